This is an optimization exercise on Yosys and OpenROAD, whose aim is small area, a short achievable clock period and few clock cycles per item, not a production implementation.
RTL that was checked went through simulation tests only; none was proved equivalent to the original.
Runs are listed by start time; runs that overlapped did not see each other's results, and the first one shown may already differ from the original design.
Some runs may be left out. An edit can pass the tests and still lose a function that they never use.
The RTL of runs 20, 22 and 24 was laid out without a check of its function.

<file path="flow/config.mk">
export PLATFORM = sky130hd
export DESIGN_NAME = pm32
export DESIGN_NICKNAME = pm32
export VERILOG_FILES = /design/flow/design.v
export SDC_FILE = /design/flow/constraint.sdc
export NUM_CORES = 4
export LEC_CHECK = 0
export CAP_MARGIN = 20
export CORE_MARGIN = 2
export CORE_UTILIZATION = 40
export SLEW_MARGIN = 20
</file>
<file path="flow/constraint.sdc">
create_clock -name core_clock -period 5.0 [get_ports {clk}]
set_input_delay 1.0000 -clock core_clock [delete_from_list [all_inputs] [get_ports {clk}]]
set_output_delay 1.0000 -clock core_clock [all_outputs]
set_load 0.01 [all_outputs]
</file>
<file path="flow/design.v">
`timescale    1ns/1ps
`default_nettype    none
module spm #(parameter SIZE = 32)(
    input  logic              clk,
    input  logic              rst,
    input  logic              clr,
    input  logic              y,
    input  logic [SIZE-1:0]   x,
    output logic              p
);
    logic [SIZE-1:1]     pp;
    logic [SIZE-1:0]     xy;
    genvar i;
    CSADD csa0 (.clk(clk), .rst(rst), .clr(clr), .x(x[0]&y), .y(pp[1]), .sum(p));
    generate
        for(i=1; i<SIZE-1; i++) begin : gen_csa
            CSADD csa (.clk(clk), .rst(rst), .clr(clr), .x(x[i]&y), .y(pp[i+1]), .sum(pp[i]));
        end
    endgenerate
    TCMP tcmp (.clk(clk), .rst(rst), .clr(clr), .a(x[SIZE-1]&y), .s(pp[SIZE-1]));
endmodule
module CSADD(
    input  logic  clk,
    input  logic  rst,
    input  logic  clr,
    input  logic  x,
    input  logic  y,
    output logic  sum
);
    logic sc;
    logic hsum1, hco1;
    assign hsum1 = y ^ sc;
    assign hco1 = y & sc;
    logic hsum2, hco2;
    assign hsum2 = x ^ hsum1;
    assign hco2 = x & hsum1;
    always_ff @(posedge clk or posedge rst) begin
        if (rst) begin
            sum <= 1'b0;
            sc <= 1'b0;
        end
        else if (clr) begin
            sum <= 1'b0;
            sc <= 1'b0;
        end
        else begin
            sum <= hsum2;
            sc <= hco1 ^ hco2;
        end
    end
endmodule
module TCMP (
    input  logic  clk,
    input  logic  rst,
    input  logic  clr,
    input  logic  a,
    output logic  s
);
    logic z;
    always_ff @(posedge clk or posedge rst) begin
        if (rst) begin
            s <= 1'b0;
            z <= 1'b0;
        end
        else if (clr) begin
            s <= 1'b0;
            z <= 1'b0;
        end
        else begin
            z <= a | z;
            s <= a ^ z;
        end
    end
endmodule
`timescale    1ns/1ps
`default_nettype    none
/*verilator lint_off TIMESCALEMOD*/
module pm32 (
    input  logic          clk,
    input  logic          rst,
    input  logic          start,
    input  logic [31:0]   mc,
    input  logic [31:0]   mp,
    output logic [63:0]   p,
    output logic          done,
    input  logic          op  
);
    logic        pw;
    logic [31:0] Y;
    logic [7:0]  cnt, ncnt;
    logic [1:0]  state, nstate;
    typedef enum logic [1:0] {
        IDLE    = 2'b00,
        RUNNING = 2'b01,
        DONE    = 2'b10
    } state_t;
    always_ff @(posedge clk or posedge rst) begin
        if(rst)
            state <= IDLE;
        else
            state <= nstate;
    end
    always_comb begin
        case(state)
            IDLE    : nstate = start ? RUNNING : IDLE;
            RUNNING : nstate = (cnt == 64) ? DONE : RUNNING;
            DONE    : nstate = start ? RUNNING : DONE;
            default : nstate = IDLE;
        endcase
    end
    always_ff @(posedge clk or posedge rst) begin
        if(rst)
            cnt <= '0;
        else
            cnt <= ncnt;
    end
    always_comb begin
        case(state)
            IDLE    : ncnt = '0;
            RUNNING : ncnt = cnt + 1'b1;
            DONE    : ncnt = '0;
            default : ncnt = '0;
        endcase
    end
    always_ff @(posedge clk or posedge rst) begin
        if(rst)
            Y <= '0;
        else if(start)
            Y <= mp;
        else if(state == RUNNING)
            Y <= {Y[31], Y[31:1]};
    end
    always_ff @(posedge clk or posedge rst) begin
        if(rst)
            p <= '0;
        else if(start)
            p <= '0;
        else if(state == RUNNING)
            p <= {pw, p[63:1]};
    end
    logic y;
    assign y = (state == RUNNING) ? Y[0] : 1'b0;
    spm #(.SIZE(32)) spm32(
        .clk(clk),
        .rst(rst),
        .clr(start),
        .x(mc),
        .y(y),
        .p(pw)
    );
    assign done = (state == DONE);
endmodule
</file>
<file path="flow/run.sh">
#!/bin/bash
# synth_recipe.tcl (not shown) runs the flow's synth.tcl, then flattens the netlist and writes it again
# the make line also repeats each setting of config.mk as NAME=value (left out here)
make -C /OpenROAD-flow-scripts/flow DESIGN_CONFIG=/design/flow/config.mk WORK_HOME=/design/flow/orfs CLKGATE_MAP_FILE= SYNTH_SCRIPT=/design/flow/synth_recipe.tcl finish
</file>
==> results of run 1 <==
cells by family after synthesis:
logic type	after synthesis	synth area share, %
compound gates	103	7.07
mux	32	4.35
flops	170	57.5
buf+inv	53	4.20
xor+xnor	3	0.355
fa+ha+maj	34	8.90
simple gates	275	17.6
area by class of cell:
class	count	area, um2
clock inverters	13	121
flip-flops and latches	170	4250
clock buffers	19	443
fillers	1614	8670
well taps	229	287
multi-input cells	447	2840
inverters	6	26.3
repair buffers	137	1380
cells in the mapped netlist:
cell type  instances
dfrtp_1          170
nand2_1          161
a21oi_1           67
nor2b_1           64
and3_1            31
fa_1              31
mux2i_1           31
o21ai_1           23
clkbuf_1          22
o21ai_0           11
buf_6             10
buf_2              8
inv_1              6
nand3_1            5
nor2_1             5
buf_4              4
ha_1               3
or3_1              3
buf_1              2
o2bb2ai_1          2
xor2_1             2
and2_1             1
and2b_1            1
buf_8              1
mux2_2             1
nand2b_1           1
nand4_1            1
nor3_1             1
nor4bb_1           1
xnor2_1            1
critical path, stage by stage (launching register included):
cell and delay (ns):
dfrtp_1 0.41, nor2b_1 0.21, clkdlybuf4s50_1 0.58
metrics by stage:
stage | setup slack, ns | util [%] | cell area [um2] | hold WS [ns]
floorplan | 1.83 | - | 7400 | 0.463
global route | 2.33 | 51.9 | 9350 | 0.531
CTS | 2.35 | 51.8 | 9330 | 0.504
detailed placement | 2.24 | 48.6 | 8770 | 0.492
global placement | 2.29 | 48.6 | 8770 | 0.491
finish | 2.39 | 51.9 | 9350 | 0.497
final timing paths:
path | to | startpoint
worst min-delay path | p[63] | spm32.csa0.sum
worst min register to register | p[63] | spm32.csa0.sum
min in group asynchronous | Y[29] | rst
worst max-delay path | done | state[0]
worst max register to register | spm32.gen_csa[14].csa.sum | state[1]
max in group asynchronous | p[54] | rst
flip-flops by register name, summed over array words and instances (netlist names):
signal	count
spm32.tcmp.s	1
p	64
spm32.csa0.sum	1
spm32.csa0.sc	1
spm32.gen_csa.csa.sum	30
spm32.gen_csa.csa.sc	30
Y	32
state	2
cnt	8
spm32.tcmp.z	1
metal layers:
layer	track usage (%)	share of wire (%)
met1	23.8	50
met2	24.1	45
met3	3.56	4.4
met4	4.42	0.83
met5	0	0
==> results_dict.tcl, run 1 <==
set metrics [dict create \
    syn_to_final_growth_pct 26.4 \
    setup_viol 0 \
    placed_cells 988 \
    skew_ns 0.00841 \
    drtIter0Drc 250 \
    dieArea_um2 19600 \
    rsz0062_at_grt "no" \
    synthTopCellsByArea "dfrtp_1 (58%), fa_1 (8.4%), nand2_1 (8.2%)" \
    synth_top_cell_by_area "dfrtp_1" \
    ant_nets 0 \
    clkTransAtPathRegs_ns 0.06 \
    drcViolationCount 0 \
    postCtsSetupBuffers 0 \
    cap_violations 0 \
    min_period_ns 2.61 \
    finish.net_count 881 \
    worst_hold_path_type "reg -> reg" \
    htreeDepth 4 \
    insertion_delay_ns 0.42 \
    arrival_ns 1.61 \
    dr_total_vias 4957 \
    worst-setup-path-type "reg -> out" \
    rows 49 \
    cp-start-kind "flip-flop" \
    end_kind "output port" \
    hold_viol 0 \
    syn_inst 670 \
    die_w_um 140 \
    start_util_pct 41.0 \
    netlist_area_um2 7400 \
    hold_buffers 0 \
    final_cell_mix "dfrtp_1 (170), nand2_1 (161), clkdlybuf4s50_1 (130), a21oi_1 (67), nor2b_1 (64)" \
    cts.repair.resized 0 \
    antenna_found_initial 0 \
    worstPathRequired_ns 4.00 \
    ys_seq_area_share_pct 57.5 \
    io_buffers 131 \
    synth_cell_types 30 \
    synth_top_area_share_pct 57.5 \
    ff2ff_path_depth 4 \
    grt.overflow.total 0 \
    crit_fanout 4 \
    totalWireLength_mm 14.6 \
    core_um2 18000 \
    gr-usage-all-layers_pct 16.1 \
    first_pass_iters 4 \
    tightestPinTransition_ns 1.10 \
    syn_area_per_cell_um2 11.0 \
    cts_tree "built" \
    layout-drive-gt1-share_pct 5.30 \
    cts_buffers 17 \
    dp_hpwl_mm 9.35 \
    clk_path_buf_depth 2 \
    synth_warnings 3 \
    whs_path_depth 2 \
    slew_viol_final 0 \
    relSlewSlack_pct 26.6 \
    fin_crit_sh_pct 52.2 \
    fin_cells 1021 \
    diodes 0 \
    fmax_mhz 383 \
    via_per_inst 4.86 \
    ios 133 \
    dieHeight_um 140 \
    status "complete, no violations" \
    grt_first_pass_wirelength_mm 25.5 \
    fin_tns_setup_ns 0 \
    cts_root_buf "clkbuf_16" \
    grt_start_max_net_pins 155 \
    final_common_cell "dfrtp_1" \
    wl_per_cell_um 14.3 \
    synth_seq_cells 170 \
    cts_sinks 170 \
    grt_pass1_vias 5074 \
    finalWeightedCongestion 0.704 \
    rrSetupSlack_ns 2.64 \
]
Testbench counts, summed over its fixed seeds: cycles 105,600, items 1,600.
Power of run 1 is not shown: the default activity estimate is doubtful for this run.
==> run 2, diff against run 1 <==
==> flow/design.v (replaced) <==
`timescale    1ns/1ps
`default_nettype    none
module pm32 (
    input  logic          clk,
    input  logic          rst,
    input  logic          start,
    input  logic [31:0]   mc,
    input  logic [31:0]   mp,
    output logic [63:0]   p,
    output logic          done,
    input  logic          op  
);
    always_ff @(posedge clk or posedge rst) begin
        if (rst)
            done <= 1'b0;
        else if (start)
            done <= 1'b1;
    end
    logic signed [31:0] a, b;
    logic signed [63:0] prod;
    assign a = mc;
    assign b = mp;
    assign prod = a * b;
    always_ff @(posedge clk) begin
        if (start)
            p <= prod;
    end
endmodule
==> results_dict.tcl, run 2 <==
set metrics [dict create \
    status "complete, but fails checks" \
    so_faults "setup timing" \
    grt.overflow.total 0 \
    drcViolationCount 0 \
    placed_area_um2 45700 \
    synth_xor_area_share_pct 1.67 \
    cts_root_buf "clkbuf_16" \
    synth_warnings 1 \
    finalWeightedCongestion 0.880 \
    ant_nets 0 \
    grt_start_max_net_pins 42 \
    whs_path_depth 1 \
    cp_common_cell "fa_1" \
    regMostFlops "p" \
    rsz0062_at_grt "yes" \
    top_regs "p (64), done (1)" \
    die_w_um 313 \
    fin_crit_sh_pct 155 \
    synth-compound-area-share_pct 3.83 \
    dr_total_vias 29500 \
    synth_common_cells "fa_1 (1,082), inv_1 (956), nand2_1 (522), and2_1 (513), clkbuf_1 (204)" \
    netlist_area_um2 38200 \
    syn_area_per_cell_um2 9.69 \
    dieArea_um2 98000 \
    post-route-util_pct 54.1 \
    cts_sinks 65 \
    syn_to_final_growth_pct 34.3 \
    synth_top_area_share_pct 56.7 \
    grt_first_pass_wirelength_mm 191 \
    synth_seq_cells 65 \
    antenna_found_initial 11 \
    dominantRegCellSynth "edfxtp_1" \
    synth_top_family_by_area "adder cells" \
    synth_top_cell_by_area "fa_1" \
    cts_tree "built" \
    cts_buffers 9 \
    setup_viol 56 \
    layout-drive-gt1-share_pct 28.1 \
    synth-simple-area-share_pct 15.2 \
    end_kind "flip-flop" \
    muxShareOfSynthArea_pct 0 \
    fmax_mhz 129 \
    dieHeight_um 313 \
    yosysMostFrequentCell "fa_1" \
    finish.net_count 5917 \
    final_area_um2 51300 \
    slowest_stage "fa_2" \
    insertion_delay_ns 0.36 \
    core_um2 94900 \
    worst_hold_path_type "reg -> reg" \
    rows 113 \
    cp-start-kind "primary input" \
    highest_layer "met5" \
    post-place-ws_ns -3.52 \
    hold_viol 0 \
    synth_cell_types 63 \
    synthArstFlopShare_pct 1.54 \
    arrival_ns 7.83 \
    crit_fanout 7 \
    clk_path_buf_depth 2 \
    ff2ff_path_depth 1 \
    slew_viol_final 0 \
    wl_per_cell_um 21.5 \
    first_pass_iters 6 \
    wl_met2_mm 63.3 \
    min_period_ns 7.73 \
    synth-adder-area-share_pct 62.8 \
    ys_seq_area_share_pct 5.10 \
    ios 133 \
    cp_slowest_stage_delay_ns 0.60 \
    dr_wl_met3_mm 9.06 \
    skew_ns 0 \
    tightestPinTransition_ns 0.939 \
    via_per_inst 5.04 \
    syn_inst 3940 \
    htreeDepth 3 \
    worstPathRequired_ns 5.10 \
    synth_edf_count 64 \
    grt_pass1_vias 32300 \
    clkTransAtPathRegs_ns 0.06 \
    gr-usage-all-layers_pct 26.1 \
    fin_ws_ns -2.73 \
    synthTopCellsByArea "fa_1 (57%), inv_1 (9.4%), and2_1 (8.4%)" \
    totalWireLength_mm 126 \
    start_util_pct 40.3 \
    drtIter0Drc 1750 \
    dp_hpwl_mm 92.1 \
    relSlewSlack_pct 37.4 \
    wl_met1_mm 47.7 \
    final_cell_mix "fa_1 (967), inv_1 (891), nand2_1 (496), buf_4 (448), and2_1 (439)" \
    final_common_cell "fa_1" \
    worst-setup-path-type "in -> reg" \
    io_buffers 131 \
    largest_register_ffs 64 \
    cap_violations 0 \
]
==> run 2: cell types whose count changed in the layout (fill, tap and decap cells not counted), sizes merged, moves of 56 or more <==
| cell | change |
|---|---|
| clkdlybuf4s50 | -64 |
| edfxtp | +64 |
| buf | +720 |
| inv | +951 |
| fa | +1051 |
| ha | +181 |
| nor2 | +56 |
| and2 | +512 |
| nand2 | +361 |
| dfrtp | -169 |
| nor2b | -57 |
==> run 2: cell type report <==
class,count,area (um2)
flip-flops and latches,65,1950
repair buffers,842,9700
fillers,8221,43600
diodes,4,10.0
well taps,1265,1580
clock buffers,9,225
clock inverters,7,111
inverters,956,3590
multi-input cells,2709,34100
==> run 2: metrics by stage <==
| stage | hold WS (ns) | instances | setup TNS [ns] |
|---|---|---|---|
| finish | 0.470 | 5857 | -125.16 |
| global placement | 0.455 | 5618 | -165.00 |
| floorplan | 0.512 | 3940 | -105.26 |
| global route | 0.498 | 5855 | -133.51 |
| CTS | 0.478 | 5814 | -122.13 |
| detailed placement | 0.466 | 5618 | -167.46 |
==> run 2: path summary, 6_finish.rpt <==
kind,start,end,slack (ns)
min in group asynchronous,rst,done,0.77
hold / removal,done,done,0.47
hold reg to reg,done,done,0.47
setup reg to reg,done,done,4.22
setup / recovery,mc[31],p[55],-2.73
max in group asynchronous,rst,done,4.13
==> run 2: critical path, delay by kind of cell <==
family | cells | cell delay (ns)
XOR/XNOR | 1 | 0.11
adder cells (fa/ha/maj) | 9 | 4.41
buffers and inverters | 10 | 1.06
AND/OR/NAND/NOR | 2 | 0.31
AO/OA/AOI/OAI | 6 | 0.95
==> run 2: what timing repair did <==
item / CTS / global route
setup endpoints to repair: 57 / 56
hold buffers: 0 / 0
resized for setup: 696 / 250
cloned: 53 / 4
pin swaps: 288 / 237
setup buffers: 131 / 43
==> run 2: layer usage <==
layer  up-vias  GRT usage (%)
met3       319           4.04
li1      12600              -
met1     15500           33.0
met4         4           8.66
met2      1081           45.8
met5         -              0
==> run 2: cell families (layout without fill, tap and decap cells) <==
kind of cell	count (synthesis)	in the layout
compound gates	210	210
simple gates	1160	1160
fa+ha+maj	1266	1266
flops	65	65
xor+xnor	73	73
other cells	0	4
buf+inv	1166	1814
Testbench counts for the RTL of run 2, summed over its fixed seeds: cycles 1,600, items 1,600.
Power of run 2 is left out: the tool's default activity adds up to more than one toggle a clock period on the data nets, which glitch-free logic cannot reach.
==> run 3, diff against run 2 <==
==> flow/design.v (replaced) <==
`timescale    1ns/1ps
`default_nettype    none
module pm32 (
    input  logic          clk,
    input  logic          rst,
    input  logic          start,
    input  logic [31:0]   mc,
    input  logic [31:0]   mp,
    output logic [63:0]   p,
    output logic          done,
    input  logic          op  
);
    always_ff @(posedge clk or posedge rst) begin
        if (rst)
            done <= 1'b0;
        else if (start)
            done <= 1'b1;
    end
    logic [15:0] ng, one, two, onen, twon;
    logic [32:0] mpx;
    assign mpx = {mp, 1'b0};
    genvar j, i;
    generate
        for (j = 0; j < 16; j++) begin : gen_enc
            assign ng[j]  = mpx[2*j+2] & ~(mpx[2*j+1] & mpx[2*j]);
            assign one[j] = mpx[2*j+1] ^ mpx[2*j];
            assign two[j] = (mpx[2*j+2] & ~mpx[2*j+1] & ~mpx[2*j]) | (~mpx[2*j+2] & mpx[2*j+1] & mpx[2*j]);
        end
    endgenerate
    assign onen = ~one;
    assign twon = ~two;
    logic [32:0] m;
    assign m = {mc[31], mc};
    logic [33:0] z0;
    logic [32:0] pp0;
    logic        ppn0;
    assign z0[0] = ~ng[0];
    assign ppn0 = ~pp0[32];
    logic [33:0] z1;
    logic [32:0] pp1;
    logic        ppn1;
    assign z1[0] = ~ng[1];
    assign ppn1 = ~pp1[32];
    logic [33:0] z2;
    logic [32:0] pp2;
    logic        ppn2;
    assign z2[0] = ~ng[2];
    assign ppn2 = ~pp2[32];
    logic [33:0] z3;
    logic [32:0] pp3;
    logic        ppn3;
    assign z3[0] = ~ng[3];
    assign ppn3 = ~pp3[32];
    logic [33:0] z4;
    logic [32:0] pp4;
    logic        ppn4;
    assign z4[0] = ~ng[4];
    assign ppn4 = ~pp4[32];
    logic [33:0] z5;
    logic [32:0] pp5;
    logic        ppn5;
    assign z5[0] = ~ng[5];
    assign ppn5 = ~pp5[32];
    logic [33:0] z6;
    logic [32:0] pp6;
    logic        ppn6;
    assign z6[0] = ~ng[6];
    assign ppn6 = ~pp6[32];
    logic [33:0] z7;
    logic [32:0] pp7;
    logic        ppn7;
    assign z7[0] = ~ng[7];
    assign ppn7 = ~pp7[32];
    logic [33:0] z8;
    logic [32:0] pp8;
    logic        ppn8;
    assign z8[0] = ~ng[8];
    assign ppn8 = ~pp8[32];
    logic [33:0] z9;
    logic [32:0] pp9;
    logic        ppn9;
    assign z9[0] = ~ng[9];
    assign ppn9 = ~pp9[32];
    logic [33:0] z10;
    logic [32:0] pp10;
    logic        ppn10;
    assign z10[0] = ~ng[10];
    assign ppn10 = ~pp10[32];
    logic [33:0] z11;
    logic [32:0] pp11;
    logic        ppn11;
    assign z11[0] = ~ng[11];
    assign ppn11 = ~pp11[32];
    logic [33:0] z12;
    logic [32:0] pp12;
    logic        ppn12;
    assign z12[0] = ~ng[12];
    assign ppn12 = ~pp12[32];
    logic [33:0] z13;
    logic [32:0] pp13;
    logic        ppn13;
    assign z13[0] = ~ng[13];
    assign ppn13 = ~pp13[32];
    logic [33:0] z14;
    logic [32:0] pp14;
    logic        ppn14;
    assign z14[0] = ~ng[14];
    assign ppn14 = ~pp14[32];
    logic [33:0] z15;
    logic [32:0] pp15;
    logic        ppn15;
    assign z15[0] = ~ng[15];
    assign ppn15 = ~pp15[32];
    generate
        for (i = 0; i < 33; i++) begin : gen_pp
            XN  x0 (.a(m[i]), .b(ng[0]), .y(z0[i+1]));
            SEL s0 (.z(z0[i+1]), .z1(z0[i]), .onen(onen[0]), .twon(twon[0]), .pp(pp0[i]));
            XN  x1 (.a(m[i]), .b(ng[1]), .y(z1[i+1]));
            SEL s1 (.z(z1[i+1]), .z1(z1[i]), .onen(onen[1]), .twon(twon[1]), .pp(pp1[i]));
            XN  x2 (.a(m[i]), .b(ng[2]), .y(z2[i+1]));
            SEL s2 (.z(z2[i+1]), .z1(z2[i]), .onen(onen[2]), .twon(twon[2]), .pp(pp2[i]));
            XN  x3 (.a(m[i]), .b(ng[3]), .y(z3[i+1]));
            SEL s3 (.z(z3[i+1]), .z1(z3[i]), .onen(onen[3]), .twon(twon[3]), .pp(pp3[i]));
            XN  x4 (.a(m[i]), .b(ng[4]), .y(z4[i+1]));
            SEL s4 (.z(z4[i+1]), .z1(z4[i]), .onen(onen[4]), .twon(twon[4]), .pp(pp4[i]));
            XN  x5 (.a(m[i]), .b(ng[5]), .y(z5[i+1]));
            SEL s5 (.z(z5[i+1]), .z1(z5[i]), .onen(onen[5]), .twon(twon[5]), .pp(pp5[i]));
            XN  x6 (.a(m[i]), .b(ng[6]), .y(z6[i+1]));
            SEL s6 (.z(z6[i+1]), .z1(z6[i]), .onen(onen[6]), .twon(twon[6]), .pp(pp6[i]));
            XN  x7 (.a(m[i]), .b(ng[7]), .y(z7[i+1]));
            SEL s7 (.z(z7[i+1]), .z1(z7[i]), .onen(onen[7]), .twon(twon[7]), .pp(pp7[i]));
            XN  x8 (.a(m[i]), .b(ng[8]), .y(z8[i+1]));
            SEL s8 (.z(z8[i+1]), .z1(z8[i]), .onen(onen[8]), .twon(twon[8]), .pp(pp8[i]));
            XN  x9 (.a(m[i]), .b(ng[9]), .y(z9[i+1]));
            SEL s9 (.z(z9[i+1]), .z1(z9[i]), .onen(onen[9]), .twon(twon[9]), .pp(pp9[i]));
            XN  x10 (.a(m[i]), .b(ng[10]), .y(z10[i+1]));
            SEL s10 (.z(z10[i+1]), .z1(z10[i]), .onen(onen[10]), .twon(twon[10]), .pp(pp10[i]));
            XN  x11 (.a(m[i]), .b(ng[11]), .y(z11[i+1]));
            SEL s11 (.z(z11[i+1]), .z1(z11[i]), .onen(onen[11]), .twon(twon[11]), .pp(pp11[i]));
            XN  x12 (.a(m[i]), .b(ng[12]), .y(z12[i+1]));
            SEL s12 (.z(z12[i+1]), .z1(z12[i]), .onen(onen[12]), .twon(twon[12]), .pp(pp12[i]));
            XN  x13 (.a(m[i]), .b(ng[13]), .y(z13[i+1]));
            SEL s13 (.z(z13[i+1]), .z1(z13[i]), .onen(onen[13]), .twon(twon[13]), .pp(pp13[i]));
            XN  x14 (.a(m[i]), .b(ng[14]), .y(z14[i+1]));
            SEL s14 (.z(z14[i+1]), .z1(z14[i]), .onen(onen[14]), .twon(twon[14]), .pp(pp14[i]));
            XN  x15 (.a(m[i]), .b(ng[15]), .y(z15[i+1]));
            SEL s15 (.z(z15[i+1]), .z1(z15[i]), .onen(onen[15]), .twon(twon[15]), .pp(pp15[i]));
        end
    endgenerate
    logic t1, t2, t3, t4, t5, t6, t7, t8, t9, t10, t11, t12, t13, t14, t15, t16, t17, t18, t19, t20, t21, t22, t23, t24, t25, t26, t27, t28, t29, t30, t31, t32, t33, t34, t35, t36, t37, t38, t39, t40, t41, t42, t43, t44, t45, t46, t47, t48, t49, t50, t51, t52, t53, t54, t55, t56, t57, t58, t59, t60, t61, t62, t63, t64, t65, t66, t67, t68, t69, t70, t71, t72, t73, t74, t75, t76, t77, t78, t79, t80, t81, t82, t83, t84, t85, t86, t87, t88, t89, t90, t91, t92, t93, t94, t95, t96, t97, t98, t99, t100, t101, t102, t103, t104, t105, t106, t107, t108, t109, t110, t111, t112, t113, t114, t115, t116, t117, t118, t119, t120, t121, t122, t123, t124, t125, t126, t127, t128, t129, t130, t131, t132, t133, t134, t135, t136, t137, t138, t139, t140, t141, t142, t143, t144, t145, t146, t147, t148, t149, t150, t151, t152, t153, t154, t155, t156, t157, t158, t159, t160, t161, t162, t163, t164, t165, t166, t167, t168, t169, t170, t171, t172, t173, t174, t175, t176, t177, t178, t179, t180, t181, t182, t183, t184, t185, t186, t187, t188, t189, t190, t191, t192, t193, t194, t195, t196, t197, t198, t199, t200, t201, t202, t203, t204, t205, t206, t207, t208, t209, t210, t211, t212, t213, t214, t215, t216, t217, t218, t219, t220, t221, t222, t223, t224, t225, t226, t227, t228, t229, t230, t231, t232, t233, t234, t235, t236, t237, t238, t239, t240, t241, t242, t243, t244, t245, t246, t247, t248, t249, t250, t251, t252, t253, t254, t255, t256, t257, t258, t259, t260, t261, t262, t263, t264, t265, t266, t267, t268, t269, t270, t271, t272, t273, t274, t275, t276, t277, t278, t279, t280, t281, t282, t283, t284, t285, t286, t287, t288, t289, t290, t291, t292, t293, t294, t295, t296, t297, t298, t299, t300, t301, t302, t303, t304, t305, t306, t307, t308, t309, t310, t311, t312, t313, t314, t315, t316, t317, t318, t319, t320, t321, t322, t323, t324, t325, t326, t327, t328, t329, t330, t331, t332, t333, t334, t335, t336, t337, t338, t339, t340, t341, t342, t343, t344, t345, t346, t347, t348, t349, t350, t351, t352, t353, t354, t355, t356, t357, t358, t359, t360, t361, t362, t363, t364, t365, t366, t367, t368, t369, t370, t371, t372, t373, t374, t375, t376, t377, t378, t379, t380, t381, t382, t383, t384, t385, t386, t387, t388, t389, t390, t391, t392, t393, t394, t395, t396, t397, t398, t399, t400, t401, t402, t403, t404, t405, t406, t407, t408, t409, t410, t411, t412, t413, t414, t415, t416, t417, t418, t419, t420, t421, t422, t423, t424, t425, t426, t427, t428, t429, t430, t431, t432, t433, t434, t435, t436, t437, t438, t439, t440, t441, t442, t443, t444, t445, t446, t447, t448, t449, t450, t451, t452, t453, t454, t455, t456, t457, t458, t459, t460, t461, t462, t463, t464, t465, t466, t467, t468, t469, t470, t471, t472, t473, t474, t475, t476, t477, t478, t479, t480, t481, t482, t483, t484, t485, t486, t487, t488, t489, t490, t491, t492, t493, t494, t495, t496, t497, t498, t499, t500, t501, t502, t503, t504, t505, t506, t507, t508, t509, t510, t511, t512, t513, t514, t515, t516, t517, t518, t519, t520, t521, t522, t523, t524, t525, t526, t527, t528, t529, t530, t531, t532, t533, t534, t535, t536, t537, t538, t539, t540, t541, t542, t543, t544, t545, t546, t547, t548, t549, t550, t551, t552, t553, t554, t555, t556, t557, t558, t559, t560, t561, t562, t563, t564, t565, t566, t567, t568, t569, t570, t571, t572, t573, t574, t575, t576, t577, t578, t579, t580, t581, t582, t583, t584, t585, t586, t587, t588, t589, t590, t591, t592, t593, t594, t595, t596, t597, t598, t599, t600, t601, t602, t603, t604, t605, t606, t607, t608, t609, t610, t611, t612, t613, t614, t615, t616, t617, t618, t619, t620, t621, t622, t623, t624, t625, t626, t627, t628, t629, t630, t631, t632, t633, t634, t635, t636, t637, t638, t639, t640, t641, t642, t643, t644, t645, t646, t647, t648, t649, t650, t651, t652, t653, t654, t655, t656, t657, t658, t659, t660, t661, t662, t663, t664, t665, t666, t667, t668, t669, t670, t671, t672, t673, t674, t675, t676, t677, t678, t679, t680, t681, t682, t683, t684, t685, t686, t687, t688, t689, t690, t691, t692, t693, t694, t695, t696, t697, t698, t699, t700, t701, t702, t703, t704, t705, t706, t707, t708, t709, t710, t711, t712, t713, t714, t715, t716, t717, t718, t719, t720, t721, t722, t723, t724, t725, t726, t727, t728, t729, t730, t731, t732, t733, t734, t735, t736, t737, t738, t739, t740, t741, t742, t743, t744, t745, t746, t747, t748, t749, t750, t751, t752, t753, t754, t755, t756, t757, t758, t759, t760, t761, t762, t763, t764, t765, t766, t767, t768, t769, t770, t771, t772, t773, t774, t775, t776, t777, t778, t779, t780, t781, t782, t783, t784, t785, t786, t787, t788, t789, t790, t791, t792, t793, t794, t795, t796, t797, t798, t799, t800, t801, t802, t803, t804, t805, t806, t807, t808, t809, t810, t811, t812, t813, t814, t815, t816, t817, t818, t819, t820, t821, t822, t823, t824, t825, t826, t827, t828, t829, t830, t831, t832, t833, t834, t835, t836, t837, t838, t839, t840, t841, t842, t843, t844, t845, t846, t847, t848, t849, t850, t851, t852, t853, t854, t855, t856, t857, t858, t859, t860, t861, t862, t863, t864, t865, t866, t867, t868, t869, t870, t871, t872, t873, t874, t875, t876, t877, t878, t879, t880, t881, t882, t883, t884, t885, t886, t887, t888, t889, t890, t891, t892, t893, t894, t895, t896, t897, t898, t899, t900, t901, t902, t903, t904, t905, t906, t907, t908, t909, t910, t911, t912, t913, t914, t915, t916, t917, t918, t919, t920, t921, t922, t923, t924, t925, t926, t927, t928, t929, t930, t931, t932, t933, t934, t935, t936, t937, t938, t939, t940, t941, t942, t943, t944, t945, t946, t947, t948, t949, t950, t951, t952, t953, t954, t955, t956, t957, t958, t959, t960;
    HA ut1 (.a(ng[1]), .b(pp0[2]), .s(t1), .c(t2));
    HA ut3 (.a(pp0[3]), .b(pp1[1]), .s(t3), .c(t4));
    FA ut5 (.a(ng[2]), .b(pp0[4]), .ci(pp1[2]), .s(t5), .c(t6));
    HA ut7 (.a(pp2[0]), .b(t4), .s(t7), .c(t8));
    FA ut9 (.a(pp0[5]), .b(pp1[3]), .ci(pp2[1]), .s(t9), .c(t10));
    HA ut11 (.a(t6), .b(t8), .s(t11), .c(t12));
    FA ut13 (.a(ng[3]), .b(pp0[6]), .ci(pp1[4]), .s(t13), .c(t14));
    FA ut15 (.a(pp2[2]), .b(pp3[0]), .ci(t10), .s(t15), .c(t16));
    HA ut17 (.a(t13), .b(t12), .s(t17), .c(t18));
    FA ut19 (.a(pp0[7]), .b(pp1[5]), .ci(pp2[3]), .s(t19), .c(t20));
    FA ut21 (.a(pp3[1]), .b(t14), .ci(t19), .s(t21), .c(t22));
    HA ut23 (.a(t16), .b(t18), .s(t23), .c(t24));
    FA ut25 (.a(ng[4]), .b(pp0[8]), .ci(pp1[6]), .s(t25), .c(t26));
    FA ut27 (.a(pp2[4]), .b(pp3[2]), .ci(pp4[0]), .s(t27), .c(t28));
    FA ut29 (.a(t20), .b(t25), .ci(t27), .s(t29), .c(t30));
    HA ut31 (.a(t22), .b(t29), .s(t31), .c(t32));
    FA ut33 (.a(pp0[9]), .b(pp1[7]), .ci(pp2[5]), .s(t33), .c(t34));
    FA ut35 (.a(pp3[3]), .b(pp4[1]), .ci(t26), .s(t35), .c(t36));
    FA ut37 (.a(t28), .b(t33), .ci(t35), .s(t37), .c(t38));
    HA ut39 (.a(t30), .b(t32), .s(t39), .c(t40));
    FA ut41 (.a(ng[5]), .b(pp0[10]), .ci(pp1[8]), .s(t41), .c(t42));
    FA ut43 (.a(pp2[6]), .b(pp3[4]), .ci(pp4[2]), .s(t43), .c(t44));
    FA ut45 (.a(pp5[0]), .b(t34), .ci(t41), .s(t45), .c(t46));
    FA ut47 (.a(t43), .b(t36), .ci(t45), .s(t47), .c(t48));
    HA ut49 (.a(t38), .b(t47), .s(t49), .c(t50));
    FA ut51 (.a(pp0[11]), .b(pp1[9]), .ci(pp2[7]), .s(t51), .c(t52));
    FA ut53 (.a(pp3[5]), .b(pp4[3]), .ci(pp5[1]), .s(t53), .c(t54));
    FA ut55 (.a(t42), .b(t44), .ci(t51), .s(t55), .c(t56));
    FA ut57 (.a(t53), .b(t46), .ci(t55), .s(t57), .c(t58));
    HA ut59 (.a(t48), .b(t57), .s(t59), .c(t60));
    FA ut61 (.a(ng[6]), .b(pp0[12]), .ci(pp1[10]), .s(t61), .c(t62));
    FA ut63 (.a(pp2[8]), .b(pp3[6]), .ci(pp4[4]), .s(t63), .c(t64));
    FA ut65 (.a(pp5[2]), .b(pp6[0]), .ci(t52), .s(t65), .c(t66));
    FA ut67 (.a(t54), .b(t61), .ci(t63), .s(t67), .c(t68));
    FA ut69 (.a(t65), .b(t56), .ci(t67), .s(t69), .c(t70));
    HA ut71 (.a(t58), .b(t69), .s(t71), .c(t72));
    FA ut73 (.a(pp0[13]), .b(pp1[11]), .ci(pp2[9]), .s(t73), .c(t74));
    FA ut75 (.a(pp3[7]), .b(pp4[5]), .ci(pp5[3]), .s(t75), .c(t76));
    FA ut77 (.a(pp6[1]), .b(t62), .ci(t64), .s(t77), .c(t78));
    FA ut79 (.a(t73), .b(t75), .ci(t66), .s(t79), .c(t80));
    FA ut81 (.a(t77), .b(t68), .ci(t79), .s(t81), .c(t82));
    HA ut83 (.a(t70), .b(t72), .s(t83), .c(t84));
    FA ut85 (.a(ng[7]), .b(pp0[14]), .ci(pp1[12]), .s(t85), .c(t86));
    FA ut87 (.a(pp2[10]), .b(pp3[8]), .ci(pp4[6]), .s(t87), .c(t88));
    FA ut89 (.a(pp5[4]), .b(pp6[2]), .ci(pp7[0]), .s(t89), .c(t90));
    FA ut91 (.a(t74), .b(t76), .ci(t85), .s(t91), .c(t92));
    FA ut93 (.a(t87), .b(t89), .ci(t78), .s(t93), .c(t94));
    FA ut95 (.a(t91), .b(t80), .ci(t93), .s(t95), .c(t96));
    HA ut97 (.a(t82), .b(t95), .s(t97), .c(t98));
    FA ut99 (.a(pp0[15]), .b(pp1[13]), .ci(pp2[11]), .s(t99), .c(t100));
    FA ut101 (.a(pp3[9]), .b(pp4[7]), .ci(pp5[5]), .s(t101), .c(t102));
    FA ut103 (.a(pp6[3]), .b(pp7[1]), .ci(t86), .s(t103), .c(t104));
    FA ut105 (.a(t88), .b(t90), .ci(t99), .s(t105), .c(t106));
    FA ut107 (.a(t101), .b(t103), .ci(t92), .s(t107), .c(t108));
    FA ut109 (.a(t105), .b(t94), .ci(t107), .s(t109), .c(t110));
    HA ut111 (.a(t96), .b(t109), .s(t111), .c(t112));
    FA ut113 (.a(ng[8]), .b(pp0[16]), .ci(pp1[14]), .s(t113), .c(t114));
    FA ut115 (.a(pp2[12]), .b(pp3[10]), .ci(pp4[8]), .s(t115), .c(t116));
    FA ut117 (.a(pp5[6]), .b(pp6[4]), .ci(pp7[2]), .s(t117), .c(t118));
    FA ut119 (.a(pp8[0]), .b(t100), .ci(t102), .s(t119), .c(t120));
    FA ut121 (.a(t113), .b(t115), .ci(t117), .s(t121), .c(t122));
    FA ut123 (.a(t104), .b(t106), .ci(t119), .s(t123), .c(t124));
    FA ut125 (.a(t121), .b(t108), .ci(t123), .s(t125), .c(t126));
    HA ut127 (.a(t110), .b(t125), .s(t127), .c(t128));
    FA ut129 (.a(pp0[17]), .b(pp1[15]), .ci(pp2[13]), .s(t129), .c(t130));
    FA ut131 (.a(pp3[11]), .b(pp4[9]), .ci(pp5[7]), .s(t131), .c(t132));
    FA ut133 (.a(pp6[5]), .b(pp7[3]), .ci(pp8[1]), .s(t133), .c(t134));
    FA ut135 (.a(t114), .b(t116), .ci(t118), .s(t135), .c(t136));
    FA ut137 (.a(t129), .b(t131), .ci(t133), .s(t137), .c(t138));
    FA ut139 (.a(t120), .b(t122), .ci(t135), .s(t139), .c(t140));
    FA ut141 (.a(t137), .b(t124), .ci(t139), .s(t141), .c(t142));
    HA ut143 (.a(t126), .b(t141), .s(t143), .c(t144));
    FA ut145 (.a(ng[9]), .b(pp0[18]), .ci(pp1[16]), .s(t145), .c(t146));
    FA ut147 (.a(pp2[14]), .b(pp3[12]), .ci(pp4[10]), .s(t147), .c(t148));
    FA ut149 (.a(pp5[8]), .b(pp6[6]), .ci(pp7[4]), .s(t149), .c(t150));
    FA ut151 (.a(pp8[2]), .b(pp9[0]), .ci(t130), .s(t151), .c(t152));
    FA ut153 (.a(t132), .b(t134), .ci(t145), .s(t153), .c(t154));
    FA ut155 (.a(t147), .b(t149), .ci(t136), .s(t155), .c(t156));
    FA ut157 (.a(t151), .b(t138), .ci(t153), .s(t157), .c(t158));
    FA ut159 (.a(t155), .b(t140), .ci(t157), .s(t159), .c(t160));
    HA ut161 (.a(t142), .b(t159), .s(t161), .c(t162));
    FA ut163 (.a(pp0[19]), .b(pp1[17]), .ci(pp2[15]), .s(t163), .c(t164));
    FA ut165 (.a(pp3[13]), .b(pp4[11]), .ci(pp5[9]), .s(t165), .c(t166));
    FA ut167 (.a(pp6[7]), .b(pp7[5]), .ci(pp8[3]), .s(t167), .c(t168));
    FA ut169 (.a(pp9[1]), .b(t146), .ci(t148), .s(t169), .c(t170));
    FA ut171 (.a(t150), .b(t163), .ci(t165), .s(t171), .c(t172));
    FA ut173 (.a(t167), .b(t152), .ci(t154), .s(t173), .c(t174));
    FA ut175 (.a(t169), .b(t171), .ci(t156), .s(t175), .c(t176));
    FA ut177 (.a(t158), .b(t173), .ci(t175), .s(t177), .c(t178));
    HA ut179 (.a(t160), .b(t177), .s(t179), .c(t180));
    FA ut181 (.a(ng[10]), .b(pp0[20]), .ci(pp1[18]), .s(t181), .c(t182));
    FA ut183 (.a(pp2[16]), .b(pp3[14]), .ci(pp4[12]), .s(t183), .c(t184));
    FA ut185 (.a(pp5[10]), .b(pp6[8]), .ci(pp7[6]), .s(t185), .c(t186));
    FA ut187 (.a(pp8[4]), .b(pp9[2]), .ci(pp10[0]), .s(t187), .c(t188));
    FA ut189 (.a(t164), .b(t166), .ci(t168), .s(t189), .c(t190));
    FA ut191 (.a(t181), .b(t183), .ci(t185), .s(t191), .c(t192));
    FA ut193 (.a(t187), .b(t170), .ci(t172), .s(t193), .c(t194));
    FA ut195 (.a(t189), .b(t191), .ci(t174), .s(t195), .c(t196));
    FA ut197 (.a(t193), .b(t176), .ci(t195), .s(t197), .c(t198));
    HA ut199 (.a(t178), .b(t197), .s(t199), .c(t200));
    FA ut201 (.a(pp0[21]), .b(pp1[19]), .ci(pp2[17]), .s(t201), .c(t202));
    FA ut203 (.a(pp3[15]), .b(pp4[13]), .ci(pp5[11]), .s(t203), .c(t204));
    FA ut205 (.a(pp6[9]), .b(pp7[7]), .ci(pp8[5]), .s(t205), .c(t206));
    FA ut207 (.a(pp9[3]), .b(pp10[1]), .ci(t182), .s(t207), .c(t208));
    FA ut209 (.a(t184), .b(t186), .ci(t188), .s(t209), .c(t210));
    FA ut211 (.a(t201), .b(t203), .ci(t205), .s(t211), .c(t212));
    FA ut213 (.a(t190), .b(t207), .ci(t192), .s(t213), .c(t214));
    FA ut215 (.a(t209), .b(t211), .ci(t194), .s(t215), .c(t216));
    FA ut217 (.a(t213), .b(t196), .ci(t215), .s(t217), .c(t218));
    HA ut219 (.a(t198), .b(t217), .s(t219), .c(t220));
    FA ut221 (.a(ng[11]), .b(pp0[22]), .ci(pp1[20]), .s(t221), .c(t222));
    FA ut223 (.a(pp2[18]), .b(pp3[16]), .ci(pp4[14]), .s(t223), .c(t224));
    FA ut225 (.a(pp5[12]), .b(pp6[10]), .ci(pp7[8]), .s(t225), .c(t226));
    FA ut227 (.a(pp8[6]), .b(pp9[4]), .ci(pp10[2]), .s(t227), .c(t228));
    FA ut229 (.a(pp11[0]), .b(t202), .ci(t204), .s(t229), .c(t230));
    FA ut231 (.a(t206), .b(t221), .ci(t223), .s(t231), .c(t232));
    FA ut233 (.a(t225), .b(t227), .ci(t208), .s(t233), .c(t234));
    FA ut235 (.a(t210), .b(t229), .ci(t212), .s(t235), .c(t236));
    FA ut237 (.a(t231), .b(t233), .ci(t214), .s(t237), .c(t238));
    FA ut239 (.a(t235), .b(t216), .ci(t237), .s(t239), .c(t240));
    HA ut241 (.a(t218), .b(t239), .s(t241), .c(t242));
    FA ut243 (.a(pp0[23]), .b(pp1[21]), .ci(pp2[19]), .s(t243), .c(t244));
    FA ut245 (.a(pp3[17]), .b(pp4[15]), .ci(pp5[13]), .s(t245), .c(t246));
    FA ut247 (.a(pp6[11]), .b(pp7[9]), .ci(pp8[7]), .s(t247), .c(t248));
    FA ut249 (.a(pp9[5]), .b(pp10[3]), .ci(pp11[1]), .s(t249), .c(t250));
    FA ut251 (.a(t222), .b(t224), .ci(t226), .s(t251), .c(t252));
    FA ut253 (.a(t228), .b(t243), .ci(t245), .s(t253), .c(t254));
    FA ut255 (.a(t247), .b(t249), .ci(t230), .s(t255), .c(t256));
    FA ut257 (.a(t232), .b(t251), .ci(t253), .s(t257), .c(t258));
    FA ut259 (.a(t234), .b(t255), .ci(t236), .s(t259), .c(t260));
    FA ut261 (.a(t257), .b(t238), .ci(t259), .s(t261), .c(t262));
    HA ut263 (.a(t240), .b(t261), .s(t263), .c(t264));
    FA ut265 (.a(ng[12]), .b(pp0[24]), .ci(pp1[22]), .s(t265), .c(t266));
    FA ut267 (.a(pp2[20]), .b(pp3[18]), .ci(pp4[16]), .s(t267), .c(t268));
    FA ut269 (.a(pp5[14]), .b(pp6[12]), .ci(pp7[10]), .s(t269), .c(t270));
    FA ut271 (.a(pp8[8]), .b(pp9[6]), .ci(pp10[4]), .s(t271), .c(t272));
    FA ut273 (.a(pp11[2]), .b(pp12[0]), .ci(t244), .s(t273), .c(t274));
    FA ut275 (.a(t246), .b(t248), .ci(t250), .s(t275), .c(t276));
    FA ut277 (.a(t265), .b(t267), .ci(t269), .s(t277), .c(t278));
    FA ut279 (.a(t271), .b(t252), .ci(t273), .s(t279), .c(t280));
    FA ut281 (.a(t254), .b(t275), .ci(t277), .s(t281), .c(t282));
    FA ut283 (.a(t256), .b(t279), .ci(t258), .s(t283), .c(t284));
    FA ut285 (.a(t281), .b(t260), .ci(t283), .s(t285), .c(t286));
    HA ut287 (.a(t262), .b(t285), .s(t287), .c(t288));
    FA ut289 (.a(pp0[25]), .b(pp1[23]), .ci(pp2[21]), .s(t289), .c(t290));
    FA ut291 (.a(pp3[19]), .b(pp4[17]), .ci(pp5[15]), .s(t291), .c(t292));
    FA ut293 (.a(pp6[13]), .b(pp7[11]), .ci(pp8[9]), .s(t293), .c(t294));
    FA ut295 (.a(pp9[7]), .b(pp10[5]), .ci(pp11[3]), .s(t295), .c(t296));
    FA ut297 (.a(pp12[1]), .b(t266), .ci(t268), .s(t297), .c(t298));
    FA ut299 (.a(t270), .b(t272), .ci(t289), .s(t299), .c(t300));
    FA ut301 (.a(t291), .b(t293), .ci(t295), .s(t301), .c(t302));
    FA ut303 (.a(t274), .b(t276), .ci(t297), .s(t303), .c(t304));
    FA ut305 (.a(t278), .b(t299), .ci(t301), .s(t305), .c(t306));
    FA ut307 (.a(t280), .b(t303), .ci(t282), .s(t307), .c(t308));
    FA ut309 (.a(t305), .b(t284), .ci(t307), .s(t309), .c(t310));
    HA ut311 (.a(t286), .b(t309), .s(t311), .c(t312));
    FA ut313 (.a(ng[13]), .b(pp0[26]), .ci(pp1[24]), .s(t313), .c(t314));
    FA ut315 (.a(pp2[22]), .b(pp3[20]), .ci(pp4[18]), .s(t315), .c(t316));
    FA ut317 (.a(pp5[16]), .b(pp6[14]), .ci(pp7[12]), .s(t317), .c(t318));
    FA ut319 (.a(pp8[10]), .b(pp9[8]), .ci(pp10[6]), .s(t319), .c(t320));
    FA ut321 (.a(pp11[4]), .b(pp12[2]), .ci(pp13[0]), .s(t321), .c(t322));
    FA ut323 (.a(t290), .b(t292), .ci(t294), .s(t323), .c(t324));
    FA ut325 (.a(t296), .b(t313), .ci(t315), .s(t325), .c(t326));
    FA ut327 (.a(t317), .b(t319), .ci(t321), .s(t327), .c(t328));
    FA ut329 (.a(t298), .b(t300), .ci(t302), .s(t329), .c(t330));
    FA ut331 (.a(t323), .b(t325), .ci(t327), .s(t331), .c(t332));
    FA ut333 (.a(t304), .b(t306), .ci(t329), .s(t333), .c(t334));
    FA ut335 (.a(t331), .b(t308), .ci(t333), .s(t335), .c(t336));
    HA ut337 (.a(t310), .b(t335), .s(t337), .c(t338));
    FA ut339 (.a(pp0[27]), .b(pp1[25]), .ci(pp2[23]), .s(t339), .c(t340));
    FA ut341 (.a(pp3[21]), .b(pp4[19]), .ci(pp5[17]), .s(t341), .c(t342));
    FA ut343 (.a(pp6[15]), .b(pp7[13]), .ci(pp8[11]), .s(t343), .c(t344));
    FA ut345 (.a(pp9[9]), .b(pp10[7]), .ci(pp11[5]), .s(t345), .c(t346));
    FA ut347 (.a(pp12[3]), .b(pp13[1]), .ci(t314), .s(t347), .c(t348));
    FA ut349 (.a(t316), .b(t318), .ci(t320), .s(t349), .c(t350));
    FA ut351 (.a(t322), .b(t339), .ci(t341), .s(t351), .c(t352));
    FA ut353 (.a(t343), .b(t345), .ci(t324), .s(t353), .c(t354));
    FA ut355 (.a(t347), .b(t326), .ci(t328), .s(t355), .c(t356));
    FA ut357 (.a(t349), .b(t351), .ci(t330), .s(t357), .c(t358));
    FA ut359 (.a(t353), .b(t332), .ci(t355), .s(t359), .c(t360));
    FA ut361 (.a(t357), .b(t334), .ci(t359), .s(t361), .c(t362));
    HA ut363 (.a(t336), .b(t361), .s(t363), .c(t364));
    FA ut365 (.a(ng[14]), .b(pp0[28]), .ci(pp1[26]), .s(t365), .c(t366));
    FA ut367 (.a(pp2[24]), .b(pp3[22]), .ci(pp4[20]), .s(t367), .c(t368));
    FA ut369 (.a(pp5[18]), .b(pp6[16]), .ci(pp7[14]), .s(t369), .c(t370));
    FA ut371 (.a(pp8[12]), .b(pp9[10]), .ci(pp10[8]), .s(t371), .c(t372));
    FA ut373 (.a(pp11[6]), .b(pp12[4]), .ci(pp13[2]), .s(t373), .c(t374));
    FA ut375 (.a(pp14[0]), .b(t340), .ci(t342), .s(t375), .c(t376));
    FA ut377 (.a(t344), .b(t346), .ci(t365), .s(t377), .c(t378));
    FA ut379 (.a(t367), .b(t369), .ci(t371), .s(t379), .c(t380));
    FA ut381 (.a(t373), .b(t348), .ci(t350), .s(t381), .c(t382));
    FA ut383 (.a(t352), .b(t375), .ci(t377), .s(t383), .c(t384));
    FA ut385 (.a(t379), .b(t354), .ci(t356), .s(t385), .c(t386));
    FA ut387 (.a(t381), .b(t383), .ci(t358), .s(t387), .c(t388));
    FA ut389 (.a(t385), .b(t360), .ci(t387), .s(t389), .c(t390));
    HA ut391 (.a(t362), .b(t389), .s(t391), .c(t392));
    FA ut393 (.a(pp0[29]), .b(pp1[27]), .ci(pp2[25]), .s(t393), .c(t394));
    FA ut395 (.a(pp3[23]), .b(pp4[21]), .ci(pp5[19]), .s(t395), .c(t396));
    FA ut397 (.a(pp6[17]), .b(pp7[15]), .ci(pp8[13]), .s(t397), .c(t398));
    FA ut399 (.a(pp9[11]), .b(pp10[9]), .ci(pp11[7]), .s(t399), .c(t400));
    FA ut401 (.a(pp12[5]), .b(pp13[3]), .ci(pp14[1]), .s(t401), .c(t402));
    FA ut403 (.a(t366), .b(t368), .ci(t370), .s(t403), .c(t404));
    FA ut405 (.a(t372), .b(t374), .ci(t393), .s(t405), .c(t406));
    FA ut407 (.a(t395), .b(t397), .ci(t399), .s(t407), .c(t408));
    FA ut409 (.a(t401), .b(t376), .ci(t378), .s(t409), .c(t410));
    FA ut411 (.a(t403), .b(t380), .ci(t405), .s(t411), .c(t412));
    FA ut413 (.a(t407), .b(t382), .ci(t384), .s(t413), .c(t414));
    FA ut415 (.a(t409), .b(t411), .ci(t386), .s(t415), .c(t416));
    FA ut417 (.a(t413), .b(t388), .ci(t415), .s(t417), .c(t418));
    HA ut419 (.a(t390), .b(t417), .s(t419), .c(t420));
    FA ut421 (.a(ng[15]), .b(pp0[30]), .ci(pp1[28]), .s(t421), .c(t422));
    FA ut423 (.a(pp2[26]), .b(pp3[24]), .ci(pp4[22]), .s(t423), .c(t424));
    FA ut425 (.a(pp5[20]), .b(pp6[18]), .ci(pp7[16]), .s(t425), .c(t426));
    FA ut427 (.a(pp8[14]), .b(pp9[12]), .ci(pp10[10]), .s(t427), .c(t428));
    FA ut429 (.a(pp11[8]), .b(pp12[6]), .ci(pp13[4]), .s(t429), .c(t430));
    FA ut431 (.a(pp14[2]), .b(pp15[0]), .ci(t394), .s(t431), .c(t432));
    FA ut433 (.a(t396), .b(t398), .ci(t400), .s(t433), .c(t434));
    FA ut435 (.a(t402), .b(t421), .ci(t423), .s(t435), .c(t436));
    FA ut437 (.a(t425), .b(t427), .ci(t429), .s(t437), .c(t438));
    FA ut439 (.a(t404), .b(t431), .ci(t406), .s(t439), .c(t440));
    FA ut441 (.a(t408), .b(t433), .ci(t435), .s(t441), .c(t442));
    FA ut443 (.a(t437), .b(t410), .ci(t412), .s(t443), .c(t444));
    FA ut445 (.a(t439), .b(t441), .ci(t414), .s(t445), .c(t446));
    FA ut447 (.a(t443), .b(t416), .ci(t445), .s(t447), .c(t448));
    HA ut449 (.a(t418), .b(t447), .s(t449), .c(t450));
    FA ut451 (.a(pp0[31]), .b(pp1[29]), .ci(pp2[27]), .s(t451), .c(t452));
    FA ut453 (.a(pp3[25]), .b(pp4[23]), .ci(pp5[21]), .s(t453), .c(t454));
    FA ut455 (.a(pp6[19]), .b(pp7[17]), .ci(pp8[15]), .s(t455), .c(t456));
    FA ut457 (.a(pp9[13]), .b(pp10[11]), .ci(pp11[9]), .s(t457), .c(t458));
    FA ut459 (.a(pp12[7]), .b(pp13[5]), .ci(pp14[3]), .s(t459), .c(t460));
    FA ut461 (.a(pp15[1]), .b(t422), .ci(t424), .s(t461), .c(t462));
    FA ut463 (.a(t426), .b(t428), .ci(t430), .s(t463), .c(t464));
    FA ut465 (.a(t451), .b(t453), .ci(t455), .s(t465), .c(t466));
    FA ut467 (.a(t457), .b(t459), .ci(t432), .s(t467), .c(t468));
    FA ut469 (.a(t434), .b(t461), .ci(t436), .s(t469), .c(t470));
    FA ut471 (.a(t438), .b(t463), .ci(t465), .s(t471), .c(t472));
    FA ut473 (.a(t467), .b(t440), .ci(t442), .s(t473), .c(t474));
    FA ut475 (.a(t469), .b(t471), .ci(t444), .s(t475), .c(t476));
    FA ut477 (.a(t473), .b(t446), .ci(t475), .s(t477), .c(t478));
    HA ut479 (.a(t448), .b(t477), .s(t479), .c(t480));
    FA1 ut481 (.a(ppn0), .b(pp1[30]), .s(t481), .c(t482));
    FA ut483 (.a(pp2[28]), .b(pp3[26]), .ci(pp4[24]), .s(t483), .c(t484));
    FA ut485 (.a(pp5[22]), .b(pp6[20]), .ci(pp7[18]), .s(t485), .c(t486));
    FA ut487 (.a(pp8[16]), .b(pp9[14]), .ci(pp10[12]), .s(t487), .c(t488));
    FA ut489 (.a(pp11[10]), .b(pp12[8]), .ci(pp13[6]), .s(t489), .c(t490));
    FA ut491 (.a(pp14[4]), .b(pp15[2]), .ci(t481), .s(t491), .c(t492));
    FA ut493 (.a(t452), .b(t454), .ci(t456), .s(t493), .c(t494));
    FA ut495 (.a(t458), .b(t460), .ci(t483), .s(t495), .c(t496));
    FA ut497 (.a(t485), .b(t487), .ci(t489), .s(t497), .c(t498));
    FA ut499 (.a(t491), .b(t462), .ci(t464), .s(t499), .c(t500));
    FA ut501 (.a(t466), .b(t493), .ci(t495), .s(t501), .c(t502));
    FA ut503 (.a(t497), .b(t468), .ci(t470), .s(t503), .c(t504));
    FA ut505 (.a(t499), .b(t472), .ci(t501), .s(t505), .c(t506));
    FA ut507 (.a(t474), .b(t503), .ci(t505), .s(t507), .c(t508));
    FA ut509 (.a(t476), .b(t507), .ci(t478), .s(t509), .c(t510));
    FA1 ut511 (.a(pp1[31]), .b(pp2[29]), .s(t511), .c(t512));
    FA ut513 (.a(pp3[27]), .b(pp4[25]), .ci(pp5[23]), .s(t513), .c(t514));
    FA ut515 (.a(pp6[21]), .b(pp7[19]), .ci(pp8[17]), .s(t515), .c(t516));
    FA ut517 (.a(pp9[15]), .b(pp10[13]), .ci(pp11[11]), .s(t517), .c(t518));
    FA ut519 (.a(pp12[9]), .b(pp13[7]), .ci(pp14[5]), .s(t519), .c(t520));
    FA ut521 (.a(pp15[3]), .b(t482), .ci(t511), .s(t521), .c(t522));
    FA ut523 (.a(t484), .b(t486), .ci(t488), .s(t523), .c(t524));
    FA ut525 (.a(t490), .b(t513), .ci(t515), .s(t525), .c(t526));
    FA ut527 (.a(t517), .b(t519), .ci(t492), .s(t527), .c(t528));
    FA ut529 (.a(t521), .b(t494), .ci(t496), .s(t529), .c(t530));
    FA ut531 (.a(t498), .b(t523), .ci(t525), .s(t531), .c(t532));
    FA ut533 (.a(t527), .b(t500), .ci(t502), .s(t533), .c(t534));
    FA ut535 (.a(t529), .b(t531), .ci(t504), .s(t535), .c(t536));
    FA ut537 (.a(t506), .b(t533), .ci(t535), .s(t537), .c(t538));
    HA ut539 (.a(t508), .b(t537), .s(t539), .c(t540));
    FA ut541 (.a(ppn1), .b(pp2[30]), .ci(pp3[28]), .s(t541), .c(t542));
    FA ut543 (.a(pp4[26]), .b(pp5[24]), .ci(pp6[22]), .s(t543), .c(t544));
    FA ut545 (.a(pp7[20]), .b(pp8[18]), .ci(pp9[16]), .s(t545), .c(t546));
    FA ut547 (.a(pp10[14]), .b(pp11[12]), .ci(pp12[10]), .s(t547), .c(t548));
    FA ut549 (.a(pp13[8]), .b(pp14[6]), .ci(pp15[4]), .s(t549), .c(t550));
    FA ut551 (.a(t512), .b(t514), .ci(t516), .s(t551), .c(t552));
    FA ut553 (.a(t518), .b(t520), .ci(t541), .s(t553), .c(t554));
    FA ut555 (.a(t543), .b(t545), .ci(t547), .s(t555), .c(t556));
    FA ut557 (.a(t549), .b(t522), .ci(t524), .s(t557), .c(t558));
    FA ut559 (.a(t526), .b(t551), .ci(t528), .s(t559), .c(t560));
    FA ut561 (.a(t553), .b(t555), .ci(t530), .s(t561), .c(t562));
    FA ut563 (.a(t557), .b(t532), .ci(t559), .s(t563), .c(t564));
    FA ut565 (.a(t534), .b(t561), .ci(t563), .s(t565), .c(t566));
    FA ut567 (.a(t536), .b(t565), .ci(t538), .s(t567), .c(t568));
    FA1 ut569 (.a(pp2[31]), .b(pp3[29]), .s(t569), .c(t570));
    FA ut571 (.a(pp4[27]), .b(pp5[25]), .ci(pp6[23]), .s(t571), .c(t572));
    FA ut573 (.a(pp7[21]), .b(pp8[19]), .ci(pp9[17]), .s(t573), .c(t574));
    FA ut575 (.a(pp10[15]), .b(pp11[13]), .ci(pp12[11]), .s(t575), .c(t576));
    FA ut577 (.a(pp13[9]), .b(pp14[7]), .ci(pp15[5]), .s(t577), .c(t578));
    FA ut579 (.a(t569), .b(t542), .ci(t544), .s(t579), .c(t580));
    FA ut581 (.a(t546), .b(t548), .ci(t550), .s(t581), .c(t582));
    FA ut583 (.a(t571), .b(t573), .ci(t575), .s(t583), .c(t584));
    FA ut585 (.a(t577), .b(t552), .ci(t554), .s(t585), .c(t586));
    FA ut587 (.a(t579), .b(t556), .ci(t581), .s(t587), .c(t588));
    FA ut589 (.a(t583), .b(t558), .ci(t560), .s(t589), .c(t590));
    FA ut591 (.a(t585), .b(t587), .ci(t562), .s(t591), .c(t592));
    FA ut593 (.a(t589), .b(t564), .ci(t591), .s(t593), .c(t594));
    HA ut595 (.a(t566), .b(t593), .s(t595), .c(t596));
    FA ut597 (.a(ppn2), .b(pp3[30]), .ci(pp4[28]), .s(t597), .c(t598));
    FA ut599 (.a(pp5[26]), .b(pp6[24]), .ci(pp7[22]), .s(t599), .c(t600));
    FA ut601 (.a(pp8[20]), .b(pp9[18]), .ci(pp10[16]), .s(t601), .c(t602));
    FA ut603 (.a(pp11[14]), .b(pp12[12]), .ci(pp13[10]), .s(t603), .c(t604));
    FA ut605 (.a(pp14[8]), .b(pp15[6]), .ci(t570), .s(t605), .c(t606));
    FA ut607 (.a(t572), .b(t574), .ci(t576), .s(t607), .c(t608));
    FA ut609 (.a(t578), .b(t597), .ci(t599), .s(t609), .c(t610));
    FA ut611 (.a(t601), .b(t603), .ci(t605), .s(t611), .c(t612));
    FA ut613 (.a(t580), .b(t582), .ci(t584), .s(t613), .c(t614));
    FA ut615 (.a(t607), .b(t609), .ci(t611), .s(t615), .c(t616));
    FA ut617 (.a(t586), .b(t588), .ci(t613), .s(t617), .c(t618));
    FA ut619 (.a(t615), .b(t590), .ci(t617), .s(t619), .c(t620));
    FA ut621 (.a(t592), .b(t619), .ci(t594), .s(t621), .c(t622));
    FA1 ut623 (.a(pp3[31]), .b(pp4[29]), .s(t623), .c(t624));
    FA ut625 (.a(pp5[27]), .b(pp6[25]), .ci(pp7[23]), .s(t625), .c(t626));
    FA ut627 (.a(pp8[21]), .b(pp9[19]), .ci(pp10[17]), .s(t627), .c(t628));
    FA ut629 (.a(pp11[15]), .b(pp12[13]), .ci(pp13[11]), .s(t629), .c(t630));
    FA ut631 (.a(pp14[9]), .b(pp15[7]), .ci(t623), .s(t631), .c(t632));
    FA ut633 (.a(t598), .b(t600), .ci(t602), .s(t633), .c(t634));
    FA ut635 (.a(t604), .b(t625), .ci(t627), .s(t635), .c(t636));
    FA ut637 (.a(t629), .b(t606), .ci(t631), .s(t637), .c(t638));
    FA ut639 (.a(t608), .b(t610), .ci(t633), .s(t639), .c(t640));
    FA ut641 (.a(t635), .b(t612), .ci(t637), .s(t641), .c(t642));
    FA ut643 (.a(t614), .b(t639), .ci(t616), .s(t643), .c(t644));
    FA ut645 (.a(t641), .b(t618), .ci(t643), .s(t645), .c(t646));
    HA ut647 (.a(t620), .b(t645), .s(t647), .c(t648));
    FA ut649 (.a(ppn3), .b(pp4[30]), .ci(pp5[28]), .s(t649), .c(t650));
    FA ut651 (.a(pp6[26]), .b(pp7[24]), .ci(pp8[22]), .s(t651), .c(t652));
    FA ut653 (.a(pp9[20]), .b(pp10[18]), .ci(pp11[16]), .s(t653), .c(t654));
    FA ut655 (.a(pp12[14]), .b(pp13[12]), .ci(pp14[10]), .s(t655), .c(t656));
    FA ut657 (.a(pp15[8]), .b(t624), .ci(t626), .s(t657), .c(t658));
    FA ut659 (.a(t628), .b(t630), .ci(t649), .s(t659), .c(t660));
    FA ut661 (.a(t651), .b(t653), .ci(t655), .s(t661), .c(t662));
    FA ut663 (.a(t632), .b(t634), .ci(t657), .s(t663), .c(t664));
    FA ut665 (.a(t636), .b(t659), .ci(t661), .s(t665), .c(t666));
    FA ut667 (.a(t638), .b(t640), .ci(t663), .s(t667), .c(t668));
    FA ut669 (.a(t665), .b(t642), .ci(t667), .s(t669), .c(t670));
    FA ut671 (.a(t644), .b(t669), .ci(t646), .s(t671), .c(t672));
    FA1 ut673 (.a(pp4[31]), .b(pp5[29]), .s(t673), .c(t674));
    FA ut675 (.a(pp6[27]), .b(pp7[25]), .ci(pp8[23]), .s(t675), .c(t676));
    FA ut677 (.a(pp9[21]), .b(pp10[19]), .ci(pp11[17]), .s(t677), .c(t678));
    FA ut679 (.a(pp12[15]), .b(pp13[13]), .ci(pp14[11]), .s(t679), .c(t680));
    FA ut681 (.a(pp15[9]), .b(t673), .ci(t650), .s(t681), .c(t682));
    FA ut683 (.a(t652), .b(t654), .ci(t656), .s(t683), .c(t684));
    FA ut685 (.a(t675), .b(t677), .ci(t679), .s(t685), .c(t686));
    FA ut687 (.a(t658), .b(t681), .ci(t660), .s(t687), .c(t688));
    FA ut689 (.a(t662), .b(t683), .ci(t685), .s(t689), .c(t690));
    FA ut691 (.a(t664), .b(t687), .ci(t666), .s(t691), .c(t692));
    FA ut693 (.a(t689), .b(t668), .ci(t691), .s(t693), .c(t694));
    HA ut695 (.a(t670), .b(t693), .s(t695), .c(t696));
    FA ut697 (.a(ppn4), .b(pp5[30]), .ci(pp6[28]), .s(t697), .c(t698));
    FA ut699 (.a(pp7[26]), .b(pp8[24]), .ci(pp9[22]), .s(t699), .c(t700));
    FA ut701 (.a(pp10[20]), .b(pp11[18]), .ci(pp12[16]), .s(t701), .c(t702));
    FA ut703 (.a(pp13[14]), .b(pp14[12]), .ci(pp15[10]), .s(t703), .c(t704));
    FA ut705 (.a(t674), .b(t676), .ci(t678), .s(t705), .c(t706));
    FA ut707 (.a(t680), .b(t697), .ci(t699), .s(t707), .c(t708));
    FA ut709 (.a(t701), .b(t703), .ci(t682), .s(t709), .c(t710));
    FA ut711 (.a(t684), .b(t705), .ci(t686), .s(t711), .c(t712));
    FA ut713 (.a(t707), .b(t709), .ci(t688), .s(t713), .c(t714));
    FA ut715 (.a(t690), .b(t711), .ci(t713), .s(t715), .c(t716));
    FA ut717 (.a(t692), .b(t715), .ci(t694), .s(t717), .c(t718));
    FA1 ut719 (.a(pp5[31]), .b(pp6[29]), .s(t719), .c(t720));
    FA ut721 (.a(pp7[27]), .b(pp8[25]), .ci(pp9[23]), .s(t721), .c(t722));
    FA ut723 (.a(pp10[21]), .b(pp11[19]), .ci(pp12[17]), .s(t723), .c(t724));
    FA ut725 (.a(pp13[15]), .b(pp14[13]), .ci(pp15[11]), .s(t725), .c(t726));
    FA ut727 (.a(t719), .b(t698), .ci(t700), .s(t727), .c(t728));
    FA ut729 (.a(t702), .b(t704), .ci(t721), .s(t729), .c(t730));
    FA ut731 (.a(t723), .b(t725), .ci(t706), .s(t731), .c(t732));
    FA ut733 (.a(t708), .b(t727), .ci(t729), .s(t733), .c(t734));
    FA ut735 (.a(t710), .b(t731), .ci(t712), .s(t735), .c(t736));
    FA ut737 (.a(t733), .b(t714), .ci(t735), .s(t737), .c(t738));
    HA ut739 (.a(t716), .b(t737), .s(t739), .c(t740));
    FA ut741 (.a(ppn5), .b(pp6[30]), .ci(pp7[28]), .s(t741), .c(t742));
    FA ut743 (.a(pp8[26]), .b(pp9[24]), .ci(pp10[22]), .s(t743), .c(t744));
    FA ut745 (.a(pp11[20]), .b(pp12[18]), .ci(pp13[16]), .s(t745), .c(t746));
    FA ut747 (.a(pp14[14]), .b(pp15[12]), .ci(t720), .s(t747), .c(t748));
    FA ut749 (.a(t722), .b(t724), .ci(t726), .s(t749), .c(t750));
    FA ut751 (.a(t741), .b(t743), .ci(t745), .s(t751), .c(t752));
    FA ut753 (.a(t747), .b(t728), .ci(t730), .s(t753), .c(t754));
    FA ut755 (.a(t749), .b(t751), .ci(t732), .s(t755), .c(t756));
    FA ut757 (.a(t734), .b(t753), .ci(t755), .s(t757), .c(t758));
    FA ut759 (.a(t736), .b(t757), .ci(t738), .s(t759), .c(t760));
    FA1 ut761 (.a(pp6[31]), .b(pp7[29]), .s(t761), .c(t762));
    FA ut763 (.a(pp8[27]), .b(pp9[25]), .ci(pp10[23]), .s(t763), .c(t764));
    FA ut765 (.a(pp11[21]), .b(pp12[19]), .ci(pp13[17]), .s(t765), .c(t766));
    FA ut767 (.a(pp14[15]), .b(pp15[13]), .ci(t761), .s(t767), .c(t768));
    FA ut769 (.a(t742), .b(t744), .ci(t746), .s(t769), .c(t770));
    FA ut771 (.a(t763), .b(t765), .ci(t748), .s(t771), .c(t772));
    FA ut773 (.a(t767), .b(t750), .ci(t752), .s(t773), .c(t774));
    FA ut775 (.a(t769), .b(t771), .ci(t754), .s(t775), .c(t776));
    FA ut777 (.a(t773), .b(t756), .ci(t775), .s(t777), .c(t778));
    HA ut779 (.a(t758), .b(t777), .s(t779), .c(t780));
    FA ut781 (.a(ppn6), .b(pp7[30]), .ci(pp8[28]), .s(t781), .c(t782));
    FA ut783 (.a(pp9[26]), .b(pp10[24]), .ci(pp11[22]), .s(t783), .c(t784));
    FA ut785 (.a(pp12[20]), .b(pp13[18]), .ci(pp14[16]), .s(t785), .c(t786));
    FA ut787 (.a(pp15[14]), .b(t762), .ci(t764), .s(t787), .c(t788));
    FA ut789 (.a(t766), .b(t781), .ci(t783), .s(t789), .c(t790));
    FA ut791 (.a(t785), .b(t768), .ci(t770), .s(t791), .c(t792));
    FA ut793 (.a(t787), .b(t772), .ci(t789), .s(t793), .c(t794));
    FA ut795 (.a(t774), .b(t791), .ci(t793), .s(t795), .c(t796));
    FA ut797 (.a(t776), .b(t795), .ci(t778), .s(t797), .c(t798));
    FA1 ut799 (.a(pp7[31]), .b(pp8[29]), .s(t799), .c(t800));
    FA ut801 (.a(pp9[27]), .b(pp10[25]), .ci(pp11[23]), .s(t801), .c(t802));
    FA ut803 (.a(pp12[21]), .b(pp13[19]), .ci(pp14[17]), .s(t803), .c(t804));
    FA ut805 (.a(pp15[15]), .b(t799), .ci(t782), .s(t805), .c(t806));
    FA ut807 (.a(t784), .b(t786), .ci(t801), .s(t807), .c(t808));
    FA ut809 (.a(t803), .b(t788), .ci(t805), .s(t809), .c(t810));
    FA ut811 (.a(t790), .b(t807), .ci(t792), .s(t811), .c(t812));
    FA ut813 (.a(t809), .b(t794), .ci(t811), .s(t813), .c(t814));
    HA ut815 (.a(t796), .b(t813), .s(t815), .c(t816));
    FA ut817 (.a(ppn7), .b(pp8[30]), .ci(pp9[28]), .s(t817), .c(t818));
    FA ut819 (.a(pp10[26]), .b(pp11[24]), .ci(pp12[22]), .s(t819), .c(t820));
    FA ut821 (.a(pp13[20]), .b(pp14[18]), .ci(pp15[16]), .s(t821), .c(t822));
    FA ut823 (.a(t800), .b(t802), .ci(t804), .s(t823), .c(t824));
    FA ut825 (.a(t817), .b(t819), .ci(t821), .s(t825), .c(t826));
    FA ut827 (.a(t806), .b(t808), .ci(t823), .s(t827), .c(t828));
    FA ut829 (.a(t825), .b(t810), .ci(t827), .s(t829), .c(t830));
    FA ut831 (.a(t812), .b(t829), .ci(t814), .s(t831), .c(t832));
    FA1 ut833 (.a(pp8[31]), .b(pp9[29]), .s(t833), .c(t834));
    FA ut835 (.a(pp10[27]), .b(pp11[25]), .ci(pp12[23]), .s(t835), .c(t836));
    FA ut837 (.a(pp13[21]), .b(pp14[19]), .ci(pp15[17]), .s(t837), .c(t838));
    FA ut839 (.a(t833), .b(t818), .ci(t820), .s(t839), .c(t840));
    FA ut841 (.a(t822), .b(t835), .ci(t837), .s(t841), .c(t842));
    FA ut843 (.a(t824), .b(t839), .ci(t826), .s(t843), .c(t844));
    FA ut845 (.a(t841), .b(t828), .ci(t843), .s(t845), .c(t846));
    HA ut847 (.a(t830), .b(t845), .s(t847), .c(t848));
    FA ut849 (.a(ppn8), .b(pp9[30]), .ci(pp10[28]), .s(t849), .c(t850));
    FA ut851 (.a(pp11[26]), .b(pp12[24]), .ci(pp13[22]), .s(t851), .c(t852));
    FA ut853 (.a(pp14[20]), .b(pp15[18]), .ci(t834), .s(t853), .c(t854));
    FA ut855 (.a(t836), .b(t838), .ci(t849), .s(t855), .c(t856));
    FA ut857 (.a(t851), .b(t853), .ci(t840), .s(t857), .c(t858));
    FA ut859 (.a(t842), .b(t855), .ci(t857), .s(t859), .c(t860));
    FA ut861 (.a(t844), .b(t859), .ci(t846), .s(t861), .c(t862));
    FA1 ut863 (.a(pp9[31]), .b(pp10[29]), .s(t863), .c(t864));
    FA ut865 (.a(pp11[27]), .b(pp12[25]), .ci(pp13[23]), .s(t865), .c(t866));
    FA ut867 (.a(pp14[21]), .b(pp15[19]), .ci(t863), .s(t867), .c(t868));
    FA ut869 (.a(t850), .b(t852), .ci(t865), .s(t869), .c(t870));
    FA ut871 (.a(t854), .b(t867), .ci(t856), .s(t871), .c(t872));
    FA ut873 (.a(t869), .b(t858), .ci(t871), .s(t873), .c(t874));
    HA ut875 (.a(t860), .b(t873), .s(t875), .c(t876));
    FA ut877 (.a(ppn9), .b(pp10[30]), .ci(pp11[28]), .s(t877), .c(t878));
    FA ut879 (.a(pp12[26]), .b(pp13[24]), .ci(pp14[22]), .s(t879), .c(t880));
    FA ut881 (.a(pp15[20]), .b(t864), .ci(t866), .s(t881), .c(t882));
    FA ut883 (.a(t877), .b(t879), .ci(t868), .s(t883), .c(t884));
    FA ut885 (.a(t881), .b(t870), .ci(t883), .s(t885), .c(t886));
    FA ut887 (.a(t872), .b(t885), .ci(t874), .s(t887), .c(t888));
    FA1 ut889 (.a(pp10[31]), .b(pp11[29]), .s(t889), .c(t890));
    FA ut891 (.a(pp12[27]), .b(pp13[25]), .ci(pp14[23]), .s(t891), .c(t892));
    FA ut893 (.a(pp15[21]), .b(t889), .ci(t878), .s(t893), .c(t894));
    FA ut895 (.a(t880), .b(t891), .ci(t882), .s(t895), .c(t896));
    FA ut897 (.a(t893), .b(t884), .ci(t895), .s(t897), .c(t898));
    HA ut899 (.a(t886), .b(t897), .s(t899), .c(t900));
    FA ut901 (.a(ppn10), .b(pp11[30]), .ci(pp12[28]), .s(t901), .c(t902));
    FA ut903 (.a(pp13[26]), .b(pp14[24]), .ci(pp15[22]), .s(t903), .c(t904));
    FA ut905 (.a(t890), .b(t892), .ci(t901), .s(t905), .c(t906));
    FA ut907 (.a(t903), .b(t894), .ci(t905), .s(t907), .c(t908));
    FA ut909 (.a(t896), .b(t907), .ci(t898), .s(t909), .c(t910));
    FA1 ut911 (.a(pp11[31]), .b(pp12[29]), .s(t911), .c(t912));
    FA ut913 (.a(pp13[27]), .b(pp14[25]), .ci(pp15[23]), .s(t913), .c(t914));
    FA ut915 (.a(t911), .b(t902), .ci(t904), .s(t915), .c(t916));
    FA ut917 (.a(t913), .b(t906), .ci(t915), .s(t917), .c(t918));
    HA ut919 (.a(t908), .b(t917), .s(t919), .c(t920));
    FA ut921 (.a(ppn11), .b(pp12[30]), .ci(pp13[28]), .s(t921), .c(t922));
    FA ut923 (.a(pp14[26]), .b(pp15[24]), .ci(t912), .s(t923), .c(t924));
    FA ut925 (.a(t914), .b(t921), .ci(t923), .s(t925), .c(t926));
    FA ut927 (.a(t916), .b(t925), .ci(t918), .s(t927), .c(t928));
    FA1 ut929 (.a(pp12[31]), .b(pp13[29]), .s(t929), .c(t930));
    FA ut931 (.a(pp14[27]), .b(pp15[25]), .ci(t929), .s(t931), .c(t932));
    FA ut933 (.a(t922), .b(t924), .ci(t931), .s(t933), .c(t934));
    HA ut935 (.a(t926), .b(t933), .s(t935), .c(t936));
    FA ut937 (.a(ppn12), .b(pp13[30]), .ci(pp14[28]), .s(t937), .c(t938));
    FA ut939 (.a(pp15[26]), .b(t930), .ci(t937), .s(t939), .c(t940));
    FA ut941 (.a(t932), .b(t939), .ci(t934), .s(t941), .c(t942));
    FA1 ut943 (.a(pp13[31]), .b(pp14[29]), .s(t943), .c(t944));
    FA ut945 (.a(pp15[27]), .b(t943), .ci(t938), .s(t945), .c(t946));
    HA ut947 (.a(t945), .b(t940), .s(t947), .c(t948));
    FA ut949 (.a(ppn13), .b(pp14[30]), .ci(pp15[28]), .s(t949), .c(t950));
    FA ut951 (.a(t944), .b(t949), .ci(t946), .s(t951), .c(t952));
    FA1 ut953 (.a(pp14[31]), .b(pp15[29]), .s(t953), .c(t954));
    HA ut955 (.a(t953), .b(t950), .s(t955), .c(t956));
    FA ut957 (.a(ppn14), .b(pp15[30]), .ci(t954), .s(t957), .c(t958));
    assign t959 = ~pp15[31];
    assign t960 = pp15[31];
    logic [63:0] s0, s1;
    assign s0 = {1'b1, ppn15, t959, t956, t955, t948, t947, t936, t935, t920, t919, t900, t899, t876, t875, t848, t847, t816, t815, t780, t779, t740, t739, t696, t695, t648, t647, t596, t568, t540, t539, t480, t450, t420, t392, t364, t338, t312, t288, t264, t242, t220, t200, t180, t162, t144, t128, t112, t98, t84, t81, t60, t50, t40, t37, t24, t21, t15, t9, t5, t2, pp1[0], pp0[1], ng[0]};
    assign s1 = {1'b0, t960, t958, t957, t952, t951, t942, t941, t928, t927, t910, t909, t888, t887, t862, t861, t832, t831, t798, t797, t760, t759, t718, t717, t672, t671, t622, t621, t595, t567, t510, t509, t479, t449, t419, t391, t363, t337, t311, t287, t263, t241, t219, t199, t179, t161, t143, t127, t111, t97, t83, t71, t59, t49, t39, t31, t23, t17, t11, t7, t3, t1, 1'b0, pp0[0]};
    logic [63:0] rs, rc;
    always_ff @(posedge clk) begin
        if (start) begin
            rs <= s0;
            rc <= s1;
        end
    end
    assign p = rs + rc;
endmodule
module XN (
    input  logic a,
    input  logic b,
    output logic y
);
    assign y = ~(a ^ b);
endmodule
module SEL (
    input  logic z,
    input  logic z1,
    input  logic onen,
    input  logic twon,
    output logic pp
);
    assign pp = ~((onen | z) & (twon | z1));
endmodule
module FA (
    input  logic a,
    input  logic b,
    input  logic ci,
    output logic s,
    output logic c
);
    assign s = a ^ b ^ ci;
    assign c = (a & b) | (a & ci) | (b & ci);
endmodule
module FA1 (
    input  logic a,
    input  logic b,
    output logic s,
    output logic c
);
    assign s = ~(a ^ b);
    assign c = a | b;
endmodule
module HA (
    input  logic a,
    input  logic b,
    output logic s,
    output logic c
);
    assign s = a ^ b;
    assign c = a & b;
endmodule
--- a/flow/config.mk
+++ b/flow/config.mk
@@ -11 +11,2 @@
 export SLEW_MARGIN = 20
+export SYNTH_HIERARCHICAL = 1
==> results_dict.tcl, run 3 <==
set metrics [dict create \
    ant_nets 0 \
    setup_viol 5 \
    hold_viol 0 \
    ios 133 \
    dieArea_um2 65600 \
    r2r_start "done" \
    antenna_found_initial 3 \
    whs_path_depth 1 \
    fin_cells 3918 \
    finish.net_count 3681 \
    io_buffers 131 \
    first_pass_iters 5 \
    syn_to_final_growth_pct 46.7 \
    grt.overflow.total 0 \
    crit_fanout 4 \
    fin_ws_ns -0.0221 \
    regMostFlops "rs" \
    syn_area_per_cell_um2 10.7 \
    core_um2 63000 \
    synth_cell_types 66 \
    placed_cells 3798 \
    cts_buffers 17 \
    syn_inst 2384 \
    dominantRegCellSynth "edfxtp_1" \
    worst-setup-path-type "in -> reg" \
    cts_tree "built" \
    fmax_mhz 199 \
    dp_hpwl_mm 80.3 \
    so_faults "setup timing" \
    dieHeight_um 256 \
    top_regs "rs (63), rc (62), done (1)" \
    layout-drive-gt1-share_pct 35.9 \
    totalWireLength_mm 98.4 \
    die_w_um 256 \
    rsz0062_at_grt "yes" \
    hold_buffers 0 \
    rrSetupSlack_ns 4.22 \
    synth_seq_cells 126 \
    cp_slowest_stage_delay_ns 0.60 \
    rows 92 \
    drcViolationCount 0 \
    skew_ns 0 \
    slowest_stage "fa_1" \
    tightestPinTransition_ns 0.844 \
    grt_pass1_vias 24100 \
    min_period_ns 5.02 \
    hold_end "done" \
    arrival_ns 5.20 \
    clk_path_buf_depth 2 \
    cts_sinks 126 \
    grt_first_pass_wirelength_mm 148 \
    largest_register_ffs 63 \
    cts_root_buf "clkbuf_16" \
    placed_area_um2 32900 \
    cp-start-kind "primary input" \
    insertion_delay_ns 0.43 \
    reg2reg_to "done" \
    hold_path.startpoint "done" \
    slew_viol_final 0 \
    drtIter0Drc 2086 \
    via_per_inst 5.98 \
    synthArstFlopShare_pct 0.794 \
    clkTransAtPathRegs_ns 0.06 \
    final_common_cell "o22ai_1" \
    dr_total_vias 23400 \
    synth_common_cells "xnor2_1 (565), o22ai_1 (531), fa_1 (420), ha_1 (137)" \
    ff2ff_path_depth 1 \
    final_cell_mix "o22ai_1 (438), buf_4 (405), xnor2_1 (382), fa_1 (307), xnor2_2 (129)" \
    fin_worst_hold_slack_ns 0.477 \
    final_area_um2 37300 \
    ys_seq_area_share_pct 14.9 \
    end_kind "flip-flop" \
    start_util_pct 40.4 \
    synth_top_cell_by_area "fa_1" \
    synthTopCellsByArea "fa_1 (33%), xnor2_1 (19%), edfxtp_1 (15%)" \
    worst_hold_path_type "reg -> reg" \
    yosysMostFrequentCell "xnor2_1" \
    worstPathRequired_ns 5.18 \
    finalWeightedCongestion 1.00 \
    gr-usage-all-layers_pct 29.3 \
    synth_warnings 7 \
    fin_crit_sh_pct 100 \
    status "complete, but fails checks" \
    grt_start_max_net_pins 65 \
    netlist_area_um2 25400 \
    relSlewSlack_pct 43.7 \
    wl_per_cell_um 25.1 \
    htreeDepth 4 \
    synth_top_area_share_pct 33.0 \
    crit_chain "dlygate4sd2_1 > buf_4 > nand2b_4 > clkinvlp_4 > buf_12 > buf_6 > xnor2_2 > o22ai_1 > fa_2 > fa_2 > fa_1 > fa_1 > fa_1 > fa_2" \
    cap_violations 0 \
    synth_edf_count 125 \
]
-- run 3: cell count changes after synthesis, moves of 465 or more --
cell,delta
and2_1,-511
fa_1,-662
inv_1,-831
nand2_1,-465
o22ai_1,+531
xnor2_1,+515
-- run 3: cells by family (layout without fill, tap and decap cells) --
| logic type | count (synthesis) | in the layout | share of synthesized area (%) |
|---|---|---|---|
| AOI/OAI and AO/OA | 762 | 762 | 19.0 |
| xor gates and xnor gates | 588 | 588 | 20.2 |
| adders and majority gates | 557 | 557 | 39.8 |
| buffers and inverters | 150 | 835 | 2.23 |
| DFF | 126 | 126 | 14.9 |
| other | 0 | 3 | 0 |
| and+or+nand+nor | 201 | 201 | 3.85 |
-- run 3: modules after synthesis, one instance, submodules excluded --
module | flip-flops and latches | times used
FA | 0 | 420
FA1 | 0 | 15
HA | 0 | 44
SEL | 0 | 528
XN | 0 | 528
pm32 | 126 | 1
-- run 3: layout make-up --
cell class | count | area (um2)
antenna | 3 | 7.51
clock buffer | 19 | 433
clock inverter | 13 | 100
fill | 5089 | 25700
inverter | 125 | 526
multi-input combinational | 2108 | 24400
sequential | 126 | 3780
tap | 846 | 1060
timing repair buffer | 677 | 7030
timing repair inverter | 1 | 7.51
-- run 3: timing repair --
action                                  CTS  global route
hold endpoints to repair                  0             0
gates resized for setup                 417           200
cloned                                   12             2
pin swaps                               125            78
endpoints found under the setup margin   82            67
buffers inserted                         41            33
-- run 3: layer usage --
layer | vias to the layer above | GRT usage, % | routed length [um]
met5 | - | 0 | 0
met4 | 0 | 8.98 | 3000
met3 | 172 | 5.84 | 8970
met2 | 1117 | 45.0 | 44100
met1 | 11900 | 41.8 | 42300
li1 | 10200 | - | -
-- run 3: how the worst max path moves through the flow --
stage	startpoint	end	slack, ns	cells past startpoint
floorplan	mp[11]	rc[30]	-0.63	12
detailed placement	mp[23]	rc[36]	-0.95	14
global route	mp[4]	rc[28]	-0.09	15
global placement	mp[23]	rc[34]	-0.92	14
finish	mp[27]	rc[32]	-0.02	14
CTS	mp[11]	rc[34]	-0.04	14
-- run 3: critical path, delay by kind of cell --
kind	cells	cell delay, ns
adders and majority gates	6	2.94
buffers and inverters	5	0.79
xor gates and xnor gates	1	0.20
AOI/OAI and AO/OA	1	0.18
and+or+nand+nor	1	0.08
-- run 3: through the flow --
| step | setup slack, ns | util [%] | setup TNS (ns) |
|---|---|---|---|
| 2_1_floorplan | -0.635 | - | -21.00 |
| 3_3_place_gp | -0.921 | 52.2 | -51.63 |
| 3_5_place_dp | -0.950 | 52.2 | -56.32 |
| 4_1_cts | -0.0405 | 57.3 | -0.0765 |
| 5_1_grt | -0.0932 | 59.2 | -0.554 |
| 6_report | -0.0221 | 59.3 | -0.0596 |
Testbench counts for the RTL of run 3, summed over its fixed seeds: cycles 1,600, items 1,600.
Power of run 3 is not shown: the default activity estimate is doubtful for this run.
==> run 4, diff against run 3 <==
--- a/flow/design.v
+++ b/flow/design.v
@@ -18,3 +18,3 @@
     end
-    logic [15:0] ng, one, two, onen, twon;
+    logic [15:0] ng, nx, one, two, onen, twon;
     logic [32:0] mpx;
@@ -24,2 +24,3 @@
         for (j = 0; j < 16; j++) begin : gen_enc
+            assign nx[j]  = mpx[2*j+2];
             assign ng[j]  = mpx[2*j+2] & ~(mpx[2*j+1] & mpx[2*j]);
@@ -36,3 +37,3 @@
     logic        ppn0;
-    assign z0[0] = ~ng[0];
+    assign z0[0] = ~nx[0];
     assign ppn0 = ~pp0[32];
@@ -41,3 +42,3 @@
     logic        ppn1;
-    assign z1[0] = ~ng[1];
+    assign z1[0] = ~nx[1];
     assign ppn1 = ~pp1[32];
@@ -46,3 +47,3 @@
     logic        ppn2;
-    assign z2[0] = ~ng[2];
+    assign z2[0] = ~nx[2];
     assign ppn2 = ~pp2[32];
@@ -51,3 +52,3 @@
     logic        ppn3;
-    assign z3[0] = ~ng[3];
+    assign z3[0] = ~nx[3];
     assign ppn3 = ~pp3[32];
@@ -56,3 +57,3 @@
     logic        ppn4;
-    assign z4[0] = ~ng[4];
+    assign z4[0] = ~nx[4];
     assign ppn4 = ~pp4[32];
@@ -61,3 +62,3 @@
     logic        ppn5;
-    assign z5[0] = ~ng[5];
+    assign z5[0] = ~nx[5];
     assign ppn5 = ~pp5[32];
@@ -66,3 +67,3 @@
     logic        ppn6;
-    assign z6[0] = ~ng[6];
+    assign z6[0] = ~nx[6];
     assign ppn6 = ~pp6[32];
@@ -71,3 +72,3 @@
     logic        ppn7;
-    assign z7[0] = ~ng[7];
+    assign z7[0] = ~nx[7];
     assign ppn7 = ~pp7[32];
@@ -76,3 +77,3 @@
     logic        ppn8;
-    assign z8[0] = ~ng[8];
+    assign z8[0] = ~nx[8];
     assign ppn8 = ~pp8[32];
@@ -81,3 +82,3 @@
     logic        ppn9;
-    assign z9[0] = ~ng[9];
+    assign z9[0] = ~nx[9];
     assign ppn9 = ~pp9[32];
@@ -86,3 +87,3 @@
     logic        ppn10;
-    assign z10[0] = ~ng[10];
+    assign z10[0] = ~nx[10];
     assign ppn10 = ~pp10[32];
@@ -91,3 +92,3 @@
     logic        ppn11;
-    assign z11[0] = ~ng[11];
+    assign z11[0] = ~nx[11];
     assign ppn11 = ~pp11[32];
@@ -96,3 +97,3 @@
     logic        ppn12;
-    assign z12[0] = ~ng[12];
+    assign z12[0] = ~nx[12];
     assign ppn12 = ~pp12[32];
@@ -101,3 +102,3 @@
     logic        ppn13;
-    assign z13[0] = ~ng[13];
+    assign z13[0] = ~nx[13];
     assign ppn13 = ~pp13[32];
@@ -106,3 +107,3 @@
     logic        ppn14;
-    assign z14[0] = ~ng[14];
+    assign z14[0] = ~nx[14];
     assign ppn14 = ~pp14[32];
@@ -111,3 +112,3 @@
     logic        ppn15;
-    assign z15[0] = ~ng[15];
+    assign z15[0] = ~nx[15];
     assign ppn15 = ~pp15[32];
@@ -115,33 +116,33 @@
         for (i = 0; i < 33; i++) begin : gen_pp
-            XN  x0 (.a(m[i]), .b(ng[0]), .y(z0[i+1]));
+            XN  x0 (.a(m[i]), .b(nx[0]), .y(z0[i+1]));
             SEL s0 (.z(z0[i+1]), .z1(z0[i]), .onen(onen[0]), .twon(twon[0]), .pp(pp0[i]));
-            XN  x1 (.a(m[i]), .b(ng[1]), .y(z1[i+1]));
+            XN  x1 (.a(m[i]), .b(nx[1]), .y(z1[i+1]));
             SEL s1 (.z(z1[i+1]), .z1(z1[i]), .onen(onen[1]), .twon(twon[1]), .pp(pp1[i]));
-            XN  x2 (.a(m[i]), .b(ng[2]), .y(z2[i+1]));
+            XN  x2 (.a(m[i]), .b(nx[2]), .y(z2[i+1]));
             SEL s2 (.z(z2[i+1]), .z1(z2[i]), .onen(onen[2]), .twon(twon[2]), .pp(pp2[i]));
-            XN  x3 (.a(m[i]), .b(ng[3]), .y(z3[i+1]));
+            XN  x3 (.a(m[i]), .b(nx[3]), .y(z3[i+1]));
             SEL s3 (.z(z3[i+1]), .z1(z3[i]), .onen(onen[3]), .twon(twon[3]), .pp(pp3[i]));
-            XN  x4 (.a(m[i]), .b(ng[4]), .y(z4[i+1]));
+            XN  x4 (.a(m[i]), .b(nx[4]), .y(z4[i+1]));
             SEL s4 (.z(z4[i+1]), .z1(z4[i]), .onen(onen[4]), .twon(twon[4]), .pp(pp4[i]));
-            XN  x5 (.a(m[i]), .b(ng[5]), .y(z5[i+1]));
+            XN  x5 (.a(m[i]), .b(nx[5]), .y(z5[i+1]));
             SEL s5 (.z(z5[i+1]), .z1(z5[i]), .onen(onen[5]), .twon(twon[5]), .pp(pp5[i]));
-            XN  x6 (.a(m[i]), .b(ng[6]), .y(z6[i+1]));
+            XN  x6 (.a(m[i]), .b(nx[6]), .y(z6[i+1]));
             SEL s6 (.z(z6[i+1]), .z1(z6[i]), .onen(onen[6]), .twon(twon[6]), .pp(pp6[i]));
-            XN  x7 (.a(m[i]), .b(ng[7]), .y(z7[i+1]));
+            XN  x7 (.a(m[i]), .b(nx[7]), .y(z7[i+1]));
             SEL s7 (.z(z7[i+1]), .z1(z7[i]), .onen(onen[7]), .twon(twon[7]), .pp(pp7[i]));
-            XN  x8 (.a(m[i]), .b(ng[8]), .y(z8[i+1]));
+            XN  x8 (.a(m[i]), .b(nx[8]), .y(z8[i+1]));
             SEL s8 (.z(z8[i+1]), .z1(z8[i]), .onen(onen[8]), .twon(twon[8]), .pp(pp8[i]));
-            XN  x9 (.a(m[i]), .b(ng[9]), .y(z9[i+1]));
+            XN  x9 (.a(m[i]), .b(nx[9]), .y(z9[i+1]));
             SEL s9 (.z(z9[i+1]), .z1(z9[i]), .onen(onen[9]), .twon(twon[9]), .pp(pp9[i]));
-            XN  x10 (.a(m[i]), .b(ng[10]), .y(z10[i+1]));
+            XN  x10 (.a(m[i]), .b(nx[10]), .y(z10[i+1]));
             SEL s10 (.z(z10[i+1]), .z1(z10[i]), .onen(onen[10]), .twon(twon[10]), .pp(pp10[i]));
-            XN  x11 (.a(m[i]), .b(ng[11]), .y(z11[i+1]));
+            XN  x11 (.a(m[i]), .b(nx[11]), .y(z11[i+1]));
             SEL s11 (.z(z11[i+1]), .z1(z11[i]), .onen(onen[11]), .twon(twon[11]), .pp(pp11[i]));
-            XN  x12 (.a(m[i]), .b(ng[12]), .y(z12[i+1]));
+            XN  x12 (.a(m[i]), .b(nx[12]), .y(z12[i+1]));
             SEL s12 (.z(z12[i+1]), .z1(z12[i]), .onen(onen[12]), .twon(twon[12]), .pp(pp12[i]));
-            XN  x13 (.a(m[i]), .b(ng[13]), .y(z13[i+1]));
+            XN  x13 (.a(m[i]), .b(nx[13]), .y(z13[i+1]));
             SEL s13 (.z(z13[i+1]), .z1(z13[i]), .onen(onen[13]), .twon(twon[13]), .pp(pp13[i]));
-            XN  x14 (.a(m[i]), .b(ng[14]), .y(z14[i+1]));
+            XN  x14 (.a(m[i]), .b(nx[14]), .y(z14[i+1]));
             SEL s14 (.z(z14[i+1]), .z1(z14[i]), .onen(onen[14]), .twon(twon[14]), .pp(pp14[i]));
-            XN  x15 (.a(m[i]), .b(ng[15]), .y(z15[i+1]));
+            XN  x15 (.a(m[i]), .b(nx[15]), .y(z15[i+1]));
             SEL s15 (.z(z15[i+1]), .z1(z15[i]), .onen(onen[15]), .twon(twon[15]), .pp(pp15[i]));
==> results_dict.tcl, run 4 <==
set metrics [dict create \
    r2r_start "done" \
    top_regs "rs (63), rc (62), done (1)" \
    ios 133 \
    final_cell_mix "xnor2_1 (535), o22ai_1 (444), buf_4 (359), fa_1 (343), edfxtp_1 (125)" \
    cts_tree "built" \
    syn_area_per_cell_um2 10.7 \
    largest_register_ffs 63 \
    final_common_cell "xnor2_1" \
    finalWeightedCongestion 0.987 \
    synth-compound-area-share_pct 19.1 \
    hold_viol 0 \
    wl_per_cell_um 24.8 \
    io_buffers 131 \
    skew_ns 0 \
    layout-drive-gt1-share_pct 26.7 \
    synth_xor_area_share_pct 20.3 \
    tightestPinTransition_ns 0.747 \
    via_per_inst 6.00 \
    muxShareOfSynthArea_pct 0 \
    syn_inst 2371 \
    cts_sinks 126 \
    synth_seq_cells 126 \
    fillCellCount 5391 \
    arrival_ns 5.17 \
    synth_top_cell_by_area "fa_1" \
    relSlewSlack_pct 50.2 \
    crit_fanout 5 \
    worst_hold_path_type "reg -> reg" \
    synth-adder-area-share_pct 39.9 \
    fmax_mhz 200 \
    ant_nets 0 \
    ys_seq_area_share_pct 14.9 \
    hold_end "done" \
    finish.net_count 3568 \
    synth_cell_types 66 \
    dieArea_um2 65500 \
    so_faults "setup timing" \
    yosysMostFrequentCell "xnor2_1" \
    cts_buffers 17 \
    fin_ws_ns -0.00451 \
    cp-start-kind "primary input" \
    start_util_pct 40.4 \
    drtIter0Drc 2152 \
    rsz0062_at_grt "yes" \
    setup_viol 1 \
    gr-usage-all-layers_pct 28.0 \
    clkTransAtPathRegs_ns 0.06 \
    grt_pass1_vias 22800 \
    synth_top_family_by_area "adder cells" \
    status "complete, but fails checks" \
    rrSetupSlack_ns 4.22 \
    dp_hpwl_mm 79.4 \
    cts_root_buf "clkbuf_16" \
    reg2reg_to "done" \
    grt_start_max_net_pins 61 \
    worstPathRequired_ns 5.17 \
    totalWireLength_mm 94.3 \
    antenna_found_initial 2 \
    synth_top_area_share_pct 33.1 \
    htreeDepth 4 \
    grt_first_pass_wirelength_mm 140 \
    worst-setup-path-type "in -> reg" \
    end_kind "flip-flop" \
    cap_violations 0 \
    dominantRegCellSynth "edfxtp_1" \
    ff2ff_path_depth 1 \
    placed_cells 3717 \
    slew_viol_final 0 \
    synth_common_cells "xnor2_1 (565), o22ai_1 (531), fa_1 (420), ha_1 (137)" \
    regMostFlops "rs" \
    min_period_ns 5.00 \
    dieHeight_um 256 \
    synthTopCellsByArea "fa_1 (33%), xnor2_1 (19%), edfxtp_1 (15%)" \
    hold_path.startpoint "done" \
    drcViolationCount 0 \
    insertion_delay_ns 0.41 \
    dr_total_vias 22800 \
    grt.overflow.total 0 \
    synth-simple-area-share_pct 3.62 \
    core_um2 62900 \
    clk_path_buf_depth 2 \
    rows 92 \
    fin_crit_sh_pct 100 \
    fin_cells 3804 \
    synthArstFlopShare_pct 0.794 \
    die_w_um 256 \
    hold_buffers 0 \
    netlist_area_um2 25400 \
    first_pass_iters 8 \
    whs_path_depth 1 \
    syn_to_final_growth_pct 34.1 \
    synth_edf_count 125 \
    synth_warnings 7 \
]
[run 4: cell count changes after synthesis]
cell,change
nand2_1,-13
nor3b_1,-2
nor2b_1,-1
and3_1,+14
nor2_1,+3
nand2b_1,-15
nor3_1,+1
[run 4: critical path, cell delays in order]
cell and delay (ns):
clkdlybuf4s50_1 0.45, buf_12 0.17, xnor2_1 0.25, o22ai_2 0.17, buf_4 0.16, fa_2 0.35, fa_1 0.47, fa_1 0.48
fa_2 0.43, fa_2 0.55, fa_1 0.41, ha_1 0.28
[run 4: per-layer routing]
metal | share of wire, % | GRT usage [%] | routed length [um] | up-vias
met3 | 11 | 6.56 | 10000 | 158
met5 | 0 | 0 | 0 | -
met2 | 44 | 42.7 | 41500 | 1209
li1 | - | - | - | 9946
met4 | 2.8 | 7.29 | 2670 | 0
met1 | 43 | 40.0 | 40100 | 11500
[run 4: kinds of logic after synthesis]
group	after synthesis
flip-flops	126
AND/OR/NAND/NOR	188
XOR/XNOR	588
buffers and inverters	150
AO/OA/AOI/OAI	762
adder cells (fa/ha/maj)	557
[run 4: repair_timing]
action | 4_1_cts | 5_1_grt
gates resized for setup | 74 | 176
endpoints found under the setup margin | 55 | 56
gates cloned | 3 | 3
pin swaps | 19 | 51
buffers inserted | 15 | 32
[run 4: layout make-up]
class,count,area [um2],area share [%]
timing repair inverter,3,22.5,0.0662
timing repair buffer,575,5550,16.3
tap,846,1060,3.11
clock buffer,18,429,1.26
antenna,2,5.00,0.0147
inverter,125,526,1.54
clock inverter,14,151,0.445
multi-input combinational,2095,22500,66.1
sequential,126,3780,11.1
[run 4: worst max-delay path by stage]
stage,from,to,slack [ns]
floorplan,mp[2],rc[34],-0.06
global placement,mp[16],rc[40],-0.67
detailed placement,mp[16],rc[40],-0.75
CTS,mp[20],rc[36],-0.07
global route,rc[9],p[58],-0.12
finish,mc[24],rc[30],-0.005
[run 4: per-module statistics from Yosys, one instance, submodules excluded]
module | cell area, um2 | flops+latches | times used | cells
FA1 | 27.5 | 0 | 15 | 5
XN | 8.76 | 0 | 528 | 1
pm32 | 8080 | 126 | 1 | 776
SEL | 6.26 | 0 | 528 | 1
HA | 12.5 | 0 | 44 | 1
FA | 20.0 | 0 | 420 | 1
[run 4: per-stage QoR]
stage / area, um2 / TNS (ns) / hold slack [ns] / utilization, % / worst slack (ns)
2_1_floorplan: 25900 / -0.120 / 0.512 / - / -0.0583
3_3_place_gp: 31800 / -32.14 / 0.452 / 50.6 / -0.673
3_5_place_dp: 31800 / -35.66 / 0.458 / 50.6 / -0.751
4_1_cts: 32900 / -0.190 / 0.485 / 52.3 / -0.0715
5_1_grt: 34000 / -0.216 / 0.497 / 54.1 / -0.122
6_report: 34000 / -0.00451 / 0.481 / 54.1 / -0.00451
Testbench counts for the RTL of run 4, summed over its fixed seeds: cycles 1,600, items 1,600.
Power of run 4 is not shown: the default activity estimate is doubtful for this run.
==> run 5, diff against run 4 <==
==> flow/flow/run.sh (new file) <==
#!/bin/bash
# The standard layout, with the port buffers made of buf_4 cells instead of the
# cell buffer_ports picks by itself (a slow delay buffer on sky130hd).
set -euo pipefail
export BUFFER_PORTS_ARGS="-buffer_cell sky130_fd_sc_hd__buf_4"
bash standard.sh > standard.log 2>&1
==> flow/standard.sh (new file) <==
#!/bin/bash
# synth_recipe.tcl (not shown) runs the flow's synth.tcl, then flattens the netlist and writes it again
# the make line also repeats each setting of config.mk as NAME=value (left out here)
make -C /OpenROAD-flow-scripts/flow DESIGN_CONFIG=/design/flow/config.mk WORK_HOME=/design/flow/orfs CLKGATE_MAP_FILE= SYNTH_SCRIPT=/design/flow/synth_recipe.tcl "${@:-finish}"
removed: flow/run.sh
==> results_dict.tcl, run 5 <==
set metrics [dict create \
    status "complete, no violations" \
    regMostFlops "rs" \
    worst_hold_path_type "in -> async" \
    grt.overflow.total 0 \
    synth_seq_cells 126 \
    largest_register_ffs 63 \
    totalWireLength_mm 91.7 \
    final_common_cell "xnor2_1" \
    dominantRegCellSynth "edfxtp_1" \
    start_util_pct 40.4 \
    tightestPinTransition_ns 0.903 \
    finish.net_count 3431 \
    syn_inst 2371 \
    end_kind "flip-flop" \
    dr_total_vias 22200 \
    cts_sinks 126 \
    synth_top_area_share_pct 33.1 \
    drtIter0Drc 2018 \
    cp-start-kind "primary input" \
    synth_warnings 7 \
    gr-usage-all-layers_pct 27.5 \
    post-route-util_pct 49.7 \
    synthArstFlopShare_pct 0.794 \
    arrival_ns 5.08 \
    grt_pass1_vias 22400 \
    worst-setup-path-type "in -> reg" \
    final_cell_mix "xnor2_1 (565), o22ai_1 (497), buf_4 (407), fa_1 (390), ha_1 (135)" \
    first_pass_iters 5 \
    layout-drive-gt1-share_pct 21.1 \
    die_w_um 256 \
    ant_nets 0 \
    fin_crit_sh_pct 98.6 \
    insertion_delay_ns 0.42 \
    rsz0062_at_grt "yes" \
    slew_viol_final 0 \
    min_period_ns 4.93 \
    dieHeight_um 256 \
    hold_buffers 0 \
    cts_tree "built" \
    synth_cell_types 66 \
    top_regs "rs (63), rc (62), done (1)" \
    diodes 0 \
    grt_first_pass_wirelength_mm 138 \
    ios 133 \
    antenna_found_initial 0 \
    cts_root_buf "clkbuf_16" \
    hold_viol 0 \
    grt_start_max_net_pins 74 \
    io_buffers 131 \
    worstPathRequired_ns 5.16 \
    ys_seq_area_share_pct 14.9 \
    netlist_area_um2 25400 \
    synth_edf_count 125 \
    finalWeightedCongestion 0.999 \
    setup_viol 0 \
    dp_hpwl_mm 78.2 \
    skew_ns 0 \
    cap_violations 0 \
    via_per_inst 6.06 \
    fmax_mhz 203 \
    core_um2 62900 \
    crit_fanout 19 \
    htreeDepth 4 \
    clkTransAtPathRegs_ns 0.06 \
    rows 92 \
    syn_area_per_cell_um2 10.7 \
    cts_buffers 17 \
    synth_common_cells "xnor2_1 (565), o22ai_1 (531), fa_1 (420), ha_1 (137)" \
    drcViolationCount 0 \
    dieArea_um2 65500 \
    clk_path_buf_depth 2 \
    synth_top_cell_by_area "fa_1" \
    wl_per_cell_um 25.0 \
    yosysMostFrequentCell "xnor2_1" \
    relSlewSlack_pct 39.8 \
    syn_to_final_growth_pct 23.0 \
    rrSetupSlack_ns 4.22 \
    synthTopCellsByArea "fa_1 (33%), xnor2_1 (19%), edfxtp_1 (15%)" \
]
## run 5: cell counts after synthesis
Identical to the previous run, type by type.
## run 5: Yosys stat by module (local to each module, per instance)
module	times used	flip-flops and latches	cells inside	area, um2
pm32	1	126	776	8080
FA1	15	0	5	27.5
FA	420	0	1	20.0
HA	44	0	1	12.5
XN	528	0	1	8.76
SEL	528	0	1	6.26
## run 5: what timing repair did
action,in CTS,in global routing
buffers inserted,0,3
resized for setup,0,12
setup endpoints to repair,0,10
## run 5: cell type report
type                       instances  area, um2
multi-input combinational       2095      21500
tap                              846       1060
fill                            5706      31600
inverter                         125        522
clock buffer                      17        425
sequential                       126       3780
clock inverter                    15        184
timing repair inverter             1       7.51
timing repair buffer             440       3710
## run 5: stage by stage
stage               std cells  setup WS [ns]  hold slack, ns  instance area (um2)  TNS [ns]
finish                   3665         0.0704           0.414                31200         0
global route             3665       -0.00623           0.402                31200  -0.00623
CTS                      3661         0.0421           0.393                31100         0
detailed placement       3629         -0.410           0.460                30500    -12.03
global placement         3629         -0.325           0.453                30500     -9.58
floorplan                2371        -0.0583           0.512                25900    -0.120
## run 5: metal layers
layer  part of all wire (%)  GRT usage, %  routed length (um)  vias up
li1                       -             -                   -     9661
met1                     43          39.4               39700    11200
met2                     44          42.2               40100     1181
met3                     10          5.16                9160      137
met4                    3.0          8.53                2780        0
met5                      0             0                   0        -
## run 5: cells by family after synthesis
| family | after synthesis | share of synthesized area [%] |
|---|---|---|
| AO/OA/AOI/OAI | 762 | 19.1 |
| XOR/XNOR | 588 | 20.3 |
| adder cells (fa/ha/maj) | 557 | 39.9 |
| AND/OR/NAND/NOR | 188 | 3.62 |
| buffers and inverters | 150 | 2.24 |
| flip-flops | 126 | 14.9 |
## run 5: final timing paths
kind | startpoint | end | cells after the start
setup / recovery | mp[15] | rc[38] | 14
hold / removal | rst | done | 2
setup reg to reg | done | done | 1
hold reg to reg | done | done | 1
max in group asynchronous | rst | done | 2
min in group core_clock | done | done | 1
## run 5: critical path, cell delays in order
cell and delay [ns]:
buf_4 0.19, buf_6 0.18, inv_1 0.06, and3_1 0.17
a21oi_4 0.14, buf_12 0.17, buf_4 0.17, o22ai_1 0.15
fa_1 0.45, fa_1 0.52, fa_1 0.43, fa_1 0.52
fa_1 0.44, fa_1 0.47
Power of run 5 is not shown: the default activity estimate is doubtful for this run.
## Run 6: large edit since run 5, in outline
flow/design.v: 688 -> 1137 lines; modules unchanged: 3
  pm32: edited, 642 -> 1040 lines, shown in part
  XR: new, 7 lines
  FSA: new, 10 lines
  FSAN: new, 10 lines
  XRN: new, 7 lines
  G0: new, 7 lines
  G1: new, 7 lines
  G2: new, 7 lines
  G3: new, 7 lines
  G4: new, 7 lines
  removed: FA1, HA
==> module pm32 as of run 6, first 66 of 1040 lines <==
module pm32 (
    input  logic          clk,
    input  logic          rst,
    input  logic          start,
    input  logic [31:0]   mc,
    input  logic [31:0]   mp,
    output logic [63:0]   p,
    output logic          done,
    input  logic          op  
);
    always_ff @(posedge clk or posedge rst) begin
        if (rst)
            done <= 1'b0;
        else if (start)
            done <= 1'b1;
    end
    logic [15:0] ng, nx, one, two, onen, twon;
    logic [32:0] mpx;
    assign mpx = {mp, 1'b0};
    genvar j, i;
    generate
        for (j = 0; j < 16; j++) begin : gen_enc
            assign nx[j]  = mpx[2*j+2];
            assign ng[j]  = mpx[2*j+2] & ~(mpx[2*j+1] & mpx[2*j]);
            assign one[j] = mpx[2*j+1] ^ mpx[2*j];
            assign two[j] = (mpx[2*j+2] & ~mpx[2*j+1] & ~mpx[2*j]) | (~mpx[2*j+2] & mpx[2*j+1] & mpx[2*j]);
        end
    endgenerate
    assign onen = ~one;
    assign twon = ~two;
    logic [32:0] m;
    assign m = {mc[31], mc};
    logic [33:0] z0;
    logic [32:0] pp0;
    assign z0[0] = ~nx[0];
    logic [33:0] z1;
    logic [32:0] pp1;
    assign z1[0] = ~nx[1];
    logic [33:0] z2;
    logic [32:0] pp2;
    assign z2[0] = ~nx[2];
    logic [33:0] z3;
    logic [32:0] pp3;
    assign z3[0] = ~nx[3];
    logic [33:0] z4;
    logic [32:0] pp4;
    assign z4[0] = ~nx[4];
    logic [33:0] z5;
    logic [32:0] pp5;
    assign z5[0] = ~nx[5];
    logic [33:0] z6;
    logic [32:0] pp6;
    assign z6[0] = ~nx[6];
    logic [33:0] z7;
    logic [32:0] pp7;
    assign z7[0] = ~nx[7];
    logic [33:0] z8;
    logic [32:0] pp8;
    assign z8[0] = ~nx[8];
    logic [33:0] z9;
    logic [32:0] pp9;
    assign z9[0] = ~nx[9];
    logic [33:0] z10;
    logic [32:0] pp10;
    assign z10[0] = ~nx[10];
    logic [33:0] z11;
==> module XR as of run 6 <==
module XR (
    input  logic a,
    input  logic b,
    output logic y
);
    assign y = a ^ b;
endmodule
==> module FSA as of run 6 <==
module FSA (
    input  logic x,
    input  logic c,
    input  logic d,
    output logic s,
    output logic con
);
    assign s   = x ^ c;
    assign con = ~(x ? c : d);
endmodule
==> module FSAN as of run 6 <==
module FSAN (
    input  logic x,
    input  logic c,
    input  logic d,
    output logic s,
    output logic con
);
    assign s   = ~(x ^ c);
    assign con = ~(x ? c : d);
endmodule
==> module XRN as of run 6 <==
module XRN (
    input  logic a,
    input  logic b,
    output logic y
);
    assign y = ~(a ^ b);
endmodule
==> module G0 as of run 6 <==
module G0 (
    input  logic a,
    input  logic b,
    output logic y
);
    assign y = a ^ b;
endmodule
==> module G1 as of run 6 <==
module G1 (
    input  logic a,
    input  logic b,
    output logic y
);
    assign y = ~(a & b);
endmodule
==> module G2 as of run 6 <==
module G2 (
    input  logic a,
    input  logic b,
    output logic y
);
    assign y = a & ~b;
endmodule
==> module G3 as of run 6 <==
module G3 (
    input  logic a,
    input  logic b,
    output logic y
);
    assign y = a | ~b;
endmodule
==> module G4 as of run 6 <==
module G4 (
    input  logic a,
    input  logic b,
    output logic y
);
    assign y = ~(a | b);
endmodule
==> results_dict.tcl, run 6 <==
set metrics [dict create \
    status "complete, no violations" \
    synthTopCellsByArea "xnor2_1 (23%), xor2_1 (17%), edfxtp_1 (13%)" \
    syn_area_per_cell_um2 9.04 \
    placed_area_um2 33500 \
    cp-start-kind "flip-flop" \
    layout-drive-gt1-share_pct 16.6 \
    fillCellCount 6725 \
    dieHeight_um 270 \
    crit_chain "ha_1 > nand4_1 > or2_2 > a211oi_2 > nor3_1 > a211oi_2 > a21oi_1 > o21ai_2 > a31oi_1 > xnor2_1 > buf_4" \
    top_regs "rs (63), rc (61), done (1)" \
    skew_ns 0 \
    dr_total_vias 25600 \
    final_area_um2 34100 \
    yosysMostFrequentCell "xnor2_1" \
    ant_nets 0 \
    cts_tree "built" \
    ios 133 \
    synth_common_cells "xnor2_1 (742), xor2_1 (535), o22ai_1 (530), mux2i_1 (317), inv_1 (154)" \
    io_buffers 131 \
    clkTransAtPathRegs_ns 0.06 \
    hold_viol 0 \
    dieArea_um2 72700 \
    syn_to_final_growth_pct 20.9 \
    start_util_pct 40.4 \
    synth_top_area_share_pct 23.0 \
    worst_hold_path_type "in -> async" \
    cts_buffers 17 \
    regMostFlops "rs" \
    cap_violations 0 \
    cts_root_buf "clkbuf_16" \
    cp_common_cell "a211oi_2" \
    grt_start_max_net_pins 126 \
    synth_top_cell_by_area "xnor2_1" \
    clk_path_buf_depth 2 \
    dominantRegCellSynth "edfxtp_1" \
    insertion_delay_ns 0.42 \
    final_common_cell "xnor2_1" \
    grt_pass1_vias 24300 \
    post-route-util_pct 48.8 \
    cp_slowest_stage_delay_ns 0.47 \
    post-place-ws_ns 0.00175 \
    cts_sinks 125 \
    dp_hpwl_mm 80.4 \
    totalWireLength_mm 94.3 \
    slowest_stage "ha_1" \
    synth_warnings 7 \
    largest_register_ffs 63 \
    netlist_area_um2 28200 \
    end_kind "output port" \
    finalWeightedCongestion 0.980 \
    slew_viol_final 0 \
    ys_seq_area_share_pct 13.3 \
    syn_inst 3123 \
    final_cell_mix "xnor2_1 (741), xor2_1 (535), o22ai_1 (530), buf_4 (487), mux2i_1 (317)" \
    fin_crit_sh_pct 98.5 \
    rsz0062_at_grt "no" \
    die_w_um 270 \
    synth_seq_cells 125 \
    finish.net_count 3880 \
    wl_per_cell_um 20.6 \
    drcViolationCount 0 \
    tightestPinTransition_ns 0.739 \
    worst-setup-path-type "reg -> out" \
    grt.overflow.total 0 \
    fin_ws_ns 0.0772 \
    gr-usage-all-layers_pct 25.2 \
    setup_viol 0 \
    rows 97 \
    synth_edf_count 124 \
    first_pass_iters 5 \
    via_per_inst 5.59 \
    min_period_ns 4.92 \
    crit_fanout 8 \
    drtIter0Drc 2396 \
    relSlewSlack_pct 50.7 \
    grt_first_pass_wirelength_mm 144 \
    fmax_mhz 203 \
    htreeDepth 4 \
    worstPathRequired_ns 4.00 \
    core_um2 69900 \
    antenna_found_initial 2 \
    synth_cell_types 63 \
    arrival_ns 3.92 \
    synthArstFlopShare_pct 0.800 \
]
## run 6: cell count changes after synthesis, moves of 29 or more
cell,delta
nand2_1,+36
xor2_1,+512
mux2i_1,+317
ha_1,-59
xnor2_1,+177
inv_1,+29
fa_1,-316
## run 6: metal layers
metal	GRT usage, %	share of wire, %	vias up
met4	6.81	2.4	0
met1	37.5	47	12200
met5	0	0	-
met3	3.68	8.6	116
met2	37.8	42	975
li1	-	-	12300
## run 6: repair_timing
action                                  in CTS  in global routing
pin swaps                                    0                  1
endpoints found under the setup margin       1                  6
gates resized for setup                      1                  5
buffers inserted                             0                  0
cloned                                       0                  0
endpoints found under the hold margin        0                  0
hold buffers                                 0                  0
## run 6: per-module statistics from Yosys, one instance, submodules excluded, a selection
module  copies in the design  flops+latches
pm32                       1            125
SEL                      528              0
G3                         1              0
G2                        24              0
G4                        15              0
XRN                       98              0
XN                       528              0
G0                        59              0
XR                       218              0
## run 6: per-stage QoR
step                instances  TNS (ns)  hold WS, ns
floorplan                3123   -0.0450        0.512
global placement         4551         0        0.455
detailed placement       4551         0        0.456
CTS                      4582         0        0.389
global route             4584         0        0.395
finish                   4584         0        0.408
## run 6: final timing paths
check | startpoint | endpoint | slack [ns] | depth (start not counted)
setup / recovery | rc[16] | p[59] | 0.08 | 11
hold / removal | rst | done | 0.41 | 2
hold reg to reg | done | done | 0.47 | 1
min in group core_clock | done | done | 0.47 | 1
max in group asynchronous | rst | done | 4.50 | 2
setup reg to reg | done | done | 4.23 | 1
## run 6: cell type report
type                    count  area (um2)  area share (%)
well taps                 940        1180            3.45
inverters                 154         578            1.69
repair buffers            514        4200            12.3
clock buffers              18         429            1.26
clock inverters            13         141           0.414
multi-input cells        2818       23900            69.9
flip-flops and latches    125        3750            11.0
diodes                      2        5.00          0.0147
## run 6: kinds of logic after synthesis
group,count (synthesis),synth area share [%]
fa+ha+maj,182,10.8
flops,125,13.3
mux,318,11.3
xor+xnor,1277,39.6
buf+inv,180,2.51
simple gates,279,5.41
compound gates,762,17.0
## run 6: worst max-delay path, delay by kind of cell, from the launching register on
family / cells / cell delay (ns)
AO/OA/AOI/OAI: 5 / 1.44
AND/OR/NAND/NOR: 3 / 0.74
adder cells (fa/ha/maj): 1 / 0.47
flip-flops: 1 / 0.38
XOR/XNOR: 1 / 0.28
buffers and inverters: 1 / 0.18
Testbench counts for the RTL of run 6, summed over its fixed seeds: cycles 1,600, items 1,600.
Power of run 6 is not shown: default switching activity piles up to over one toggle a cycle in this logic, so the estimate is an artifact.
==> run 7, diff against run 6 <==
--- a/flow/design.v
+++ b/flow/design.v
@@ -1040,3 +1040,548 @@
     end
-    assign p = (rs ^ 64'h634f02aa20570458) + (rc ^ 64'h08202880efd85100);
+    logic a1, a2, a3, a4, a5, a6, a7, a8, a9, a10, a11, a12, a13, a14, a15, a16, a17, a18, a19, a20, a21, a22, a23, a24, a25, a26, a27, a28, a29, a30, a31, a32, a33, a34, a35, a36, a37, a38, a39, a40, a41, a42, a43, a44, a45, a46, a47, a48, a49, a50, a51, a52, a53, a54, a55, a56, a57, a58, a59, a60, a61, a62, a63, a64, a65, a66, a67, a68, a69, a70, a71, a72, a73, a74, a75, a76, a77, a78, a79, a80, a81, a82, a83, a84, a85, a86, a87, a88, a89, a90, a91, a92, a93, a94, a95, a96, a97, a98, a99, a100, a101, a102, a103, a104, a105, a106, a107, a108, a109, a110, a111, a112, a113, a114, a115, a116, a117, a118, a119, a120, a121, a122, a123, a124, a125, a126, a127, a128, a129, a130, a131, a132, a133, a134, a135, a136, a137, a138, a139, a140, a141, a142, a143, a144, a145, a146, a147, a148, a149, a150, a151, a152, a153, a154, a155, a156, a157, a158, a159, a160, a161, a162, a163, a164, a165, a166, a167, a168, a169, a170, a171, a172, a173, a174, a175, a176, a177, a178, a179, a180, a181, a182, a183, a184, a185, a186, a187, a188, a189, a190, a191, a192, a193, a194, a195, a196, a197, a198, a199, a200, a201, a202, a203, a204, a205, a206, a207, a208, a209, a210, a211, a212, a213, a214, a215, a216, a217, a218, a219, a220, a221, a222, a223, a224, a225, a226, a227, a228, a229, a230, a231, a232, a233, a234, a235, a236, a237, a238, a239, a240, a241, a242, a243, a244, a245, a246, a247, a248, a249, a250, a251, a252, a253, a254, a255, a256, a257, a258, a259, a260, a261, a262, a263, a264, a265, a266, a267, a268, a269, a270, a271, a272, a273, a274, a275, a276, a277, a278, a279, a280, a281, a282, a283, a284, a285, a286, a287, a288, a289, a290, a291, a292, a293, a294, a295, a296, a297, a298, a299, a300, a301, a302, a303, a304, a305, a306, a307, a308, a309, a310, a311, a312, a313, a314, a315, a316, a317, a318, a319, a320, a321, a322, a323, a324, a325, a326, a327, a328, a329, a330, a331, a332, a333, a334, a335, a336, a337, a338, a339, a340, a341, a342, a343, a344, a345, a346, a347, a348, a349, a350, a351, a352, a353, a354, a355, a356, a357, a358, a359, a360, a361, a362, a363, a364, a365, a366, a367, a368, a369, a370, a371, a372, a373, a374, a375, a376, a377, a378, a379, a380, a381, a382, a383, a384, a385, a386, a387, a388, a389, a390, a391, a392, a393, a394, a395, a396, a397, a398, a399, a400, a401, a402, a403, a404, a405, a406, a407, a408, a409, a410, a411, a412, a413, a414, a415, a416, a417, a418, a419, a420, a421, a422, a423, a424, a425, a426, a427, a428, a429, a430, a431, a432, a433, a434, a435, a436, a437, a438, a439, a440, a441, a442, a443, a444, a445, a446, a447, a448, a449, a450, a451, a452, a453, a454, a455, a456, a457, a458, a459, a460, a461, a462, a463, a464, a465, a466, a467, a468, a469, a470, a471, a472, a473, a474, a475, a476, a477, a478, a479, a480, a481, a482, a483, a484, a485, a486, a487, a488, a489, a490, a491, a492, a493, a494, a495, a496, a497, a498, a499, a500, a501, a502, a503, a504, a505, a506, a507, a508, a509, a510, a511, a512, a513, a514, a515, a516, a517, a518, a519, a520, a521, a522, a523, a524, a525, a526, a527, a528, a529, a530, a531, a532, a533, a534, a535, a536, a537, a538, a539, a540, a541, a542, a543, a544;
+    assign a1 = ~rs[3];
+    assign a2 = ~rs[4];
+    assign a3 = ~rs[6];
+    assign a4 = ~rc[8];
+    assign a5 = ~rs[10];
+    assign a6 = ~rc[12];
+    assign a7 = ~rc[14];
+    assign a8 = ~rs[16];
+    assign a9 = ~rs[17];
+    assign a10 = ~rs[18];
+    assign a11 = ~rc[19];
+    assign a12 = ~rs[20];
+    assign a13 = ~rc[20];
+    assign a14 = ~rs[22];
+    assign a15 = ~rc[22];
+    assign a16 = ~rc[23];
+    assign a17 = ~rc[24];
+    assign a18 = ~rc[25];
+    assign a19 = ~rc[26];
+    assign a20 = ~rc[27];
+    assign a21 = ~rs[29];
+    assign a22 = ~rc[29];
+    assign a23 = ~rc[30];
+    assign a24 = ~rc[31];
+    assign a25 = ~rs[33];
+    assign a26 = ~rs[35];
+    assign a27 = ~rs[37];
+    assign a28 = ~rs[39];
+    assign a29 = ~rc[39];
+    assign a30 = ~rs[41];
+    assign a31 = ~rc[43];
+    assign a32 = ~rc[45];
+    assign a33 = ~rs[48];
+    assign a34 = ~rs[49];
+    assign a35 = ~rs[50];
+    assign a36 = ~rs[51];
+    assign a37 = ~rc[53];
+    assign a38 = ~rs[54];
+    assign a39 = ~rs[56];
+    assign a40 = ~rs[57];
+    assign a41 = ~rc[59];
+    assign a42 = ~rs[61];
+    assign a43 = ~rs[62];
+    H0 ua44 (.a(rs[0]), .b(rc[0]), .y(a44));
+    H0 ua45 (.a(rs[1]), .b(rc[1]), .y(a45));
+    H0 ua46 (.a(rs[2]), .b(rc[2]), .y(a46));
+    H0 ua47 (.a(a1), .b(rc[3]), .y(a47));
+    H0 ua48 (.a(a2), .b(rc[4]), .y(a48));
+    H0 ua49 (.a(rs[5]), .b(rc[5]), .y(a49));
+    H0 ua50 (.a(a3), .b(rc[6]), .y(a50));
+    H0 ua51 (.a(rs[7]), .b(rc[7]), .y(a51));
+    H0 ua52 (.a(rs[8]), .b(a4), .y(a52));
+    H0 ua53 (.a(rs[9]), .b(rc[9]), .y(a53));
+    H0 ua54 (.a(a5), .b(rc[10]), .y(a54));
+    H0 ua55 (.a(rs[11]), .b(rc[11]), .y(a55));
+    H0 ua56 (.a(rs[12]), .b(a6), .y(a56));
+    H0 ua57 (.a(rs[13]), .b(rc[13]), .y(a57));
+    H0 ua58 (.a(rs[14]), .b(a7), .y(a58));
+    H0 ua59 (.a(rs[15]), .b(rc[15]), .y(a59));
+    H0 ua60 (.a(a8), .b(rc[16]), .y(a60));
+    H0 ua61 (.a(a9), .b(rc[17]), .y(a61));
+    H0 ua62 (.a(a10), .b(rc[18]), .y(a62));
+    H0 ua63 (.a(rs[19]), .b(a11), .y(a63));
+    H0 ua64 (.a(a12), .b(a13), .y(a64));
+    H0 ua65 (.a(rs[21]), .b(rc[21]), .y(a65));
+    H0 ua66 (.a(a14), .b(a15), .y(a66));
+    H0 ua67 (.a(rs[23]), .b(a16), .y(a67));
+    H0 ua68 (.a(rs[24]), .b(a17), .y(a68));
+    H0 ua69 (.a(rs[25]), .b(a18), .y(a69));
+    H0 ua70 (.a(rs[26]), .b(a19), .y(a70));
+    H0 ua71 (.a(rs[27]), .b(a20), .y(a71));
+    H0 ua72 (.a(rs[28]), .b(rc[28]), .y(a72));
+    H0 ua73 (.a(a21), .b(a22), .y(a73));
+    H0 ua74 (.a(rs[30]), .b(a23), .y(a74));
+    H0 ua75 (.a(rs[31]), .b(a24), .y(a75));
+    H0 ua76 (.a(rs[32]), .b(rc[32]), .y(a76));
+    H0 ua77 (.a(a25), .b(rc[33]), .y(a77));
+    H0 ua78 (.a(rs[34]), .b(rc[34]), .y(a78));
+    H0 ua79 (.a(a26), .b(rc[35]), .y(a79));
+    H0 ua80 (.a(rs[36]), .b(rc[36]), .y(a80));
+    H0 ua81 (.a(a27), .b(rc[37]), .y(a81));
+    H0 ua82 (.a(rs[38]), .b(rc[38]), .y(a82));
+    H0 ua83 (.a(a28), .b(a29), .y(a83));
+    H0 ua84 (.a(rs[40]), .b(rc[40]), .y(a84));
+    H0 ua85 (.a(a30), .b(rc[41]), .y(a85));
+    H0 ua86 (.a(rs[42]), .b(rc[42]), .y(a86));
+    H0 ua87 (.a(rs[43]), .b(a31), .y(a87));
+    H0 ua88 (.a(rs[44]), .b(rc[44]), .y(a88));
+    H0 ua89 (.a(rs[45]), .b(a32), .y(a89));
+    H0 ua90 (.a(rs[46]), .b(rc[46]), .y(a90));
+    H0 ua91 (.a(rs[47]), .b(rc[47]), .y(a91));
+    H0 ua92 (.a(a33), .b(rc[48]), .y(a92));
+    H0 ua93 (.a(a34), .b(rc[49]), .y(a93));
+    H0 ua94 (.a(a35), .b(rc[50]), .y(a94));
+    H0 ua95 (.a(a36), .b(rc[51]), .y(a95));
+    H0 ua96 (.a(rs[52]), .b(rc[52]), .y(a96));
+    H0 ua97 (.a(rs[53]), .b(a37), .y(a97));
+    H0 ua98 (.a(a38), .b(rc[54]), .y(a98));
+    H0 ua99 (.a(rs[55]), .b(rc[55]), .y(a99));
+    H0 ua100 (.a(a39), .b(rc[56]), .y(a100));
+    H0 ua101 (.a(a40), .b(rc[57]), .y(a101));
+    H0 ua102 (.a(rs[58]), .b(rc[58]), .y(a102));
+    H0 ua103 (.a(rs[59]), .b(a41), .y(a103));
+    H0 ua104 (.a(rs[60]), .b(rc[60]), .y(a104));
+    H0 ua105 (.a(a42), .b(rc[61]), .y(a105));
+    H0 ua106 (.a(a43), .b(rc[62]), .y(a106));
+    H0 ua107 (.a(rs[63]), .b(rc[63]), .y(a107));
+    H1 ua108 (.a(rs[0]), .b(rc[0]), .y(a108));
+    H1 ua109 (.a(rs[1]), .b(rc[1]), .y(a109));
+    H1 ua110 (.a(rs[2]), .b(rc[2]), .y(a110));
+    H1 ua111 (.a(a1), .b(rc[3]), .y(a111));
+    H1 ua112 (.a(a2), .b(rc[4]), .y(a112));
+    H1 ua113 (.a(rs[5]), .b(rc[5]), .y(a113));
+    H1 ua114 (.a(a3), .b(rc[6]), .y(a114));
+    H1 ua115 (.a(rs[7]), .b(rc[7]), .y(a115));
+    H1 ua116 (.a(rs[8]), .b(a4), .y(a116));
+    H1 ua117 (.a(rs[9]), .b(rc[9]), .y(a117));
+    H1 ua118 (.a(a5), .b(rc[10]), .y(a118));
+    H1 ua119 (.a(rs[11]), .b(rc[11]), .y(a119));
+    H1 ua120 (.a(rs[12]), .b(a6), .y(a120));
+    H1 ua121 (.a(rs[13]), .b(rc[13]), .y(a121));
+    H1 ua122 (.a(rs[14]), .b(a7), .y(a122));
+    H1 ua123 (.a(rs[15]), .b(rc[15]), .y(a123));
+    H1 ua124 (.a(a8), .b(rc[16]), .y(a124));
+    H1 ua125 (.a(a9), .b(rc[17]), .y(a125));
+    H1 ua126 (.a(a10), .b(rc[18]), .y(a126));
+    H1 ua127 (.a(rs[19]), .b(a11), .y(a127));
+    H1 ua128 (.a(a12), .b(a13), .y(a128));
+    H1 ua129 (.a(rs[21]), .b(rc[21]), .y(a129));
+    H1 ua130 (.a(a14), .b(a15), .y(a130));
+    H1 ua131 (.a(rs[23]), .b(a16), .y(a131));
+    H1 ua132 (.a(rs[24]), .b(a17), .y(a132));
+    H1 ua133 (.a(rs[25]), .b(a18), .y(a133));
+    H1 ua134 (.a(rs[26]), .b(a19), .y(a134));
+    H1 ua135 (.a(rs[27]), .b(a20), .y(a135));
+    H1 ua136 (.a(rs[28]), .b(rc[28]), .y(a136));
+    H1 ua137 (.a(a21), .b(a22), .y(a137));
+    H1 ua138 (.a(rs[30]), .b(a23), .y(a138));
+    H1 ua139 (.a(rs[31]), .b(a24), .y(a139));
+    H1 ua140 (.a(rs[32]), .b(rc[32]), .y(a140));
+    H1 ua141 (.a(a25), .b(rc[33]), .y(a141));
+    H1 ua142 (.a(rs[34]), .b(rc[34]), .y(a142));
+    H1 ua143 (.a(a26), .b(rc[35]), .y(a143));
+    H1 ua144 (.a(rs[36]), .b(rc[36]), .y(a144));
+    H1 ua145 (.a(a27), .b(rc[37]), .y(a145));
+    H1 ua146 (.a(rs[38]), .b(rc[38]), .y(a146));
+    H1 ua147 (.a(a28), .b(a29), .y(a147));
+    H1 ua148 (.a(rs[40]), .b(rc[40]), .y(a148));
+    H1 ua149 (.a(a30), .b(rc[41]), .y(a149));
+    H1 ua150 (.a(rs[42]), .b(rc[42]), .y(a150));
+    H1 ua151 (.a(rs[43]), .b(a31), .y(a151));
+    H1 ua152 (.a(rs[44]), .b(rc[44]), .y(a152));
+    H1 ua153 (.a(rs[45]), .b(a32), .y(a153));
+    H1 ua154 (.a(rs[46]), .b(rc[46]), .y(a154));
+    H1 ua155 (.a(rs[47]), .b(rc[47]), .y(a155));
+    H1 ua156 (.a(a33), .b(rc[48]), .y(a156));
+    H1 ua157 (.a(a34), .b(rc[49]), .y(a157));
+    H1 ua158 (.a(a35), .b(rc[50]), .y(a158));
+    H1 ua159 (.a(a36), .b(rc[51]), .y(a159));
+    H1 ua160 (.a(rs[52]), .b(rc[52]), .y(a160));
+    H1 ua161 (.a(rs[53]), .b(a37), .y(a161));
+    H1 ua162 (.a(a38), .b(rc[54]), .y(a162));
+    H1 ua163 (.a(rs[55]), .b(rc[55]), .y(a163));
+    H1 ua164 (.a(a39), .b(rc[56]), .y(a164));
+    H1 ua165 (.a(a40), .b(rc[57]), .y(a165));
+    H1 ua166 (.a(rs[58]), .b(rc[58]), .y(a166));
+    H1 ua167 (.a(rs[59]), .b(a41), .y(a167));
+    H1 ua168 (.a(rs[60]), .b(rc[60]), .y(a168));
+    H1 ua169 (.a(a42), .b(rc[61]), .y(a169));
+    H1 ua170 (.a(a43), .b(rc[62]), .y(a170));
+    H2 ua171 (.a(a109), .b(a45), .c(a108), .y(a171));
+    H2 ua172 (.a(a111), .b(a47), .c(a110), .y(a172));
+    H3 ua173 (.a(a47), .b(a46), .y(a173));
+    H2 ua174 (.a(a113), .b(a49), .c(a112), .y(a174));
+    H3 ua175 (.a(a49), .b(a48), .y(a175));
+    H2 ua176 (.a(a115), .b(a51), .c(a114), .y(a176));
+    H3 ua177 (.a(a51), .b(a50), .y(a177));
+    H2 ua178 (.a(a117), .b(a53), .c(a116), .y(a178));
+    H3 ua179 (.a(a53), .b(a52), .y(a179));
+    H2 ua180 (.a(a119), .b(a55), .c(a118), .y(a180));
+    H3 ua181 (.a(a55), .b(a54), .y(a181));
+    H2 ua182 (.a(a121), .b(a57), .c(a120), .y(a182));
+    H3 ua183 (.a(a57), .b(a56), .y(a183));
+    H2 ua184 (.a(a123), .b(a59), .c(a122), .y(a184));
+    H3 ua185 (.a(a59), .b(a58), .y(a185));
+    H2 ua186 (.a(a125), .b(a61), .c(a124), .y(a186));
+    H3 ua187 (.a(a61), .b(a60), .y(a187));
+    H2 ua188 (.a(a127), .b(a63), .c(a126), .y(a188));
+    H3 ua189 (.a(a63), .b(a62), .y(a189));
+    H2 ua190 (.a(a129), .b(a65), .c(a128), .y(a190));
+    H3 ua191 (.a(a65), .b(a64), .y(a191));
+    H2 ua192 (.a(a131), .b(a67), .c(a130), .y(a192));
+    H3 ua193 (.a(a67), .b(a66), .y(a193));
+    H2 ua194 (.a(a133), .b(a69), .c(a132), .y(a194));
+    H3 ua195 (.a(a69), .b(a68), .y(a195));
+    H2 ua196 (.a(a135), .b(a71), .c(a134), .y(a196));
+    H3 ua197 (.a(a71), .b(a70), .y(a197));
+    H2 ua198 (.a(a137), .b(a73), .c(a136), .y(a198));
+    H3 ua199 (.a(a73), .b(a72), .y(a199));
+    H2 ua200 (.a(a139), .b(a75), .c(a138), .y(a200));
+    H3 ua201 (.a(a75), .b(a74), .y(a201));
+    H2 ua202 (.a(a141), .b(a77), .c(a140), .y(a202));
+    H3 ua203 (.a(a77), .b(a76), .y(a203));
+    H2 ua204 (.a(a143), .b(a79), .c(a142), .y(a204));
+    H3 ua205 (.a(a79), .b(a78), .y(a205));
+    H2 ua206 (.a(a145), .b(a81), .c(a144), .y(a206));
+    H3 ua207 (.a(a81), .b(a80), .y(a207));
+    H2 ua208 (.a(a147), .b(a83), .c(a146), .y(a208));
+    H3 ua209 (.a(a83), .b(a82), .y(a209));
+    H2 ua210 (.a(a149), .b(a85), .c(a148), .y(a210));
+    H3 ua211 (.a(a85), .b(a84), .y(a211));
+    H2 ua212 (.a(a151), .b(a87), .c(a150), .y(a212));
+    H3 ua213 (.a(a87), .b(a86), .y(a213));
+    H2 ua214 (.a(a153), .b(a89), .c(a152), .y(a214));
+    H3 ua215 (.a(a89), .b(a88), .y(a215));
+    H2 ua216 (.a(a155), .b(a91), .c(a154), .y(a216));
+    H3 ua217 (.a(a91), .b(a90), .y(a217));
+    H2 ua218 (.a(a157), .b(a93), .c(a156), .y(a218));
+    H3 ua219 (.a(a93), .b(a92), .y(a219));
+    H2 ua220 (.a(a159), .b(a95), .c(a158), .y(a220));
+    H3 ua221 (.a(a95), .b(a94), .y(a221));
+    H2 ua222 (.a(a161), .b(a97), .c(a160), .y(a222));
+    H3 ua223 (.a(a97), .b(a96), .y(a223));
+    H2 ua224 (.a(a163), .b(a99), .c(a162), .y(a224));
+    H3 ua225 (.a(a99), .b(a98), .y(a225));
+    H2 ua226 (.a(a165), .b(a101), .c(a164), .y(a226));
+    H3 ua227 (.a(a101), .b(a100), .y(a227));
+    H2 ua228 (.a(a167), .b(a103), .c(a166), .y(a228));
+    H3 ua229 (.a(a103), .b(a102), .y(a229));
+    H2 ua230 (.a(a169), .b(a105), .c(a168), .y(a230));
+    H3 ua231 (.a(a105), .b(a104), .y(a231));
+    H4 ua232 (.a(a172), .b(a173), .c(a171), .y(a232));
+    H4 ua233 (.a(a174), .b(a175), .c(a172), .y(a233));
+    H1 ua234 (.a(a175), .b(a173), .y(a234));
+    H4 ua235 (.a(a176), .b(a177), .c(a174), .y(a235));
+    H1 ua236 (.a(a177), .b(a175), .y(a236));
+    H4 ua237 (.a(a178), .b(a179), .c(a176), .y(a237));
+    H1 ua238 (.a(a179), .b(a177), .y(a238));
+    H4 ua239 (.a(a180), .b(a181), .c(a178), .y(a239));
+    H1 ua240 (.a(a181), .b(a179), .y(a240));
+    H4 ua241 (.a(a182), .b(a183), .c(a180), .y(a241));
+    H1 ua242 (.a(a183), .b(a181), .y(a242));
+    H4 ua243 (.a(a184), .b(a185), .c(a182), .y(a243));
+    H1 ua244 (.a(a185), .b(a183), .y(a244));
+    H4 ua245 (.a(a186), .b(a187), .c(a184), .y(a245));
+    H1 ua246 (.a(a187), .b(a185), .y(a246));
+    H4 ua247 (.a(a188), .b(a189), .c(a186), .y(a247));
+    H1 ua248 (.a(a189), .b(a187), .y(a248));
+    H4 ua249 (.a(a190), .b(a191), .c(a188), .y(a249));
+    H1 ua250 (.a(a191), .b(a189), .y(a250));
+    H4 ua251 (.a(a192), .b(a193), .c(a190), .y(a251));
+    H1 ua252 (.a(a193), .b(a191), .y(a252));
+    H4 ua253 (.a(a194), .b(a195), .c(a192), .y(a253));
+    H1 ua254 (.a(a195), .b(a193), .y(a254));
+    H4 ua255 (.a(a196), .b(a197), .c(a194), .y(a255));
+    H1 ua256 (.a(a197), .b(a195), .y(a256));
+    H4 ua257 (.a(a198), .b(a199), .c(a196), .y(a257));
+    H1 ua258 (.a(a199), .b(a197), .y(a258));
+    H4 ua259 (.a(a200), .b(a201), .c(a198), .y(a259));
+    H1 ua260 (.a(a201), .b(a199), .y(a260));
+    H4 ua261 (.a(a202), .b(a203), .c(a200), .y(a261));
+    H1 ua262 (.a(a203), .b(a201), .y(a262));
+    H4 ua263 (.a(a204), .b(a205), .c(a202), .y(a263));
+    H1 ua264 (.a(a205), .b(a203), .y(a264));
+    H4 ua265 (.a(a206), .b(a207), .c(a204), .y(a265));
+    H1 ua266 (.a(a207), .b(a205), .y(a266));
+    H4 ua267 (.a(a208), .b(a209), .c(a206), .y(a267));
+    H1 ua268 (.a(a209), .b(a207), .y(a268));
+    H4 ua269 (.a(a210), .b(a211), .c(a208), .y(a269));
+    H1 ua270 (.a(a211), .b(a209), .y(a270));
+    H4 ua271 (.a(a212), .b(a213), .c(a210), .y(a271));
+    H1 ua272 (.a(a213), .b(a211), .y(a272));
+    H4 ua273 (.a(a214), .b(a215), .c(a212), .y(a273));
+    H1 ua274 (.a(a215), .b(a213), .y(a274));
+    H4 ua275 (.a(a216), .b(a217), .c(a214), .y(a275));
+    H1 ua276 (.a(a217), .b(a215), .y(a276));
+    H4 ua277 (.a(a218), .b(a219), .c(a216), .y(a277));
+    H1 ua278 (.a(a219), .b(a217), .y(a278));
+    H4 ua279 (.a(a220), .b(a221), .c(a218), .y(a279));
+    H1 ua280 (.a(a221), .b(a219), .y(a280));
+    H4 ua281 (.a(a222), .b(a223), .c(a220), .y(a281));
+    H1 ua282 (.a(a223), .b(a221), .y(a282));
+    H4 ua283 (.a(a224), .b(a225), .c(a222), .y(a283));
+    H1 ua284 (.a(a225), .b(a223), .y(a284));
+    H4 ua285 (.a(a226), .b(a227), .c(a224), .y(a285));
+    H1 ua286 (.a(a227), .b(a225), .y(a286));
+    H4 ua287 (.a(a228), .b(a229), .c(a226), .y(a287));
+    H1 ua288 (.a(a229), .b(a227), .y(a288));
+    H4 ua289 (.a(a230), .b(a231), .c(a228), .y(a289));
+    H1 ua290 (.a(a231), .b(a229), .y(a290));
+    H5 ua291 (.a(a233), .b(a234), .c(a171), .y(a291));
+    H2 ua292 (.a(a235), .b(a236), .c(a232), .y(a292));
+    H2 ua293 (.a(a237), .b(a238), .c(a233), .y(a293));
+    H3 ua294 (.a(a238), .b(a234), .y(a294));
+    H2 ua295 (.a(a239), .b(a240), .c(a235), .y(a295));
+    H3 ua296 (.a(a240), .b(a236), .y(a296));
+    H2 ua297 (.a(a241), .b(a242), .c(a237), .y(a297));
+    H3 ua298 (.a(a242), .b(a238), .y(a298));
+    H2 ua299 (.a(a243), .b(a244), .c(a239), .y(a299));
+    H3 ua300 (.a(a244), .b(a240), .y(a300));
+    H2 ua301 (.a(a245), .b(a246), .c(a241), .y(a301));
+    H3 ua302 (.a(a246), .b(a242), .y(a302));
+    H2 ua303 (.a(a247), .b(a248), .c(a243), .y(a303));
+    H3 ua304 (.a(a248), .b(a244), .y(a304));
+    H2 ua305 (.a(a249), .b(a250), .c(a245), .y(a305));
+    H3 ua306 (.a(a250), .b(a246), .y(a306));
+    H2 ua307 (.a(a251), .b(a252), .c(a247), .y(a307));
+    H3 ua308 (.a(a252), .b(a248), .y(a308));
+    H2 ua309 (.a(a253), .b(a254), .c(a249), .y(a309));
+    H3 ua310 (.a(a254), .b(a250), .y(a310));
+    H2 ua311 (.a(a255), .b(a256), .c(a251), .y(a311));
+    H3 ua312 (.a(a256), .b(a252), .y(a312));
+    H2 ua313 (.a(a257), .b(a258), .c(a253), .y(a313));
+    H3 ua314 (.a(a258), .b(a254), .y(a314));
+    H2 ua315 (.a(a259), .b(a260), .c(a255), .y(a315));
+    H3 ua316 (.a(a260), .b(a256), .y(a316));
+    H2 ua317 (.a(a261), .b(a262), .c(a257), .y(a317));
+    H3 ua318 (.a(a262), .b(a258), .y(a318));
+    H2 ua319 (.a(a263), .b(a264), .c(a259), .y(a319));
+    H3 ua320 (.a(a264), .b(a260), .y(a320));
+    H2 ua321 (.a(a265), .b(a266), .c(a261), .y(a321));
+    H3 ua322 (.a(a266), .b(a262), .y(a322));
+    H2 ua323 (.a(a267), .b(a268), .c(a263), .y(a323));
+    H3 ua324 (.a(a268), .b(a264), .y(a324));
+    H2 ua325 (.a(a269), .b(a270), .c(a265), .y(a325));
+    H3 ua326 (.a(a270), .b(a266), .y(a326));
+    H2 ua327 (.a(a271), .b(a272), .c(a267), .y(a327));
+    H3 ua328 (.a(a272), .b(a268), .y(a328));
+    H2 ua329 (.a(a273), .b(a274), .c(a269), .y(a329));
+    H3 ua330 (.a(a274), .b(a270), .y(a330));
+    H2 ua331 (.a(a275), .b(a276), .c(a271), .y(a331));
+    H3 ua332 (.a(a276), .b(a272), .y(a332));
+    H2 ua333 (.a(a277), .b(a278), .c(a273), .y(a333));
+    H3 ua334 (.a(a278), .b(a274), .y(a334));
+    H2 ua335 (.a(a279), .b(a280), .c(a275), .y(a335));
+    H3 ua336 (.a(a280), .b(a276), .y(a336));
+    H2 ua337 (.a(a281), .b(a282), .c(a277), .y(a337));
+    H3 ua338 (.a(a282), .b(a278), .y(a338));
+    H2 ua339 (.a(a283), .b(a284), .c(a279), .y(a339));
+    H3 ua340 (.a(a284), .b(a280), .y(a340));
+    H2 ua341 (.a(a285), .b(a286), .c(a281), .y(a341));
+    H3 ua342 (.a(a286), .b(a282), .y(a342));
+    H2 ua343 (.a(a287), .b(a288), .c(a283), .y(a343));
+    H3 ua344 (.a(a288), .b(a284), .y(a344));
+    H2 ua345 (.a(a289), .b(a290), .c(a285), .y(a345));
+    H3 ua346 (.a(a290), .b(a286), .y(a346));
+    H4 ua347 (.a(a293), .b(a294), .c(a171), .y(a347));
+    H6 ua348 (.a(a295), .b(a296), .c(a232), .y(a348));
+    H4 ua349 (.a(a297), .b(a298), .c(a291), .y(a349));
+    H4 ua350 (.a(a299), .b(a300), .c(a292), .y(a350));
+    H4 ua351 (.a(a301), .b(a302), .c(a293), .y(a351));
+    H1 ua352 (.a(a302), .b(a294), .y(a352));
+    H4 ua353 (.a(a303), .b(a304), .c(a295), .y(a353));
+    H1 ua354 (.a(a304), .b(a296), .y(a354));
+    H4 ua355 (.a(a305), .b(a306), .c(a297), .y(a355));
+    H1 ua356 (.a(a306), .b(a298), .y(a356));
+    H4 ua357 (.a(a307), .b(a308), .c(a299), .y(a357));
+    H1 ua358 (.a(a308), .b(a300), .y(a358));
+    H4 ua359 (.a(a309), .b(a310), .c(a301), .y(a359));
+    H1 ua360 (.a(a310), .b(a302), .y(a360));
+    H4 ua361 (.a(a311), .b(a312), .c(a303), .y(a361));
+    H1 ua362 (.a(a312), .b(a304), .y(a362));
+    H4 ua363 (.a(a313), .b(a314), .c(a305), .y(a363));
+    H1 ua364 (.a(a314), .b(a306), .y(a364));
+    H4 ua365 (.a(a315), .b(a316), .c(a307), .y(a365));
+    H1 ua366 (.a(a316), .b(a308), .y(a366));
+    H4 ua367 (.a(a317), .b(a318), .c(a309), .y(a367));
+    H1 ua368 (.a(a318), .b(a310), .y(a368));
+    H4 ua369 (.a(a319), .b(a320), .c(a311), .y(a369));
+    H1 ua370 (.a(a320), .b(a312), .y(a370));
+    H4 ua371 (.a(a321), .b(a322), .c(a313), .y(a371));
+    H1 ua372 (.a(a322), .b(a314), .y(a372));
+    H4 ua373 (.a(a323), .b(a324), .c(a315), .y(a373));
+    H1 ua374 (.a(a324), .b(a316), .y(a374));
+    H4 ua375 (.a(a325), .b(a326), .c(a317), .y(a375));
+    H1 ua376 (.a(a326), .b(a318), .y(a376));
+    H4 ua377 (.a(a327), .b(a328), .c(a319), .y(a377));
+    H1 ua378 (.a(a328), .b(a320), .y(a378));
+    H4 ua379 (.a(a329), .b(a330), .c(a321), .y(a379));
+    H1 ua380 (.a(a330), .b(a322), .y(a380));
+    H4 ua381 (.a(a331), .b(a332), .c(a323), .y(a381));
+    H1 ua382 (.a(a332), .b(a324), .y(a382));
+    H4 ua383 (.a(a333), .b(a334), .c(a325), .y(a383));
+    H1 ua384 (.a(a334), .b(a326), .y(a384));
+    H4 ua385 (.a(a335), .b(a336), .c(a327), .y(a385));
+    H1 ua386 (.a(a336), .b(a328), .y(a386));
+    H4 ua387 (.a(a337), .b(a338), .c(a329), .y(a387));
+    H1 ua388 (.a(a338), .b(a330), .y(a388));
+    H4 ua389 (.a(a339), .b(a340), .c(a331), .y(a389));
+    H1 ua390 (.a(a340), .b(a332), .y(a390));
+    H4 ua391 (.a(a341), .b(a342), .c(a333), .y(a391));
+    H1 ua392 (.a(a342), .b(a334), .y(a392));
+    H4 ua393 (.a(a343), .b(a344), .c(a335), .y(a393));
+    H1 ua394 (.a(a344), .b(a336), .y(a394));
+    H4 ua395 (.a(a345), .b(a346), .c(a337), .y(a395));
+    H1 ua396 (.a(a346), .b(a338), .y(a396));
+    H5 ua397 (.a(a351), .b(a352), .c(a171), .y(a397));
+    H2 ua398 (.a(a353), .b(a354), .c(a232), .y(a398));
+    H5 ua399 (.a(a355), .b(a356), .c(a291), .y(a399));
+    H5 ua400 (.a(a357), .b(a358), .c(a292), .y(a400));
+    H2 ua401 (.a(a359), .b(a360), .c(a347), .y(a401));
+    H2 ua402 (.a(a361), .b(a362), .c(a348), .y(a402));
+    H2 ua403 (.a(a363), .b(a364), .c(a349), .y(a403));
+    H2 ua404 (.a(a365), .b(a366), .c(a350), .y(a404));
+    H2 ua405 (.a(a367), .b(a368), .c(a351), .y(a405));
+    H3 ua406 (.a(a368), .b(a352), .y(a406));
+    H2 ua407 (.a(a369), .b(a370), .c(a353), .y(a407));
+    H3 ua408 (.a(a370), .b(a354), .y(a408));
+    H2 ua409 (.a(a371), .b(a372), .c(a355), .y(a409));
+    H3 ua410 (.a(a372), .b(a356), .y(a410));
+    H2 ua411 (.a(a373), .b(a374), .c(a357), .y(a411));
+    H3 ua412 (.a(a374), .b(a358), .y(a412));
+    H2 ua413 (.a(a375), .b(a376), .c(a359), .y(a413));
+    H3 ua414 (.a(a376), .b(a360), .y(a414));
+    H2 ua415 (.a(a377), .b(a378), .c(a361), .y(a415));
+    H3 ua416 (.a(a378), .b(a362), .y(a416));
+    H2 ua417 (.a(a379), .b(a380), .c(a363), .y(a417));
+    H3 ua418 (.a(a380), .b(a364), .y(a418));
+    H2 ua419 (.a(a381), .b(a382), .c(a365), .y(a419));
+    H3 ua420 (.a(a382), .b(a366), .y(a420));
+    H2 ua421 (.a(a383), .b(a384), .c(a367), .y(a421));
+    H3 ua422 (.a(a384), .b(a368), .y(a422));
+    H2 ua423 (.a(a385), .b(a386), .c(a369), .y(a423));
+    H3 ua424 (.a(a386), .b(a370), .y(a424));
+    H2 ua425 (.a(a387), .b(a388), .c(a371), .y(a425));
+    H3 ua426 (.a(a388), .b(a372), .y(a426));
+    H2 ua427 (.a(a389), .b(a390), .c(a373), .y(a427));
+    H3 ua428 (.a(a390), .b(a374), .y(a428));
+    H2 ua429 (.a(a391), .b(a392), .c(a375), .y(a429));
+    H3 ua430 (.a(a392), .b(a376), .y(a430));
+    H2 ua431 (.a(a393), .b(a394), .c(a377), .y(a431));
+    H3 ua432 (.a(a394), .b(a378), .y(a432));
+    H2 ua433 (.a(a395), .b(a396), .c(a379), .y(a433));
+    H3 ua434 (.a(a396), .b(a380), .y(a434));
+    H4 ua435 (.a(a405), .b(a406), .c(a171), .y(a435));
+    H6 ua436 (.a(a407), .b(a408), .c(a232), .y(a436));
+    H4 ua437 (.a(a409), .b(a410), .c(a291), .y(a437));
+    H4 ua438 (.a(a411), .b(a412), .c(a292), .y(a438));
+    H6 ua439 (.a(a413), .b(a414), .c(a347), .y(a439));
+    H6 ua440 (.a(a415), .b(a416), .c(a348), .y(a440));
+    H6 ua441 (.a(a417), .b(a418), .c(a349), .y(a441));
+    H6 ua442 (.a(a419), .b(a420), .c(a350), .y(a442));
+    H4 ua443 (.a(a421), .b(a422), .c(a397), .y(a443));
+    H4 ua444 (.a(a423), .b(a424), .c(a398), .y(a444));
+    H4 ua445 (.a(a425), .b(a426), .c(a399), .y(a445));
+    H4 ua446 (.a(a427), .b(a428), .c(a400), .y(a446));
+    H4 ua447 (.a(a429), .b(a430), .c(a401), .y(a447));
+    H4 ua448 (.a(a431), .b(a432), .c(a402), .y(a448));
+    H4 ua449 (.a(a433), .b(a434), .c(a403), .y(a449));
+    H5 ua450 (.a(a110), .b(a46), .c(a171), .y(a450));
+    H2 ua451 (.a(a112), .b(a48), .c(a232), .y(a451));
+    H5 ua452 (.a(a114), .b(a50), .c(a291), .y(a452));
+    H5 ua453 (.a(a116), .b(a52), .c(a292), .y(a453));
+    H2 ua454 (.a(a118), .b(a54), .c(a347), .y(a454));
+    H2 ua455 (.a(a120), .b(a56), .c(a348), .y(a455));
+    H2 ua456 (.a(a122), .b(a58), .c(a349), .y(a456));
+    H2 ua457 (.a(a124), .b(a60), .c(a350), .y(a457));
+    H5 ua458 (.a(a126), .b(a62), .c(a397), .y(a458));
+    H5 ua459 (.a(a128), .b(a64), .c(a398), .y(a459));
+    H5 ua460 (.a(a130), .b(a66), .c(a399), .y(a460));
+    H5 ua461 (.a(a132), .b(a68), .c(a400), .y(a461));
+    H5 ua462 (.a(a134), .b(a70), .c(a401), .y(a462));
+    H5 ua463 (.a(a136), .b(a72), .c(a402), .y(a463));
+    H5 ua464 (.a(a138), .b(a74), .c(a403), .y(a464));
+    H5 ua465 (.a(a140), .b(a76), .c(a404), .y(a465));
+    H2 ua466 (.a(a142), .b(a78), .c(a435), .y(a466));
+    H2 ua467 (.a(a144), .b(a80), .c(a436), .y(a467));
+    H2 ua468 (.a(a146), .b(a82), .c(a437), .y(a468));
+    H2 ua469 (.a(a148), .b(a84), .c(a438), .y(a469));
+    H2 ua470 (.a(a150), .b(a86), .c(a439), .y(a470));
+    H2 ua471 (.a(a152), .b(a88), .c(a440), .y(a471));
+    H2 ua472 (.a(a154), .b(a90), .c(a441), .y(a472));
+    H2 ua473 (.a(a156), .b(a92), .c(a442), .y(a473));
+    H2 ua474 (.a(a158), .b(a94), .c(a443), .y(a474));
+    H2 ua475 (.a(a160), .b(a96), .c(a444), .y(a475));
+    H2 ua476 (.a(a162), .b(a98), .c(a445), .y(a476));
+    H2 ua477 (.a(a164), .b(a100), .c(a446), .y(a477));
+    H2 ua478 (.a(a166), .b(a102), .c(a447), .y(a478));
+    H2 ua479 (.a(a168), .b(a104), .c(a448), .y(a479));
+    H2 ua480 (.a(a170), .b(a106), .c(a449), .y(a480));
+    H7 ua481 (.a(a44), .y(a481));
+    H8 ua482 (.a(a45), .b(a108), .y(a482));
+    H0 ua483 (.a(a46), .b(a171), .y(a483));
+    H0 ua484 (.a(a47), .b(a450), .y(a484));
+    H8 ua485 (.a(a48), .b(a232), .y(a485));
+    H0 ua486 (.a(a49), .b(a451), .y(a486));
+    H0 ua487 (.a(a50), .b(a291), .y(a487));
+    H0 ua488 (.a(a51), .b(a452), .y(a488));
+    H0 ua489 (.a(a52), .b(a292), .y(a489));
+    H0 ua490 (.a(a53), .b(a453), .y(a490));
+    H8 ua491 (.a(a54), .b(a347), .y(a491));
+    H0 ua492 (.a(a55), .b(a454), .y(a492));
+    H8 ua493 (.a(a56), .b(a348), .y(a493));
+    H0 ua494 (.a(a57), .b(a455), .y(a494));
+    H8 ua495 (.a(a58), .b(a349), .y(a495));
+    H0 ua496 (.a(a59), .b(a456), .y(a496));
+    H8 ua497 (.a(a60), .b(a350), .y(a497));
+    H0 ua498 (.a(a61), .b(a457), .y(a498));
+    H0 ua499 (.a(a62), .b(a397), .y(a499));
+    H0 ua500 (.a(a63), .b(a458), .y(a500));
+    H0 ua501 (.a(a64), .b(a398), .y(a501));
+    H0 ua502 (.a(a65), .b(a459), .y(a502));
+    H0 ua503 (.a(a66), .b(a399), .y(a503));
+    H0 ua504 (.a(a67), .b(a460), .y(a504));
+    H0 ua505 (.a(a68), .b(a400), .y(a505));
+    H0 ua506 (.a(a69), .b(a461), .y(a506));
+    H0 ua507 (.a(a70), .b(a401), .y(a507));
+    H0 ua508 (.a(a71), .b(a462), .y(a508));
+    H0 ua509 (.a(a72), .b(a402), .y(a509));
+    H0 ua510 (.a(a73), .b(a463), .y(a510));
+    H0 ua511 (.a(a74), .b(a403), .y(a511));
+    H0 ua512 (.a(a75), .b(a464), .y(a512));
+    H0 ua513 (.a(a76), .b(a404), .y(a513));
+    H0 ua514 (.a(a77), .b(a465), .y(a514));
+    H8 ua515 (.a(a78), .b(a435), .y(a515));
+    H0 ua516 (.a(a79), .b(a466), .y(a516));
+    H8 ua517 (.a(a80), .b(a436), .y(a517));
+    H0 ua518 (.a(a81), .b(a467), .y(a518));
+    H8 ua519 (.a(a82), .b(a437), .y(a519));
+    H0 ua520 (.a(a83), .b(a468), .y(a520));
+    H8 ua521 (.a(a84), .b(a438), .y(a521));
+    H0 ua522 (.a(a85), .b(a469), .y(a522));
+    H8 ua523 (.a(a86), .b(a439), .y(a523));
+    H0 ua524 (.a(a87), .b(a470), .y(a524));
+    H8 ua525 (.a(a88), .b(a440), .y(a525));
+    H0 ua526 (.a(a89), .b(a471), .y(a526));
+    H8 ua527 (.a(a90), .b(a441), .y(a527));
+    H0 ua528 (.a(a91), .b(a472), .y(a528));
+    H8 ua529 (.a(a92), .b(a442), .y(a529));
+    H0 ua530 (.a(a93), .b(a473), .y(a530));
+    H8 ua531 (.a(a94), .b(a443), .y(a531));
+    H0 ua532 (.a(a95), .b(a474), .y(a532));
+    H8 ua533 (.a(a96), .b(a444), .y(a533));
+    H0 ua534 (.a(a97), .b(a475), .y(a534));
+    H8 ua535 (.a(a98), .b(a445), .y(a535));
+    H0 ua536 (.a(a99), .b(a476), .y(a536));
+    H8 ua537 (.a(a100), .b(a446), .y(a537));
+    H0 ua538 (.a(a101), .b(a477), .y(a538));
+    H8 ua539 (.a(a102), .b(a447), .y(a539));
+    H0 ua540 (.a(a103), .b(a478), .y(a540));
+    H8 ua541 (.a(a104), .b(a448), .y(a541));
+    H0 ua542 (.a(a105), .b(a479), .y(a542));
+    H8 ua543 (.a(a106), .b(a449), .y(a543));
+    H0 ua544 (.a(a107), .b(a480), .y(a544));
+    assign p = {a544, a543, a542, a541, a540, a539, a538, a537, a536, a535, a534, a533, a532, a531, a530, a529, a528, a527, a526, a525, a524, a523, a522, a521, a520, a519, a518, a517, a516, a515, a514, a513, a512, a511, a510, a509, a508, a507, a506, a505, a504, a503, a502, a501, a500, a499, a498, a497, a496, a495, a494, a493, a492, a491, a490, a489, a488, a487, a486, a485, a484, a483, a482, a481};
 endmodule
@@ -1137 +1682,67 @@
 endmodule
+module H0 (
+    input  logic a,
+    input  logic b,
+    output logic y
+);
+    assign y = ~(a ^ b);
+endmodule
+module H1 (
+    input  logic a,
+    input  logic b,
+    output logic y
+);
+    assign y = ~(a & b);
+endmodule
+module H2 (
+    input  logic a,
+    input  logic b,
+    input  logic c,
+    output logic y
+);
+    assign y = ~a | (~b & ~c);
+endmodule
+module H3 (
+    input  logic a,
+    input  logic b,
+    output logic y
+);
+    assign y = ~(a | b);
+endmodule
+module H4 (
+    input  logic a,
+    input  logic b,
+    input  logic c,
+    output logic y
+);
+    assign y = ~(a | (b & c));
+endmodule
+module H5 (
+    input  logic a,
+    input  logic b,
+    input  logic c,
+    output logic y
+);
+    assign y = ~a | (~b & c);
+endmodule
+module H6 (
+    input  logic a,
+    input  logic b,
+    input  logic c,
+    output logic y
+);
+    assign y = ~(a | (b & ~c));
+endmodule
+module H7 (
+    input  logic a,
+    output logic y
+);
+    assign y = ~a;
+endmodule
+module H8 (
+    input  logic a,
+    input  logic b,
+    output logic y
+);
+    assign y = a ^ b;
+endmodule
==> results_dict.tcl, run 7 <==
set metrics [dict create \
    status "complete, no violations" \
    crit_start "mp[11]" \
    drtIter0Drc 2493 \
    insertion_delay_ns 0.45 \
    fin_crit_sh_pct 95.0 \
    synth_top_cell_by_area "xnor2_1" \
    finish.net_count 3839 \
    slew_viol_final 0 \
    synthArstFlopShare_pct 0.800 \
    hold_viol 0 \
    grt_pass1_vias 24300 \
    crit_fanout 17 \
    largest_register_ffs 63 \
    ff2ff_path_depth 1 \
    dominantRegCellSynth "edfxtp_1" \
    relSlewSlack_pct 41.4 \
    worst-setup-path-type "in -> reg" \
    synthTopCellsByArea "xnor2_1 (25%), xor2_1 (17%), edfxtp_1 (13%)" \
    first_pass_iters 5 \
    antenna_found_initial 1 \
    die_w_um 269 \
    drcViolationCount 0 \
    setup_viol 0 \
    critPathCapture "rc[32]" \
    cts_root_buf "clkbuf_16" \
    tightestPinTransition_ns 0.879 \
    dieArea_um2 72400 \
    synth_edf_count 124 \
    r2r_start "done" \
    syn_area_per_cell_um2 8.92 \
    dr_total_vias 25500 \
    final_common_cell "xnor2_1" \
    htreeDepth 4 \
    rsz0062_at_grt "yes" \
    worstPathRequired_ns 5.21 \
    synth_seq_cells 125 \
    grt.overflow.total 0 \
    cts_buffers 17 \
    synth_cell_types 23 \
    netlist_area_um2 28100 \
    fillCellCount 6760 \
    ant_nets 0 \
    ios 133 \
    io_buffers 131 \
    regMostFlops "rs" \
    skew_ns 0 \
    fmax_mhz 211 \
    layout-drive-gt1-share_pct 19.3 \
    clk_path_buf_depth 2 \
    ys_seq_area_share_pct 13.3 \
    fin_ws_ns 0.252 \
    clkTransAtPathRegs_ns 0.07 \
    top_regs "rs (63), rc (61), done (1)" \
    hold_buffers 0 \
    via_per_inst 5.55 \
    grt_first_pass_wirelength_mm 148 \
    wl_per_cell_um 21.5 \
    cap_violations 0 \
    rrSetupSlack_ns 4.23 \
    totalWireLength_mm 98.9 \
    finalWeightedCongestion 0.982 \
    grt_start_max_net_pins 89 \
    fin_cells 4605 \
    cts_sinks 125 \
    dp_hpwl_mm 83.0 \
    final_cell_mix "xnor2_1 (815), xor2_1 (530), o22ai_1 (527), buf_4 (519), mux2i_1 (315)" \
    post-place-ws_ns -0.206 \
    syn_to_final_growth_pct 20.6 \
    cts_tree "built" \
    arrival_ns 4.96 \
    reg2reg_to "done" \
    cp-start-kind "primary input" \
    worst_hold_path_type "in -> async" \
    gr-usage-all-layers_pct 27.1 \
    synth_top_area_share_pct 25.4 \
    yosysMostFrequentCell "xnor2_1" \
    dieHeight_um 269 \
    core_um2 69800 \
    min_period_ns 4.75 \
    end_kind "flip-flop" \
    syn_inst 3149 \
    start_util_pct 40.3 \
    placed_cells 4572 \
    synth_common_cells "xnor2_1 (815), xor2_1 (531), o22ai_1 (528), mux2i_1 (316), inv_1 (155)" \
    diodes 0 \
    rows 97 \
    synth_warnings 7 \
]
## run 7: modules after synthesis, one instance, submodules excluded, a selection
module	cell area [um2]	cells inside
G4	3.75	1
FSA	18.8	2
H1	3.75	1
G0	8.76	1
SEL	6.26	1
pm32	5260	401
G1	3.75	1
G2	13.8	1
H7	3.75	1
H8	8.76	1
## run 7: per-layer routing
layer	wire length, um	share of wire (%)	vias to the layer above	global-route usage (%)
met1	42300	43	12200	35.6
met2	43900	44	1039	43.0
met3	7540	7.6	211	4.56
li1	-	-	12100	-
met5	0	0	-	0
met4	5140	5.2	0	13.4
## run 7: worst min-delay path by stage
stage               from  slack (ns)    to
floorplan           done        0.51  done
global placement    done        0.46  done
detailed placement  done        0.46  done
CTS                  rst        0.35  done
global route         rst        0.36  done
finish               rst        0.37  done
## run 7: cell families (layout without fill, tap and decap cells)
kind of cell,count (synthesis),after routing,synth area share [%]
simple gates,293,293,5.07
mux,316,316,11.3
other cells,2,4,0.0267
compound gates,729,729,16.5
flops,125,125,13.3
xor+xnor,1346,1346,42.0
buf+inv,219,733,3.78
fa+ha+maj,119,119,8.08
## run 7: critical path: stages
cell,delay [ns]
buf_4,0.16
buf_4,0.14
and3b_1,0.16
a21oi_2,0.14
buf_4,0.27
o22ai_1,0.12
xor2_1,0.34
xor2_2,0.26
xor2_1,0.26
mux2i_1,0.25
xor2_1,0.24
mux2i_1,0.29
xnor2_1,0.20
mux2i_1,0.28
xor2_1,0.27
mux2i_1,0.30
xnor2_1,0.11
buf_4,0.15
## run 7: repair_timing
| action | in CTS | in global routing |
|---|---|---|
| resized for setup | 0 | 3 |
| setup endpoints to repair | 0 | 4 |
| setup buffers | 0 | 1 |
## run 7: final cells by class
cell class	count	area (um2)	share of cell area (%)
repair buffers	546	4430	13.1
well taps	940	1180	3.47
inverters	155	582	1.72
multi-input cells	2807	23400	69.0
flip-flops and latches	125	3750	11.1
clock inverters	13	133	0.391
clock buffers	19	443	1.31
## run 7: stage by stage
step | TNS (ns) | area [um2] | util, % | hold WS (ns)
6_report | 0 | 33900 | 48.6 | 0.375
5_1_grt | -0.0111 | 33900 | 48.6 | 0.362
4_1_cts | 0 | 33900 | 48.5 | 0.348
3_5_place_dp | -1.64 | 33300 | 47.7 | 0.461
3_3_place_gp | -1.20 | 33300 | 47.7 | 0.457
2_1_floorplan | -0.0450 | 28200 | - | 0.512
Testbench counts for the RTL of run 7, summed over its fixed seeds: cycles 1,600, items 1,600.
Power of run 7 is left out for the same reason.
==> run 8, diff against run 7 <==
--- a/flow/config.mk
+++ b/flow/config.mk
@@ -7,6 +7,6 @@
 export LEC_CHECK = 0
-export CAP_MARGIN = 20
+export CAP_MARGIN = 0
 export CORE_MARGIN = 2
 export CORE_UTILIZATION = 40
-export SLEW_MARGIN = 20
+export SLEW_MARGIN = 0
 export SYNTH_HIERARCHICAL = 1
==> results_dict.tcl, run 8 <==
set metrics [dict create \
    status "complete, no violations" \
    synth_top_cell_by_area "xnor2_1" \
    crit_chain "buf_4 > buf_4 > and3b_1 > a21oi_2 > buf_4 > o22ai_1 > xor2_1 > xor2_2 > xor2_1 > mux2i_1 > xor2_1 > mux2i_1 > xnor2_1 > mux2i_1 > xor2_1 > mux2i_1 > xnor2_1 > buf_4" \
    via_per_inst 5.55 \
    wl_met2_mm 43.9 \
    synth_cell_types 23 \
    cap_violations 0 \
    min_period_ns 4.75 \
    hold_buffers 0 \
    crit_fanout 17 \
    ant_nets 0 \
    fmax_mhz 211 \
    fillCellCount 6760 \
    worst_hold_path_type "in -> async" \
    dr_wl_met3_mm 7.54 \
    synthTopCellsByArea "xnor2_1 (25%), xor2_1 (17%), edfxtp_1 (13%)" \
    wl_met1_mm 42.3 \
    highest_layer "met4" \
    worstPathRequired_ns 5.21 \
    insertion_delay_ns 0.45 \
    htreeDepth 4 \
    synth_common_cells "xnor2_1 (815), xor2_1 (531), o22ai_1 (528), mux2i_1 (316), inv_1 (155)" \
    io_buffers 131 \
    largest_register_ffs 63 \
    slew_viol_final 0 \
    cp-start-kind "primary input" \
    grt_pass1_vias 24300 \
    first_pass_iters 5 \
    cts_root_buf "clkbuf_16" \
    synth_warnings 7 \
    grt_first_pass_wirelength_mm 148 \
    synth_top_area_share_pct 25.4 \
    totalWireLength_mm 98.9 \
    drtIter0Drc 2493 \
    ios 133 \
    syn_to_final_growth_pct 20.6 \
    dp_hpwl_mm 83.0 \
    ys_seq_area_share_pct 13.3 \
    dieHeight_um 269 \
    cts_tree "built" \
    end_kind "flip-flop" \
    multiInputGateArea_um2 23400 \
    final_cell_mix "xnor2_1 (815), xor2_1 (530), o22ai_1 (527), buf_4 (519), mux2i_1 (315)" \
    clkTransAtPathRegs_ns 0.07 \
    dr_total_vias 25500 \
    start_util_pct 40.3 \
    cts_buffers 17 \
    fin_crit_sh_pct 95.0 \
    die_w_um 269 \
    fin_worst_hold_slack_ns 0.375 \
    clk_path_buf_depth 2 \
    setup_viol 0 \
    cts_sinks 125 \
    final_common_cell "xnor2_1" \
    regMostFlops "rs" \
    rsz0062_at_grt "yes" \
    top_regs "rs (63), rc (61), done (1)" \
    antenna_found_initial 1 \
    dominantRegCellSynth "edfxtp_1" \
    drcViolationCount 0 \
    syn_area_per_cell_um2 8.92 \
    diodes 0 \
    wl_per_cell_um 21.5 \
    tightestPinTransition_ns 0.879 \
    rows 97 \
    finish.net_count 3839 \
    syn_inst 3149 \
    relSlewSlack_pct 41.4 \
    dieArea_um2 72400 \
    yosysMostFrequentCell "xnor2_1" \
    grt.overflow.total 0 \
    skew_ns 0 \
    netlist_area_um2 28100 \
    finalWeightedCongestion 0.982 \
    gr-usage-all-layers_pct 27.1 \
    slowest_stage "xor2_1" \
    arrival_ns 4.96 \
    cp_slowest_stage_delay_ns 0.34 \
    grt_start_max_net_pins 89 \
    hold_viol 0 \
    synth_seq_cells 125 \
    worst-setup-path-type "in -> reg" \
    core_um2 69800 \
    layout-drive-gt1-share_pct 19.3 \
    seq_area_um2 3750 \
    synth_edf_count 124 \
    synthArstFlopShare_pct 0.800 \
]
## run 8: kinds of logic (layout without fill, tap and decap cells)
kind of cell | after synthesis | after routing | synth area share (%)
compound gates | 729 | 729 | 16.5
xor+xnor | 1346 | 1346 | 42.0
fa+ha+maj | 119 | 119 | 8.08
buf+inv | 219 | 733 | 3.78
flops | 125 | 125 | 13.3
mux | 316 | 316 | 11.3
other cells | 2 | 4 | 0.0267
simple gates | 293 | 293 | 5.07
## run 8: area by class of cell
| cell class | instances | share of cell area [%] |
|---|---|---|
| Clock inverter | 13 | 0.391 |
| Multi-Input combinational cell | 2807 | 69.0 |
| Sequential cell | 125 | 11.1 |
| Clock buffer | 19 | 1.31 |
| Timing Repair Buffer | 546 | 13.1 |
| Inverter | 155 | 1.72 |
| Tap cell | 940 | 3.47 |
## run 8: final timing paths
check	cells after the start	to	slack [ns]	startpoint
worst max-delay path	18	rc[32]	0.25	mp[11]
worst min-delay path	2	done	0.37	rst
worst max register to register	1	done	4.23	done
worst min register to register	1	done	0.47	done
max in group asynchronous	2	done	4.54	rst
min in group core_clock	1	done	0.47	done
## run 8: worst max-delay path, delay by kind of cell
family / cells / cell delay, ns
XOR/XNOR: 7 / 1.68
AND/OR/NAND/NOR: 1 / 0.16
buffers and inverters: 4 / 0.72
multiplexers: 4 / 1.12
AO/OA/AOI/OAI: 2 / 0.26
## run 8: routing by layer
layer  vias up  GRT usage (%)
met1     12200           35.6
met2      1039           43.0
met5         -              0
li1      12100              -
met4         0           13.4
met3       211           4.56
## run 8: Yosys stat by module, one instance, submodules excluded, excerpt
module / flip-flops and latches / times used
G4: 0 / 15
H7: 0 / 1
XRN: 0 / 98
G1: 0 / 19
FA: 0 / 104
H2: 0 / 99
H1: 0 / 115
## run 8: metrics by stage
| step | util [%] | std cells | setup TNS, ns | area (um2) | worst slack, ns |
|---|---|---|---|---|---|
| after floorplan | - | 3151 | -0.0450 | 28200 | -0.0450 |
| after global placement | 47.7 | 4572 | -1.20 | 33300 | -0.210 |
| after detailed placement | 47.7 | 4572 | -1.64 | 33300 | -0.206 |
| after CTS | 48.5 | 4604 | 0 | 33900 | 0.240 |
| after global routing | 48.6 | 4605 | -0.0111 | 33900 | -0.0111 |
| final | 48.6 | 4605 | 0 | 33900 | 0.252 |
## run 8: repair_timing
| action | CTS | global route |
|---|---|---|
| buffers inserted | 0 | 1 |
| endpoints found under the setup margin | 0 | 4 |
| gates resized for setup | 0 | 3 |
| hold endpoints to repair | 0 | 0 |
Power of run 8 is left out for the same reason.
## Run 9: large edit since run 8, in outline
flow/design.v: 1748 -> 1435 lines; modules unchanged: 18
  pm32: edited, 1585 -> 1256 lines, shown in part
  ENG: new, 8 lines
  EONE: new, 7 lines
  ETWO: new, 8 lines
  G2: edited, 7 -> 7 lines
  G3: edited, 7 -> 7 lines
  removed: G4
==> module pm32, changes in run 9, first 20 of 2061 lines <==
@@ -16,3 +16,3 @@
     end
-    logic [15:0] ng, nx, one, two, onen, twon;
+    logic [15:0] ng, nx, onen, twon;
     logic [32:0] mpx;
@@ -23,9 +23,7 @@
             assign nx[j]  = mpx[2*j+2];
-            assign ng[j]  = mpx[2*j+2] & ~(mpx[2*j+1] & mpx[2*j]);
-            assign one[j] = mpx[2*j+1] ^ mpx[2*j];
-            assign two[j] = (mpx[2*j+2] & ~mpx[2*j+1] & ~mpx[2*j]) | (~mpx[2*j+2] & mpx[2*j+1] & mpx[2*j]);
+            ENG  e0 (.c(mpx[2*j+2]), .a(mpx[2*j+1]), .b(mpx[2*j]), .y(ng[j]));
+            EONE e1 (.a(mpx[2*j+1]), .b(mpx[2*j]), .y(onen[j]));
+            ETWO e2 (.c(mpx[2*j+2]), .a(mpx[2*j+1]), .b(mpx[2*j]), .y(twon[j]));
         end
     endgenerate
-    assign onen = ~one;
-    assign twon = ~two;
     logic [32:0] m;
@@ -116,3 +114,3 @@
     endgenerate
==> module ENG as of run 9 <==
module ENG (
    input  logic c,
    input  logic a,
    input  logic b,
    output logic y
);
    assign y = c & ~(a & b);
endmodule
==> module EONE as of run 9 <==
module EONE (
    input  logic a,
    input  logic b,
    output logic y
);
    assign y = ~(a ^ b);
endmodule
==> module ETWO as of run 9 <==
module ETWO (
    input  logic c,
    input  logic a,
    input  logic b,
    output logic y
);
    assign y = ~((c & ~a & ~b) | (~c & a & b));
endmodule
==> module G2 as of run 9 <==
module G2 (
    input  logic a,
    input  logic b,
    output logic y
);
    assign y = a | ~b;
endmodule
==> module G3 as of run 9 <==
module G3 (
    input  logic a,
    input  logic b,
    output logic y
);
    assign y = ~(a | b);
endmodule
--- a/flow/config.mk
+++ b/flow/config.mk
@@ -7,6 +7,6 @@
 export LEC_CHECK = 0
-export CAP_MARGIN = 0
+export CAP_MARGIN = 20
 export CORE_MARGIN = 2
 export CORE_UTILIZATION = 40
-export SLEW_MARGIN = 0
+export SLEW_MARGIN = 20
 export SYNTH_HIERARCHICAL = 1
==> results_dict.tcl, run 9 <==
set metrics [dict create \
    grt_pass1_vias 22100 \
    fin_crit_sh_pct 97.8 \
    worst-setup-path-type "in -> reg" \
    ios 133 \
    finish.net_count 3359 \
    grt_first_pass_wirelength_mm 138 \
    synth_cell_types 20 \
    final_cell_mix "xnor2_1 (634), o22ai_1 (512), fa_1 (409), buf_4 (380), nand2_1 (143)" \
    rows 92 \
    clk_path_buf_depth 2 \
    synth_common_cells "xnor2_1 (650), o22ai_1 (528), fa_1 (420), nand2_1 (143), inv_1 (128)" \
    slowest_stage "fa_1" \
    cpLargestDelayFamily "adder cells" \
    crit_start "mp[23]" \
    tightestPinTransition_ns 0.969 \
    synth_warnings 7 \
    fin_tns_setup_ns 0 \
    io_buffers 131 \
    rsz0062_at_grt "no" \
    r2r_start "done" \
    rrSetupSlack_ns 4.28 \
    synth_top_area_share_pct 32.9 \
    cp_slowest_stage_delay_ns 0.52 \
    start_util_pct 40.5 \
    finalWeightedCongestion 0.975 \
    cp_common_cell "fa_1" \
    status "complete, no violations" \
    htreeDepth 4 \
    worstPathRequired_ns 5.16 \
    min_period_ns 4.89 \
    ys_seq_area_share_pct 14.7 \
    dp_hpwl_mm 79.3 \
    synth_edf_count 124 \
    layout-drive-gt1-share_pct 21.2 \
    end_kind "flip-flop" \
    grt_start_max_net_pins 70 \
    ff2ff_path_depth 1 \
    crit_chain "buf_4 > nor3b_1 > buf_4 > a21oi_4 > buf_4 > buf_4 > o22ai_1 > fa_1 > fa_1 > fa_1 > fa_1 > fa_1 > fa_1" \
    yosysMostFrequentCell "xnor2_1" \
    syn_area_per_cell_um2 10.2 \
    largest_register_ffs 63 \
    fmax_mhz 204 \
    final_common_cell "xnor2_1" \
    dominantRegCellSynth "edfxtp_1" \
    syn_inst 2494 \
    hold_viol 0 \
    drtIter0Drc 2014 \
    synthArstFlopShare_pct 0.800 \
    crit_fanout 16 \
    dr_total_vias 21700 \
    clkTransAtPathRegs_ns 0.06 \
    cts_root_buf "clkbuf_16" \
    antenna_found_initial 0 \
    cts_sinks 125 \
    core_um2 63100 \
    worst-path-buf-inv 4 \
    cp-start-kind "primary input" \
    cap_violations 0 \
    hold_buffers 0 \
    grt.overflow.total 0 \
    critPathCapture "rc[42]" \
    ant_nets 0 \
    insertion_delay_ns 0.43 \
    skew_ns 0 \
    worst_hold_path_type "in -> async" \
    regMostFlops "rs" \
    reg2reg_to "done" \
    slew_viol_final 0 \
    relSlewSlack_pct 35.4 \
    arrival_ns 5.05 \
    gr-usage-all-layers_pct 27.7 \
    synth_top_cell_by_area "fa_1" \
    drcViolationCount 0 \
    setup_viol 0 \
    diodes 0 \
    wl_per_cell_um 24.5 \
    via_per_inst 5.81 \
    cts_tree "built" \
    cts_buffers 17 \
    totalWireLength_mm 91.6 \
    synth_seq_cells 125 \
    dieArea_um2 65900 \
    netlist_area_um2 25500 \
    top_regs "rs (63), rc (61), done (1)" \
    dieHeight_um 257 \
    synthTopCellsByArea "fa_1 (33%), xnor2_1 (22%), edfxtp_1 (15%)" \
    die_w_um 257 \
    first_pass_iters 5 \
    path_depth 13 \
    syn_to_final_growth_pct 21.1 \
]
-- run 9: cell count changes after synthesis, moves of 16 or more --
cell      previous run  this run
fa_1               104       420
xor2_1             531        80
nor2_1             114        86
a21boi_2             0        16
mux2i_1            316         0
nand2b_1             1        17
nor2b_4             24         0
inv_1              155       128
xnor2_1            815       650
-- run 9: per-layer routing --
metal / global-route usage [%] / routed length (um) / vias up
met2: 44.8 / 42300 / 963
met3: 4.54 / 7080 / 133
met5: 0 / 0 / -
li1: - / - / 9580
met4: 7.38 / 2340 / 0
met1: 38.7 / 39900 / 11000
-- run 9: repair_timing --
action / in CTS / in global routing
buffers inserted: 0 / 2
endpoints found under the setup margin: 0 / 2
resized for setup: 0 / 6
-- run 9: stage by stage --
stage               hold slack, ns  setup slack, ns  util (%)  cells  cell area [um2]
finish                       0.398            0.110      49.0   3730            30900
floorplan                    0.504         -0.00300         -   2500            26100
global placement             0.451           -0.333      47.9   3695            30200
global route                 0.389           0.0153      49.0   3730            30900
detailed placement           0.469           -0.394      47.9   3695            30200
CTS                          0.373           0.0659      48.9   3727            30900
-- run 9: final cells by class --
type	instances	area, um2
fill	5873	32100
multi-input combinational	2184	21500
sequential	125	3750
timing repair buffer	415	3550
tap	846	1060
inverter	128	480
clock buffer	19	433
clock inverter	13	196
-- run 9: cell families (layout without fill, tap and decap cells) --
logic type / count (synthesis) / count (layout) / share of synthesized area (%)
AO/OA/AOI/OAI: 746 / 747 / 18.9
XOR/XNOR: 730 / 730 / 25.0
adder cells (fa/ha/maj): 420 / 420 / 32.9
buffers and inverters: 192 / 575 / 3.76
flip-flops: 125 / 125 / 14.7
other: 2 / 8 / 0.0294
AND/OR/NAND/NOR: 279 / 279 / 4.67
-- run 9: worst min path at each step --
stage,startpoint,end,cells after the start
after floorplan,done,done,1
after detailed placement,done,done,1
after global routing,rst,done,2
after CTS,rst,done,2
after global placement,done,done,1
final,rst,done,2
-- run 9: per-module statistics from Yosys, one instance, submodules excluded, a selection --
module  cells  area, um2  flip-flops and latches  times used
ETWO        3       18.8                       0          16
G1          1       3.75                       0          28
H5          2       12.5                       0          15
H6          2       12.5                       0           6
XN          1       8.76                       0         528
pm32      298       4640                     125           1
Testbench counts for the RTL of run 9, summed over its fixed seeds: cycles 1,600, items 1,600.
Power of run 9 is not shown: the default activity estimate is doubtful for this run.
## Run 10: large edit since run 9, in outline
flow/design.v: 1435 -> 1415 lines; modules unchanged: 23
  pm32: edited, 1256 -> 1236 lines, shown in part
==> module pm32 as of run 10, first 67 of 1236 lines <==
module pm32 (
    input  logic          clk,
    input  logic          rst,
    input  logic          start,
    input  logic [31:0]   mc,
    input  logic [31:0]   mp,
    output logic [63:0]   p,
    output logic          done,
    input  logic          op  
);
    always_ff @(posedge clk or posedge rst) begin
        if (rst)
            done <= 1'b0;
        else if (start)
            done <= 1'b1;
    end
    logic [15:0] ng, nx, onen, twon;
    logic [32:0] mpx;
    assign mpx = {mp, 1'b0};
    genvar j, i;
    generate
        for (j = 0; j < 16; j++) begin : gen_enc
            assign nx[j]  = mpx[2*j+2];
            ENG  e0 (.c(mpx[2*j+2]), .a(mpx[2*j+1]), .b(mpx[2*j]), .y(ng[j]));
            EONE e1 (.a(mpx[2*j+1]), .b(mpx[2*j]), .y(onen[j]));
            ETWO e2 (.c(mpx[2*j+2]), .a(mpx[2*j+1]), .b(mpx[2*j]), .y(twon[j]));
        end
    endgenerate
    logic [32:0] m;
    assign m = {mc[31], mc};
    logic [33:0] z0;
    logic [32:0] pp0;
    assign z0[0] = ~nx[0];
    logic [33:0] z1;
    logic [32:0] pp1;
    assign z1[0] = ~nx[1];
    logic [33:0] z2;
    logic [32:0] pp2;
    assign z2[0] = ~nx[2];
    logic [33:0] z3;
    logic [32:0] pp3;
    assign z3[0] = ~nx[3];
    logic [33:0] z4;
    logic [32:0] pp4;
    assign z4[0] = ~nx[4];
    logic [33:0] z5;
    logic [32:0] pp5;
    assign z5[0] = ~nx[5];
    logic [33:0] z6;
    logic [32:0] pp6;
    assign z6[0] = ~nx[6];
    logic [33:0] z7;
    logic [32:0] pp7;
    assign z7[0] = ~nx[7];
    logic [33:0] z8;
    logic [32:0] pp8;
    assign z8[0] = ~nx[8];
    logic [33:0] z9;
    logic [32:0] pp9;
    assign z9[0] = ~nx[9];
    logic [33:0] z10;
    logic [32:0] pp10;
    assign z10[0] = ~nx[10];
    logic [33:0] z11;
    logic [32:0] pp11;
    assign z11[0] = ~nx[11];
    logic [33:0] z12;
==> results_dict.tcl, run 10 <==
set metrics [dict create \
    ant_nets 0 \
    clkTransAtPathRegs_ns 0.05 \
    tightestPinTransition_ns 0.745 \
    fin_crit_sh_pct 98.2 \
    arrival_ns 5.09 \
    rows 91 \
    worstPathRequired_ns 5.18 \
    yosysMostFrequentCell "xnor2_1" \
    hold_viol 0 \
    syn_inst 2451 \
    ys_seq_area_share_pct 13.8 \
    dieHeight_um 254 \
    synthArstFlopShare_pct 0.870 \
    relSlewSlack_pct 50.3 \
    fin_worst_hold_slack_ns 0.393 \
    layout-drive-gt1-share_pct 23.0 \
    grt.overflow.total 0 \
    synth_warnings 7 \
    drcViolationCount 0 \
    start_util_pct 40.5 \
    muxShareOfSynthArea_pct 0 \
    fmax_mhz 204 \
    cap_violations 0 \
    synth_top_area_share_pct 33.6 \
    slew_viol_final 0 \
    cts_sinks 115 \
    fillCellCount 5573 \
    cts_tree "built" \
    netlist_area_um2 25000 \
    fin_tns_setup_ns 0 \
    synth_xor_area_share_pct 25.5 \
    gr-usage-all-layers_pct 28.5 \
    synth_edf_count 114 \
    synthTopCellsByArea "fa_1 (34%), xnor2_1 (23%), edfxtp_1 (14%)" \
    final_cell_mix "xnor2_1 (637), o22ai_1 (513), buf_4 (457), fa_1 (410), nand2_1 (137)" \
    ios 133 \
    syn_area_per_cell_um2 10.2 \
    syn_to_final_growth_pct 23.4 \
    totalWireLength_mm 90.7 \
    end_kind "flip-flop" \
    clk_path_buf_depth 2 \
    worst_hold_path_type "in -> async" \
    fin_cells 3759 \
    synth_common_cells "xnor2_1 (653), o22ai_1 (528), fa_1 (420), nand2_1 (137), inv_1 (135)" \
    grt_first_pass_wirelength_mm 137 \
    die_w_um 254 \
    regMostFlops "rs" \
    top_regs "rs (51), rc (50), rl (12)" \
    synth_top_cell_by_area "fa_1" \
    synth_cell_types 20 \
    cts_root_buf "clkbuf_16" \
    dieArea_um2 64600 \
    dr_total_vias 22000 \
    hold_buffers 0 \
    antenna_found_initial 0 \
    status "complete, no violations" \
    insertion_delay_ns 0.44 \
    htreeDepth 4 \
    dp_hpwl_mm 77.6 \
    setup_viol 0 \
    first_pass_iters 6 \
    skew_ns 0 \
    cts_buffers 17 \
    final_common_cell "xnor2_1" \
    via_per_inst 5.85 \
    finish.net_count 3399 \
    worst-setup-path-type "in -> reg" \
    synth_top_family_by_area "adder cells" \
    drtIter0Drc 2040 \
    dominantRegCellSynth "edfxtp_1" \
    rsz0062_at_grt "no" \
    crit_fanout 10 \
    synth_seq_cells 115 \
    synth-compound-area-share_pct 18.9 \
    grt_start_max_net_pins 116 \
    grt_pass1_vias 22400 \
    cp-start-kind "primary input" \
    min_period_ns 4.91 \
    wl_per_cell_um 24.1 \
    largest_register_ffs 51 \
    placed_cells 3728 \
    synth-simple-area-share_pct 4.55 \
    synth-adder-area-share_pct 33.6 \
    io_buffers 131 \
    finalWeightedCongestion 1.06 \
    diodes 0 \
    core_um2 61800 \
]
[run 10: changes by cell type after synthesis]
| cell | delta |
|---|---|
| nand2_1 | -6 |
| nor2_1 | -8 |
| xnor2_1 | +3 |
| xor2_1 | -3 |
| o21ai_1 | -11 |
| a21oi_2 | -8 |
| o21ai_2 | +5 |
| buf_4 | -12 |
| inv_1 | +7 |
| edfxtp_1 | -10 |
[run 10: cell type report]
type / instances / area, um2 / area share (%)
Timing Repair Buffer: 487 / 4010 / 13.0
Clock buffer: 18 / 429 / 1.39
Sequential cell: 115 / 3450 / 11.2
Inverter: 135 / 507 / 1.64
Tap cell: 837 / 1050 / 3.39
Multi-Input combinational cell: 2155 / 21300 / 69.0
Clock inverter: 12 / 141 / 0.458
[run 10: per-module statistics from Yosys (local to each module, per instance), a selection]
module	flops+latches	cells inside
FA	0	1
EONE	0	1
G3	0	1
ETWO	0	3
H6	0	2
H0	0	1
H8	0	1
G1	0	1
H1	0	1
SEL	0	1
pm32	115	276
H3	0	1
H4	0	1
H7	0	1
H2	0	1
[run 10: path summary, 6_finish.rpt]
| path | start | endpoint | slack [ns] | cells past startpoint |
|---|---|---|---|---|
| setup reg to reg | done | done | 4.30 | 1 |
| setup / recovery | mp[7] | rc[24] | 0.09 | 11 |
| hold / removal | rst | done | 0.39 | 2 |
| min in group core_clock | done | done | 0.46 | 1 |
| hold reg to reg | done | done | 0.46 | 1 |
| max in group asynchronous | rst | done | 4.52 | 2 |
[run 10: repair_timing]
action / 4_1_cts / 5_1_grt
resized for setup: 0 / 6
setup endpoints to repair: 0 / 6
setup buffers: 0 / 1
[run 10: metal layers]
metal  routed length [um]  track usage, %  share of wire [%]
met5                    0               0                  0
met4                 4310            12.6                4.7
met3                 9620            6.81                 11
met2                39900            43.8                 44
met1                36900            38.4                 41
[run 10: worst max-delay path, stage by stage]
cell and delay, ns:
buf_4 0.16, nor2b_1 0.16, a21oi_4 0.35, o22ai_1 0.18, fa_1 0.48, fa_1 0.43
fa_1 0.48, fa_1 0.43, fa_1 0.47, fa_1 0.48, fa_1 0.45
[run 10: stage by stage]
stage	worst slack [ns]	area [um2]	utilization [%]
after floorplan	-0.00300	25600	-
after global placement	-0.339	30300	49.0
after detailed placement	-0.409	30300	49.0
after CTS	0.0791	30900	49.9
after global routing	0.00290	30900	50.0
final	0.0886	30900	50.0
[run 10: kinds of logic after synthesis]
kind of cell,Yosys count
AO/OA/AOI/OAI,732
XOR/XNOR,730
adder cells (fa/ha/maj),420
AND/OR/NAND/NOR,265
buffers and inverters,187
flip-flops,115
other,2
Testbench counts for the RTL of run 10, summed over its fixed seeds: cycles 1,600, items 1,600.
Power of run 10 is not shown: the default activity estimate is doubtful for this run.
==> run 11, diff against run 10 <==
==> flow/flow/run.sh (replaced) <==
#!/bin/bash
# The standard layout, with the port buffers chosen here instead of by
# buffer_ports itself (it picks a slow delay buffer on sky130hd): buf_4 on the
# inputs, which feed the multiplier's wide fanout, and buf_1 on the outputs.
set -euo pipefail
export DONT_BUFFER_PORTS=1
export PRE_GLOBAL_PLACE_TCL="$PWD/flow/ports.tcl"
bash standard.sh > standard.log 2>&1
==> flow/flow/ports.tcl (new file) <==
# Sourced by ORFS's global_place.tcl before placement (DONT_BUFFER_PORTS=1
# skips its own buffer_ports call): every input and output port gets a buffer.
buffer_ports -inputs -buffer_cell sky130_fd_sc_hd__buf_4
buffer_ports -outputs -buffer_cell sky130_fd_sc_hd__buf_1
==> results_dict.tcl, run 11 <==
set metrics [dict create \
    hold_viol 0 \
    synth_edf_count 114 \
    grt_first_pass_wirelength_mm 129 \
    gr-usage-all-layers_pct 26.5 \
    first_pass_iters 5 \
    fin_tns_setup_ns 0 \
    placed_area_um2 27200 \
    largest_register_ffs 51 \
    relSlewSlack_pct 51.0 \
    top_regs "rs (51), rc (50), rl (12)" \
    syn_area_per_cell_um2 10.2 \
    fillCellCount 5753 \
    htreeDepth 4 \
    cp_common_cell "fa_1" \
    layout-drive-gt1-share_pct 11.4 \
    wl_per_cell_um 25.1 \
    antenna_found_initial 0 \
    worst-setup-path-type "in -> reg" \
    crit_chain "nor2b_1 > a21oi_4 > buf_4 > o22ai_1 > fa_1 > fa_1 > fa_1 > fa_1 > fa_1 > fa_1" \
    dominantRegCellSynth "edfxtp_1" \
    rows 91 \
    ys_seq_area_share_pct 13.8 \
    synth_warnings 7 \
    cts_sinks 115 \
    drtIter0Drc 2145 \
    cts_tree "built" \
    synthArstFlopShare_pct 0.870 \
    core_um2 61800 \
    hold_buffers 0 \
    final_area_um2 27800 \
    fin_crit_sh_pct 95.1 \
    diodes 0 \
    arrival_ns 4.93 \
    fin_cells 3375 \
    yosysMostFrequentCell "xnor2_1" \
    slew_viol_final 0 \
    netlist_area_um2 25000 \
    placed_cells 3343 \
    cp-start-kind "primary input" \
    synth_seq_cells 115 \
    rsz0062_at_grt "no" \
    start_util_pct 40.5 \
    worstPathRequired_ns 5.18 \
    syn_inst 2451 \
    regMostFlops "rs" \
    dp_hpwl_mm 68.4 \
    finish.net_count 3013 \
    final_common_cell "xnor2_1" \
    tightestPinTransition_ns 0.729 \
    drcViolationCount 0 \
    via_per_inst 6.03 \
    finalWeightedCongestion 0.983 \
    setup_viol 0 \
    slowest_stage "fa_1" \
    end_kind "flip-flop" \
    skew_ns 0 \
    syn_to_final_growth_pct 11.0 \
    cap_violations 0 \
    ios 133 \
    dieArea_um2 64600 \
    grt_pass1_vias 20900 \
    synth_common_cells "xnor2_1 (653), o22ai_1 (528), fa_1 (420), nand2_1 (137), inv_1 (135)" \
    synth_top_cell_by_area "fa_1" \
    insertion_delay_ns 0.43 \
    ant_nets 0 \
    cp_slowest_stage_delay_ns 0.58 \
    worst_hold_path_type "in -> async" \
    io_buffers 131 \
    clk_path_buf_depth 2 \
    synth_cell_types 20 \
    grt_start_max_net_pins 116 \
    fmax_mhz 210 \
    status "complete, no violations" \
    dieHeight_um 254 \
    cts.repair.resized 0 \
    dr_total_vias 20300 \
    clkTransAtPathRegs_ns 0.06 \
    postCtsSetupBuffers 0 \
    crit_fanout 41 \
    grt.overflow.total 0 \
    synthTopCellsByArea "fa_1 (34%), xnor2_1 (23%), edfxtp_1 (14%)" \
    totalWireLength_mm 84.7 \
    cts_root_buf "clkbuf_16" \
    final_cell_mix "xnor2_1 (637), o22ai_1 (513), fa_1 (410), nand2_1 (137), inv_1 (135)" \
    post-route-util_pct 44.9 \
    cts_buffers 17 \
    die_w_um 254 \
    synth_top_area_share_pct 33.6 \
    min_period_ns 4.76 \
]
[run 11: cell counts after synthesis]
No cell type changed its count.
[run 11: worst paths after layout]
check                      slack, ns      to  startpoint  depth (start not counted)
max in group asynchronous       4.63    done         rst                          1
min reg2reg                     0.54    done        done                          1
min in group core_clock         0.54    done        done                          1
min                             0.28    done         rst                          1
max                             0.24  rc[22]      mp[11]                         10
max reg2reg                     4.25    done        done                          1
[run 11: per-stage QoR]
stage / hold WS [ns] / setup slack, ns
5_1_grt: 0.260 / 0.123
3_5_place_dp: 0.526 / -0.151
4_1_cts: 0.251 / 0.309
3_3_place_gp: 0.527 / -0.112
2_1_floorplan: 0.504 / -0.00300
6_report: 0.280 / 0.244
[run 11: layout make-up]
cell class                 instances  area (um2)  share of cell area [%]
clock buffer                      17         425                    1.53
clock inverter                    15         156                   0.563
inverter                         135         507                    1.82
multi-input combinational       2155       21300                    76.6
sequential                       115        3450                    12.4
tap                              837        1050                    3.77
timing repair buffer             101         908                    3.27
[run 11: cell families after synthesis]
| group | Yosys count | share of synthesized area, % |
|---|---|---|
| compound gates | 732 | 18.9 |
| xor+xnor | 730 | 25.5 |
| fa+ha+maj | 420 | 33.6 |
| buf+inv | 187 | 3.58 |
| flops | 115 | 13.8 |
| other cells | 2 | 0.0300 |
| simple gates | 265 | 4.55 |
[run 11: modules after synthesis, one instance, submodules excluded, excerpt]
module	cell area, um2	flops+latches	cells	times used
pm32	4250	115	276	1
FA	20.0	0	1	420
H5	12.5	0	2	20
ENG	11.3	0	1	16
EONE	8.76	0	1	16
H4	8.76	0	1	57
G2	6.26	0	1	17
SEL	6.26	0	1	528
H2	5.00	0	1	88
H3	3.75	0	1	64
H1	3.75	0	1	109
G3	3.75	0	1	14
[run 11: routing by layer]
| metal | vias up | share of wire (%) | global-route usage [%] |
|---|---|---|---|
| li1 | 8830 | - | - |
| met1 | 10300 | 42 | 36.6 |
| met2 | 1082 | 44 | 40.4 |
| met3 | 132 | 11 | 7.70 |
| met4 | 2 | 2.6 | 7.71 |
| met5 | - | 0.039 | 0.677 |
[run 11: worst max-delay path, delay by kind of cell]
| family | cells | cell delay [ns] |
|---|---|---|
| AOI/OAI and AO/OA | 2 | 0.50 |
| adders and majority gates | 6 | 2.99 |
| buffers and inverters | 1 | 0.29 |
| and+or+nand+nor | 1 | 0.15 |
Power of run 11 is not shown: the default activity estimate is doubtful for this run.
==> run 12, diff against run 11 <==
--- a/flow/design.v
+++ b/flow/design.v
@@ -695,3 +695,3 @@
     FA ut997 (.a(pp14[32]), .b(t996), .ci(t993), .s(t997), .c(t998));
-    logic a1, a2, a3, a4, a5, a6, a7, a8, a9, a10, a11, a12, a13, a14, a15, a16, a17, a18, a19, a20, a21, a22, a23, a24, a25, a26, a27, a28, a29, a30, a31, a32, a33, a34, a35, a36, a37, a38, a39, a40, a41, a42, a43, a44, a45, a46, a47, a48, a49, a50, a51, a52, a53, a54, a55, a56, a57, a58, a59, a60, a61, a62, a63, a64, a65, a66, a67, a68, a69, a70, a71, a72, a73, a74, a75, a76, a77, a78, a79, a80, a81, a82, a83, a84, a85, a86, a87, a88, a89, a90, a91, a92, a93, a94, a95, a96, a97, a98, a99, a100, a101, a102, a103, a104, a105, a106, a107, a108, a109, a110, a111, a112, a113, a114, a115, a116, a117, a118, a119, a120, a121, a122, a123, a124, a125, a126, a127, a128, a129, a130, a131, a132, a133, a134, a135, a136, a137, a138, a139, a140, a141, a142, a143, a144, a145, a146, a147, a148, a149, a150, a151, a152, a153, a154, a155, a156, a157, a158, a159, a160, a161, a162, a163, a164, a165, a166, a167, a168, a169, a170, a171, a172, a173, a174, a175, a176, a177, a178, a179, a180, a181, a182, a183, a184, a185, a186, a187, a188, a189, a190, a191, a192, a193, a194, a195, a196, a197, a198, a199, a200, a201, a202, a203, a204, a205, a206, a207, a208, a209, a210, a211, a212, a213, a214, a215, a216, a217, a218, a219, a220, a221, a222, a223, a224, a225, a226, a227, a228, a229, a230, a231, a232, a233, a234, a235, a236, a237, a238, a239, a240, a241, a242, a243, a244, a245, a246, a247, a248, a249, a250, a251, a252, a253, a254, a255, a256, a257, a258, a259, a260, a261, a262, a263, a264, a265, a266, a267, a268, a269, a270, a271, a272, a273, a274, a275, a276, a277, a278, a279, a280, a281, a282, a283, a284, a285, a286, a287, a288, a289, a290, a291, a292, a293, a294, a295, a296, a297, a298, a299, a300, a301, a302, a303, a304, a305, a306, a307, a308, a309, a310, a311, a312, a313, a314, a315, a316, a317, a318, a319, a320, a321, a322, a323, a324, a325, a326, a327, a328, a329, a330, a331, a332, a333, a334, a335, a336, a337, a338, a339, a340, a341, a342, a343, a344, a345, a346, a347, a348, a349, a350, a351, a352, a353, a354, a355, a356, a357, a358, a359, a360, a361, a362, a363, a364, a365, a366, a367, a368, a369, a370, a371, a372, a373, a374, a375, a376, a377, a378, a379, a380, a381, a382, a383, a384, a385, a386, a387, a388, a389, a390, a391, a392, a393, a394, a395, a396, a397, a398, a399, a400, a401, a402, a403, a404, a405, a406, a407, a408, a409, a410, a411, a412, a413, a414, a415, a416, a417, a418, a419, a420, a421, a422, a423, a424, a425, a426, a427, a428, a429, a430, a431, a432, a433, a434, a435, a436, a437, a438, a439, a440, a441, a442, a443, a444, a445, a446, a447, a448, a449, a450, a451, a452, a453, a454, a455, a456, a457, a458, a459, a460, a461, a462, a463, a464, a465, a466, a467, a468, a469, a470, a471, a472, a473, a474, a475, a476, a477, a478, a479, a480, a481, a482, a483, a484, a485, a486, a487, a488, a489, a490, a491, a492, a493, a494, a495, a496, a497, a498, a499, a500, a501, a502, a503, a504, a505, a506, a507, a508, a509, a510, a511, a512, a513, a514, a515, a516, a517, a518, a519, a520, a521, a522, a523, a524;
+    logic a1, a2, a3, a4, a5, a6, a7, a8, a9, a10, a11, a12, a13, a14, a15, a16, a17, a18, a19, a20, a21, a22, a23, a24, a25, a26, a27, a28, a29, a30, a31, a32, a33, a34, a35, a36, a37, a38, a39, a40, a41, a42, a43, a44, a45, a46, a47, a48, a49, a50, a51, a52, a53, a54, a55, a56, a57, a58, a59, a60, a61, a62, a63, a64, a65, a66, a67, a68, a69, a70, a71, a72, a73, a74, a75, a76, a77, a78, a79, a80, a81, a82, a83, a84, a85, a86, a87, a88, a89, a90, a91, a92, a93, a94, a95, a96, a97, a98, a99, a100, a101, a102, a103, a104, a105, a106, a107, a108, a109, a110, a111, a112, a113, a114, a115, a116, a117, a118, a119, a120, a121, a122, a123, a124, a125, a126, a127, a128, a129, a130, a131, a132, a133, a134, a135, a136, a137, a138, a139, a140, a141, a142, a143, a144, a145, a146, a147, a148, a149, a150, a151, a152, a153, a154, a155, a156, a157, a158, a159, a160, a161, a162, a163, a164, a165, a166, a167, a168, a169, a170, a171, a172, a173, a174, a175, a176, a177, a178, a179, a180, a181, a182, a183, a184, a185, a186, a187, a188, a189, a190, a191, a192, a193, a194, a195, a196, a197, a198, a199, a200, a201, a202, a203, a204, a205, a206, a207, a208, a209, a210, a211, a212, a213, a214, a215, a216, a217, a218, a219, a220, a221, a222, a223, a224, a225, a226, a227, a228, a229, a230, a231, a232, a233, a234, a235, a236, a237, a238, a239, a240, a241, a242, a243, a244, a245, a246, a247, a248, a249, a250, a251, a252, a253, a254, a255, a256, a257, a258, a259, a260, a261, a262, a263, a264, a265, a266, a267, a268, a269, a270, a271, a272, a273, a274, a275, a276, a277, a278, a279, a280, a281, a282, a283, a284, a285, a286, a287, a288, a289, a290, a291, a292, a293, a294, a295, a296, a297, a298, a299, a300, a301, a302, a303, a304, a305, a306, a307, a308, a309, a310, a311, a312, a313, a314, a315, a316, a317, a318, a319, a320, a321, a322, a323, a324, a325, a326, a327, a328, a329, a330, a331, a332, a333, a334, a335, a336, a337, a338, a339, a340, a341, a342, a343, a344, a345, a346, a347, a348, a349, a350, a351, a352, a353, a354, a355, a356, a357, a358, a359, a360, a361, a362, a363, a364, a365, a366, a367, a368, a369, a370, a371, a372, a373, a374, a375, a376, a377, a378, a379, a380, a381, a382, a383, a384, a385, a386, a387, a388, a389, a390, a391, a392, a393, a394, a395, a396, a397, a398, a399, a400, a401, a402, a403, a404, a405, a406, a407, a408, a409, a410, a411, a412, a413, a414;
     assign a1 = ~t2;
@@ -971,251 +971,141 @@
     H4 ua275 (.a(a225), .b(a226), .c(a224), .y(a275));
-    H4 ua276 (.a(a227), .b(a228), .c(a225), .y(a276));
-    H1 ua277 (.a(a228), .b(a226), .y(a277));
-    H4 ua278 (.a(a229), .b(a230), .c(a227), .y(a278));
-    H1 ua279 (.a(a230), .b(a228), .y(a279));
-    H4 ua280 (.a(a231), .b(a232), .c(a229), .y(a280));
-    H1 ua281 (.a(a232), .b(a230), .y(a281));
-    H4 ua282 (.a(a233), .b(a234), .c(a231), .y(a282));
-    H1 ua283 (.a(a234), .b(a232), .y(a283));
-    H4 ua284 (.a(a235), .b(a236), .c(a233), .y(a284));
-    H1 ua285 (.a(a236), .b(a234), .y(a285));
-    H4 ua286 (.a(a237), .b(a238), .c(a235), .y(a286));
-    H1 ua287 (.a(a238), .b(a236), .y(a287));
-    H4 ua288 (.a(a239), .b(a240), .c(a237), .y(a288));
-    H1 ua289 (.a(a240), .b(a238), .y(a289));
-    H4 ua290 (.a(a241), .b(a242), .c(a239), .y(a290));
-    H1 ua291 (.a(a242), .b(a240), .y(a291));
-    H4 ua292 (.a(a243), .b(a244), .c(a241), .y(a292));
-    H1 ua293 (.a(a244), .b(a242), .y(a293));
-    H4 ua294 (.a(a245), .b(a246), .c(a243), .y(a294));
-    H1 ua295 (.a(a246), .b(a244), .y(a295));
-    H4 ua296 (.a(a247), .b(a248), .c(a245), .y(a296));
-    H1 ua297 (.a(a248), .b(a246), .y(a297));
-    H4 ua298 (.a(a249), .b(a250), .c(a247), .y(a298));
-    H1 ua299 (.a(a250), .b(a248), .y(a299));
-    H4 ua300 (.a(a251), .b(a252), .c(a249), .y(a300));
-    H1 ua301 (.a(a252), .b(a250), .y(a301));
-    H4 ua302 (.a(a253), .b(a254), .c(a251), .y(a302));
-    H1 ua303 (.a(a254), .b(a252), .y(a303));
-    H4 ua304 (.a(a255), .b(a256), .c(a253), .y(a304));
-    H1 ua305 (.a(a256), .b(a254), .y(a305));
-    H4 ua306 (.a(a257), .b(a258), .c(a255), .y(a306));
-    H1 ua307 (.a(a258), .b(a256), .y(a307));
-    H4 ua308 (.a(a259), .b(a260), .c(a257), .y(a308));
-    H1 ua309 (.a(a260), .b(a258), .y(a309));
-    H4 ua310 (.a(a261), .b(a262), .c(a259), .y(a310));
-    H1 ua311 (.a(a262), .b(a260), .y(a311));
-    H4 ua312 (.a(a263), .b(a264), .c(a261), .y(a312));
-    H1 ua313 (.a(a264), .b(a262), .y(a313));
-    H4 ua314 (.a(a265), .b(a266), .c(a263), .y(a314));
-    H1 ua315 (.a(a266), .b(a264), .y(a315));
-    H4 ua316 (.a(a267), .b(a268), .c(a265), .y(a316));
-    H1 ua317 (.a(a268), .b(a266), .y(a317));
-    H4 ua318 (.a(a269), .b(a270), .c(a267), .y(a318));
-    H1 ua319 (.a(a270), .b(a268), .y(a319));
-    H4 ua320 (.a(a271), .b(a272), .c(a269), .y(a320));
-    H1 ua321 (.a(a272), .b(a270), .y(a321));
-    H4 ua322 (.a(a273), .b(a274), .c(a271), .y(a322));
-    H1 ua323 (.a(a274), .b(a272), .y(a323));
-    H5 ua324 (.a(a276), .b(a277), .c(a224), .y(a324));
-    H2 ua325 (.a(a278), .b(a279), .c(a275), .y(a325));
-    H2 ua326 (.a(a280), .b(a281), .c(a276), .y(a326));
-    H3 ua327 (.a(a281), .b(a277), .y(a327));
-    H2 ua328 (.a(a282), .b(a283), .c(a278), .y(a328));
-    H3 ua329 (.a(a283), .b(a279), .y(a329));
-    H2 ua330 (.a(a284), .b(a285), .c(a280), .y(a330));
-    H3 ua331 (.a(a285), .b(a281), .y(a331));
-    H2 ua332 (.a(a286), .b(a287), .c(a282), .y(a332));
-    H3 ua333 (.a(a287), .b(a283), .y(a333));
-    H2 ua334 (.a(a288), .b(a289), .c(a284), .y(a334));
-    H3 ua335 (.a(a289), .b(a285), .y(a335));
-    H2 ua336 (.a(a290), .b(a291), .c(a286), .y(a336));
-    H3 ua337 (.a(a291), .b(a287), .y(a337));
-    H2 ua338 (.a(a292), .b(a293), .c(a288), .y(a338));
-    H3 ua339 (.a(a293), .b(a289), .y(a339));
-    H2 ua340 (.a(a294), .b(a295), .c(a290), .y(a340));
-    H3 ua341 (.a(a295), .b(a291), .y(a341));
-    H2 ua342 (.a(a296), .b(a297), .c(a292), .y(a342));
-    H3 ua343 (.a(a297), .b(a293), .y(a343));
-    H2 ua344 (.a(a298), .b(a299), .c(a294), .y(a344));
-    H3 ua345 (.a(a299), .b(a295), .y(a345));
-    H2 ua346 (.a(a300), .b(a301), .c(a296), .y(a346));
-    H3 ua347 (.a(a301), .b(a297), .y(a347));
-    H2 ua348 (.a(a302), .b(a303), .c(a298), .y(a348));
-    H3 ua349 (.a(a303), .b(a299), .y(a349));
-    H2 ua350 (.a(a304), .b(a305), .c(a300), .y(a350));
-    H3 ua351 (.a(a305), .b(a301), .y(a351));
-    H2 ua352 (.a(a306), .b(a307), .c(a302), .y(a352));
-    H3 ua353 (.a(a307), .b(a303), .y(a353));
-    H2 ua354 (.a(a308), .b(a309), .c(a304), .y(a354));
-    H3 ua355 (.a(a309), .b(a305), .y(a355));
-    H2 ua356 (.a(a310), .b(a311), .c(a306), .y(a356));
-    H3 ua357 (.a(a311), .b(a307), .y(a357));
-    H2 ua358 (.a(a312), .b(a313), .c(a308), .y(a358));
-    H3 ua359 (.a(a313), .b(a309), .y(a359));
-    H2 ua360 (.a(a314), .b(a315), .c(a310), .y(a360));
-    H3 ua361 (.a(a315), .b(a311), .y(a361));
-    H2 ua362 (.a(a316), .b(a317), .c(a312), .y(a362));
-    H3 ua363 (.a(a317), .b(a313), .y(a363));
-    H2 ua364 (.a(a318), .b(a319), .c(a314), .y(a364));
-    H3 ua365 (.a(a319), .b(a315), .y(a365));
-    H2 ua366 (.a(a320), .b(a321), .c(a316), .y(a366));
-    H3 ua367 (.a(a321), .b(a317), .y(a367));
-    H2 ua368 (.a(a322), .b(a323), .c(a318), .y(a368));
-    H3 ua369 (.a(a323), .b(a319), .y(a369));
-    H4 ua370 (.a(a326), .b(a327), .c(a224), .y(a370));
-    H6 ua371 (.a(a328), .b(a329), .c(a275), .y(a371));
-    H4 ua372 (.a(a330), .b(a331), .c(a324), .y(a372));
-    H4 ua373 (.a(a332), .b(a333), .c(a325), .y(a373));
-    H4 ua374 (.a(a334), .b(a335), .c(a326), .y(a374));
-    H1 ua375 (.a(a335), .b(a327), .y(a375));
-    H4 ua376 (.a(a336), .b(a337), .c(a328), .y(a376));
-    H1 ua377 (.a(a337), .b(a329), .y(a377));
-    H4 ua378 (.a(a338), .b(a339), .c(a330), .y(a378));
-    H1 ua379 (.a(a339), .b(a331), .y(a379));
-    H4 ua380 (.a(a340), .b(a341), .c(a332), .y(a380));
-    H1 ua381 (.a(a341), .b(a333), .y(a381));
-    H4 ua382 (.a(a342), .b(a343), .c(a334), .y(a382));
-    H1 ua383 (.a(a343), .b(a335), .y(a383));
-    H4 ua384 (.a(a344), .b(a345), .c(a336), .y(a384));
-    H1 ua385 (.a(a345), .b(a337), .y(a385));
-    H4 ua386 (.a(a346), .b(a347), .c(a338), .y(a386));
-    H1 ua387 (.a(a347), .b(a339), .y(a387));
-    H4 ua388 (.a(a348), .b(a349), .c(a340), .y(a388));
-    H1 ua389 (.a(a349), .b(a341), .y(a389));
-    H4 ua390 (.a(a350), .b(a351), .c(a342), .y(a390));
-    H1 ua391 (.a(a351), .b(a343), .y(a391));
-    H4 ua392 (.a(a352), .b(a353), .c(a344), .y(a392));
-    H1 ua393 (.a(a353), .b(a345), .y(a393));
-    H4 ua394 (.a(a354), .b(a355), .c(a346), .y(a394));
-    H1 ua395 (.a(a355), .b(a347), .y(a395));
-    H4 ua396 (.a(a356), .b(a357), .c(a348), .y(a396));
-    H1 ua397 (.a(a357), .b(a349), .y(a397));
-    H4 ua398 (.a(a358), .b(a359), .c(a350), .y(a398));
-    H1 ua399 (.a(a359), .b(a351), .y(a399));
-    H4 ua400 (.a(a360), .b(a361), .c(a352), .y(a400));
-    H1 ua401 (.a(a361), .b(a353), .y(a401));
-    H4 ua402 (.a(a362), .b(a363), .c(a354), .y(a402));
-    H1 ua403 (.a(a363), .b(a355), .y(a403));
-    H4 ua404 (.a(a364), .b(a365), .c(a356), .y(a404));
-    H1 ua405 (.a(a365), .b(a357), .y(a405));
-    H4 ua406 (.a(a366), .b(a367), .c(a358), .y(a406));
-    H1 ua407 (.a(a367), .b(a359), .y(a407));
-    H4 ua408 (.a(a368), .b(a369), .c(a360), .y(a408));
-    H1 ua409 (.a(a369), .b(a361), .y(a409));
-    H5 ua410 (.a(a374), .b(a375), .c(a224), .y(a410));
-    H2 ua411 (.a(a376), .b(a377), .c(a275), .y(a411));
-    H5 ua412 (.a(a378), .b(a379), .c(a324), .y(a412));
-    H5 ua413 (.a(a380), .b(a381), .c(a325), .y(a413));
-    H2 ua414 (.a(a382), .b(a383), .c(a370), .y(a414));
-    H2 ua415 (.a(a384), .b(a385), .c(a371), .y(a415));
-    H2 ua416 (.a(a386), .b(a387), .c(a372), .y(a416));
-    H2 ua417 (.a(a388), .b(a389), .c(a373), .y(a417));
-    H2 ua418 (.a(a390), .b(a391), .c(a374), .y(a418));
-    H3 ua419 (.a(a391), .b(a375), .y(a419));
-    H2 ua420 (.a(a392), .b(a393), .c(a376), .y(a420));
-    H3 ua421 (.a(a393), .b(a377), .y(a421));
-    H2 ua422 (.a(a394), .b(a395), .c(a378), .y(a422));
-    H3 ua423 (.a(a395), .b(a379), .y(a423));
-    H2 ua424 (.a(a396), .b(a397), .c(a380), .y(a424));
-    H3 ua425 (.a(a397), .b(a381), .y(a425));
-    H2 ua426 (.a(a398), .b(a399), .c(a382), .y(a426));
-    H3 ua427 (.a(a399), .b(a383), .y(a427));
-    H2 ua428 (.a(a400), .b(a401), .c(a384), .y(a428));
-    H3 ua429 (.a(a401), .b(a385), .y(a429));
-    H2 ua430 (.a(a402), .b(a403), .c(a386), .y(a430));
-    H3 ua431 (.a(a403), .b(a387), .y(a431));
-    H2 ua432 (.a(a404), .b(a405), .c(a388), .y(a432));
-    H3 ua433 (.a(a405), .b(a389), .y(a433));
-    H2 ua434 (.a(a406), .b(a407), .c(a390), .y(a434));
-    H3 ua435 (.a(a407), .b(a391), .y(a435));
-    H2 ua436 (.a(a408), .b(a409), .c(a392), .y(a436));
-    H3 ua437 (.a(a409), .b(a393), .y(a437));
-    H4 ua438 (.a(a418), .b(a419), .c(a224), .y(a438));
-    H6 ua439 (.a(a420), .b(a421), .c(a275), .y(a439));
-    H4 ua440 (.a(a422), .b(a423), .c(a324), .y(a440));
-    H4 ua441 (.a(a424), .b(a425), .c(a325), .y(a441));
-    H6 ua442 (.a(a426), .b(a427), .c(a370), .y(a442));
-    H6 ua443 (.a(a428), .b(a429), .c(a371), .y(a443));
-    H6 ua444 (.a(a430), .b(a431), .c(a372), .y(a444));
-    H6 ua445 (.a(a432), .b(a433), .c(a373), .y(a445));
-    H4 ua446 (.a(a434), .b(a435), .c(a410), .y(a446));
-    H4 ua447 (.a(a436), .b(a437), .c(a411), .y(a447));
-    H5 ua448 (.a(a173), .b(a121), .c(a224), .y(a448));
-    H2 ua449 (.a(a175), .b(a123), .c(a275), .y(a449));
-    H5 ua450 (.a(a177), .b(a125), .c(a324), .y(a450));
-    H5 ua451 (.a(a179), .b(a127), .c(a325), .y(a451));
-    H2 ua452 (.a(a181), .b(a129), .c(a370), .y(a452));
-    H2 ua453 (.a(a183), .b(a131), .c(a371), .y(a453));
-    H2 ua454 (.a(a185), .b(a133), .c(a372), .y(a454));
-    H2 ua455 (.a(a187), .b(a135), .c(a373), .y(a455));
-    H5 ua456 (.a(a189), .b(a137), .c(a410), .y(a456));
-    H5 ua457 (.a(a191), .b(a139), .c(a411), .y(a457));
-    H5 ua458 (.a(a193), .b(a141), .c(a412), .y(a458));
-    H5 ua459 (.a(a195), .b(a143), .c(a413), .y(a459));
-    H5 ua460 (.a(a197), .b(a145), .c(a414), .y(a460));
-    H5 ua461 (.a(a199), .b(a147), .c(a415), .y(a461));
-    H5 ua462 (.a(a201), .b(a149), .c(a416), .y(a462));
-    H5 ua463 (.a(a203), .b(a151), .c(a417), .y(a463));
-    H2 ua464 (.a(a205), .b(a153), .c(a438), .y(a464));
-    H2 ua465 (.a(a207), .b(a155), .c(a439), .y(a465));
-    H2 ua466 (.a(a209), .b(a157), .c(a440), .y(a466));
-    H2 ua467 (.a(a211), .b(a159), .c(a441), .y(a467));
-    H2 ua468 (.a(a213), .b(a161), .c(a442), .y(a468));
-    H2 ua469 (.a(a215), .b(a163), .c(a443), .y(a469));
-    H2 ua470 (.a(a217), .b(a165), .c(a444), .y(a470));
-    H2 ua471 (.a(a219), .b(a167), .c(a445), .y(a471));
-    H2 ua472 (.a(a221), .b(a169), .c(a446), .y(a472));
-    H0 ua473 (.a(a120), .b(rcl), .y(a473));
-    H0 ua474 (.a(a121), .b(a224), .y(a474));
-    H0 ua475 (.a(a122), .b(a448), .y(a475));
-    H8 ua476 (.a(a123), .b(a275), .y(a476));
-    H0 ua477 (.a(a124), .b(a449), .y(a477));
-    H0 ua478 (.a(a125), .b(a324), .y(a478));
-    H0 ua479 (.a(a126), .b(a450), .y(a479));
-    H0 ua480 (.a(a127), .b(a325), .y(a480));
-    H0 ua481 (.a(a128), .b(a451), .y(a481));
-    H8 ua482 (.a(a129), .b(a370), .y(a482));
-    H0 ua483 (.a(a130), .b(a452), .y(a483));
-    H8 ua484 (.a(a131), .b(a371), .y(a484));
-    H0 ua485 (.a(a132), .b(a453), .y(a485));
-    H8 ua486 (.a(a133), .b(a372), .y(a486));
-    H0 ua487 (.a(a134), .b(a454), .y(a487));
-    H8 ua488 (.a(a135), .b(a373), .y(a488));
-    H0 ua489 (.a(a136), .b(a455), .y(a489));
-    H0 ua490 (.a(a137), .b(a410), .y(a490));
-    H0 ua491 (.a(a138), .b(a456), .y(a491));
-    H0 ua492 (.a(a139), .b(a411), .y(a492));
-    H0 ua493 (.a(a140), .b(a457), .y(a493));
-    H0 ua494 (.a(a141), .b(a412), .y(a494));
-    H0 ua495 (.a(a142), .b(a458), .y(a495));
-    H0 ua496 (.a(a143), .b(a413), .y(a496));
-    H0 ua497 (.a(a144), .b(a459), .y(a497));
-    H0 ua498 (.a(a145), .b(a414), .y(a498));
-    H0 ua499 (.a(a146), .b(a460), .y(a499));
-    H0 ua500 (.a(a147), .b(a415), .y(a500));
-    H0 ua501 (.a(a148), .b(a461), .y(a501));
-    H0 ua502 (.a(a149), .b(a416), .y(a502));
-    H0 ua503 (.a(a150), .b(a462), .y(a503));
-    H0 ua504 (.a(a151), .b(a417), .y(a504));
-    H0 ua505 (.a(a152), .b(a463), .y(a505));
-    H8 ua506 (.a(a153), .b(a438), .y(a506));
-    H0 ua507 (.a(a154), .b(a464), .y(a507));
-    H8 ua508 (.a(a155), .b(a439), .y(a508));
-    H0 ua509 (.a(a156), .b(a465), .y(a509));
-    H8 ua510 (.a(a157), .b(a440), .y(a510));
-    H0 ua511 (.a(a158), .b(a466), .y(a511));
-    H8 ua512 (.a(a159), .b(a441), .y(a512));
-    H0 ua513 (.a(a160), .b(a467), .y(a513));
-    H8 ua514 (.a(a161), .b(a442), .y(a514));
-    H0 ua515 (.a(a162), .b(a468), .y(a515));
-    H8 ua516 (.a(a163), .b(a443), .y(a516));
-    H0 ua517 (.a(a164), .b(a469), .y(a517));
-    H8 ua518 (.a(a165), .b(a444), .y(a518));
-    H0 ua519 (.a(a166), .b(a470), .y(a519));
-    H8 ua520 (.a(a167), .b(a445), .y(a520));
-    H0 ua521 (.a(a168), .b(a471), .y(a521));
-    H8 ua522 (.a(a169), .b(a446), .y(a522));
-    H0 ua523 (.a(a170), .b(a472), .y(a523));
-    H8 ua524 (.a(a171), .b(a447), .y(a524));
+    H4 ua276 (.a(a229), .b(a230), .c(a227), .y(a276));
+    H1 ua277 (.a(a230), .b(a228), .y(a277));
+    H4 ua278 (.a(a233), .b(a234), .c(a231), .y(a278));
+    H1 ua279 (.a(a234), .b(a232), .y(a279));
+    H4 ua280 (.a(a237), .b(a238), .c(a235), .y(a280));
+    H1 ua281 (.a(a238), .b(a236), .y(a281));
+    H4 ua282 (.a(a241), .b(a242), .c(a239), .y(a282));
+    H1 ua283 (.a(a242), .b(a240), .y(a283));
+    H4 ua284 (.a(a245), .b(a246), .c(a243), .y(a284));
+    H1 ua285 (.a(a246), .b(a244), .y(a285));
+    H4 ua286 (.a(a249), .b(a250), .c(a247), .y(a286));
+    H1 ua287 (.a(a250), .b(a248), .y(a287));
+    H4 ua288 (.a(a253), .b(a254), .c(a251), .y(a288));
+    H1 ua289 (.a(a254), .b(a252), .y(a289));
+    H4 ua290 (.a(a257), .b(a258), .c(a255), .y(a290));
+    H1 ua291 (.a(a258), .b(a256), .y(a291));
+    H4 ua292 (.a(a261), .b(a262), .c(a259), .y(a292));
+    H1 ua293 (.a(a262), .b(a260), .y(a293));
+    H4 ua294 (.a(a265), .b(a266), .c(a263), .y(a294));
+    H1 ua295 (.a(a266), .b(a264), .y(a295));
+    H4 ua296 (.a(a269), .b(a270), .c(a267), .y(a296));
+    H1 ua297 (.a(a270), .b(a268), .y(a297));
+    H4 ua298 (.a(a273), .b(a274), .c(a271), .y(a298));
+    H1 ua299 (.a(a274), .b(a272), .y(a299));
+    H2 ua300 (.a(a276), .b(a277), .c(a275), .y(a300));
+    H2 ua301 (.a(a280), .b(a281), .c(a278), .y(a301));
+    H3 ua302 (.a(a281), .b(a279), .y(a302));
+    H2 ua303 (.a(a284), .b(a285), .c(a282), .y(a303));
+    H3 ua304 (.a(a285), .b(a283), .y(a304));
+    H2 ua305 (.a(a288), .b(a289), .c(a286), .y(a305));
+    H3 ua306 (.a(a289), .b(a287), .y(a306));
+    H2 ua307 (.a(a292), .b(a293), .c(a290), .y(a307));
+    H3 ua308 (.a(a293), .b(a291), .y(a308));
+    H2 ua309 (.a(a296), .b(a297), .c(a294), .y(a309));
+    H3 ua310 (.a(a297), .b(a295), .y(a310));
+    H4 ua311 (.a(a301), .b(a302), .c(a300), .y(a311));
+    H4 ua312 (.a(a305), .b(a306), .c(a303), .y(a312));
+    H1 ua313 (.a(a306), .b(a304), .y(a313));
+    H4 ua314 (.a(a309), .b(a310), .c(a307), .y(a314));
+    H1 ua315 (.a(a310), .b(a308), .y(a315));
+    H2 ua316 (.a(a312), .b(a313), .c(a311), .y(a316));
+    H5 ua317 (.a(a314), .b(a315), .c(a316), .y(a317));
+    H6 ua318 (.a(a303), .b(a304), .c(a311), .y(a318));
+    H4 ua319 (.a(a307), .b(a308), .c(a316), .y(a319));
+    H5 ua320 (.a(a278), .b(a279), .c(a300), .y(a320));
+    H2 ua321 (.a(a282), .b(a283), .c(a311), .y(a321));
+    H2 ua322 (.a(a286), .b(a287), .c(a318), .y(a322));
+    H5 ua323 (.a(a290), .b(a291), .c(a316), .y(a323));
+    H2 ua324 (.a(a294), .b(a295), .c(a319), .y(a324));
+    H5 ua325 (.a(a298), .b(a299), .c(a317), .y(a325));
+    H6 ua326 (.a(a227), .b(a228), .c(a275), .y(a326));
+    H4 ua327 (.a(a231), .b(a232), .c(a300), .y(a327));
+    H4 ua328 (.a(a235), .b(a236), .c(a320), .y(a328));
+    H6 ua329 (.a(a239), .b(a240), .c(a311), .y(a329));
+    H4 ua330 (.a(a243), .b(a244), .c(a321), .y(a330));
+    H6 ua331 (.a(a247), .b(a248), .c(a318), .y(a331));
+    H4 ua332 (.a(a251), .b(a252), .c(a322), .y(a332));
+    H4 ua333 (.a(a255), .b(a256), .c(a316), .y(a333));
+    H4 ua334 (.a(a259), .b(a260), .c(a323), .y(a334));
+    H6 ua335 (.a(a263), .b(a264), .c(a319), .y(a335));
+    H4 ua336 (.a(a267), .b(a268), .c(a324), .y(a336));
+    H4 ua337 (.a(a271), .b(a272), .c(a317), .y(a337));
+    H5 ua338 (.a(a173), .b(a121), .c(a224), .y(a338));
+    H2 ua339 (.a(a175), .b(a123), .c(a275), .y(a339));
+    H2 ua340 (.a(a177), .b(a125), .c(a326), .y(a340));
+    H5 ua341 (.a(a179), .b(a127), .c(a300), .y(a341));
+    H2 ua342 (.a(a181), .b(a129), .c(a327), .y(a342));
+    H5 ua343 (.a(a183), .b(a131), .c(a320), .y(a343));
+    H2 ua344 (.a(a185), .b(a133), .c(a328), .y(a344));
+    H2 ua345 (.a(a187), .b(a135), .c(a311), .y(a345));
+    H2 ua346 (.a(a189), .b(a137), .c(a329), .y(a346));
+    H5 ua347 (.a(a191), .b(a139), .c(a321), .y(a347));
+    H2 ua348 (.a(a193), .b(a141), .c(a330), .y(a348));
+    H2 ua349 (.a(a195), .b(a143), .c(a318), .y(a349));
+    H2 ua350 (.a(a197), .b(a145), .c(a331), .y(a350));
+    H5 ua351 (.a(a199), .b(a147), .c(a322), .y(a351));
+    H2 ua352 (.a(a201), .b(a149), .c(a332), .y(a352));
+    H5 ua353 (.a(a203), .b(a151), .c(a316), .y(a353));
+    H2 ua354 (.a(a205), .b(a153), .c(a333), .y(a354));
+    H5 ua355 (.a(a207), .b(a155), .c(a323), .y(a355));
+    H2 ua356 (.a(a209), .b(a157), .c(a334), .y(a356));
+    H2 ua357 (.a(a211), .b(a159), .c(a319), .y(a357));
+    H2 ua358 (.a(a213), .b(a161), .c(a335), .y(a358));
+    H5 ua359 (.a(a215), .b(a163), .c(a324), .y(a359));
+    H2 ua360 (.a(a217), .b(a165), .c(a336), .y(a360));
+    H5 ua361 (.a(a219), .b(a167), .c(a317), .y(a361));
+    H2 ua362 (.a(a221), .b(a169), .c(a337), .y(a362));
+    H0 ua363 (.a(a120), .b(rcl), .y(a363));
+    H0 ua364 (.a(a121), .b(a224), .y(a364));
+    H0 ua365 (.a(a122), .b(a338), .y(a365));
+    H8 ua366 (.a(a123), .b(a275), .y(a366));
+    H0 ua367 (.a(a124), .b(a339), .y(a367));
+    H8 ua368 (.a(a125), .b(a326), .y(a368));
+    H0 ua369 (.a(a126), .b(a340), .y(a369));
+    H0 ua370 (.a(a127), .b(a300), .y(a370));
+    H0 ua371 (.a(a128), .b(a341), .y(a371));
+    H8 ua372 (.a(a129), .b(a327), .y(a372));
+    H0 ua373 (.a(a130), .b(a342), .y(a373));
+    H0 ua374 (.a(a131), .b(a320), .y(a374));
+    H0 ua375 (.a(a132), .b(a343), .y(a375));
+    H8 ua376 (.a(a133), .b(a328), .y(a376));
+    H0 ua377 (.a(a134), .b(a344), .y(a377));
+    H8 ua378 (.a(a135), .b(a311), .y(a378));
+    H0 ua379 (.a(a136), .b(a345), .y(a379));
+    H8 ua380 (.a(a137), .b(a329), .y(a380));
+    H0 ua381 (.a(a138), .b(a346), .y(a381));
+    H0 ua382 (.a(a139), .b(a321), .y(a382));
+    H0 ua383 (.a(a140), .b(a347), .y(a383));
+    H8 ua384 (.a(a141), .b(a330), .y(a384));
+    H0 ua385 (.a(a142), .b(a348), .y(a385));
+    H8 ua386 (.a(a143), .b(a318), .y(a386));
+    H0 ua387 (.a(a144), .b(a349), .y(a387));
+    H8 ua388 (.a(a145), .b(a331), .y(a388));
+    H0 ua389 (.a(a146), .b(a350), .y(a389));
+    H0 ua390 (.a(a147), .b(a322), .y(a390));
+    H0 ua391 (.a(a148), .b(a351), .y(a391));
+    H8 ua392 (.a(a149), .b(a332), .y(a392));
+    H0 ua393 (.a(a150), .b(a352), .y(a393));
+    H0 ua394 (.a(a151), .b(a316), .y(a394));
+    H0 ua395 (.a(a152), .b(a353), .y(a395));
+    H8 ua396 (.a(a153), .b(a333), .y(a396));
+    H0 ua397 (.a(a154), .b(a354), .y(a397));
+    H0 ua398 (.a(a155), .b(a323), .y(a398));
+    H0 ua399 (.a(a156), .b(a355), .y(a399));
+    H8 ua400 (.a(a157), .b(a334), .y(a400));
+    H0 ua401 (.a(a158), .b(a356), .y(a401));
+    H8 ua402 (.a(a159), .b(a319), .y(a402));
+    H0 ua403 (.a(a160), .b(a357), .y(a403));
+    H8 ua404 (.a(a161), .b(a335), .y(a404));
+    H0 ua405 (.a(a162), .b(a358), .y(a405));
+    H0 ua406 (.a(a163), .b(a324), .y(a406));
+    H0 ua407 (.a(a164), .b(a359), .y(a407));
+    H8 ua408 (.a(a165), .b(a336), .y(a408));
+    H0 ua409 (.a(a166), .b(a360), .y(a409));
+    H0 ua410 (.a(a167), .b(a317), .y(a410));
+    H0 ua411 (.a(a168), .b(a361), .y(a411));
+    H8 ua412 (.a(a169), .b(a337), .y(a412));
+    H0 ua413 (.a(a170), .b(a362), .y(a413));
+    H0 ua414 (.a(a171), .b(a325), .y(a414));
     logic [11:0] sl, rl;
@@ -1236,3 +1126,3 @@
     end
-    assign p = {a524, a523, a522, a521, a520, a519, a518, a517, a516, a515, a514, a513, a512, a511, a510, a509, a508, a507, a506, a505, a504, a503, a502, a501, a500, a499, a498, a497, a496, a495, a494, a493, a492, a491, a490, a489, a488, a487, a486, a485, a484, a483, a482, a481, a480, a479, a478, a477, a476, a475, a474, a473, rl};
+    assign p = {a414, a413, a412, a411, a410, a409, a408, a407, a406, a405, a404, a403, a402, a401, a400, a399, a398, a397, a396, a395, a394, a393, a392, a391, a390, a389, a388, a387, a386, a385, a384, a383, a382, a381, a380, a379, a378, a377, a376, a375, a374, a373, a372, a371, a370, a369, a368, a367, a366, a365, a364, a363, rl};
 endmodule
--- a/flow/flow/run.sh
+++ b/flow/flow/run.sh
@@ -7,2 +7,3 @@
 export PRE_GLOBAL_PLACE_TCL="$PWD/flow/ports.tcl"
+export POST_GLOBAL_PLACE_TCL="$PWD/flow/ports_post.tcl"
 bash standard.sh > standard.log 2>&1
==> flow/flow/ports.tcl (replaced) <==
# Sourced by ORFS's global_place.tcl before placement (DONT_BUFFER_PORTS=1
# skips its own buffer_ports call): every input and output port gets a buffer.
# They are kept from remove_buffers, which runs next, by dont_touch until
# placement is done (ports_post.tcl).
buffer_ports -inputs -buffer_cell sky130_fd_sc_hd__buf_4
buffer_ports -outputs -buffer_cell sky130_fd_sc_hd__buf_1
set port_bufs [concat [get_cells input*] [get_cells output*]]
puts "port buffers: [llength $port_bufs]"
set_dont_touch $port_bufs
==> flow/flow/ports_post.tcl (new file) <==
# Sourced by ORFS's global_place.tcl after placement: the port buffers may be
# resized again from here on.
set port_bufs [concat [get_cells input*] [get_cells output*]]
puts "port buffers after placement: [llength $port_bufs]"
unset_dont_touch $port_bufs
==> results_dict.tcl, run 12 <==
set metrics [dict create \
    status "complete, no violations" \
    final_cell_mix "xnor2_1 (636), o22ai_1 (512), buf_4 (434), fa_1 (410), inv_1 (132)" \
    synthArstFlopShare_pct 0.870 \
    slew_viol_final 0 \
    cap_violations 0 \
    relSlewSlack_pct 40.2 \
    dr_total_vias 20700 \
    io_buffers 131 \
    fin_worst_hold_slack_ns 0.349 \
    layout-drive-gt1-share_pct 22.0 \
    cts_tree "built" \
    ys_seq_area_share_pct 14.1 \
    fin_tns_setup_ns 0 \
    top_regs "rs (51), rc (50), rl (12)" \
    dominantRegCellSynth "edfxtp_1" \
    cp_common_cell "fa_1" \
    fin_crit_sh_pct 96.9 \
    reg2reg_to "done" \
    fmax_mhz 206 \
    dieHeight_um 251 \
    start_util_pct 40.5 \
    cts_sinks 115 \
    cpLargestDelayFamily "adder cells" \
    path_depth 13 \
    crit_fanout 8 \
    first_pass_iters 5 \
    grt_pass1_vias 21500 \
    min_period_ns 4.84 \
    arrival_ns 5.07 \
    regMostFlops "rs" \
    yosysMostFrequentCell "xnor2_1" \
    slowest_stage "fa_1" \
    final_common_cell "xnor2_1" \
    drtIter0Drc 1681 \
    worstPathRequired_ns 5.22 \
    rsz0062_at_grt "no" \
    synthTopCellsByArea "fa_1 (34%), xnor2_1 (23%), edfxtp_1 (14%)" \
    rrSetupSlack_ns 4.30 \
    dp_hpwl_mm 69.6 \
    netlist_area_um2 24400 \
    syn_to_final_growth_pct 24.2 \
    synth_edf_count 114 \
    worst_hold_path_type "in -> async" \
    insertion_delay_ns 0.48 \
    crit_chain "buf_4 > nor3b_1 > buf_4 > a21oi_4 > buf_12 > buf_4 > o22ai_1 > fa_1 > fa_1 > fa_1 > fa_1 > fa_1 > fa_1" \
    setup_viol 0 \
    skew_ns 0 \
    ff2ff_path_depth 1 \
    rows 90 \
    synth_common_cells "xnor2_1 (652), o22ai_1 (528), fa_1 (420), inv_1 (132), edfxtp_1 (114)" \
    drcViolationCount 0 \
    synth_seq_cells 115 \
    worst-setup-path-type "in -> reg" \
    syn_area_per_cell_um2 10.5 \
    antenna_found_initial 3 \
    cts_buffers 17 \
    wl_per_cell_um 22.6 \
    synth_cell_types 20 \
    cts_root_buf "clkbuf_16" \
    r2r_start "done" \
    gr-usage-all-layers_pct 26.9 \
    grt.overflow.total 0 \
    postCtsSetupBuffers 0 \
    hold_buffers 0 \
    ant_nets 0 \
    dieArea_um2 63100 \
    via_per_inst 5.70 \
    die_w_um 251 \
    finish.net_count 3329 \
    cp_slowest_stage_delay_ns 0.61 \
    largest_register_ffs 51 \
    cts.repair.resized 0 \
    clkTransAtPathRegs_ns 0.06 \
    crit_start "mp[15]" \
    grt_start_max_net_pins 66 \
    synth_top_cell_by_area "fa_1" \
    end_kind "flip-flop" \
    clk_path_buf_depth 2 \
    tightestPinTransition_ns 0.898 \
    synth_top_area_share_pct 34.4 \
    critPathCapture "rc[24]" \
    core_um2 60400 \
    cp-start-kind "primary input" \
    syn_inst 2338 \
    ios 133 \
    grt_first_pass_wirelength_mm 128 \
    hold_viol 0 \
    htreeDepth 4 \
    totalWireLength_mm 82.4 \
    worst-path-buf-inv 4 \
    synth_warnings 7 \
]
## run 12: cell type report
cell class | instances | area (um2)
clock inverters | 15 | 135
flip-flops and latches | 115 | 3450
fillers | 5501 | 30000
clock buffers | 17 | 425
repair buffers | 478 | 3730
plain buffers | 52 | 390
multi-input cells | 2045 | 20700
diodes | 3 | 7.51
inverters | 132 | 495
well taps | 782 | 978
## run 12: logic make-up after synthesis
logic type      share of synthesized area (%)
compound gates                           17.8
xor+xnor                                 26.2
fa+ha+maj                                34.4
buf+inv                                  3.63
flops                                    14.1
other cells                            0.0307
simple gates                             3.82
## run 12: metal layers
metal	share of wire [%]	track usage [%]
met1	43	37.6
met2	46	42.2
met3	7.7	5.14
met4	2.9	8.69
met5	0	0
## run 12: how the worst min path moves through the flow
stage | to | from | slack, ns | cells past startpoint
finish | done | rst | 0.35 | 2
global placement | done | done | 0.44 | 1
detailed placement | done | done | 0.45 | 1
CTS | done | rst | 0.31 | 2
global route | done | rst | 0.32 | 2
floorplan | done | done | 0.50 | 1
## run 12: modules after synthesis (local to each module, per instance), excerpt
module | cells | copies in the design
EONE | 1 | 16
G3 | 1 | 14
H0 | 1 | 108
H2 | 1 | 62
H7 | 1 | 2
H8 | 1 | 19
SEL | 1 | 528
## run 12: through the flow
| step | cells | cell area [um2] | util, % | setup slack (ns) |
|---|---|---|---|---|
| 6_report | 3639 | 30300 | 50.3 | 0.157 |
| 5_1_grt | 3639 | 30300 | 50.3 | 0.0290 |
| 4_1_cts | 3636 | 30300 | 50.2 | 0.0150 |
| 3_5_place_dp | 3604 | 29700 | 49.3 | -0.380 |
| 3_3_place_gp | 3604 | 29700 | 49.3 | -0.353 |
| 2_1_floorplan | 2344 | 25000 | - | -0.00300 |
Testbench counts for the RTL of run 12, summed over its fixed seeds: cycles 1,600, items 1,600.
Power of run 12 is not shown: the default activity estimate is doubtful for this run.
==> run 13, diff against run 12 <==
--- a/flow/config.mk
+++ b/flow/config.mk
@@ -10,2 +10,3 @@
 export CORE_UTILIZATION = 40
+export PLACE_DENSITY = 0.8
 export SLEW_MARGIN = 20
==> results_dict.tcl, run 13 <==
set metrics [dict create \
    synth_cell_types 20 \
    dieHeight_um 251 \
    crit_fanout 13 \
    finish.net_count 3282 \
    insertion_delay_ns 0.47 \
    cts_sinks 115 \
    io_buffers 131 \
    final_cell_mix "xnor2_1 (634), o22ai_1 (513), fa_1 (410), buf_4 (390), inv_1 (132)" \
    hold_buffers 0 \
    dr_total_vias 21000 \
    grt_pass1_vias 21300 \
    worst_hold_path_type "in -> async" \
    crit_chain "buf_4 > nor3b_1 > a21oi_4 > buf_12 > buf_12 > o22ai_1 > fa_1 > fa_1 > fa_1 > fa_1 > fa_1 > fa_1" \
    synth_warnings 7 \
    die_w_um 251 \
    first_pass_iters 6 \
    drtIter0Drc 1910 \
    relSlewSlack_pct 45.4 \
    worstPathRequired_ns 5.21 \
    worst-setup-path-type "in -> reg" \
    synth_common_cells "xnor2_1 (652), o22ai_1 (528), fa_1 (420), inv_1 (132), edfxtp_1 (114)" \
    grt_start_max_net_pins 63 \
    cp_common_cell "fa_1" \
    drcViolationCount 0 \
    cp-start-kind "primary input" \
    largest_register_ffs 51 \
    final_area_um2 30000 \
    fin_cells 3590 \
    min_period_ns 4.86 \
    cpLargestDelayFamily "adder cells" \
    yosysMostFrequentCell "xnor2_1" \
    dominantRegCellSynth "edfxtp_1" \
    worst-path-buf-inv 3 \
    final_common_cell "xnor2_1" \
    cts_tree "built" \
    antenna_found_initial 3 \
    status "complete, no violations" \
    synthTopCellsByArea "fa_1 (34%), xnor2_1 (23%), edfxtp_1 (14%)" \
    synthArstFlopShare_pct 0.870 \
    synth_top_cell_by_area "fa_1" \
    rsz0062_at_grt "no" \
    wl_per_cell_um 21.6 \
    grt.overflow.total 0 \
    gr-usage-all-layers_pct 25.0 \
    cap_violations 0 \
    synth_edf_count 114 \
    cts_root_buf "clkbuf_16" \
    arrival_ns 5.07 \
    synth_top_area_share_pct 34.4 \
    tightestPinTransition_ns 0.819 \
    core_um2 60400 \
    clkTransAtPathRegs_ns 0.05 \
    grt_first_pass_wirelength_mm 121 \
    netlist_area_um2 24400 \
    hold_viol 0 \
    start_util_pct 40.5 \
    dieArea_um2 63100 \
    top_regs "rs (51), rc (50), rl (12)" \
    clk_path_buf_depth 2 \
    via_per_inst 5.84 \
    htreeDepth 4 \
    syn_to_final_growth_pct 22.8 \
    fin_crit_sh_pct 97.1 \
    layout-drive-gt1-share_pct 20.6 \
    totalWireLength_mm 77.5 \
    slew_viol_final 0 \
    dp_hpwl_mm 64.6 \
    postCtsSetupBuffers 0 \
    skew_ns 0 \
    slowest_stage "fa_1" \
    end_kind "flip-flop" \
    ant_nets 0 \
    post-route-util_pct 49.7 \
    synth_seq_cells 115 \
    syn_area_per_cell_um2 10.5 \
    ios 133 \
    fmax_mhz 206 \
    placed_cells 3557 \
    rows 90 \
    regMostFlops "rs" \
    setup_viol 0 \
    cts_buffers 17 \
    cp_slowest_stage_delay_ns 0.53 \
    placed_area_um2 29400 \
    syn_inst 2338 \
    ys_seq_area_share_pct 14.1 \
]
==> run 13: cell counts after synthesis <==
Identical to the previous run, type by type.
==> run 13: final cells by class <==
type / count / area (um2)
fillers: 5292 / 30400
diodes: 1 / 2.50
clock buffers: 19 / 433
clock inverters: 13 / 165
flip-flops and latches: 115 / 3450
well taps: 782 / 978
multi-input cells: 2045 / 20700
repair buffers: 431 / 3340
inverters: 132 / 495
plain buffers: 52 / 390
==> run 13: per-module statistics from Yosys (local to each module, per instance), a selection <==
module	cells	times used	flip-flops and latches	area (um2)
G1	1	28	0	3.75
XN	1	528	0	8.76
ETWO	3	16	0	18.8
H4	1	31	0	8.76
H3	1	37	0	3.75
H0	1	108	0	8.76
EONE	1	16	0	8.76
H1	1	81	0	3.75
pm32	276	1	115	4250
==> run 13: worst paths after layout <==
kind	start	cells after the start	slack (ns)	to
max in group asynchronous	rst	2	4.55	done
min in group core_clock	done	1	0.49	done
setup reg to reg	done	1	4.28	done
setup / recovery	mp[11]	12	0.14	rc[22]
hold / removal	rst	2	0.36	done
hold reg to reg	done	1	0.49	done
==> run 13: cell families after synthesis <==
family | after synthesis | share of synthesized area (%)
xor gates and xnor gates | 730 | 26.2
AOI/OAI and AO/OA | 677 | 17.8
adders and majority gates | 420 | 34.4
and+or+nand+nor | 210 | 3.82
buffers and inverters | 184 | 3.63
DFF | 115 | 14.1
other | 2 | 0.0307
==> run 13: timing repair <==
action | CTS | global route
pin swaps | 0 | 1
resized for setup | 2 | 5
setup endpoints to repair | 11 | 8
==> run 13: metal layers <==
metal	track usage, %	routed length [um]	up-vias
li1	-	-	9198
met2	39.2	35100	1227
met5	0.695	77	-
met3	7.97	9120	217
met4	11.2	3390	6
met1	31.7	29900	10300
==> run 13: per-stage QoR <==
stage	setup slack (ns)	hold slack, ns	setup TNS (ns)
CTS	0.103	0.337	0
floorplan	-0.00300	0.504	-0.00300
finish	0.144	0.361	0
global placement	-0.201	0.494	-2.69
detailed placement	-0.319	0.485	-5.14
global route	0.0256	0.359	0
Power of run 13 is not shown: the default activity estimate is doubtful for this run.
==> run 14, diff against run 13 <==
--- a/flow/config.mk
+++ b/flow/config.mk
@@ -10,3 +10,3 @@
 export CORE_UTILIZATION = 40
-export PLACE_DENSITY = 0.8
+export SETUP_SLACK_MARGIN = 0.3
 export SLEW_MARGIN = 20
==> results_dict.tcl, run 14 <==
set metrics [dict create \
    fin_cells 3596 \
    synth_seq_cells 115 \
    worst-setup-path-type "in -> reg" \
    relSlewSlack_pct 58.6 \
    cts_sinks 115 \
    worstPathRequired_ns 5.24 \
    grt_first_pass_wirelength_mm 132 \
    min_period_ns 4.66 \
    worst_hold_path_type "in -> async" \
    worst-path-buf-inv 3 \
    end_kind "flip-flop" \
    wl_per_cell_um 24.1 \
    cp-start-kind "primary input" \
    syn_to_final_growth_pct 26.2 \
    syn_inst 2338 \
    post-place-ws_ns -0.286 \
    muxShareOfSynthArea_pct 0 \
    fmax_mhz 214 \
    synth_top_family_by_area "adder cells" \
    regMostFlops "rs" \
    slew_viol_final 0 \
    ys_seq_area_share_pct 14.1 \
    synth_cell_types 20 \
    grt_start_max_net_pins 49 \
    ant_nets 0 \
    arrival_ns 4.90 \
    gr-usage-all-layers_pct 27.9 \
    cp_slowest_stage_delay_ns 0.52 \
    core_um2 60400 \
    cts_root_buf "clkbuf_16" \
    diodes 0 \
    synth_common_cells "xnor2_1 (652), o22ai_1 (528), fa_1 (420), inv_1 (132), edfxtp_1 (114)" \
    insertion_delay_ns 0.50 \
    crit_fanout 15 \
    synth_top_cell_by_area "fa_1" \
    io_buffers 131 \
    tightestPinTransition_ns 0.621 \
    dr_total_vias 21000 \
    dieArea_um2 63100 \
    cts_tree "built" \
    totalWireLength_mm 86.7 \
    cpLargestDelayFamily "adder cells" \
    final_cell_mix "xnor2_1 (626), o22ai_1 (489), fa_1 (381), buf_4 (359), inv_1 (132)" \
    fin_tns_setup_ns 0 \
    final_common_cell "xnor2_1" \
    start_util_pct 40.5 \
    clkTransAtPathRegs_ns 0.06 \
    drtIter0Drc 2010 \
    synthArstFlopShare_pct 0.870 \
    fin_ws_ns 0.337 \
    antenna_found_initial 3 \
    synth-simple-area-share_pct 3.82 \
    status "complete, no violations" \
    placed_cells 3554 \
    dominantRegCellSynth "edfxtp_1" \
    die_w_um 251 \
    ios 133 \
    hold_viol 0 \
    syn_area_per_cell_um2 10.5 \
    dp_hpwl_mm 71.1 \
    synth_top_area_share_pct 34.4 \
    first_pass_iters 6 \
    grt.overflow.total 0 \
    setup_viol 0 \
    htreeDepth 4 \
    drcViolationCount 0 \
    slowest_stage "fa_1" \
    synth_edf_count 114 \
    synth_xor_area_share_pct 26.2 \
    skew_ns 0 \
    cts_buffers 17 \
    grt_pass1_vias 21600 \
    yosysMostFrequentCell "xnor2_1" \
    cap_violations 0 \
    rsz0062_at_grt "yes" \
    synth-adder-area-share_pct 34.4 \
    clk_path_buf_depth 2 \
    finish.net_count 3289 \
    fin_worst_hold_slack_ns 0.332 \
    layout-drive-gt1-share_pct 23.5 \
    synthTopCellsByArea "fa_1 (34%), xnor2_1 (23%), edfxtp_1 (14%)" \
    fin_crit_sh_pct 93.3 \
    dieHeight_um 251 \
    synth_warnings 7 \
    cp_common_cell "fa_2" \
    netlist_area_um2 24400 \
    via_per_inst 5.83 \
    rows 90 \
    synth-compound-area-share_pct 17.8 \
    top_regs "rs (51), rc (50), rl (12)" \
    largest_register_ffs 51 \
    crit_chain "buf_4 > buf_4 > nor2b_1 > a21oi_4 > buf_12 > o22ai_1 > fa_1 > fa_1 > fa_2 > fa_2 > fa_1 > fa_2 > fa_2" \
]
## run 14: path summary, 6_finish.rpt
path / slack (ns) / cells after the start / end / start
setup / recovery: 0.34 / 13 / rc[20] / mp[21]
hold / removal: 0.33 / 2 / done / rst
setup reg to reg: 4.30 / 1 / done / done
hold reg to reg: 0.47 / 1 / done / done
max in group asynchronous: 4.58 / 2 / done / rst
min in group core_clock: 0.47 / 1 / done / done
## run 14: repair_timing
action                                 CTS  global route
setup buffers                            3             5
hold buffers                             0             0
setup endpoints to repair               17            44
endpoints found under the hold margin    0             0
gates cloned                             1             1
gates resized for setup                 11            52
pin swaps                                3             9
## run 14: cell families (layout without fill, tap and decap cells)
kind of cell / Yosys count / count (layout)
other cells: 2 / 8
simple gates: 210 / 210
xor+xnor: 730 / 730
flops: 115 / 115
compound gates: 677 / 678
fa+ha+maj: 420 / 420
buf+inv: 184 / 653
## run 14: per-module statistics from Yosys (local to each module, per instance), excerpt
module / flip-flops and latches / times used
H8: 0 / 19
H3: 0 / 37
ENG: 0 / 16
G3: 0 / 14
pm32: 115 / 1
EONE: 0 / 16
H1: 0 / 81
XN: 0 / 528
H5: 0 / 18
SEL: 0 / 528
H0: 0 / 108
H7: 0 / 2
ETWO: 0 / 16
## run 14: layout make-up
cell class / count / area, um2
Multi-Input combinational cell: 2046 / 21200
Sequential cell: 115 / 3450
Inverter: 132 / 495
Timing Repair Buffer: 437 / 3750
Fill cell: 5399 / 29500
Tap cell: 782 / 978
Clock buffer: 20 / 437
Buffer: 52 / 390
Clock inverter: 12 / 163
## run 14: per-layer routing
metal	routed length, um	up-vias	global-route usage, %
met2	38700	1011	42.4
met4	2650	4	9.42
met1	37200	10600	38.9
met3	8160	155	7.21
met5	30	-	0
li1	-	9223	-
## run 14: through the flow
stage               util (%)  instance area (um2)
floorplan                  -                25200
global placement        49.3                29800
detailed placement      49.3                29800
CTS                     50.5                30500
global route            51.1                30800
finish                  51.1                30800
Power of run 14 is not shown: the default activity estimate is doubtful for this run.
--- run 15: outline of the changes from run 14 ---
flow/design.v: 1305 -> 1418 lines; modules unchanged: 23
  pm32: edited, 1126 -> 1239 lines, shown in part
==> module pm32 as of run 15, first 67 of 1239 lines <==
module pm32 (
    input  logic          clk,
    input  logic          rst,
    input  logic          start,
    input  logic [31:0]   mc,
    input  logic [31:0]   mp,
    output logic [63:0]   p,
    output logic          done,
    input  logic          op  
);
    always_ff @(posedge clk or posedge rst) begin
        if (rst)
            done <= 1'b0;
        else if (start)
            done <= 1'b1;
    end
    logic [15:0] ng, nx, onen, twon;
    logic [32:0] mpx;
    assign mpx = {mp, 1'b0};
    genvar j, i;
    generate
        for (j = 0; j < 16; j++) begin : gen_enc
            assign nx[j]  = mpx[2*j+2];
            ENG  e0 (.c(mpx[2*j+2]), .a(mpx[2*j+1]), .b(mpx[2*j]), .y(ng[j]));
            EONE e1 (.a(mpx[2*j+1]), .b(mpx[2*j]), .y(onen[j]));
            ETWO e2 (.c(mpx[2*j+2]), .a(mpx[2*j+1]), .b(mpx[2*j]), .y(twon[j]));
        end
    endgenerate
    logic [32:0] m;
    assign m = {mc[31], mc};
    logic [33:0] z0;
    logic [32:0] pp0;
    assign z0[0] = ~nx[0];
    logic [33:0] z1;
    logic [32:0] pp1;
    assign z1[0] = ~nx[1];
    logic [33:0] z2;
    logic [32:0] pp2;
    assign z2[0] = ~nx[2];
    logic [33:0] z3;
    logic [32:0] pp3;
    assign z3[0] = ~nx[3];
    logic [33:0] z4;
    logic [32:0] pp4;
    assign z4[0] = ~nx[4];
    logic [33:0] z5;
    logic [32:0] pp5;
    assign z5[0] = ~nx[5];
    logic [33:0] z6;
    logic [32:0] pp6;
    assign z6[0] = ~nx[6];
    logic [33:0] z7;
    logic [32:0] pp7;
    assign z7[0] = ~nx[7];
    logic [33:0] z8;
    logic [32:0] pp8;
    assign z8[0] = ~nx[8];
    logic [33:0] z9;
    logic [32:0] pp9;
    assign z9[0] = ~nx[9];
    logic [33:0] z10;
    logic [32:0] pp10;
    assign z10[0] = ~nx[10];
    logic [33:0] z11;
    logic [32:0] pp11;
    assign z11[0] = ~nx[11];
    logic [33:0] z12;
--- a/flow/config.mk
+++ b/flow/config.mk
@@ -10,3 +10,2 @@
 export CORE_UTILIZATION = 40
-export SETUP_SLACK_MARGIN = 0.3
 export SLEW_MARGIN = 20
==> results_dict.tcl, run 15 <==
set metrics [dict create \
    fillCellCount 6022 \
    synthTopCellsByArea "fa_1 (33%), xnor2_1 (22%), edfxtp_1 (16%)" \
    skew_ns 0 \
    top_regs "rs (51), rc (49), rt (23)" \
    layout-drive-gt1-share_pct 13.1 \
    dominantRegCellSynth "edfxtp_1" \
    crit_fanout 6 \
    totalWireLength_mm 87.1 \
    core_um2 63300 \
    dieArea_um2 66300 \
    fin_crit_sh_pct 98.7 \
    synth_top_cell_by_area "fa_1" \
    grt.overflow.total 0 \
    synth_edf_count 136 \
    rsz0062_at_grt "no" \
    cap_violations 0 \
    synthArstFlopShare_pct 0.730 \
    htreeDepth 4 \
    synth_top_area_share_pct 32.7 \
    post-route-util_pct 46.4 \
    status "complete, no violations" \
    synth_seq_cells 137 \
    dp_hpwl_mm 68.1 \
    dieHeight_um 257 \
    cts.repair.resized 0 \
    multiInputGateArea_um2 20900 \
    dr_total_vias 21200 \
    regMostFlops "rs" \
    synth_cell_types 20 \
    final_common_cell "xnor2_1" \
    fmax_mhz 203 \
    hold_viol 0 \
    syn_to_final_growth_pct 14.3 \
    tightestPinTransition_ns 0.794 \
    netlist_area_um2 25700 \
    die_w_um 257 \
    largest_register_ffs 51 \
    grt_start_max_net_pins 84 \
    grt_first_pass_wirelength_mm 133 \
    syn_area_per_cell_um2 10.4 \
    min_period_ns 4.94 \
    synth_common_cells "xnor2_1 (653), o22ai_1 (528), fa_1 (420), nand2_1 (137), edfxtp_1 (136)" \
    synth_warnings 7 \
    cts_tree "built" \
    final_cell_mix "xnor2_1 (637), o22ai_1 (528), fa_1 (420), buf_4 (149), nand2_1 (137)" \
    finish.net_count 3192 \
    worst_hold_path_type "in -> async" \
    ant_nets 0 \
    start_util_pct 40.6 \
    io_buffers 131 \
    end_kind "output port" \
    fin_worst_hold_slack_ns 0.356 \
    hold_buffers 0 \
    slew_viol_final 0 \
    insertion_delay_ns 0.47 \
    r2r_start "done" \
    cts_root_buf "clkbuf_16" \
    relSlewSlack_pct 46.7 \
    antenna_found_initial 1 \
    worst-setup-path-type "reg -> out" \
    crit_start "rc[1]" \
    syn_inst 2473 \
    first_pass_iters 7 \
    drcViolationCount 0 \
    via_per_inst 5.94 \
    cts_buffers 17 \
    setup_viol 0 \
    wl_per_cell_um 24.4 \
    postCtsSetupBuffers 0 \
    clk_path_buf_depth 2 \
    worstPathRequired_ns 4.00 \
    clkTransAtPathRegs_ns 0.07 \
    ios 133 \
    rows 92 \
    gr-usage-all-layers_pct 26.4 \
    drtIter0Drc 2039 \
    cts_sinks 137 \
    grt_pass1_vias 21500 \
    seq_area_um2 4110 \
    cp-start-kind "flip-flop" \
    ys_seq_area_share_pct 16.0 \
    yosysMostFrequentCell "xnor2_1" \
    fin_tns_setup_ns 0 \
    arrival_ns 3.94 \
]
## run 15: changes by cell type after synthesis, moves of 2 or more
cell | before | now
inv_1 | 132 | 135
o21ai_1 | 62 | 88
nand2_1 | 109 | 137
edfxtp_1 | 114 | 136
o21ai_2 | 18 | 20
nor2_1 | 51 | 78
a21oi_2 | 37 | 64
## run 15: through the flow
stage	instances	setup WS, ns	instance area (um2)
after detailed placement	3531	0.140	28800
after floorplan	2479	0.241	25900
after global routing	3563	0.00792	29400
after CTS	3562	0.0861	29400
final	3563	0.0634	29400
after global placement	3531	0.202	28800
## run 15: area by class of cell
| type | instances | area share [%] |
|---|---|---|
| well taps | 846 | 3.60 |
| clock buffers | 18 | 1.46 |
| repair buffers | 206 | 6.31 |
| multi-input cells | 2155 | 71.1 |
| flip-flops and latches | 137 | 14.0 |
| clock inverters | 13 | 0.418 |
| inverters | 135 | 1.73 |
| plain buffers | 52 | 1.33 |
| diodes | 1 | 0.00852 |
## run 15: worst paths after layout
| kind | end | slack [ns] | cells after the start |
|---|---|---|---|
| max in group asynchronous | done | 4.56 | 2 |
| worst max register to register | done | 4.29 | 1 |
| worst min-delay path | done | 0.36 | 2 |
| worst min register to register | done | 0.47 | 1 |
| worst max-delay path | p[44] | 0.06 | 13 |
| min in group core_clock | done | 0.47 | 1 |
## run 15: worst max-delay path, stage by stage (launching register included)
cell      delay, ns
edfxtp_1       0.37
inv_1          0.15
nand2_1        0.11
o21ai_1        0.51
a21oi_2        0.21
o21ai_1        0.69
a21oi_2        0.26
o21ai_1        0.37
buf_4          0.22
inv_1          0.05
o21ai_2        0.11
xnor2_1        0.13
buf_4          0.12
buf_1          0.14
## run 15: Yosys stat by module (local to each module, per instance), excerpt
module  area (um2)  cells  flops+latches  times used
G3            3.75      1              0          14
SEL           6.26      1              0         528
ETWO          18.8      3              0          16
H0            8.76      1              0         109
H2            5.00      1              0          88
pm32          4910    298            137           1
G2            6.26      1              0          17
ENG           11.3      1              0          16
H8            8.76      1              0          19
H6            12.5      2              0           7
XN            8.76      1              0         528
G1            3.75      1              0          27
FA            20.0      1              0         420
## run 15: kinds of logic (layout without fill, tap and decap cells)
logic type	count (synthesis)	in the layout	synth area share, %
AOI/OAI and AO/OA	732	732	18.4
xor gates and xnor gates	730	730	24.9
adders and majority gates	420	420	32.7
buffers and inverters	187	424	3.49
DFF	137	137	16.0
other	2	9	0.0292
and+or+nand+nor	265	265	4.44
## run 15: layer usage
layer	vias up	global-route usage [%]	share of wire, %
met5	-	0.219	0
met4	0	9.76	3.6
met3	180	5.57	9.0
met2	1134	41.9	46
met1	10600	35.6	42
li1	9262	-	-
Testbench counts for the RTL of run 15, summed over its fixed seeds: cycles 1,600, items 1,600.
Power of run 15 is not shown: the default activity estimate is doubtful for this run.
==> run 16, diff against run 15 <==
==> flow/design.v: back to that of run 12 <==
--- a/flow/config.mk
+++ b/flow/config.mk
@@ -10,2 +10,4 @@
 export CORE_UTILIZATION = 40
+export PLACE_DENSITY = 0.8
+export SETUP_SLACK_MARGIN = 0.6
 export SLEW_MARGIN = 20
==> results_dict.tcl, run 16 <==
set metrics [dict create \
    via_per_inst 6.05 \
    slew_viol_final 0 \
    crit_start "mp[27]" \
    gr-usage-all-layers_pct 25.2 \
    drtIter0Drc 2246 \
    synth_warnings 7 \
    multiInputGateArea_um2 22700 \
    dieArea_um2 63100 \
    fillCellCount 4834 \
    largest_register_ffs 51 \
    netlist_area_um2 24400 \
    syn_to_final_growth_pct 32.3 \
    fin_ws_ns 0.384 \
    drcViolationCount 0 \
    synth_cell_types 20 \
    arrival_ns 4.83 \
    antenna_found_initial 2 \
    worstPathRequired_ns 5.22 \
    grt_first_pass_wirelength_mm 123 \
    grt_pass1_vias 21500 \
    cts_buffers 17 \
    r2r_start "done" \
    worst-setup-path-type "in -> reg" \
    synth_seq_cells 115 \
    relSlewSlack_pct 56.4 \
    end_kind "flip-flop" \
    fin_crit_sh_pct 92.3 \
    worst_hold_path_type "in -> async" \
    clkTransAtPathRegs_ns 0.06 \
    start_util_pct 40.5 \
    post-route-util_pct 53.6 \
    cts_sinks 115 \
    cp_common_cell "fa_1" \
    synth_top_area_share_pct 34.4 \
    slowest_stage "fa_1" \
    skew_ns 0 \
    dominantRegCellSynth "edfxtp_1" \
    crit_chain "buf_4 > buf_4 > xnor2_1 > o22ai_1 > fa_1 > fa_2 > fa_1 > fa_1 > fa_1 > fa_2" \
    first_pass_iters 9 \
    yosysMostFrequentCell "xnor2_1" \
    tightestPinTransition_ns 0.655 \
    setup_viol 0 \
    worst-path-buf-inv 2 \
    syn_area_per_cell_um2 10.5 \
    synthTopCellsByArea "fa_1 (34%), xnor2_1 (23%), edfxtp_1 (14%)" \
    synth_common_cells "xnor2_1 (652), o22ai_1 (528), fa_1 (420), inv_1 (132), edfxtp_1 (114)" \
    rsz0062_at_grt "yes" \
    hold_viol 0 \
    insertion_delay_ns 0.47 \
    dp_hpwl_mm 63.9 \
    rows 90 \
    crit_fanout 9 \
    post-place-ws_ns -0.178 \
    dr_total_vias 21700 \
    top_regs "rs (51), rc (50), rl (12)" \
    fmax_mhz 217 \
    finish.net_count 3272 \
    ant_nets 0 \
    io_buffers 131 \
    htreeDepth 4 \
    cpLargestDelayFamily "adder cells" \
    ys_seq_area_share_pct 14.1 \
    synthArstFlopShare_pct 0.870 \
    syn_inst 2338 \
    synth_edf_count 114 \
    cts_root_buf "clkbuf_16" \
    totalWireLength_mm 82.2 \
    grt_start_max_net_pins 73 \
    core_um2 60400 \
    ios 133 \
    final_cell_mix "xnor2_1 (580), o22ai_1 (400), buf_4 (321), fa_1 (279), fa_2 (141)" \
    clk_path_buf_depth 2 \
    regMostFlops "rs" \
    wl_per_cell_um 23.0 \
    cp_slowest_stage_delay_ns 0.57 \
    grt.overflow.total 0 \
    cp-start-kind "primary input" \
    fin_tns_setup_ns 0 \
    min_period_ns 4.62 \
    die_w_um 251 \
    layout-drive-gt1-share_pct 32.9 \
    dieHeight_um 251 \
    final_common_cell "xnor2_1" \
    status "complete, no violations" \
    synth_top_cell_by_area "fa_1" \
    cap_violations 0 \
    cts_tree "built" \
    seq_area_um2 3450 \
]
-- run 16: stage by stage --
step                hold slack, ns  area, um2  instances
finish                       0.372      32300       3580
global route                 0.366      32300       3580
CTS                          0.351      30900       3546
detailed placement           0.476      29700       3503
global placement             0.448      29700       3503
floorplan                    0.504      25600       2344
-- run 16: final timing paths --
path,slack (ns),cells after the start,endpoint
max,0.38,10,rc[22]
min,0.37,2,done
max reg2reg,4.28,1,done
min reg2reg,0.48,1,done
max in group asynchronous,4.53,2,done
min in group core_clock,0.48,1,done
-- run 16: layout make-up --
| cell class | instances | area share (%) |
|---|---|---|
| Tap cell | 782 | 3.03 |
| Inverter | 132 | 1.53 |
| Sequential cell | 115 | 10.7 |
| Antenna cell | 1 | 0.00774 |
| Buffer | 52 | 1.21 |
| Multi-Input combinational cell | 2048 | 70.2 |
| Timing Repair Buffer | 418 | 11.5 |
| Clock inverter | 14 | 0.573 |
| Clock buffer | 18 | 1.33 |
-- run 16: timing repair --
action,in CTS,in global routing
hold buffers,0,0
pin swaps,25,77
buffers inserted,9,30
gates resized for setup,103,230
setup endpoints to repair,76,79
cloned,2,3
-- run 16: cell families (layout without fill, tap and decap cells) --
group | after synthesis | count (layout) | share of synthesized area, %
flops | 115 | 115 | 14.1
compound gates | 677 | 679 | 17.8
other cells | 2 | 9 | 0.0307
fa+ha+maj | 420 | 420 | 34.4
simple gates | 210 | 210 | 3.82
buf+inv | 184 | 634 | 3.63
xor+xnor | 730 | 731 | 26.2
-- run 16: layer usage --
layer  vias to the layer above  GRT usage (%)  part of all wire, %
met5                         -              0                0.019
met2                      1427           39.6                   46
met1                     10800           33.1                   37
li1                       9193              -                    -
met4                         2           10.1                  4.3
met3                       296           6.97                   12
-- run 16: Yosys stat by module, one instance, submodules excluded, a selection --
module  cells inside  flip-flops and latches  cell area, um2
FA                 1                       0            20.0
H7                 1                       0            3.75
G0                 1                       0            8.76
H0                 1                       0            8.76
H2                 1                       0            5.00
XN                 1                       0            8.76
H6                 2                       0            12.5
G1                 1                       0            3.75
ETWO               3                       0            18.8
EONE               1                       0            8.76
H8                 1                       0            8.76
pm32             276                     115            4250
Testbench counts for the RTL of run 16, summed over its fixed seeds: cycles 1,600, items 1,600.
Power of run 16 is not shown: the default activity estimate is doubtful for this run.
==> run 17, diff against run 16 <==
==> flow/design.v: back to that of run 15 <==
==> results_dict.tcl, run 17 <==
set metrics [dict create \
    setup_viol 0 \
    wl_per_cell_um 24.5 \
    first_pass_iters 6 \
    rows 92 \
    worstPathRequired_ns 5.18 \
    dp_hpwl_mm 66.6 \
    fmax_mhz 227 \
    largest_register_ffs 51 \
    hold_buffers 0 \
    synth_common_cells "xnor2_1 (653), o22ai_1 (528), fa_1 (420), nand2_1 (137), edfxtp_1 (136)" \
    end_kind "flip-flop" \
    skew_ns 0 \
    cap_violations 0 \
    cts_sinks 137 \
    fin_worst_hold_slack_ns 0.369 \
    syn_to_final_growth_pct 20.2 \
    worst_hold_path_type "in -> async" \
    core_um2 63300 \
    worst-setup-path-type "in -> reg" \
    slew_viol_final 0 \
    min_period_ns 4.41 \
    final_cell_mix "xnor2_1 (610), o22ai_1 (516), fa_1 (408), buf_4 (194), edfxtp_1 (136)" \
    relSlewSlack_pct 47.8 \
    gr-usage-all-layers_pct 25.8 \
    crit_fanout 7 \
    fin_crit_sh_pct 88.2 \
    cts_tree "built" \
    ios 133 \
    r2r_start "done" \
    ant_nets 0 \
    final_area_um2 30900 \
    grt_pass1_vias 21600 \
    synth_cell_types 20 \
    cts_root_buf "clkbuf_16" \
    layout-drive-gt1-share_pct 18.7 \
    cp_slowest_stage_delay_ns 0.56 \
    slowest_stage "fa_1" \
    synthTopCellsByArea "fa_1 (33%), xnor2_1 (22%), edfxtp_1 (16%)" \
    dominantRegCellSynth "edfxtp_1" \
    grt.overflow.total 0 \
    synth_top_area_share_pct 32.7 \
    placed_area_um2 29100 \
    io_buffers 131 \
    dieHeight_um 257 \
    synthArstFlopShare_pct 0.730 \
    syn_area_per_cell_um2 10.4 \
    yosysMostFrequentCell "xnor2_1" \
    dr_total_vias 22100 \
    synth_top_cell_by_area "fa_1" \
    cts_buffers 17 \
    rrSetupSlack_ns 4.27 \
    start_util_pct 40.6 \
    clkTransAtPathRegs_ns 0.07 \
    antenna_found_initial 5 \
    top_regs "rs (51), rc (49), rt (23)" \
    ys_seq_area_share_pct 16.0 \
    rsz0062_at_grt "yes" \
    grt_first_pass_wirelength_mm 130 \
    insertion_delay_ns 0.46 \
    reg2reg_to "done" \
    synth_seq_cells 137 \
    htreeDepth 4 \
    synth_edf_count 136 \
    grt_start_max_net_pins 80 \
    cp-start-kind "primary input" \
    drtIter0Drc 2346 \
    final_common_cell "xnor2_1" \
    cpLargestDelayFamily "adder cells" \
    regMostFlops "rs" \
    dieArea_um2 66300 \
    finish.net_count 3247 \
    crit_chain "buf_4 > nor3b_4 > buf_4 > a21oi_4 > o22ai_1 > fa_1 > fa_1 > fa_1 > fa_1 > fa_1" \
    ff2ff_path_depth 1 \
    drcViolationCount 0 \
    hold_viol 0 \
    synth_warnings 7 \
    die_w_um 257 \
    status "complete, no violations" \
    syn_inst 2473 \
    clk_path_buf_depth 2 \
    via_per_inst 6.09 \
    worst-path-buf-inv 2 \
    arrival_ns 4.59 \
    tightestPinTransition_ns 0.783 \
    cp_common_cell "fa_1" \
    totalWireLength_mm 88.7 \
    netlist_area_um2 25700 \
]
==> run 17: changes by cell type after synthesis, sizes merged <==
cell / before / now
xnor2: 652 / 653
a21oi: 53 / 80
o21ai: 80 / 108
xor2: 78 / 77
nor2: 51 / 78
nand2: 109 / 137
edfxtp: 114 / 136
inv: 132 / 135
==> run 17: worst max path at each step <==
stage | slack (ns) | depth (start not counted) | start | to
after global routing | 0.47 | 12 | rt[24] | p[58]
after global placement | 0.05 | 10 | mp[11] | rt[42]
after detailed placement | -0.04 | 10 | mp[11] | rt[42]
after CTS | 0.53 | 9 | mp[12] | rc[10]
final | 0.59 | 10 | mp[12] | rt[36]
after floorplan | 0.56 | 9 | mp[11] | rc[10]
==> run 17: cell families (layout without fill, tap and decap cells) <==
kind of cell | count (synthesis) | after routing | share of synthesized area (%)
xor+xnor | 730 | 732 | 24.9
flops | 137 | 137 | 16.0
other cells | 2 | 9 | 0.0292
buf+inv | 187 | 472 | 3.49
fa+ha+maj | 420 | 420 | 32.7
simple gates | 265 | 265 | 4.44
compound gates | 732 | 738 | 18.4
==> run 17: layout make-up <==
class | instances | area [um2]
antenna | 1 | 2.50
buffer | 52 | 390
clock buffer | 17 | 425
clock inverter | 15 | 219
fill | 5633 | 32400
inverter | 135 | 507
multi-input combinational | 2163 | 22000
sequential | 137 | 4110
tap | 846 | 1060
timing repair buffer | 253 | 2200
==> run 17: repair_timing <==
item,in CTS,in global routing
gates cloned,3,8
setup endpoints to repair,35,61
buffers inserted,2,28
resized for setup,24,102
pin swaps,4,23
==> run 17: per-stage QoR <==
stage	setup slack, ns	instances	setup TNS, ns	util [%]
final	0.592	3619	0	48.8
after global routing	0.474	3619	0	48.8
after CTS	0.527	3582	0	47.3
after detailed placement	-0.0420	3545	-0.0420	46.0
after global placement	0.0530	3545	0	46.0
after floorplan	0.556	2479	0	-
==> run 17: per-module statistics from Yosys, one instance, submodules excluded, excerpt <==
module,cell area [um2],cells,copies in the design,flops+latches
ENG,11.3,1,16,0
EONE,8.76,1,16,0
G0,8.76,1,58,0
G2,6.26,1,17,0
G3,3.75,1,14,0
H1,3.75,1,110,0
H2,5.00,1,88,0
H3,3.75,1,64,0
H7,3.75,1,2,0
H8,8.76,1,19,0
SEL,6.26,1,528,0
XN,8.76,1,528,0
==> run 17: routing by layer <==
| layer | GRT usage, % | up-vias | wire length [um] |
|---|---|---|---|
| li1 | - | 9387 | - |
| met1 | 31.8 | 10800 | 31800 |
| met2 | 41.9 | 1529 | 40900 |
| met3 | 6.34 | 333 | 10400 |
| met4 | 13.3 | 8 | 5550 |
| met5 | 0 | - | 56 |
Testbench counts for the RTL of run 17, summed over its fixed seeds: cycles 1,600, items 1,600.
Power of run 17 is not shown: the default activity estimate is doubtful for this run.
==> run 18, diff against run 17 <==
--- a/flow/config.mk
+++ b/flow/config.mk
@@ -11,3 +11,3 @@
 export PLACE_DENSITY = 0.8
-export SETUP_SLACK_MARGIN = 0.6
+export SETUP_SLACK_MARGIN = 0.45
 export SLEW_MARGIN = 20
==> results_dict.tcl, run 18 <==
set metrics [dict create \
    arrival_ns 4.77 \
    die_w_um 257 \
    drtIter0Drc 2085 \
    clkTransAtPathRegs_ns 0.08 \
    dr_total_vias 21700 \
    fin_tns_setup_ns 0 \
    dieHeight_um 257 \
    hold_viol 0 \
    cp-start-kind "primary input" \
    reg2reg_to "done" \
    final_common_cell "xnor2_1" \
    final_cell_mix "xnor2_1 (621), o22ai_1 (528), fa_1 (420), buf_4 (202), nand2_1 (137)" \
    fin_cells 3603 \
    crit_start "mp[11]" \
    worstPathRequired_ns 5.17 \
    cp_common_cell "fa_1" \
    finish.net_count 3228 \
    cts_buffers 17 \
    netlist_area_um2 25700 \
    end_kind "flip-flop" \
    largest_register_ffs 51 \
    slew_viol_final 0 \
    cts_root_buf "clkbuf_16" \
    rrSetupSlack_ns 4.27 \
    first_pass_iters 6 \
    htreeDepth 4 \
    gr-usage-all-layers_pct 24.8 \
    layout-drive-gt1-share_pct 15.4 \
    dp_hpwl_mm 67.3 \
    ios 133 \
    top_regs "rs (51), rc (49), rt (23)" \
    synth_edf_count 136 \
    syn_to_final_growth_pct 16.4 \
    status "complete, no violations" \
    totalWireLength_mm 84.0 \
    wl_per_cell_um 23.3 \
    synthArstFlopShare_pct 0.730 \
    synth_common_cells "xnor2_1 (653), o22ai_1 (528), fa_1 (420), nand2_1 (137), edfxtp_1 (136)" \
    setup_viol 0 \
    fillCellCount 5709 \
    cts_sinks 137 \
    skew_ns 0 \
    synth_top_cell_by_area "fa_1" \
    synthTopCellsByArea "fa_1 (33%), xnor2_1 (22%), edfxtp_1 (16%)" \
    met2_usage_pct 40.7 \
    slowest_stage "xnor2_2" \
    rsz0062_at_grt "yes" \
    via_per_inst 6.03 \
    io_buffers 131 \
    regMostFlops "rs" \
    min_period_ns 4.60 \
    synth_warnings 7 \
    relSlewSlack_pct 32.8 \
    fmax_mhz 218 \
    insertion_delay_ns 0.45 \
    rows 92 \
    cts_tree "built" \
    grt_pass1_vias 22000 \
    synth_top_area_share_pct 32.7 \
    placed_cells 3561 \
    busiest_layer "met2" \
    fin_worst_hold_slack_ns 0.379 \
    cap_violations 0 \
    grt_start_max_net_pins 79 \
    clk_path_buf_depth 2 \
    synth_cell_types 20 \
    core_um2 63300 \
    tightestPinTransition_ns 1.00 \
    fin_crit_sh_pct 91.9 \
    use_met1_pct 30.2 \
    ff2ff_path_depth 1 \
    dominantRegCellSynth "edfxtp_1" \
    yosysMostFrequentCell "xnor2_1" \
    grt.overflow.total 0 \
    worst-setup-path-type "in -> reg" \
    synth_seq_cells 137 \
    worst_hold_path_type "in -> async" \
    met3_usage_pct 5.86 \
    cp_slowest_stage_delay_ns 0.80 \
    dieArea_um2 66300 \
    syn_inst 2473 \
    ys_seq_area_share_pct 16.0 \
    r2r_start "done" \
    syn_area_per_cell_um2 10.4 \
    drcViolationCount 0 \
    antenna_found_initial 4 \
    crit_fanout 13 \
    grt_first_pass_wirelength_mm 126 \
    ant_nets 0 \
    start_util_pct 40.6 \
    post-route-util_pct 47.2 \
    crit_chain "buf_4 > buf_4 > xnor2_2 > o22ai_1 > fa_1 > fa_1 > fa_1 > fa_1 > fa_1" \
]
==> run 18: cell types whose count changed in the layout (fill, tap and decap cells not counted), sizes merged, moves of 2 or more <==
cell    change
a21oi       -4
clkbuf      -5
buf        -10
diode       +3
clkinv      +2
==> run 18: layout make-up <==
class	count	area, um2	area share [%]
timing repair buffer	238	1830	6.12
clock buffer	17	425	1.42
inverter	135	507	1.69
tap	846	1060	3.54
buffer	52	390	1.31
multi-input combinational	2159	21400	71.5
clock inverter	15	199	0.665
sequential	137	4110	13.7
antenna	4	10.0	0.0335
==> run 18: per-layer routing <==
layer  share of wire, %  vias to the layer above
li1                   -                     9323
met3                 11                      287
met4                5.9                        0
met5                  0                        -
met2                 47                     1404
met1                 37                    10700
==> run 18: through the flow <==
step / area (um2) / worst slack (ns)
finish: 29900 / 0.404
CTS: 29700 / 0.441
global placement: 29000 / 0.00201
global route: 29900 / 0.359
floorplan: 26100 / 0.451
detailed placement: 29000 / -0.0557
==> run 18: timing repair <==
item,in CTS,in global routing
hold buffers,0,0
pin swaps,1,5
cloned,0,4
gates resized for setup,2,31
buffers inserted,0,2
setup endpoints to repair,3,34
==> run 18: worst max-delay path, delay by kind of cell <==
family	cells	cell delay [ns]
adder cells (fa/ha/maj)	5	2.43
AO/OA/AOI/OAI	1	0.19
buffers and inverters	2	0.32
XOR/XNOR	1	0.80
==> run 18: Yosys stat by module (local to each module, per instance), excerpt <==
module	cells inside	flops+latches	cell area, um2	times used
FA	1	0	20.0	420
H3	1	0	3.75	64
ENG	1	0	11.3	16
G0	1	0	8.76	58
EONE	1	0	8.76	16
H0	1	0	8.76	109
H7	1	0	3.75	2
H8	1	0	8.76	19
ETWO	3	0	18.8	16
pm32	298	137	4910	1
H5	2	0	12.5	20
SEL	1	0	6.26	528
H4	1	0	8.76	57
XN	1	0	8.76	528
H2	1	0	5.00	88
==> run 18: worst max-delay path by stage <==
stage	slack [ns]	cells past startpoint	end
2_1_floorplan	0.45	8	rt[36]
3_3_place_gp	0.002	10	rt[40]
3_5_place_dp	-0.06	10	rt[40]
4_1_cts	0.44	10	rt[40]
5_1_grt	0.36	9	rt[34]
6_report	0.40	9	rt[36]
==> run 18: logic make-up after synthesis <==
group / synth area share [%]
AO/OA/AOI/OAI: 18.4
XOR/XNOR: 24.9
adder cells (fa/ha/maj): 32.7
AND/OR/NAND/NOR: 4.44
buffers and inverters: 3.49
flip-flops: 16.0
other: 0.0292
Power of run 18 is not shown: the default activity estimate is doubtful for this run.
==> run 19, diff against run 18 <==
--- a/flow/config.mk
+++ b/flow/config.mk
@@ -11,3 +11,3 @@
 export PLACE_DENSITY = 0.8
-export SETUP_SLACK_MARGIN = 0.45
+export SETUP_SLACK_MARGIN = 0.75
 export SLEW_MARGIN = 20
==> results_dict.tcl, run 19 <==
set metrics [dict create \
    status "complete, no violations" \
    tightestPinTransition_ns 0.920 \
    crit_start "mp[7]" \
    arrival_ns 4.57 \
    grt_pass1_vias 22900 \
    synthArstFlopShare_pct 0.730 \
    dominantRegCellSynth "edfxtp_1" \
    fin_ws_ns 0.648 \
    finish.net_count 3327 \
    r2r_start "done" \
    setup_viol 0 \
    core_um2 63300 \
    cts_root_buf "clkbuf_16" \
    synth-adder-area-share_pct 32.7 \
    fmax_mhz 230 \
    start_util_pct 40.6 \
    synth-compound-area-share_pct 18.4 \
    worst-setup-path-type "in -> reg" \
    final_common_cell "xnor2_1" \
    fin_crit_sh_pct 87.0 \
    regMostFlops "rs" \
    wl_per_cell_um 25.3 \
    synth-simple-area-share_pct 4.44 \
    synth_top_cell_by_area "fa_1" \
    rows 92 \
    cts_sinks 137 \
    syn_inst 2473 \
    antenna_found_initial 5 \
    synth_xor_area_share_pct 24.9 \
    via_per_inst 6.25 \
    worstPathRequired_ns 5.21 \
    syn_to_final_growth_pct 26.3 \
    largest_register_ffs 51 \
    end_kind "flip-flop" \
    io_buffers 131 \
    dp_hpwl_mm 69.0 \
    grt_start_max_net_pins 71 \
    hold_viol 0 \
    fillCellCount 5278 \
    slew_viol_final 0 \
    post-place-ws_ns 0.0421 \
    yosysMostFrequentCell "xnor2_1" \
    rrSetupSlack_ns 4.29 \
    dieHeight_um 257 \
    synth_top_family_by_area "adder cells" \
    top_regs "rs (51), rc (49), rt (23)" \
    synth_seq_cells 137 \
    dr_total_vias 23100 \
    clkTransAtPathRegs_ns 0.07 \
    grt_first_pass_wirelength_mm 131 \
    ff2ff_path_depth 1 \
    synth_edf_count 136 \
    relSlewSlack_pct 38.7 \
    synth_top_area_share_pct 32.7 \
    cts_tree "built" \
    final_cell_mix "xnor2_1 (594), o22ai_1 (485), fa_1 (380), buf_4 (257), edfxtp_1 (136)" \
    cap_violations 0 \
    cts_buffers 17 \
    post-route-util_pct 51.3 \
    synthTopCellsByArea "fa_1 (33%), xnor2_1 (22%), edfxtp_1 (16%)" \
    ys_seq_area_share_pct 16.0 \
    synth_warnings 7 \
    first_pass_iters 10 \
    multiInputGateArea_um2 22700 \
    netlist_area_um2 25700 \
    cp-start-kind "primary input" \
    htreeDepth 4 \
    totalWireLength_mm 93.9 \
    drcViolationCount 0 \
    skew_ns 0 \
    fin_tns_setup_ns 0 \
    synth_cell_types 20 \
    seq_area_um2 4110 \
    critPathCapture "rt[31]" \
    crit_fanout 23 \
    ios 133 \
    ant_nets 0 \
    clk_path_buf_depth 2 \
    gr-usage-all-layers_pct 25.9 \
    rsz0062_at_grt "yes" \
    reg2reg_to "done" \
    die_w_um 257 \
    grt.overflow.total 0 \
    drtIter0Drc 2819 \
    dieArea_um2 66300 \
    syn_area_per_cell_um2 10.4 \
    min_period_ns 4.35 \
    muxShareOfSynthArea_pct 0 \
    layout-drive-gt1-share_pct 26.2 \
    synth_common_cells "xnor2_1 (653), o22ai_1 (528), fa_1 (420), nand2_1 (137), edfxtp_1 (136)" \
    insertion_delay_ns 0.45 \
    worst_hold_path_type "in -> async" \
]
## run 19: cell counts after synthesis
Identical to the previous run, type by type.
## run 19: worst min-delay path by stage
stage | start | end | slack, ns
2_1_floorplan | done | done | 0.50
3_3_place_gp | done | done | 0.45
3_5_place_dp | done | done | 0.46
4_1_cts | rst | done | 0.34
5_1_grt | rst | done | 0.37
6_report | rst | done | 0.37
## run 19: cell families after synthesis
group,Yosys count
xor gates and xnor gates,730
AOI/OAI and AO/OA,732
other,2
and+or+nand+nor,265
DFF,137
adders and majority gates,420
buffers and inverters,187
## run 19: final cells by class
type	instances	share of cell area (%)
clock buffers	17	1.31
plain buffers	52	1.20
multi-input cells	2161	69.9
repair buffers	335	9.62
flip-flops and latches	137	12.7
clock inverters	15	0.420
well taps	846	3.26
diodes	5	0.0386
inverters	135	1.56
## run 19: what timing repair did
item                                    CTS  global route
gates cloned                              4            15
pin swaps                                21           108
hold buffers                              0             0
resized for setup                        85           211
setup buffers                            18            65
endpoints found under the setup margin   59            68
## run 19: stage by stage
step / instances / area (um2) / hold WS (ns)
final: 3703 / 32400 / 0.374
after global routing: 3702 / 32400 / 0.373
after global placement: 3564 / 29400 / 0.445
after detailed placement: 3564 / 29400 / 0.461
after floorplan: 2479 / 26400 / 0.504
after CTS: 3618 / 30600 / 0.339
## run 19: per-module statistics from Yosys (local to each module, per instance), a selection
module  area [um2]  cells
pm32          4910    298
H5            12.5      2
H6            12.5      2
H8            8.76      1
SEL           6.26      1
H2            5.00      1
## run 19: layer usage
| layer | wire, um | share of wire (%) | GRT usage, % |
|---|---|---|---|
| met5 | 0 | 0 | 0 |
| met4 | 7160 | 7.6 | 16.0 |
| met3 | 12300 | 13 | 7.78 |
| met2 | 42100 | 45 | 41.4 |
| met1 | 32300 | 34 | 30.7 |
## run 19: worst max-delay path, stage by stage
cell and delay (ns):
buf_4 0.15, buf_12 0.19, buf_6 0.18, xnor2_1 0.35, o22ai_1 0.19, fa_1 0.56, fa_1 0.42, fa_1 0.46
fa_1 0.41, fa_1 0.44, xor2_1 0.18
Power of run 19 is not shown: the default activity estimate is doubtful for this run.
==> run 20, diff against run 19 <==
--- a/flow/design.v
+++ b/flow/design.v
@@ -672,3 +672,3 @@
     FA ut952 (.a(pp14[32]), .b(t951), .ci(t948), .s(t952), .c(t953));
-    logic a1, a2, a3, a4, a5, a6, a7, a8, a9, a10, a11, a12, a13, a14, a15, a16, a17, a18, a19, a20, a21, a22, a23, a24, a25, a26, a27, a28, a29, a30, a31, a32, a33, a34, a35, a36, a37, a38, a39, a40, a41, a42, a43, a44, a45, a46, a47, a48, a49, a50, a51, a52, a53, a54, a55, a56, a57, a58, a59, a60, a61, a62, a63, a64, a65, a66, a67, a68, a69, a70, a71, a72, a73, a74, a75, a76, a77, a78, a79, a80, a81, a82, a83, a84, a85, a86, a87, a88, a89, a90, a91, a92, a93, a94, a95, a96, a97, a98, a99, a100, a101, a102, a103, a104, a105, a106, a107, a108, a109, a110, a111, a112, a113, a114, a115, a116, a117, a118, a119, a120, a121, a122, a123, a124, a125, a126, a127, a128, a129, a130, a131, a132, a133, a134, a135, a136, a137, a138, a139, a140, a141, a142, a143, a144, a145, a146, a147, a148, a149, a150, a151, a152, a153, a154, a155, a156, a157, a158, a159, a160, a161, a162, a163, a164, a165, a166, a167, a168, a169, a170, a171, a172, a173, a174, a175, a176, a177, a178, a179, a180, a181, a182, a183, a184, a185, a186, a187, a188, a189, a190, a191, a192, a193, a194, a195, a196, a197, a198, a199, a200, a201, a202, a203, a204, a205, a206, a207, a208, a209, a210, a211, a212, a213, a214, a215, a216, a217, a218, a219, a220, a221, a222, a223, a224, a225, a226, a227, a228, a229, a230, a231, a232, a233, a234, a235, a236, a237, a238, a239, a240, a241, a242, a243, a244, a245, a246, a247, a248, a249, a250, a251, a252, a253, a254, a255, a256, a257, a258, a259, a260, a261, a262, a263, a264, a265, a266, a267, a268, a269, a270, a271, a272, a273, a274, a275, a276, a277, a278, a279, a280, a281, a282, a283, a284, a285, a286, a287, a288, a289, a290, a291, a292, a293, a294, a295, a296, a297, a298, a299, a300, a301, a302, a303, a304, a305, a306, a307, a308, a309, a310, a311, a312, a313, a314, a315, a316, a317, a318, a319, a320, a321, a322, a323, a324, a325, a326, a327, a328, a329, a330, a331, a332, a333, a334, a335, a336, a337, a338, a339, a340, a341, a342, a343, a344, a345, a346, a347, a348, a349, a350, a351, a352, a353, a354, a355, a356, a357, a358, a359, a360, a361, a362, a363, a364, a365, a366, a367, a368, a369, a370, a371, a372, a373, a374, a375, a376, a377, a378, a379, a380, a381, a382, a383, a384, a385, a386, a387, a388, a389, a390, a391, a392, a393, a394, a395, a396, a397, a398, a399, a400, a401, a402, a403, a404, a405, a406, a407, a408, a409, a410, a411, a412, a413, a414, a415, a416, a417, a418, a419, a420, a421, a422, a423, a424, a425, a426, a427, a428, a429, a430, a431, a432, a433, a434, a435, a436, a437, a438, a439, a440, a441, a442, a443, a444, a445, a446, a447, a448, a449, a450, a451, a452, a453, a454, a455, a456, a457, a458, a459, a460, a461, a462, a463, a464, a465, a466, a467, a468, a469, a470, a471, a472, a473, a474, a475, a476, a477, a478, a479, a480, a481, a482, a483, a484, a485, a486, a487, a488, a489, a490, a491, a492, a493, a494, a495, a496, a497, a498, a499, a500, a501, a502, a503, a504, a505, a506, a507, a508, a509, a510, a511, a512, a513, a514, a515, a516, a517, a518, a519, a520, a521, a522, a523, a524, a525, a526, a527, a528, a529, a530, a531, a532, a533, a534, a535, a536, a537, a538, a539, a540, a541, a542, a543, a544, a545, a546, a547, a548, a549, a550, a551, a552, a553, a554, a555, a556, a557, a558, a559, a560, a561, a562, a563, a564, a565, a566, a567, a568, a569;
+    logic a1, a2, a3, a4, a5, a6, a7, a8, a9, a10, a11, a12, a13, a14, a15, a16, a17, a18, a19, a20, a21, a22, a23, a24, a25, a26, a27, a28, a29, a30, a31, a32, a33, a34, a35, a36, a37, a38, a39, a40, a41, a42, a43, a44, a45, a46, a47, a48, a49, a50, a51, a52, a53, a54, a55, a56, a57, a58, a59, a60, a61, a62, a63, a64, a65, a66, a67, a68, a69, a70, a71, a72, a73, a74, a75, a76, a77, a78, a79, a80, a81, a82, a83, a84, a85, a86, a87, a88, a89, a90, a91, a92, a93, a94, a95, a96, a97, a98, a99, a100, a101, a102, a103, a104, a105, a106, a107, a108, a109, a110, a111, a112, a113, a114, a115, a116, a117, a118, a119, a120, a121, a122, a123, a124, a125, a126, a127, a128, a129, a130, a131, a132, a133, a134, a135, a136, a137, a138, a139, a140, a141, a142, a143, a144, a145, a146, a147, a148, a149, a150, a151, a152, a153, a154, a155, a156, a157, a158, a159, a160, a161, a162, a163, a164, a165, a166, a167, a168, a169, a170, a171, a172, a173, a174, a175, a176, a177, a178, a179, a180, a181, a182, a183, a184, a185, a186, a187, a188, a189, a190, a191, a192, a193, a194, a195, a196, a197, a198, a199, a200, a201, a202, a203, a204, a205, a206, a207, a208, a209, a210, a211, a212, a213, a214, a215, a216, a217, a218, a219, a220, a221, a222, a223, a224, a225, a226, a227, a228, a229, a230, a231, a232, a233, a234, a235, a236, a237, a238, a239, a240, a241, a242, a243, a244, a245, a246, a247, a248, a249, a250, a251, a252, a253, a254, a255, a256, a257, a258, a259, a260, a261, a262, a263, a264, a265, a266, a267, a268, a269, a270, a271, a272, a273, a274, a275, a276, a277, a278, a279, a280, a281, a282, a283, a284, a285, a286, a287, a288, a289, a290, a291, a292, a293, a294, a295, a296, a297, a298, a299, a300, a301, a302, a303, a304, a305, a306, a307, a308, a309, a310, a311, a312, a313, a314, a315, a316, a317, a318, a319, a320, a321, a322, a323, a324, a325, a326, a327, a328, a329, a330, a331, a332, a333, a334, a335, a336, a337, a338, a339, a340, a341, a342, a343, a344, a345, a346, a347, a348, a349, a350, a351, a352, a353, a354, a355, a356, a357, a358, a359, a360, a361, a362, a363, a364, a365, a366, a367, a368, a369, a370, a371, a372, a373, a374, a375, a376, a377, a378, a379, a380, a381, a382, a383, a384, a385, a386, a387, a388, a389, a390, a391, a392, a393, a394, a395, a396, a397, a398, a399, a400, a401, a402, a403, a404, a405, a406, a407, a408, a409, a410, a411, a412, a413, a414, a415, a416, a417, a418, a419, a420, a421, a422, a423, a424, a425, a426, a427, a428, a429, a430, a431, a432, a433, a434, a435, a436, a437, a438, a439, a440, a441, a442, a443, a444, a445, a446, a447, a448, a449, a450, a451, a452, a453, a454, a455, a456, a457, a458, a459, a460, a461, a462, a463, a464, a465, a466, a467, a468, a469, a470, a471, a472, a473, a474, a475, a476, a477, a478, a479, a480, a481, a482, a483, a484, a485, a486, a487, a488, a489, a490, a491, a492, a493, a494, a495, a496, a497, a498, a499, a500, a501, a502, a503, a504, a505, a506, a507, a508, a509, a510, a511, a512, a513, a514, a515, a516, a517, a518, a519, a520, a521, a522, a523, a524, a525, a526, a527, a528, a529, a530, a531, a532, a533, a534, a535, a536, a537, a538, a539, a540, a541, a542, a543, a544, a545, a546, a547, a548, a549, a550, a551, a552, a553, a554, a555, a556, a557, a558, a559, a560, a561, a562, a563, a564, a565, a566, a567, a568, a569, a570, a571, a572, a573, a574, a575, a576, a577, a578, a579, a580, a581, a582, a583, a584, a585, a586, a587, a588, a589, a590, a591, a592, a593, a594, a595, a596, a597, a598, a599, a600, a601, a602, a603, a604, a605, a606, a607, a608, a609, a610, a611, a612, a613, a614, a615, a616, a617, a618, a619, a620, a621, a622, a623, a624, a625, a626, a627, a628, a629, a630, a631, a632, a633, a634, a635, a636, a637, a638, a639, a640, a641, a642, a643, a644, a645, a646, a647, a648, a649, a650, a651, a652, a653, a654, a655, a656, a657, a658, a659, a660, a661, a662, a663, a664, a665, a666, a667, a668, a669, a670, a671, a672, a673, a674, a675, a676, a677, a678, a679, a680, a681, a682, a683, a684, a685, a686, a687, a688, a689, a690, a691, a692, a693, a694, a695, a696, a697, a698, a699, a700, a701, a702, a703, a704, a705, a706, a707, a708, a709, a710, a711, a712, a713, a714, a715, a716, a717, a718, a719, a720, a721, a722, a723, a724, a725, a726, a727, a728, a729, a730, a731, a732, a733, a734, a735, a736, a737, a738, a739, a740, a741, a742, a743, a744, a745, a746, a747, a748, a749, a750, a751, a752, a753, a754, a755, a756, a757, a758, a759, a760, a761, a762, a763, a764, a765, a766, a767;
     assign a1 = ~t2;
@@ -920,302 +920,500 @@
     H5 ua269 (.a(a217), .b(a165), .c(rcl), .y(a269));
-    H2 ua270 (.a(a219), .b(a167), .c(a218), .y(a270));
-    H3 ua271 (.a(a167), .b(a166), .y(a271));
-    H2 ua272 (.a(a221), .b(a169), .c(a220), .y(a272));
-    H3 ua273 (.a(a169), .b(a168), .y(a273));
-    H2 ua274 (.a(a223), .b(a171), .c(a222), .y(a274));
-    H3 ua275 (.a(a171), .b(a170), .y(a275));
-    H2 ua276 (.a(a225), .b(a173), .c(a224), .y(a276));
-    H3 ua277 (.a(a173), .b(a172), .y(a277));
-    H2 ua278 (.a(a227), .b(a175), .c(a226), .y(a278));
-    H3 ua279 (.a(a175), .b(a174), .y(a279));
-    H2 ua280 (.a(a229), .b(a177), .c(a228), .y(a280));
-    H3 ua281 (.a(a177), .b(a176), .y(a281));
-    H2 ua282 (.a(a231), .b(a179), .c(a230), .y(a282));
-    H3 ua283 (.a(a179), .b(a178), .y(a283));
-    H2 ua284 (.a(a233), .b(a181), .c(a232), .y(a284));
-    H3 ua285 (.a(a181), .b(a180), .y(a285));
-    H2 ua286 (.a(a235), .b(a183), .c(a234), .y(a286));
-    H3 ua287 (.a(a183), .b(a182), .y(a287));
-    H2 ua288 (.a(a237), .b(a185), .c(a236), .y(a288));
-    H3 ua289 (.a(a185), .b(a184), .y(a289));
-    H2 ua290 (.a(a239), .b(a187), .c(a238), .y(a290));
-    H3 ua291 (.a(a187), .b(a186), .y(a291));
-    H2 ua292 (.a(a241), .b(a189), .c(a240), .y(a292));
-    H3 ua293 (.a(a189), .b(a188), .y(a293));
-    H2 ua294 (.a(a243), .b(a191), .c(a242), .y(a294));
-    H3 ua295 (.a(a191), .b(a190), .y(a295));
-    H2 ua296 (.a(a245), .b(a193), .c(a244), .y(a296));
-    H3 ua297 (.a(a193), .b(a192), .y(a297));
-    H2 ua298 (.a(a247), .b(a195), .c(a246), .y(a298));
-    H3 ua299 (.a(a195), .b(a194), .y(a299));
-    H2 ua300 (.a(a249), .b(a197), .c(a248), .y(a300));
-    H3 ua301 (.a(a197), .b(a196), .y(a301));
-    H2 ua302 (.a(a251), .b(a199), .c(a250), .y(a302));
-    H3 ua303 (.a(a199), .b(a198), .y(a303));
-    H2 ua304 (.a(a253), .b(a201), .c(a252), .y(a304));
-    H3 ua305 (.a(a201), .b(a200), .y(a305));
-    H2 ua306 (.a(a255), .b(a203), .c(a254), .y(a306));
-    H3 ua307 (.a(a203), .b(a202), .y(a307));
-    H2 ua308 (.a(a257), .b(a205), .c(a256), .y(a308));
-    H3 ua309 (.a(a205), .b(a204), .y(a309));
-    H2 ua310 (.a(a259), .b(a207), .c(a258), .y(a310));
-    H3 ua311 (.a(a207), .b(a206), .y(a311));
-    H2 ua312 (.a(a261), .b(a209), .c(a260), .y(a312));
-    H3 ua313 (.a(a209), .b(a208), .y(a313));
-    H2 ua314 (.a(a263), .b(a211), .c(a262), .y(a314));
-    H3 ua315 (.a(a211), .b(a210), .y(a315));
-    H2 ua316 (.a(a265), .b(a213), .c(a264), .y(a316));
-    H3 ua317 (.a(a213), .b(a212), .y(a317));
-    H2 ua318 (.a(a267), .b(a215), .c(a266), .y(a318));
-    H3 ua319 (.a(a215), .b(a214), .y(a319));
-    H4 ua320 (.a(a270), .b(a271), .c(a269), .y(a320));
-    H4 ua321 (.a(a272), .b(a273), .c(a270), .y(a321));
-    H1 ua322 (.a(a273), .b(a271), .y(a322));
-    H4 ua323 (.a(a274), .b(a275), .c(a272), .y(a323));
-    H1 ua324 (.a(a275), .b(a273), .y(a324));
-    H4 ua325 (.a(a276), .b(a277), .c(a274), .y(a325));
-    H1 ua326 (.a(a277), .b(a275), .y(a326));
-    H4 ua327 (.a(a278), .b(a279), .c(a276), .y(a327));
-    H1 ua328 (.a(a279), .b(a277), .y(a328));
-    H4 ua329 (.a(a280), .b(a281), .c(a278), .y(a329));
-    H1 ua330 (.a(a281), .b(a279), .y(a330));
-    H4 ua331 (.a(a282), .b(a283), .c(a280), .y(a331));
-    H1 ua332 (.a(a283), .b(a281), .y(a332));
-    H4 ua333 (.a(a284), .b(a285), .c(a282), .y(a333));
-    H1 ua334 (.a(a285), .b(a283), .y(a334));
-    H4 ua335 (.a(a286), .b(a287), .c(a284), .y(a335));
-    H1 ua336 (.a(a287), .b(a285), .y(a336));
-    H4 ua337 (.a(a288), .b(a289), .c(a286), .y(a337));
-    H1 ua338 (.a(a289), .b(a287), .y(a338));
-    H4 ua339 (.a(a290), .b(a291), .c(a288), .y(a339));
-    H1 ua340 (.a(a291), .b(a289), .y(a340));
-    H4 ua341 (.a(a292), .b(a293), .c(a290), .y(a341));
-    H1 ua342 (.a(a293), .b(a291), .y(a342));
-    H4 ua343 (.a(a294), .b(a295), .c(a292), .y(a343));
-    H1 ua344 (.a(a295), .b(a293), .y(a344));
-    H4 ua345 (.a(a296), .b(a297), .c(a294), .y(a345));
-    H1 ua346 (.a(a297), .b(a295), .y(a346));
-    H4 ua347 (.a(a298), .b(a299), .c(a296), .y(a347));
-    H1 ua348 (.a(a299), .b(a297), .y(a348));
-    H4 ua349 (.a(a300), .b(a301), .c(a298), .y(a349));
-    H1 ua350 (.a(a301), .b(a299), .y(a350));
-    H4 ua351 (.a(a302), .b(a303), .c(a300), .y(a351));
-    H1 ua352 (.a(a303), .b(a301), .y(a352));
-    H4 ua353 (.a(a304), .b(a305), .c(a302), .y(a353));
-    H1 ua354 (.a(a305), .b(a303), .y(a354));
-    H4 ua355 (.a(a306), .b(a307), .c(a304), .y(a355));
-    H1 ua356 (.a(a307), .b(a305), .y(a356));
-    H4 ua357 (.a(a308), .b(a309), .c(a306), .y(a357));
-    H1 ua358 (.a(a309), .b(a307), .y(a358));
-    H4 ua359 (.a(a310), .b(a311), .c(a308), .y(a359));
-    H1 ua360 (.a(a311), .b(a309), .y(a360));
-    H4 ua361 (.a(a312), .b(a313), .c(a310), .y(a361));
-    H1 ua362 (.a(a313), .b(a311), .y(a362));
-    H4 ua363 (.a(a314), .b(a315), .c(a312), .y(a363));
-    H1 ua364 (.a(a315), .b(a313), .y(a364));
-    H4 ua365 (.a(a316), .b(a317), .c(a314), .y(a365));
-    H1 ua366 (.a(a317), .b(a315), .y(a366));
-    H4 ua367 (.a(a318), .b(a319), .c(a316), .y(a367));
-    H1 ua368 (.a(a319), .b(a317), .y(a368));
-    H5 ua369 (.a(a321), .b(a322), .c(a269), .y(a369));
-    H2 ua370 (.a(a323), .b(a324), .c(a320), .y(a370));
-    H2 ua371 (.a(a325), .b(a326), .c(a321), .y(a371));
-    H3 ua372 (.a(a326), .b(a322), .y(a372));
-    H2 ua373 (.a(a327), .b(a328), .c(a323), .y(a373));
-    H3 ua374 (.a(a328), .b(a324), .y(a374));
-    H2 ua375 (.a(a329), .b(a330), .c(a325), .y(a375));
-    H3 ua376 (.a(a330), .b(a326), .y(a376));
-    H2 ua377 (.a(a331), .b(a332), .c(a327), .y(a377));
-    H3 ua378 (.a(a332), .b(a328), .y(a378));
-    H2 ua379 (.a(a333), .b(a334), .c(a329), .y(a379));
-    H3 ua380 (.a(a334), .b(a330), .y(a380));
-    H2 ua381 (.a(a335), .b(a336), .c(a331), .y(a381));
-    H3 ua382 (.a(a336), .b(a332), .y(a382));
-    H2 ua383 (.a(a337), .b(a338), .c(a333), .y(a383));
-    H3 ua384 (.a(a338), .b(a334), .y(a384));
-    H2 ua385 (.a(a339), .b(a340), .c(a335), .y(a385));
-    H3 ua386 (.a(a340), .b(a336), .y(a386));
-    H2 ua387 (.a(a341), .b(a342), .c(a337), .y(a387));
-    H3 ua388 (.a(a342), .b(a338), .y(a388));
-    H2 ua389 (.a(a343), .b(a344), .c(a339), .y(a389));
-    H3 ua390 (.a(a344), .b(a340), .y(a390));
-    H2 ua391 (.a(a345), .b(a346), .c(a341), .y(a391));
-    H3 ua392 (.a(a346), .b(a342), .y(a392));
-    H2 ua393 (.a(a347), .b(a348), .c(a343), .y(a393));
-    H3 ua394 (.a(a348), .b(a344), .y(a394));
-    H2 ua395 (.a(a349), .b(a350), .c(a345), .y(a395));
-    H3 ua396 (.a(a350), .b(a346), .y(a396));
-    H2 ua397 (.a(a351), .b(a352), .c(a347), .y(a397));
-    H3 ua398 (.a(a352), .b(a348), .y(a398));
-    H2 ua399 (.a(a353), .b(a354), .c(a349), .y(a399));
-    H3 ua400 (.a(a354), .b(a350), .y(a400));
-    H2 ua401 (.a(a355), .b(a356), .c(a351), .y(a401));
-    H3 ua402 (.a(a356), .b(a352), .y(a402));
-    H2 ua403 (.a(a357), .b(a358), .c(a353), .y(a403));
-    H3 ua404 (.a(a358), .b(a354), .y(a404));
-    H2 ua405 (.a(a359), .b(a360), .c(a355), .y(a405));
-    H3 ua406 (.a(a360), .b(a356), .y(a406));
-    H2 ua407 (.a(a361), .b(a362), .c(a357), .y(a407));
-    H3 ua408 (.a(a362), .b(a358), .y(a408));
-    H2 ua409 (.a(a363), .b(a364), .c(a359), .y(a409));
-    H3 ua410 (.a(a364), .b(a360), .y(a410));
-    H2 ua411 (.a(a365), .b(a366), .c(a361), .y(a411));
-    H3 ua412 (.a(a366), .b(a362), .y(a412));
-    H2 ua413 (.a(a367), .b(a368), .c(a363), .y(a413));
-    H3 ua414 (.a(a368), .b(a364), .y(a414));
-    H4 ua415 (.a(a371), .b(a372), .c(a269), .y(a415));
-    H6 ua416 (.a(a373), .b(a374), .c(a320), .y(a416));
-    H4 ua417 (.a(a375), .b(a376), .c(a369), .y(a417));
-    H4 ua418 (.a(a377), .b(a378), .c(a370), .y(a418));
-    H4 ua419 (.a(a379), .b(a380), .c(a371), .y(a419));
-    H1 ua420 (.a(a380), .b(a372), .y(a420));
-    H4 ua421 (.a(a381), .b(a382), .c(a373), .y(a421));
-    H1 ua422 (.a(a382), .b(a374), .y(a422));
-    H4 ua423 (.a(a383), .b(a384), .c(a375), .y(a423));
-    H1 ua424 (.a(a384), .b(a376), .y(a424));
-    H4 ua425 (.a(a385), .b(a386), .c(a377), .y(a425));
-    H1 ua426 (.a(a386), .b(a378), .y(a426));
-    H4 ua427 (.a(a387), .b(a388), .c(a379), .y(a427));
-    H1 ua428 (.a(a388), .b(a380), .y(a428));
-    H4 ua429 (.a(a389), .b(a390), .c(a381), .y(a429));
-    H1 ua430 (.a(a390), .b(a382), .y(a430));
-    H4 ua431 (.a(a391), .b(a392), .c(a383), .y(a431));
-    H1 ua432 (.a(a392), .b(a384), .y(a432));
-    H4 ua433 (.a(a393), .b(a394), .c(a385), .y(a433));
-    H1 ua434 (.a(a394), .b(a386), .y(a434));
-    H4 ua435 (.a(a395), .b(a396), .c(a387), .y(a435));
-    H1 ua436 (.a(a396), .b(a388), .y(a436));
-    H4 ua437 (.a(a397), .b(a398), .c(a389), .y(a437));
-    H1 ua438 (.a(a398), .b(a390), .y(a438));
-    H4 ua439 (.a(a399), .b(a400), .c(a391), .y(a439));
-    H1 ua440 (.a(a400), .b(a392), .y(a440));
-    H4 ua441 (.a(a401), .b(a402), .c(a393), .y(a441));
-    H1 ua442 (.a(a402), .b(a394), .y(a442));
-    H4 ua443 (.a(a403), .b(a404), .c(a395), .y(a443));
-    H1 ua444 (.a(a404), .b(a396), .y(a444));
-    H4 ua445 (.a(a405), .b(a406), .c(a397), .y(a445));
-    H1 ua446 (.a(a406), .b(a398), .y(a446));
-    H4 ua447 (.a(a407), .b(a408), .c(a399), .y(a447));
-    H1 ua448 (.a(a408), .b(a400), .y(a448));
-    H4 ua449 (.a(a409), .b(a410), .c(a401), .y(a449));
-    H1 ua450 (.a(a410), .b(a402), .y(a450));
-    H4 ua451 (.a(a411), .b(a412), .c(a403), .y(a451));
-    H1 ua452 (.a(a412), .b(a404), .y(a452));
-    H4 ua453 (.a(a413), .b(a414), .c(a405), .y(a453));
-    H1 ua454 (.a(a414), .b(a406), .y(a454));
-    H5 ua455 (.a(a419), .b(a420), .c(a269), .y(a455));
-    H2 ua456 (.a(a421), .b(a422), .c(a320), .y(a456));
-    H5 ua457 (.a(a423), .b(a424), .c(a369), .y(a457));
-    H5 ua458 (.a(a425), .b(a426), .c(a370), .y(a458));
-    H2 ua459 (.a(a427), .b(a428), .c(a415), .y(a459));
-    H2 ua460 (.a(a429), .b(a430), .c(a416), .y(a460));
-    H2 ua461 (.a(a431), .b(a432), .c(a417), .y(a461));
-    H2 ua462 (.a(a433), .b(a434), .c(a418), .y(a462));
-    H2 ua463 (.a(a435), .b(a436), .c(a419), .y(a463));
-    H3 ua464 (.a(a436), .b(a420), .y(a464));
-    H2 ua465 (.a(a437), .b(a438), .c(a421), .y(a465));
-    H3 ua466 (.a(a438), .b(a422), .y(a466));
-    H2 ua467 (.a(a439), .b(a440), .c(a423), .y(a467));
-    H3 ua468 (.a(a440), .b(a424), .y(a468));
-    H2 ua469 (.a(a441), .b(a442), .c(a425), .y(a469));
-    H3 ua470 (.a(a442), .b(a426), .y(a470));
-    H2 ua471 (.a(a443), .b(a444), .c(a427), .y(a471));
-    H3 ua472 (.a(a444), .b(a428), .y(a472));
-    H2 ua473 (.a(a445), .b(a446), .c(a429), .y(a473));
-    H3 ua474 (.a(a446), .b(a430), .y(a474));
-    H2 ua475 (.a(a447), .b(a448), .c(a431), .y(a475));
-    H3 ua476 (.a(a448), .b(a432), .y(a476));
-    H2 ua477 (.a(a449), .b(a450), .c(a433), .y(a477));
-    H3 ua478 (.a(a450), .b(a434), .y(a478));
-    H2 ua479 (.a(a451), .b(a452), .c(a435), .y(a479));
-    H3 ua480 (.a(a452), .b(a436), .y(a480));
-    H2 ua481 (.a(a453), .b(a454), .c(a437), .y(a481));
-    H3 ua482 (.a(a454), .b(a438), .y(a482));
-    H4 ua483 (.a(a463), .b(a464), .c(a269), .y(a483));
-    H6 ua484 (.a(a465), .b(a466), .c(a320), .y(a484));
-    H4 ua485 (.a(a467), .b(a468), .c(a369), .y(a485));
-    H4 ua486 (.a(a469), .b(a470), .c(a370), .y(a486));
-    H6 ua487 (.a(a471), .b(a472), .c(a415), .y(a487));
-    H6 ua488 (.a(a473), .b(a474), .c(a416), .y(a488));
-    H6 ua489 (.a(a475), .b(a476), .c(a417), .y(a489));
-    H6 ua490 (.a(a477), .b(a478), .c(a418), .y(a490));
-    H4 ua491 (.a(a479), .b(a480), .c(a455), .y(a491));
-    H4 ua492 (.a(a481), .b(a482), .c(a456), .y(a492));
-    H5 ua493 (.a(a218), .b(a166), .c(a269), .y(a493));
-    H2 ua494 (.a(a220), .b(a168), .c(a320), .y(a494));
-    H5 ua495 (.a(a222), .b(a170), .c(a369), .y(a495));
-    H5 ua496 (.a(a224), .b(a172), .c(a370), .y(a496));
-    H2 ua497 (.a(a226), .b(a174), .c(a415), .y(a497));
-    H2 ua498 (.a(a228), .b(a176), .c(a416), .y(a498));
-    H2 ua499 (.a(a230), .b(a178), .c(a417), .y(a499));
-    H2 ua500 (.a(a232), .b(a180), .c(a418), .y(a500));
-    H5 ua501 (.a(a234), .b(a182), .c(a455), .y(a501));
-    H5 ua502 (.a(a236), .b(a184), .c(a456), .y(a502));
-    H5 ua503 (.a(a238), .b(a186), .c(a457), .y(a503));
-    H5 ua504 (.a(a240), .b(a188), .c(a458), .y(a504));
-    H5 ua505 (.a(a242), .b(a190), .c(a459), .y(a505));
-    H5 ua506 (.a(a244), .b(a192), .c(a460), .y(a506));
-    H5 ua507 (.a(a246), .b(a194), .c(a461), .y(a507));
-    H5 ua508 (.a(a248), .b(a196), .c(a462), .y(a508));
-    H2 ua509 (.a(a250), .b(a198), .c(a483), .y(a509));
-    H2 ua510 (.a(a252), .b(a200), .c(a484), .y(a510));
-    H2 ua511 (.a(a254), .b(a202), .c(a485), .y(a511));
-    H2 ua512 (.a(a256), .b(a204), .c(a486), .y(a512));
-    H2 ua513 (.a(a258), .b(a206), .c(a487), .y(a513));
-    H2 ua514 (.a(a260), .b(a208), .c(a488), .y(a514));
-    H2 ua515 (.a(a262), .b(a210), .c(a489), .y(a515));
-    H2 ua516 (.a(a264), .b(a212), .c(a490), .y(a516));
-    H2 ua517 (.a(a266), .b(a214), .c(a491), .y(a517));
-    H0 ua518 (.a(a165), .b(rcl), .y(a518));
-    H0 ua519 (.a(a166), .b(a269), .y(a519));
-    H0 ua520 (.a(a167), .b(a493), .y(a520));
-    H8 ua521 (.a(a168), .b(a320), .y(a521));
-    H0 ua522 (.a(a169), .b(a494), .y(a522));
-    H0 ua523 (.a(a170), .b(a369), .y(a523));
-    H0 ua524 (.a(a171), .b(a495), .y(a524));
-    H0 ua525 (.a(a172), .b(a370), .y(a525));
-    H0 ua526 (.a(a173), .b(a496), .y(a526));
-    H8 ua527 (.a(a174), .b(a415), .y(a527));
-    H0 ua528 (.a(a175), .b(a497), .y(a528));
-    H8 ua529 (.a(a176), .b(a416), .y(a529));
-    H0 ua530 (.a(a177), .b(a498), .y(a530));
-    H8 ua531 (.a(a178), .b(a417), .y(a531));
-    H0 ua532 (.a(a179), .b(a499), .y(a532));
-    H8 ua533 (.a(a180), .b(a418), .y(a533));
-    H0 ua534 (.a(a181), .b(a500), .y(a534));
-    H0 ua535 (.a(a182), .b(a455), .y(a535));
-    H0 ua536 (.a(a183), .b(a501), .y(a536));
-    H0 ua537 (.a(a184), .b(a456), .y(a537));
-    H0 ua538 (.a(a185), .b(a502), .y(a538));
-    H0 ua539 (.a(a186), .b(a457), .y(a539));
-    H0 ua540 (.a(a187), .b(a503), .y(a540));
-    H0 ua541 (.a(a188), .b(a458), .y(a541));
-    H0 ua542 (.a(a189), .b(a504), .y(a542));
-    H0 ua543 (.a(a190), .b(a459), .y(a543));
-    H0 ua544 (.a(a191), .b(a505), .y(a544));
-    H0 ua545 (.a(a192), .b(a460), .y(a545));
-    H0 ua546 (.a(a193), .b(a506), .y(a546));
-    H0 ua547 (.a(a194), .b(a461), .y(a547));
-    H0 ua548 (.a(a195), .b(a507), .y(a548));
-    H0 ua549 (.a(a196), .b(a462), .y(a549));
-    H0 ua550 (.a(a197), .b(a508), .y(a550));
-    H8 ua551 (.a(a198), .b(a483), .y(a551));
-    H0 ua552 (.a(a199), .b(a509), .y(a552));
-    H8 ua553 (.a(a200), .b(a484), .y(a553));
-    H0 ua554 (.a(a201), .b(a510), .y(a554));
-    H8 ua555 (.a(a202), .b(a485), .y(a555));
-    H0 ua556 (.a(a203), .b(a511), .y(a556));
-    H8 ua557 (.a(a204), .b(a486), .y(a557));
-    H0 ua558 (.a(a205), .b(a512), .y(a558));
-    H8 ua559 (.a(a206), .b(a487), .y(a559));
-    H0 ua560 (.a(a207), .b(a513), .y(a560));
-    H8 ua561 (.a(a208), .b(a488), .y(a561));
-    H0 ua562 (.a(a209), .b(a514), .y(a562));
-    H8 ua563 (.a(a210), .b(a489), .y(a563));
-    H0 ua564 (.a(a211), .b(a515), .y(a564));
-    H8 ua565 (.a(a212), .b(a490), .y(a565));
-    H0 ua566 (.a(a213), .b(a516), .y(a566));
-    H8 ua567 (.a(a214), .b(a491), .y(a567));
-    H0 ua568 (.a(a215), .b(a517), .y(a568));
-    H8 ua569 (.a(a216), .b(a492), .y(a569));
+    H2 ua270 (.a(a218), .b(a166), .c(a217), .y(a270));
+    H3 ua271 (.a(a166), .b(a165), .y(a271));
+    H2 ua272 (.a(a219), .b(a167), .c(a218), .y(a272));
+    H3 ua273 (.a(a167), .b(a166), .y(a273));
+    H2 ua274 (.a(a220), .b(a168), .c(a219), .y(a274));
+    H3 ua275 (.a(a168), .b(a167), .y(a275));
+    H2 ua276 (.a(a221), .b(a169), .c(a220), .y(a276));
+    H3 ua277 (.a(a169), .b(a168), .y(a277));
+    H2 ua278 (.a(a222), .b(a170), .c(a221), .y(a278));
+    H3 ua279 (.a(a170), .b(a169), .y(a279));
+    H2 ua280 (.a(a223), .b(a171), .c(a222), .y(a280));
+    H3 ua281 (.a(a171), .b(a170), .y(a281));
+    H2 ua282 (.a(a224), .b(a172), .c(a223), .y(a282));
+    H3 ua283 (.a(a172), .b(a171), .y(a283));
+    H2 ua284 (.a(a225), .b(a173), .c(a224), .y(a284));
+    H3 ua285 (.a(a173), .b(a172), .y(a285));
+    H2 ua286 (.a(a226), .b(a174), .c(a225), .y(a286));
+    H3 ua287 (.a(a174), .b(a173), .y(a287));
+    H2 ua288 (.a(a227), .b(a175), .c(a226), .y(a288));
+    H3 ua289 (.a(a175), .b(a174), .y(a289));
+    H2 ua290 (.a(a228), .b(a176), .c(a227), .y(a290));
+    H3 ua291 (.a(a176), .b(a175), .y(a291));
+    H2 ua292 (.a(a229), .b(a177), .c(a228), .y(a292));
+    H3 ua293 (.a(a177), .b(a176), .y(a293));
+    H2 ua294 (.a(a230), .b(a178), .c(a229), .y(a294));
+    H3 ua295 (.a(a178), .b(a177), .y(a295));
+    H2 ua296 (.a(a231), .b(a179), .c(a230), .y(a296));
+    H3 ua297 (.a(a179), .b(a178), .y(a297));
+    H2 ua298 (.a(a232), .b(a180), .c(a231), .y(a298));
+    H3 ua299 (.a(a180), .b(a179), .y(a299));
+    H2 ua300 (.a(a233), .b(a181), .c(a232), .y(a300));
+    H3 ua301 (.a(a181), .b(a180), .y(a301));
+    H2 ua302 (.a(a234), .b(a182), .c(a233), .y(a302));
+    H3 ua303 (.a(a182), .b(a181), .y(a303));
+    H2 ua304 (.a(a235), .b(a183), .c(a234), .y(a304));
+    H3 ua305 (.a(a183), .b(a182), .y(a305));
+    H2 ua306 (.a(a236), .b(a184), .c(a235), .y(a306));
+    H3 ua307 (.a(a184), .b(a183), .y(a307));
+    H2 ua308 (.a(a237), .b(a185), .c(a236), .y(a308));
+    H3 ua309 (.a(a185), .b(a184), .y(a309));
+    H2 ua310 (.a(a238), .b(a186), .c(a237), .y(a310));
+    H3 ua311 (.a(a186), .b(a185), .y(a311));
+    H2 ua312 (.a(a239), .b(a187), .c(a238), .y(a312));
+    H3 ua313 (.a(a187), .b(a186), .y(a313));
+    H2 ua314 (.a(a240), .b(a188), .c(a239), .y(a314));
+    H3 ua315 (.a(a188), .b(a187), .y(a315));
+    H2 ua316 (.a(a241), .b(a189), .c(a240), .y(a316));
+    H3 ua317 (.a(a189), .b(a188), .y(a317));
+    H2 ua318 (.a(a242), .b(a190), .c(a241), .y(a318));
+    H3 ua319 (.a(a190), .b(a189), .y(a319));
+    H2 ua320 (.a(a243), .b(a191), .c(a242), .y(a320));
+    H3 ua321 (.a(a191), .b(a190), .y(a321));
+    H2 ua322 (.a(a244), .b(a192), .c(a243), .y(a322));
+    H3 ua323 (.a(a192), .b(a191), .y(a323));
+    H2 ua324 (.a(a245), .b(a193), .c(a244), .y(a324));
+    H3 ua325 (.a(a193), .b(a192), .y(a325));
+    H2 ua326 (.a(a246), .b(a194), .c(a245), .y(a326));
+    H3 ua327 (.a(a194), .b(a193), .y(a327));
+    H2 ua328 (.a(a247), .b(a195), .c(a246), .y(a328));
+    H3 ua329 (.a(a195), .b(a194), .y(a329));
+    H2 ua330 (.a(a248), .b(a196), .c(a247), .y(a330));
+    H3 ua331 (.a(a196), .b(a195), .y(a331));
+    H2 ua332 (.a(a249), .b(a197), .c(a248), .y(a332));
+    H3 ua333 (.a(a197), .b(a196), .y(a333));
+    H2 ua334 (.a(a250), .b(a198), .c(a249), .y(a334));
+    H3 ua335 (.a(a198), .b(a197), .y(a335));
+    H2 ua336 (.a(a251), .b(a199), .c(a250), .y(a336));
+    H3 ua337 (.a(a199), .b(a198), .y(a337));
+    H2 ua338 (.a(a252), .b(a200), .c(a251), .y(a338));
+    H3 ua339 (.a(a200), .b(a199), .y(a339));
+    H2 ua340 (.a(a253), .b(a201), .c(a252), .y(a340));
+    H3 ua341 (.a(a201), .b(a200), .y(a341));
+    H2 ua342 (.a(a254), .b(a202), .c(a253), .y(a342));
+    H3 ua343 (.a(a202), .b(a201), .y(a343));
+    H2 ua344 (.a(a255), .b(a203), .c(a254), .y(a344));
+    H3 ua345 (.a(a203), .b(a202), .y(a345));
+    H2 ua346 (.a(a256), .b(a204), .c(a255), .y(a346));
+    H3 ua347 (.a(a204), .b(a203), .y(a347));
+    H2 ua348 (.a(a257), .b(a205), .c(a256), .y(a348));
+    H3 ua349 (.a(a205), .b(a204), .y(a349));
+    H2 ua350 (.a(a258), .b(a206), .c(a257), .y(a350));
+    H3 ua351 (.a(a206), .b(a205), .y(a351));
+    H2 ua352 (.a(a259), .b(a207), .c(a258), .y(a352));
+    H3 ua353 (.a(a207), .b(a206), .y(a353));
+    H2 ua354 (.a(a260), .b(a208), .c(a259), .y(a354));
+    H3 ua355 (.a(a208), .b(a207), .y(a355));
+    H2 ua356 (.a(a261), .b(a209), .c(a260), .y(a356));
+    H3 ua357 (.a(a209), .b(a208), .y(a357));
+    H2 ua358 (.a(a262), .b(a210), .c(a261), .y(a358));
+    H3 ua359 (.a(a210), .b(a209), .y(a359));
+    H2 ua360 (.a(a263), .b(a211), .c(a262), .y(a360));
+    H3 ua361 (.a(a211), .b(a210), .y(a361));
+    H2 ua362 (.a(a264), .b(a212), .c(a263), .y(a362));
+    H3 ua363 (.a(a212), .b(a211), .y(a363));
+    H2 ua364 (.a(a265), .b(a213), .c(a264), .y(a364));
+    H3 ua365 (.a(a213), .b(a212), .y(a365));
+    H2 ua366 (.a(a266), .b(a214), .c(a265), .y(a366));
+    H3 ua367 (.a(a214), .b(a213), .y(a367));
+    H2 ua368 (.a(a267), .b(a215), .c(a266), .y(a368));
+    H3 ua369 (.a(a215), .b(a214), .y(a369));
+    H4 ua370 (.a(a270), .b(a271), .c(rcl), .y(a370));
+    H4 ua371 (.a(a272), .b(a273), .c(a269), .y(a371));
+    H4 ua372 (.a(a274), .b(a275), .c(a270), .y(a372));
+    H1 ua373 (.a(a275), .b(a271), .y(a373));
+    H4 ua374 (.a(a276), .b(a277), .c(a272), .y(a374));
+    H1 ua375 (.a(a277), .b(a273), .y(a375));
+    H4 ua376 (.a(a278), .b(a279), .c(a274), .y(a376));
+    H1 ua377 (.a(a279), .b(a275), .y(a377));
+    H4 ua378 (.a(a280), .b(a281), .c(a276), .y(a378));
+    H1 ua379 (.a(a281), .b(a277), .y(a379));
+    H4 ua380 (.a(a282), .b(a283), .c(a278), .y(a380));
+    H1 ua381 (.a(a283), .b(a279), .y(a381));
+    H4 ua382 (.a(a284), .b(a285), .c(a280), .y(a382));
+    H1 ua383 (.a(a285), .b(a281), .y(a383));
+    H4 ua384 (.a(a286), .b(a287), .c(a282), .y(a384));
+    H1 ua385 (.a(a287), .b(a283), .y(a385));
+    H4 ua386 (.a(a288), .b(a289), .c(a284), .y(a386));
+    H1 ua387 (.a(a289), .b(a285), .y(a387));
+    H4 ua388 (.a(a290), .b(a291), .c(a286), .y(a388));
+    H1 ua389 (.a(a291), .b(a287), .y(a389));
+    H4 ua390 (.a(a292), .b(a293), .c(a288), .y(a390));
+    H1 ua391 (.a(a293), .b(a289), .y(a391));
+    H4 ua392 (.a(a294), .b(a295), .c(a290), .y(a392));
+    H1 ua393 (.a(a295), .b(a291), .y(a393));
+    H4 ua394 (.a(a296), .b(a297), .c(a292), .y(a394));
+    H1 ua395 (.a(a297), .b(a293), .y(a395));
+    H4 ua396 (.a(a298), .b(a299), .c(a294), .y(a396));
+    H1 ua397 (.a(a299), .b(a295), .y(a397));
+    H4 ua398 (.a(a300), .b(a301), .c(a296), .y(a398));
+    H1 ua399 (.a(a301), .b(a297), .y(a399));
+    H4 ua400 (.a(a302), .b(a303), .c(a298), .y(a400));
+    H1 ua401 (.a(a303), .b(a299), .y(a401));
+    H4 ua402 (.a(a304), .b(a305), .c(a300), .y(a402));
+    H1 ua403 (.a(a305), .b(a301), .y(a403));
+    H4 ua404 (.a(a306), .b(a307), .c(a302), .y(a404));
+    H1 ua405 (.a(a307), .b(a303), .y(a405));
+    H4 ua406 (.a(a308), .b(a309), .c(a304), .y(a406));
+    H1 ua407 (.a(a309), .b(a305), .y(a407));
+    H4 ua408 (.a(a310), .b(a311), .c(a306), .y(a408));
+    H1 ua409 (.a(a311), .b(a307), .y(a409));
+    H4 ua410 (.a(a312), .b(a313), .c(a308), .y(a410));
+    H1 ua411 (.a(a313), .b(a309), .y(a411));
+    H4 ua412 (.a(a314), .b(a315), .c(a310), .y(a412));
+    H1 ua413 (.a(a315), .b(a311), .y(a413));
+    H4 ua414 (.a(a316), .b(a317), .c(a312), .y(a414));
+    H1 ua415 (.a(a317), .b(a313), .y(a415));
+    H4 ua416 (.a(a318), .b(a319), .c(a314), .y(a416));
+    H1 ua417 (.a(a319), .b(a315), .y(a417));
+    H4 ua418 (.a(a320), .b(a321), .c(a316), .y(a418));
+    H1 ua419 (.a(a321), .b(a317), .y(a419));
+    H4 ua420 (.a(a322), .b(a323), .c(a318), .y(a420));
+    H1 ua421 (.a(a323), .b(a319), .y(a421));
+    H4 ua422 (.a(a324), .b(a325), .c(a320), .y(a422));
+    H1 ua423 (.a(a325), .b(a321), .y(a423));
+    H4 ua424 (.a(a326), .b(a327), .c(a322), .y(a424));
+    H1 ua425 (.a(a327), .b(a323), .y(a425));
+    H4 ua426 (.a(a328), .b(a329), .c(a324), .y(a426));
+    H1 ua427 (.a(a329), .b(a325), .y(a427));
+    H4 ua428 (.a(a330), .b(a331), .c(a326), .y(a428));
+    H1 ua429 (.a(a331), .b(a327), .y(a429));
+    H4 ua430 (.a(a332), .b(a333), .c(a328), .y(a430));
+    H1 ua431 (.a(a333), .b(a329), .y(a431));
+    H4 ua432 (.a(a334), .b(a335), .c(a330), .y(a432));
+    H1 ua433 (.a(a335), .b(a331), .y(a433));
+    H4 ua434 (.a(a336), .b(a337), .c(a332), .y(a434));
+    H1 ua435 (.a(a337), .b(a333), .y(a435));
+    H4 ua436 (.a(a338), .b(a339), .c(a334), .y(a436));
+    H1 ua437 (.a(a339), .b(a335), .y(a437));
+    H4 ua438 (.a(a340), .b(a341), .c(a336), .y(a438));
+    H1 ua439 (.a(a341), .b(a337), .y(a439));
+    H4 ua440 (.a(a342), .b(a343), .c(a338), .y(a440));
+    H1 ua441 (.a(a343), .b(a339), .y(a441));
+    H4 ua442 (.a(a344), .b(a345), .c(a340), .y(a442));
+    H1 ua443 (.a(a345), .b(a341), .y(a443));
+    H4 ua444 (.a(a346), .b(a347), .c(a342), .y(a444));
+    H1 ua445 (.a(a347), .b(a343), .y(a445));
+    H4 ua446 (.a(a348), .b(a349), .c(a344), .y(a446));
+    H1 ua447 (.a(a349), .b(a345), .y(a447));
+    H4 ua448 (.a(a350), .b(a351), .c(a346), .y(a448));
+    H1 ua449 (.a(a351), .b(a347), .y(a449));
+    H4 ua450 (.a(a352), .b(a353), .c(a348), .y(a450));
+    H1 ua451 (.a(a353), .b(a349), .y(a451));
+    H4 ua452 (.a(a354), .b(a355), .c(a350), .y(a452));
+    H1 ua453 (.a(a355), .b(a351), .y(a453));
+    H4 ua454 (.a(a356), .b(a357), .c(a352), .y(a454));
+    H1 ua455 (.a(a357), .b(a353), .y(a455));
+    H4 ua456 (.a(a358), .b(a359), .c(a354), .y(a456));
+    H1 ua457 (.a(a359), .b(a355), .y(a457));
+    H4 ua458 (.a(a360), .b(a361), .c(a356), .y(a458));
+    H1 ua459 (.a(a361), .b(a357), .y(a459));
+    H4 ua460 (.a(a362), .b(a363), .c(a358), .y(a460));
+    H1 ua461 (.a(a363), .b(a359), .y(a461));
+    H4 ua462 (.a(a364), .b(a365), .c(a360), .y(a462));
+    H1 ua463 (.a(a365), .b(a361), .y(a463));
+    H4 ua464 (.a(a366), .b(a367), .c(a362), .y(a464));
+    H1 ua465 (.a(a367), .b(a363), .y(a465));
+    H4 ua466 (.a(a368), .b(a369), .c(a364), .y(a466));
+    H1 ua467 (.a(a369), .b(a365), .y(a467));
+    H5 ua468 (.a(a372), .b(a373), .c(rcl), .y(a468));
+    H5 ua469 (.a(a374), .b(a375), .c(a269), .y(a469));
+    H2 ua470 (.a(a376), .b(a377), .c(a370), .y(a470));
+    H2 ua471 (.a(a378), .b(a379), .c(a371), .y(a471));
+    H2 ua472 (.a(a380), .b(a381), .c(a372), .y(a472));
+    H3 ua473 (.a(a381), .b(a373), .y(a473));
+    H2 ua474 (.a(a382), .b(a383), .c(a374), .y(a474));
+    H3 ua475 (.a(a383), .b(a375), .y(a475));
+    H2 ua476 (.a(a384), .b(a385), .c(a376), .y(a476));
+    H3 ua477 (.a(a385), .b(a377), .y(a477));
+    H2 ua478 (.a(a386), .b(a387), .c(a378), .y(a478));
+    H3 ua479 (.a(a387), .b(a379), .y(a479));
+    H2 ua480 (.a(a388), .b(a389), .c(a380), .y(a480));
+    H3 ua481 (.a(a389), .b(a381), .y(a481));
+    H2 ua482 (.a(a390), .b(a391), .c(a382), .y(a482));
+    H3 ua483 (.a(a391), .b(a383), .y(a483));
+    H2 ua484 (.a(a392), .b(a393), .c(a384), .y(a484));
+    H3 ua485 (.a(a393), .b(a385), .y(a485));
+    H2 ua486 (.a(a394), .b(a395), .c(a386), .y(a486));
+    H3 ua487 (.a(a395), .b(a387), .y(a487));
+    H2 ua488 (.a(a396), .b(a397), .c(a388), .y(a488));
+    H3 ua489 (.a(a397), .b(a389), .y(a489));
+    H2 ua490 (.a(a398), .b(a399), .c(a390), .y(a490));
+    H3 ua491 (.a(a399), .b(a391), .y(a491));
+    H2 ua492 (.a(a400), .b(a401), .c(a392), .y(a492));
+    H3 ua493 (.a(a401), .b(a393), .y(a493));
+    H2 ua494 (.a(a402), .b(a403), .c(a394), .y(a494));
+    H3 ua495 (.a(a403), .b(a395), .y(a495));
+    H2 ua496 (.a(a404), .b(a405), .c(a396), .y(a496));
+    H3 ua497 (.a(a405), .b(a397), .y(a497));
+    H2 ua498 (.a(a406), .b(a407), .c(a398), .y(a498));
+    H3 ua499 (.a(a407), .b(a399), .y(a499));
+    H2 ua500 (.a(a408), .b(a409), .c(a400), .y(a500));
+    H3 ua501 (.a(a409), .b(a401), .y(a501));
+    H2 ua502 (.a(a410), .b(a411), .c(a402), .y(a502));
+    H3 ua503 (.a(a411), .b(a403), .y(a503));
+    H2 ua504 (.a(a412), .b(a413), .c(a404), .y(a504));
+    H3 ua505 (.a(a413), .b(a405), .y(a505));
+    H2 ua506 (.a(a414), .b(a415), .c(a406), .y(a506));
+    H3 ua507 (.a(a415), .b(a407), .y(a507));
+    H2 ua508 (.a(a416), .b(a417), .c(a408), .y(a508));
+    H3 ua509 (.a(a417), .b(a409), .y(a509));
+    H2 ua510 (.a(a418), .b(a419), .c(a410), .y(a510));
+    H3 ua511 (.a(a419), .b(a411), .y(a511));
+    H2 ua512 (.a(a420), .b(a421), .c(a412), .y(a512));
+    H3 ua513 (.a(a421), .b(a413), .y(a513));
+    H2 ua514 (.a(a422), .b(a423), .c(a414), .y(a514));
+    H3 ua515 (.a(a423), .b(a415), .y(a515));
+    H2 ua516 (.a(a424), .b(a425), .c(a416), .y(a516));
+    H3 ua517 (.a(a425), .b(a417), .y(a517));
+    H2 ua518 (.a(a426), .b(a427), .c(a418), .y(a518));
+    H3 ua519 (.a(a427), .b(a419), .y(a519));
+    H2 ua520 (.a(a428), .b(a429), .c(a420), .y(a520));
+    H3 ua521 (.a(a429), .b(a421), .y(a521));
+    H2 ua522 (.a(a430), .b(a431), .c(a422), .y(a522));
+    H3 ua523 (.a(a431), .b(a423), .y(a523));
+    H2 ua524 (.a(a432), .b(a433), .c(a424), .y(a524));
+    H3 ua525 (.a(a433), .b(a425), .y(a525));
+    H2 ua526 (.a(a434), .b(a435), .c(a426), .y(a526));
+    H3 ua527 (.a(a435), .b(a427), .y(a527));
+    H2 ua528 (.a(a436), .b(a437), .c(a428), .y(a528));
+    H3 ua529 (.a(a437), .b(a429), .y(a529));
+    H2 ua530 (.a(a438), .b(a439), .c(a430), .y(a530));
+    H3 ua531 (.a(a439), .b(a431), .y(a531));
+    H2 ua532 (.a(a440), .b(a441), .c(a432), .y(a532));
+    H3 ua533 (.a(a441), .b(a433), .y(a533));
+    H2 ua534 (.a(a442), .b(a443), .c(a434), .y(a534));
+    H3 ua535 (.a(a443), .b(a435), .y(a535));
+    H2 ua536 (.a(a444), .b(a445), .c(a436), .y(a536));
+    H3 ua537 (.a(a445), .b(a437), .y(a537));
+    H2 ua538 (.a(a446), .b(a447), .c(a438), .y(a538));
+    H3 ua539 (.a(a447), .b(a439), .y(a539));
+    H2 ua540 (.a(a448), .b(a449), .c(a440), .y(a540));
+    H3 ua541 (.a(a449), .b(a441), .y(a541));
+    H2 ua542 (.a(a450), .b(a451), .c(a442), .y(a542));
+    H3 ua543 (.a(a451), .b(a443), .y(a543));
+    H2 ua544 (.a(a452), .b(a453), .c(a444), .y(a544));
+    H3 ua545 (.a(a453), .b(a445), .y(a545));
+    H2 ua546 (.a(a454), .b(a455), .c(a446), .y(a546));
+    H3 ua547 (.a(a455), .b(a447), .y(a547));
+    H2 ua548 (.a(a456), .b(a457), .c(a448), .y(a548));
+    H3 ua549 (.a(a457), .b(a449), .y(a549));
+    H2 ua550 (.a(a458), .b(a459), .c(a450), .y(a550));
+    H3 ua551 (.a(a459), .b(a451), .y(a551));
+    H2 ua552 (.a(a460), .b(a461), .c(a452), .y(a552));
+    H3 ua553 (.a(a461), .b(a453), .y(a553));
+    H2 ua554 (.a(a462), .b(a463), .c(a454), .y(a554));
+    H3 ua555 (.a(a463), .b(a455), .y(a555));
+    H2 ua556 (.a(a464), .b(a465), .c(a456), .y(a556));
+    H3 ua557 (.a(a465), .b(a457), .y(a557));
+    H2 ua558 (.a(a466), .b(a467), .c(a458), .y(a558));
+    H3 ua559 (.a(a467), .b(a459), .y(a559));
+    H4 ua560 (.a(a472), .b(a473), .c(rcl), .y(a560));
+    H4 ua561 (.a(a474), .b(a475), .c(a269), .y(a561));
+    H6 ua562 (.a(a476), .b(a477), .c(a370), .y(a562));
+    H6 ua563 (.a(a478), .b(a479), .c(a371), .y(a563));
+    H4 ua564 (.a(a480), .b(a481), .c(a468), .y(a564));
+    H4 ua565 (.a(a482), .b(a483), .c(a469), .y(a565));
+    H4 ua566 (.a(a484), .b(a485), .c(a470), .y(a566));
+    H4 ua567 (.a(a486), .b(a487), .c(a471), .y(a567));
+    H4 ua568 (.a(a488), .b(a489), .c(a472), .y(a568));
+    H1 ua569 (.a(a489), .b(a473), .y(a569));
+    H4 ua570 (.a(a490), .b(a491), .c(a474), .y(a570));
+    H1 ua571 (.a(a491), .b(a475), .y(a571));
+    H4 ua572 (.a(a492), .b(a493), .c(a476), .y(a572));
+    H1 ua573 (.a(a493), .b(a477), .y(a573));
+    H4 ua574 (.a(a494), .b(a495), .c(a478), .y(a574));
+    H1 ua575 (.a(a495), .b(a479), .y(a575));
+    H4 ua576 (.a(a496), .b(a497), .c(a480), .y(a576));
+    H1 ua577 (.a(a497), .b(a481), .y(a577));
+    H4 ua578 (.a(a498), .b(a499), .c(a482), .y(a578));
+    H1 ua579 (.a(a499), .b(a483), .y(a579));
+    H4 ua580 (.a(a500), .b(a501), .c(a484), .y(a580));
+    H1 ua581 (.a(a501), .b(a485), .y(a581));
+    H4 ua582 (.a(a502), .b(a503), .c(a486), .y(a582));
+    H1 ua583 (.a(a503), .b(a487), .y(a583));
+    H4 ua584 (.a(a504), .b(a505), .c(a488), .y(a584));
+    H1 ua585 (.a(a505), .b(a489), .y(a585));
+    H4 ua586 (.a(a506), .b(a507), .c(a490), .y(a586));
+    H1 ua587 (.a(a507), .b(a491), .y(a587));
+    H4 ua588 (.a(a508), .b(a509), .c(a492), .y(a588));
+    H1 ua589 (.a(a509), .b(a493), .y(a589));
+    H4 ua590 (.a(a510), .b(a511), .c(a494), .y(a590));
+    H1 ua591 (.a(a511), .b(a495), .y(a591));
+    H4 ua592 (.a(a512), .b(a513), .c(a496), .y(a592));
+    H1 ua593 (.a(a513), .b(a497), .y(a593));
+    H4 ua594 (.a(a514), .b(a515), .c(a498), .y(a594));
+    H1 ua595 (.a(a515), .b(a499), .y(a595));
+    H4 ua596 (.a(a516), .b(a517), .c(a500), .y(a596));
+    H1 ua597 (.a(a517), .b(a501), .y(a597));
+    H4 ua598 (.a(a518), .b(a519), .c(a502), .y(a598));
+    H1 ua599 (.a(a519), .b(a503), .y(a599));
+    H4 ua600 (.a(a520), .b(a521), .c(a504), .y(a600));
+    H1 ua601 (.a(a521), .b(a505), .y(a601));
+    H4 ua602 (.a(a522), .b(a523), .c(a506), .y(a602));
+    H1 ua603 (.a(a523), .b(a507), .y(a603));
+    H4 ua604 (.a(a524), .b(a525), .c(a508), .y(a604));
+    H1 ua605 (.a(a525), .b(a509), .y(a605));
+    H4 ua606 (.a(a526), .b(a527), .c(a510), .y(a606));
+    H1 ua607 (.a(a527), .b(a511), .y(a607));
+    H4 ua608 (.a(a528), .b(a529), .c(a512), .y(a608));
+    H1 ua609 (.a(a529), .b(a513), .y(a609));
+    H4 ua610 (.a(a530), .b(a531), .c(a514), .y(a610));
+    H1 ua611 (.a(a531), .b(a515), .y(a611));
+    H4 ua612 (.a(a532), .b(a533), .c(a516), .y(a612));
+    H1 ua613 (.a(a533), .b(a517), .y(a613));
+    H4 ua614 (.a(a534), .b(a535), .c(a518), .y(a614));
+    H1 ua615 (.a(a535), .b(a519), .y(a615));
+    H4 ua616 (.a(a536), .b(a537), .c(a520), .y(a616));
+    H1 ua617 (.a(a537), .b(a521), .y(a617));
+    H4 ua618 (.a(a538), .b(a539), .c(a522), .y(a618));
+    H1 ua619 (.a(a539), .b(a523), .y(a619));
+    H4 ua620 (.a(a540), .b(a541), .c(a524), .y(a620));
+    H1 ua621 (.a(a541), .b(a525), .y(a621));
+    H4 ua622 (.a(a542), .b(a543), .c(a526), .y(a622));
+    H1 ua623 (.a(a543), .b(a527), .y(a623));
+    H4 ua624 (.a(a544), .b(a545), .c(a528), .y(a624));
+    H1 ua625 (.a(a545), .b(a529), .y(a625));
+    H4 ua626 (.a(a546), .b(a547), .c(a530), .y(a626));
+    H1 ua627 (.a(a547), .b(a531), .y(a627));
+    H4 ua628 (.a(a548), .b(a549), .c(a532), .y(a628));
+    H1 ua629 (.a(a549), .b(a533), .y(a629));
+    H4 ua630 (.a(a550), .b(a551), .c(a534), .y(a630));
+    H1 ua631 (.a(a551), .b(a535), .y(a631));
+    H4 ua632 (.a(a552), .b(a553), .c(a536), .y(a632));
+    H1 ua633 (.a(a553), .b(a537), .y(a633));
+    H4 ua634 (.a(a554), .b(a555), .c(a538), .y(a634));
+    H1 ua635 (.a(a555), .b(a539), .y(a635));
+    H4 ua636 (.a(a556), .b(a557), .c(a540), .y(a636));
+    H1 ua637 (.a(a557), .b(a541), .y(a637));
+    H4 ua638 (.a(a558), .b(a559), .c(a542), .y(a638));
+    H1 ua639 (.a(a559), .b(a543), .y(a639));
+    H5 ua640 (.a(a568), .b(a569), .c(rcl), .y(a640));
+    H5 ua641 (.a(a570), .b(a571), .c(a269), .y(a641));
+    H2 ua642 (.a(a572), .b(a573), .c(a370), .y(a642));
+    H2 ua643 (.a(a574), .b(a575), .c(a371), .y(a643));
+    H5 ua644 (.a(a576), .b(a577), .c(a468), .y(a644));
+    H5 ua645 (.a(a578), .b(a579), .c(a469), .y(a645));
+    H5 ua646 (.a(a580), .b(a581), .c(a470), .y(a646));
+    H5 ua647 (.a(a582), .b(a583), .c(a471), .y(a647));
+    H2 ua648 (.a(a584), .b(a585), .c(a560), .y(a648));
+    H2 ua649 (.a(a586), .b(a587), .c(a561), .y(a649));
+    H2 ua650 (.a(a588), .b(a589), .c(a562), .y(a650));
+    H2 ua651 (.a(a590), .b(a591), .c(a563), .y(a651));
+    H2 ua652 (.a(a592), .b(a593), .c(a564), .y(a652));
+    H2 ua653 (.a(a594), .b(a595), .c(a565), .y(a653));
+    H2 ua654 (.a(a596), .b(a597), .c(a566), .y(a654));
+    H2 ua655 (.a(a598), .b(a599), .c(a567), .y(a655));
+    H2 ua656 (.a(a600), .b(a601), .c(a568), .y(a656));
+    H3 ua657 (.a(a601), .b(a569), .y(a657));
+    H2 ua658 (.a(a602), .b(a603), .c(a570), .y(a658));
+    H3 ua659 (.a(a603), .b(a571), .y(a659));
+    H2 ua660 (.a(a604), .b(a605), .c(a572), .y(a660));
+    H3 ua661 (.a(a605), .b(a573), .y(a661));
+    H2 ua662 (.a(a606), .b(a607), .c(a574), .y(a662));
+    H3 ua663 (.a(a607), .b(a575), .y(a663));
+    H2 ua664 (.a(a608), .b(a609), .c(a576), .y(a664));
+    H3 ua665 (.a(a609), .b(a577), .y(a665));
+    H2 ua666 (.a(a610), .b(a611), .c(a578), .y(a666));
+    H3 ua667 (.a(a611), .b(a579), .y(a667));
+    H2 ua668 (.a(a612), .b(a613), .c(a580), .y(a668));
+    H3 ua669 (.a(a613), .b(a581), .y(a669));
+    H2 ua670 (.a(a614), .b(a615), .c(a582), .y(a670));
+    H3 ua671 (.a(a615), .b(a583), .y(a671));
+    H2 ua672 (.a(a616), .b(a617), .c(a584), .y(a672));
+    H3 ua673 (.a(a617), .b(a585), .y(a673));
+    H2 ua674 (.a(a618), .b(a619), .c(a586), .y(a674));
+    H3 ua675 (.a(a619), .b(a587), .y(a675));
+    H2 ua676 (.a(a620), .b(a621), .c(a588), .y(a676));
+    H3 ua677 (.a(a621), .b(a589), .y(a677));
+    H2 ua678 (.a(a622), .b(a623), .c(a590), .y(a678));
+    H3 ua679 (.a(a623), .b(a591), .y(a679));
+    H2 ua680 (.a(a624), .b(a625), .c(a592), .y(a680));
+    H3 ua681 (.a(a625), .b(a593), .y(a681));
+    H2 ua682 (.a(a626), .b(a627), .c(a594), .y(a682));
+    H3 ua683 (.a(a627), .b(a595), .y(a683));
+    H2 ua684 (.a(a628), .b(a629), .c(a596), .y(a684));
+    H3 ua685 (.a(a629), .b(a597), .y(a685));
+    H2 ua686 (.a(a630), .b(a631), .c(a598), .y(a686));
+    H3 ua687 (.a(a631), .b(a599), .y(a687));
+    H2 ua688 (.a(a632), .b(a633), .c(a600), .y(a688));
+    H3 ua689 (.a(a633), .b(a601), .y(a689));
+    H2 ua690 (.a(a634), .b(a635), .c(a602), .y(a690));
+    H3 ua691 (.a(a635), .b(a603), .y(a691));
+    H2 ua692 (.a(a636), .b(a637), .c(a604), .y(a692));
+    H3 ua693 (.a(a637), .b(a605), .y(a693));
+    H2 ua694 (.a(a638), .b(a639), .c(a606), .y(a694));
+    H3 ua695 (.a(a639), .b(a607), .y(a695));
+    H4 ua696 (.a(a656), .b(a657), .c(rcl), .y(a696));
+    H4 ua697 (.a(a658), .b(a659), .c(a269), .y(a697));
+    H6 ua698 (.a(a660), .b(a661), .c(a370), .y(a698));
+    H6 ua699 (.a(a662), .b(a663), .c(a371), .y(a699));
+    H4 ua700 (.a(a664), .b(a665), .c(a468), .y(a700));
+    H4 ua701 (.a(a666), .b(a667), .c(a469), .y(a701));
+    H4 ua702 (.a(a668), .b(a669), .c(a470), .y(a702));
+    H4 ua703 (.a(a670), .b(a671), .c(a471), .y(a703));
+    H6 ua704 (.a(a672), .b(a673), .c(a560), .y(a704));
+    H6 ua705 (.a(a674), .b(a675), .c(a561), .y(a705));
+    H6 ua706 (.a(a676), .b(a677), .c(a562), .y(a706));
+    H6 ua707 (.a(a678), .b(a679), .c(a563), .y(a707));
+    H6 ua708 (.a(a680), .b(a681), .c(a564), .y(a708));
+    H6 ua709 (.a(a682), .b(a683), .c(a565), .y(a709));
+    H6 ua710 (.a(a684), .b(a685), .c(a566), .y(a710));
+    H6 ua711 (.a(a686), .b(a687), .c(a567), .y(a711));
+    H4 ua712 (.a(a688), .b(a689), .c(a640), .y(a712));
+    H4 ua713 (.a(a690), .b(a691), .c(a641), .y(a713));
+    H4 ua714 (.a(a692), .b(a693), .c(a642), .y(a714));
+    H4 ua715 (.a(a694), .b(a695), .c(a643), .y(a715));
+    H0 ua716 (.a(a165), .b(rcl), .y(a716));
+    H0 ua717 (.a(a166), .b(a269), .y(a717));
+    H8 ua718 (.a(a167), .b(a370), .y(a718));
+    H8 ua719 (.a(a168), .b(a371), .y(a719));
+    H0 ua720 (.a(a169), .b(a468), .y(a720));
+    H0 ua721 (.a(a170), .b(a469), .y(a721));
+    H0 ua722 (.a(a171), .b(a470), .y(a722));
+    H0 ua723 (.a(a172), .b(a471), .y(a723));
+    H8 ua724 (.a(a173), .b(a560), .y(a724));
+    H8 ua725 (.a(a174), .b(a561), .y(a725));
+    H8 ua726 (.a(a175), .b(a562), .y(a726));
+    H8 ua727 (.a(a176), .b(a563), .y(a727));
+    H8 ua728 (.a(a177), .b(a564), .y(a728));
+    H8 ua729 (.a(a178), .b(a565), .y(a729));
+    H8 ua730 (.a(a179), .b(a566), .y(a730));
+    H8 ua731 (.a(a180), .b(a567), .y(a731));
+    H0 ua732 (.a(a181), .b(a640), .y(a732));
+    H0 ua733 (.a(a182), .b(a641), .y(a733));
+    H0 ua734 (.a(a183), .b(a642), .y(a734));
+    H0 ua735 (.a(a184), .b(a643), .y(a735));
+    H0 ua736 (.a(a185), .b(a644), .y(a736));
+    H0 ua737 (.a(a186), .b(a645), .y(a737));
+    H0 ua738 (.a(a187), .b(a646), .y(a738));
+    H0 ua739 (.a(a188), .b(a647), .y(a739));
+    H0 ua740 (.a(a189), .b(a648), .y(a740));
+    H0 ua741 (.a(a190), .b(a649), .y(a741));
+    H0 ua742 (.a(a191), .b(a650), .y(a742));
+    H0 ua743 (.a(a192), .b(a651), .y(a743));
+    H0 ua744 (.a(a193), .b(a652), .y(a744));
+    H0 ua745 (.a(a194), .b(a653), .y(a745));
+    H0 ua746 (.a(a195), .b(a654), .y(a746));
+    H0 ua747 (.a(a196), .b(a655), .y(a747));
+    H8 ua748 (.a(a197), .b(a696), .y(a748));
+    H8 ua749 (.a(a198), .b(a697), .y(a749));
+    H8 ua750 (.a(a199), .b(a698), .y(a750));
+    H8 ua751 (.a(a200), .b(a699), .y(a751));
+    H8 ua752 (.a(a201), .b(a700), .y(a752));
+    H8 ua753 (.a(a202), .b(a701), .y(a753));
+    H8 ua754 (.a(a203), .b(a702), .y(a754));
+    H8 ua755 (.a(a204), .b(a703), .y(a755));
+    H8 ua756 (.a(a205), .b(a704), .y(a756));
+    H8 ua757 (.a(a206), .b(a705), .y(a757));
+    H8 ua758 (.a(a207), .b(a706), .y(a758));
+    H8 ua759 (.a(a208), .b(a707), .y(a759));
+    H8 ua760 (.a(a209), .b(a708), .y(a760));
+    H8 ua761 (.a(a210), .b(a709), .y(a761));
+    H8 ua762 (.a(a211), .b(a710), .y(a762));
+    H8 ua763 (.a(a212), .b(a711), .y(a763));
+    H8 ua764 (.a(a213), .b(a712), .y(a764));
+    H8 ua765 (.a(a214), .b(a713), .y(a765));
+    H8 ua766 (.a(a215), .b(a714), .y(a766));
+    H8 ua767 (.a(a216), .b(a715), .y(a767));
     logic [11:0] sl, rl;
@@ -1239,3 +1437,3 @@
     end
-    assign p = {a569, a568, a567, a566, a565, a564, a563, a562, a561, a560, a559, a558, a557, a556, a555, a554, a553, a552, a551, a550, a549, a548, a547, a546, a545, a544, a543, a542, a541, a540, a539, a538, a537, a536, a535, a534, a533, a532, a531, a530, a529, a528, a527, a526, a525, a524, a523, a522, a521, a520, a519, a518, rl};
+    assign p = {a767, a766, a765, a764, a763, a762, a761, a760, a759, a758, a757, a756, a755, a754, a753, a752, a751, a750, a749, a748, a747, a746, a745, a744, a743, a742, a741, a740, a739, a738, a737, a736, a735, a734, a733, a732, a731, a730, a729, a728, a727, a726, a725, a724, a723, a722, a721, a720, a719, a718, a717, a716, rl};
 endmodule
--- a/flow/config.mk
+++ b/flow/config.mk
@@ -11,3 +11,3 @@
 export PLACE_DENSITY = 0.8
-export SETUP_SLACK_MARGIN = 0.75
+export SETUP_SLACK_MARGIN = 0.6
 export SLEW_MARGIN = 20
==> results_dict.tcl, run 20 <==
set metrics [dict create \
    status "complete, no violations" \
    htreeDepth 4 \
    slowest_stage "fa_1" \
    regMostFlops "rs" \
    cp_common_cell "fa_1" \
    grt_start_max_net_pins 70 \
    synth_top_family_by_area "adder cells" \
    final_common_cell "xnor2_1" \
    worst_hold_path_type "in -> async" \
    synthArstFlopShare_pct 0.730 \
    die_w_um 263 \
    crit_fanout 7 \
    grt_first_pass_wirelength_mm 138 \
    synthTopCellsByArea "fa_1 (31%), xnor2_1 (21%), edfxtp_1 (15%)" \
    crit_chain "buf_4 > nor3b_4 > buf_4 > buf_4 > a21oi_4 > buf_4 > o22ai_2 > fa_1 > fa_1 > fa_1 > fa_1 > fa_1" \
    drtIter0Drc 2577 \
    grt_pass1_vias 23200 \
    syn_area_per_cell_um2 10.0 \
    synth_warnings 7 \
    min_period_ns 4.46 \
    multiInputGateArea_um2 23000 \
    cp-start-kind "primary input" \
    rsz0062_at_grt "yes" \
    ant_nets 0 \
    worstPathRequired_ns 5.16 \
    fin_crit_sh_pct 89.3 \
    muxShareOfSynthArea_pct 0 \
    finish.net_count 3432 \
    synth_top_cell_by_area "fa_1" \
    hold_viol 0 \
    dr_total_vias 23500 \
    first_pass_iters 8 \
    dp_hpwl_mm 71.9 \
    cap_violations 0 \
    synth-adder-area-share_pct 31.4 \
    relSlewSlack_pct 40.7 \
    worst-path-buf-inv 4 \
    fmax_mhz 224 \
    synth-compound-area-share_pct 20.3 \
    ys_seq_area_share_pct 15.4 \
    start_util_pct 40.5 \
    yosysMostFrequentCell "xnor2_1" \
    end_kind "flip-flop" \
    cts_sinks 137 \
    synth_common_cells "xnor2_1 (638), o22ai_1 (528), fa_1 (420), nand2_1 (179), o21ai_1 (137)" \
    grt.overflow.total 0 \
    placed_area_um2 30200 \
    synth_edf_count 136 \
    insertion_delay_ns 0.44 \
    synth_xor_area_share_pct 23.9 \
    totalWireLength_mm 91.6 \
    cts_root_buf "clkbuf_16" \
    tightestPinTransition_ns 0.890 \
    synth_seq_cells 137 \
    post-route-util_pct 48.1 \
    cpLargestDelayFamily "adder cells" \
    syn_inst 2670 \
    skew_ns 0 \
    fillCellCount 5819 \
    synth-simple-area-share_pct 5.65 \
    via_per_inst 6.14 \
    cts_buffers 17 \
    syn_to_final_growth_pct 18.6 \
    final_area_um2 31700 \
    rows 94 \
    largest_register_ffs 51 \
    synth_cell_types 20 \
    clkTransAtPathRegs_ns 0.07 \
    placed_cells 3760 \
    io_buffers 131 \
    synth_top_area_share_pct 31.4 \
    seq_area_um2 4110 \
    core_um2 66000 \
    drcViolationCount 0 \
    cp_slowest_stage_delay_ns 0.57 \
    dominantRegCellSynth "edfxtp_1" \
    netlist_area_um2 26700 \
    final_cell_mix "xnor2_1 (590), o22ai_1 (508), fa_1 (404), buf_4 (185), nand2_1 (179)" \
    setup_viol 0 \
    layout-drive-gt1-share_pct 18.5 \
    ios 133 \
    wl_per_cell_um 24.0 \
    worst-setup-path-type "in -> reg" \
    top_regs "rs (51), rc (49), rt (23)" \
    clk_path_buf_depth 2 \
    cts_tree "built" \
    dieArea_um2 68900 \
    fin_cells 3822 \
    slew_viol_final 0 \
    gr-usage-all-layers_pct 25.7 \
    antenna_found_initial 2 \
    dieHeight_um 263 \
    arrival_ns 4.63 \
]
## run 20: cell type report
type | count | area share [%]
clock inverters | 15 | 0.564
diodes | 1 | 0.00789
flip-flops and latches | 137 | 13.0
plain buffers | 52 | 1.23
multi-input cells | 2360 | 72.4
inverters | 134 | 1.59
well taps | 864 | 3.41
clock buffers | 17 | 1.34
repair buffers | 242 | 6.54
## run 20: kinds of logic after synthesis
| group | count (synthesis) |
|---|---|
| AO/OA/AOI/OAI | 831 |
| XOR/XNOR | 730 |
| adder cells (fa/ha/maj) | 420 |
| AND/OR/NAND/NOR | 364 |
| buffers and inverters | 186 |
| flip-flops | 137 |
| other | 2 |
## run 20: routing by layer
layer	vias to the layer above	GRT usage, %	share of wire, %
met4	0	12.1	5.9
li1	10100	-	-
met2	1580	40.5	45
met5	-	0	0
met1	11500	33.1	38
met3	332	6.70	12
## run 20: Yosys stat by module (local to each module, per instance), excerpt
module	area, um2	times used	flip-flops and latches	cells inside
FA	20.0	420	0	1
ETWO	18.8	16	0	3
H5	12.5	13	0	2
H6	12.5	13	0	2
ENG	11.3	16	0	1
EONE	8.76	16	0	1
H8	8.76	34	0	1
G0	8.76	58	0	1
SEL	6.26	528	0	1
H2	5.00	137	0	1
H7	3.75	2	0	1
H1	3.75	152	0	1
G1	3.75	27	0	1
H3	3.75	121	0	1
## run 20: repair_timing
item | 4_1_cts | 5_1_grt
gates cloned | 5 | 3
setup buffers | 4 | 17
pin swaps | 3 | 21
resized for setup | 24 | 80
hold buffers | 0 | 0
setup endpoints to repair | 30 | 49
## run 20: final timing paths
check,slack (ns),to,depth (start not counted),start
setup / recovery,0.54,rt[36],12,mp[12]
max in group asynchronous,4.52,done,2,rst
hold reg to reg,0.47,done,1,done
setup reg to reg,4.30,done,1,done
min in group core_clock,0.47,done,1,done
hold / removal,0.39,done,2,rst
## run 20: per-stage QoR
| step | setup WS [ns] | hold slack [ns] | setup TNS [ns] |
|---|---|---|---|
| floorplan | 0.556 | 0.504 | 0 |
| global placement | -0.00737 | 0.446 | -0.00737 |
| finish | 0.536 | 0.391 | 0 |
| global route | 0.511 | 0.376 | 0 |
| CTS | 0.586 | 0.371 | 0 |
| detailed placement | -0.0552 | 0.457 | -0.161 |
Power of run 20 is not shown: the default activity estimate is doubtful for this run.
==> run 21, diff against run 20 <==
==> flow/design.v: back to that of run 15 <==
--- a/flow/flow/run.sh
+++ b/flow/flow/run.sh
@@ -3,3 +3,3 @@
 # buffer_ports itself (it picks a slow delay buffer on sky130hd): buf_4 on the
-# inputs, which feed the multiplier's wide fanout, and buf_1 on the outputs.
+# inputs, which feed the multiplier's wide fanout, and on the outputs.
 set -euo pipefail
--- a/flow/flow/ports.tcl
+++ b/flow/flow/ports.tcl
@@ -5,3 +5,3 @@
 buffer_ports -inputs -buffer_cell sky130_fd_sc_hd__buf_4
-buffer_ports -outputs -buffer_cell sky130_fd_sc_hd__buf_1
+buffer_ports -outputs -buffer_cell sky130_fd_sc_hd__buf_4
 set port_bufs [concat [get_cells input*] [get_cells output*]]
==> results_dict.tcl, run 21 <==
set metrics [dict create \
    synth_seq_cells 137 \
    crit_chain "buf_4 > nor2b_4 > a21oi_4 > buf_6 > o22ai_1 > fa_1 > fa_1 > fa_1 > fa_1 > fa_1" \
    top_regs "rs (51), rc (49), rt (23)" \
    synth_top_family_by_area "adder cells" \
    first_pass_iters 8 \
    start_util_pct 40.6 \
    hold_viol 0 \
    largest_register_ffs 51 \
    grt_start_max_net_pins 80 \
    status "complete, no violations" \
    synthArstFlopShare_pct 0.730 \
    worst-setup-path-type "in -> reg" \
    synth_warnings 7 \
    arrival_ns 4.55 \
    worst_hold_path_type "in -> async" \
    grt_pass1_vias 22300 \
    hold_buffers 0 \
    slowest_stage "fa_1" \
    final_cell_mix "xnor2_1 (612), o22ai_1 (515), fa_1 (408), buf_4 (252), edfxtp_1 (136)" \
    syn_to_final_growth_pct 20.2 \
    muxShareOfSynthArea_pct 0 \
    dieArea_um2 66300 \
    dr_wl_met3_mm 9.94 \
    clk_path_buf_depth 2 \
    crit_fanout 7 \
    drcViolationCount 0 \
    syn_inst 2473 \
    syn_area_per_cell_um2 10.4 \
    synth_cell_types 20 \
    core_um2 63300 \
    synth-simple-area-share_pct 4.44 \
    synth-adder-area-share_pct 32.7 \
    dp_hpwl_mm 67.3 \
    ant_nets 0 \
    cts_sinks 137 \
    insertion_delay_ns 0.46 \
    layout-drive-gt1-share_pct 20.2 \
    dieHeight_um 257 \
    cap_violations 0 \
    gr-usage-all-layers_pct 26.2 \
    dominantRegCellSynth "edfxtp_1" \
    slew_viol_final 0 \
    synthTopCellsByArea "fa_1 (33%), xnor2_1 (22%), edfxtp_1 (16%)" \
    skew_ns 0 \
    final_common_cell "xnor2_1" \
    synth-compound-area-share_pct 18.4 \
    grt.overflow.total 0 \
    cp_slowest_stage_delay_ns 0.59 \
    min_period_ns 4.37 \
    netlist_area_um2 25700 \
    final_area_um2 30900 \
    synth_edf_count 136 \
    rsz0062_at_grt "yes" \
    fmax_mhz 229 \
    synth_top_cell_by_area "fa_1" \
    antenna_found_initial 4 \
    die_w_um 257 \
    synth_common_cells "xnor2_1 (653), o22ai_1 (528), fa_1 (420), nand2_1 (137), edfxtp_1 (136)" \
    rows 92 \
    cpLargestDelayFamily "adder cells" \
    grt_first_pass_wirelength_mm 133 \
    cts_root_buf "clkbuf_16" \
    ys_seq_area_share_pct 16.0 \
    fillCellCount 5559 \
    ios 133 \
    synth_xor_area_share_pct 24.9 \
    post-place-ws_ns -0.0286 \
    finish.net_count 3234 \
    post-route-util_pct 48.8 \
    wl_per_cell_um 24.6 \
    cts_buffers 17 \
    end_kind "flip-flop" \
    wl_met2_mm 41.1 \
    totalWireLength_mm 88.8 \
    worst-path-buf-inv 2 \
    clkTransAtPathRegs_ns 0.07 \
    drtIter0Drc 2496 \
    highest_layer "met5" \
    via_per_inst 6.11 \
    regMostFlops "rs" \
    cp_common_cell "fa_1" \
    fin_ws_ns 0.634 \
    fin_crit_sh_pct 87.3 \
    cp-start-kind "primary input" \
    worstPathRequired_ns 5.19 \
    dr_total_vias 22100 \
    io_buffers 131 \
    placed_area_um2 29400 \
    relSlewSlack_pct 50.1 \
    htreeDepth 4 \
    wl_met1_mm 31.9 \
    cts_tree "built" \
    yosysMostFrequentCell "xnor2_1" \
    synth_top_area_share_pct 32.7 \
    tightestPinTransition_ns 0.749 \
    setup_viol 0 \
]
## run 21: what timing repair did
action,4_1_cts,5_1_grt
endpoints found under the setup margin,31,52
gates cloned,3,3
resized for setup,30,67
setup buffers,4,20
pin swaps,4,25
## run 21: per-module statistics from Yosys, one instance, submodules excluded, excerpt
module  times used  cells  flops+latches  cell area, um2
EONE            16      1              0            8.76
H4              57      1              0            8.76
ETWO            16      3              0            18.8
ENG             16      1              0            11.3
G1              27      1              0            3.75
G2              17      1              0            6.26
XN             528      1              0            8.76
H2              88      1              0            5.00
H8              19      1              0            8.76
pm32             1    298            137            4910
H1             110      1              0            3.75
## run 21: final timing paths
kind	to	cells after the start	startpoint	slack, ns
min in group core_clock	done	1	done	0.48
worst min register to register	done	1	done	0.48
worst min-delay path	done	2	rst	0.37
worst max-delay path	rt[34]	10	mp[11]	0.63
worst max register to register	done	1	done	4.29
max in group asynchronous	done	2	rst	4.53
## run 21: per-stage QoR
stage	setup TNS (ns)	hold slack (ns)	std cells
3_5_place_dp	-0.0322	0.458	3543
2_1_floorplan	0	0.504	2479
5_1_grt	0	0.367	3608
3_3_place_gp	0	0.451	3543
6_report	0	0.374	3608
4_1_cts	0	0.340	3582
## run 21: logic make-up after synthesis
family	Yosys count
XOR/XNOR	730
buffers and inverters	187
AO/OA/AOI/OAI	732
other	2
AND/OR/NAND/NOR	265
adder cells (fa/ha/maj)	420
flip-flops	137
## run 21: final cells by class
cell class | count | area [um2] | area share [%]
antenna | 3 | 7.51 | 0.0243
buffer | 52 | 390 | 1.26
clock buffer | 17 | 425 | 1.38
clock inverter | 15 | 184 | 0.596
inverter | 135 | 507 | 1.64
multi-input combinational | 2160 | 21900 | 70.8
sequential | 137 | 4110 | 13.3
tap | 846 | 1060 | 3.43
timing repair buffer | 243 | 2340 | 7.59
## run 21: per-layer routing
| metal | GRT usage (%) | vias up |
|---|---|---|
| met3 | 6.49 | 349 |
| met2 | 42.3 | 1557 |
| li1 | - | 9357 |
| met5 | 0 | - |
| met4 | 15.4 | 2 |
| met1 | 31.8 | 10800 |
Testbench counts for the RTL of run 21, summed over its fixed seeds: cycles 1,600, items 1,600.
Power of run 21 is not shown: the default activity estimate is doubtful for this run.
==> run 22: too many edits to list; what changed since run 21 <==
flow/design.v: 1418 -> 1410 lines; modules unchanged: 23
  pm32: edited, 1239 -> 1231 lines, shown in part
==> module pm32 as of run 22, first 67 of 1231 lines <==
module pm32 (
    input  logic          clk,
    input  logic          rst,
    input  logic          start,
    input  logic [31:0]   mc,
    input  logic [31:0]   mp,
    output logic [63:0]   p,
    output logic          done,
    input  logic          op  
);
    always_ff @(posedge clk or posedge rst) begin
        if (rst)
            done <= 1'b0;
        else if (start)
            done <= 1'b1;
    end
    logic [15:0] ng, nx, onen, twon;
    logic [32:0] mpx;
    assign mpx = {mp, 1'b0};
    genvar j, i;
    generate
        for (j = 0; j < 16; j++) begin : gen_enc
            assign nx[j]  = mpx[2*j+2];
            ENG  e0 (.c(mpx[2*j+2]), .a(mpx[2*j+1]), .b(mpx[2*j]), .y(ng[j]));
            EONE e1 (.a(mpx[2*j+1]), .b(mpx[2*j]), .y(onen[j]));
            ETWO e2 (.c(mpx[2*j+2]), .a(mpx[2*j+1]), .b(mpx[2*j]), .y(twon[j]));
        end
    endgenerate
    logic [32:0] m;
    assign m = {mc[31], mc};
    logic [33:0] z0;
    logic [32:0] pp0;
    assign z0[0] = ~nx[0];
    logic [33:0] z1;
    logic [32:0] pp1;
    assign z1[0] = ~nx[1];
    logic [33:0] z2;
    logic [32:0] pp2;
    assign z2[0] = ~nx[2];
    logic [33:0] z3;
    logic [32:0] pp3;
    assign z3[0] = ~nx[3];
    logic [33:0] z4;
    logic [32:0] pp4;
    assign z4[0] = ~nx[4];
    logic [33:0] z5;
    logic [32:0] pp5;
    assign z5[0] = ~nx[5];
    logic [33:0] z6;
    logic [32:0] pp6;
    assign z6[0] = ~nx[6];
    logic [33:0] z7;
    logic [32:0] pp7;
    assign z7[0] = ~nx[7];
    logic [33:0] z8;
    logic [32:0] pp8;
    assign z8[0] = ~nx[8];
    logic [33:0] z9;
    logic [32:0] pp9;
    assign z9[0] = ~nx[9];
    logic [33:0] z10;
    logic [32:0] pp10;
    assign z10[0] = ~nx[10];
    logic [33:0] z11;
    logic [32:0] pp11;
    assign z11[0] = ~nx[11];
    logic [33:0] z12;
==> results_dict.tcl, run 22 <==
set metrics [dict create \
    status "complete, no violations" \
    synthArstFlopShare_pct 0.752 \
    cts_root_buf "clkbuf_16" \
    finish.net_count 3259 \
    ios 133 \
    skew_ns 0 \
    htreeDepth 4 \
    regMostFlops "rs" \
    fmax_mhz 227 \
    dp_hpwl_mm 65.5 \
    die_w_um 256 \
    io_buffers 131 \
    core_um2 63100 \
    hold_viol 0 \
    synth_common_cells "xnor2_1 (653), o22ai_1 (528), fa_1 (420), inv_1 (135), nand2_1 (135)" \
    setup_viol 0 \
    insertion_delay_ns 0.48 \
    cts_tree "built" \
    rows 92 \
    final_cell_mix "xnor2_1 (607), o22ai_1 (499), fa_1 (409), buf_4 (294), nand2_1 (134)" \
    end_kind "flip-flop" \
    antenna_found_initial 3 \
    syn_inst 2457 \
    worst-setup-path-type "in -> reg" \
    cp-start-kind "primary input" \
    crit_fanout 20 \
    gr-usage-all-layers_pct 24.7 \
    totalWireLength_mm 83.5 \
    worst_hold_path_type "in -> async" \
    cap_violations 0 \
    synth_seq_cells 133 \
    dr_total_vias 21900 \
    dieArea_um2 65800 \
    netlist_area_um2 25500 \
    synthTopCellsByArea "fa_1 (33%), xnor2_1 (22%), edfxtp_1 (16%)" \
    final_common_cell "xnor2_1" \
    drcViolationCount 0 \
    synth_top_area_share_pct 33.0 \
    grt.overflow.total 0 \
    cp_slowest_stage_delay_ns 0.51 \
    syn_area_per_cell_um2 10.4 \
    top_regs "rs (47), rc (45), rt (23)" \
    layout-drive-gt1-share_pct 22.7 \
    min_period_ns 4.40 \
    start_util_pct 40.4 \
    largest_register_ffs 47 \
    ys_seq_area_share_pct 15.6 \
    arrival_ns 4.62 \
    crit_chain "buf_4 > nor3b_4 > buf_12 > a21oi_4 > buf_12 > o22ai_2 > fa_1 > fa_1 > fa_1 > fa_1 > fa_1 > xor2_1" \
    via_per_inst 6.04 \
    relSlewSlack_pct 52.8 \
    yosysMostFrequentCell "xnor2_1" \
    worstPathRequired_ns 5.22 \
    slowest_stage "fa_1" \
    drtIter0Drc 2248 \
    syn_to_final_growth_pct 22.0 \
    synth_warnings 7 \
    synth_edf_count 132 \
    dominantRegCellSynth "edfxtp_1" \
    dieHeight_um 256 \
    cp_common_cell "fa_1" \
    first_pass_iters 6 \
    clkTransAtPathRegs_ns 0.07 \
    clk_path_buf_depth 2 \
    grt_start_max_net_pins 82 \
    fin_ws_ns 0.597 \
    synth_top_cell_by_area "fa_1" \
    slew_viol_final 0 \
    fin_worst_hold_slack_ns 0.349 \
    wl_per_cell_um 23.0 \
    ant_nets 0 \
    grt_first_pass_wirelength_mm 125 \
    synth_cell_types 20 \
    tightestPinTransition_ns 0.707 \
    fin_crit_sh_pct 88.1 \
    post-place-ws_ns -0.0294 \
    cts_sinks 133 \
    hold_buffers 0 \
    rsz0062_at_grt "yes" \
    cts_buffers 17 \
    grt_pass1_vias 21700 \
]
## run 22: cell families (layout without fill, tap and decap cells)
kind of cell	Yosys count	after routing	synth area share, %
other	2	11	0.0294
AOI/OAI and AO/OA	728	730	18.5
xor gates and xnor gates	730	731	25.1
adders and majority gates	420	420	33.0
DFF	133	133	15.6
and+or+nand+nor	261	261	4.41
buffers and inverters	183	501	3.40
## run 22: final timing paths
| path | startpoint | to | slack, ns | cells after the start |
|---|---|---|---|---|
| min in group core_clock | done | done | 0.47 | 1 |
| max in group asynchronous | rst | done | 4.56 | 2 |
| worst min-delay path | rst | done | 0.35 | 2 |
| worst max register to register | done | done | 4.29 | 1 |
| worst min register to register | done | done | 0.47 | 1 |
| worst max-delay path | mp[2] | rc[6] | 0.60 | 12 |
## run 22: through the flow
step,instances,util (%),setup TNS (ns),instance area (um2)
2_1_floorplan,2463,-,0,26200
3_3_place_gp,3554,46.7,0,29500
3_5_place_dp,3554,46.7,-0.0294,29500
4_1_cts,3597,47.9,0,30200
5_1_grt,3633,49.3,0,31100
6_report,3633,49.3,0,31100
## run 22: timing repair
item	in CTS	in global routing
resized for setup	23	109
buffers inserted	10	31
gates cloned	1	2
endpoints found under the setup margin	21	51
hold endpoints to repair	0	0
pin swaps	3	20
## run 22: worst max-delay path, delay by kind of cell
kind            cells  cell delay, ns
compound gates      2            0.25
xor+xnor            1            0.18
fa+ha+maj           5            2.33
buf+inv             3            0.52
simple gates        1            0.33
## run 22: final cells by class
type,instances,area (um2)
fill,5581,32000
multi-input combinational,2150,22000
sequential,133,3990
timing repair buffer,286,2610
tap,846,1060
inverter,135,507
clock buffer,17,425
buffer,48,360
clock inverter,15,159
antenna,3,7.51
## run 22: metal layers
layer / wire length, um / vias up / GRT usage [%]
met5: 0 / - / 0
met4: 5620 / 0 / 15.0
met3: 9270 / 353 / 6.45
met2: 38500 / 1507 / 39.5
met1: 30100 / 10700 / 29.9
li1: - / 9362 / -
## run 22: per-module statistics from Yosys (local to each module, per instance), excerpt
module | cells | flip-flops and latches
G1 | 1 | 0
H4 | 1 | 0
ETWO | 3 | 0
H1 | 1 | 0
EONE | 1 | 0
G0 | 1 | 0
SEL | 1 | 0
H7 | 1 | 0
G2 | 1 | 0
H8 | 1 | 0
H3 | 1 | 0
H0 | 1 | 0
XN | 1 | 0
FA | 1 | 0
Power of run 22 is not shown: the default activity estimate is doubtful for this run.
==> run 23: too many edits to list; what changed since run 22 <==
flow/design.v: 1410 -> 1398 lines; modules unchanged: 15
  pm32: edited, 1231 -> 1205 lines, shown in part
  H1: edited, 7 -> 7 lines
  H2: edited, 8 -> 7 lines
  H3: edited, 7 -> 7 lines
  H4: edited, 8 -> 8 lines
  H5: edited, 8 -> 7 lines
  H6: edited, 8 -> 8 lines
  H7: edited, 6 -> 8 lines
  H8: edited, 7 -> 8 lines
  H9: new, 6 lines
  H10: new, 7 lines
==> module pm32 as of run 23, first 67 of 1205 lines <==
module pm32 (
    input  logic          clk,
    input  logic          rst,
    input  logic          start,
    input  logic [31:0]   mc,
    input  logic [31:0]   mp,
    output logic [63:0]   p,
    output logic          done,
    input  logic          op  
);
    always_ff @(posedge clk or posedge rst) begin
        if (rst)
            done <= 1'b0;
        else if (start)
            done <= 1'b1;
    end
    logic [15:0] ng, nx, onen, twon;
    logic [32:0] mpx;
    assign mpx = {mp, 1'b0};
    genvar j, i;
    generate
        for (j = 0; j < 16; j++) begin : gen_enc
            assign nx[j]  = mpx[2*j+2];
            ENG  e0 (.c(mpx[2*j+2]), .a(mpx[2*j+1]), .b(mpx[2*j]), .y(ng[j]));
            EONE e1 (.a(mpx[2*j+1]), .b(mpx[2*j]), .y(onen[j]));
            ETWO e2 (.c(mpx[2*j+2]), .a(mpx[2*j+1]), .b(mpx[2*j]), .y(twon[j]));
        end
    endgenerate
    logic [32:0] m;
    assign m = {mc[31], mc};
    logic [33:0] z0;
    logic [32:0] pp0;
    assign z0[0] = ~nx[0];
    logic [33:0] z1;
    logic [32:0] pp1;
    assign z1[0] = ~nx[1];
    logic [33:0] z2;
    logic [32:0] pp2;
    assign z2[0] = ~nx[2];
    logic [33:0] z3;
    logic [32:0] pp3;
    assign z3[0] = ~nx[3];
    logic [33:0] z4;
    logic [32:0] pp4;
    assign z4[0] = ~nx[4];
    logic [33:0] z5;
    logic [32:0] pp5;
    assign z5[0] = ~nx[5];
    logic [33:0] z6;
    logic [32:0] pp6;
    assign z6[0] = ~nx[6];
    logic [33:0] z7;
    logic [32:0] pp7;
    assign z7[0] = ~nx[7];
    logic [33:0] z8;
    logic [32:0] pp8;
    assign z8[0] = ~nx[8];
    logic [33:0] z9;
    logic [32:0] pp9;
    assign z9[0] = ~nx[9];
    logic [33:0] z10;
    logic [32:0] pp10;
    assign z10[0] = ~nx[10];
    logic [33:0] z11;
    logic [32:0] pp11;
    assign z11[0] = ~nx[11];
    logic [33:0] z12;
==> module H1 as of run 23 <==
module H1 (
    input  logic a,
    input  logic b,
    output logic y
);
    assign y = a ^ b;
endmodule
==> module H2 as of run 23 <==
module H2 (
    input  logic a,
    input  logic b,
    output logic y
);
    assign y = ~(a & b);
endmodule
==> module H3 as of run 23 <==
module H3 (
    input  logic a,
    input  logic b,
    output logic y
);
    assign y = a | ~b;
endmodule
==> module H4 as of run 23 <==
module H4 (
    input  logic a,
    input  logic b,
    input  logic c,
    output logic y
);
    assign y = ~a | (~b & ~c);
endmodule
==> module H5 as of run 23 <==
module H5 (
    input  logic a,
    input  logic b,
    output logic y
);
    assign y = ~(a | b);
endmodule
==> module H6 as of run 23 <==
module H6 (
    input  logic a,
    input  logic b,
    input  logic c,
    output logic y
);
    assign y = ~(a | (b & c));
endmodule
==> module H7 as of run 23 <==
module H7 (
    input  logic a,
    input  logic b,
    input  logic c,
    output logic y
);
    assign y = ~a | (~b & c);
endmodule
==> module H8 as of run 23 <==
module H8 (
    input  logic a,
    input  logic b,
    input  logic c,
    output logic y
);
    assign y = ~(a | (b & ~c));
endmodule
==> module H9 as of run 23 <==
module H9 (
    input  logic a,
    output logic y
);
    assign y = ~a;
endmodule
==> module H10 as of run 23 <==
module H10 (
    input  logic a,
    input  logic b,
    output logic y
);
    assign y = a | b;
endmodule
==> results_dict.tcl, run 23 <==
set metrics [dict create \
    status "complete, no violations" \
    antenna_found_initial 2 \
    largest_register_ffs 51 \
    finish.net_count 3208 \
    syn_inst 2439 \
    worst-path-buf-inv 6 \
    crit_chain "buf_4 > buf_4 > xnor2_4 > buf_12 > buf_4 > buf_4 > o22ai_1 > inv_1 > fa_1 > fa_1 > fa_1 > fa_1 > fa_1" \
    rrSetupSlack_ns 4.29 \
    syn_to_final_growth_pct 19.4 \
    cts_sinks 137 \
    grt_start_max_net_pins 89 \
    setup_viol 0 \
    ios 133 \
    dieArea_um2 66200 \
    synth_seq_cells 137 \
    r2r_start "done" \
    fin_worst_hold_slack_ns 0.377 \
    die_w_um 257 \
    cpLargestDelayFamily "adder cells" \
    relSlewSlack_pct 54.0 \
    slew_viol_final 0 \
    crit_fanout 17 \
    fin_crit_sh_pct 87.5 \
    core_um2 63200 \
    end_kind "flip-flop" \
    final_cell_mix "xnor2_1 (581), o22ai_1 (516), fa_1 (410), buf_4 (270), edfxtp_1 (136)" \
    skew_ns 0 \
    cap_violations 0 \
    worst-setup-path-type "in -> reg" \
    dp_hpwl_mm 66.8 \
    fmax_mhz 229 \
    fin_tns_setup_ns 0 \
    min_period_ns 4.38 \
    synth_edf_count 136 \
    hold_viol 0 \
    worst_hold_path_type "in -> async" \
    insertion_delay_ns 0.46 \
    synthTopCellsByArea "fa_1 (33%), xnor2_1 (21%), edfxtp_1 (16%)" \
    layout-drive-gt1-share_pct 20.6 \
    reg2reg_to "done" \
    rsz0062_at_grt "yes" \
    arrival_ns 4.56 \
    cp_slowest_stage_delay_ns 0.52 \
    drtIter0Drc 2339 \
    synth_warnings 7 \
    synth_cell_types 20 \
    netlist_area_um2 25600 \
    ant_nets 0 \
    io_buffers 131 \
    rows 92 \
    syn_area_per_cell_um2 10.5 \
    wl_per_cell_um 23.9 \
    start_util_pct 40.6 \
    grt.overflow.total 0 \
    gr-usage-all-layers_pct 25.2 \
    via_per_inst 6.06 \
    grt_pass1_vias 21800 \
    worstPathRequired_ns 5.19 \
    dieHeight_um 257 \
    top_regs "rs (51), rc (49), rt (23)" \
    slowest_stage "fa_1" \
    htreeDepth 4 \
    yosysMostFrequentCell "xnor2_1" \
    ys_seq_area_share_pct 16.0 \
    grt_first_pass_wirelength_mm 127 \
    tightestPinTransition_ns 0.690 \
    drcViolationCount 0 \
    synth_top_cell_by_area "fa_1" \
    cts_root_buf "clkbuf_16" \
    cts_tree "built" \
    fillCellCount 5531 \
    totalWireLength_mm 85.7 \
    dr_total_vias 21700 \
    dominantRegCellSynth "edfxtp_1" \
    synth_top_area_share_pct 32.8 \
    cp_common_cell "fa_1" \
    cts_buffers 17 \
    ff2ff_path_depth 1 \
    synth_common_cells "xnor2_1 (623), o22ai_1 (528), fa_1 (420), edfxtp_1 (136), xor2_1 (107)" \
    final_common_cell "xnor2_1" \
    regMostFlops "rs" \
    first_pass_iters 5 \
    clkTransAtPathRegs_ns 0.06 \
    synthArstFlopShare_pct 0.730 \
    clk_path_buf_depth 2 \
    cp-start-kind "primary input" \
]
## run 23: worst max path at each step
stage,from,to,cells past startpoint
CTS,mp[11],rt[30],11
detailed placement,mp[11],rt[30],11
floorplan,mp[11],rc[10],9
global route,rs[13],p[58],13
finish,mp[11],rs[34],13
global placement,mp[11],rt[30],11
## run 23: kinds of logic after synthesis
family	count (synthesis)	synth area share [%]
AOI/OAI and AO/OA	732	18.5
buffers and inverters	153	3.00
DFF	137	16.0
and+or+nand+nor	265	4.76
adders and majority gates	420	32.8
xor gates and xnor gates	730	24.9
other	2	0.0293
## run 23: repair_timing
| action | 4_1_cts | 5_1_grt |
|---|---|---|
| hold buffers | 0 | 0 |
| endpoints found under the setup margin | 13 | 63 |
| setup buffers | 2 | 16 |
| gates resized for setup | 15 | 69 |
| cloned | 0 | 3 |
| pin swaps | 0 | 12 |
## run 23: routing by layer
metal / track usage (%) / up-vias / routed length [um]
met2: 39.9 / 1450 / 39400
met3: 6.86 / 296 / 10200
met1: 30.9 / 10700 / 30900
met5: 0 / - / 0
met4: 14.4 / 0 / 5110
li1: - / 9258 / -
## run 23: per-stage QoR
stage | instances | instance area, um2 | utilization [%] | worst slack, ns
after floorplan | 2445 | 26300 | - | 0.556
after global placement | 3526 | 29400 | 46.6 | 0.161
after detailed placement | 3526 | 29400 | 46.6 | 0.0688
after CTS | 3560 | 30100 | 47.6 | 0.554
after global routing | 3581 | 30600 | 48.5 | 0.510
final | 3581 | 30600 | 48.5 | 0.625
## run 23: layout make-up
type | count | area (um2) | share of cell area, %
Multi-Input combinational cell | 2158 | 21800 | 71.3
Clock buffer | 17 | 425 | 1.39
Timing Repair Buffer | 253 | 2310 | 7.54
Clock inverter | 15 | 116 | 0.380
Inverter | 101 | 379 | 1.24
Antenna cell | 2 | 5.00 | 0.0163
Buffer | 52 | 390 | 1.27
Sequential cell | 137 | 4110 | 13.4
Tap cell | 846 | 1060 | 3.46
## run 23: per-module statistics from Yosys (local to each module, per instance), a selection
module  cells inside  cell area, um2  copies in the design
G2                 1            6.26                    17
H0                 1            8.76                    79
H5                 1            3.75                    64
H9                 1            3.75                     2
SEL                1            6.26                   528
FA                 1            20.0                   420
H6                 1            8.76                    57
ETWO               3            18.8                    16
pm32             264            4780                     1
ENG                1            11.3                    16
Testbench counts for the RTL of run 23, summed over its fixed seeds: cycles 1,600, items 1,600.
Power of run 23 is not shown: the default activity estimate is doubtful for this run.
==> run 24, diff against run 23 <==
--- a/flow/design.v
+++ b/flow/design.v
@@ -18,3 +18,5 @@
     end
-    logic [15:0] ng, nx, onen, twon;
+    logic [15:0] ng, nx;
+    logic [1:0]  onen [16];
+    logic [1:0]  twon [16];
     logic [32:0] mpx;
@@ -26,4 +28,6 @@
             ENG  e0 (.c(mpx[2*j+2]), .a(mpx[2*j+1]), .b(mpx[2*j]), .y(ng[j]));
-            EONE e1 (.a(mpx[2*j+1]), .b(mpx[2*j]), .y(onen[j]));
-            ETWO e2 (.c(mpx[2*j+2]), .a(mpx[2*j+1]), .b(mpx[2*j]), .y(twon[j]));
+            EONE e1 (.a(mpx[2*j+1]), .b(mpx[2*j]), .y(onen[j][0]));
+            EONE e3 (.a(mpx[2*j+1]), .b(mpx[2*j]), .y(onen[j][1]));
+            ETWO e2 (.c(mpx[2*j+2]), .a(mpx[2*j+1]), .b(mpx[2*j]), .y(twon[j][0]));
+            ETWO e4 (.c(mpx[2*j+2]), .a(mpx[2*j+1]), .b(mpx[2*j]), .y(twon[j][1]));
         end
@@ -83,33 +87,33 @@
             XN  x0 (.a(m[i]), .b(nx[0]), .y(z0[i+1]));
-            SEL s0 (.z(z0[i+1]), .z1(z0[i]), .onen(onen[0]), .twon(twon[0]), .pp(pp0[i]));
+            SEL s0 (.z(z0[i+1]), .z1(z0[i]), .onen(onen[0][i/17]), .twon(twon[0][i/17]), .pp(pp0[i]));
             XN  x1 (.a(m[i]), .b(nx[1]), .y(z1[i+1]));
-            SEL s1 (.z(z1[i+1]), .z1(z1[i]), .onen(onen[1]), .twon(twon[1]), .pp(pp1[i]));
+            SEL s1 (.z(z1[i+1]), .z1(z1[i]), .onen(onen[1][i/17]), .twon(twon[1][i/17]), .pp(pp1[i]));
             XN  x2 (.a(m[i]), .b(nx[2]), .y(z2[i+1]));
-            SEL s2 (.z(z2[i+1]), .z1(z2[i]), .onen(onen[2]), .twon(twon[2]), .pp(pp2[i]));
+            SEL s2 (.z(z2[i+1]), .z1(z2[i]), .onen(onen[2][i/17]), .twon(twon[2][i/17]), .pp(pp2[i]));
             XN  x3 (.a(m[i]), .b(nx[3]), .y(z3[i+1]));
-            SEL s3 (.z(z3[i+1]), .z1(z3[i]), .onen(onen[3]), .twon(twon[3]), .pp(pp3[i]));
+            SEL s3 (.z(z3[i+1]), .z1(z3[i]), .onen(onen[3][i/17]), .twon(twon[3][i/17]), .pp(pp3[i]));
             XN  x4 (.a(m[i]), .b(nx[4]), .y(z4[i+1]));
-            SEL s4 (.z(z4[i+1]), .z1(z4[i]), .onen(onen[4]), .twon(twon[4]), .pp(pp4[i]));
+            SEL s4 (.z(z4[i+1]), .z1(z4[i]), .onen(onen[4][i/17]), .twon(twon[4][i/17]), .pp(pp4[i]));
             XN  x5 (.a(m[i]), .b(nx[5]), .y(z5[i+1]));
-            SEL s5 (.z(z5[i+1]), .z1(z5[i]), .onen(onen[5]), .twon(twon[5]), .pp(pp5[i]));
+            SEL s5 (.z(z5[i+1]), .z1(z5[i]), .onen(onen[5][i/17]), .twon(twon[5][i/17]), .pp(pp5[i]));
             XN  x6 (.a(m[i]), .b(nx[6]), .y(z6[i+1]));
-            SEL s6 (.z(z6[i+1]), .z1(z6[i]), .onen(onen[6]), .twon(twon[6]), .pp(pp6[i]));
+            SEL s6 (.z(z6[i+1]), .z1(z6[i]), .onen(onen[6][i/17]), .twon(twon[6][i/17]), .pp(pp6[i]));
             XN  x7 (.a(m[i]), .b(nx[7]), .y(z7[i+1]));
-            SEL s7 (.z(z7[i+1]), .z1(z7[i]), .onen(onen[7]), .twon(twon[7]), .pp(pp7[i]));
+            SEL s7 (.z(z7[i+1]), .z1(z7[i]), .onen(onen[7][i/17]), .twon(twon[7][i/17]), .pp(pp7[i]));
             XN  x8 (.a(m[i]), .b(nx[8]), .y(z8[i+1]));
-            SEL s8 (.z(z8[i+1]), .z1(z8[i]), .onen(onen[8]), .twon(twon[8]), .pp(pp8[i]));
+            SEL s8 (.z(z8[i+1]), .z1(z8[i]), .onen(onen[8][i/17]), .twon(twon[8][i/17]), .pp(pp8[i]));
             XN  x9 (.a(m[i]), .b(nx[9]), .y(z9[i+1]));
-            SEL s9 (.z(z9[i+1]), .z1(z9[i]), .onen(onen[9]), .twon(twon[9]), .pp(pp9[i]));
+            SEL s9 (.z(z9[i+1]), .z1(z9[i]), .onen(onen[9][i/17]), .twon(twon[9][i/17]), .pp(pp9[i]));
             XN  x10 (.a(m[i]), .b(nx[10]), .y(z10[i+1]));
-            SEL s10 (.z(z10[i+1]), .z1(z10[i]), .onen(onen[10]), .twon(twon[10]), .pp(pp10[i]));
+            SEL s10 (.z(z10[i+1]), .z1(z10[i]), .onen(onen[10][i/17]), .twon(twon[10][i/17]), .pp(pp10[i]));
             XN  x11 (.a(m[i]), .b(nx[11]), .y(z11[i+1]));
-            SEL s11 (.z(z11[i+1]), .z1(z11[i]), .onen(onen[11]), .twon(twon[11]), .pp(pp11[i]));
+            SEL s11 (.z(z11[i+1]), .z1(z11[i]), .onen(onen[11][i/17]), .twon(twon[11][i/17]), .pp(pp11[i]));
             XN  x12 (.a(m[i]), .b(nx[12]), .y(z12[i+1]));
-            SEL s12 (.z(z12[i+1]), .z1(z12[i]), .onen(onen[12]), .twon(twon[12]), .pp(pp12[i]));
+            SEL s12 (.z(z12[i+1]), .z1(z12[i]), .onen(onen[12][i/17]), .twon(twon[12][i/17]), .pp(pp12[i]));
             XN  x13 (.a(m[i]), .b(nx[13]), .y(z13[i+1]));
-            SEL s13 (.z(z13[i+1]), .z1(z13[i]), .onen(onen[13]), .twon(twon[13]), .pp(pp13[i]));
+            SEL s13 (.z(z13[i+1]), .z1(z13[i]), .onen(onen[13][i/17]), .twon(twon[13][i/17]), .pp(pp13[i]));
             XN  x14 (.a(m[i]), .b(nx[14]), .y(z14[i+1]));
-            SEL s14 (.z(z14[i+1]), .z1(z14[i]), .onen(onen[14]), .twon(twon[14]), .pp(pp14[i]));
+            SEL s14 (.z(z14[i+1]), .z1(z14[i]), .onen(onen[14][i/17]), .twon(twon[14][i/17]), .pp(pp14[i]));
             XN  x15 (.a(m[i]), .b(nx[15]), .y(z15[i+1]));
-            SEL s15 (.z(z15[i+1]), .z1(z15[i]), .onen(onen[15]), .twon(twon[15]), .pp(pp15[i]));
+            SEL s15 (.z(z15[i+1]), .z1(z15[i]), .onen(onen[15][i/17]), .twon(twon[15][i/17]), .pp(pp15[i]));
         end
==> results_dict.tcl, run 24 <==
set metrics [dict create \
    insertion_delay_ns 0.44 \
    grt_start_max_net_pins 71 \
    diodes 0 \
    largest_register_ffs 51 \
    dp_hpwl_mm 67.5 \
    gr-usage-all-layers_pct 24.2 \
    reg2reg_to "done" \
    rrSetupSlack_ns 4.29 \
    min_period_ns 4.43 \
    ff2ff_path_depth 1 \
    io_buffers 131 \
    wl_per_cell_um 22.4 \
    synthArstFlopShare_pct 0.730 \
    setup_viol 0 \
    cts_root_buf "clkbuf_16" \
    dieHeight_um 259 \
    worst-setup-path-type "reg -> out" \
    final_common_cell "xnor2_1" \
    grt.overflow.total 0 \
    synth_cell_types 20 \
    ant_nets 0 \
    cts_tree "built" \
    syn_inst 2503 \
    crit_fanout 3 \
    clkTransAtPathRegs_ns 0.07 \
    worstPathRequired_ns 4.00 \
    htreeDepth 4 \
    skew_ns 0 \
    synth_common_cells "xnor2_1 (639), o22ai_1 (528), fa_1 (420), edfxtp_1 (136), xor2_1 (107)" \
    final_cell_mix "xnor2_1 (588), o22ai_1 (522), fa_1 (416), buf_4 (291), edfxtp_1 (136)" \
    status "complete, no violations" \
    fin_ws_ns 0.575 \
    hold_buffers 0 \
    synth_top_area_share_pct 32.2 \
    antenna_found_initial 1 \
    totalWireLength_mm 82.0 \
    slew_viol_final 0 \
    top_regs "rs (51), rc (49), rt (23)" \
    synth_warnings 9 \
    cts_buffers 17 \
    die_w_um 259 \
    syn_to_final_growth_pct 17.9 \
    layout-drive-gt1-share_pct 20.7 \
    r2r_start "done" \
    rows 93 \
    start_util_pct 40.5 \
    grt_pass1_vias 21900 \
    tightestPinTransition_ns 0.837 \
    cp-start-kind "flip-flop" \
    regMostFlops "rs" \
    relSlewSlack_pct 44.2 \
    end_kind "output port" \
    worst_hold_path_type "in -> async" \
    ys_seq_area_share_pct 15.8 \
    first_pass_iters 6 \
    dr_total_vias 21700 \
    dominantRegCellSynth "edfxtp_1" \
    core_um2 64500 \
    rsz0062_at_grt "yes" \
    fin_crit_sh_pct 88.5 \
    synth_top_cell_by_area "fa_1" \
    fin_tns_setup_ns 0 \
    grt_first_pass_wirelength_mm 126 \
    dieArea_um2 67300 \
    arrival_ns 3.43 \
    synth_seq_cells 137 \
    ios 133 \
    post-place-ws_ns 0.0465 \
    drcViolationCount 0 \
    yosysMostFrequentCell "xnor2_1" \
    via_per_inst 5.92 \
    cts_sinks 137 \
    netlist_area_um2 26100 \
    fmax_mhz 226 \
    drtIter0Drc 2095 \
    cap_violations 0 \
    synth_edf_count 136 \
    clk_path_buf_depth 2 \
    finish.net_count 3278 \
    hold_viol 0 \
    syn_area_per_cell_um2 10.4 \
    synthTopCellsByArea "fa_1 (32%), xnor2_1 (21%), edfxtp_1 (16%)" \
]
## run 24: cell count changes after synthesis, sizes merged
cell | before | now
nor3b | 16 | 32
nor2b | 16 | 32
a21oi | 80 | 96
xnor2 | 623 | 639
## run 24: layer usage
metal  track usage (%)  vias up  wire [um]
li1                  -     9491          -
met5                 0        -         12
met4              9.24        2       3480
met2              39.4     1226      38100
met1              31.3    10700      31600
met3              5.65      242       8800
## run 24: how the worst max path moves through the flow
stage | slack (ns) | startpoint | depth (start not counted) | end
3_3_place_gp | 0.11 | mp[6] | 9 | rc[10]
3_5_place_dp | 0.05 | mp[21] | 8 | rt[34]
6_report | 0.57 | rs[12] | 13 | p[50]
2_1_floorplan | 0.61 | mp[5] | 9 | rc[10]
4_1_cts | 0.51 | rs[12] | 12 | p[62]
5_1_grt | 0.50 | rs[13] | 14 | p[50]
## run 24: cells by family after synthesis
group                      count (synthesis)  synth area share, %
AOI/OAI and AO/OA                        748                 18.5
xor gates and xnor gates                 746                 25.0
adders and majority gates                420                 32.2
buffers and inverters                    153                 2.95
DFF                                      137                 15.8
other                                      2               0.0288
and+or+nand+nor                          297                 5.52
## run 24: final cells by class
class	instances	area, um2
Fill cell	5804	33700
Multi-Input combinational cell	2222	22200
Sequential cell	137	4110
Timing Repair Buffer	259	2070
Tap cell	855	1070
Clock buffer	17	425
Buffer	52	390
Inverter	101	379
Clock inverter	15	146
## run 24: critical path, cell delays in order (launching register included)
cell and delay (ns):
edfxtp_1 0.41, fa_1 0.63, xor2_2 0.30, o21ai_4 0.11, a21oi_4 0.19, o21ai_4 0.11, a21oi_2 0.17, o21ai_1 0.10
a21oi_2 0.10, buf_4 0.15, o21ai_1 0.09, xnor2_1 0.33, buf_4 0.17, buf_4 0.11
## run 24: timing repair
item | CTS | global route
gates resized for setup | 17 | 108
endpoints found under the setup margin | 13 | 59
cloned | 0 | 1
hold endpoints to repair | 0 | 0
buffers inserted | 3 | 14
pin swaps | 1 | 17
## run 24: per-module statistics from Yosys (local to each module, per instance), excerpt
| module | cells inside | area [um2] | flip-flops and latches | times used |
|---|---|---|---|---|
| H1 | 1 | 8.76 | 0 | 49 |
| H2 | 1 | 3.75 | 0 | 78 |
| SEL | 1 | 6.26 | 0 | 528 |
| pm32 | 264 | 4780 | 137 | 1 |
| H3 | 1 | 6.26 | 0 | 30 |
| ETWO | 3 | 18.8 | 0 | 32 |
| G0 | 1 | 8.76 | 0 | 58 |
| H6 | 1 | 8.76 | 0 | 57 |
| FA | 1 | 20.0 | 0 | 420 |
| ENG | 1 | 11.3 | 0 | 16 |
| H5 | 1 | 3.75 | 0 | 64 |
## run 24: stage by stage
| stage | std cells | util (%) | area [um2] | hold slack, ns |
|---|---|---|---|---|
| final | 3658 | 47.7 | 30800 | 0.381 |
| after global routing | 3658 | 47.7 | 30800 | 0.361 |
| after CTS | 3643 | 46.7 | 30100 | 0.365 |
| after detailed placement | 3608 | 45.6 | 29400 | 0.462 |
| after global placement | 3608 | 45.6 | 29400 | 0.450 |
| after floorplan | 2512 | - | 26400 | 0.504 |
Power of run 24 is not shown: the default activity estimate is doubtful for this run.
## Run 25: large edit since run 24, in outline
flow/design.v: 1402 -> 1470 lines; modules unchanged: 25
  pm32: edited, 1209 -> 1268 lines, shown in part
  SELN: new, 9 lines
==> module pm32, changes in run 25, first 74 of 1622 lines <==
@@ -35,48 +35,64 @@
     logic [33:0] z0;
-    logic [32:0] pp0;
+    logic [31:0] pp0;
+    logic        ppn0;
     assign z0[0] = ~nx[0];
     logic [33:0] z1;
-    logic [32:0] pp1;
+    logic [31:0] pp1;
+    logic        ppn1;
     assign z1[0] = ~nx[1];
     logic [33:0] z2;
-    logic [32:0] pp2;
+    logic [31:0] pp2;
+    logic        ppn2;
     assign z2[0] = ~nx[2];
     logic [33:0] z3;
-    logic [32:0] pp3;
+    logic [31:0] pp3;
+    logic        ppn3;
     assign z3[0] = ~nx[3];
     logic [33:0] z4;
-    logic [32:0] pp4;
+    logic [31:0] pp4;
+    logic        ppn4;
     assign z4[0] = ~nx[4];
     logic [33:0] z5;
-    logic [32:0] pp5;
+    logic [31:0] pp5;
+    logic        ppn5;
     assign z5[0] = ~nx[5];
     logic [33:0] z6;
-    logic [32:0] pp6;
+    logic [31:0] pp6;
+    logic        ppn6;
     assign z6[0] = ~nx[6];
     logic [33:0] z7;
-    logic [32:0] pp7;
+    logic [31:0] pp7;
+    logic        ppn7;
     assign z7[0] = ~nx[7];
     logic [33:0] z8;
-    logic [32:0] pp8;
+    logic [31:0] pp8;
+    logic        ppn8;
     assign z8[0] = ~nx[8];
     logic [33:0] z9;
-    logic [32:0] pp9;
+    logic [31:0] pp9;
+    logic        ppn9;
     assign z9[0] = ~nx[9];
     logic [33:0] z10;
-    logic [32:0] pp10;
+    logic [31:0] pp10;
+    logic        ppn10;
     assign z10[0] = ~nx[10];
     logic [33:0] z11;
-    logic [32:0] pp11;
+    logic [31:0] pp11;
+    logic        ppn11;
     assign z11[0] = ~nx[11];
     logic [33:0] z12;
-    logic [32:0] pp12;
+    logic [31:0] pp12;
+    logic        ppn12;
     assign z12[0] = ~nx[12];
     logic [33:0] z13;
-    logic [32:0] pp13;
+    logic [31:0] pp13;
+    logic        ppn13;
     assign z13[0] = ~nx[13];
     logic [33:0] z14;
-    logic [32:0] pp14;
+    logic [31:0] pp14;
==> module SELN as of run 25 <==
module SELN (
    input  logic z,
    input  logic z1,
    input  logic onen,
    input  logic twon,
    output logic ppn
);
    assign ppn = (onen | z) & (twon | z1);
endmodule
==> results_dict.tcl, run 25 <==
set metrics [dict create \
    status "complete, no violations" \
    cap_violations 0 \
    clk_path_buf_depth 2 \
    grt_start_max_net_pins 83 \
    ff2ff_path_depth 1 \
    yosysMostFrequentCell "xnor2_1" \
    regMostFlops "rs" \
    rsz0062_at_grt "yes" \
    synth_top_area_share_pct 32.1 \
    end_kind "output port" \
    arrival_ns 3.42 \
    crit_fanout 3 \
    dr_total_vias 21900 \
    ios 133 \
    top_regs "rs (51), rc (49), rt (23)" \
    synth_common_cells "xnor2_1 (639), o22ai_1 (512), fa_1 (420), edfxtp_1 (136), inv_1 (124)" \
    grt_pass1_vias 21800 \
    cts_root_buf "clkbuf_16" \
    slew_viol_final 0 \
    dieArea_um2 67600 \
    reg2reg_to "done" \
    r2r_start "done" \
    fillCellCount 5737 \
    synth_top_cell_by_area "fa_1" \
    syn_area_per_cell_um2 10.4 \
    hold_viol 0 \
    cts_buffers 17 \
    worst_hold_path_type "in -> async" \
    wl_per_cell_um 22.3 \
    first_pass_iters 6 \
    dieHeight_um 260 \
    final_common_cell "xnor2_1" \
    die_w_um 260 \
    grt_first_pass_wirelength_mm 126 \
    slowest_stage "fa_1" \
    grt.overflow.total 0 \
    setup_viol 0 \
    rows 93 \
    core_um2 64600 \
    ys_seq_area_share_pct 15.7 \
    finish.net_count 3296 \
    worstPathRequired_ns 4.00 \
    worst-setup-path-type "reg -> out" \
    cts_tree "built" \
    drtIter0Drc 2581 \
    cp_slowest_stage_delay_ns 0.62 \
    clkTransAtPathRegs_ns 0.06 \
    ant_nets 0 \
    totalWireLength_mm 82.1 \
    hold_buffers 0 \
    dp_hpwl_mm 67.4 \
    dominantRegCellSynth "edfxtp_1" \
    synthArstFlopShare_pct 0.730 \
    final_cell_mix "xnor2_1 (595), o22ai_1 (509), fa_1 (419), buf_4 (296), edfxtp_1 (136)" \
    min_period_ns 4.42 \
    largest_register_ffs 51 \
    layout-drive-gt1-share_pct 19.0 \
    drcViolationCount 0 \
    syn_to_final_growth_pct 16.5 \
    fin_crit_sh_pct 88.4 \
    cts_sinks 137 \
    synth_seq_cells 137 \
    worst-path-buf-inv 3 \
    highest_layer "met4" \
    post-route-util_pct 47.3 \
    crit_chain "fa_1 > xor2_2 > nor2_2 > a21oi_2 > o21ai_4 > a21oi_2 > o21ai_1 > a21oi_2 > buf_4 > o21ai_1 > xnor2_1 > buf_4 > buf_4" \
    insertion_delay_ns 0.44 \
    htreeDepth 4 \
    tightestPinTransition_ns 0.740 \
    syn_inst 2526 \
    relSlewSlack_pct 50.3 \
    gr-usage-all-layers_pct 24.2 \
    skew_ns 0 \
    netlist_area_um2 26200 \
    cpLargestDelayFamily "compound AO/OA/AOI/OAI gates" \
    io_buffers 131 \
    synthTopCellsByArea "fa_1 (32%), xnor2_1 (21%), edfxtp_1 (16%)" \
    start_util_pct 40.6 \
    synth_warnings 9 \
    synth_cell_types 21 \
    synth_edf_count 136 \
    wl_met2_mm 37.7 \
    cp-start-kind "flip-flop" \
    rrSetupSlack_ns 4.29 \
    wl_met1_mm 31.0 \
    via_per_inst 5.95 \
    fin_tns_setup_ns 0 \
    fmax_mhz 226 \
    antenna_found_initial 1 \
    seq_area_um2 4110 \
    dr_wl_met3_mm 10.1 \
    multiInputGateArea_um2 22000 \
]
## run 25: cell count changes after synthesis, sizes merged
cell / previous run / this run
o22ai: 528 / 512
nand2b: 47 / 48
nand2: 105 / 102
nor2: 78 / 79
inv: 101 / 124
or2: 3 / 4
o22a: 0 / 16
## run 25: cells by family (layout without fill, tap and decap cells)
| logic type | after synthesis | after routing | share of synthesized area, % |
|---|---|---|---|
| AOI/OAI and AO/OA | 748 | 748 | 18.5 |
| xor gates and xnor gates | 746 | 746 | 24.9 |
| adders and majority gates | 420 | 420 | 32.1 |
| buffers and inverters | 176 | 462 | 3.26 |
| DFF | 137 | 137 | 15.7 |
| other | 2 | 12 | 0.0286 |
| and+or+nand+nor | 297 | 297 | 5.51 |
## run 25: how the worst max path moves through the flow
stage	start	end	slack [ns]	cells past startpoint
6_report	rc[12]	p[50]	0.58	13
5_1_grt	rc[12]	p[50]	0.43	13
4_1_cts	rt[24]	p[62]	0.58	12
3_5_place_dp	mp[9]	rt[32]	0.18	8
3_3_place_gp	mp[25]	rt[38]	0.21	8
2_1_floorplan	mp[5]	rc[10]	0.61	9
## run 25: routing by layer
| layer | track usage [%] | vias to the layer above |
|---|---|---|
| met5 | 0 | - |
| met4 | 9.98 | 0 |
| met3 | 6.13 | 236 |
| met2 | 38.6 | 1357 |
| met1 | 31.3 | 10700 |
| li1 | - | 9552 |
## run 25: per-stage QoR
stage                     hold slack, ns  cells  instance area, um2  setup WS, ns
after detailed placement           0.460   3629               29500         0.181
final                              0.390   3677               30600         0.580
after global placement             0.451   3629               29500         0.214
after CTS                          0.357   3664               30100         0.579
after floorplan                    0.504   2535               26600         0.608
after global routing               0.370   3677               30600         0.428
## run 25: per-module statistics from Yosys, one instance, submodules excluded, excerpt
| module | cell area (um2) | copies in the design | flops+latches | cells |
|---|---|---|---|---|
| H8 | 12.5 | 7 | 0 | 2 |
| H1 | 8.76 | 49 | 0 | 1 |
| H6 | 8.76 | 57 | 0 | 1 |
| SEL | 6.26 | 512 | 0 | 1 |
| H3 | 6.26 | 30 | 0 | 1 |
| G1 | 3.75 | 25 | 0 | 1 |
| H5 | 3.75 | 64 | 0 | 1 |
## run 25: area by class of cell
type,instances,share of cell area (%)
Sequential cell,137,13.4
Tap cell,855,3.50
Timing Repair Buffer,254,6.42
Inverter,124,1.52
Antenna cell,1,0.00819
Clock buffer,18,1.40
Multi-Input combinational cell,2222,72.0
Buffer,52,1.28
Clock inverter,14,0.393
## run 25: timing repair
item                                    in CTS  in global routing
buffers inserted                             3                 12
resized for setup                           14                 60
pin swaps                                    4                  7
endpoints found under the setup margin      16                 38
Testbench counts for the RTL of run 25, summed over its fixed seeds: cycles 1,600, items 1,600.
Power of run 25 is not shown: the default activity estimate is doubtful for this run.
==> run 26, diff against run 25 <==
--- a/flow/config.mk
+++ b/flow/config.mk
@@ -10,2 +10,3 @@
 export CORE_UTILIZATION = 40
+export CTS_BUF_LIST = sky130_fd_sc_hd__clkbuf_4 sky130_fd_sc_hd__clkbuf_8
 export PLACE_DENSITY = 0.8
==> results_dict.tcl, run 26 <==
set metrics [dict create \
    status "complete, no violations" \
    netlist_area_um2 26200 \
    cp-start-kind "flip-flop" \
    first_pass_iters 5 \
    fin_crit_sh_pct 88.3 \
    cap_violations 0 \
    cts_root_buf "clkbuf_8" \
    clkTransAtPathRegs_ns 0.08 \
    ios 133 \
    synth_cell_types 21 \
    drtIter0Drc 2546 \
    cts_tree "built" \
    fin_tns_setup_ns 0 \
    syn_inst 2526 \
    top_regs "rs (51), rc (49), rt (23)" \
    cts_sinks 137 \
    largest_register_ffs 51 \
    io_buffers 131 \
    layout-drive-gt1-share_pct 19.4 \
    finish.net_count 3300 \
    hold_viol 0 \
    final_cell_mix "xnor2_1 (593), o22ai_1 (512), fa_1 (419), buf_4 (304), edfxtp_1 (136)" \
    core_um2 64600 \
    dr_total_vias 21800 \
    synthArstFlopShare_pct 0.730 \
    htreeDepth 4 \
    dominantRegCellSynth "edfxtp_1" \
    cp_common_cell "a21oi_2" \
    crit_chain "fa_1 > xor2_2 > nor2_2 > a21oi_2 > o21ai_4 > a21oi_2 > o21ai_1 > a21oi_2 > o21ai_1 > xnor2_1 > buf_4 > buf_4" \
    placed_cells 3629 \
    wl_per_cell_um 22.2 \
    gr-usage-all-layers_pct 24.1 \
    grt_first_pass_wirelength_mm 125 \
    syn_to_final_growth_pct 16.1 \
    min_period_ns 4.41 \
    totalWireLength_mm 81.6 \
    hold_buffers 0 \
    clk_path_buf_depth 2 \
    synthTopCellsByArea "fa_1 (32%), xnor2_1 (21%), edfxtp_1 (16%)" \
    ant_nets 0 \
    crit_fanout 3 \
    relSlewSlack_pct 49.4 \
    arrival_ns 3.41 \
    grt_start_max_net_pins 83 \
    end_kind "output port" \
    start_util_pct 40.6 \
    synth_edf_count 136 \
    fin_cells 3682 \
    cts_buffers 17 \
    synth_warnings 9 \
    dp_hpwl_mm 67.4 \
    worst-setup-path-type "reg -> out" \
    synth_seq_cells 137 \
    fillCellCount 5766 \
    tightestPinTransition_ns 0.754 \
    synth_top_area_share_pct 32.1 \
    multiInputGateArea_um2 22000 \
    insertion_delay_ns 0.50 \
    antenna_found_initial 2 \
    syn_area_per_cell_um2 10.4 \
    fmax_mhz 227 \
    rsz0062_at_grt "yes" \
    grt_pass1_vias 21900 \
    cp_slowest_stage_delay_ns 0.62 \
    rows 93 \
    dieHeight_um 260 \
    die_w_um 260 \
    skew_ns 0 \
    regMostFlops "rs" \
    final_common_cell "xnor2_1" \
    synth_top_cell_by_area "fa_1" \
    worstPathRequired_ns 4.00 \
    seq_area_um2 4110 \
    ys_seq_area_share_pct 15.7 \
    slew_viol_final 0 \
    grt.overflow.total 0 \
    setup_viol 0 \
    yosysMostFrequentCell "xnor2_1" \
    worst_hold_path_type "in -> async" \
    via_per_inst 5.92 \
    drcViolationCount 0 \
    synth_common_cells "xnor2_1 (639), o22ai_1 (512), fa_1 (420), edfxtp_1 (136), inv_1 (124)" \
    slowest_stage "fa_1" \
    dieArea_um2 67600 \
]
## run 26: cell types whose count changed in the layout (fill, tap and decap cells not counted), sizes merged
cell / delta
diode: +1
buf: +4
## run 26: stage by stage
stage,area [um2],hold WS [ns],util (%),worst slack (ns)
CTS,30000,0.283,46.5,0.576
global placement,29500,0.451,45.6,0.214
global route,30400,0.304,47.1,0.496
finish,30400,0.325,47.1,0.585
detailed placement,29500,0.460,45.6,0.181
floorplan,26600,0.504,-,0.608
## run 26: Yosys stat by module, one instance, submodules excluded, a selection
module | flops+latches | cell area, um2
pm32 | 137 | 4870
ETWO | 0 | 18.8
H8 | 0 | 12.5
H7 | 0 | 12.5
ENG | 0 | 11.3
H0 | 0 | 8.76
G0 | 0 | 8.76
H6 | 0 | 8.76
H1 | 0 | 8.76
G2 | 0 | 6.26
H10 | 0 | 6.26
SEL | 0 | 6.26
G1 | 0 | 3.75
H9 | 0 | 3.75
H2 | 0 | 3.75
G3 | 0 | 3.75
## run 26: worst max-delay path: cells and delay by family, from the launching register on
kind	cells	cell delay, ns
AO/OA/AOI/OAI	6	1.00
XOR/XNOR	2	0.51
adder cells (fa/ha/maj)	1	0.62
AND/OR/NAND/NOR	1	0.10
flip-flops	1	0.41
buffers and inverters	2	0.27
## run 26: layer usage
layer  part of all wire [%]  vias up  track usage, %
met1                     38    10700            30.7
met2                     46     1286            38.7
met3                     12      228            6.51
met4                    4.4        0            10.1
li1                       -     9550               -
met5                      0        -               0
## run 26: timing repair
item | 4_1_cts | 5_1_grt
pin swaps | 9 | 17
setup buffers | 6 | 13
gates resized for setup | 28 | 53
endpoints found under the setup margin | 21 | 34
## run 26: cell type report
cell class | instances | area share, %
timing repair buffer | 258 | 6.50
tap | 855 | 3.52
sequential | 137 | 13.5
multi-input combinational | 2222 | 72.5
antenna | 2 | 0.0164
inverter | 124 | 1.53
clock buffer | 18 | 0.794
clock inverter | 14 | 0.395
buffer | 52 | 1.28
## run 26: kinds of logic (layout without fill, tap and decap cells)
kind of cell             after synthesis  in the layout  synth area share, %
buffers and inverters                176            466                 3.26
AO/OA/AOI/OAI                        748            748                 18.5
flip-flops                           137            137                 15.7
AND/OR/NAND/NOR                      297            297                 5.51
adder cells (fa/ha/maj)              420            420                 32.1
XOR/XNOR                             746            746                 24.9
other                                  2             13               0.0286
## run 26: path summary, 6_finish.rpt
kind | startpoint | end | slack [ns] | cells past startpoint
setup / recovery | rc[12] | p[50] | 0.59 | 12
hold / removal | rst | done | 0.33 | 2
setup reg to reg | done | done | 4.29 | 1
hold reg to reg | done | done | 0.48 | 1
max in group asynchronous | rst | done | 4.59 | 2
min in group core_clock | done | done | 0.48 | 1
Power of run 26 is not shown: the default activity estimate is doubtful for this run.
==> run 27, diff against run 26 <==
--- a/flow/config.mk
+++ b/flow/config.mk
@@ -9,4 +9,3 @@
 export CORE_MARGIN = 2
-export CORE_UTILIZATION = 40
-export CTS_BUF_LIST = sky130_fd_sc_hd__clkbuf_4 sky130_fd_sc_hd__clkbuf_8
+export CORE_UTILIZATION = 70
 export PLACE_DENSITY = 0.8
==> results_dict.tcl, run 27 <==
set metrics [dict create \
    skew_ns 0 \
    rsz0062_at_grt "yes" \
    slowest_stage "fa_1" \
    synth_top_area_share_pct 32.1 \
    die_w_um 198 \
    dieHeight_um 198 \
    dominantRegCellSynth "edfxtp_1" \
    largest_register_ffs 51 \
    clkTransAtPathRegs_ns 0.09 \
    min_period_ns 4.45 \
    wl_per_cell_um 28.0 \
    crit_fanout 3 \
    drtIter0Drc 3378 \
    finish.net_count 3312 \
    totalWireLength_mm 92.6 \
    drcViolationCount 0 \
    insertion_delay_ns 0.46 \
    post-place-ws_ns 0.0879 \
    met2_usage_pct 71.1 \
    relSlewSlack_pct 33.1 \
    cts_sinks 137 \
    grt_pass1_vias 23600 \
    dieArea_um2 39000 \
    synthArstFlopShare_pct 0.730 \
    start_util_pct 71.3 \
    syn_to_final_growth_pct 17.2 \
    fmax_mhz 225 \
    fin_crit_sh_pct 89.0 \
    grt_first_pass_wirelength_mm 137 \
    worst-path-buf-inv 2 \
    cpLargestDelayFamily "compound AO/OA/AOI/OAI gates" \
    layout-drive-gt1-share_pct 20.9 \
    synthTopCellsByArea "fa_1 (32%), xnor2_1 (21%), edfxtp_1 (16%)" \
    via_per_inst 7.17 \
    cts_root_buf "clkbuf_16" \
    clk_path_buf_depth 2 \
    syn_area_per_cell_um2 10.4 \
    final_cell_mix "xnor2_1 (593), o22ai_1 (508), fa_1 (413), buf_4 (294), edfxtp_1 (136)" \
    synth_edf_count 136 \
    hold_viol 0 \
    slew_viol_final 0 \
    antenna_found_initial 1 \
    cp-start-kind "flip-flop" \
    gr-usage-all-layers_pct 47.5 \
    post-route-util_pct 83.5 \
    top_regs "rs (51), rc (49), rt (23)" \
    synth_common_cells "xnor2_1 (639), o22ai_1 (512), fa_1 (420), edfxtp_1 (136), inv_1 (124)" \
    cap_violations 0 \
    fin_tns_setup_ns 0 \
    io_buffers 131 \
    cp_slowest_stage_delay_ns 0.59 \
    syn_inst 2526 \
    yosysMostFrequentCell "xnor2_1" \
    cts_tree "built" \
    dr_total_vias 23700 \
    core_um2 36800 \
    ios 133 \
    setup_viol 0 \
    end_kind "output port" \
    met3_usage_pct 16.5 \
    synth_warnings 9 \
    dp_hpwl_mm 69.8 \
    ant_nets 0 \
    hold_buffers 0 \
    synth_top_cell_by_area "fa_1" \
    busiest_layer "met2" \
    use_met1_pct 61.3 \
    tightestPinTransition_ns 1.00 \
    rows 70 \
    first_pass_iters 9 \
    grt.overflow.total 0 \
    htreeDepth 4 \
    regMostFlops "rs" \
    fin_ws_ns 0.548 \
    cts_buffers 17 \
    grt_start_max_net_pins 78 \
    final_common_cell "xnor2_1" \
    status "complete, no violations" \
    worst_hold_path_type "in -> async" \
    ys_seq_area_share_pct 15.7 \
    crit_chain "fa_1 > xor2_2 > o21ai_4 > a21oi_4 > o21ai_4 > a21oi_2 > o21ai_1 > a21oi_2 > o21ai_1 > xnor2_1 > buf_4 > buf_6" \
    netlist_area_um2 26200 \
    synth_seq_cells 137 \
    worst-setup-path-type "reg -> out" \
    arrival_ns 3.45 \
    synth_cell_types 21 \
    worstPathRequired_ns 4.00 \
]
## run 27: area by class of cell
cell class / instances / area [um2]
fillers: 2115 / 6060
diodes: 1 / 2.50
flip-flops and latches: 137 / 4110
plain buffers: 52 / 390
repair buffers: 268 / 2230
clock buffers: 17 / 425
multi-input cells: 2224 / 22300
clock inverters: 12 / 224
inverters: 124 / 465
well taps: 468 / 586
## run 27: logic make-up (layout without fill, tap and decap cells)
group,Yosys count,count (layout),synth area share [%]
and+or+nand+nor,297,297,5.51
AOI/OAI and AO/OA,748,750,18.5
adders and majority gates,420,420,32.1
other,2,12,0.0286
DFF,137,137,15.7
xor gates and xnor gates,746,746,24.9
buffers and inverters,176,473,3.26
## run 27: layer usage
metal | wire length (um) | share of wire [%] | up-vias
met5 | 15 | 0.016 | -
met4 | 5810 | 6.3 | 2
met3 | 14500 | 16 | 447
met2 | 40100 | 43 | 2166
met1 | 32200 | 35 | 11500
li1 | - | - | 9569
## run 27: per-module statistics from Yosys, one instance, submodules excluded, a selection
module,cells,flops+latches
H6,1,0
H3,1,0
H0,1,0
G0,1,0
H5,1,0
H1,1,0
pm32,287,137
XN,1,0
G2,1,0
H9,1,0
ENG,1,0
H7,2,0
SELN,1,0
ETWO,3,0
## run 27: final timing paths
kind / startpoint / to / slack [ns] / depth (start not counted)
worst max-delay path: rt[24] / p[50] / 0.55 / 12
min in group core_clock: done / done / 0.48 / 1
max in group asynchronous: rst / done / 4.52 / 2
worst min register to register: done / done / 0.48 / 1
worst min-delay path: rst / done / 0.38 / 2
worst max register to register: done / done / 4.28 / 1
## run 27: repair_timing
action / 4_1_cts / 5_1_grt
cloned: 0 / 3
resized for setup: 29 / 108
setup buffers: 0 / 26
setup endpoints to repair: 25 / 57
pin swaps: 1 / 35
## run 27: through the flow
step	area (um2)	hold slack, ns	instances
global route	30700	0.379	3303
finish	30700	0.383	3303
detailed placement	29100	0.472	3244
floorplan	26600	0.504	2535
global placement	29100	0.449	3244
CTS	29900	0.375	3273
Power of run 27 is not shown: the default activity estimate is doubtful for this run.
==> run 28, diff against run 27 <==
--- a/flow/config.mk
+++ b/flow/config.mk
@@ -9,3 +9,3 @@
 export CORE_MARGIN = 2
-export CORE_UTILIZATION = 70
+export CORE_UTILIZATION = 55
 export PLACE_DENSITY = 0.8
==> results_dict.tcl, run 28 <==
set metrics [dict create \
    status "complete, no violations" \
    synthTopCellsByArea "fa_1 (32%), xnor2_1 (21%), edfxtp_1 (16%)" \
    wl_per_cell_um 25.8 \
    fin_crit_sh_pct 88.1 \
    dieHeight_um 222 \
    fin_tns_setup_ns 0 \
    synth_top_cell_by_area "fa_1" \
    totalWireLength_mm 89.1 \
    final_cell_mix "xnor2_1 (588), o22ai_1 (510), fa_1 (409), buf_4 (305), edfxtp_1 (136)" \
    highest_layer "met5" \
    finish.net_count 3314 \
    clkTransAtPathRegs_ns 0.06 \
    reg2reg_to "done" \
    antenna_found_initial 2 \
    syn_inst 2526 \
    synth_cell_types 21 \
    dr_wl_met3_mm 10.2 \
    synthArstFlopShare_pct 0.730 \
    ant_nets 0 \
    cp_slowest_stage_delay_ns 0.63 \
    ios 133 \
    placed_area_um2 29400 \
    first_pass_iters 6 \
    syn_area_per_cell_um2 10.4 \
    regMostFlops "rs" \
    yosysMostFrequentCell "xnor2_1" \
    clk_path_buf_depth 2 \
    synth_warnings 9 \
    rrSetupSlack_ns 4.30 \
    layout-drive-gt1-share_pct 21.1 \
    io_buffers 131 \
    arrival_ns 3.41 \
    worst-setup-path-type "reg -> out" \
    synth_top_area_share_pct 32.1 \
    skew_ns 0 \
    largest_register_ffs 51 \
    min_period_ns 4.41 \
    top_regs "rs (51), rc (49), rt (23)" \
    ys_seq_area_share_pct 15.7 \
    cp-start-kind "flip-flop" \
    die_w_um 222 \
    rsz0062_at_grt "yes" \
    start_util_pct 55.4 \
    dp_hpwl_mm 71.5 \
    cap_violations 0 \
    wl_met2_mm 38.8 \
    crit_fanout 3 \
    synth_edf_count 136 \
    end_kind "output port" \
    grt_first_pass_wirelength_mm 134 \
    netlist_area_um2 26200 \
    dr_total_vias 22300 \
    placed_cells 3411 \
    syn_to_final_growth_pct 17.2 \
    hold_viol 0 \
    cts_sinks 137 \
    final_common_cell "xnor2_1" \
    ff2ff_path_depth 1 \
    fmax_mhz 227 \
    r2r_start "done" \
    grt.overflow.total 0 \
    drcViolationCount 0 \
    dieArea_um2 49400 \
    htreeDepth 4 \
    insertion_delay_ns 0.48 \
    drtIter0Drc 2702 \
    rows 80 \
    synth_common_cells "xnor2_1 (639), o22ai_1 (512), fa_1 (420), edfxtp_1 (136), inv_1 (124)" \
    grt_start_max_net_pins 88 \
    worst_hold_path_type "in -> async" \
    hold_buffers 0 \
    synth_seq_cells 137 \
    slew_viol_final 0 \
    crit_chain "fa_2 > xor2_2 > o21ai_1 > a21oi_2 > o21ai_2 > a21oi_2 > o21ai_2 > a21oi_4 > o21ai_1 > xnor2_1 > buf_4 > buf_4" \
    cts_tree "built" \
    core_um2 47300 \
    fin_cells 3455 \
    grt_pass1_vias 22300 \
    dominantRegCellSynth "edfxtp_1" \
    cts_buffers 17 \
    gr-usage-all-layers_pct 36.2 \
    via_per_inst 6.46 \
    slowest_stage "fa_2" \
    wl_met1_mm 35.9 \
    relSlewSlack_pct 45.3 \
    worstPathRequired_ns 4.00 \
    final_area_um2 30700 \
    tightestPinTransition_ns 0.820 \
    cts_root_buf "clkbuf_16" \
    setup_viol 0 \
]
## run 28: cell types whose count changed in the layout (fill, tap and decap cells not counted), moves of 3 or more
cell,change
buf_4,+11
buf_6,-3
bufinv_16,-4
clkinv_4,+3
fa_1,-4
fa_2,+4
o21ai_2,+4
o21ai_4,-6
xnor2_1,-5
xnor2_2,+5
## run 28: kinds of logic after synthesis
logic type / count (synthesis) / synth area share (%)
simple gates: 297 / 5.51
fa+ha+maj: 420 / 32.1
compound gates: 748 / 18.5
flops: 137 / 15.7
xor+xnor: 746 / 24.9
buf+inv: 176 / 3.26
other cells: 2 / 0.0286
## run 28: how the worst max path moves through the flow
stage,from,endpoint,slack [ns],depth (start not counted)
6_report,rs[12],p[46],0.59,12
5_1_grt,rs[12],p[46],0.49,12
4_1_cts,rs[33],p[48],0.55,12
3_5_place_dp,mp[23],rt[34],0.07,8
3_3_place_gp,mp[11],rc[10],0.14,9
2_1_floorplan,mp[5],rc[10],0.61,9
## run 28: through the flow
step / util (%) / hold WS [ns] / worst slack (ns)
detailed placement: 62.1 / 0.453 / 0.0655
global route: 64.9 / 0.344 / 0.487
floorplan: - / 0.504 / 0.608
CTS: 63.8 / 0.319 / 0.555
global placement: 62.1 / 0.448 / 0.137
finish: 64.9 / 0.348 / 0.594
## run 28: repair_timing
| item | in CTS | in global routing |
|---|---|---|
| hold endpoints to repair | 0 | 0 |
| resized for setup | 36 | 92 |
| setup endpoints to repair | 28 | 48 |
| buffers inserted | 1 | 10 |
| pin swaps | 4 | 11 |
## run 28: worst max-delay path: cells and delay by family (launching register included)
kind,cells,cell delay (ns)
compound gates,7,1.23
fa+ha+maj,1,0.63
flops,1,0.40
xor+xnor,2,0.40
buf+inv,2,0.25
## run 28: per-layer routing
metal,track usage (%),vias to the layer above
met5,0,-
met2,54.6,1426
li1,-,9572
met1,50.0,11100
met4,15.7,2
met3,8.65,262
## run 28: cell type report
| class | count | area, um2 |
|---|---|---|
| fill | 3773 | 16600 |
| multi-input combinational | 2222 | 22200 |
| timing repair buffer | 272 | 2180 |
| sequential | 137 | 4110 |
| clock inverter | 14 | 149 |
| tap | 615 | 769 |
| antenna | 1 | 2.50 |
| inverter | 124 | 465 |
| clock buffer | 18 | 429 |
| buffer | 52 | 390 |
## run 28: per-module statistics from Yosys, one instance, submodules excluded, excerpt
module  cells  cell area, um2  flops+latches  copies in the design
EONE        1            8.76              0                    32
H2          1            3.75              0                    77
H4          1            5.00              0                    88
H7          2            12.5              0                    20
G0          1            8.76              0                    58
H5          1            3.75              0                    64
G3          1            3.75              0                    15
FA          1            20.0              0                   420
XN          1            8.76              0                   528
ENG         1            11.3              0                    16
SEL         1            6.26              0                   512
G2          1            6.26              0                    18
pm32      287            4870            137                     1
H8          2            12.5              0                     7
SELN        1            8.76              0                    16
H10         1            6.26              0                     3
Power of run 28 is not shown: the default activity estimate is doubtful for this run.

## re-timing with driven ports
The flow's constraints put no driver on any port. The routed layouts listed below were extracted and timed again, unchanged, in two steps.
Step 1 sets driving cells, clkbuf_16 on the clock port and buf_2 on the other inputs (assumed; they add their load-dependent delay and slew).
Step 2, shift: input delay + t, output delay - t, t = (earliest + latest rising clock arrival at the registers) / 2. This alone moves slack from input paths to output paths.
Three values: ideal, step 1, step 2; two values: the first two.
run | t, ns | setup WS [ns] | hold slack, ns | clock arrival spread, ns | slew violations | capacitance violations
run 1 | 0.453 | 2.392 / 2.351 / 2.326 | 0.497 / 0.497 / 0.497 | 0.009 / 0.009 | 0 / 0 | 0 / 0
run 2 | 0.413 | -2.730 / -2.733 / -3.146 | 0.470 / 0.470 / 0.470 | 0.008 / 0.008 | 0 / 0 | 0 / 0
run 3 | 0.482 | -0.022 / -0.007 / -0.490 | 0.477 / 0.477 / 0.477 | 0.010 / 0.011 | 0 / 0 | 0 / 0
run 4 | 0.465 | -0.005 / 0.023 / -0.442 | 0.481 / 0.481 / 0.481 | 0.014 / 0.014 | 0 / 0 | 0 / 0
run 5 | 0.465 | 0.070 / 0.088 / -0.376 | 0.414 / 0.389 / 0.479 | 0.013 / 0.013 | 0 / 0 | 0 / 0
run 6 | 0.465 | 0.077 / 0.029 / -0.091 | 0.408 / 0.380 / 0.466 | 0.011 / 0.011 | 0 / 0 | 0 / 0
run 7 | 0.514 | 0.252 / 0.224 / -0.291 | 0.375 / 0.340 / 0.469 | 0.021 / 0.021 | 0 / 0 | 0 / 0
run 8 | 0.514 | 0.252 / 0.224 / -0.291 | 0.375 / 0.340 / 0.469 | 0.021 / 0.021 | 0 / 0 | 0 / 0
run 9 | 0.489 | 0.110 / 0.095 / -0.394 | 0.398 / 0.362 / 0.488 | 0.011 / 0.011 | 0 / 0 | 0 / 0
run 10 | 0.503 | 0.089 / 0.108 / -0.395 | 0.393 / 0.358 / 0.464 | 0.015 / 0.014 | 0 / 0 | 0 / 0
run 11 | 0.499 | 0.244 / -0.676 / -1.175 | 0.280 / 0.240 / 0.539 | 0.018 / 0.019 | 0 / 116 | 0 / 1
run 12 | 0.548 | 0.157 / 0.060 / -0.488 | 0.349 / 0.307 / 0.463 | 0.013 / 0.012 | 0 / 0 | 0 / 0
run 13 | 0.529 | 0.144 / 0.161 / -0.368 | 0.361 / 0.336 / 0.493 | 0.011 / 0.012 | 0 / 0 | 0 / 0
run 14 | 0.563 | 0.337 / 0.295 / -0.268 | 0.332 / 0.290 / 0.467 | 0.017 / 0.016 | 0 / 0 | 0 / 0
run 15 | 0.536 | 0.063 / 0.007 / 0.056 | 0.356 / 0.327 / 0.473 | 0.028 / 0.028 | 0 / 0 | 0 / 0
run 16 | 0.528 | 0.384 / 0.373 / -0.155 | 0.372 / 0.342 / 0.483 | 0.011 / 0.011 | 0 / 0 | 0 / 0
run 17 | 0.518 | 0.592 / 0.560 / 0.106 | 0.369 / 0.343 / 0.495 | 0.022 / 0.022 | 0 / 0 | 0 / 0
run 18 | 0.505 | 0.404 / 0.437 / -0.068 | 0.379 / 0.342 / 0.500 | 0.032 / 0.032 | 0 / 0 | 0 / 0
run 19 | 0.522 | 0.648 / 0.610 / 0.112 | 0.374 / 0.336 / 0.470 | 0.027 / 0.027 | 0 / 0 | 0 / 0
run 20 | 0.485 | 0.536 / 0.532 / 0.082 | 0.391 / 0.359 / 0.468 | 0.015 / 0.015 | 0 / 0 | 0 / 0
run 21 | 0.516 | 0.634 / 0.595 / 0.144 | 0.374 / 0.341 / 0.475 | 0.022 / 0.022 | 0 / 0 | 0 / 0
run 22 | 0.536 | 0.597 / 0.548 / 0.096 | 0.349 / 0.311 / 0.474 | 0.018 / 0.019 | 0 / 0 | 0 / 0
run 23 | 0.510 | 0.625 / 0.587 / 0.078 | 0.377 / 0.345 / 0.474 | 0.018 / 0.018 | 0 / 0 | 0 / 0
run 24 | 0.496 | 0.575 / 0.520 / 0.133 | 0.381 / 0.351 / 0.475 | 0.029 / 0.029 | 0 / 0 | 0 / 0
run 25 | 0.500 | 0.580 / 0.522 / 0.158 | 0.390 / 0.356 / 0.471 | 0.025 / 0.025 | 0 / 0 | 0 / 0
run 26 | 0.559 | 0.585 / 0.529 / 0.129 | 0.325 / 0.293 / 0.477 | 0.036 / 0.036 | 0 / 0 | 0 / 0
run 27 | 0.518 | 0.548 / 0.491 / 0.062 | 0.383 / 0.352 / 0.480 | 0.029 / 0.029 | 0 / 0 | 0 / 0
run 28 | 0.538 | 0.594 / 0.538 / 0.136 | 0.348 / 0.314 / 0.464 | 0.017 / 0.017 | 0 / 0 | 0 / 0
Met with ideal ports but missed after step 2: setup timing in 12 of these runs. With drivers on, slew violations rise in run 11. With drivers on, capacitance violations rise in run 11. For run 11, which loses most, drivers alone change the setup slack by -0.920 ns; drivers and shift together by -1.419 ns.
